This design comes from an exercise in tuning for small area, a short achievable clock period and few clock cycles on the open sky130 flow, not from production work.
At most, simulation tests tie the RTL to the original design; equivalence was not proved.
Runs are listed by start time; runs that overlapped did not see each other's results, and the first one shown may already differ from the original design.
Not every run is shown, and edits may drop behaviour that the tests do not exercise.
The RTL of runs 2 to 5, 9 to 17, 23, 28, 29 and 31 was laid out without a check of its function.
Power and IR drop assume default switching activity.

## config.mk

```make
export PLATFORM = sky130hd
export DESIGN_NAME = mult
export DESIGN_NICKNAME = mult
export VERILOG_FILES = /design/flow/design.v
export SDC_FILE = /design/flow/constraint.sdc
export NUM_CORES = 4
export LEC_CHECK = 0
export CAP_MARGIN = 20
export CORE_MARGIN = 2
export CORE_UTILIZATION = 40
export PLACE_DENSITY = 0.6
export SLEW_MARGIN = 20
```

## constraint.sdc

```tcl
create_clock -name core_clock -period 10.0 [get_ports {clock}]
set_input_delay 2.0000 -clock core_clock [delete_from_list [all_inputs] [get_ports {clock}]]
set_output_delay 2.0000 -clock core_clock [all_outputs]
set_load 0.01 [all_outputs]
```

## design.v

```verilog
module mult #(parameter XLEN = 32, parameter NUM_STAGE = 4) 
(
    input clock, reset,
    input start,
    input [1:0] sign,
    input [XLEN-1:0] mcand, mplier,
    output [(2*XLEN)-1:0] product,
    output done
);
    logic [(2*XLEN)-1:0] mcand_out, next_mplier, mcand_in, multiplier_in;
    logic [NUM_STAGE:0][2*XLEN-1:0] internal_mcands, internal_mpliers;
    logic [NUM_STAGE:0][2*XLEN-1:0] internal_sums;
    logic [NUM_STAGE:0] internal_dones;
    assign mcand_in  = sign[0] ? {{XLEN{mcand[XLEN-1]}}, mcand}   : {{XLEN{1'b0}}, mcand} ;
    assign multiplier_in = sign[1] ? {{XLEN{mplier[XLEN-1]}}, mplier} : {{XLEN{1'b0}}, mplier};
    assign internal_mcands[0]   = mcand_in;
    assign internal_mpliers[0]  = multiplier_in;
    assign internal_sums[0] = 'h0;
    assign internal_dones[0]    = start;
    assign done    = internal_dones[NUM_STAGE];
    assign product = internal_sums[NUM_STAGE];
    genvar i;
    for (i = 0; i < NUM_STAGE; ++i) begin : mstage
        mult_stage ms (
            .clock(clock),
            .reset(reset),
            .start(internal_dones[i]),
            .prev_sum(internal_sums[i]),
            .mplier(internal_mpliers[i]),
            .mcand(internal_mcands[i]),
            .product_sum(internal_sums[i+1]),
            .next_mplier(internal_mpliers[i+1]),
            .next_mcand(internal_mcands[i+1]),
            .done(internal_dones[i+1])
        );
    end
    endmodule
module mult_stage (
    input clock, reset, start,
    input [63:0] prev_sum, mplier, mcand,
    output logic [63:0] product_sum, next_mplier, next_mcand,
    output logic done
);
    parameter SHIFT = 64/4;
    logic [63:0] partial_product, shifted_mplier, shifted_mcand;
    assign partial_product = mplier[SHIFT-1:0] * mcand;
    assign shifted_mplier = {{SHIFT{1'b0}}, mplier[63:SHIFT]};
    assign shifted_mcand = {mcand[63-SHIFT:0], {SHIFT{1'b0}}};
    always_ff @(posedge clock) begin
        product_sum <= prev_sum + partial_product;
        next_mplier <= shifted_mplier;
        next_mcand  <= shifted_mcand;
    end
    always_ff @(posedge clock) begin
        if (reset) begin
            done <= 1'b0;
        end else begin
            done <= start;
        end
    end
endmodule  
```

## run.sh

```bash
#!/bin/bash
# synth_recipe.tcl (not shown) runs the flow's synth.tcl, then flattens the netlist and writes it again
# the make line also repeats each setting of config.mk as NAME=value (left out here)
make -C /OpenROAD-flow-scripts/flow DESIGN_CONFIG=/design/flow/config.mk WORK_HOME=/design/flow/orfs CLKGATE_MAP_FILE= SYNTH_SCRIPT=/design/flow/synth_recipe.tcl finish
```

==> results of run 1 <==
[how the worst max path moves through the flow]
stage | from | end | slack (ns) | depth (start not counted)
6_report | mstage[0].ms.next_mplier[1] | mstage[1].ms.product_sum[62] | 0.43 | 33
5_1_grt | mstage[0].ms.next_mplier[1] | mstage[1].ms.product_sum[62] | 0.02 | 33
4_1_cts | mstage[0].ms.next_mplier[7] | mstage[1].ms.product_sum[62] | 0.14 | 34
3_5_place_dp | mstage[0].ms.next_mplier[7] | mstage[1].ms.product_sum[62] | 0.17 | 34
3_3_place_gp | mstage[0].ms.next_mplier[7] | mstage[1].ms.product_sum[62] | 0.19 | 34
2_1_floorplan | mstage[0].ms.next_mcand[30] | mstage[1].ms.product_sum[62] | 1.71 | 34
[routing by layer]
| metal | track usage, % | vias up |
|---|---|---|
| li1 | - | 17200 |
| met1 | 29.0 | 19300 |
| met2 | 35.6 | 1202 |
| met3 | 3.26 | 203 |
| met4 | 5.30 | 6 |
| met5 | 0 | - |
[per-stage QoR]
stage | util [%] | setup WS [ns] | hold WS, ns | cell area (um2) | cells
6_report | 43.9 | 0.434 | 0.322 | 59500 | 7612
5_1_grt | 43.9 | 0.0157 | 0.323 | 59500 | 7609
4_1_cts | 43.9 | 0.142 | 0.320 | 59500 | 7609
3_5_place_dp | 42.8 | 0.175 | 0.312 | 58000 | 7529
3_3_place_gp | 42.8 | 0.187 | 0.310 | 58000 | 7529
2_1_floorplan | - | 1.71 | 0.310 | 54700 | 5748
[final cells by class]
cell class	instances	area, um2
Fill cell	13000	76000
Clock buffer	55	1190
Antenna cell	3	7.51
Sequential cell	360	7220
Inverter	1235	4640
Timing Repair Buffer	252	2270
Multi-Input combinational cell	3901	41600
Tap cell	1781	2230
Clock inverter	25	322
[sequential cells by signal, indices dropped and copies added (netlist names)]
register,flops
mstage.ms.product_sum,256
mstage.ms.done,4
mstage.ms.next_mcand,81
mstage.ms.next_mplier,19
[cell usage after synthesis, types with 32 or more instances]
library cell     n  area (um2)
ha_1           323        4040
buf_4           64         480
and3_1          32         200
inv_1         1235        4640
o21ai_0         90         450
nand3_1         37         185
nor2_1         120         450
xor2_1          62         543
nand2_1        800        3000
and2_1         380        2380
clkbuf_1       187         702
a21o_1          98         736
dfxtp_1        360        7210
a21oi_1        186         931
xnor2_1        178        1560
fa_1          1219       24400
o21bai_1        38         285
[critical path: cells and delay by family, from the launching register on]
kind | cells | cell delay, ns
buffers and inverters | 5 | 0.55
adders and majority gates | 8 | 3.80
and+or+nand+nor | 8 | 1.79
DFF | 1 | 0.61
xor gates and xnor gates | 2 | 0.27
AOI/OAI and AO/OA | 10 | 2.48
[what timing repair did]
| action | 4_1_cts | 5_1_grt |
|---|---|---|
| endpoints found under the hold margin | 0 | 0 |
| setup endpoints to repair | 0 | 3 |
| resized for setup | 0 | 7 |
[cell families (layout without fill, tap and decap cells)]
kind of cell	count (synthesis)	count (layout)	share of synthesized area, %
compound gates	593	593	7.05
xor+xnor	240	240	3.85
fa+ha+maj	1542	1542	52.0
buf+inv	1487	1567	10.7
flops	360	360	13.2
mux	1	1	0.0183
other cells	0	3	0
simple gates	1525	1525	13.2
==> results.py, run 1 <==
metrics = {
    "status": {
        "outcome": "complete, no violations",
    },
    "flow_run": {
        "drv_cap": 0,
    },
    "clock_tree": {
        "clkSinkCount": 360,
        "clk_pin_slew_ns": 0.06,
        "cts_hold_buf": 0,
        "cts_buffers": 43,
        "worstSkewPairLatency_ns": 0.62,
        "cts_setup_buffers": 0,
        "cts_tree": "yes",
        "clockBufferDepth": 3,
        "cts-root-buf": "clkbuf_16",
        "htreeDepth": 2,
    },
    "place": {
        "portBuffers": 133,
        "dp_hpwl_um": 121000,
        "gp_congestion": 0.937,
    },
    "drt": {
        "drtIter0Drc": 2479,
        "viasPerCell": 4.98,
        "vias": 37900,
        "wire_per_inst_um": 19.1,
        "met1_length_um": 64200,
        "dr.max_layer_used": "met5",
        "met3WireLength_um": 9500,
        "drc_errors": 0,
        "firstDrtPassIters": 5,
        "drt.antenna.violating_nets": 0,
        "dr_wl_met2_um": 68200,
        "wirelength_um": 146000,
    },
    "timing": {
        "clock_skew_ns": 0.0384,
        "rsz0062_at_grt": "false",
        "relSlewSlack_pct": 29.8,
        "worst_pin_slew_ns": 1.05,
        "setup_tns_ns": 0,
        "period_share_pct": 95.7,
        "period_needed_ns": 9.57,
        "fmax_mhz": 105,
        "hold_viol": 0,
        "finalSetupViolCount": 0,
        "finalMaxSlewViolations": 0,
    },
    "global_routing": {
        "grt_pass1_wl_um": 234000,
        "grt_overflow": 0,
        "grt_max_degree": 34,
        "track_usage_pct": 21.3,
        "grt_pass1_vias": 41600,
        "antenna_found_initial": 7,
    },
    "setup_path": {
        "worst_setup_path_start_kind": "flop",
        "cp.arrival_ns": 10.10,
        "slowest_delay_ns": 0.61,
        "r2r_end": "mstage[1].ms.product_sum[62]",
        "crit_top_cell": "fa_1",
        "path_max_fanout": 12,
        "endpoint_kind": "flop",
        "rrSetupSlack_ns": 0.43,
        "critPathRequiredTime_ns": 10.54,
        "critical_path_class": "flop to flop",
        "cpMaxStageDelayCell": "dfxtp_1",
        "r2r_start": "mstage[0].ms.next_mplier[1]",
        "worstRegToRegCells": 33,
    },
    "synth": {
        "synth_area_um2": 54700,
        "synth-main-ff-cell": "dfxtp_1",
        "yosysSeqAreaShare_pct": 13.2,
        "syn_inst": 5748,
        "async_flop_share_pct": 0,
        "ys_types": 71,
        "yosys_warnings": 1,
        "synth_edf_count": 0,
        "avgSynthCellArea_um2": 9.51,
        "ys_ff_latch": 360,
    },
    "hold_path": {
        "hp-start": "mstage[2].ms.product_sum[37]",
        "holdPathStages": 0,
        "hold_end": "mstage[3].ms.product_sum[37]",
        "hold_class": "flop to flop",
    },
    "floorplan": {
        "core_um2": 135000,
        "fp-row-count": 135,
        "die_y_um": 374,
        "dieArea_um2": 140000,
        "die_x_um": 374,
        "start_util_pct": 40.3,
        "io_pins": 134,
    },
    "cells_and_area": {
        "mostFrequentLayoutCell": "inv_1",
        "syn2layout_area_growth_pct": 8.86,
        "layout_common_cells": "inv_1 (1,235), fa_1 (1,219), nand2_1 (800)",
        "fin_nets": 7404,
        "drive_gt1_share_pct": 3.98,
    },
}
Testbench counts, summed over its fixed seeds: cycles 8,024.
Power of run 1 is not shown: default switching activity piles up to over one toggle a cycle in this logic, so the estimate is an artifact.
==> run 2: too many edits to list; what changed since run 1 <==
design.v: 61 -> 1954 lines; modules unchanged: 0
  mult: edited, 37 -> 1946 lines, shown in part
  mult_fa: new, 4 lines
  mult_ha: new, 4 lines
  removed: mult_stage
==> module mult, changes in run 2, first 43 of 1975 lines <==
@@ -1,3 +1,3 @@
-module mult #(parameter XLEN = 32, parameter NUM_STAGE = 4) 
+module mult #(parameter XLEN = 32, parameter NUM_STAGE = 4)
 (
     input clock, reset,
@@ -6,32 +6,1941 @@
     input [XLEN-1:0] mcand, mplier,
     output [(2*XLEN)-1:0] product,
-    output done
+    output logic done
 );
-    logic [(2*XLEN)-1:0] mcand_out, next_mplier, mcand_in, multiplier_in;
-    logic [NUM_STAGE:0][2*XLEN-1:0] internal_mcands, internal_mpliers;
-    logic [NUM_STAGE:0][2*XLEN-1:0] internal_sums;
-    logic [NUM_STAGE:0] internal_dones;
-    assign mcand_in  = sign[0] ? {{XLEN{mcand[XLEN-1]}}, mcand}   : {{XLEN{1'b0}}, mcand} ;
-    assign multiplier_in = sign[1] ? {{XLEN{mplier[XLEN-1]}}, mplier} : {{XLEN{1'b0}}, mplier};
-    assign internal_mcands[0]   = mcand_in;
-    assign internal_mpliers[0]  = multiplier_in;
-    assign internal_sums[0] = 'h0;
-    assign internal_dones[0]    = start;
-    assign done    = internal_dones[NUM_STAGE];
-    assign product = internal_sums[NUM_STAGE];
-    genvar i;
-    for (i = 0; i < NUM_STAGE; ++i) begin : mstage
-        mult_stage ms (
-            .clock(clock),
-            .reset(reset),
-            .start(internal_dones[i]),
-            .prev_sum(internal_sums[i]),
-            .mplier(internal_mpliers[i]),
-            .mcand(internal_mcands[i]),
-            .product_sum(internal_sums[i+1]),
-            .next_mplier(internal_mpliers[i+1]),
-            .next_mcand(internal_mcands[i+1]),
-            .done(internal_dones[i+1])
-        );
+    wire [32:0] a = {sign[0] & mcand[31], mcand};
+    wire [32:0] b = {sign[1] & mplier[31], mplier};
+    wire one0_d = b[0] ^ 1'b0;
+    wire two0_d = (b[1] & ~b[0] & ~1'b0) | (~b[1] & b[0] & 1'b0);
+    wire neg0_d = b[1];
+    wire one1_d = b[2] ^ b[1];
==> module mult_fa as of run 2 <==
module mult_fa (input a, b, c, output s, co);
    assign s = a ^ b ^ c;
    assign co = (a & b) | (a & c) | (b & c);
endmodule
==> module mult_ha as of run 2 <==
module mult_ha (input a, b, output s, co);
    assign s = a ^ b;
    assign co = a & b;
endmodule
--- a/config.mk
+++ b/config.mk
@@ -6,4 +6,5 @@
 export NUM_CORES = 4
 export LEC_CHECK = 0
+export ABC_AREA = 1
 export CAP_MARGIN = 20
 export CORE_MARGIN = 2
@@ -11,2 +12,3 @@
 export PLACE_DENSITY = 0.6
 export SLEW_MARGIN = 20
+export SYNTH_HIERARCHICAL = 1
==> results.py, run 2 <==
metrics = {
    "floorplan": {
        "fp-row-count": 103,
        "die_y_um": 285,
        "io_pins": 134,
        "die_x_um": 285,
        "dieArea_um2": 81500,
        "start_util_pct": 40.2,
        "core_um2": 78700,
    },
    "place": {
        "dpl_cell_area_um2": 33900,
        "dp_hpwl_um": 79300,
        "portBuffers": 133,
        "gp_congestion": 0.957,
    },
    "timing": {
        "rsz0062_at_grt": "false",
        "period_needed_ns": 5.81,
        "setup_tns_ns": 0,
        "hold_viol": 0,
        "finalMaxSlewViolations": 0,
        "relSlewSlack_pct": 27.1,
        "worst_pin_slew_ns": 1.09,
        "period_share_pct": 58.1,
        "hold_ws_ns": 0.404,
        "fmax_mhz": 172,
        "finalSetupViolCount": 0,
        "clock_skew_ns": 0.0231,
    },
    "setup_path": {
        "critPathRequiredTime_ns": 8.00,
        "path_max_fanout": 5,
        "critPathBufInv": 2,
        "worst_setup_path_start_kind": "flop",
        "crit_chain": "fa_1 -> ha_1 -> nand2_1 -> nor2_2 -> inv_1 -> nor2_2 -> nand2_1 -> nor4_1 -> nand2_1 -> nand2_1 -> nand2_1 -> nand2_1 -> clkdlybuf4s50_1",
        "critical_path_class": "flop to output port",
        "cp_top_family": "simple AND/OR/NAND/NOR gates",
        "slowest_delay_ns": 0.55,
        "endpoint_kind": "output port",
        "crit_top_cell": "nand2_1",
        "cpMaxStageDelayCell": "clkdlybuf4s50_1",
        "cp.arrival_ns": 3.81,
    },
    "global_routing": {
        "track_usage_pct": 28.3,
        "grt_pass1_wl_um": 174000,
        "antenna_found_initial": 2,
        "grt_overflow": 0,
        "grt_pass1_vias": 27300,
        "grt_max_degree": 36,
    },
    "drt": {
        "drc_errors": 0,
        "wirelength_um": 117000,
        "viasPerCell": 5.73,
        "drt.antenna.violating_nets": 0,
        "vias": 27000,
        "wire_per_inst_um": 24.9,
        "drtIter0Drc": 3281,
        "firstDrtPassIters": 6,
    },
    "flow_run": {
        "drv_cap": 0,
    },
    "synth": {
        "synth_area_um2": 31700,
        "synth_common_cells": "nand2_1 (678), xor2_1 (591), o22ai_1 (512), fa_1 (481), inv_1 (408)",
        "synth-main-ff-cell": "dfxtp_1",
        "synth_area_leaders": "fa_1 (30%), dfxtp_1 (17%), xor2_1 (16%)",
        "synth_top_area_cell": "fa_1",
        "synth_edf_count": 0,
        "synth.most_common_cell": "nand2_1",
        "avgSynthCellArea_um2": 8.68,
        "syn_inst": 3649,
        "ys_ff_latch": 272,
        "synth_top_area_share_pct": 30.4,
        "ys_types": 30,
        "yosys_warnings": 7,
        "yosysSeqAreaShare_pct": 17.2,
        "async_flop_share_pct": 0,
    },
    "cells_and_area": {
        "multi_input_area_um2": 23700,
        "syn2layout_area_growth_pct": 10.3,
        "fillers": 7674,
        "largest_reg_flops": 187,
        "top_regs": "t5 x187, ar x33",
        "seq_area_um2": 5470,
        "design_area_um2": 35000,
        "layout_common_cells": "nand2_1 (678), xor2_1 (591), o22ai_1 (512)",
        "regMostFlops": "t5",
        "fin_nets": 4297,
        "drive_gt1_share_pct": 5.19,
        "mostFrequentLayoutCell": "nand2_1",
    },
    "status": {
        "outcome": "complete, no violations",
    },
    "clock_tree": {
        "cts_setup_buffers": 0,
        "htreeDepth": 1,
        "cts_hold_buf": 0,
        "clk_pin_slew_ns": 0.06,
        "cts_resized": 0,
        "worstSkewPairLatency_ns": 0.61,
        "cts_buffers": 29,
        "cts_tree": "yes",
        "clockBufferDepth": 3,
        "clkSinkCount": 272,
        "cts-root-buf": "clkbuf_16",
    },
    "hold_path": {
        "hold_class": "flop to flop",
    },
}
[run 2: changes by cell type after synthesis, sizes merged, moves of 34 or more]
cell	change
and2	-380
a21oi	-142
fa	-738
inv	-826
o21bai	-34
nand2	-112
ha	-214
o21ai	-81
xnor2	-161
xor2	+529
a21o	-99
o22ai	+508
dfxtp	-88
[run 2: path summary, 6_finish.rpt]
path,startpoint,end,slack [ns],depth (start not counted)
max,t5[107],product[62],4.19,13
min,vld[0],vld[1],0.40,2
max reg2reg,ar[32],t5[103],5.58,9
min reg2reg,vld[0],vld[1],0.40,2
[run 2: logic make-up (layout without fill, tap and decap cells)]
family          after synthesis  after routing  synth area share [%]
compound gates              581            581                  11.2
fa+ha+maj                   590            590                  34.7
flops                       272            272                  17.2
buf+inv                     673            670                  8.18
mux                          14             14                 0.498
xor+xnor                    608            608                  16.8
other cells                   1             18                0.0118
simple gates                910            910                  11.4
[run 2: Yosys stat by module, one instance, submodules excluded]
module	cells	cell area [um2]	times used	flops+latches
mult	3122	21500	1	272
mult_fa	1	20.0	481	0
mult_ha	1	12.5	46	0
[run 2: worst reg2reg max path: stages, from the launching register on]
cell and delay [ns]:
dfxtp_1 0.30, buf_4 0.21, inv_1 0.79, o22ai_1 0.25, xor2_1 0.21, fa_1 0.65, fa_1 0.46, fa_1 0.51
fa_1 0.42, fa_1 0.49
[run 2: routing by layer]
metal	track usage [%]	routed length (um)	vias up
li1	-	-	11700
met1	36.5	45800	13000
met2	42.4	49900	1940
met3	10.0	15400	413
met4	13.2	6240	2
met5	0	13	-
[run 2: final cells by class]
| class | instances | share of cell area [%] |
|---|---|---|
| multi-input cells | 2719 | 67.8 |
| well taps | 1050 | 3.76 |
| repair buffers | 207 | 5.40 |
| inverters | 409 | 4.39 |
| diodes | 2 | 0.0143 |
| clock buffers | 35 | 2.20 |
| clock inverters | 19 | 0.784 |
| flip-flops and latches | 272 | 15.6 |
[run 2: per-stage QoR]
step / instances / setup WS [ns] / utilization (%)
CTS: 4711 / 4.22 / 44.4
global placement: 4657 / 4.81 / 43.1
global route: 4711 / 4.05 / 44.4
floorplan: 3664 / 5.97 / -
finish: 4713 / 4.19 / 44.4
detailed placement: 4657 / 4.87 / 43.1
Power of run 2 is not shown: the default activity estimate is doubtful for this run.
==> run 3, diff against run 2 <==
--- a/design.v
+++ b/design.v
@@ -1451,249 +1451,249 @@
     wire hs60_40, hc60_40;
     mult_ha v40 (.a(pp14_32), .b(pp15_30), .s(hs60_40), .co(hc60_40));
+    logic [241:0] t4;
     wire hs4_41, hc4_41;
-    mult_ha v41 (.a(pp0_4), .b(pp1_2), .s(hs4_41), .co(hc4_41));
+    mult_ha v41 (.a(t4[8]), .b(t4[9]), .s(hs4_41), .co(hc4_41));
     wire hs5_42, hc5_42;
-    mult_ha v42 (.a(pp0_5), .b(pp1_3), .s(hs5_42), .co(hc5_42));
+    mult_ha v42 (.a(t4[12]), .b(t4[13]), .s(hs5_42), .co(hc5_42));
     wire s6_365, c6_365;
-    mult_fa u365 (.a(pp2_2), .b(pp3_0), .c(neg[3]), .s(s6_365), .co(c6_365));
+    mult_fa u365 (.a(t4[15]), .b(t4[16]), .c(t4[17]), .s(s6_365), .co(c6_365));
     wire s7_366, c7_366;
-    mult_fa u366 (.a(pp2_3), .b(pp3_1), .c(hc6_35), .s(s7_366), .co(c7_366));
+    mult_fa u366 (.a(t4[19]), .b(t4[20]), .c(t4[21]), .s(s7_366), .co(c7_366));
     wire s8_367, c8_367;
-    mult_fa u367 (.a(neg[4]), .b(hc7_36), .c(s8_265), .s(s8_367), .co(c8_367));
+    mult_fa u367 (.a(t4[23]), .b(t4[24]), .c(t4[25]), .s(s8_367), .co(c8_367));
     wire s9_368, c9_368;
-    mult_fa u368 (.a(c8_265), .b(hc8_37), .c(s9_266), .s(s9_368), .co(c9_368));
+    mult_fa u368 (.a(t4[27]), .b(t4[28]), .c(t4[29]), .s(s9_368), .co(c9_368));
     wire s10_369, c10_369;
-    mult_fa u369 (.a(c9_266), .b(hc9_38), .c(s10_267), .s(s10_369), .co(c10_369));
+    mult_fa u369 (.a(t4[31]), .b(t4[32]), .c(t4[33]), .s(s10_369), .co(c10_369));
     wire s11_370, c11_370;
-    mult_fa u370 (.a(c10_267), .b(c10_268), .c(s11_269), .s(s11_370), .co(c11_370));
+    mult_fa u370 (.a(t4[35]), .b(t4[36]), .c(t4[37]), .s(s11_370), .co(c11_370));
     wire s12_371, c12_371;
-    mult_fa u371 (.a(c11_269), .b(c11_270), .c(s12_271), .s(s12_371), .co(c12_371));
+    mult_fa u371 (.a(t4[39]), .b(t4[40]), .c(t4[41]), .s(s12_371), .co(c12_371));
     wire s13_372, c13_372;
-    mult_fa u372 (.a(c12_271), .b(c12_272), .c(s13_273), .s(s13_372), .co(c13_372));
+    mult_fa u372 (.a(t4[43]), .b(t4[44]), .c(t4[45]), .s(s13_372), .co(c13_372));
     wire s14_373, c14_373;
-    mult_fa u373 (.a(c13_273), .b(c13_274), .c(s14_275), .s(s14_373), .co(c14_373));
+    mult_fa u373 (.a(t4[47]), .b(t4[48]), .c(t4[49]), .s(s14_373), .co(c14_373));
     wire s15_374, c15_374;
-    mult_fa u374 (.a(c14_275), .b(c14_276), .c(s15_277), .s(s15_374), .co(c15_374));
+    mult_fa u374 (.a(t4[51]), .b(t4[52]), .c(t4[53]), .s(s15_374), .co(c15_374));
     wire s16_375, c16_375;
-    mult_fa u375 (.a(c15_277), .b(c15_278), .c(s16_279), .s(s16_375), .co(c16_375));
+    mult_fa u375 (.a(t4[55]), .b(t4[56]), .c(t4[57]), .s(s16_375), .co(c16_375));
     wire s17_376, c17_376;
-    mult_fa u376 (.a(c16_279), .b(c16_280), .c(s17_281), .s(s17_376), .co(c17_376));
+    mult_fa u376 (.a(t4[59]), .b(t4[60]), .c(t4[61]), .s(s17_376), .co(c17_376));
     wire s18_377, c18_377;
-    mult_fa u377 (.a(c17_281), .b(c17_282), .c(s18_283), .s(s18_377), .co(c18_377));
+    mult_fa u377 (.a(t4[63]), .b(t4[64]), .c(t4[65]), .s(s18_377), .co(c18_377));
     wire s19_378, c19_378;
-    mult_fa u378 (.a(c18_283), .b(c18_284), .c(s19_285), .s(s19_378), .co(c19_378));
+    mult_fa u378 (.a(t4[67]), .b(t4[68]), .c(t4[69]), .s(s19_378), .co(c19_378));
     wire s20_379, c20_379;
-    mult_fa u379 (.a(c19_285), .b(c19_286), .c(s20_287), .s(s20_379), .co(c20_379));
+    mult_fa u379 (.a(t4[71]), .b(t4[72]), .c(t4[73]), .s(s20_379), .co(c20_379));
     wire s21_380, c21_380;
-    mult_fa u380 (.a(c20_287), .b(c20_288), .c(s21_289), .s(s21_380), .co(c21_380));
+    mult_fa u380 (.a(t4[75]), .b(t4[76]), .c(t4[77]), .s(s21_380), .co(c21_380));
     wire s22_381, c22_381;
-    mult_fa u381 (.a(c21_289), .b(c21_290), .c(s22_291), .s(s22_381), .co(c22_381));
+    mult_fa u381 (.a(t4[79]), .b(t4[80]), .c(t4[81]), .s(s22_381), .co(c22_381));
     wire s23_382, c23_382;
-    mult_fa u382 (.a(c22_291), .b(c22_292), .c(s23_293), .s(s23_382), .co(c23_382));
+    mult_fa u382 (.a(t4[83]), .b(t4[84]), .c(t4[85]), .s(s23_382), .co(c23_382));
     wire s24_383, c24_383;
-    mult_fa u383 (.a(c23_293), .b(c23_294), .c(s24_295), .s(s24_383), .co(c24_383));
+    mult_fa u383 (.a(t4[87]), .b(t4[88]), .c(t4[89]), .s(s24_383), .co(c24_383));
     wire s25_384, c25_384;
-    mult_fa u384 (.a(c24_295), .b(c24_296), .c(s25_297), .s(s25_384), .co(c25_384));
+    mult_fa u384 (.a(t4[91]), .b(t4[92]), .c(t4[93]), .s(s25_384), .co(c25_384));
     wire s26_385, c26_385;
-    mult_fa u385 (.a(c25_297), .b(c25_298), .c(s26_299), .s(s26_385), .co(c26_385));
+    mult_fa u385 (.a(t4[95]), .b(t4[96]), .c(t4[97]), .s(s26_385), .co(c26_385));
     wire s27_386, c27_386;
-    mult_fa u386 (.a(c26_299), .b(c26_300), .c(s27_301), .s(s27_386), .co(c27_386));
+    mult_fa u386 (.a(t4[99]), .b(t4[100]), .c(t4[101]), .s(s27_386), .co(c27_386));
     wire s28_387, c28_387;
-    mult_fa u387 (.a(c27_301), .b(c27_302), .c(s28_303), .s(s28_387), .co(c28_387));
+    mult_fa u387 (.a(t4[103]), .b(t4[104]), .c(t4[105]), .s(s28_387), .co(c28_387));
     wire s29_388, c29_388;
-    mult_fa u388 (.a(c28_303), .b(c28_304), .c(s29_305), .s(s29_388), .co(c29_388));
+    mult_fa u388 (.a(t4[107]), .b(t4[108]), .c(t4[109]), .s(s29_388), .co(c29_388));
     wire s30_389, c30_389;
-    mult_fa u389 (.a(c29_305), .b(c29_306), .c(s30_307), .s(s30_389), .co(c30_389));
+    mult_fa u389 (.a(t4[111]), .b(t4[112]), .c(t4[113]), .s(s30_389), .co(c30_389));
     wire s31_390, c31_390;
-    mult_fa u390 (.a(c30_307), .b(c30_308), .c(s31_309), .s(s31_390), .co(c31_390));
+    mult_fa u390 (.a(t4[115]), .b(t4[116]), .c(t4[117]), .s(s31_390), .co(c31_390));
     wire s32_391, c32_391;
-    mult_fa u391 (.a(c31_309), .b(c31_310), .c(s32_311), .s(s32_391), .co(c32_391));
+    mult_fa u391 (.a(t4[119]), .b(t4[120]), .c(t4[121]), .s(s32_391), .co(c32_391));
     wire s33_392, c33_392;
-    mult_fa u392 (.a(c32_311), .b(c32_312), .c(s33_313), .s(s33_392), .co(c33_392));
+    mult_fa u392 (.a(t4[123]), .b(t4[124]), .c(t4[125]), .s(s33_392), .co(c33_392));
     wire s34_393, c34_393;
-    mult_fa u393 (.a(c33_313), .b(c33_314), .c(s34_315), .s(s34_393), .co(c34_393));
+    mult_fa u393 (.a(t4[127]), .b(t4[128]), .c(t4[129]), .s(s34_393), .co(c34_393));
     wire s35_394, c35_394;
-    mult_fa u394 (.a(c34_315), .b(c34_316), .c(s35_317), .s(s35_394), .co(c35_394));
+    mult_fa u394 (.a(t4[131]), .b(t4[132]), .c(t4[133]), .s(s35_394), .co(c35_394));
     wire s36_395, c36_395;
-    mult_fa u395 (.a(c35_317), .b(c35_318), .c(s36_319), .s(s36_395), .co(c36_395));
+    mult_fa u395 (.a(t4[135]), .b(t4[136]), .c(t4[137]), .s(s36_395), .co(c36_395));
     wire s37_396, c37_396;
-    mult_fa u396 (.a(c36_319), .b(c36_320), .c(s37_321), .s(s37_396), .co(c37_396));
+    mult_fa u396 (.a(t4[139]), .b(t4[140]), .c(t4[141]), .s(s37_396), .co(c37_396));
     wire s38_397, c38_397;
-    mult_fa u397 (.a(c37_321), .b(c37_322), .c(s38_323), .s(s38_397), .co(c38_397));
+    mult_fa u397 (.a(t4[143]), .b(t4[144]), .c(t4[145]), .s(s38_397), .co(c38_397));
     wire s39_398, c39_398;
-    mult_fa u398 (.a(c38_323), .b(c38_324), .c(s39_325), .s(s39_398), .co(c39_398));
+    mult_fa u398 (.a(t4[147]), .b(t4[148]), .c(t4[149]), .s(s39_398), .co(c39_398));
     wire s40_399, c40_399;
-    mult_fa u399 (.a(c39_325), .b(c39_326), .c(s40_327), .s(s40_399), .co(c40_399));
+    mult_fa u399 (.a(t4[151]), .b(t4[152]), .c(t4[153]), .s(s40_399), .co(c40_399));
     wire s41_400, c41_400;
-    mult_fa u400 (.a(c40_327), .b(c40_328), .c(s41_329), .s(s41_400), .co(c41_400));
+    mult_fa u400 (.a(t4[155]), .b(t4[156]), .c(t4[157]), .s(s41_400), .co(c41_400));
     wire s42_401, c42_401;
-    mult_fa u401 (.a(c41_329), .b(c41_330), .c(s42_331), .s(s42_401), .co(c42_401));
+    mult_fa u401 (.a(t4[159]), .b(t4[160]), .c(t4[161]), .s(s42_401), .co(c42_401));
     wire s43_402, c43_402;
-    mult_fa u402 (.a(c42_331), .b(c42_332), .c(s43_333), .s(s43_402), .co(c43_402));
+    mult_fa u402 (.a(t4[163]), .b(t4[164]), .c(t4[165]), .s(s43_402), .co(c43_402));
     wire s44_403, c44_403;
-    mult_fa u403 (.a(c43_333), .b(c43_334), .c(s44_335), .s(s44_403), .co(c44_403));
+    mult_fa u403 (.a(t4[167]), .b(t4[168]), .c(t4[169]), .s(s44_403), .co(c44_403));
     wire s45_404, c45_404;
-    mult_fa u404 (.a(c44_335), .b(c44_336), .c(s45_337), .s(s45_404), .co(c45_404));
+    mult_fa u404 (.a(t4[171]), .b(t4[172]), .c(t4[173]), .s(s45_404), .co(c45_404));
     wire s46_405, c46_405;
-    mult_fa u405 (.a(c45_337), .b(c45_338), .c(s46_339), .s(s46_405), .co(c46_405));
+    mult_fa u405 (.a(t4[175]), .b(t4[176]), .c(t4[177]), .s(s46_405), .co(c46_405));
     wire s47_406, c47_406;
-    mult_fa u406 (.a(c46_339), .b(c46_340), .c(s47_341), .s(s47_406), .co(c47_406));
+    mult_fa u406 (.a(t4[179]), .b(t4[180]), .c(t4[181]), .s(s47_406), .co(c47_406));
     wire s48_407, c48_407;
-    mult_fa u407 (.a(c47_341), .b(c47_342), .c(s48_343), .s(s48_407), .co(c48_407));
+    mult_fa u407 (.a(t4[183]), .b(t4[184]), .c(t4[185]), .s(s48_407), .co(c48_407));
     wire s49_408, c49_408;
-    mult_fa u408 (.a(c48_343), .b(c48_344), .c(s49_345), .s(s49_408), .co(c49_408));
+    mult_fa u408 (.a(t4[187]), .b(t4[188]), .c(t4[189]), .s(s49_408), .co(c49_408));
     wire s50_409, c50_409;
-    mult_fa u409 (.a(c49_345), .b(c49_346), .c(s50_347), .s(s50_409), .co(c50_409));
+    mult_fa u409 (.a(t4[191]), .b(t4[192]), .c(t4[193]), .s(s50_409), .co(c50_409));
     wire s51_410, c51_410;
-    mult_fa u410 (.a(c50_347), .b(c50_348), .c(s51_349), .s(s51_410), .co(c51_410));
+    mult_fa u410 (.a(t4[195]), .b(t4[196]), .c(t4[197]), .s(s51_410), .co(c51_410));
     wire s52_411, c52_411;
-    mult_fa u411 (.a(c51_349), .b(c51_350), .c(s52_351), .s(s52_411), .co(c52_411));
+    mult_fa u411 (.a(t4[199]), .b(t4[200]), .c(t4[201]), .s(s52_411), .co(c52_411));
     wire s53_412, c53_412;
-    mult_fa u412 (.a(c52_351), .b(c52_352), .c(s53_353), .s(s53_412), .co(c53_412));
+    mult_fa u412 (.a(t4[203]), .b(t4[204]), .c(t4[205]), .s(s53_412), .co(c53_412));
     wire s54_413, c54_413;
-    mult_fa u413 (.a(c53_353), .b(c53_354), .c(s54_355), .s(s54_413), .co(c54_413));
+    mult_fa u413 (.a(t4[207]), .b(t4[208]), .c(t4[209]), .s(s54_413), .co(c54_413));
     wire s55_414, c55_414;
-    mult_fa u414 (.a(c54_355), .b(c54_356), .c(s55_357), .s(s55_414), .co(c55_414));
+    mult_fa u414 (.a(t4[211]), .b(t4[212]), .c(t4[213]), .s(s55_414), .co(c55_414));
     wire s56_415, c56_415;
-    mult_fa u415 (.a(c55_357), .b(c55_358), .c(s56_359), .s(s56_415), .co(c56_415));
+    mult_fa u415 (.a(t4[215]), .b(t4[216]), .c(t4[217]), .s(s56_415), .co(c56_415));
     wire s57_416, c57_416;
-    mult_fa u416 (.a(c56_359), .b(c56_360), .c(s57_361), .s(s57_416), .co(c57_416));
+    mult_fa u416 (.a(t4[219]), .b(t4[220]), .c(t4[221]), .s(s57_416), .co(c57_416));
     wire s58_417, c58_417;
-    mult_fa u417 (.a(c57_361), .b(c57_362), .c(s58_363), .s(s58_417), .co(c58_417));
+    mult_fa u417 (.a(t4[223]), .b(t4[224]), .c(t4[225]), .s(s58_417), .co(c58_417));
     wire s59_418, c59_418;
-    mult_fa u418 (.a(pp16_27), .b(c58_363), .c(hc58_39), .s(s59_418), .co(c59_418));
+    mult_fa u418 (.a(t4[227]), .b(t4[228]), .c(t4[229]), .s(s59_418), .co(c59_418));
     wire s60_419, c60_419;
-    mult_fa u419 (.a(pp16_28), .b(1'b1), .c(c59_364), .s(s60_419), .co(c60_419));
+    mult_fa u419 (.a(t4[231]), .b(1'b1), .c(t4[232]), .s(s60_419), .co(c60_419));
     wire s61_420, c61_420;
-    mult_fa u420 (.a(pp14_33), .b(pp15_31), .c(pp16_29), .s(s61_420), .co(c61_420));
+    mult_fa u420 (.a(t4[234]), .b(t4[235]), .c(t4[236]), .s(s61_420), .co(c61_420));
     wire hs62_43, hc62_43;
-    mult_ha v43 (.a(pp15_32), .b(pp16_30), .s(hs62_43), .co(hc62_43));
-    logic [186:0] t5;
+    mult_ha v43 (.a(t4[238]), .b(t4[239]), .s(hs62_43), .co(hc62_43));
     wire hs2_44, hc2_44;
-    mult_ha v44 (.a(t5[3]), .b(t5[4]), .s(hs2_44), .co(hc2_44));
+    mult_ha v44 (.a(t4[3]), .b(t4[4]), .s(hs2_44), .co(hc2_44));
     wire hs3_45, hc3_45;
-    mult_ha v45 (.a(t5[6]), .b(t5[7]), .s(hs3_45), .co(hc3_45));
+    mult_ha v45 (.a(t4[6]), .b(t4[7]), .s(hs3_45), .co(hc3_45));
     wire s4_421, c4_421;
-    mult_fa u421 (.a(t5[8]), .b(t5[9]), .c(t5[10]), .s(s4_421), .co(c4_421));
+    mult_fa u421 (.a(t4[10]), .b(t4[11]), .c(hs4_41), .s(s4_421), .co(c4_421));
     wire s5_422, c5_422;
-    mult_fa u422 (.a(t5[11]), .b(t5[12]), .c(t5[13]), .s(s5_422), .co(c5_422));
+    mult_fa u422 (.a(t4[14]), .b(hc4_41), .c(hs5_42), .s(s5_422), .co(c5_422));
     wire s6_423, c6_423;
-    mult_fa u423 (.a(t5[14]), .b(t5[15]), .c(t5[16]), .s(s6_423), .co(c6_423));
+    mult_fa u423 (.a(t4[18]), .b(hc5_42), .c(s6_365), .s(s6_423), .co(c6_423));
     wire s7_424, c7_424;
-    mult_fa u424 (.a(t5[17]), .b(t5[18]), .c(t5[19]), .s(s7_424), .co(c7_424));
+    mult_fa u424 (.a(t4[22]), .b(c6_365), .c(s7_366), .s(s7_424), .co(c7_424));
     wire s8_425, c8_425;
-    mult_fa u425 (.a(t5[20]), .b(t5[21]), .c(t5[22]), .s(s8_425), .co(c8_425));
+    mult_fa u425 (.a(t4[26]), .b(c7_366), .c(s8_367), .s(s8_425), .co(c8_425));
     wire s9_426, c9_426;
-    mult_fa u426 (.a(t5[23]), .b(t5[24]), .c(t5[25]), .s(s9_426), .co(c9_426));
+    mult_fa u426 (.a(t4[30]), .b(c8_367), .c(s9_368), .s(s9_426), .co(c9_426));
     wire s10_427, c10_427;
-    mult_fa u427 (.a(t5[26]), .b(t5[27]), .c(t5[28]), .s(s10_427), .co(c10_427));
+    mult_fa u427 (.a(t4[34]), .b(c9_368), .c(s10_369), .s(s10_427), .co(c10_427));
     wire s11_428, c11_428;
-    mult_fa u428 (.a(t5[29]), .b(t5[30]), .c(t5[31]), .s(s11_428), .co(c11_428));
+    mult_fa u428 (.a(t4[38]), .b(c10_369), .c(s11_370), .s(s11_428), .co(c11_428));
     wire s12_429, c12_429;
-    mult_fa u429 (.a(t5[32]), .b(t5[33]), .c(t5[34]), .s(s12_429), .co(c12_429));
+    mult_fa u429 (.a(t4[42]), .b(c11_370), .c(s12_371), .s(s12_429), .co(c12_429));
     wire s13_430, c13_430;
-    mult_fa u430 (.a(t5[35]), .b(t5[36]), .c(t5[37]), .s(s13_430), .co(c13_430));
+    mult_fa u430 (.a(t4[46]), .b(c12_371), .c(s13_372), .s(s13_430), .co(c13_430));
     wire s14_431, c14_431;
-    mult_fa u431 (.a(t5[38]), .b(t5[39]), .c(t5[40]), .s(s14_431), .co(c14_431));
+    mult_fa u431 (.a(t4[50]), .b(c13_372), .c(s14_373), .s(s14_431), .co(c14_431));
     wire s15_432, c15_432;
-    mult_fa u432 (.a(t5[41]), .b(t5[42]), .c(t5[43]), .s(s15_432), .co(c15_432));
+    mult_fa u432 (.a(t4[54]), .b(c14_373), .c(s15_374), .s(s15_432), .co(c15_432));
     wire s16_433, c16_433;
-    mult_fa u433 (.a(t5[44]), .b(t5[45]), .c(t5[46]), .s(s16_433), .co(c16_433));
+    mult_fa u433 (.a(t4[58]), .b(c15_374), .c(s16_375), .s(s16_433), .co(c16_433));
     wire s17_434, c17_434;
-    mult_fa u434 (.a(t5[47]), .b(t5[48]), .c(t5[49]), .s(s17_434), .co(c17_434));
+    mult_fa u434 (.a(t4[62]), .b(c16_375), .c(s17_376), .s(s17_434), .co(c17_434));
     wire s18_435, c18_435;
-    mult_fa u435 (.a(t5[50]), .b(t5[51]), .c(t5[52]), .s(s18_435), .co(c18_435));
+    mult_fa u435 (.a(t4[66]), .b(c17_376), .c(s18_377), .s(s18_435), .co(c18_435));
     wire s19_436, c19_436;
-    mult_fa u436 (.a(t5[53]), .b(t5[54]), .c(t5[55]), .s(s19_436), .co(c19_436));
+    mult_fa u436 (.a(t4[70]), .b(c18_377), .c(s19_378), .s(s19_436), .co(c19_436));
     wire s20_437, c20_437;
-    mult_fa u437 (.a(t5[56]), .b(t5[57]), .c(t5[58]), .s(s20_437), .co(c20_437));
+    mult_fa u437 (.a(t4[74]), .b(c19_378), .c(s20_379), .s(s20_437), .co(c20_437));
     wire s21_438, c21_438;
-    mult_fa u438 (.a(t5[59]), .b(t5[60]), .c(t5[61]), .s(s21_438), .co(c21_438));
+    mult_fa u438 (.a(t4[78]), .b(c20_379), .c(s21_380), .s(s21_438), .co(c21_438));
     wire s22_439, c22_439;
-    mult_fa u439 (.a(t5[62]), .b(t5[63]), .c(t5[64]), .s(s22_439), .co(c22_439));
+    mult_fa u439 (.a(t4[82]), .b(c21_380), .c(s22_381), .s(s22_439), .co(c22_439));
     wire s23_440, c23_440;
-    mult_fa u440 (.a(t5[65]), .b(t5[66]), .c(t5[67]), .s(s23_440), .co(c23_440));
+    mult_fa u440 (.a(t4[86]), .b(c22_381), .c(s23_382), .s(s23_440), .co(c23_440));
     wire s24_441, c24_441;
-    mult_fa u441 (.a(t5[68]), .b(t5[69]), .c(t5[70]), .s(s24_441), .co(c24_441));
+    mult_fa u441 (.a(t4[90]), .b(c23_382), .c(s24_383), .s(s24_441), .co(c24_441));
     wire s25_442, c25_442;
-    mult_fa u442 (.a(t5[71]), .b(t5[72]), .c(t5[73]), .s(s25_442), .co(c25_442));
+    mult_fa u442 (.a(t4[94]), .b(c24_383), .c(s25_384), .s(s25_442), .co(c25_442));
     wire s26_443, c26_443;
-    mult_fa u443 (.a(t5[74]), .b(t5[75]), .c(t5[76]), .s(s26_443), .co(c26_443));
+    mult_fa u443 (.a(t4[98]), .b(c25_384), .c(s26_385), .s(s26_443), .co(c26_443));
     wire s27_444, c27_444;
-    mult_fa u444 (.a(t5[77]), .b(t5[78]), .c(t5[79]), .s(s27_444), .co(c27_444));
+    mult_fa u444 (.a(t4[102]), .b(c26_385), .c(s27_386), .s(s27_444), .co(c27_444));
     wire s28_445, c28_445;
-    mult_fa u445 (.a(t5[80]), .b(t5[81]), .c(t5[82]), .s(s28_445), .co(c28_445));
+    mult_fa u445 (.a(t4[106]), .b(c27_386), .c(s28_387), .s(s28_445), .co(c28_445));
     wire s29_446, c29_446;
-    mult_fa u446 (.a(t5[83]), .b(t5[84]), .c(t5[85]), .s(s29_446), .co(c29_446));
+    mult_fa u446 (.a(t4[110]), .b(c28_387), .c(s29_388), .s(s29_446), .co(c29_446));
     wire s30_447, c30_447;
-    mult_fa u447 (.a(t5[86]), .b(t5[87]), .c(t5[88]), .s(s30_447), .co(c30_447));
+    mult_fa u447 (.a(t4[114]), .b(c29_388), .c(s30_389), .s(s30_447), .co(c30_447));
     wire s31_448, c31_448;
-    mult_fa u448 (.a(t5[89]), .b(t5[90]), .c(t5[91]), .s(s31_448), .co(c31_448));
+    mult_fa u448 (.a(t4[118]), .b(c30_389), .c(s31_390), .s(s31_448), .co(c31_448));
     wire s32_449, c32_449;
-    mult_fa u449 (.a(t5[92]), .b(t5[93]), .c(t5[94]), .s(s32_449), .co(c32_449));
+    mult_fa u449 (.a(t4[122]), .b(c31_390), .c(s32_391), .s(s32_449), .co(c32_449));
     wire s33_450, c33_450;
-    mult_fa u450 (.a(t5[95]), .b(t5[96]), .c(t5[97]), .s(s33_450), .co(c33_450));
+    mult_fa u450 (.a(t4[126]), .b(c32_391), .c(s33_392), .s(s33_450), .co(c33_450));
     wire s34_451, c34_451;
-    mult_fa u451 (.a(t5[98]), .b(t5[99]), .c(t5[100]), .s(s34_451), .co(c34_451));
+    mult_fa u451 (.a(t4[130]), .b(c33_392), .c(s34_393), .s(s34_451), .co(c34_451));
     wire s35_452, c35_452;
-    mult_fa u452 (.a(t5[101]), .b(t5[102]), .c(t5[103]), .s(s35_452), .co(c35_452));
+    mult_fa u452 (.a(t4[134]), .b(c34_393), .c(s35_394), .s(s35_452), .co(c35_452));
     wire s36_453, c36_453;
-    mult_fa u453 (.a(t5[104]), .b(t5[105]), .c(t5[106]), .s(s36_453), .co(c36_453));
+    mult_fa u453 (.a(t4[138]), .b(c35_394), .c(s36_395), .s(s36_453), .co(c36_453));
     wire s37_454, c37_454;
-    mult_fa u454 (.a(t5[107]), .b(t5[108]), .c(t5[109]), .s(s37_454), .co(c37_454));
+    mult_fa u454 (.a(t4[142]), .b(c36_395), .c(s37_396), .s(s37_454), .co(c37_454));
     wire s38_455, c38_455;
-    mult_fa u455 (.a(t5[110]), .b(t5[111]), .c(t5[112]), .s(s38_455), .co(c38_455));
+    mult_fa u455 (.a(t4[146]), .b(c37_396), .c(s38_397), .s(s38_455), .co(c38_455));
     wire s39_456, c39_456;
-    mult_fa u456 (.a(t5[113]), .b(t5[114]), .c(t5[115]), .s(s39_456), .co(c39_456));
+    mult_fa u456 (.a(t4[150]), .b(c38_397), .c(s39_398), .s(s39_456), .co(c39_456));
     wire s40_457, c40_457;
-    mult_fa u457 (.a(t5[116]), .b(t5[117]), .c(t5[118]), .s(s40_457), .co(c40_457));
+    mult_fa u457 (.a(t4[154]), .b(c39_398), .c(s40_399), .s(s40_457), .co(c40_457));
     wire s41_458, c41_458;
-    mult_fa u458 (.a(t5[119]), .b(t5[120]), .c(t5[121]), .s(s41_458), .co(c41_458));
+    mult_fa u458 (.a(t4[158]), .b(c40_399), .c(s41_400), .s(s41_458), .co(c41_458));
     wire s42_459, c42_459;
-    mult_fa u459 (.a(t5[122]), .b(t5[123]), .c(t5[124]), .s(s42_459), .co(c42_459));
+    mult_fa u459 (.a(t4[162]), .b(c41_400), .c(s42_401), .s(s42_459), .co(c42_459));
     wire s43_460, c43_460;
-    mult_fa u460 (.a(t5[125]), .b(t5[126]), .c(t5[127]), .s(s43_460), .co(c43_460));
+    mult_fa u460 (.a(t4[166]), .b(c42_401), .c(s43_402), .s(s43_460), .co(c43_460));
     wire s44_461, c44_461;
-    mult_fa u461 (.a(t5[128]), .b(t5[129]), .c(t5[130]), .s(s44_461), .co(c44_461));
+    mult_fa u461 (.a(t4[170]), .b(c43_402), .c(s44_403), .s(s44_461), .co(c44_461));
     wire s45_462, c45_462;
-    mult_fa u462 (.a(t5[131]), .b(t5[132]), .c(t5[133]), .s(s45_462), .co(c45_462));
+    mult_fa u462 (.a(t4[174]), .b(c44_403), .c(s45_404), .s(s45_462), .co(c45_462));
     wire s46_463, c46_463;
-    mult_fa u463 (.a(t5[134]), .b(t5[135]), .c(t5[136]), .s(s46_463), .co(c46_463));
+    mult_fa u463 (.a(t4[178]), .b(c45_404), .c(s46_405), .s(s46_463), .co(c46_463));
     wire s47_464, c47_464;
-    mult_fa u464 (.a(t5[137]), .b(t5[138]), .c(t5[139]), .s(s47_464), .co(c47_464));
+    mult_fa u464 (.a(t4[182]), .b(c46_405), .c(s47_406), .s(s47_464), .co(c47_464));
     wire s48_465, c48_465;
-    mult_fa u465 (.a(t5[140]), .b(t5[141]), .c(t5[142]), .s(s48_465), .co(c48_465));
+    mult_fa u465 (.a(t4[186]), .b(c47_406), .c(s48_407), .s(s48_465), .co(c48_465));
     wire s49_466, c49_466;
-    mult_fa u466 (.a(t5[143]), .b(t5[144]), .c(t5[145]), .s(s49_466), .co(c49_466));
+    mult_fa u466 (.a(t4[190]), .b(c48_407), .c(s49_408), .s(s49_466), .co(c49_466));
     wire s50_467, c50_467;
-    mult_fa u467 (.a(t5[146]), .b(t5[147]), .c(t5[148]), .s(s50_467), .co(c50_467));
+    mult_fa u467 (.a(t4[194]), .b(c49_408), .c(s50_409), .s(s50_467), .co(c50_467));
     wire s51_468, c51_468;
-    mult_fa u468 (.a(t5[149]), .b(t5[150]), .c(t5[151]), .s(s51_468), .co(c51_468));
+    mult_fa u468 (.a(t4[198]), .b(c50_409), .c(s51_410), .s(s51_468), .co(c51_468));
     wire s52_469, c52_469;
-    mult_fa u469 (.a(t5[152]), .b(t5[153]), .c(t5[154]), .s(s52_469), .co(c52_469));
+    mult_fa u469 (.a(t4[202]), .b(c51_410), .c(s52_411), .s(s52_469), .co(c52_469));
     wire s53_470, c53_470;
-    mult_fa u470 (.a(t5[155]), .b(t5[156]), .c(t5[157]), .s(s53_470), .co(c53_470));
+    mult_fa u470 (.a(t4[206]), .b(c52_411), .c(s53_412), .s(s53_470), .co(c53_470));
     wire s54_471, c54_471;
-    mult_fa u471 (.a(t5[158]), .b(t5[159]), .c(t5[160]), .s(s54_471), .co(c54_471));
+    mult_fa u471 (.a(t4[210]), .b(c53_412), .c(s54_413), .s(s54_471), .co(c54_471));
     wire s55_472, c55_472;
-    mult_fa u472 (.a(t5[161]), .b(t5[162]), .c(t5[163]), .s(s55_472), .co(c55_472));
+    mult_fa u472 (.a(t4[214]), .b(c54_413), .c(s55_414), .s(s55_472), .co(c55_472));
     wire s56_473, c56_473;
-    mult_fa u473 (.a(t5[164]), .b(t5[165]), .c(t5[166]), .s(s56_473), .co(c56_473));
+    mult_fa u473 (.a(t4[218]), .b(c55_414), .c(s56_415), .s(s56_473), .co(c56_473));
     wire s57_474, c57_474;
-    mult_fa u474 (.a(t5[167]), .b(t5[168]), .c(t5[169]), .s(s57_474), .co(c57_474));
+    mult_fa u474 (.a(t4[222]), .b(c56_415), .c(s57_416), .s(s57_474), .co(c57_474));
     wire s58_475, c58_475;
-    mult_fa u475 (.a(t5[170]), .b(t5[171]), .c(t5[172]), .s(s58_475), .co(c58_475));
+    mult_fa u475 (.a(t4[226]), .b(c57_416), .c(s58_417), .s(s58_475), .co(c58_475));
     wire s59_476, c59_476;
-    mult_fa u476 (.a(t5[173]), .b(t5[174]), .c(t5[175]), .s(s59_476), .co(c59_476));
+    mult_fa u476 (.a(t4[230]), .b(c58_417), .c(s59_418), .s(s59_476), .co(c59_476));
     wire s60_477, c60_477;
-    mult_fa u477 (.a(t5[176]), .b(t5[177]), .c(t5[178]), .s(s60_477), .co(c60_477));
+    mult_fa u477 (.a(t4[233]), .b(c59_418), .c(s60_419), .s(s60_477), .co(c60_477));
     wire s61_478, c61_478;
-    mult_fa u478 (.a(t5[179]), .b(t5[180]), .c(t5[181]), .s(s61_478), .co(c61_478));
+    mult_fa u478 (.a(t4[237]), .b(c60_419), .c(s61_420), .s(s61_478), .co(c61_478));
     wire s62_479, c62_479;
-    mult_fa u479 (.a(1'b1), .b(t5[182]), .c(t5[183]), .s(s62_479), .co(c62_479));
+    mult_fa u479 (.a(1'b1), .b(c61_420), .c(hs62_43), .s(s62_479), .co(c62_479));
     wire s63_480, c63_480;
-    mult_fa u480 (.a(t5[184]), .b(t5[185]), .c(t5[186]), .s(s63_480), .co(c63_480));
-    wire [63:0] row0 = {c62_479, c61_478, c60_477, c59_476, c58_475, c57_474, c56_473, c55_472, c54_471, c53_470, c52_469, c51_468, c50_467, c49_466, c48_465, c47_464, c46_463, c45_462, c44_461, c43_460, c42_459, c41_458, c40_457, c39_456, c38_455, c37_454, c36_453, c35_452, c34_451, c33_450, c32_449, c31_448, c30_447, c29_446, c28_445, c27_444, c26_443, c25_442, c24_441, c23_440, c22_439, c21_438, c20_437, c19_436, c18_435, c17_434, c16_433, c15_432, c14_431, c13_430, c12_429, c11_428, c10_427, c9_426, c8_425, c7_424, c6_423, c5_422, c4_421, hc3_45, hc2_44, t5[5], t5[2], t5[0]};
-    wire [63:0] row1 = {s63_480, s62_479, s61_478, s60_477, s59_476, s58_475, s57_474, s56_473, s55_472, s54_471, s53_470, s52_469, s51_468, s50_467, s49_466, s48_465, s47_464, s46_463, s45_462, s44_461, s43_460, s42_459, s41_458, s40_457, s39_456, s38_455, s37_454, s36_453, s35_452, s34_451, s33_450, s32_449, s31_448, s30_447, s29_446, s28_445, s27_444, s26_443, s25_442, s24_441, s23_440, s22_439, s21_438, s20_437, s19_436, s18_435, s17_434, s16_433, s15_432, s14_431, s13_430, s12_429, s11_428, s10_427, s9_426, s8_425, s7_424, s6_423, s5_422, s4_421, hs3_45, hs2_44, 1'b0, t5[1]};
+    mult_fa u480 (.a(t4[240]), .b(t4[241]), .c(hc62_43), .s(s63_480), .co(c63_480));
+    wire [63:0] row0 = {c62_479, c61_478, c60_477, c59_476, c58_475, c57_474, c56_473, c55_472, c54_471, c53_470, c52_469, c51_468, c50_467, c49_466, c48_465, c47_464, c46_463, c45_462, c44_461, c43_460, c42_459, c41_458, c40_457, c39_456, c38_455, c37_454, c36_453, c35_452, c34_451, c33_450, c32_449, c31_448, c30_447, c29_446, c28_445, c27_444, c26_443, c25_442, c24_441, c23_440, c22_439, c21_438, c20_437, c19_436, c18_435, c17_434, c16_433, c15_432, c14_431, c13_430, c12_429, c11_428, c10_427, c9_426, c8_425, c7_424, c6_423, c5_422, c4_421, hc3_45, hc2_44, t4[5], t4[2], t4[0]};
+    wire [63:0] row1 = {s63_480, s62_479, s61_478, s60_477, s59_476, s58_475, s57_474, s56_473, s55_472, s54_471, s53_470, s52_469, s51_468, s50_467, s49_466, s48_465, s47_464, s46_463, s45_462, s44_461, s43_460, s42_459, s41_458, s40_457, s39_456, s38_455, s37_454, s36_453, s35_452, s34_451, s33_450, s32_449, s31_448, s30_447, s29_446, s28_445, s27_444, s26_443, s25_442, s24_441, s23_440, s22_439, s21_438, s20_437, s19_436, s18_435, s17_434, s16_433, s15_432, s14_431, s13_430, s12_429, s11_428, s10_427, s9_426, s8_425, s7_424, s6_423, s5_422, s4_421, hs3_45, hs2_44, 1'b0, t4[1]};
     assign product = row0 + row1;
     always_ff @(posedge clock) begin
@@ -1750,191 +1750,246 @@
         two[16] <= two16_d;
         neg[16] <= neg16_d;
-        t5[0] <= pp0_0;
-        t5[1] <= neg[0];
-        t5[2] <= pp0_1;
-        t5[3] <= pp0_2;
-        t5[4] <= pp1_0;
-        t5[5] <= neg[1];
-        t5[6] <= pp0_3;
-        t5[7] <= pp1_1;
-        t5[8] <= pp2_0;
-        t5[9] <= neg[2];
-        t5[10] <= hs4_41;
-        t5[11] <= pp2_1;
-        t5[12] <= hc4_41;
-        t5[13] <= hs5_42;
-        t5[14] <= hs6_35;
-        t5[15] <= hc5_42;
-        t5[16] <= s6_365;
-        t5[17] <= hs7_36;
-        t5[18] <= c6_365;
-        t5[19] <= s7_366;
-        t5[20] <= hs8_37;
-        t5[21] <= c7_366;
-        t5[22] <= s8_367;
-        t5[23] <= hs9_38;
-        t5[24] <= c8_367;
-        t5[25] <= s9_368;
-        t5[26] <= s10_268;
-        t5[27] <= c9_368;
-        t5[28] <= s10_369;
-        t5[29] <= s11_270;
-        t5[30] <= c10_369;
-        t5[31] <= s11_370;
-        t5[32] <= s12_272;
-        t5[33] <= c11_370;
-        t5[34] <= s12_371;
-        t5[35] <= s13_274;
-        t5[36] <= c12_371;
-        t5[37] <= s13_372;
-        t5[38] <= s14_276;
-        t5[39] <= c13_372;
-        t5[40] <= s14_373;
-        t5[41] <= s15_278;
-        t5[42] <= c14_373;
-        t5[43] <= s15_374;
-        t5[44] <= s16_280;
-        t5[45] <= c15_374;
-        t5[46] <= s16_375;
-        t5[47] <= s17_282;
-        t5[48] <= c16_375;
-        t5[49] <= s17_376;
-        t5[50] <= s18_284;
-        t5[51] <= c17_376;
-        t5[52] <= s18_377;
-        t5[53] <= s19_286;
-        t5[54] <= c18_377;
-        t5[55] <= s19_378;
-        t5[56] <= s20_288;
-        t5[57] <= c19_378;
-        t5[58] <= s20_379;
-        t5[59] <= s21_290;
-        t5[60] <= c20_379;
-        t5[61] <= s21_380;
-        t5[62] <= s22_292;
-        t5[63] <= c21_380;
-        t5[64] <= s22_381;
-        t5[65] <= s23_294;
-        t5[66] <= c22_381;
-        t5[67] <= s23_382;
-        t5[68] <= s24_296;
-        t5[69] <= c23_382;
-        t5[70] <= s24_383;
-        t5[71] <= s25_298;
-        t5[72] <= c24_383;
-        t5[73] <= s25_384;
-        t5[74] <= s26_300;
-        t5[75] <= c25_384;
-        t5[76] <= s26_385;
-        t5[77] <= s27_302;
-        t5[78] <= c26_385;
-        t5[79] <= s27_386;
-        t5[80] <= s28_304;
-        t5[81] <= c27_386;
-        t5[82] <= s28_387;
-        t5[83] <= s29_306;
-        t5[84] <= c28_387;
-        t5[85] <= s29_388;
-        t5[86] <= s30_308;
-        t5[87] <= c29_388;
-        t5[88] <= s30_389;
-        t5[89] <= s31_310;
-        t5[90] <= c30_389;
-        t5[91] <= s31_390;
-        t5[92] <= s32_312;
-        t5[93] <= c31_390;
-        t5[94] <= s32_391;
-        t5[95] <= s33_314;
-        t5[96] <= c32_391;
-        t5[97] <= s33_392;
-        t5[98] <= s34_316;
-        t5[99] <= c33_392;
-        t5[100] <= s34_393;
-        t5[101] <= s35_318;
-        t5[102] <= c34_393;
-        t5[103] <= s35_394;
-        t5[104] <= s36_320;
-        t5[105] <= c35_394;
-        t5[106] <= s36_395;
-        t5[107] <= s37_322;
-        t5[108] <= c36_395;
-        t5[109] <= s37_396;
-        t5[110] <= s38_324;
-        t5[111] <= c37_396;
-        t5[112] <= s38_397;
-        t5[113] <= s39_326;
-        t5[114] <= c38_397;
-        t5[115] <= s39_398;
-        t5[116] <= s40_328;
-        t5[117] <= c39_398;
-        t5[118] <= s40_399;
-        t5[119] <= s41_330;
-        t5[120] <= c40_399;
-        t5[121] <= s41_400;
-        t5[122] <= s42_332;
-        t5[123] <= c41_400;
-        t5[124] <= s42_401;
-        t5[125] <= s43_334;
-        t5[126] <= c42_401;
-        t5[127] <= s43_402;
-        t5[128] <= s44_336;
-        t5[129] <= c43_402;
-        t5[130] <= s44_403;
-        t5[131] <= s45_338;
-        t5[132] <= c44_403;
-        t5[133] <= s45_404;
-        t5[134] <= s46_340;
-        t5[135] <= c45_404;
-        t5[136] <= s46_405;
-        t5[137] <= s47_342;
-        t5[138] <= c46_405;
-        t5[139] <= s47_406;
-        t5[140] <= s48_344;
-        t5[141] <= c47_406;
-        t5[142] <= s48_407;
-        t5[143] <= s49_346;
-        t5[144] <= c48_407;
-        t5[145] <= s49_408;
-        t5[146] <= s50_348;
-        t5[147] <= c49_408;
-        t5[148] <= s50_409;
-        t5[149] <= s51_350;
-        t5[150] <= c50_409;
-        t5[151] <= s51_410;
-        t5[152] <= s52_352;
-        t5[153] <= c51_410;
-        t5[154] <= s52_411;
-        t5[155] <= s53_354;
-        t5[156] <= c52_411;
-        t5[157] <= s53_412;
-        t5[158] <= s54_356;
-        t5[159] <= c53_412;
-        t5[160] <= s54_413;
-        t5[161] <= s55_358;
-        t5[162] <= c54_413;
-        t5[163] <= s55_414;
-        t5[164] <= s56_360;
-        t5[165] <= c55_414;
-        t5[166] <= s56_415;
-        t5[167] <= s57_362;
-        t5[168] <= c56_415;
-        t5[169] <= s57_416;
-        t5[170] <= hs58_39;
-        t5[171] <= c57_416;
-        t5[172] <= s58_417;
-        t5[173] <= s59_364;
-        t5[174] <= c58_417;
-        t5[175] <= s59_418;
-        t5[176] <= hs60_40;
-        t5[177] <= c59_418;
-        t5[178] <= s60_419;
-        t5[179] <= hc60_40;
-        t5[180] <= c60_419;
-        t5[181] <= s61_420;
-        t5[182] <= c61_420;
-        t5[183] <= hs62_43;
-        t5[184] <= pp15_33;
-        t5[185] <= pp16_31;
-        t5[186] <= hc62_43;
+        t4[0] <= pp0_0;
+        t4[1] <= neg[0];
+        t4[2] <= pp0_1;
+        t4[3] <= pp0_2;
+        t4[4] <= pp1_0;
+        t4[5] <= neg[1];
+        t4[6] <= pp0_3;
+        t4[7] <= pp1_1;
+        t4[8] <= pp0_4;
+        t4[9] <= pp1_2;
+        t4[10] <= pp2_0;
+        t4[11] <= neg[2];
+        t4[12] <= pp0_5;
+        t4[13] <= pp1_3;
+        t4[14] <= pp2_1;
+        t4[15] <= pp2_2;
+        t4[16] <= pp3_0;
+        t4[17] <= neg[3];
+        t4[18] <= hs6_35;
+        t4[19] <= pp2_3;
+        t4[20] <= pp3_1;
+        t4[21] <= hc6_35;
+        t4[22] <= hs7_36;
+        t4[23] <= neg[4];
+        t4[24] <= hc7_36;
+        t4[25] <= s8_265;
+        t4[26] <= hs8_37;
+        t4[27] <= c8_265;
+        t4[28] <= hc8_37;
+        t4[29] <= s9_266;
+        t4[30] <= hs9_38;
+        t4[31] <= c9_266;
+        t4[32] <= hc9_38;
+        t4[33] <= s10_267;
+        t4[34] <= s10_268;
+        t4[35] <= c10_267;
+        t4[36] <= c10_268;
+        t4[37] <= s11_269;
+        t4[38] <= s11_270;
+        t4[39] <= c11_269;
+        t4[40] <= c11_270;
+        t4[41] <= s12_271;
+        t4[42] <= s12_272;
+        t4[43] <= c12_271;
+        t4[44] <= c12_272;
+        t4[45] <= s13_273;
+        t4[46] <= s13_274;
+        t4[47] <= c13_273;
+        t4[48] <= c13_274;
+        t4[49] <= s14_275;
+        t4[50] <= s14_276;
+        t4[51] <= c14_275;
+        t4[52] <= c14_276;
+        t4[53] <= s15_277;
+        t4[54] <= s15_278;
+        t4[55] <= c15_277;
+        t4[56] <= c15_278;
+        t4[57] <= s16_279;
+        t4[58] <= s16_280;
+        t4[59] <= c16_279;
+        t4[60] <= c16_280;
+        t4[61] <= s17_281;
+        t4[62] <= s17_282;
+        t4[63] <= c17_281;
+        t4[64] <= c17_282;
+        t4[65] <= s18_283;
+        t4[66] <= s18_284;
+        t4[67] <= c18_283;
+        t4[68] <= c18_284;
+        t4[69] <= s19_285;
+        t4[70] <= s19_286;
+        t4[71] <= c19_285;
+        t4[72] <= c19_286;
+        t4[73] <= s20_287;
+        t4[74] <= s20_288;
+        t4[75] <= c20_287;
+        t4[76] <= c20_288;
+        t4[77] <= s21_289;
+        t4[78] <= s21_290;
+        t4[79] <= c21_289;
+        t4[80] <= c21_290;
+        t4[81] <= s22_291;
+        t4[82] <= s22_292;
+        t4[83] <= c22_291;
+        t4[84] <= c22_292;
+        t4[85] <= s23_293;
+        t4[86] <= s23_294;
+        t4[87] <= c23_293;
+        t4[88] <= c23_294;
+        t4[89] <= s24_295;
+        t4[90] <= s24_296;
+        t4[91] <= c24_295;
+        t4[92] <= c24_296;
+        t4[93] <= s25_297;
+        t4[94] <= s25_298;
+        t4[95] <= c25_297;
+        t4[96] <= c25_298;
+        t4[97] <= s26_299;
+        t4[98] <= s26_300;
+        t4[99] <= c26_299;
+        t4[100] <= c26_300;
+        t4[101] <= s27_301;
+        t4[102] <= s27_302;
+        t4[103] <= c27_301;
+        t4[104] <= c27_302;
+        t4[105] <= s28_303;
+        t4[106] <= s28_304;
+        t4[107] <= c28_303;
+        t4[108] <= c28_304;
+        t4[109] <= s29_305;
+        t4[110] <= s29_306;
+        t4[111] <= c29_305;
+        t4[112] <= c29_306;
+        t4[113] <= s30_307;
+        t4[114] <= s30_308;
+        t4[115] <= c30_307;
+        t4[116] <= c30_308;
+        t4[117] <= s31_309;
+        t4[118] <= s31_310;
+        t4[119] <= c31_309;
+        t4[120] <= c31_310;
+        t4[121] <= s32_311;
+        t4[122] <= s32_312;
+        t4[123] <= c32_311;
+        t4[124] <= c32_312;
+        t4[125] <= s33_313;
+        t4[126] <= s33_314;
+        t4[127] <= c33_313;
+        t4[128] <= c33_314;
+        t4[129] <= s34_315;
+        t4[130] <= s34_316;
+        t4[131] <= c34_315;
+        t4[132] <= c34_316;
+        t4[133] <= s35_317;
+        t4[134] <= s35_318;
+        t4[135] <= c35_317;
+        t4[136] <= c35_318;
+        t4[137] <= s36_319;
+        t4[138] <= s36_320;
+        t4[139] <= c36_319;
+        t4[140] <= c36_320;
+        t4[141] <= s37_321;
+        t4[142] <= s37_322;
+        t4[143] <= c37_321;
+        t4[144] <= c37_322;
+        t4[145] <= s38_323;
+        t4[146] <= s38_324;
+        t4[147] <= c38_323;
+        t4[148] <= c38_324;
+        t4[149] <= s39_325;
+        t4[150] <= s39_326;
+        t4[151] <= c39_325;
+        t4[152] <= c39_326;
+        t4[153] <= s40_327;
+        t4[154] <= s40_328;
+        t4[155] <= c40_327;
+        t4[156] <= c40_328;
+        t4[157] <= s41_329;
+        t4[158] <= s41_330;
+        t4[159] <= c41_329;
+        t4[160] <= c41_330;
+        t4[161] <= s42_331;
+        t4[162] <= s42_332;
+        t4[163] <= c42_331;
+        t4[164] <= c42_332;
+        t4[165] <= s43_333;
+        t4[166] <= s43_334;
+        t4[167] <= c43_333;
+        t4[168] <= c43_334;
+        t4[169] <= s44_335;
+        t4[170] <= s44_336;
+        t4[171] <= c44_335;
+        t4[172] <= c44_336;
+        t4[173] <= s45_337;
+        t4[174] <= s45_338;
+        t4[175] <= c45_337;
+        t4[176] <= c45_338;
+        t4[177] <= s46_339;
+        t4[178] <= s46_340;
+        t4[179] <= c46_339;
+        t4[180] <= c46_340;
+        t4[181] <= s47_341;
+        t4[182] <= s47_342;
+        t4[183] <= c47_341;
+        t4[184] <= c47_342;
+        t4[185] <= s48_343;
+        t4[186] <= s48_344;
+        t4[187] <= c48_343;
+        t4[188] <= c48_344;
+        t4[189] <= s49_345;
+        t4[190] <= s49_346;
+        t4[191] <= c49_345;
+        t4[192] <= c49_346;
+        t4[193] <= s50_347;
+        t4[194] <= s50_348;
+        t4[195] <= c50_347;
+        t4[196] <= c50_348;
+        t4[197] <= s51_349;
+        t4[198] <= s51_350;
+        t4[199] <= c51_349;
+        t4[200] <= c51_350;
+        t4[201] <= s52_351;
+        t4[202] <= s52_352;
+        t4[203] <= c52_351;
+        t4[204] <= c52_352;
+        t4[205] <= s53_353;
+        t4[206] <= s53_354;
+        t4[207] <= c53_353;
+        t4[208] <= c53_354;
+        t4[209] <= s54_355;
+        t4[210] <= s54_356;
+        t4[211] <= c54_355;
+        t4[212] <= c54_356;
+        t4[213] <= s55_357;
+        t4[214] <= s55_358;
+        t4[215] <= c55_357;
+        t4[216] <= c55_358;
+        t4[217] <= s56_359;
+        t4[218] <= s56_360;
+        t4[219] <= c56_359;
+        t4[220] <= c56_360;
+        t4[221] <= s57_361;
+        t4[222] <= s57_362;
+        t4[223] <= c57_361;
+        t4[224] <= c57_362;
+        t4[225] <= s58_363;
+        t4[226] <= hs58_39;
+        t4[227] <= pp16_27;
+        t4[228] <= c58_363;
+        t4[229] <= hc58_39;
+        t4[230] <= s59_364;
+        t4[231] <= pp16_28;
+        t4[232] <= c59_364;
+        t4[233] <= hs60_40;
+        t4[234] <= pp14_33;
+        t4[235] <= pp15_31;
+        t4[236] <= pp16_29;
+        t4[237] <= hc60_40;
+        t4[238] <= pp15_32;
+        t4[239] <= pp16_30;
+        t4[240] <= pp15_33;
+        t4[241] <= pp16_31;
     end
     logic [1:0] vld;
==> results.py, run 3 <==
metrics = {
    "floorplan": {
        "io_pins": 134,
        "core_um2": 80800,
        "dieArea_um2": 84300,
        "die_x_um": 290,
        "fp-row-count": 104,
        "die_y_um": 290,
        "start_util_pct": 40.6,
    },
    "global_routing": {
        "antenna_found_initial": 7,
        "grt_max_degree": 36,
        "track_usage_pct": 28.3,
        "grt_pass1_vias": 27800,
        "grt_overflow": 0,
        "grt_pass1_wl_um": 179000,
    },
    "place": {
        "gp_congestion": 0.923,
        "dp_hpwl_um": 82200,
        "dpl_cell_area_um2": 35000,
        "portBuffers": 133,
    },
    "cells_and_area": {
        "fillers": 7812,
        "syn2layout_area_growth_pct": 10.9,
        "drive_gt1_share_pct": 5.60,
        "fin_nets": 4364,
        "top_regs": "t4 x242, ar x33",
        "design_area_um2": 36400,
        "mostFrequentLayoutCell": "nand2_1",
        "layout_common_cells": "nand2_1 (678), xor2_1 (591), o22ai_1 (512)",
        "largest_reg_flops": 242,
        "final_core_util_pct": 45.0,
        "regMostFlops": "t4",
    },
    "timing": {
        "period_needed_ns": 6.24,
        "finalMaxSlewViolations": 0,
        "fmax_mhz": 160,
        "setup_tns_ns": 0,
        "finalSetupViolCount": 0,
        "hold_viol": 0,
        "relSlewSlack_pct": 31.6,
        "clock_skew_ns": 0.0224,
        "worst_pin_slew_ns": 1.02,
        "period_share_pct": 62.4,
        "rsz0062_at_grt": "false",
    },
    "drt": {
        "firstDrtPassIters": 6,
        "drtIter0Drc": 3200,
        "wirelength_um": 121000,
        "wire_per_inst_um": 25.3,
        "viasPerCell": 5.68,
        "drt.antenna.violating_nets": 0,
        "vias": 27200,
        "drc_errors": 0,
    },
    "setup_path": {
        "cp.arrival_ns": 4.24,
        "path_max_fanout": 4,
        "critical_path_class": "flop to output port",
        "critPathRequiredTime_ns": 8.00,
        "endpoint_kind": "output port",
        "worstRegToRegCells": 7,
        "worst_setup_path_start_kind": "flop",
    },
    "synth": {
        "async_flop_share_pct": 0,
        "synth_edf_count": 0,
        "ys_types": 30,
        "syn_inst": 3704,
        "synth.most_common_cell": "nand2_1",
        "synth_area_um2": 32800,
        "synth_area_leaders": "fa_1 (29%), dfxtp_1 (20%), xor2_1 (16%)",
        "synth_top_area_share_pct": 29.4,
        "synth-main-ff-cell": "dfxtp_1",
        "avgSynthCellArea_um2": 8.85,
        "synth_top_area_cell": "fa_1",
        "yosys_warnings": 7,
        "yosysSeqAreaShare_pct": 20.0,
        "ys_ff_latch": 327,
        "synth_common_cells": "nand2_1 (678), xor2_1 (591), o22ai_1 (512), fa_1 (481), inv_1 (408)",
    },
    "clock_tree": {
        "clk_pin_slew_ns": 0.06,
        "cts_resized": 0,
        "cts_tree": "yes",
        "cts_hold_buf": 0,
        "cts_setup_buffers": 0,
        "clkSinkCount": 327,
        "worstSkewPairLatency_ns": 0.58,
        "htreeDepth": 2,
        "cts-root-buf": "clkbuf_16",
        "cts_buffers": 38,
        "clockBufferDepth": 3,
    },
    "flow_run": {
        "drv_cap": 0,
    },
    "status": {
        "outcome": "complete, no violations",
    },
    "hold_path": {
        "holdPathStages": 2,
        "hold_class": "flop to flop",
    },
}
==> run 3: cell count changes after synthesis, sizes merged <==
cell / delta
dfxtp: +55
==> run 3: modules after synthesis, one instance, submodules excluded <==
module / times used / area, um2
mult: 1 / 22600
mult_ha: 46 / 12.5
mult_fa: 481 / 20.0
==> run 3: cell type report <==
class	instances	area, um2	share of cell area [%]
timing repair buffer	210	1910	5.25
antenna	1	2.50	0.00688
tap	1060	1330	3.65
clock inverter	20	233	0.640
sequential	327	6570	18.1
inverter	409	1540	4.22
clock buffer	49	1080	2.98
multi-input combinational	2719	23700	65.2
==> run 3: per-layer routing <==
metal | track usage (%) | up-vias | wire length (um)
li1 | - | 11900 | -
met1 | 36.7 | 13100 | 47600
met2 | 42.5 | 1884 | 52000
met3 | 8.64 | 403 | 15200
met4 | 14.6 | 6 | 6580
met5 | 0 | - | 39
==> run 3: per-stage QoR <==
| stage | cells | setup WS [ns] | hold WS (ns) |
|---|---|---|---|
| floorplan | 3719 | 5.49 | 0.329 |
| global placement | 4725 | 4.36 | 0.392 |
| detailed placement | 4725 | 4.32 | 0.395 |
| CTS | 4794 | 3.72 | 0.407 |
| global route | 4795 | 3.56 | 0.450 |
| finish | 4795 | 3.76 | 0.406 |
==> run 3: worst paths after layout <==
path                start          end  slack (ns)
setup reg to reg  one[12]      t4[130]        6.04
hold reg to reg    vld[0]       vld[1]        0.41
setup / recovery   t4[27]  product[59]        3.76
hold / removal     vld[0]       vld[1]        0.41
==> run 3: critical path, stage by stage (launching register included) <==
cell and delay (ns):
dfxtp_1 0.32, fa_1 0.56, fa_1 0.44, ha_1 0.38
nand2_1 0.14, nor2_1 0.31, nand3_1 0.13, nand2_1 0.23
nand2_1 0.08, nand2_1 0.25, nand2_1 0.12, nand2_1 0.08
nand2_1 0.04, nand2_1 0.05, clkdlybuf4s50_1 0.57
==> run 3: cell families (layout without fill, tap and decap cells) <==
kind of cell    count (synthesis)  after routing  synth area share [%]
simple gates                  910            910                  11.0
other cells                     1             17                0.0114
mux                            14             14                 0.481
flops                         327            327                  20.0
compound gates                581            581                  10.9
xor+xnor                      608            608                  16.2
fa+ha+maj                     590            590                  33.5
buf+inv                       673            688                  7.90
Power of run 3 is left out: the tool's default activity adds up to more than one toggle a clock period on the data nets, which glitch-free logic cannot reach.
--- run 4: outline of the changes from run 3 ---
design.v: 2009 -> 2073 lines; modules unchanged: 2
  mult: edited, 2001 -> 2065 lines, shown in part
==> module mult, changes in run 4, first 30 of 928 lines <==
@@ -1451,250 +1451,429 @@
     wire hs60_40, hc60_40;
     mult_ha v40 (.a(pp14_32), .b(pp15_30), .s(hs60_40), .co(hc60_40));
-    logic [241:0] t4;
     wire hs4_41, hc4_41;
-    mult_ha v41 (.a(t4[8]), .b(t4[9]), .s(hs4_41), .co(hc4_41));
+    mult_ha v41 (.a(pp0_4), .b(pp1_2), .s(hs4_41), .co(hc4_41));
     wire hs5_42, hc5_42;
-    mult_ha v42 (.a(t4[12]), .b(t4[13]), .s(hs5_42), .co(hc5_42));
+    mult_ha v42 (.a(pp0_5), .b(pp1_3), .s(hs5_42), .co(hc5_42));
     wire s6_365, c6_365;
-    mult_fa u365 (.a(t4[15]), .b(t4[16]), .c(t4[17]), .s(s6_365), .co(c6_365));
+    mult_fa u365 (.a(pp2_2), .b(pp3_0), .c(neg[3]), .s(s6_365), .co(c6_365));
     wire s7_366, c7_366;
-    mult_fa u366 (.a(t4[19]), .b(t4[20]), .c(t4[21]), .s(s7_366), .co(c7_366));
+    mult_fa u366 (.a(pp2_3), .b(pp3_1), .c(hc6_35), .s(s7_366), .co(c7_366));
     wire s8_367, c8_367;
-    mult_fa u367 (.a(t4[23]), .b(t4[24]), .c(t4[25]), .s(s8_367), .co(c8_367));
+    mult_fa u367 (.a(neg[4]), .b(hc7_36), .c(s8_265), .s(s8_367), .co(c8_367));
     wire s9_368, c9_368;
-    mult_fa u368 (.a(t4[27]), .b(t4[28]), .c(t4[29]), .s(s9_368), .co(c9_368));
+    mult_fa u368 (.a(c8_265), .b(hc8_37), .c(s9_266), .s(s9_368), .co(c9_368));
     wire s10_369, c10_369;
-    mult_fa u369 (.a(t4[31]), .b(t4[32]), .c(t4[33]), .s(s10_369), .co(c10_369));
+    mult_fa u369 (.a(c9_266), .b(hc9_38), .c(s10_267), .s(s10_369), .co(c10_369));
     wire s11_370, c11_370;
-    mult_fa u370 (.a(t4[35]), .b(t4[36]), .c(t4[37]), .s(s11_370), .co(c11_370));
+    mult_fa u370 (.a(c10_267), .b(c10_268), .c(s11_269), .s(s11_370), .co(c11_370));
     wire s12_371, c12_371;
-    mult_fa u371 (.a(t4[39]), .b(t4[40]), .c(t4[41]), .s(s12_371), .co(c12_371));
removed: run.sh
==> flow/run.sh (new file) <==
#!/bin/bash
set -euo pipefail
bash standard.sh SETUP_SLACK_MARGIN=6.3 finish > flow_make.log 2>&1
==> standard.sh (new file) <==
#!/bin/bash
# synth_recipe.tcl (not shown) runs the flow's synth.tcl, then flattens the netlist and writes it again
# the make line also repeats each setting of config.mk as NAME=value (left out here)
make -C /OpenROAD-flow-scripts/flow DESIGN_CONFIG=/design/flow/config.mk WORK_HOME=/design/flow/orfs CLKGATE_MAP_FILE= SYNTH_SCRIPT=/design/flow/synth_recipe.tcl "${@:-finish}"
==> results.py, run 4 <==
metrics = {
    "setup_path": {
        "worstRegToRegCells": 9,
        "cp_top_family": "simple AND/OR/NAND/NOR gates",
        "slowest_delay_ns": 0.44,
        "r2r_start": "one[0]",
        "worst_setup_path_start_kind": "flop",
        "cpMaxStageDelayCell": "fa_2",
        "critPathRequiredTime_ns": 8.00,
        "rrSetupSlack_ns": 5.71,
        "r2r_end": "t6[66]",
        "critical_path_class": "flop to output port",
        "crit_chain": "ha_4 -> nand2_2 -> nor2_1 -> nand2_2 -> nor2_2 -> nand2_4 -> nand2_8 -> nand2_4 -> nand2_8 -> buf_12 -> clkinv_8 -> o21bai_4 -> nand3_2 -> nand2_2 -> fa_2 -> buf_6",
        "path_max_fanout": 4,
        "endpoint_kind": "output port",
        "critPathBufInv": 3,
        "cp.arrival_ns": 3.24,
        "crit_top_cell": "nand2_2",
    },
    "cells_and_area": {
        "design_area_um2": 36400,
        "layout_common_cells": "xor2_1 (489), o22ai_1 (374), fa_1 (279)",
        "top_regs": "t6 x127, ar x33",
        "largest_reg_flops": 127,
        "mostFrequentLayoutCell": "xor2_1",
        "fin_nets": 3469,
        "fillers": 5475,
        "syn2layout_area_growth_pct": 32.7,
        "drive_gt1_share_pct": 39.1,
        "regMostFlops": "t6",
    },
    "synth": {
        "yosys_warnings": 7,
        "syn_inst": 2653,
        "ys_ff_latch": 212,
        "synth_edf_count": 0,
        "async_flop_share_pct": 0,
        "yosysSeqAreaShare_pct": 15.5,
        "synth_common_cells": "xor2_1 (582), fa_1 (512), o22ai_1 (512), dfxtp_1 (212), clkbuf_1 (210)",
        "synth_top_area_cell": "fa_1",
        "synth_area_leaders": "fa_1 (37%), xor2_1 (19%), dfxtp_1 (15%)",
        "synth_top_area_share_pct": 37.4,
        "avgSynthCellArea_um2": 10.3,
        "ys_types": 35,
        "synth.most_common_cell": "xor2_1",
        "synth_area_um2": 27400,
        "synth-main-ff-cell": "dfxtp_1",
    },
    "clock_tree": {
        "cts_buffers": 25,
        "worstSkewPairLatency_ns": 0.59,
        "clkSinkCount": 212,
        "clockBufferDepth": 3,
        "cts_tree": "yes",
        "htreeDepth": 1,
        "clk_pin_slew_ns": 0.06,
        "cts-root-buf": "clkbuf_16",
        "cts_hold_buf": 0,
    },
    "floorplan": {
        "start_util_pct": 40.6,
        "fp-row-count": 95,
        "core_um2": 67500,
        "dieArea_um2": 70600,
        "die_y_um": 266,
        "die_x_um": 266,
        "io_pins": 134,
    },
    "timing": {
        "relSlewSlack_pct": 48.1,
        "finalMaxSlewViolations": 0,
        "worst_pin_slew_ns": 0.779,
        "setup_tns_ns": 0,
        "finalSetupViolCount": 0,
        "period_needed_ns": 5.24,
        "rsz0062_at_grt": "true",
        "period_share_pct": 52.4,
        "hold_viol": 0,
        "clock_skew_ns": 0.0102,
        "fmax_mhz": 191,
    },
    "global_routing": {
        "antenna_found_initial": 1,
        "grt_most_used_layer": "met2",
        "grtUsageMet3_pct": 8.57,
        "grt_use_met1_pct": 34.7,
        "grt_overflow": 0,
        "grt_pass1_wl_um": 151000,
        "grt_pass1_vias": 24400,
        "track_usage_pct": 28.2,
        "grt_max_degree": 36,
        "grt_util_met2_pct": 44.0,
    },
    "drt": {
        "wirelength_um": 102000,
        "viasPerCell": 6.18,
        "wire_per_inst_um": 27.8,
        "drtIter0Drc": 2988,
        "drt.antenna.violating_nets": 0,
        "drc_errors": 0,
        "vias": 22700,
        "firstDrtPassIters": 8,
    },
    "hold_path": {
        "hp-start": "vld[0]",
        "holdPathStages": 2,
        "hold_class": "flop to flop",
        "hold_end": "vld[1]",
    },
    "power": {
        "combPwrFrac_pct": 80.2,
        "clkPwrFrac_pct": 7.1,
        "pwr_density_cell_nw_per_um2": 345,
        "p_int_w": 0.00680,
        "ir_worst_vdd_mv": 0.270,
        "pwr-share-seq_pct": 12.7,
        "power.leakage_nw": 14.2,
        "p_sw_w": 0.00576,
        "netSwitchingFraction_pct": 45.9,
    },
    "place": {
        "portBuffers": 133,
        "dpl_cell_area_um2": 30000,
        "gp_congestion": 0.878,
        "dp_hpwl_um": 62900,
    },
    "flow_run": {
        "drv_cap": 0,
    },
    "status": {
        "outcome": "complete, no violations",
    },
}
[run 4: cell families after synthesis]
kind of cell             after synthesis  share of synthesized area, %
AO/OA/AOI/OAI                        574                          13.1
XOR/XNOR                             608                          19.4
AND/OR/NAND/NOR                      212                          3.16
adder cells (fa/ha/maj)              620                          42.3
multiplexers                          14                         0.575
other                                  1                        0.0137
buffers and inverters                412                          5.89
flip-flops                           212                          15.5
[run 4: power by group through the flow]
stage / registers (W) / logic (W) / clock network (W)
4_1_cts: 0.00156 / 0.00977 / 0.000922
5_1_grt: 0.00162 / 0.0113 / 0.000953
3_5_place_dp: 0.00153 / 0.00909 / 0
3_3_place_gp: 0.00151 / 0.00898 / 0
2_1_floorplan: 0.00148 / 0.00595 / 0
6_report: 0.00159 / 0.0101 / 0.000896
[run 4: what timing repair did]
item,CTS,global route
setup endpoints to repair,145,132
gates resized for setup,847,370
cloned,34,4
setup buffers,98,28
pin swaps,157,200
[run 4: metal layers]
metal | share of wire [%] | up-vias
li1 | - | 9065
met1 | 36 | 11500
met2 | 46 | 1710
met3 | 12 | 388
met4 | 5.9 | 0
met5 | 0 | -
[run 4: final cells by class]
cell class | instances | area, um2 | area share (%)
clock buffer | 34 | 679 | 1.87
tap | 873 | 1090 | 3.00
clock inverter | 12 | 109 | 0.299
multi-input combinational | 2044 | 25100 | 68.9
inverter | 147 | 1070 | 2.96
timing repair buffer | 331 | 3700 | 10.2
timing repair inverter | 19 | 164 | 0.451
sequential | 212 | 4480 | 12.3
antenna | 1 | 2.50 | 0.00688
[run 4: worst max-delay path by stage]
stage	startpoint	to	cells past startpoint
5_1_grt	t6[18]	product[63]	20
3_3_place_gp	t6[13]	product[62]	19
3_5_place_dp	t6[13]	product[63]	20
4_1_cts	t6[17]	product[59]	18
6_report	t6[37]	product[54]	16
2_1_floorplan	t6[5]	product[62]	17
[run 4: per-module statistics from Yosys, one instance, submodules excluded]
module,cell area (um2),cells
mult,17200,2126
mult_fa,20.0,1
mult_ha,12.5,1
[run 4: per-stage QoR]
stage | power, W | cells | worst slack, ns | util [%] | hold slack, ns
global placement | 0.0105 | 3462 | 4.73 | 44.4 | 0.395
finish | 0.0126 | 3673 | 4.76 | 53.9 | 0.401
global route | 0.0139 | 3673 | 4.64 | 53.9 | 0.432
floorplan | 0.00743 | 2668 | 5.79 | - | 0.330
CTS | 0.0122 | 3640 | 4.72 | 51.2 | 0.404
detailed placement | 0.0106 | 3462 | 4.73 | 44.4 | 0.400
[run 4: tightest hold or removal path, delay by kind of cell (launching register included)]
kind | cells | cell delay, ns
flip-flops | 1 | 0.29
AND/OR/NAND/NOR | 1 | 0.03
buffers and inverters | 1 | 0.04
==> run 5, diff against run 4 <==
==> run.sh (new file) <==
#!/bin/bash
# synth_recipe.tcl (not shown) runs the flow's synth.tcl, then flattens the netlist and writes it again
# the make line also repeats each setting of config.mk as NAME=value (left out here)
make -C /OpenROAD-flow-scripts/flow DESIGN_CONFIG=/design/flow/config.mk WORK_HOME=/design/flow/orfs CLKGATE_MAP_FILE= SYNTH_SCRIPT=/design/flow/synth_recipe.tcl finish
removed: flow/run.sh
removed: standard.sh
==> results.py, run 5 <==
metrics = {
    "clock_tree": {
        "worstSkewPairLatency_ns": 0.58,
        "cts_buffers": 25,
        "htreeDepth": 1,
        "clkSinkCount": 212,
        "clockBufferDepth": 3,
        "clk_pin_slew_ns": 0.06,
        "cts_resized": 0,
        "cts_tree": "yes",
        "cts-root-buf": "clkbuf_16",
        "cts_hold_buf": 0,
        "cts_setup_buffers": 0,
    },
    "setup_path": {
        "critPathRequiredTime_ns": 8.00,
        "path_max_fanout": 5,
        "critical_path_class": "flop to output port",
        "cp.arrival_ns": 3.86,
        "endpoint_kind": "output port",
        "worst_setup_path_start_kind": "flop",
    },
    "cells_and_area": {
        "top_regs": "t6 x127, ar x33",
        "regMostFlops": "t6",
        "syn2layout_area_growth_pct": 10.6,
        "fin_cells": 3538,
        "final_core_util_pct": 44.9,
        "layout_common_cells": "xor2_1 (582), o22ai_1 (512), fa_1 (512)",
        "drive_gt1_share_pct": 6.64,
        "fin_nets": 3334,
        "largest_reg_flops": 127,
        "mostFrequentLayoutCell": "xor2_1",
        "design_area_um2": 30300,
    },
    "synth": {
        "synth_common_cells": "xor2_1 (582), fa_1 (512), o22ai_1 (512), dfxtp_1 (212), clkbuf_1 (210)",
        "ys_types": 35,
        "synth_edf_count": 0,
        "syn_inst": 2653,
        "yosysSeqAreaShare_pct": 15.5,
        "async_flop_share_pct": 0,
        "ys_ff_latch": 212,
        "synth-main-ff-cell": "dfxtp_1",
        "synth_top_area_share_pct": 37.4,
        "synth.most_common_cell": "xor2_1",
        "synth_area_um2": 27400,
        "synth_top_area_cell": "fa_1",
        "yosys_warnings": 7,
        "avgSynthCellArea_um2": 10.3,
        "synth_area_leaders": "fa_1 (37%), xor2_1 (19%), dfxtp_1 (15%)",
    },
    "timing": {
        "setup_tns_ns": 0,
        "finalMaxSlewViolations": 0,
        "period_needed_ns": 5.86,
        "fmax_mhz": 171,
        "worst_pin_slew_ns": 1.11,
        "finalSetupViolCount": 0,
        "hold_viol": 0,
        "relSlewSlack_pct": 25.7,
        "clock_skew_ns": 0.0141,
        "rsz0062_at_grt": "false",
        "period_share_pct": 58.6,
    },
    "flow_run": {
        "drv_cap": 0,
    },
    "global_routing": {
        "grt_overflow": 0,
        "track_usage_pct": 25.5,
        "antenna_found_initial": 1,
        "grt_max_degree": 36,
        "grt_pass1_vias": 23000,
        "grt_pass1_wl_um": 139000,
    },
    "place": {
        "portBuffers": 133,
        "dp_hpwl_um": 62700,
        "gp_congestion": 0.898,
        "dpl_cell_area_um2": 29500,
        "post-place-cells": 3491,
    },
    "status": {
        "outcome": "complete, no violations",
    },
    "drt": {
        "vias": 21300,
        "drtIter0Drc": 2278,
        "drc_errors": 0,
        "wirelength_um": 90200,
        "wire_per_inst_um": 25.5,
        "firstDrtPassIters": 5,
        "drt.antenna.violating_nets": 0,
        "viasPerCell": 6.03,
    },
    "floorplan": {
        "io_pins": 134,
        "fp-row-count": 95,
        "core_um2": 67500,
        "die_x_um": 266,
        "start_util_pct": 40.6,
        "dieArea_um2": 70600,
        "die_y_um": 266,
    },
    "power": {
        "power.leakage_nw": 12.6,
        "pwr_density_cell_nw_per_um2": 364,
        "ir_worst_vdd_mv": 0.304,
    },
    "hold_path": {
        "hold_class": "flop to flop",
    },
}
==> run 5: per-stage QoR <==
step                      setup WS [ns]  hold slack, ns  total power (W)
after floorplan                    5.71           0.329          0.00700
after global placement             4.71           0.391           0.0101
after detailed placement           4.74           0.397           0.0102
after CTS                          4.10           0.416           0.0113
after global routing               3.86           0.439           0.0124
final                              4.14           0.413           0.0110
==> run 5: final cells by class <==
type / count / area, um2
sequential: 212 / 4260
tap: 873 / 1090
clock inverter: 13 / 168
timing repair buffer: 215 / 1950
antenna: 1 / 2.50
multi-input combinational: 2044 / 21600
clock buffer: 33 / 696
fill: 6231 / 37200
inverter: 147 / 552
==> run 5: worst paths after layout <==
| path | startpoint | endpoint | slack (ns) | depth (start not counted) |
|---|---|---|---|---|
| max | t6[13] | product[63] | 4.14 | 20 |
| max reg2reg | one[9] | t6[74] | 5.27 | 10 |
| min reg2reg | vld[0] | vld[1] | 0.41 | 2 |
| min | vld[0] | vld[1] | 0.41 | 2 |
==> run 5: cell families after synthesis <==
kind of cell,after synthesis,synth area share (%)
AO/OA/AOI/OAI,574,13.1
AND/OR/NAND/NOR,212,3.16
flip-flops,212,15.5
multiplexers,14,0.575
other,1,0.0137
XOR/XNOR,608,19.4
buffers and inverters,412,5.89
adder cells (fa/ha/maj),620,42.3
==> run 5: worst max-delay path, stage by stage, from the launching register on <==
cell,delay [ns]
dfxtp_1,0.30
ha_1,0.33
nand2_1,0.10
inv_1,0.04
a21oi_1,0.16
nand2_2,0.11
nand2_1,0.09
nand2_2,0.13
nand2_2,0.11
nand2_4,0.10
nand2_2,0.09
nand2_2,0.11
nand2_1,0.10
nand2_1,0.11
nand2_1,0.10
nand2_2,0.07
nand2_2,0.07
nand2_2,0.04
fa_1,0.37
xnor2_1,0.17
clkdlybuf4s50_1,0.55
==> run 5: metal layers <==
| layer | GRT usage [%] | wire, um |
|---|---|---|
| met4 | 11.0 | 4040 |
| met5 | 0 | 0 |
| met1 | 33.1 | 34500 |
| met3 | 6.77 | 10300 |
| met2 | 40.2 | 41400 |
==> run 5: per-module statistics from Yosys, one instance, submodules excluded <==
module / flip-flops and latches / area [um2]
mult: 212 / 17200
mult_ha: 0 / 12.5
mult_fa: 0 / 20.0
==> run 5: power breakdown <==
part           total, W  switching, W  internal (W)
registers       0.00150      0.000175       0.00133
clock network  0.000955      0.000386      0.000570
logic           0.00858       0.00447       0.00411
total            0.0110       0.00503       0.00601
==> run 6: too many edits to list; what changed since run 5 <==
design.v: 2073 -> 2011 lines; modules unchanged: 2
  mult: edited, 2065 -> 2003 lines, shown in part
==> module mult, changes in run 6, first 30 of 939 lines <==
@@ -1451,429 +1451,251 @@
     wire hs60_40, hc60_40;
     mult_ha v40 (.a(pp14_32), .b(pp15_30), .s(hs60_40), .co(hc60_40));
+    logic [241:0] t4;
     wire hs4_41, hc4_41;
-    mult_ha v41 (.a(pp0_4), .b(pp1_2), .s(hs4_41), .co(hc4_41));
+    mult_ha v41 (.a(t4[8]), .b(t4[9]), .s(hs4_41), .co(hc4_41));
     wire hs5_42, hc5_42;
-    mult_ha v42 (.a(pp0_5), .b(pp1_3), .s(hs5_42), .co(hc5_42));
+    mult_ha v42 (.a(t4[12]), .b(t4[13]), .s(hs5_42), .co(hc5_42));
     wire s6_365, c6_365;
-    mult_fa u365 (.a(pp2_2), .b(pp3_0), .c(neg[3]), .s(s6_365), .co(c6_365));
+    mult_fa u365 (.a(t4[15]), .b(t4[16]), .c(t4[17]), .s(s6_365), .co(c6_365));
     wire s7_366, c7_366;
-    mult_fa u366 (.a(pp2_3), .b(pp3_1), .c(hc6_35), .s(s7_366), .co(c7_366));
+    mult_fa u366 (.a(t4[19]), .b(t4[20]), .c(t4[21]), .s(s7_366), .co(c7_366));
     wire s8_367, c8_367;
-    mult_fa u367 (.a(neg[4]), .b(hc7_36), .c(s8_265), .s(s8_367), .co(c8_367));
+    mult_fa u367 (.a(t4[23]), .b(t4[24]), .c(t4[25]), .s(s8_367), .co(c8_367));
     wire s9_368, c9_368;
-    mult_fa u368 (.a(c8_265), .b(hc8_37), .c(s9_266), .s(s9_368), .co(c9_368));
+    mult_fa u368 (.a(t4[27]), .b(t4[28]), .c(t4[29]), .s(s9_368), .co(c9_368));
     wire s10_369, c10_369;
-    mult_fa u369 (.a(c9_266), .b(hc9_38), .c(s10_267), .s(s10_369), .co(c10_369));
+    mult_fa u369 (.a(t4[31]), .b(t4[32]), .c(t4[33]), .s(s10_369), .co(c10_369));
     wire s11_370, c11_370;
-    mult_fa u370 (.a(c10_267), .b(c10_268), .c(s11_269), .s(s11_370), .co(c11_370));
+    mult_fa u370 (.a(t4[35]), .b(t4[36]), .c(t4[37]), .s(s11_370), .co(c11_370));
     wire s12_371, c12_371;
-    mult_fa u371 (.a(c11_269), .b(c11_270), .c(s12_271), .s(s12_371), .co(c12_371));
==> results.py, run 6 <==
metrics = {
    "synth": {
        "synth-main-ff-cell": "dfxtp_1",
        "synth.most_common_cell": "nand2_1",
        "yosys_warnings": 7,
        "synth_top_area_share_pct": 28.2,
        "yosysSeqAreaShare_pct": 23.0,
        "synth_area_um2": 34100,
        "synth_edf_count": 0,
        "synth_area_leaders": "fa_1 (28%), dfxtp_1 (23%), xor2_1 (15%)",
        "synth_top_area_cell": "fa_1",
        "ys_types": 31,
        "ys_ff_latch": 392,
        "syn_inst": 3769,
        "synth_common_cells": "nand2_1 (673), xor2_1 (591), o22ai_1 (512), fa_1 (481), inv_1 (407)",
        "async_flop_share_pct": 0,
        "avgSynthCellArea_um2": 9.05,
    },
    "setup_path": {
        "cp.arrival_ns": 4.27,
        "r2r_start": "ar[32]",
        "worstRegToRegCells": 8,
        "critical_path.startpoint": "ar[32]",
        "endpoint_kind": "flop",
        "path_max_fanout": 17,
        "critical_path_class": "flop to flop",
        "worst_setup_path_start_kind": "flop",
        "critPathRequiredTime_ns": 10.50,
    },
    "floorplan": {
        "die_x_um": 296,
        "dieArea_um2": 87600,
        "die_y_um": 296,
        "fp-row-count": 107,
        "core_um2": 84900,
        "start_util_pct": 40.2,
        "io_pins": 134,
    },
    "timing": {
        "finalSetupViolCount": 0,
        "worst_pin_slew_ns": 0.836,
        "fmax_mhz": 265,
        "clock_skew_ns": 0.0367,
        "period_share_pct": 37.7,
        "rsz0062_at_grt": "false",
        "finalMaxSlewViolations": 0,
        "relSlewSlack_pct": 44.2,
        "period_needed_ns": 3.77,
        "hold_viol": 0,
        "setup_tns_ns": 0,
    },
    "hold_path": {
        "hp-start": "vld[1]",
        "hold_class": "flop to flop",
        "holdPathStages": 2,
    },
    "clock_tree": {
        "cts_resized": 0,
        "cts_setup_buffers": 0,
        "cts_tree": "yes",
        "clkSinkCount": 392,
        "clockBufferDepth": 3,
        "cts_buffers": 48,
        "htreeDepth": 2,
        "worstSkewPairLatency_ns": 0.62,
        "cts-root-buf": "clkbuf_16",
        "clk_pin_slew_ns": 0.06,
        "cts_hold_buf": 0,
    },
    "global_routing": {
        "track_usage_pct": 27.2,
        "antenna_found_initial": 0,
        "grt_pass1_wl_um": 177000,
        "grt_max_degree": 36,
        "grt_overflow": 0,
        "grt_pass1_vias": 27800,
    },
    "cells_and_area": {
        "syn2layout_area_growth_pct": 11.8,
        "top_regs": "t4 x242, p x64, ar x33",
        "layout_common_cells": "nand2_1 (673), xor2_1 (591), o22ai_1 (512)",
        "drive_gt1_share_pct": 5.97,
        "final_core_util_pct": 44.9,
        "largest_reg_flops": 242,
        "fin_nets": 4445,
        "regMostFlops": "t4",
        "fillers": 8290,
        "mostFrequentLayoutCell": "nand2_1",
    },
    "drt": {
        "viasPerCell": 5.52,
        "wire_per_inst_um": 23.9,
        "vias": 27400,
        "drc_errors": 0,
        "drt.antenna.violating_nets": 0,
        "wirelength_um": 119000,
        "firstDrtPassIters": 5,
        "drtIter0Drc": 3009,
    },
    "place": {
        "portBuffers": 133,
        "gp_congestion": 0.929,
        "dp_hpwl_um": 82700,
    },
    "status": {
        "outcome": "complete, no violations",
    },
    "flow_run": {
        "drv_cap": 0,
    },
}
[run 6: area by class of cell]
type | count | area (um2) | area share (%)
multi-input cells | 2718 | 23700 | 62.2
clock inverters | 22 | 269 | 0.705
inverters | 410 | 1540 | 4.04
diodes | 1 | 2.50 | 0.00656
clock buffers | 63 | 1340 | 3.51
well taps | 1144 | 1430 | 3.75
repair buffers | 216 | 1950 | 5.13
flip-flops and latches | 392 | 7870 | 20.6
[run 6: worst max-delay path, stage by stage (launching register included)]
cell and delay [ns]:
dfxtp_1 0.29, buf_4 0.22, inv_1 0.65, o22ai_1 0.22, xor2_1 0.20, fa_1 0.60
fa_1 0.45, fa_1 0.58, fa_1 0.42
[run 6: per-module statistics from Yosys, one instance, submodules excluded]
module,copies in the design,cell area (um2),cells
mult,1,23900,3242
mult_ha,46,12.5,1
mult_fa,481,20.0,1
[run 6: path summary, 6_finish.rpt]
kind | to | slack [ns]
worst max-delay path | t4[130] | 6.23
worst min-delay path | vld[2] | 0.40
worst max register to register | t4[130] | 6.23
worst min register to register | vld[2] | 0.40
[run 6: through the flow]
step | worst slack, ns | cell area, um2 | hold slack, ns | std cells
after floorplan | 6.91 | 34200 | 0.329 | 3784
after global placement | 6.19 | 36500 | 0.393 | 4880
after detailed placement | 6.32 | 36500 | 0.393 | 4880
after CTS | 6.31 | 38100 | 0.401 | 4965
after global routing | 6.12 | 38100 | 0.426 | 4965
final | 6.23 | 38100 | 0.400 | 4966
[run 6: logic make-up (layout without fill, tap and decap cells)]
kind of cell / count (synthesis) / in the layout / share of synthesized area [%]
AND/OR/NAND/NOR: 911 / 911 / 10.7
buffers and inverters: 674 / 711 / 7.61
XOR/XNOR: 608 / 608 / 15.6
adder cells (fa/ha/maj): 590 / 590 / 32.2
AO/OA/AOI/OAI: 579 / 579 / 10.4
flip-flops: 392 / 392 / 23.0
multiplexers: 14 / 14 / 0.462
other: 1 / 17 / 0.0110
[run 6: per-layer routing]
layer,track usage [%],vias up,wire length [um]
li1,-,12100,-
met1,35.1,13300,47000
met2,41.7,1648,51800
met3,7.81,377,13400
met4,13.3,0,6620
met5,0,-,0
Testbench counts for the RTL of run 6, summed over its fixed seeds: cycles 7,056.
Power of run 6 is left out: the tool's default activity adds up to more than one toggle a clock period on the data nets, which glitch-free logic cannot reach.
==> run 7, diff against run 6 <==
==> flow/run.sh (new file) <==
#!/bin/bash
set -euo pipefail
bash standard.sh SETUP_SLACK_MARGIN=6.6 finish > flow_make.log 2>&1
==> standard.sh (new file) <==
#!/bin/bash
# synth_recipe.tcl (not shown) runs the flow's synth.tcl, then flattens the netlist and writes it again
# the make line also repeats each setting of config.mk as NAME=value (left out here)
make -C /OpenROAD-flow-scripts/flow DESIGN_CONFIG=/design/flow/config.mk WORK_HOME=/design/flow/orfs CLKGATE_MAP_FILE= SYNTH_SCRIPT=/design/flow/synth_recipe.tcl "${@:-finish}"
removed: run.sh
==> results.py, run 7 <==
metrics = {
    "drt": {
        "wirelength_um": 119000,
        "drt.antenna.violating_nets": 0,
        "firstDrtPassIters": 6,
        "viasPerCell": 5.53,
        "drc_errors": 0,
        "wire_per_inst_um": 24.0,
        "vias": 27500,
        "drtIter0Drc": 3002,
    },
    "cells_and_area": {
        "drive_gt1_share_pct": 6.45,
        "regMostFlops": "t4",
        "mostFrequentLayoutCell": "nand2_1",
        "largest_reg_flops": 242,
        "top_regs": "t4 x242, p x64, ar x33",
        "design_area_um2": 38300,
        "fin_nets": 4455,
        "layout_common_cells": "nand2_1 (673), xor2_1 (590), o22ai_1 (508)",
        "syn2layout_area_growth_pct": 12.1,
    },
    "synth": {
        "synth_top_area_cell": "fa_1",
        "synth_area_um2": 34100,
        "synth_area_leaders": "fa_1 (28%), dfxtp_1 (23%), xor2_1 (15%)",
        "synth_edf_count": 0,
        "synth-main-ff-cell": "dfxtp_1",
        "syn_inst": 3769,
        "synth.most_common_cell": "nand2_1",
        "synth_top_area_share_pct": 28.2,
        "ys_ff_latch": 392,
        "yosys_warnings": 7,
        "synth_common_cells": "nand2_1 (673), xor2_1 (591), o22ai_1 (512), fa_1 (481), inv_1 (407)",
        "avgSynthCellArea_um2": 9.05,
        "ys_types": 31,
        "yosysSeqAreaShare_pct": 23.0,
        "async_flop_share_pct": 0,
    },
    "global_routing": {
        "grt_pass1_vias": 27800,
        "grt_pass1_wl_um": 177000,
        "track_usage_pct": 27.2,
        "antenna_found_initial": 0,
        "grt_overflow": 0,
        "grt_max_degree": 36,
    },
    "timing": {
        "finalSetupViolCount": 0,
        "fmax_mhz": 295,
        "finalMaxSlewViolations": 0,
        "relSlewSlack_pct": 47.7,
        "clock_skew_ns": 0.0366,
        "setup_tns_ns": 0,
        "hold_viol": 0,
        "worst_pin_slew_ns": 0.776,
        "period_share_pct": 33.9,
        "hold_ws_ns": 0.400,
        "rsz0062_at_grt": "false",
        "period_needed_ns": 3.39,
    },
    "clock_tree": {
        "cts-root-buf": "clkbuf_16",
        "worstSkewPairLatency_ns": 0.62,
        "clk_pin_slew_ns": 0.06,
        "htreeDepth": 2,
        "clkSinkCount": 392,
        "cts_buffers": 48,
        "clockBufferDepth": 3,
        "cts_tree": "yes",
    },
    "place": {
        "portBuffers": 133,
        "dpl_cell_area_um2": 36500,
        "gp_congestion": 0.929,
        "dp_hpwl_um": 82700,
    },
    "setup_path": {
        "cp.arrival_ns": 3.87,
        "worst_setup_path_start_kind": "flop",
        "path_max_fanout": 18,
        "critPathRequiredTime_ns": 10.48,
        "critical_path_class": "flop to flop",
        "endpoint_kind": "flop",
    },
    "floorplan": {
        "die_x_um": 296,
        "die_y_um": 296,
        "dieArea_um2": 87600,
        "core_um2": 84900,
        "start_util_pct": 40.2,
        "fp-row-count": 107,
        "io_pins": 134,
    },
    "hold_path": {
        "hold_class": "flop to flop",
    },
    "flow_run": {
        "drv_cap": 0,
    },
    "status": {
        "outcome": "complete, no violations",
    },
}
[run 7: critical path, stage by stage (launching register included)]
cell        delay [ns]
dfxtp_1           0.46
clkinvlp_4        0.40
buf_4             0.36
o22ai_1           0.24
xor2_1            0.36
fa_1              0.48
fa_1              0.53
fa_1              0.41
[run 7: per-stage QoR]
step | utilization [%] | setup WS [ns] | cells
5_1_grt | 45.1 | 6.60 | 4975
3_5_place_dp | 43.0 | 6.32 | 4880
2_1_floorplan | - | 6.91 | 3784
4_1_cts | 44.9 | 6.62 | 4968
6_report | 45.1 | 6.61 | 4976
3_3_place_gp | 43.0 | 6.19 | 4880
[run 7: layer usage]
| metal | wire length [um] | global-route usage (%) |
|---|---|---|
| met1 | 47000 | 34.9 |
| met2 | 51800 | 41.8 |
| met3 | 13800 | 7.98 |
| met4 | 6610 | 13.1 |
| met5 | 0 | 0 |
[run 7: final cells by class]
cell class / instances / area (um2)
timing repair buffer: 226 / 2030
tap: 1144 / 1430
inverter: 410 / 1560
fill: 8335 / 46600
multi-input combinational: 2718 / 23800
clock buffer: 63 / 1340
clock inverter: 22 / 269
sequential: 392 / 7870
antenna: 1 / 2.50
[run 7: cell families (layout without fill, tap and decap cells)]
family	Yosys count	after routing	share of synthesized area, %
AND/OR/NAND/NOR	911	911	10.7
buffers and inverters	674	721	7.61
XOR/XNOR	608	608	15.6
adder cells (fa/ha/maj)	590	590	32.2
AO/OA/AOI/OAI	579	579	10.4
flip-flops	392	392	23.0
multiplexers	14	14	0.462
other	1	17	0.0110
[run 7: path summary, 6_finish.rpt]
kind,start,endpoint,slack [ns],cells past startpoint
max,one[14],t4[110],6.61,7
max reg2reg,one[14],t4[110],6.61,7
min,vld[1],vld[2],0.40,2
min reg2reg,vld[1],vld[2],0.40,2
[run 7: timing repair]
item	4_1_cts	5_1_grt
setup buffers	3	7
hold buffers	0	0
pin swaps	0	3
resized for setup	68	26
endpoints found under the setup margin	109	28
[run 7: per-module statistics from Yosys (local to each module, per instance)]
module,cell area [um2],cells,times used
mult,23900,3242,1
mult_ha,12.5,1,46
mult_fa,20.0,1,481
Power of run 7 is left out for the same reason.
==> run 8, diff against run 7 <==
==> flow/run.sh (replaced) <==
#!/bin/bash
set -euo pipefail
bash standard.sh SETUP_SLACK_MARGIN=6.6 "BUFFER_PORTS_ARGS=-buffer_cell sky130_fd_sc_hd__buf_2" finish > flow_make.log 2>&1
==> results.py, run 8 <==
metrics = {
    "cells_and_area": {
        "seq_area_um2": 7880,
        "fillers": 8333,
        "multi_input_area_um2": 23800,
        "syn2layout_area_growth_pct": 11.5,
        "layout_common_cells": "nand2_1 (673), xor2_1 (589), o22ai_1 (509)",
        "fin_nets": 4468,
        "regMostFlops": "t4",
        "drive_gt1_share_pct": 10.7,
        "diodes": 0,
        "mostFrequentLayoutCell": "nand2_1",
        "largest_reg_flops": 242,
        "top_regs": "t4 x242, p x64, ar x33",
    },
    "hold_path": {
        "hp-start": "vld[1]",
        "hold_class": "flop to flop",
    },
    "synth": {
        "synth_common_cells": "nand2_1 (673), xor2_1 (591), o22ai_1 (512), fa_1 (481), inv_1 (407)",
        "synth_top_area_cell": "fa_1",
        "synth_top_area_share_pct": 28.2,
        "synthMuxAreaShare_pct": 0.462,
        "synth_area_um2": 34100,
        "synth_area_leaders": "fa_1 (28%), dfxtp_1 (23%), xor2_1 (15%)",
        "yosys_warnings": 7,
        "yosysSeqAreaShare_pct": 23.0,
        "ys_types": 31,
        "synth-adder-area-share_pct": 32.2,
        "async_flop_share_pct": 0,
        "ys_ff_latch": 392,
        "synth_compound_area_share_pct": 10.4,
        "synthXorXnorAreaFrac_pct": 15.6,
        "syn_inst": 3769,
        "synth.most_common_cell": "nand2_1",
        "yosys.area_share.simple_pct": 10.7,
        "avgSynthCellArea_um2": 9.05,
        "synth_edf_count": 0,
        "synth_top_family_by_area": "adder cells",
        "synth-main-ff-cell": "dfxtp_1",
    },
    "drt": {
        "wire_per_inst_um": 24.2,
        "drt.antenna.violating_nets": 0,
        "drtIter0Drc": 3217,
        "vias": 27700,
        "wirelength_um": 121000,
        "firstDrtPassIters": 8,
        "viasPerCell": 5.55,
        "drc_errors": 0,
    },
    "floorplan": {
        "io_pins": 134,
        "fp-row-count": 107,
        "die_x_um": 296,
        "core_um2": 84900,
        "start_util_pct": 40.2,
        "dieArea_um2": 87600,
        "die_y_um": 296,
    },
    "timing": {
        "rsz0062_at_grt": "true",
        "finalMaxSlewViolations": 0,
        "period_needed_ns": 3.37,
        "period_share_pct": 33.7,
        "relSlewSlack_pct": 24.9,
        "fmax_mhz": 297,
        "finalSetupViolCount": 0,
        "clock_skew_ns": 0.0310,
        "hold_viol": 0,
        "setup_tns_ns": 0,
        "worst_pin_slew_ns": 1.11,
    },
    "status": {
        "outcome": "complete, no violations",
    },
    "global_routing": {
        "antenna_found_initial": 1,
        "track_usage_pct": 27.5,
        "grt_overflow": 0,
        "grt_pass1_wl_um": 179000,
        "grt_pass1_vias": 28200,
        "grt_max_degree": 36,
    },
    "setup_path": {
        "cpMaxStageDelayCell": "fa_1",
        "cp.arrival_ns": 3.85,
        "worst_setup_path_start_kind": "flop",
        "slowest_delay_ns": 0.58,
        "crit_chain": "inv_1 -> buf_4 -> o22ai_1 -> xor2_1 -> fa_1 -> fa_1 -> fa_1",
        "critPathBufInv": 2,
        "rrSetupSlack_ns": 6.63,
        "critPathRequiredTime_ns": 10.48,
        "path_max_fanout": 17,
        "cp_top_family": "adder cells",
        "endpoint_kind": "flop",
        "critical_path_class": "flop to flop",
        "crit_top_cell": "fa_1",
        "r2r_start": "one[15]",
        "critical_path.startpoint": "one[15]",
    },
    "place": {
        "dp_hpwl_um": 83300,
        "portBuffers": 133,
        "gp_congestion": 0.961,
    },
    "clock_tree": {
        "cts_tree": "yes",
        "cts-root-buf": "clkbuf_16",
        "cts_buffers": 49,
        "worstSkewPairLatency_ns": 0.63,
        "cts_hold_buf": 0,
        "clockBufferDepth": 3,
        "clkSinkCount": 392,
        "htreeDepth": 2,
        "clk_pin_slew_ns": 0.06,
    },
    "flow_run": {
        "drv_cap": 0,
    },
}
run 8: cell counts after synthesis:
No cell type changed its count.
run 8: final cells by class:
cell class              count  area share (%)
clock buffers              61            3.64
clock inverters            30            1.11
inverters                 410            4.13
multi-input cells        2718            62.5
flip-flops and latches    392            20.7
well taps                1144            3.76
repair buffers            235            4.11
repair inverters            3          0.0526
run 8: final timing paths:
kind | to | depth (start not counted)
worst max register to register | t4[142] | 7
worst min register to register | vld[2] | 2
worst max-delay path | t4[142] | 7
worst min-delay path | vld[2] | 2
run 8: modules after synthesis (local to each module, per instance):
module	area (um2)	flops+latches	copies in the design
mult	23900	392	1
mult_fa	20.0	0	481
mult_ha	12.5	0	46
run 8: logic make-up (layout without fill, tap and decap cells):
logic type	count (synthesis)	count (layout)
AND/OR/NAND/NOR	911	911
other	1	16
flip-flops	392	392
XOR/XNOR	608	608
multiplexers	14	14
adder cells (fa/ha/maj)	590	590
buffers and inverters	674	739
AO/OA/AOI/OAI	579	579
run 8: per-stage QoR:
stage	utilization, %	hold WS [ns]	setup slack [ns]	instances	instance area, um2
after floorplan	-	0.329	6.91	3784	34200
after global placement	42.2	0.393	6.33	4879	35800
after detailed placement	42.2	0.398	6.25	4879	35800
after CTS	44.5	0.407	6.57	4981	37800
after global routing	44.8	0.423	6.59	4993	38000
final	44.8	0.405	6.63	4993	38000
run 8: metal layers:
layer | up-vias | global-route usage (%) | routed length (um)
li1 | 12200 | - | -
met1 | 13400 | 35.0 | 47400
met2 | 1735 | 42.2 | 53000
met3 | 394 | 8.05 | 13600
met4 | 2 | 14.5 | 7000
met5 | - | 0 | 13
run 8: repair_timing:
action | CTS | global route
cloned | 2 | 1
setup endpoints to repair | 35 | 42
gates resized for setup | 5 | 48
pin swaps | 0 | 2
buffers inserted | 9 | 11
run 8: tightest hold or removal path, cell delays in order, from the launching register on:
cell	delay, ns
dfxtp_1	0.30
inv_1	0.04
nor2_1	0.03
Power of run 8 is left out for the same reason.
==> run 9: too many edits to list; what changed since run 8 <==
design.v: 2011 -> 2014 lines; modules unchanged: 2
  mult: edited, 2003 -> 2006 lines, shown in part
==> module mult, changes in run 9, first 30 of 954 lines <==
@@ -690,23 +690,23 @@
     mult_ha v8 (.a(pp12_8), .b(pp13_6), .s(hs32_8), .co(hc32_8));
     wire s33_16, c33_16;
-    mult_fa u16 (.a(pp0_33), .b(pp1_31), .c(pp2_29), .s(s33_16), .co(c33_16));
+    mult_fa u16 (.a(1'b1), .b(pp0_33), .c(pp1_31), .s(s33_16), .co(c33_16));
     wire s33_17, c33_17;
-    mult_fa u17 (.a(pp3_27), .b(pp4_25), .c(pp5_23), .s(s33_17), .co(c33_17));
+    mult_fa u17 (.a(pp2_29), .b(pp3_27), .c(pp4_25), .s(s33_17), .co(c33_17));
     wire s33_18, c33_18;
-    mult_fa u18 (.a(pp6_21), .b(pp7_19), .c(pp8_17), .s(s33_18), .co(c33_18));
+    mult_fa u18 (.a(pp5_23), .b(pp6_21), .c(pp7_19), .s(s33_18), .co(c33_18));
     wire s33_19, c33_19;
-    mult_fa u19 (.a(pp9_15), .b(pp10_13), .c(pp11_11), .s(s33_19), .co(c33_19));
+    mult_fa u19 (.a(pp8_17), .b(pp9_15), .c(pp10_13), .s(s33_19), .co(c33_19));
     wire s33_20, c33_20;
-    mult_fa u20 (.a(pp12_9), .b(pp13_7), .c(pp14_5), .s(s33_20), .co(c33_20));
+    mult_fa u20 (.a(pp11_11), .b(pp12_9), .c(pp13_7), .s(s33_20), .co(c33_20));
     wire s34_21, c34_21;
-    mult_fa u21 (.a(pp1_32), .b(pp2_30), .c(pp3_28), .s(s34_21), .co(c34_21));
+    mult_fa u21 (.a(1'b1), .b(pp1_32), .c(pp2_30), .s(s34_21), .co(c34_21));
     wire s34_22, c34_22;
-    mult_fa u22 (.a(pp4_26), .b(pp5_24), .c(pp6_22), .s(s34_22), .co(c34_22));
+    mult_fa u22 (.a(pp3_28), .b(pp4_26), .c(pp5_24), .s(s34_22), .co(c34_22));
     wire s34_23, c34_23;
-    mult_fa u23 (.a(pp7_20), .b(pp8_18), .c(pp9_16), .s(s34_23), .co(c34_23));
+    mult_fa u23 (.a(pp6_22), .b(pp7_20), .c(pp8_18), .s(s34_23), .co(c34_23));
     wire s34_24, c34_24;
-    mult_fa u24 (.a(pp10_14), .b(pp11_12), .c(pp12_10), .s(s34_24), .co(c34_24));
+    mult_fa u24 (.a(pp9_16), .b(pp10_14), .c(pp11_12), .s(s34_24), .co(c34_24));
     wire hs34_9, hc34_9;
==> results.py, run 9 <==
metrics = {
    "drt": {
        "viasPerCell": 5.47,
        "firstDrtPassIters": 6,
        "wire_per_inst_um": 23.8,
        "drtIter0Drc": 3235,
        "drc_errors": 0,
        "vias": 27300,
        "drt.antenna.violating_nets": 0,
        "wirelength_um": 119000,
    },
    "global_routing": {
        "antenna_found_initial": 5,
        "grt_max_degree": 36,
        "grt_pass1_vias": 27300,
        "track_usage_pct": 27.0,
        "grt_pass1_wl_um": 177000,
        "grt_overflow": 0,
    },
    "floorplan": {
        "dieArea_um2": 87700,
        "die_x_um": 296,
        "die_y_um": 296,
        "io_pins": 134,
        "start_util_pct": 40.2,
        "core_um2": 84900,
        "fp-row-count": 107,
    },
    "cells_and_area": {
        "fillers": 8314,
        "syn2layout_area_growth_pct": 10.7,
        "layout_common_cells": "nand2_1 (671), xor2_1 (591), o22ai_1 (511)",
        "drive_gt1_share_pct": 10.3,
        "multi_input_area_um2": 23800,
        "fin_nets": 4467,
        "seq_area_um2": 7890,
        "design_area_um2": 37800,
        "regMostFlops": "t4",
        "final_core_util_pct": 44.6,
        "top_regs": "t4 x243, p x64, ar x33",
        "largest_reg_flops": 243,
        "mostFrequentLayoutCell": "nand2_1",
    },
    "clock_tree": {
        "cts-root-buf": "clkbuf_16",
        "clockBufferDepth": 3,
        "htreeDepth": 2,
        "clkSinkCount": 393,
        "cts_hold_buf": 0,
        "cts_buffers": 48,
        "worstSkewPairLatency_ns": 0.63,
        "clk_pin_slew_ns": 0.06,
        "cts_tree": "yes",
    },
    "setup_path": {
        "r2r_end": "t4[130]",
        "rrSetupSlack_ns": 6.66,
        "crit_top_cell": "fa_1",
        "crit_chain": "buf_12 -> clkinvlp_4 -> buf_4 -> o22ai_2 -> xor2_1 -> fa_1 -> fa_1 -> fa_1 -> fa_1",
        "r2r_start": "ar[32]",
        "path_max_fanout": 17,
        "worst_setup_path_start_kind": "flop",
        "cpMaxStageDelayCell": "fa_1",
        "cp_top_family": "adder cells",
        "critical_path_class": "flop to flop",
        "critPathBufInv": 3,
        "critPathRequiredTime_ns": 10.50,
        "slowest_delay_ns": 0.58,
        "cp.arrival_ns": 3.85,
        "worstRegToRegCells": 9,
        "endpoint_kind": "flop",
    },
    "synth": {
        "synth_area_leaders": "fa_1 (28%), dfxtp_1 (23%), xor2_1 (15%)",
        "synth.most_common_cell": "nand2_1",
        "yosys_warnings": 7,
        "synth_top_area_share_pct": 28.2,
        "synth_top_area_cell": "fa_1",
        "ys_types": 30,
        "async_flop_share_pct": 0,
        "synth_area_um2": 34200,
        "synth_common_cells": "nand2_1 (671), xor2_1 (591), o22ai_1 (512), fa_1 (481), inv_1 (405)",
        "ys_ff_latch": 393,
        "synth-main-ff-cell": "dfxtp_1",
        "synth_edf_count": 0,
        "yosysSeqAreaShare_pct": 23.0,
        "avgSynthCellArea_um2": 9.06,
        "syn_inst": 3769,
    },
    "timing": {
        "finalSetupViolCount": 0,
        "period_share_pct": 33.4,
        "fmax_mhz": 299,
        "rsz0062_at_grt": "false",
        "hold_viol": 0,
        "period_needed_ns": 3.34,
        "clock_skew_ns": 0.0307,
        "worst_pin_slew_ns": 1.03,
        "relSlewSlack_pct": 30.9,
        "setup_tns_ns": 0,
        "setup_slack_ns": 6.66,
        "finalMaxSlewViolations": 0,
    },
    "place": {
        "dp_slack_ns": 6.19,
        "gp_congestion": 0.966,
        "dp_hpwl_um": 83400,
        "dpl_cell_area_um2": 35900,
        "portBuffers": 133,
    },
    "hold_path": {
        "hold_class": "flop to flop",
        "hp-start": "vld[1]",
        "holdPathStages": 2,
        "hold_end": "vld[2]",
    },
    "status": {
        "outcome": "complete, no violations",
    },
    "flow_run": {
        "drv_cap": 0,
    },
}
run 9: how the worst max path moves through the flow:
stage | from | endpoint | cells after the start
floorplan | ar[32] | t4[134] | 8
finish | ar[32] | t4[130] | 9
detailed placement | ar[32] | t4[130] | 8
CTS | ar[32] | t4[130] | 8
global route | ar[32] | t4[130] | 9
global placement | ar[32] | t4[126] | 8
run 9: final cells by class:
type	count	area share, %
Multi-Input combinational cell	2718	62.8
Clock inverter	25	0.777
Sequential cell	393	20.9
Timing Repair Buffer	235	3.97
Timing Repair inverter	3	0.0529
Antenna cell	2	0.0132
Inverter	409	4.13
Clock buffer	64	3.60
Tap cell	1144	3.78
run 9: Yosys stat by module (local to each module, per instance):
module   flip-flops and latches  times used
mult                        393           1
mult_fa                       0         481
mult_ha                       0          46
run 9: timing repair:
item	in CTS	in global routing
pin swaps	0	2
endpoints found under the hold margin	0	0
setup buffers	6	16
gates resized for setup	7	20
gates cloned	3	0
endpoints found under the setup margin	46	33
run 9: stage by stage:
step	std cells	hold WS [ns]
3_5_place_dp	4877	0.403
3_3_place_gp	4877	0.395
5_1_grt	4991	0.422
6_report	4993	0.413
4_1_cts	4975	0.413
2_1_floorplan	3784	0.329
run 9: logic make-up (layout without fill, tap and decap cells):
logic type,Yosys count,after routing,share of synthesized area [%]
flops,393,393,23.0
compound gates,581,581,10.4
buf+inv,673,736,7.59
fa+ha+maj,590,590,32.2
simple gates,909,909,10.7
xor+xnor,608,608,15.6
other cells,1,18,0.0110
mux,14,14,0.462
run 9: tightest hold or removal path, stage by stage (launching register included):
cell     delay [ns]
dfxtp_1        0.30
inv_1          0.04
nor2_1         0.03
run 9: per-layer routing:
metal	global-route usage (%)	share of wire, %
met1	35.5	40
met2	41.0	43
met3	8.82	11
met4	11.1	4.8
met5	0	0.13
Power of run 9 is left out for the same reason.
==> run 10, diff against run 9 <==
--- a/design.v
+++ b/design.v
@@ -1699,5 +1699,328 @@
     wire [63:0] sum;
     assign product = p;
-    assign sum = row0 + row1;
+  wire [63:0] kg0 = row0 & row1;
+  wire [63:0] kp0 = row0 ^ row1;
+  wire kG0 = kg0[1] | (kp0[1] & kg0[0]);
+  wire kG1 = kg0[3] | (kp0[3] & kg0[2]);
+  wire kP1 = kp0[3] & kp0[2];
+  wire kG2 = kg0[5] | (kp0[5] & kg0[4]);
+  wire kP2 = kp0[5] & kp0[4];
+  wire kG3 = kg0[7] | (kp0[7] & kg0[6]);
+  wire kP3 = kp0[7] & kp0[6];
+  wire kG4 = kg0[9] | (kp0[9] & kg0[8]);
+  wire kP4 = kp0[9] & kp0[8];
+  wire kG5 = kg0[11] | (kp0[11] & kg0[10]);
+  wire kP5 = kp0[11] & kp0[10];
+  wire kG6 = kg0[13] | (kp0[13] & kg0[12]);
+  wire kP6 = kp0[13] & kp0[12];
+  wire kG7 = kg0[15] | (kp0[15] & kg0[14]);
+  wire kP7 = kp0[15] & kp0[14];
+  wire kG8 = kg0[17] | (kp0[17] & kg0[16]);
+  wire kP8 = kp0[17] & kp0[16];
+  wire kG9 = kg0[19] | (kp0[19] & kg0[18]);
+  wire kP9 = kp0[19] & kp0[18];
+  wire kG10 = kg0[21] | (kp0[21] & kg0[20]);
+  wire kP10 = kp0[21] & kp0[20];
+  wire kG11 = kg0[23] | (kp0[23] & kg0[22]);
+  wire kP11 = kp0[23] & kp0[22];
+  wire kG12 = kg0[25] | (kp0[25] & kg0[24]);
+  wire kP12 = kp0[25] & kp0[24];
+  wire kG13 = kg0[27] | (kp0[27] & kg0[26]);
+  wire kP13 = kp0[27] & kp0[26];
+  wire kG14 = kg0[29] | (kp0[29] & kg0[28]);
+  wire kP14 = kp0[29] & kp0[28];
+  wire kG15 = kg0[31] | (kp0[31] & kg0[30]);
+  wire kP15 = kp0[31] & kp0[30];
+  wire kG16 = kg0[33] | (kp0[33] & kg0[32]);
+  wire kP16 = kp0[33] & kp0[32];
+  wire kG17 = kg0[35] | (kp0[35] & kg0[34]);
+  wire kP17 = kp0[35] & kp0[34];
+  wire kG18 = kg0[37] | (kp0[37] & kg0[36]);
+  wire kP18 = kp0[37] & kp0[36];
+  wire kG19 = kg0[39] | (kp0[39] & kg0[38]);
+  wire kP19 = kp0[39] & kp0[38];
+  wire kG20 = kg0[41] | (kp0[41] & kg0[40]);
+  wire kP20 = kp0[41] & kp0[40];
+  wire kG21 = kg0[43] | (kp0[43] & kg0[42]);
+  wire kP21 = kp0[43] & kp0[42];
+  wire kG22 = kg0[45] | (kp0[45] & kg0[44]);
+  wire kP22 = kp0[45] & kp0[44];
+  wire kG23 = kg0[47] | (kp0[47] & kg0[46]);
+  wire kP23 = kp0[47] & kp0[46];
+  wire kG24 = kg0[49] | (kp0[49] & kg0[48]);
+  wire kP24 = kp0[49] & kp0[48];
+  wire kG25 = kg0[51] | (kp0[51] & kg0[50]);
+  wire kP25 = kp0[51] & kp0[50];
+  wire kG26 = kg0[53] | (kp0[53] & kg0[52]);
+  wire kP26 = kp0[53] & kp0[52];
+  wire kG27 = kg0[55] | (kp0[55] & kg0[54]);
+  wire kP27 = kp0[55] & kp0[54];
+  wire kG28 = kg0[57] | (kp0[57] & kg0[56]);
+  wire kP28 = kp0[57] & kp0[56];
+  wire kG29 = kg0[59] | (kp0[59] & kg0[58]);
+  wire kP29 = kp0[59] & kp0[58];
+  wire kG30 = kg0[61] | (kp0[61] & kg0[60]);
+  wire kP30 = kp0[61] & kp0[60];
+  wire kG31 = kg0[63] | (kp0[63] & kg0[62]);
+  wire kP31 = kp0[63] & kp0[62];
+  wire kG32 = kG1 | (kP1 & kG0);
+  wire kG33 = kG2 | (kP2 & kG1);
+  wire kP33 = kP2 & kP1;
+  wire kG34 = kG3 | (kP3 & kG2);
+  wire kP34 = kP3 & kP2;
+  wire kG35 = kG4 | (kP4 & kG3);
+  wire kP35 = kP4 & kP3;
+  wire kG36 = kG5 | (kP5 & kG4);
+  wire kP36 = kP5 & kP4;
+  wire kG37 = kG6 | (kP6 & kG5);
+  wire kP37 = kP6 & kP5;
+  wire kG38 = kG7 | (kP7 & kG6);
+  wire kP38 = kP7 & kP6;
+  wire kG39 = kG8 | (kP8 & kG7);
+  wire kP39 = kP8 & kP7;
+  wire kG40 = kG9 | (kP9 & kG8);
+  wire kP40 = kP9 & kP8;
+  wire kG41 = kG10 | (kP10 & kG9);
+  wire kP41 = kP10 & kP9;
+  wire kG42 = kG11 | (kP11 & kG10);
+  wire kP42 = kP11 & kP10;
+  wire kG43 = kG12 | (kP12 & kG11);
+  wire kP43 = kP12 & kP11;
+  wire kG44 = kG13 | (kP13 & kG12);
+  wire kP44 = kP13 & kP12;
+  wire kG45 = kG14 | (kP14 & kG13);
+  wire kP45 = kP14 & kP13;
+  wire kG46 = kG15 | (kP15 & kG14);
+  wire kP46 = kP15 & kP14;
+  wire kG47 = kG16 | (kP16 & kG15);
+  wire kP47 = kP16 & kP15;
+  wire kG48 = kG17 | (kP17 & kG16);
+  wire kP48 = kP17 & kP16;
+  wire kG49 = kG18 | (kP18 & kG17);
+  wire kP49 = kP18 & kP17;
+  wire kG50 = kG19 | (kP19 & kG18);
+  wire kP50 = kP19 & kP18;
+  wire kG51 = kG20 | (kP20 & kG19);
+  wire kP51 = kP20 & kP19;
+  wire kG52 = kG21 | (kP21 & kG20);
+  wire kP52 = kP21 & kP20;
+  wire kG53 = kG22 | (kP22 & kG21);
+  wire kP53 = kP22 & kP21;
+  wire kG54 = kG23 | (kP23 & kG22);
+  wire kP54 = kP23 & kP22;
+  wire kG55 = kG24 | (kP24 & kG23);
+  wire kP55 = kP24 & kP23;
+  wire kG56 = kG25 | (kP25 & kG24);
+  wire kP56 = kP25 & kP24;
+  wire kG57 = kG26 | (kP26 & kG25);
+  wire kP57 = kP26 & kP25;
+  wire kG58 = kG27 | (kP27 & kG26);
+  wire kP58 = kP27 & kP26;
+  wire kG59 = kG28 | (kP28 & kG27);
+  wire kP59 = kP28 & kP27;
+  wire kG60 = kG29 | (kP29 & kG28);
+  wire kP60 = kP29 & kP28;
+  wire kG61 = kG30 | (kP30 & kG29);
+  wire kP61 = kP30 & kP29;
+  wire kG62 = kG31 | (kP31 & kG30);
+  wire kP62 = kP31 & kP30;
+  wire kG63 = kG33 | (kP33 & kG0);
+  wire kG64 = kG34 | (kP34 & kG32);
+  wire kG65 = kG35 | (kP35 & kG33);
+  wire kP65 = kP35 & kP33;
+  wire kG66 = kG36 | (kP36 & kG34);
+  wire kP66 = kP36 & kP34;
+  wire kG67 = kG37 | (kP37 & kG35);
+  wire kP67 = kP37 & kP35;
+  wire kG68 = kG38 | (kP38 & kG36);
+  wire kP68 = kP38 & kP36;
+  wire kG69 = kG39 | (kP39 & kG37);
+  wire kP69 = kP39 & kP37;
+  wire kG70 = kG40 | (kP40 & kG38);
+  wire kP70 = kP40 & kP38;
+  wire kG71 = kG41 | (kP41 & kG39);
+  wire kP71 = kP41 & kP39;
+  wire kG72 = kG42 | (kP42 & kG40);
+  wire kP72 = kP42 & kP40;
+  wire kG73 = kG43 | (kP43 & kG41);
+  wire kP73 = kP43 & kP41;
+  wire kG74 = kG44 | (kP44 & kG42);
+  wire kP74 = kP44 & kP42;
+  wire kG75 = kG45 | (kP45 & kG43);
+  wire kP75 = kP45 & kP43;
+  wire kG76 = kG46 | (kP46 & kG44);
+  wire kP76 = kP46 & kP44;
+  wire kG77 = kG47 | (kP47 & kG45);
+  wire kP77 = kP47 & kP45;
+  wire kG78 = kG48 | (kP48 & kG46);
+  wire kP78 = kP48 & kP46;
+  wire kG79 = kG49 | (kP49 & kG47);
+  wire kP79 = kP49 & kP47;
+  wire kG80 = kG50 | (kP50 & kG48);
+  wire kP80 = kP50 & kP48;
+  wire kG81 = kG51 | (kP51 & kG49);
+  wire kP81 = kP51 & kP49;
+  wire kG82 = kG52 | (kP52 & kG50);
+  wire kP82 = kP52 & kP50;
+  wire kG83 = kG53 | (kP53 & kG51);
+  wire kP83 = kP53 & kP51;
+  wire kG84 = kG54 | (kP54 & kG52);
+  wire kP84 = kP54 & kP52;
+  wire kG85 = kG55 | (kP55 & kG53);
+  wire kP85 = kP55 & kP53;
+  wire kG86 = kG56 | (kP56 & kG54);
+  wire kP86 = kP56 & kP54;
+  wire kG87 = kG57 | (kP57 & kG55);
+  wire kP87 = kP57 & kP55;
+  wire kG88 = kG58 | (kP58 & kG56);
+  wire kP88 = kP58 & kP56;
+  wire kG89 = kG59 | (kP59 & kG57);
+  wire kP89 = kP59 & kP57;
+  wire kG90 = kG60 | (kP60 & kG58);
+  wire kP90 = kP60 & kP58;
+  wire kG91 = kG61 | (kP61 & kG59);
+  wire kP91 = kP61 & kP59;
+  wire kG92 = kG62 | (kP62 & kG60);
+  wire kP92 = kP62 & kP60;
+  wire kG93 = kG65 | (kP65 & kG0);
+  wire kG94 = kG66 | (kP66 & kG32);
+  wire kG95 = kG67 | (kP67 & kG63);
+  wire kG96 = kG68 | (kP68 & kG64);
+  wire kG97 = kG69 | (kP69 & kG65);
+  wire kP97 = kP69 & kP65;
+  wire kG98 = kG70 | (kP70 & kG66);
+  wire kP98 = kP70 & kP66;
+  wire kG99 = kG71 | (kP71 & kG67);
+  wire kP99 = kP71 & kP67;
+  wire kG100 = kG72 | (kP72 & kG68);
+  wire kP100 = kP72 & kP68;
+  wire kG101 = kG73 | (kP73 & kG69);
+  wire kP101 = kP73 & kP69;
+  wire kG102 = kG74 | (kP74 & kG70);
+  wire kP102 = kP74 & kP70;
+  wire kG103 = kG75 | (kP75 & kG71);
+  wire kP103 = kP75 & kP71;
+  wire kG104 = kG76 | (kP76 & kG72);
+  wire kP104 = kP76 & kP72;
+  wire kG105 = kG77 | (kP77 & kG73);
+  wire kP105 = kP77 & kP73;
+  wire kG106 = kG78 | (kP78 & kG74);
+  wire kP106 = kP78 & kP74;
+  wire kG107 = kG79 | (kP79 & kG75);
+  wire kP107 = kP79 & kP75;
+  wire kG108 = kG80 | (kP80 & kG76);
+  wire kP108 = kP80 & kP76;
+  wire kG109 = kG81 | (kP81 & kG77);
+  wire kP109 = kP81 & kP77;
+  wire kG110 = kG82 | (kP82 & kG78);
+  wire kP110 = kP82 & kP78;
+  wire kG111 = kG83 | (kP83 & kG79);
+  wire kP111 = kP83 & kP79;
+  wire kG112 = kG84 | (kP84 & kG80);
+  wire kP112 = kP84 & kP80;
+  wire kG113 = kG85 | (kP85 & kG81);
+  wire kP113 = kP85 & kP81;
+  wire kG114 = kG86 | (kP86 & kG82);
+  wire kP114 = kP86 & kP82;
+  wire kG115 = kG87 | (kP87 & kG83);
+  wire kP115 = kP87 & kP83;
+  wire kG116 = kG88 | (kP88 & kG84);
+  wire kP116 = kP88 & kP84;
+  wire kG117 = kG89 | (kP89 & kG85);
+  wire kP117 = kP89 & kP85;
+  wire kG118 = kG90 | (kP90 & kG86);
+  wire kP118 = kP90 & kP86;
+  wire kG119 = kG91 | (kP91 & kG87);
+  wire kP119 = kP91 & kP87;
+  wire kG120 = kG92 | (kP92 & kG88);
+  wire kP120 = kP92 & kP88;
+  wire kG121 = kG97 | (kP97 & kG0);
+  wire kG122 = kG98 | (kP98 & kG32);
+  wire kG123 = kG99 | (kP99 & kG63);
+  wire kG124 = kG100 | (kP100 & kG64);
+  wire kG125 = kG101 | (kP101 & kG93);
+  wire kG126 = kG102 | (kP102 & kG94);
+  wire kG127 = kG103 | (kP103 & kG95);
+  wire kG128 = kG104 | (kP104 & kG96);
+  wire kG129 = kG105 | (kP105 & kG97);
+  wire kP129 = kP105 & kP97;
+  wire kG130 = kG106 | (kP106 & kG98);
+  wire kP130 = kP106 & kP98;
+  wire kG131 = kG107 | (kP107 & kG99);
+  wire kP131 = kP107 & kP99;
+  wire kG132 = kG108 | (kP108 & kG100);
+  wire kP132 = kP108 & kP100;
+  wire kG133 = kG109 | (kP109 & kG101);
+  wire kP133 = kP109 & kP101;
+  wire kG134 = kG110 | (kP110 & kG102);
+  wire kP134 = kP110 & kP102;
+  wire kG135 = kG111 | (kP111 & kG103);
+  wire kP135 = kP111 & kP103;
+  wire kG136 = kG112 | (kP112 & kG104);
+  wire kP136 = kP112 & kP104;
+  wire kG137 = kG113 | (kP113 & kG105);
+  wire kP137 = kP113 & kP105;
+  wire kG138 = kG114 | (kP114 & kG106);
+  wire kP138 = kP114 & kP106;
+  wire kG139 = kG115 | (kP115 & kG107);
+  wire kP139 = kP115 & kP107;
+  wire kG140 = kG116 | (kP116 & kG108);
+  wire kP140 = kP116 & kP108;
+  wire kG141 = kG117 | (kP117 & kG109);
+  wire kP141 = kP117 & kP109;
+  wire kG142 = kG118 | (kP118 & kG110);
+  wire kP142 = kP118 & kP110;
+  wire kG143 = kG119 | (kP119 & kG111);
+  wire kP143 = kP119 & kP111;
+  wire kG144 = kG120 | (kP120 & kG112);
+  wire kP144 = kP120 & kP112;
+  wire kG145 = kG129 | (kP129 & kG0);
+  wire kG146 = kG130 | (kP130 & kG32);
+  wire kG147 = kG131 | (kP131 & kG63);
+  wire kG148 = kG132 | (kP132 & kG64);
+  wire kG149 = kG133 | (kP133 & kG93);
+  wire kG150 = kG134 | (kP134 & kG94);
+  wire kG151 = kG135 | (kP135 & kG95);
+  wire kG152 = kG136 | (kP136 & kG96);
+  wire kG153 = kG137 | (kP137 & kG121);
+  wire kG154 = kG138 | (kP138 & kG122);
+  wire kG155 = kG139 | (kP139 & kG123);
+  wire kG156 = kG140 | (kP140 & kG124);
+  wire kG157 = kG141 | (kP141 & kG125);
+  wire kG158 = kG142 | (kP142 & kG126);
+  wire kG159 = kG143 | (kP143 & kG127);
+  wire kG160 = kG144 | (kP144 & kG128);
+  wire kG161 = kg0[2] | (kp0[2] & kG0);
+  wire kG162 = kg0[4] | (kp0[4] & kG32);
+  wire kG163 = kg0[6] | (kp0[6] & kG63);
+  wire kG164 = kg0[8] | (kp0[8] & kG64);
+  wire kG165 = kg0[10] | (kp0[10] & kG93);
+  wire kG166 = kg0[12] | (kp0[12] & kG94);
+  wire kG167 = kg0[14] | (kp0[14] & kG95);
+  wire kG168 = kg0[16] | (kp0[16] & kG96);
+  wire kG169 = kg0[18] | (kp0[18] & kG121);
+  wire kG170 = kg0[20] | (kp0[20] & kG122);
+  wire kG171 = kg0[22] | (kp0[22] & kG123);
+  wire kG172 = kg0[24] | (kp0[24] & kG124);
+  wire kG173 = kg0[26] | (kp0[26] & kG125);
+  wire kG174 = kg0[28] | (kp0[28] & kG126);
+  wire kG175 = kg0[30] | (kp0[30] & kG127);
+  wire kG176 = kg0[32] | (kp0[32] & kG128);
+  wire kG177 = kg0[34] | (kp0[34] & kG145);
+  wire kG178 = kg0[36] | (kp0[36] & kG146);
+  wire kG179 = kg0[38] | (kp0[38] & kG147);
+  wire kG180 = kg0[40] | (kp0[40] & kG148);
+  wire kG181 = kg0[42] | (kp0[42] & kG149);
+  wire kG182 = kg0[44] | (kp0[44] & kG150);
+  wire kG183 = kg0[46] | (kp0[46] & kG151);
+  wire kG184 = kg0[48] | (kp0[48] & kG152);
+  wire kG185 = kg0[50] | (kp0[50] & kG153);
+  wire kG186 = kg0[52] | (kp0[52] & kG154);
+  wire kG187 = kg0[54] | (kp0[54] & kG155);
+  wire kG188 = kg0[56] | (kp0[56] & kG156);
+  wire kG189 = kg0[58] | (kp0[58] & kG157);
+  wire kG190 = kg0[60] | (kp0[60] & kG158);
+  wire kG191 = kg0[62] | (kp0[62] & kG159);
+  assign sum = {kp0[63] ^ kG191, kp0[62] ^ kG159, kp0[61] ^ kG190, kp0[60] ^ kG158, kp0[59] ^ kG189, kp0[58] ^ kG157, kp0[57] ^ kG188, kp0[56] ^ kG156, kp0[55] ^ kG187, kp0[54] ^ kG155, kp0[53] ^ kG186, kp0[52] ^ kG154, kp0[51] ^ kG185, kp0[50] ^ kG153, kp0[49] ^ kG184, kp0[48] ^ kG152, kp0[47] ^ kG183, kp0[46] ^ kG151, kp0[45] ^ kG182, kp0[44] ^ kG150, kp0[43] ^ kG181, kp0[42] ^ kG149, kp0[41] ^ kG180, kp0[40] ^ kG148, kp0[39] ^ kG179, kp0[38] ^ kG147, kp0[37] ^ kG178, kp0[36] ^ kG146, kp0[35] ^ kG177, kp0[34] ^ kG145, kp0[33] ^ kG176, kp0[32] ^ kG128, kp0[31] ^ kG175, kp0[30] ^ kG127, kp0[29] ^ kG174, kp0[28] ^ kG126, kp0[27] ^ kG173, kp0[26] ^ kG125, kp0[25] ^ kG172, kp0[24] ^ kG124, kp0[23] ^ kG171, kp0[22] ^ kG123, kp0[21] ^ kG170, kp0[20] ^ kG122, kp0[19] ^ kG169, kp0[18] ^ kG121, kp0[17] ^ kG168, kp0[16] ^ kG96, kp0[15] ^ kG167, kp0[14] ^ kG95, kp0[13] ^ kG166, kp0[12] ^ kG94, kp0[11] ^ kG165, kp0[10] ^ kG93, kp0[9] ^ kG164, kp0[8] ^ kG64, kp0[7] ^ kG163, kp0[6] ^ kG63, kp0[5] ^ kG162, kp0[4] ^ kG32, kp0[3] ^ kG161, kp0[2] ^ kG0, kp0[1] ^ kg0[0], kp0[0]};
     always_ff @(posedge clock) begin
         ar <= a;
==> results.py, run 10 <==
metrics = {
    "timing": {
        "clock_skew_ns": 0.0368,
        "setup_slack_ns": 6.54,
        "hold_ws_ns": 0.401,
        "period_share_pct": 34.6,
        "worst_pin_slew_ns": 0.870,
        "setup_tns_ns": 0,
        "period_needed_ns": 3.46,
        "rsz0062_at_grt": "true",
        "fmax_mhz": 289,
        "relSlewSlack_pct": 41.8,
        "finalSetupViolCount": 0,
        "finalMaxSlewViolations": 0,
        "hold_viol": 0,
    },
    "synth": {
        "synth_area_um2": 32300,
        "ys_types": 29,
        "synth-main-ff-cell": "dfxtp_1",
        "avgSynthCellArea_um2": 10.2,
        "yosysSeqAreaShare_pct": 24.3,
        "ys_ff_latch": 393,
        "synth_top_area_share_pct": 31.7,
        "synth_edf_count": 0,
        "yosys_warnings": 7,
        "synth_common_cells": "xor2_1 (582), fa_1 (512), o22ai_1 (512), dfxtp_1 (393), nand2_1 (307)",
        "async_flop_share_pct": 0,
        "synth_top_area_cell": "fa_1",
        "synth.most_common_cell": "xor2_1",
        "syn_inst": 3158,
        "synth_area_leaders": "fa_1 (32%), dfxtp_1 (24%), xor2_1 (16%)",
    },
    "setup_path": {
        "crit_chain": "fa_1 -> fa_1 -> ha_1 -> nand2_2 -> o21ai_1 -> a21oi_2 -> nand2_1 -> a21oi_2 -> nand2_4 -> fa_1 -> xor2_1",
        "slowest_delay_ns": 0.56,
        "critPathRequiredTime_ns": 10.48,
        "endpoint_kind": "flop",
        "critPathBufInv": 0,
        "cp.arrival_ns": 3.94,
        "cpMaxStageDelayCell": "fa_1",
        "path_max_fanout": 3,
        "critical_path_class": "flop to flop",
        "cp_top_family": "adder cells",
        "worst_setup_path_start_kind": "flop",
        "crit_top_cell": "fa_1",
    },
    "drt": {
        "firstDrtPassIters": 6,
        "vias": 24300,
        "drtIter0Drc": 2573,
        "wire_per_inst_um": 25.6,
        "drt.antenna.violating_nets": 0,
        "wirelength_um": 110000,
        "drc_errors": 0,
        "viasPerCell": 5.65,
    },
    "clock_tree": {
        "cts_hold_buf": 0,
        "cts-root-buf": "clkbuf_16",
        "worstSkewPairLatency_ns": 0.62,
        "clockBufferDepth": 3,
        "cts_tree": "yes",
        "htreeDepth": 2,
        "clk_pin_slew_ns": 0.06,
        "clkSinkCount": 393,
        "cts_buffers": 48,
    },
    "flow_run": {
        "drv_cap": 0,
    },
    "global_routing": {
        "antenna_found_initial": 4,
        "grt_overflow": 0,
        "grt_max_degree": 36,
        "grt_pass1_wl_um": 163000,
        "grt_pass1_vias": 25100,
        "track_usage_pct": 26.6,
    },
    "cells_and_area": {
        "mostFrequentLayoutCell": "xor2_1",
        "fin_nets": 3898,
        "fillers": 7454,
        "drive_gt1_share_pct": 17.2,
        "design_area_um2": 36700,
        "largest_reg_flops": 243,
        "syn2layout_area_growth_pct": 13.4,
        "top_regs": "t4 x243, p x64, ar x33",
        "layout_common_cells": "xor2_1 (574), o22ai_1 (512), fa_1 (499)",
        "regMostFlops": "t4",
    },
    "floorplan": {
        "dieArea_um2": 83100,
        "die_x_um": 288,
        "die_y_um": 288,
        "start_util_pct": 40.3,
        "io_pins": 134,
        "core_um2": 80300,
        "fp-row-count": 104,
    },
    "status": {
        "outcome": "complete, no violations",
    },
    "place": {
        "dp_hpwl_um": 73400,
        "dpl_cell_area_um2": 33900,
        "gp_congestion": 0.924,
        "dp_slack_ns": 6.07,
        "portBuffers": 133,
    },
    "hold_path": {
        "hold_class": "flop to flop",
    },
}
run 10: cell types whose count changed after synthesis, sizes merged, moves of 2 or more:
cell | before | now
o21bai | 4 | 6
xnor2 | 17 | 26
clkbuf | 191 | 183
nand2 | 686 | 322
nand3 | 54 | 23
xor2 | 591 | 582
inv | 408 | 258
buf | 73 | 81
nand4 | 9 | 2
nor2 | 145 | 82
a21oi | 45 | 26
nor3 | 13 | 7
fa | 481 | 512
run 10: cell type report:
type / instances / area (um2) / share of cell area [%]
antenna: 1 / 2.50 / 0.00683
clock buffer: 61 / 1320 / 3.60
clock inverter: 29 / 285 / 0.778
inverter: 259 / 1020 / 2.80
multi-input combinational: 2257 / 23200 / 63.2
sequential: 393 / 7890 / 21.5
tap: 1060 / 1330 / 3.62
timing repair buffer: 250 / 1630 / 4.44
run 10: path summary, 6_finish.rpt:
kind,endpoint,startpoint,slack (ns),cells past startpoint
worst max-delay path,p[61],t4[223],6.54,11
worst max register to register,p[61],t4[223],6.54,11
worst min-delay path,vld[2],vld[1],0.40,2
worst min register to register,vld[2],vld[1],0.40,2
run 10: Yosys stat by module (local to each module, per instance):
module,area [um2],flops+latches,cells,times used
mult,22100,393,2631,1
mult_fa,20.0,0,1,481
mult_ha,12.5,0,1,46
run 10: what timing repair did:
action                     in CTS  in global routing
setup buffers                  17                 18
gates resized for setup        80                106
pin swaps                       3                 18
setup endpoints to repair      82                 61
run 10: routing by layer:
| layer | GRT usage [%] | share of wire, % |
|---|---|---|
| met1 | 33.7 | 39 |
| met5 | 0 | 0.038 |
| met3 | 10.7 | 13 |
| met4 | 12.6 | 5.2 |
| met2 | 39.7 | 43 |
run 10: cell families after synthesis:
kind of cell    synth area share [%]
xor+xnor                        16.5
compound gates                  10.7
fa+ha+maj                       35.9
buf+inv                         6.35
mux                            0.488
other cells                   0.0116
simple gates                    5.70
flops                           24.3
run 10: worst reg2reg max path, cell delays in order, from the launching register on:
cell and delay (ns):
dfxtp_1 0.32, fa_1 0.56, fa_1 0.47, ha_1 0.34, nand2_2 0.21, o21ai_1 0.29
a21oi_2 0.21, nand2_1 0.08, a21oi_2 0.16, nand2_4 0.12, fa_1 0.39, xor2_1 0.19
run 10: per-stage QoR:
step	instances	utilization, %
6_report	4310	45.7
5_1_grt	4310	45.7
4_1_cts	4291	44.9
3_5_place_dp	4184	42.3
3_3_place_gp	4184	42.3
2_1_floorplan	3173	-
Power of run 10 is left out for the same reason.
==> run 11, diff against run 10 <==
==> design.v: back to that of run 9 <==
--- a/config.mk
+++ b/config.mk
@@ -10,4 +10,6 @@
 export CORE_MARGIN = 2
 export CORE_UTILIZATION = 40
+export CTS_BUF_LIST = sky130_fd_sc_hd__clkbuf_8
+export CTS_CLUSTER_SIZE = 30
 export PLACE_DENSITY = 0.6
 export SLEW_MARGIN = 20
==> results.py, run 11 <==
metrics = {
    "synth": {
        "syn_inst": 3769,
        "ys_ff_latch": 393,
        "synth_top_area_cell": "fa_1",
        "synth_common_cells": "nand2_1 (671), xor2_1 (591), o22ai_1 (512), fa_1 (481), inv_1 (405)",
        "synth_area_um2": 34200,
        "ys_types": 30,
        "synth_edf_count": 0,
        "yosysSeqAreaShare_pct": 23.0,
        "avgSynthCellArea_um2": 9.06,
        "synth-main-ff-cell": "dfxtp_1",
        "async_flop_share_pct": 0,
        "yosys_warnings": 7,
        "synth_area_leaders": "fa_1 (28%), dfxtp_1 (23%), xor2_1 (15%)",
        "synth_top_area_share_pct": 28.2,
        "synth.most_common_cell": "nand2_1",
    },
    "cells_and_area": {
        "layout_common_cells": "nand2_1 (671), xor2_1 (590), o22ai_1 (509)",
        "mostFrequentLayoutCell": "nand2_1",
        "fillers": 8330,
        "largest_reg_flops": 243,
        "seq_area_um2": 7890,
        "fin_nets": 4493,
        "top_regs": "t4 x243, p x64, ar x33",
        "multi_input_area_um2": 23800,
        "regMostFlops": "t4",
        "syn2layout_area_growth_pct": 10.6,
        "drive_gt1_share_pct": 11.2,
    },
    "global_routing": {
        "grt_max_degree": 36,
        "grt_pass1_wl_um": 176000,
        "grt_pass1_vias": 27700,
        "grt_overflow": 0,
        "track_usage_pct": 27.1,
        "antenna_found_initial": 5,
    },
    "clock_tree": {
        "cts-root-buf": "clkbuf_8",
        "clkSinkCount": 393,
        "clk_pin_slew_ns": 0.06,
        "worstSkewPairLatency_ns": 0.71,
        "clockBufferDepth": 3,
        "cts_tree": "yes",
        "cts_hold_buf": 0,
        "htreeDepth": 3,
        "cts_buffers": 77,
    },
    "drt": {
        "viasPerCell": 5.45,
        "drtIter0Drc": 3355,
        "firstDrtPassIters": 6,
        "drc_errors": 0,
        "wirelength_um": 119000,
        "wire_per_inst_um": 23.5,
        "vias": 27500,
        "drt.antenna.violating_nets": 0,
    },
    "floorplan": {
        "dieArea_um2": 87700,
        "start_util_pct": 40.2,
        "die_x_um": 296,
        "core_um2": 84900,
        "fp-row-count": 107,
        "io_pins": 134,
        "die_y_um": 296,
    },
    "timing": {
        "rsz0062_at_grt": "false",
        "period_needed_ns": 3.36,
        "clock_skew_ns": 0.0635,
        "finalMaxSlewViolations": 0,
        "setup_tns_ns": 0,
        "hold_viol": 0,
        "worst_pin_slew_ns": 1.02,
        "period_share_pct": 33.6,
        "fmax_mhz": 297,
        "relSlewSlack_pct": 31.4,
        "finalSetupViolCount": 0,
    },
    "setup_path": {
        "critPathRequiredTime_ns": 10.58,
        "path_max_fanout": 32,
        "r2r_start": "ar[25]",
        "rrSetupSlack_ns": 6.64,
        "crit_end": "t4[130]",
        "critical_path.startpoint": "ar[25]",
        "worst_setup_path_start_kind": "flop",
        "endpoint_kind": "flop",
        "cp.arrival_ns": 3.94,
        "critical_path_class": "flop to flop",
        "r2r_end": "t4[130]",
        "worstRegToRegCells": 8,
    },
    "place": {
        "gp_congestion": 0.966,
        "portBuffers": 133,
        "dp_hpwl_um": 83400,
    },
    "status": {
        "outcome": "complete, no violations",
    },
    "flow_run": {
        "drv_cap": 0,
    },
    "hold_path": {
        "hold_class": "flop to flop",
    },
}
==> run 11: per-stage QoR <==
step	setup WS (ns)	utilization, %	hold slack (ns)	cell area [um2]	instances
after floorplan	6.92	-	0.329	34200	3784
after global placement	6.21	42.3	0.395	35900	4877
after detailed placement	6.19	42.3	0.403	35900	4877
after CTS	6.59	44.2	0.414	37500	5026
after global routing	6.60	44.5	0.424	37800	5039
final	6.64	44.5	0.413	37800	5040
==> run 11: metal layers <==
metal	vias up	share of wire [%]	routed length [um]	GRT usage [%]
li1	12200	-	-	-
met1	13200	40	47500	35.2
met2	1758	43	50800	40.5
met3	333	12	14700	9.52
met4	6	4.8	5660	11.9
met5	-	0.030	35	0
==> run 11: worst min path at each step <==
stage                 from      to  depth (start not counted)
finish              vld[0]  vld[1]                          2
global route        vld[1]  vld[2]                          2
CTS                 vld[1]  vld[2]                          2
detailed placement  vld[1]  vld[2]                          2
global placement    vld[1]  vld[2]                          2
floorplan           neg[2]  t4[11]                          0
==> run 11: logic make-up after synthesis <==
group | after synthesis | share of synthesized area, %
compound gates | 581 | 10.4
xor+xnor | 608 | 15.6
fa+ha+maj | 590 | 32.2
buf+inv | 673 | 7.59
flops | 393 | 23.0
mux | 14 | 0.462
other cells | 1 | 0.0110
simple gates | 909 | 10.7
==> run 11: Yosys stat by module (local to each module, per instance) <==
module	cells	area, um2	times used
mult	3242	23900	1
mult_ha	1	12.5	46
mult_fa	1	20.0	481
==> run 11: timing repair <==
action | in CTS | in global routing
pin swaps | 0 | 3
cloned | 3 | 0
gates resized for setup | 5 | 24
setup buffers | 7 | 12
endpoints found under the setup margin | 46 | 40
==> run 11: critical path: stages, from the launching register on <==
cell	delay, ns
dfxtp_1	0.33
inv_1	0.05
buf_4	0.48
o22ai_1	0.17
xor2_1	0.19
fa_1	0.53
fa_1	0.47
fa_1	0.58
fa_1	0.44
==> run 11: final cells by class <==
class / instances / share of cell area (%)
Timing Repair inverter: 3 / 0.0530
Timing Repair Buffer: 232 / 3.96
Sequential cell: 393 / 20.9
Multi-Input combinational cell: 2718 / 63.0
Antenna cell: 2 / 0.0132
Clock buffer: 98 / 3.57
Clock inverter: 41 / 0.636
Inverter: 409 / 4.13
Tap cell: 1144 / 3.79
Power of run 11 is left out for the same reason.
==> run 12, diff against run 11 <==
--- a/config.mk
+++ b/config.mk
@@ -10,6 +10,6 @@
 export CORE_MARGIN = 2
 export CORE_UTILIZATION = 40
-export CTS_BUF_LIST = sky130_fd_sc_hd__clkbuf_8
-export CTS_CLUSTER_SIZE = 30
+export CTS_BUF_LIST = sky130_fd_sc_hd__clkbuf_4 sky130_fd_sc_hd__clkbuf_8
+export CTS_CLUSTER_SIZE = 20
 export PLACE_DENSITY = 0.6
 export SLEW_MARGIN = 20
==> results.py, run 12 <==
metrics = {
    "timing": {
        "clock_skew_ns": 0.0700,
        "relSlewSlack_pct": 33.7,
        "finalMaxSlewViolations": 0,
        "period_needed_ns": 3.37,
        "setup_tns_ns": 0,
        "fmax_mhz": 297,
        "period_share_pct": 33.7,
        "worst_pin_slew_ns": 0.983,
        "setup_slack_ns": 6.63,
        "finalSetupViolCount": 0,
        "rsz0062_at_grt": "false",
        "hold_viol": 0,
    },
    "global_routing": {
        "grt_pass1_vias": 27600,
        "grt_max_degree": 36,
        "grt_pass1_wl_um": 176000,
        "grt_util_met2_pct": 40.4,
        "antenna_found_initial": 5,
        "grt_overflow": 0,
        "grtUsageMet3_pct": 9.70,
        "grt_most_used_layer": "met2",
        "track_usage_pct": 27.1,
        "grt_use_met1_pct": 35.3,
    },
    "cells_and_area": {
        "top_regs": "t4 x243, p x64, ar x33",
        "drive_gt1_share_pct": 11.6,
        "layout_common_cells": "nand2_1 (671), xor2_1 (590), o22ai_1 (509)",
        "syn2layout_area_growth_pct": 10.8,
        "mostFrequentLayoutCell": "nand2_1",
        "regMostFlops": "t4",
        "fin_nets": 4492,
        "largest_reg_flops": 243,
    },
    "status": {
        "outcome": "complete, no violations",
    },
    "synth": {
        "synth-main-ff-cell": "dfxtp_1",
        "synth_top_area_share_pct": 28.2,
        "synth_edf_count": 0,
        "synth.most_common_cell": "nand2_1",
        "synth_common_cells": "nand2_1 (671), xor2_1 (591), o22ai_1 (512), fa_1 (481), inv_1 (405)",
        "synth_top_area_cell": "fa_1",
        "synth_area_um2": 34200,
        "async_flop_share_pct": 0,
        "yosysSeqAreaShare_pct": 23.0,
        "yosys_warnings": 7,
        "synth_area_leaders": "fa_1 (28%), dfxtp_1 (23%), xor2_1 (15%)",
        "ys_ff_latch": 393,
        "avgSynthCellArea_um2": 9.06,
        "syn_inst": 3769,
        "ys_types": 30,
    },
    "clock_tree": {
        "cts-root-buf": "clkbuf_8",
        "cts_buffers": 77,
        "htreeDepth": 3,
        "cts_hold_buf": 0,
        "clockBufferDepth": 3,
        "clkSinkCount": 393,
        "worstSkewPairLatency_ns": 0.71,
        "clk_pin_slew_ns": 0.06,
        "cts_tree": "yes",
    },
    "floorplan": {
        "fp-row-count": 107,
        "io_pins": 134,
        "core_um2": 84900,
        "die_y_um": 296,
        "start_util_pct": 40.2,
        "die_x_um": 296,
        "dieArea_um2": 87700,
    },
    "setup_path": {
        "slowest_delay_ns": 0.61,
        "endpoint_kind": "flop",
        "cp.arrival_ns": 3.93,
        "cpMaxStageDelayCell": "fa_1",
        "critPathRequiredTime_ns": 10.56,
        "path_max_fanout": 32,
        "crit_top_cell": "fa_1",
        "crit_chain": "inv_1 -> buf_4 -> o22ai_1 -> xor2_1 -> fa_1 -> fa_1 -> fa_1 -> fa_1",
        "worst_setup_path_start_kind": "flop",
        "rrSetupSlack_ns": 6.63,
        "critical_path_class": "flop to flop",
    },
    "drt": {
        "firstDrtPassIters": 6,
        "drtIter0Drc": 3141,
        "drt.antenna.violating_nets": 0,
        "drc_errors": 0,
        "viasPerCell": 5.44,
        "wirelength_um": 119000,
        "vias": 27400,
        "wire_per_inst_um": 23.6,
    },
    "place": {
        "gp_congestion": 0.966,
        "dp_hpwl_um": 83400,
        "dp_slack_ns": 6.19,
        "portBuffers": 133,
    },
    "hold_path": {
        "hold_class": "flop to flop",
    },
    "flow_run": {
        "drv_cap": 0,
    },
}
[run 12: repair_timing]
action | CTS | global route
gates cloned | 3 | 0
gates resized for setup | 5 | 24
endpoints found under the setup margin | 46 | 40
buffers inserted | 5 | 13
pin swaps | 0 | 3
[run 12: final timing paths]
path	end	startpoint	cells past startpoint
hold / removal	vld[1]	vld[0]	2
setup / recovery	t4[142]	ar[25]	8
hold reg to reg	vld[1]	vld[0]	2
setup reg to reg	t4[142]	ar[25]	8
[run 12: cell type report]
type                            instances  area (um2)
Fill cell                            8324       47000
Antenna cell                            1        2.50
Clock inverter                         21         165
Timing Repair Buffer                  231        1490
Timing Repair inverter                  3        20.0
Inverter                              409        1560
Multi-Input combinational cell       2718       23800
Clock buffer                          118        1500
Tap cell                             1144        1430
Sequential cell                       393        7890
[run 12: cell families (layout without fill, tap and decap cells)]
family | after synthesis | in the layout | synth area share, %
adders and majority gates | 590 | 590 | 32.2
buffers and inverters | 673 | 782 | 7.59
other | 1 | 17 | 0.0110
muxes | 14 | 14 | 0.462
DFF | 393 | 393 | 23.0
xor gates and xnor gates | 608 | 608 | 15.6
and+or+nand+nor | 909 | 909 | 10.7
AOI/OAI and AO/OA | 581 | 581 | 10.4
[run 12: critical path, delay by kind of cell (launching register included)]
kind                       cells  cell delay [ns]
DFF                            1             0.33
adders and majority gates      4             1.99
xor gates and xnor gates       1             0.19
buffers and inverters          2             0.54
AOI/OAI and AO/OA              1             0.17
[run 12: metrics by stage]
stage	utilization (%)	area (um2)	std cells	hold WS, ns
CTS	44.3	37600	5024	0.414
global placement	42.3	35900	4877	0.395
detailed placement	42.3	35900	4877	0.403
global route	44.6	37800	5038	0.424
finish	44.6	37800	5038	0.413
floorplan	-	34200	3784	0.329
[run 12: layer usage]
layer	wire length (um)	part of all wire (%)
met2	51100	43
met3	14800	12
met1	47600	40
met4	5340	4.5
met5	50	0.042
[run 12: per-module statistics from Yosys, one instance, submodules excluded]
module | flops+latches | cells inside | copies in the design | area [um2]
mult_fa | 0 | 1 | 481 | 20.0
mult | 393 | 3242 | 1 | 23900
mult_ha | 0 | 1 | 46 | 12.5
Power of run 12 is left out for the same reason.
==> run 13: too many edits to list; what changed since run 12 <==
design.v: 2014 -> 1983 lines; modules unchanged: 2
  mult: edited, 2006 -> 1975 lines, shown in part
==> module mult, changes in run 13, first 35 of 949 lines <==
@@ -1451,249 +1451,249 @@
     wire hs60_40, hc60_40;
     mult_ha v40 (.a(1'b1), .b(pp14_32), .s(hs60_40), .co(hc60_40));
-    logic [242:0] t4;
-    wire hs4_41, hc4_41;
-    mult_ha v41 (.a(t4[8]), .b(t4[9]), .s(hs4_41), .co(hc4_41));
-    wire hs5_42, hc5_42;
-    mult_ha v42 (.a(t4[12]), .b(t4[13]), .s(hs5_42), .co(hc5_42));
-    wire s6_365, c6_365;
-    mult_fa u365 (.a(t4[15]), .b(t4[16]), .c(t4[17]), .s(s6_365), .co(c6_365));
-    wire s7_366, c7_366;
-    mult_fa u366 (.a(t4[19]), .b(t4[20]), .c(t4[21]), .s(s7_366), .co(c7_366));
-    wire s8_367, c8_367;
-    mult_fa u367 (.a(t4[23]), .b(t4[24]), .c(t4[25]), .s(s8_367), .co(c8_367));
-    wire s9_368, c9_368;
-    mult_fa u368 (.a(t4[27]), .b(t4[28]), .c(t4[29]), .s(s9_368), .co(c9_368));
-    wire s10_369, c10_369;
-    mult_fa u369 (.a(t4[31]), .b(t4[32]), .c(t4[33]), .s(s10_369), .co(c10_369));
-    wire s11_370, c11_370;
-    mult_fa u370 (.a(t4[35]), .b(t4[36]), .c(t4[37]), .s(s11_370), .co(c11_370));
-    wire s12_371, c12_371;
-    mult_fa u371 (.a(t4[39]), .b(t4[40]), .c(t4[41]), .s(s12_371), .co(c12_371));
-    wire s13_372, c13_372;
-    mult_fa u372 (.a(t4[43]), .b(t4[44]), .c(t4[45]), .s(s13_372), .co(c13_372));
-    wire s14_373, c14_373;
-    mult_fa u373 (.a(t4[47]), .b(t4[48]), .c(t4[49]), .s(s14_373), .co(c14_373));
-    wire s15_374, c15_374;
-    mult_fa u374 (.a(t4[51]), .b(t4[52]), .c(t4[53]), .s(s15_374), .co(c15_374));
-    wire s16_375, c16_375;
-    mult_fa u375 (.a(t4[55]), .b(t4[56]), .c(t4[57]), .s(s16_375), .co(c16_375));
-    wire s17_376, c17_376;
-    mult_fa u376 (.a(t4[59]), .b(t4[60]), .c(t4[61]), .s(s17_376), .co(c17_376));
-    wire s18_377, c18_377;
-    mult_fa u377 (.a(t4[63]), .b(t4[64]), .c(t4[65]), .s(s18_377), .co(c18_377));
-    wire s19_378, c19_378;
--- a/config.mk
+++ b/config.mk
@@ -10,6 +10,4 @@
 export CORE_MARGIN = 2
 export CORE_UTILIZATION = 40
-export CTS_BUF_LIST = sky130_fd_sc_hd__clkbuf_4 sky130_fd_sc_hd__clkbuf_8
-export CTS_CLUSTER_SIZE = 20
 export PLACE_DENSITY = 0.6
 export SLEW_MARGIN = 20
==> results.py, run 13 <==
metrics = {
    "status": {
        "outcome": "complete, no violations",
    },
    "place": {
        "dp_slack_ns": 5.66,
        "gp_congestion": 0.948,
        "dpl_cell_area_um2": 35000,
        "dp_hpwl_um": 81800,
        "portBuffers": 133,
    },
    "timing": {
        "hold_viol": 0,
        "fmax_mhz": 295,
        "setup_slack_ns": 6.60,
        "period_needed_ns": 3.40,
        "finalSetupViolCount": 0,
        "finalMaxSlewViolations": 0,
        "relSlewSlack_pct": 44.6,
        "clock_skew_ns": 0.0247,
        "setup_tns_ns": 0,
        "rsz0062_at_grt": "true",
        "worst_pin_slew_ns": 0.831,
        "period_share_pct": 34.0,
    },
    "drt": {
        "firstDrtPassIters": 5,
        "drt.antenna.violating_nets": 0,
        "drc_errors": 0,
        "drtIter0Drc": 2922,
        "wire_per_inst_um": 24.6,
        "vias": 27200,
        "wirelength_um": 118000,
        "viasPerCell": 5.64,
    },
    "cells_and_area": {
        "design_area_um2": 36800,
        "drive_gt1_share_pct": 11.0,
        "syn2layout_area_growth_pct": 10.3,
        "regMostFlops": "t4",
        "top_regs": "t4 x212, p x64, ar x33",
        "fillers": 7923,
        "layout_common_cells": "nand2_1 (629), xor2_1 (593), o22ai_1 (512)",
        "mostFrequentLayoutCell": "nand2_1",
        "largest_reg_flops": 212,
        "fin_nets": 4371,
    },
    "setup_path": {
        "endpoint_kind": "flop",
        "crit_top_cell": "fa_1",
        "cp_top_family": "adder cells",
        "critPathRequiredTime_ns": 10.48,
        "crit_chain": "buf_4 -> xor2_1 -> fa_1 -> fa_1 -> fa_1 -> fa_1",
        "cp.arrival_ns": 3.88,
        "critPathBufInv": 1,
        "critical_path_class": "flop to flop",
        "cpMaxStageDelayCell": "buf_4",
        "worst_setup_path_start_kind": "flop",
        "path_max_fanout": 35,
        "rrSetupSlack_ns": 6.60,
        "slowest_delay_ns": 0.58,
    },
    "clock_tree": {
        "clockBufferDepth": 3,
        "cts_tree": "yes",
        "cts-root-buf": "clkbuf_16",
        "clk_pin_slew_ns": 0.06,
        "cts_buffers": 45,
        "cts_hold_buf": 0,
        "clkSinkCount": 362,
        "worstSkewPairLatency_ns": 0.60,
        "htreeDepth": 2,
    },
    "global_routing": {
        "antenna_found_initial": 3,
        "grt_max_degree": 36,
        "grt_pass1_wl_um": 176000,
        "grt_overflow": 0,
        "track_usage_pct": 27.5,
        "grt_pass1_vias": 27900,
    },
    "floorplan": {
        "die_x_um": 293,
        "die_y_um": 293,
        "fp-row-count": 105,
        "dieArea_um2": 85800,
        "io_pins": 134,
        "start_util_pct": 40.5,
        "core_um2": 82400,
    },
    "synth": {
        "yosysSeqAreaShare_pct": 21.7,
        "ys_types": 28,
        "synth_top_area_share_pct": 29.0,
        "avgSynthCellArea_um2": 9.05,
        "synth_common_cells": "nand2_1 (629), xor2_1 (593), o22ai_1 (512), fa_1 (484), inv_1 (382)",
        "synth_edf_count": 0,
        "synth_area_leaders": "fa_1 (29%), dfxtp_1 (22%), xor2_1 (16%)",
        "syn_inst": 3687,
        "synth-main-ff-cell": "dfxtp_1",
        "synth_area_um2": 33400,
        "yosys_warnings": 7,
        "synth_top_area_cell": "fa_1",
        "async_flop_share_pct": 0,
        "synth.most_common_cell": "nand2_1",
        "ys_ff_latch": 362,
    },
    "hold_path": {
        "hold_class": "flop to flop",
    },
    "flow_run": {
        "drv_cap": 0,
    },
}
[run 13: worst paths after layout]
path,end,startpoint,cells past startpoint
worst max-delay path,t4[169],neg[5],6
worst min-delay path,vld[1],vld[0],2
worst max register to register,t4[169],neg[5],6
worst min register to register,vld[1],vld[0],2
[run 13: area by class of cell]
cell class                      instances  area [um2]  share of cell area, %
Sequential cell                       362        7280                   19.8
Antenna cell                            2        5.00                 0.0136
Multi-Input combinational cell       2684       23700                   64.3
Tap cell                             1070        1340                   3.64
Timing Repair Buffer                  230        1470                   3.98
Clock buffer                           60        1230                   3.35
Clock inverter                         18         263                  0.714
Inverter                              392        1550                   4.21
[run 13: logic make-up (layout without fill, tap and decap cells)]
logic type | Yosys count | after routing | synth area share (%)
adders and majority gates | 587 | 587 | 32.9
other | 1 | 18 | 0.0112
buffers and inverters | 656 | 700 | 7.57
AOI/OAI and AO/OA | 575 | 575 | 10.6
muxes | 14 | 14 | 0.472
DFF | 362 | 362 | 21.7
and+or+nand+nor | 882 | 882 | 10.8
xor gates and xnor gates | 610 | 610 | 16.0
[run 13: modules after synthesis (local to each module, per instance)]
| module | copies in the design | cells inside | cell area (um2) | flops+latches |
|---|---|---|---|---|
| mult | 1 | 3160 | 23200 | 362 |
| mult_ha | 43 | 1 | 12.5 | 0 |
| mult_fa | 484 | 1 | 20.0 | 0 |
[run 13: metal layers]
metal	up-vias	track usage [%]	wire length (um)
li1	11900	-	-
met1	13200	35.2	46700
met2	1702	42.2	51600
met3	366	8.74	14100
met4	6	12.8	5930
met5	-	0	95
[run 13: timing repair]
action | in CTS | in global routing
setup endpoints to repair | 123 | 35
pin swaps | 0 | 0
setup buffers | 16 | 4
cloned | 0 | 0
resized for setup | 19 | 37
[run 13: metrics by stage]
stage | cells | utilization, % | hold slack (ns)
3_3_place_gp | 4718 | 42.5 | 0.391
4_1_cts | 4812 | 44.5 | 0.406
3_5_place_dp | 4718 | 42.5 | 0.397
2_1_floorplan | 3702 | - | 0.329
5_1_grt | 4816 | 44.7 | 0.423
6_report | 4818 | 44.7 | 0.402
[run 13: worst register-to-register path: cells and delay by family, from the launching register on]
family,cells,cell delay [ns]
buf+inv,1,0.58
xor+xnor,1,0.56
flops,1,0.31
fa+ha+maj,4,1.86
Power of run 13 is left out for the same reason.
==> run 14, diff against run 13 <==
--- a/config.mk
+++ b/config.mk
@@ -10,4 +10,6 @@
 export CORE_MARGIN = 2
 export CORE_UTILIZATION = 40
+export CTS_CLUSTER_DIAMETER = 100
+export CTS_CLUSTER_SIZE = 20
 export PLACE_DENSITY = 0.6
 export SLEW_MARGIN = 20
==> results.py, run 14 <==
metrics = {
    "clock_tree": {
        "htreeDepth": 1,
        "clkSinkCount": 362,
        "clk_pin_slew_ns": 0.08,
        "worstSkewPairLatency_ns": 0.61,
        "cts-root-buf": "clkbuf_16",
        "cts_hold_buf": 0,
        "cts_buffers": 27,
        "clockBufferDepth": 3,
        "cts_tree": "yes",
    },
    "cells_and_area": {
        "top_regs": "t4 x212, p x64, ar x33",
        "fillers": 8005,
        "regMostFlops": "t4",
        "design_area_um2": 36200,
        "mostFrequentLayoutCell": "nand2_1",
        "drive_gt1_share_pct": 10.5,
        "largest_reg_flops": 212,
        "layout_common_cells": "nand2_1 (629), xor2_1 (593), o22ai_1 (512)",
        "fin_nets": 4353,
        "syn2layout_area_growth_pct": 8.45,
    },
    "synth": {
        "synth_top_area_cell": "fa_1",
        "synthMuxAreaShare_pct": 0.472,
        "ys_ff_latch": 362,
        "avgSynthCellArea_um2": 9.05,
        "synth_common_cells": "nand2_1 (629), xor2_1 (593), o22ai_1 (512), fa_1 (484), inv_1 (382)",
        "yosys.area_share.simple_pct": 10.8,
        "synthXorXnorAreaFrac_pct": 16.0,
        "synth-adder-area-share_pct": 32.9,
        "synth.most_common_cell": "nand2_1",
        "syn_inst": 3687,
        "synth-main-ff-cell": "dfxtp_1",
        "synth_top_family_by_area": "adder cells",
        "synth_compound_area_share_pct": 10.6,
        "yosysSeqAreaShare_pct": 21.7,
        "async_flop_share_pct": 0,
        "synth_top_area_share_pct": 29.0,
        "synth_area_um2": 33400,
        "ys_types": 28,
        "synth_area_leaders": "fa_1 (29%), dfxtp_1 (22%), xor2_1 (16%)",
        "synth_edf_count": 0,
        "yosys_warnings": 7,
    },
    "drt": {
        "vias": 27000,
        "firstDrtPassIters": 6,
        "viasPerCell": 5.64,
        "drt.antenna.violating_nets": 0,
        "drtIter0Drc": 2937,
        "wirelength_um": 118000,
        "wire_per_inst_um": 24.7,
        "drc_errors": 0,
    },
    "global_routing": {
        "grt_overflow": 0,
        "antenna_found_initial": 2,
        "grtUsageMet3_pct": 8.82,
        "grt_use_met1_pct": 35.3,
        "grt_max_degree": 36,
        "grt_pass1_wl_um": 176000,
        "grt_most_used_layer": "met2",
        "track_usage_pct": 27.3,
        "grt_util_met2_pct": 41.7,
        "grt_pass1_vias": 27600,
    },
    "timing": {
        "setup_tns_ns": 0,
        "rsz0062_at_grt": "true",
        "clock_skew_ns": 0.0316,
        "finalSetupViolCount": 0,
        "relSlewSlack_pct": 44.4,
        "period_needed_ns": 3.43,
        "fmax_mhz": 292,
        "hold_ws_ns": 0.406,
        "finalMaxSlewViolations": 0,
        "worst_pin_slew_ns": 0.833,
        "period_share_pct": 34.3,
        "hold_viol": 0,
    },
    "floorplan": {
        "fp-row-count": 105,
        "die_x_um": 293,
        "core_um2": 82400,
        "start_util_pct": 40.5,
        "dieArea_um2": 85800,
        "io_pins": 134,
        "die_y_um": 293,
    },
    "setup_path": {
        "worst_setup_path_start_kind": "flop",
        "rrSetupSlack_ns": 6.57,
        "critical_path_class": "flop to flop",
        "r2r_start": "neg[5]",
        "worstRegToRegCells": 6,
        "path_max_fanout": 35,
        "r2r_end": "t4[169]",
        "endpoint_kind": "flop",
        "critPathRequiredTime_ns": 10.48,
        "cp.arrival_ns": 3.91,
    },
    "place": {
        "gp_congestion": 0.948,
        "dpl_cell_area_um2": 35000,
        "dp_hpwl_um": 81800,
        "portBuffers": 133,
    },
    "hold_path": {
        "hold_class": "flop to flop",
        "hold_end": "vld[1]",
        "hp-start": "vld[0]",
        "holdPathStages": 2,
    },
    "status": {
        "outcome": "complete, no violations",
    },
    "flow_run": {
        "drv_cap": 0,
    },
}
-- run 14: cell counts after synthesis --
No cell type changed its count.
-- run 14: logic make-up after synthesis --
group                    count (synthesis)
adder cells (fa/ha/maj)                587
multiplexers                            14
AO/OA/AOI/OAI                          575
XOR/XNOR                               610
other                                    1
AND/OR/NAND/NOR                        882
flip-flops                             362
buffers and inverters                  656
-- run 14: how the worst max path moves through the flow --
stage | startpoint | end | slack (ns)
after detailed placement | ar[32] | t4[131] | 5.66
after global routing | neg[5] | t4[169] | 6.59
after global placement | ar[32] | t4[127] | 5.68
final | neg[5] | t4[169] | 6.57
after floorplan | ar[32] | t4[131] | 6.92
after CTS | ar[32] | t4[131] | 6.60
-- run 14: Yosys stat by module (local to each module, per instance) --
module   times used  cells
mult              1   3160
mult_fa         484      1
mult_ha          43      1
-- run 14: metal layers --
| layer | wire (um) | part of all wire (%) | up-vias |
|---|---|---|---|
| met5 | 76 | 0.064 | - |
| met4 | 5770 | 4.9 | 2 |
| met3 | 14100 | 12 | 341 |
| met2 | 51300 | 43 | 1674 |
| met1 | 46700 | 40 | 13200 |
| li1 | - | - | 11800 |
-- run 14: layout make-up --
class	instances	area [um2]	area share (%)
Clock buffer	30	717	1.98
Inverter	392	1530	4.22
Timing Repair Buffer	230	1490	4.12
Multi-Input combinational cell	2684	23700	65.4
Antenna cell	3	7.51	0.0207
Tap cell	1070	1340	3.70
Sequential cell	362	7280	20.1
Clock inverter	13	169	0.467
-- run 14: per-stage QoR --
step / setup slack, ns / cells / utilization [%]
2_1_floorplan: 6.92 / 3702 / -
3_3_place_gp: 5.68 / 4718 / 42.5
3_5_place_dp: 5.66 / 4718 / 42.5
4_1_cts: 6.60 / 4777 / 43.8
5_1_grt: 6.59 / 4781 / 43.9
6_report: 6.57 / 4784 / 44.0
-- run 14: worst max-delay path, cell delays in order (launching register included) --
cell and delay [ns]:
dfxtp_2 0.31, buf_4 0.60, xor2_1 0.55, fa_1 0.53
fa_1 0.43, fa_1 0.44, fa_1 0.46
-- run 14: what timing repair did --
item                                    in CTS  in global routing
resized for setup                           22                 41
endpoints found under the setup margin     123                 36
endpoints found under the hold margin        0                  0
setup buffers                               16                  4
pin swaps                                    0                  0
Power of run 14 is left out for the same reason.
==> run 15, diff against run 14 <==
--- a/config.mk
+++ b/config.mk
@@ -10,6 +10,6 @@
 export CORE_MARGIN = 2
 export CORE_UTILIZATION = 40
-export CTS_CLUSTER_DIAMETER = 100
-export CTS_CLUSTER_SIZE = 20
+export CTS_CLUSTER_DIAMETER = 150
+export CTS_CLUSTER_SIZE = 25
 export PLACE_DENSITY = 0.6
 export SLEW_MARGIN = 20
==> results.py, run 15 <==
metrics = {
    "drt": {
        "wirelength_um": 118000,
        "drtIter0Drc": 2912,
        "firstDrtPassIters": 6,
        "drt.antenna.violating_nets": 0,
        "vias": 27000,
        "wire_per_inst_um": 24.8,
        "viasPerCell": 5.67,
        "drc_errors": 0,
    },
    "synth": {
        "syn_inst": 3687,
        "ys_ff_latch": 362,
        "avgSynthCellArea_um2": 9.05,
        "synth_area_um2": 33400,
        "ys_types": 28,
        "synth_common_cells": "nand2_1 (629), xor2_1 (593), o22ai_1 (512), fa_1 (484), inv_1 (382)",
        "synth_top_area_share_pct": 29.0,
        "synth_area_leaders": "fa_1 (29%), dfxtp_1 (22%), xor2_1 (16%)",
        "yosysSeqAreaShare_pct": 21.7,
        "synth.most_common_cell": "nand2_1",
        "async_flop_share_pct": 0,
        "yosys_warnings": 7,
        "synth-main-ff-cell": "dfxtp_1",
        "synth_top_area_cell": "fa_1",
        "synth_edf_count": 0,
    },
    "cells_and_area": {
        "drive_gt1_share_pct": 9.99,
        "syn2layout_area_growth_pct": 7.45,
        "mostFrequentLayoutCell": "nand2_1",
        "largest_reg_flops": 212,
        "fin_cells": 4763,
        "multi_input_area_um2": 23700,
        "regMostFlops": "t4",
        "top_regs": "t4 x212, p x64, ar x33",
        "fin_nets": 4345,
        "seq_area_um2": 7280,
        "fillers": 8032,
        "layout_common_cells": "nand2_1 (628), xor2_1 (593), o22ai_1 (512)",
    },
    "floorplan": {
        "die_y_um": 293,
        "fp-row-count": 105,
        "core_um2": 82400,
        "die_x_um": 293,
        "io_pins": 134,
        "start_util_pct": 40.5,
        "dieArea_um2": 85800,
    },
    "timing": {
        "finalSetupViolCount": 0,
        "worst_pin_slew_ns": 0.856,
        "fmax_mhz": 295,
        "period_share_pct": 33.9,
        "rsz0062_at_grt": "false",
        "period_needed_ns": 3.39,
        "setup_tns_ns": 0,
        "finalMaxSlewViolations": 0,
        "hold_viol": 0,
        "clock_skew_ns": 0.0361,
        "setup_slack_ns": 6.61,
        "relSlewSlack_pct": 42.9,
    },
    "setup_path": {
        "worst_setup_path_start_kind": "flop",
        "slowest_delay_ns": 0.59,
        "crit_top_cell": "fa_1",
        "crit_chain": "buf_4 -> xor2_1 -> fa_1 -> fa_1 -> fa_1 -> fa_1",
        "cpMaxStageDelayCell": "buf_4",
        "endpoint_kind": "flop",
        "cp.arrival_ns": 3.87,
        "critPathRequiredTime_ns": 10.47,
        "critical_path_class": "flop to flop",
        "path_max_fanout": 35,
    },
    "place": {
        "gp_congestion": 0.948,
        "portBuffers": 133,
        "dp_hpwl_um": 81800,
        "dp_slack_ns": 5.66,
        "post-place-cells": 4718,
    },
    "clock_tree": {
        "cts_tree": "yes",
        "clk_pin_slew_ns": 0.11,
        "clockBufferDepth": 3,
        "clkSinkCount": 362,
        "cts-root-buf": "clkbuf_16",
        "worstSkewPairLatency_ns": 0.59,
        "htreeDepth": 1,
        "cts_buffers": 19,
    },
    "global_routing": {
        "grt_pass1_vias": 27600,
        "grt_util_met2_pct": 42.1,
        "grt_overflow": 0,
        "grt_most_used_layer": "met2",
        "grt_pass1_wl_um": 175000,
        "antenna_found_initial": 4,
        "grtUsageMet3_pct": 7.87,
        "grt_max_degree": 36,
        "track_usage_pct": 27.3,
        "grt_use_met1_pct": 35.8,
    },
    "status": {
        "outcome": "complete, no violations",
    },
    "hold_path": {
        "hold_class": "flop to flop",
    },
    "flow_run": {
        "drv_cap": 0,
    },
}
==> run 15: cell count changes in the layout (fill, tap and decap cells not counted), moves of 2 or more <==
cell	before	now
buf_4	71	73
diode_2	3	1
clkbuf_8	3	1
clkinv_8	4	0
clkinv_4	3	1
buf_6	26	23
inv_8	3	1
clkbuf_16	27	19
==> run 15: critical path, delay by kind of cell, from the launching register on <==
family	cells	cell delay, ns
buffers and inverters	1	0.59
xor gates and xnor gates	1	0.54
DFF	1	0.31
adders and majority gates	4	1.86
==> run 15: cell type report <==
cell class                      count  share of cell area (%)
Antenna cell                        1                 0.00698
Timing Repair Buffer              230                    4.15
Clock buffer                       20                    1.36
Inverter                          392                    4.32
Tap cell                         1070                    3.73
Multi-Input combinational cell   2684                    66.0
Clock inverter                      4                   0.136
Sequential cell                   362                    20.3
==> run 15: per-module statistics from Yosys, one instance, submodules excluded <==
module | area (um2) | flops+latches | copies in the design | cells
mult_fa | 20.0 | 0 | 484 | 1
mult_ha | 12.5 | 0 | 43 | 1
mult | 23200 | 362 | 1 | 3160
==> run 15: cell families after synthesis <==
family | Yosys count | synth area share [%]
buf+inv | 656 | 7.57
mux | 14 | 0.472
flops | 362 | 21.7
other cells | 1 | 0.0112
simple gates | 882 | 10.8
xor+xnor | 610 | 16.0
fa+ha+maj | 587 | 32.9
compound gates | 575 | 10.6
==> run 15: what timing repair did <==
action | CTS | global route
hold buffers | 0 | 0
setup endpoints to repair | 123 | 40
pin swaps | 0 | 0
setup buffers | 16 | 4
hold endpoints to repair | 0 | 0
resized for setup | 21 | 42
==> run 15: final timing paths <==
kind / start / endpoint / slack (ns) / cells past startpoint
hold / removal: vld[0] / vld[1] / 0.41 / 2
setup / recovery: neg[5] / t4[169] / 6.61 / 6
setup reg to reg: neg[5] / t4[169] / 6.61 / 6
hold reg to reg: vld[0] / vld[1] / 0.41 / 2
==> run 15: stage by stage <==
| stage | util [%] | hold slack [ns] | cell area, um2 |
|---|---|---|---|
| 3_3_place_gp | 42.5 | 0.391 | 35000 |
| 5_1_grt | 43.5 | 0.430 | 35900 |
| 4_1_cts | 43.4 | 0.412 | 35700 |
| 3_5_place_dp | 42.5 | 0.397 | 35000 |
| 6_report | 43.5 | 0.408 | 35900 |
| 2_1_floorplan | - | 0.329 | 33400 |
==> run 15: per-layer routing <==
metal	up-vias	wire length, um
met3	353	14000
met4	4	5680
met2	1714	51500
li1	11800	-
met5	-	27
met1	13100	46900
Power of run 15 is left out for the same reason.
==> run 16, diff against run 15 <==
--- a/design.v
+++ b/design.v
@@ -690,5 +690,5 @@
     mult_ha v8 (.a(pp12_8), .b(pp13_6), .s(hs32_8), .co(hc32_8));
     wire s33_16, c33_16;
-    mult_fa u16 (.a(1'b1), .b(pp0_33), .c(pp1_31), .s(s33_16), .co(c33_16));
+    mult_fa1 u16 (.b(pp0_33), .c(pp1_31), .s(s33_16), .co(c33_16));
     wire s33_17, c33_17;
     mult_fa u17 (.a(pp2_29), .b(pp3_27), .c(pp4_25), .s(s33_17), .co(c33_17));
@@ -700,5 +700,5 @@
     mult_fa u20 (.a(pp11_11), .b(pp12_9), .c(pp13_7), .s(s33_20), .co(c33_20));
     wire s34_21, c34_21;
-    mult_fa u21 (.a(1'b1), .b(pp1_32), .c(pp2_30), .s(s34_21), .co(c34_21));
+    mult_fa1 u21 (.b(pp1_32), .c(pp2_30), .s(s34_21), .co(c34_21));
     wire s34_22, c34_22;
     mult_fa u22 (.a(pp3_28), .b(pp4_26), .c(pp5_24), .s(s34_22), .co(c34_22));
@@ -718,5 +718,5 @@
     mult_fa u28 (.a(pp10_15), .b(pp11_13), .c(pp12_11), .s(s35_28), .co(c35_28));
     wire s36_29, c36_29;
-    mult_fa u29 (.a(1'b1), .b(pp2_32), .c(pp3_30), .s(s36_29), .co(c36_29));
+    mult_fa1 u29 (.b(pp2_32), .c(pp3_30), .s(s36_29), .co(c36_29));
     wire s36_30, c36_30;
     mult_fa u30 (.a(pp4_28), .b(pp5_26), .c(pp6_24), .s(s36_30), .co(c36_30));
@@ -732,5 +732,5 @@
     mult_fa u34 (.a(pp8_21), .b(pp9_19), .c(pp10_17), .s(s37_34), .co(c37_34));
     wire s38_35, c38_35;
-    mult_fa u35 (.a(1'b1), .b(pp3_32), .c(pp4_30), .s(s38_35), .co(c38_35));
+    mult_fa1 u35 (.b(pp3_32), .c(pp4_30), .s(s38_35), .co(c38_35));
     wire s38_36, c38_36;
     mult_fa u36 (.a(pp5_28), .b(pp6_26), .c(pp7_24), .s(s38_36), .co(c38_36));
@@ -742,5 +742,5 @@
     mult_fa u38 (.a(pp6_27), .b(pp7_25), .c(pp8_23), .s(s39_38), .co(c39_38));
     wire s40_39, c40_39;
-    mult_fa u39 (.a(1'b1), .b(pp4_32), .c(pp5_30), .s(s40_39), .co(c40_39));
+    mult_fa1 u39 (.b(pp4_32), .c(pp5_30), .s(s40_39), .co(c40_39));
     wire hs40_12, hc40_12;
     mult_ha v12 (.a(pp6_28), .b(pp7_26), .s(hs40_12), .co(hc40_12));
@@ -748,5 +748,6 @@
     mult_fa u40 (.a(pp4_33), .b(pp5_31), .c(pp6_29), .s(s41_40), .co(c41_40));
     wire hs42_13, hc42_13;
-    mult_ha v13 (.a(1'b1), .b(pp5_32), .s(hs42_13), .co(hc42_13));
+    assign hs42_13 = ~pp5_32;
+    assign hc42_13 = pp5_32;
     wire hs16_14, hc16_14;
     mult_ha v14 (.a(pp0_16), .b(pp1_14), .s(hs16_14), .co(hc16_14));
@@ -950,5 +951,5 @@
     mult_fa u132 (.a(pp14_15), .b(pp15_13), .c(pp16_11), .s(s43_132), .co(c43_132));
     wire s44_133, c44_133;
-    mult_fa u133 (.a(1'b1), .b(pp6_32), .c(pp7_30), .s(s44_133), .co(c44_133));
+    mult_fa1 u133 (.b(pp6_32), .c(pp7_30), .s(s44_133), .co(c44_133));
     wire s44_134, c44_134;
     mult_fa u134 (.a(pp8_28), .b(pp9_26), .c(pp10_24), .s(s44_134), .co(c44_134));
@@ -964,5 +965,5 @@
     mult_fa u138 (.a(pp12_21), .b(pp13_19), .c(pp14_17), .s(s45_138), .co(c45_138));
     wire s46_139, c46_139;
-    mult_fa u139 (.a(1'b1), .b(pp7_32), .c(pp8_30), .s(s46_139), .co(c46_139));
+    mult_fa1 u139 (.b(pp7_32), .c(pp8_30), .s(s46_139), .co(c46_139));
     wire s46_140, c46_140;
     mult_fa u140 (.a(pp9_28), .b(pp10_26), .c(pp11_24), .s(s46_140), .co(c46_140));
@@ -974,5 +975,5 @@
     mult_fa u142 (.a(pp10_27), .b(pp11_25), .c(pp12_23), .s(s47_142), .co(c47_142));
     wire s48_143, c48_143;
-    mult_fa u143 (.a(1'b1), .b(pp8_32), .c(pp9_30), .s(s48_143), .co(c48_143));
+    mult_fa1 u143 (.b(pp8_32), .c(pp9_30), .s(s48_143), .co(c48_143));
     wire hs48_24, hc48_24;
     mult_ha v24 (.a(pp10_28), .b(pp11_26), .s(hs48_24), .co(hc48_24));
@@ -980,5 +981,6 @@
     mult_fa u144 (.a(pp8_33), .b(pp9_31), .c(pp10_29), .s(s49_144), .co(c49_144));
     wire hs50_25, hc50_25;
-    mult_ha v25 (.a(1'b1), .b(pp9_32), .s(hs50_25), .co(hc50_25));
+    assign hs50_25 = ~pp9_32;
+    assign hc50_25 = pp9_32;
     wire hs10_26, hc10_26;
     mult_ha v26 (.a(pp0_10), .b(pp1_8), .s(hs10_26), .co(hc10_26));
@@ -1222,5 +1224,5 @@
     mult_fa u258 (.a(pp15_21), .b(pp16_19), .c(hc50_25), .s(s51_258), .co(c51_258));
     wire s52_259, c52_259;
-    mult_fa u259 (.a(1'b1), .b(pp10_32), .c(pp11_30), .s(s52_259), .co(c52_259));
+    mult_fa1 u259 (.b(pp10_32), .c(pp11_30), .s(s52_259), .co(c52_259));
     wire s52_260, c52_260;
     mult_fa u260 (.a(pp12_28), .b(pp13_26), .c(pp14_24), .s(s52_260), .co(c52_260));
@@ -1232,5 +1234,5 @@
     mult_fa u262 (.a(pp13_27), .b(pp14_25), .c(pp15_23), .s(s53_262), .co(c53_262));
     wire s54_263, c54_263;
-    mult_fa u263 (.a(1'b1), .b(pp11_32), .c(pp12_30), .s(s54_263), .co(c54_263));
+    mult_fa1 u263 (.b(pp11_32), .c(pp12_30), .s(s54_263), .co(c54_263));
     wire hs54_33, hc54_33;
     mult_ha v33 (.a(pp13_28), .b(pp14_26), .s(hs54_33), .co(hc54_33));
@@ -1238,5 +1240,6 @@
     mult_fa u264 (.a(pp11_33), .b(pp12_31), .c(pp13_29), .s(s55_264), .co(c55_264));
     wire hs56_34, hc56_34;
-    mult_ha v34 (.a(1'b1), .b(pp12_32), .s(hs56_34), .co(hc56_34));
+    assign hs56_34 = ~pp12_32;
+    assign hc56_34 = pp12_32;
     wire hs6_35, hc6_35;
     mult_ha v35 (.a(pp0_6), .b(pp1_4), .s(hs6_35), .co(hc6_35));
@@ -1444,5 +1447,5 @@
     mult_fa u362 (.a(pp15_27), .b(pp16_25), .c(hc56_34), .s(s57_362), .co(c57_362));
     wire s58_363, c58_363;
-    mult_fa u363 (.a(1'b1), .b(pp13_32), .c(pp14_30), .s(s58_363), .co(c58_363));
+    mult_fa1 u363 (.b(pp13_32), .c(pp14_30), .s(s58_363), .co(c58_363));
     wire hs58_39, hc58_39;
     mult_ha v39 (.a(pp15_28), .b(pp16_26), .s(hs58_39), .co(hc58_39));
@@ -1450,7 +1453,8 @@
     mult_fa u364 (.a(pp13_33), .b(pp14_31), .c(pp15_29), .s(s59_364), .co(c59_364));
     wire hs60_40, hc60_40;
-    mult_ha v40 (.a(1'b1), .b(pp14_32), .s(hs60_40), .co(hc60_40));
+    assign hs60_40 = ~pp14_32;
+    assign hc60_40 = pp14_32;
     wire s62_365, c62_365;
-    mult_fa u365 (.a(1'b1), .b(pp15_32), .c(pp16_30), .s(s62_365), .co(c62_365));
+    mult_fa1 u365 (.b(pp15_32), .c(pp16_30), .s(s62_365), .co(c62_365));
     wire s61_366, c61_366;
     mult_fa u366 (.a(pp14_33), .b(pp15_31), .c(pp16_29), .s(s61_366), .co(c61_366));
@@ -1978,4 +1982,8 @@
     assign co = (a & b) | (a & c) | (b & c);
 endmodule
+module mult_fa1 (input b, c, output s, co);
+    assign s = ~(b ^ c);
+    assign co = b | c;
+endmodule
 module mult_ha (input a, b, output s, co);
     assign s = a ^ b;
==> flow/run.sh (replaced) <==
#!/bin/bash
set -euo pipefail
bash standard.sh SETUP_SLACK_MARGIN=6.8 "BUFFER_PORTS_ARGS=-buffer_cell sky130_fd_sc_hd__buf_2" finish > flow_make.log 2>&1
--- a/config.mk
+++ b/config.mk
@@ -10,6 +10,6 @@
 export CORE_MARGIN = 2
 export CORE_UTILIZATION = 40
-export CTS_CLUSTER_DIAMETER = 150
-export CTS_CLUSTER_SIZE = 25
+export CTS_CLUSTER_DIAMETER = 120
+export CTS_CLUSTER_SIZE = 22
 export PLACE_DENSITY = 0.6
 export SLEW_MARGIN = 20
==> results.py, run 16 <==
metrics = {
    "status": {
        "outcome": "complete, no violations",
    },
    "clock_tree": {
        "cts_hold_buf": 0,
        "cts_buffers": 23,
        "clk_pin_slew_ns": 0.10,
        "cts_tree": "yes",
        "htreeDepth": 1,
        "clkSinkCount": 362,
        "worstSkewPairLatency_ns": 0.61,
        "cts-root-buf": "clkbuf_16",
        "clockBufferDepth": 3,
    },
    "setup_path": {
        "r2r_end": "t4[197]",
        "worstRegToRegCells": 6,
        "critical_path.startpoint": "one[11]",
        "critical_path_class": "flop to flop",
        "crit_chain": "o21ai_0 -> xor2_1 -> fa_1 -> fa_1 -> fa_1 -> fa_1",
        "worst_setup_path_start_kind": "flop",
        "slowest_delay_ns": 0.61,
        "crit_top_cell": "fa_1",
        "path_max_fanout": 3,
        "critPathRequiredTime_ns": 10.50,
        "crit_end": "t4[197]",
        "cp.arrival_ns": 3.73,
        "r2r_start": "one[11]",
        "rrSetupSlack_ns": 6.77,
        "endpoint_kind": "flop",
        "cpMaxStageDelayCell": "o21ai_0",
    },
    "drt": {
        "vias": 27500,
        "met3WireLength_um": 15500,
        "firstDrtPassIters": 5,
        "dr.max_layer_used": "met5",
        "drc_errors": 0,
        "drtIter0Drc": 3188,
        "dr_wl_met2_um": 54700,
        "viasPerCell": 5.67,
        "met1_length_um": 47700,
        "wire_per_inst_um": 25.5,
        "drt.antenna.violating_nets": 0,
        "wirelength_um": 124000,
    },
    "global_routing": {
        "grt_max_degree": 36,
        "antenna_found_initial": 9,
        "grt_pass1_wl_um": 180000,
        "track_usage_pct": 28.2,
        "grt_overflow": 0,
        "grt_pass1_vias": 27600,
    },
    "cells_and_area": {
        "fillers": 8151,
        "fin_nets": 4408,
        "design_area_um2": 37700,
        "syn2layout_area_growth_pct": 12.6,
        "largest_reg_flops": 212,
        "top_regs": "t4 x212, p x64, ar x33",
        "mostFrequentLayoutCell": "nand2_1",
        "regMostFlops": "t4",
        "drive_gt1_share_pct": 14.4,
        "layout_common_cells": "nand2_1 (626), xor2_1 (580), o22ai_1 (468)",
    },
    "floorplan": {
        "fp-row-count": 106,
        "die_y_um": 293,
        "dieArea_um2": 86000,
        "core_um2": 83300,
        "start_util_pct": 40.2,
        "io_pins": 134,
        "die_x_um": 293,
    },
    "timing": {
        "period_needed_ns": 3.23,
        "clock_skew_ns": 0.0331,
        "relSlewSlack_pct": 39.1,
        "rsz0062_at_grt": "true",
        "worst_pin_slew_ns": 0.904,
        "hold_viol": 0,
        "period_share_pct": 32.3,
        "finalSetupViolCount": 0,
        "finalMaxSlewViolations": 0,
        "setup_tns_ns": 0,
        "fmax_mhz": 310,
        "hold_ws_ns": 0.411,
    },
    "flow_run": {
        "drv_cap": 0,
    },
    "synth": {
        "synth_top_family_by_area": "adder cells",
        "synth_compound_area_share_pct": 10.6,
        "yosys_warnings": 7,
        "avgSynthCellArea_um2": 8.95,
        "synth-main-ff-cell": "dfxtp_1",
        "ys_ff_latch": 362,
        "syn_inst": 3738,
        "synth.most_common_cell": "nand2_1",
        "synth_common_cells": "nand2_1 (629), xor2_1 (597), o22ai_1 (512), fa_1 (472), inv_1 (438)",
        "ys_types": 27,
        "yosys.area_share.simple_pct": 10.7,
        "async_flop_share_pct": 0,
        "synth_edf_count": 0,
        "synthMuxAreaShare_pct": 0.471,
        "synth_area_um2": 33400,
        "synth_area_leaders": "fa_1 (28%), dfxtp_1 (22%), xor2_1 (16%)",
        "synthXorXnorAreaFrac_pct": 16.0,
        "synth_top_area_cell": "fa_1",
        "yosysSeqAreaShare_pct": 21.7,
        "synth-adder-area-share_pct": 32.4,
        "synth_top_area_share_pct": 28.2,
    },
    "hold_path": {
        "holdPathStages": 2,
        "hold_class": "flop to flop",
    },
    "place": {
        "portBuffers": 133,
        "gp_congestion": 0.956,
        "dp_hpwl_um": 84000,
        "dpl_cell_area_um2": 35000,
    },
}
[run 16: cell count changes after synthesis, sizes merged, moves of 8 or more]
cell	delta
ha	+8
buf	+16
inv	+56
fa	-12
clkbuf	-16
[run 16: how the worst min path moves through the flow]
stage | slack [ns] | from | end
floorplan | 0.33 | neg[3] | t4[14]
global placement | 0.39 | vld[0] | vld[1]
detailed placement | 0.40 | vld[0] | vld[1]
CTS | 0.41 | vld[1] | vld[2]
global route | 0.44 | vld[1] | vld[2]
finish | 0.41 | vld[0] | vld[1]
[run 16: cell type report]
type / count / area, um2 / share of cell area (%)
repair inverters: 3 / 20.0 / 0.0531
clock inverters: 13 / 159 / 0.422
well taps: 1080 / 1350 / 3.59
repair buffers: 254 / 2350 / 6.25
inverters: 448 / 1750 / 4.65
clock buffers: 24 / 589 / 1.56
diodes: 6 / 15.0 / 0.0398
flip-flops and latches: 362 / 7340 / 19.5
multi-input cells: 2664 / 24100 / 63.9
[run 16: stage by stage]
step	utilization (%)	instances	setup slack [ns]
floorplan	-	3738	6.93
global placement	42.0	4763	6.14
detailed placement	42.0	4763	6.15
CTS	43.5	4820	6.80
global route	45.2	4849	6.75
finish	45.2	4854	6.77
[run 16: logic make-up (layout without fill, tap and decap cells)]
group / count (synthesis) / in the layout
compound gates: 575 / 575
fa+ha+maj: 583 / 583
simple gates: 882 / 882
xor+xnor: 610 / 610
flops: 362 / 362
mux: 14 / 14
buf+inv: 712 / 742
other cells: 0 / 6
[run 16: modules after synthesis, one instance, submodules excluded]
| module | flops+latches | times used | cells inside |
|---|---|---|---|
| mult_fa1 | 0 | 12 | 5 |
| mult_ha | 0 | 39 | 1 |
| mult_fa | 0 | 472 | 1 |
| mult | 362 | 1 | 3167 |
[run 16: routing by layer]
layer	global-route usage [%]	vias up
met1	36.2	13400
met3	9.30	329
li1	-	12000
met5	0	-
met2	43.5	1818
met4	12.0	6
[run 16: critical path: cells and delay by family, from the launching register on]
| family | cells | cell delay [ns] |
|---|---|---|
| flip-flops | 1 | 0.37 |
| adder cells (fa/ha/maj) | 4 | 1.91 |
| AO/OA/AOI/OAI | 1 | 0.61 |
| XOR/XNOR | 1 | 0.24 |
[run 16: repair_timing]
item,4_1_cts,5_1_grt
resized for setup,109,268
cloned,2,8
buffers inserted,18,20
setup endpoints to repair,83,66
pin swaps,0,26
Power of run 16 is left out for the same reason.
==> run 17, diff against run 16 <==
==> flow/run.sh (replaced) <==
#!/bin/bash
set -euo pipefail
bash standard.sh SETUP_SLACK_MARGIN=6.6 "BUFFER_PORTS_ARGS=-buffer_cell sky130_fd_sc_hd__buf_2" finish > flow_make.log 2>&1
--- a/config.mk
+++ b/config.mk
@@ -6,10 +6,10 @@
 export NUM_CORES = 4
 export LEC_CHECK = 0
-export ABC_AREA = 1
+export ABC_AREA = 0
 export CAP_MARGIN = 20
 export CORE_MARGIN = 2
 export CORE_UTILIZATION = 40
-export CTS_CLUSTER_DIAMETER = 120
-export CTS_CLUSTER_SIZE = 22
+export CTS_CLUSTER_DIAMETER = 100
+export CTS_CLUSTER_SIZE = 20
 export PLACE_DENSITY = 0.6
 export SLEW_MARGIN = 20
==> results.py, run 17 <==
metrics = {
    "global_routing": {
        "grt_pass1_wl_um": 162000,
        "grt_pass1_vias": 25500,
        "antenna_found_initial": 0,
        "grt_overflow": 0,
        "grt_max_degree": 36,
        "track_usage_pct": 25.8,
    },
    "floorplan": {
        "fp-row-count": 103,
        "core_um2": 79100,
        "die_x_um": 287,
        "die_y_um": 287,
        "io_pins": 134,
        "dieArea_um2": 82400,
        "start_util_pct": 40.5,
    },
    "synth": {
        "synth_common_cells": "xnor2_1 (596), a22oi_1 (513), fa_1 (472), dfxtp_1 (362), clkbuf_1 (299)",
        "synth_area_leaders": "fa_1 (29%), dfxtp_1 (23%), xnor2_1 (16%)",
        "ys_ff_latch": 362,
        "synth_top_area_share_pct": 29.5,
        "synth-main-ff-cell": "dfxtp_1",
        "yosys_warnings": 7,
        "syn_inst": 3032,
        "synth_edf_count": 0,
        "avgSynthCellArea_um2": 10.6,
        "synth.most_common_cell": "xnor2_1",
        "ys_types": 60,
        "yosysSeqAreaShare_pct": 22.6,
        "synth_top_area_cell": "fa_1",
        "synth_area_um2": 32000,
        "async_flop_share_pct": 0,
    },
    "setup_path": {
        "r2r_start": "t4[140]",
        "cpMaxStageDelayCell": "fa_1",
        "crit_end": "p[63]",
        "endpoint_kind": "flop",
        "worstRegToRegCells": 11,
        "r2r_end": "p[63]",
        "cp.arrival_ns": 4.23,
        "rrSetupSlack_ns": 6.29,
        "critical_path.startpoint": "t4[140]",
        "slowest_delay_ns": 0.58,
        "critPathRequiredTime_ns": 10.52,
        "path_max_fanout": 6,
        "critical_path_class": "flop to flop",
        "worst_setup_path_start_kind": "flop",
        "crit_chain": "fa_1 -> fa_1 -> ha_2 -> nand4_1 -> nor3_2 -> nand4_1 -> o2111ai_4 -> a211oi_4 -> buf_6 -> a221o_1 -> nor4_2",
    },
    "cells_and_area": {
        "fin_nets": 3612,
        "regMostFlops": "t4",
        "drive_gt1_share_pct": 16.7,
        "layout_common_cells": "xnor2_1 (589), a22oi_1 (512), fa_1 (471)",
        "fin_cells": 4020,
        "mostFrequentLayoutCell": "xnor2_1",
        "fillers": 7407,
        "syn2layout_area_growth_pct": 12.2,
        "largest_reg_flops": 212,
        "top_regs": "t4 x212, p x64, ar x33",
    },
    "drt": {
        "firstDrtPassIters": 6,
        "drc_errors": 0,
        "wire_per_inst_um": 26.9,
        "met3WireLength_um": 11800,
        "drtIter0Drc": 2315,
        "drt.antenna.violating_nets": 0,
        "met1_length_um": 42500,
        "vias": 24000,
        "dr_wl_met2_um": 48100,
        "wirelength_um": 108000,
        "viasPerCell": 5.96,
        "dr.max_layer_used": "met4",
    },
    "clock_tree": {
        "clk_pin_slew_ns": 0.09,
        "cts_tree": "yes",
        "clkSinkCount": 362,
        "worstSkewPairLatency_ns": 0.61,
        "cts-root-buf": "clkbuf_16",
        "cts_hold_buf": 0,
        "cts_buffers": 25,
        "clockBufferDepth": 3,
        "htreeDepth": 1,
    },
    "place": {
        "post-place-cells": 3927,
        "dp_hpwl_um": 68900,
        "portBuffers": 133,
        "gp_congestion": 0.864,
    },
    "status": {
        "outcome": "complete, no violations",
    },
    "timing": {
        "finalSetupViolCount": 0,
        "setup_tns_ns": 0,
        "period_share_pct": 37.1,
        "hold_viol": 0,
        "clock_skew_ns": 0.0248,
        "worst_pin_slew_ns": 0.932,
        "fmax_mhz": 270,
        "rsz0062_at_grt": "true",
        "finalMaxSlewViolations": 0,
        "period_needed_ns": 3.71,
        "relSlewSlack_pct": 37.8,
    },
    "flow_run": {
        "drv_cap": 0,
    },
    "hold_path": {
        "hold_class": "flop to flop",
        "hp-start": "vld[0]",
    },
}
[run 17: cell families (layout without fill, tap and decap cells)]
family                     count (synthesis)  after routing  share of synthesized area, %
xor gates and xnor gates                 652            652                          17.8
buffers and inverters                    415            352                          4.90
and+or+nand+nor                          274            274                          4.11
adders and majority gates                583            583                          33.8
other                                      0              1                             0
AOI/OAI and AO/OA                        746            746                          16.7
DFF                                      362            362                          22.6
[run 17: how the worst min path moves through the flow]
stage / slack, ns / end / cells after the start
4_1_cts: 0.45 / vld[1] / 1
3_5_place_dp: 0.43 / vld[1] / 1
2_1_floorplan: 0.33 / t4[14] / 0
6_report: 0.45 / vld[1] / 1
5_1_grt: 0.47 / vld[1] / 1
3_3_place_gp: 0.42 / vld[1] / 1
[run 17: final cells by class]
class	count	area [um2]	share of cell area (%)
clock buffers	28	647	1.80
clock inverters	8	98.8	0.275
repair buffers	250	1920	5.34
inverters	66	253	0.703
multi-input cells	2255	24300	67.7
well taps	1050	1310	3.65
diodes	1	2.50	0.00696
flip-flops and latches	362	7380	20.5
[run 17: stage by stage]
step	hold slack [ns]	worst slack, ns	area (um2)	util, %
4_1_cts	0.451	6.34	35300	44.6
6_report	0.446	6.29	35900	45.4
2_1_floorplan	0.329	6.64	32000	-
3_5_place_dp	0.430	5.68	33200	42.0
5_1_grt	0.475	6.16	35900	45.4
3_3_place_gp	0.417	5.69	33200	42.0
[run 17: modules after synthesis, one instance, submodules excluded]
module,times used,flops+latches,cells inside,area [um2]
mult_fa1,12,0,5,27.5
mult_ha,39,0,1,12.5
mult_fa,472,0,1,20.0
mult,1,362,2461,21800
[run 17: timing repair]
action	CTS	global route
resized for setup	204	91
buffers inserted	34	22
endpoints found under the setup margin	72	44
pin swaps	69	35
[run 17: per-layer routing]
metal / vias up / GRT usage [%]
li1: 10100 / -
met1: 12000 / 33.4
met2: 1527 / 40.5
met3: 320 / 6.18
met4: 0 / 12.5
met5: - / 0
[run 17: worst max-delay path, delay by kind of cell (launching register included)]
family	cells	cell delay, ns
AO/OA/AOI/OAI	3	0.81
AND/OR/NAND/NOR	4	0.89
buffers and inverters	1	0.15
flip-flops	1	0.32
adder cells (fa/ha/maj)	3	1.45
Power of run 17 is left out for the same reason.
==> run 18, diff against run 17 <==
--- a/design.v
+++ b/design.v
@@ -1703,5 +1703,328 @@
     wire [63:0] sum;
     assign product = p;
-    assign sum = row0 + row1;
+  wire [63:0] kg0 = row0 & row1;
+  wire [63:0] kp0 = row0 ^ row1;
+  wire kG0 = kg0[1] | (kp0[1] & kg0[0]);
+  wire kG1 = kg0[3] | (kp0[3] & kg0[2]);
+  wire kP1 = kp0[3] & kp0[2];
+  wire kG2 = kg0[5] | (kp0[5] & kg0[4]);
+  wire kP2 = kp0[5] & kp0[4];
+  wire kG3 = kg0[7] | (kp0[7] & kg0[6]);
+  wire kP3 = kp0[7] & kp0[6];
+  wire kG4 = kg0[9] | (kp0[9] & kg0[8]);
+  wire kP4 = kp0[9] & kp0[8];
+  wire kG5 = kg0[11] | (kp0[11] & kg0[10]);
+  wire kP5 = kp0[11] & kp0[10];
+  wire kG6 = kg0[13] | (kp0[13] & kg0[12]);
+  wire kP6 = kp0[13] & kp0[12];
+  wire kG7 = kg0[15] | (kp0[15] & kg0[14]);
+  wire kP7 = kp0[15] & kp0[14];
+  wire kG8 = kg0[17] | (kp0[17] & kg0[16]);
+  wire kP8 = kp0[17] & kp0[16];
+  wire kG9 = kg0[19] | (kp0[19] & kg0[18]);
+  wire kP9 = kp0[19] & kp0[18];
+  wire kG10 = kg0[21] | (kp0[21] & kg0[20]);
+  wire kP10 = kp0[21] & kp0[20];
+  wire kG11 = kg0[23] | (kp0[23] & kg0[22]);
+  wire kP11 = kp0[23] & kp0[22];
+  wire kG12 = kg0[25] | (kp0[25] & kg0[24]);
+  wire kP12 = kp0[25] & kp0[24];
+  wire kG13 = kg0[27] | (kp0[27] & kg0[26]);
+  wire kP13 = kp0[27] & kp0[26];
+  wire kG14 = kg0[29] | (kp0[29] & kg0[28]);
+  wire kP14 = kp0[29] & kp0[28];
+  wire kG15 = kg0[31] | (kp0[31] & kg0[30]);
+  wire kP15 = kp0[31] & kp0[30];
+  wire kG16 = kg0[33] | (kp0[33] & kg0[32]);
+  wire kP16 = kp0[33] & kp0[32];
+  wire kG17 = kg0[35] | (kp0[35] & kg0[34]);
+  wire kP17 = kp0[35] & kp0[34];
+  wire kG18 = kg0[37] | (kp0[37] & kg0[36]);
+  wire kP18 = kp0[37] & kp0[36];
+  wire kG19 = kg0[39] | (kp0[39] & kg0[38]);
+  wire kP19 = kp0[39] & kp0[38];
+  wire kG20 = kg0[41] | (kp0[41] & kg0[40]);
+  wire kP20 = kp0[41] & kp0[40];
+  wire kG21 = kg0[43] | (kp0[43] & kg0[42]);
+  wire kP21 = kp0[43] & kp0[42];
+  wire kG22 = kg0[45] | (kp0[45] & kg0[44]);
+  wire kP22 = kp0[45] & kp0[44];
+  wire kG23 = kg0[47] | (kp0[47] & kg0[46]);
+  wire kP23 = kp0[47] & kp0[46];
+  wire kG24 = kg0[49] | (kp0[49] & kg0[48]);
+  wire kP24 = kp0[49] & kp0[48];
+  wire kG25 = kg0[51] | (kp0[51] & kg0[50]);
+  wire kP25 = kp0[51] & kp0[50];
+  wire kG26 = kg0[53] | (kp0[53] & kg0[52]);
+  wire kP26 = kp0[53] & kp0[52];
+  wire kG27 = kg0[55] | (kp0[55] & kg0[54]);
+  wire kP27 = kp0[55] & kp0[54];
+  wire kG28 = kg0[57] | (kp0[57] & kg0[56]);
+  wire kP28 = kp0[57] & kp0[56];
+  wire kG29 = kg0[59] | (kp0[59] & kg0[58]);
+  wire kP29 = kp0[59] & kp0[58];
+  wire kG30 = kg0[61] | (kp0[61] & kg0[60]);
+  wire kP30 = kp0[61] & kp0[60];
+  wire kG31 = kg0[63] | (kp0[63] & kg0[62]);
+  wire kP31 = kp0[63] & kp0[62];
+  wire kG32 = kG1 | (kP1 & kG0);
+  wire kG33 = kG2 | (kP2 & kG1);
+  wire kP33 = kP2 & kP1;
+  wire kG34 = kG3 | (kP3 & kG2);
+  wire kP34 = kP3 & kP2;
+  wire kG35 = kG4 | (kP4 & kG3);
+  wire kP35 = kP4 & kP3;
+  wire kG36 = kG5 | (kP5 & kG4);
+  wire kP36 = kP5 & kP4;
+  wire kG37 = kG6 | (kP6 & kG5);
+  wire kP37 = kP6 & kP5;
+  wire kG38 = kG7 | (kP7 & kG6);
+  wire kP38 = kP7 & kP6;
+  wire kG39 = kG8 | (kP8 & kG7);
+  wire kP39 = kP8 & kP7;
+  wire kG40 = kG9 | (kP9 & kG8);
+  wire kP40 = kP9 & kP8;
+  wire kG41 = kG10 | (kP10 & kG9);
+  wire kP41 = kP10 & kP9;
+  wire kG42 = kG11 | (kP11 & kG10);
+  wire kP42 = kP11 & kP10;
+  wire kG43 = kG12 | (kP12 & kG11);
+  wire kP43 = kP12 & kP11;
+  wire kG44 = kG13 | (kP13 & kG12);
+  wire kP44 = kP13 & kP12;
+  wire kG45 = kG14 | (kP14 & kG13);
+  wire kP45 = kP14 & kP13;
+  wire kG46 = kG15 | (kP15 & kG14);
+  wire kP46 = kP15 & kP14;
+  wire kG47 = kG16 | (kP16 & kG15);
+  wire kP47 = kP16 & kP15;
+  wire kG48 = kG17 | (kP17 & kG16);
+  wire kP48 = kP17 & kP16;
+  wire kG49 = kG18 | (kP18 & kG17);
+  wire kP49 = kP18 & kP17;
+  wire kG50 = kG19 | (kP19 & kG18);
+  wire kP50 = kP19 & kP18;
+  wire kG51 = kG20 | (kP20 & kG19);
+  wire kP51 = kP20 & kP19;
+  wire kG52 = kG21 | (kP21 & kG20);
+  wire kP52 = kP21 & kP20;
+  wire kG53 = kG22 | (kP22 & kG21);
+  wire kP53 = kP22 & kP21;
+  wire kG54 = kG23 | (kP23 & kG22);
+  wire kP54 = kP23 & kP22;
+  wire kG55 = kG24 | (kP24 & kG23);
+  wire kP55 = kP24 & kP23;
+  wire kG56 = kG25 | (kP25 & kG24);
+  wire kP56 = kP25 & kP24;
+  wire kG57 = kG26 | (kP26 & kG25);
+  wire kP57 = kP26 & kP25;
+  wire kG58 = kG27 | (kP27 & kG26);
+  wire kP58 = kP27 & kP26;
+  wire kG59 = kG28 | (kP28 & kG27);
+  wire kP59 = kP28 & kP27;
+  wire kG60 = kG29 | (kP29 & kG28);
+  wire kP60 = kP29 & kP28;
+  wire kG61 = kG30 | (kP30 & kG29);
+  wire kP61 = kP30 & kP29;
+  wire kG62 = kG31 | (kP31 & kG30);
+  wire kP62 = kP31 & kP30;
+  wire kG63 = kG33 | (kP33 & kG0);
+  wire kG64 = kG34 | (kP34 & kG32);
+  wire kG65 = kG35 | (kP35 & kG33);
+  wire kP65 = kP35 & kP33;
+  wire kG66 = kG36 | (kP36 & kG34);
+  wire kP66 = kP36 & kP34;
+  wire kG67 = kG37 | (kP37 & kG35);
+  wire kP67 = kP37 & kP35;
+  wire kG68 = kG38 | (kP38 & kG36);
+  wire kP68 = kP38 & kP36;
+  wire kG69 = kG39 | (kP39 & kG37);
+  wire kP69 = kP39 & kP37;
+  wire kG70 = kG40 | (kP40 & kG38);
+  wire kP70 = kP40 & kP38;
+  wire kG71 = kG41 | (kP41 & kG39);
+  wire kP71 = kP41 & kP39;
+  wire kG72 = kG42 | (kP42 & kG40);
+  wire kP72 = kP42 & kP40;
+  wire kG73 = kG43 | (kP43 & kG41);
+  wire kP73 = kP43 & kP41;
+  wire kG74 = kG44 | (kP44 & kG42);
+  wire kP74 = kP44 & kP42;
+  wire kG75 = kG45 | (kP45 & kG43);
+  wire kP75 = kP45 & kP43;
+  wire kG76 = kG46 | (kP46 & kG44);
+  wire kP76 = kP46 & kP44;
+  wire kG77 = kG47 | (kP47 & kG45);
+  wire kP77 = kP47 & kP45;
+  wire kG78 = kG48 | (kP48 & kG46);
+  wire kP78 = kP48 & kP46;
+  wire kG79 = kG49 | (kP49 & kG47);
+  wire kP79 = kP49 & kP47;
+  wire kG80 = kG50 | (kP50 & kG48);
+  wire kP80 = kP50 & kP48;
+  wire kG81 = kG51 | (kP51 & kG49);
+  wire kP81 = kP51 & kP49;
+  wire kG82 = kG52 | (kP52 & kG50);
+  wire kP82 = kP52 & kP50;
+  wire kG83 = kG53 | (kP53 & kG51);
+  wire kP83 = kP53 & kP51;
+  wire kG84 = kG54 | (kP54 & kG52);
+  wire kP84 = kP54 & kP52;
+  wire kG85 = kG55 | (kP55 & kG53);
+  wire kP85 = kP55 & kP53;
+  wire kG86 = kG56 | (kP56 & kG54);
+  wire kP86 = kP56 & kP54;
+  wire kG87 = kG57 | (kP57 & kG55);
+  wire kP87 = kP57 & kP55;
+  wire kG88 = kG58 | (kP58 & kG56);
+  wire kP88 = kP58 & kP56;
+  wire kG89 = kG59 | (kP59 & kG57);
+  wire kP89 = kP59 & kP57;
+  wire kG90 = kG60 | (kP60 & kG58);
+  wire kP90 = kP60 & kP58;
+  wire kG91 = kG61 | (kP61 & kG59);
+  wire kP91 = kP61 & kP59;
+  wire kG92 = kG62 | (kP62 & kG60);
+  wire kP92 = kP62 & kP60;
+  wire kG93 = kG65 | (kP65 & kG0);
+  wire kG94 = kG66 | (kP66 & kG32);
+  wire kG95 = kG67 | (kP67 & kG63);
+  wire kG96 = kG68 | (kP68 & kG64);
+  wire kG97 = kG69 | (kP69 & kG65);
+  wire kP97 = kP69 & kP65;
+  wire kG98 = kG70 | (kP70 & kG66);
+  wire kP98 = kP70 & kP66;
+  wire kG99 = kG71 | (kP71 & kG67);
+  wire kP99 = kP71 & kP67;
+  wire kG100 = kG72 | (kP72 & kG68);
+  wire kP100 = kP72 & kP68;
+  wire kG101 = kG73 | (kP73 & kG69);
+  wire kP101 = kP73 & kP69;
+  wire kG102 = kG74 | (kP74 & kG70);
+  wire kP102 = kP74 & kP70;
+  wire kG103 = kG75 | (kP75 & kG71);
+  wire kP103 = kP75 & kP71;
+  wire kG104 = kG76 | (kP76 & kG72);
+  wire kP104 = kP76 & kP72;
+  wire kG105 = kG77 | (kP77 & kG73);
+  wire kP105 = kP77 & kP73;
+  wire kG106 = kG78 | (kP78 & kG74);
+  wire kP106 = kP78 & kP74;
+  wire kG107 = kG79 | (kP79 & kG75);
+  wire kP107 = kP79 & kP75;
+  wire kG108 = kG80 | (kP80 & kG76);
+  wire kP108 = kP80 & kP76;
+  wire kG109 = kG81 | (kP81 & kG77);
+  wire kP109 = kP81 & kP77;
+  wire kG110 = kG82 | (kP82 & kG78);
+  wire kP110 = kP82 & kP78;
+  wire kG111 = kG83 | (kP83 & kG79);
+  wire kP111 = kP83 & kP79;
+  wire kG112 = kG84 | (kP84 & kG80);
+  wire kP112 = kP84 & kP80;
+  wire kG113 = kG85 | (kP85 & kG81);
+  wire kP113 = kP85 & kP81;
+  wire kG114 = kG86 | (kP86 & kG82);
+  wire kP114 = kP86 & kP82;
+  wire kG115 = kG87 | (kP87 & kG83);
+  wire kP115 = kP87 & kP83;
+  wire kG116 = kG88 | (kP88 & kG84);
+  wire kP116 = kP88 & kP84;
+  wire kG117 = kG89 | (kP89 & kG85);
+  wire kP117 = kP89 & kP85;
+  wire kG118 = kG90 | (kP90 & kG86);
+  wire kP118 = kP90 & kP86;
+  wire kG119 = kG91 | (kP91 & kG87);
+  wire kP119 = kP91 & kP87;
+  wire kG120 = kG92 | (kP92 & kG88);
+  wire kP120 = kP92 & kP88;
+  wire kG121 = kG97 | (kP97 & kG0);
+  wire kG122 = kG98 | (kP98 & kG32);
+  wire kG123 = kG99 | (kP99 & kG63);
+  wire kG124 = kG100 | (kP100 & kG64);
+  wire kG125 = kG101 | (kP101 & kG93);
+  wire kG126 = kG102 | (kP102 & kG94);
+  wire kG127 = kG103 | (kP103 & kG95);
+  wire kG128 = kG104 | (kP104 & kG96);
+  wire kG129 = kG105 | (kP105 & kG97);
+  wire kP129 = kP105 & kP97;
+  wire kG130 = kG106 | (kP106 & kG98);
+  wire kP130 = kP106 & kP98;
+  wire kG131 = kG107 | (kP107 & kG99);
+  wire kP131 = kP107 & kP99;
+  wire kG132 = kG108 | (kP108 & kG100);
+  wire kP132 = kP108 & kP100;
+  wire kG133 = kG109 | (kP109 & kG101);
+  wire kP133 = kP109 & kP101;
+  wire kG134 = kG110 | (kP110 & kG102);
+  wire kP134 = kP110 & kP102;
+  wire kG135 = kG111 | (kP111 & kG103);
+  wire kP135 = kP111 & kP103;
+  wire kG136 = kG112 | (kP112 & kG104);
+  wire kP136 = kP112 & kP104;
+  wire kG137 = kG113 | (kP113 & kG105);
+  wire kP137 = kP113 & kP105;
+  wire kG138 = kG114 | (kP114 & kG106);
+  wire kP138 = kP114 & kP106;
+  wire kG139 = kG115 | (kP115 & kG107);
+  wire kP139 = kP115 & kP107;
+  wire kG140 = kG116 | (kP116 & kG108);
+  wire kP140 = kP116 & kP108;
+  wire kG141 = kG117 | (kP117 & kG109);
+  wire kP141 = kP117 & kP109;
+  wire kG142 = kG118 | (kP118 & kG110);
+  wire kP142 = kP118 & kP110;
+  wire kG143 = kG119 | (kP119 & kG111);
+  wire kP143 = kP119 & kP111;
+  wire kG144 = kG120 | (kP120 & kG112);
+  wire kP144 = kP120 & kP112;
+  wire kG145 = kG129 | (kP129 & kG0);
+  wire kG146 = kG130 | (kP130 & kG32);
+  wire kG147 = kG131 | (kP131 & kG63);
+  wire kG148 = kG132 | (kP132 & kG64);
+  wire kG149 = kG133 | (kP133 & kG93);
+  wire kG150 = kG134 | (kP134 & kG94);
+  wire kG151 = kG135 | (kP135 & kG95);
+  wire kG152 = kG136 | (kP136 & kG96);
+  wire kG153 = kG137 | (kP137 & kG121);
+  wire kG154 = kG138 | (kP138 & kG122);
+  wire kG155 = kG139 | (kP139 & kG123);
+  wire kG156 = kG140 | (kP140 & kG124);
+  wire kG157 = kG141 | (kP141 & kG125);
+  wire kG158 = kG142 | (kP142 & kG126);
+  wire kG159 = kG143 | (kP143 & kG127);
+  wire kG160 = kG144 | (kP144 & kG128);
+  wire kG161 = kg0[2] | (kp0[2] & kG0);
+  wire kG162 = kg0[4] | (kp0[4] & kG32);
+  wire kG163 = kg0[6] | (kp0[6] & kG63);
+  wire kG164 = kg0[8] | (kp0[8] & kG64);
+  wire kG165 = kg0[10] | (kp0[10] & kG93);
+  wire kG166 = kg0[12] | (kp0[12] & kG94);
+  wire kG167 = kg0[14] | (kp0[14] & kG95);
+  wire kG168 = kg0[16] | (kp0[16] & kG96);
+  wire kG169 = kg0[18] | (kp0[18] & kG121);
+  wire kG170 = kg0[20] | (kp0[20] & kG122);
+  wire kG171 = kg0[22] | (kp0[22] & kG123);
+  wire kG172 = kg0[24] | (kp0[24] & kG124);
+  wire kG173 = kg0[26] | (kp0[26] & kG125);
+  wire kG174 = kg0[28] | (kp0[28] & kG126);
+  wire kG175 = kg0[30] | (kp0[30] & kG127);
+  wire kG176 = kg0[32] | (kp0[32] & kG128);
+  wire kG177 = kg0[34] | (kp0[34] & kG145);
+  wire kG178 = kg0[36] | (kp0[36] & kG146);
+  wire kG179 = kg0[38] | (kp0[38] & kG147);
+  wire kG180 = kg0[40] | (kp0[40] & kG148);
+  wire kG181 = kg0[42] | (kp0[42] & kG149);
+  wire kG182 = kg0[44] | (kp0[44] & kG150);
+  wire kG183 = kg0[46] | (kp0[46] & kG151);
+  wire kG184 = kg0[48] | (kp0[48] & kG152);
+  wire kG185 = kg0[50] | (kp0[50] & kG153);
+  wire kG186 = kg0[52] | (kp0[52] & kG154);
+  wire kG187 = kg0[54] | (kp0[54] & kG155);
+  wire kG188 = kg0[56] | (kp0[56] & kG156);
+  wire kG189 = kg0[58] | (kp0[58] & kG157);
+  wire kG190 = kg0[60] | (kp0[60] & kG158);
+  wire kG191 = kg0[62] | (kp0[62] & kG159);
+  assign sum = {kp0[63] ^ kG191, kp0[62] ^ kG159, kp0[61] ^ kG190, kp0[60] ^ kG158, kp0[59] ^ kG189, kp0[58] ^ kG157, kp0[57] ^ kG188, kp0[56] ^ kG156, kp0[55] ^ kG187, kp0[54] ^ kG155, kp0[53] ^ kG186, kp0[52] ^ kG154, kp0[51] ^ kG185, kp0[50] ^ kG153, kp0[49] ^ kG184, kp0[48] ^ kG152, kp0[47] ^ kG183, kp0[46] ^ kG151, kp0[45] ^ kG182, kp0[44] ^ kG150, kp0[43] ^ kG181, kp0[42] ^ kG149, kp0[41] ^ kG180, kp0[40] ^ kG148, kp0[39] ^ kG179, kp0[38] ^ kG147, kp0[37] ^ kG178, kp0[36] ^ kG146, kp0[35] ^ kG177, kp0[34] ^ kG145, kp0[33] ^ kG176, kp0[32] ^ kG128, kp0[31] ^ kG175, kp0[30] ^ kG127, kp0[29] ^ kG174, kp0[28] ^ kG126, kp0[27] ^ kG173, kp0[26] ^ kG125, kp0[25] ^ kG172, kp0[24] ^ kG124, kp0[23] ^ kG171, kp0[22] ^ kG123, kp0[21] ^ kG170, kp0[20] ^ kG122, kp0[19] ^ kG169, kp0[18] ^ kG121, kp0[17] ^ kG168, kp0[16] ^ kG96, kp0[15] ^ kG167, kp0[14] ^ kG95, kp0[13] ^ kG166, kp0[12] ^ kG94, kp0[11] ^ kG165, kp0[10] ^ kG93, kp0[9] ^ kG164, kp0[8] ^ kG64, kp0[7] ^ kG163, kp0[6] ^ kG63, kp0[5] ^ kG162, kp0[4] ^ kG32, kp0[3] ^ kG161, kp0[2] ^ kG0, kp0[1] ^ kg0[0], kp0[0]};
     always_ff @(posedge clock) begin
         ar <= a;
--- a/config.mk
+++ b/config.mk
@@ -6,5 +6,5 @@
 export NUM_CORES = 4
 export LEC_CHECK = 0
-export ABC_AREA = 0
+export ABC_AREA = 1
 export CAP_MARGIN = 20
 export CORE_MARGIN = 2
==> results.py, run 18 <==
metrics = {
    "drt": {
        "drtIter0Drc": 2790,
        "vias": 24100,
        "viasPerCell": 5.71,
        "wirelength_um": 110000,
        "firstDrtPassIters": 7,
        "drt.antenna.violating_nets": 0,
        "drc_errors": 0,
        "wire_per_inst_um": 26.1,
    },
    "synth": {
        "yosys_warnings": 7,
        "synth_area_um2": 31800,
        "async_flop_share_pct": 0,
        "synth_area_leaders": "fa_1 (32%), dfxtp_1 (23%), xor2_1 (16%)",
        "synth-main-ff-cell": "dfxtp_1",
        "yosysSeqAreaShare_pct": 22.8,
        "ys_types": 33,
        "avgSynthCellArea_um2": 10.1,
        "synth_top_area_cell": "fa_1",
        "synth.most_common_cell": "xor2_1",
        "syn_inst": 3152,
        "ys_ff_latch": 362,
        "synth_common_cells": "xor2_1 (587), o22ai_1 (512), fa_1 (501), dfxtp_1 (362), inv_1 (288)",
        "synth_edf_count": 0,
        "synth_top_area_share_pct": 31.6,
    },
    "clock_tree": {
        "clk_pin_slew_ns": 0.09,
        "cts-root-buf": "clkbuf_16",
        "cts_hold_buf": 0,
        "worstSkewPairLatency_ns": 0.63,
        "htreeDepth": 1,
        "clockBufferDepth": 3,
        "cts_tree": "yes",
        "clkSinkCount": 362,
        "cts_buffers": 27,
    },
    "floorplan": {
        "die_x_um": 286,
        "io_pins": 134,
        "fp-row-count": 103,
        "die_y_um": 286,
        "dieArea_um2": 81700,
        "start_util_pct": 40.3,
        "core_um2": 78900,
    },
    "status": {
        "outcome": "complete, no violations",
    },
    "timing": {
        "finalMaxSlewViolations": 0,
        "setup_tns_ns": 0,
        "fmax_mhz": 292,
        "rsz0062_at_grt": "true",
        "clock_skew_ns": 0.0314,
        "worst_pin_slew_ns": 0.866,
        "period_share_pct": 34.2,
        "finalSetupViolCount": 0,
        "relSlewSlack_pct": 41.7,
        "hold_viol": 0,
        "hold_ws_ns": 0.407,
        "period_needed_ns": 3.42,
    },
    "setup_path": {
        "path_max_fanout": 32,
        "endpoint_kind": "flop",
        "cpMaxStageDelayCell": "fa_1",
        "crit_chain": "inv_1 -> buf_4 -> o22ai_1 -> xor2_1 -> fa_1 -> fa_1 -> fa_1 -> fa_1",
        "crit_top_cell": "fa_1",
        "critPathRequiredTime_ns": 10.50,
        "cp.arrival_ns": 3.92,
        "slowest_delay_ns": 0.62,
        "critical_path_class": "flop to flop",
        "worst_setup_path_start_kind": "flop",
    },
    "global_routing": {
        "grt_overflow": 0,
        "grt_pass1_wl_um": 162000,
        "grt_pass1_vias": 24300,
        "grt_max_degree": 36,
        "antenna_found_initial": 2,
        "track_usage_pct": 26.6,
    },
    "cells_and_area": {
        "design_area_um2": 34900,
        "layout_common_cells": "xor2_1 (578), o22ai_1 (511), fa_1 (488)",
        "largest_reg_flops": 212,
        "top_regs": "t4 x212, p x64, ar x33",
        "fillers": 7555,
        "final_core_util_pct": 44.2,
        "drive_gt1_share_pct": 15.4,
        "fin_nets": 3832,
        "regMostFlops": "t4",
        "syn2layout_area_growth_pct": 9.77,
        "mostFrequentLayoutCell": "xor2_1",
    },
    "flow_run": {
        "drv_cap": 0,
    },
    "place": {
        "dp_hpwl_um": 74200,
        "portBuffers": 133,
        "gp_congestion": 0.949,
        "dpl_cell_area_um2": 33300,
    },
    "hold_path": {
        "hold_class": "flop to flop",
    },
}
[run 18: area by class of cell]
cell class                      count  area (um2)  area share, %
Tap cell                         1050        1310           3.77
Sequential cell                   362        7290           20.9
Clock inverter                     12         140          0.402
Multi-Input combinational cell   2220       22800           65.3
Inverter                          306        1180           3.37
Clock buffer                       29         683           1.96
Timing Repair Buffer              232        1520           4.35
Antenna cell                        1        2.50        0.00717
[run 18: per-layer routing]
metal	GRT usage [%]	vias to the layer above	part of all wire [%]
met5	0.872	-	0.34
li1	-	10200	-
met2	39.6	1621	42
met4	10.7	8	4.7
met1	35.2	11900	39
met3	9.56	307	14
[run 18: metrics by stage]
stage	std cells	worst slack (ns)
after global routing	4211	6.53
after global placement	4153	6.17
final	4212	6.58
after floorplan	3152	6.99
after CTS	4205	6.51
after detailed placement	4153	6.20
[run 18: kinds of logic after synthesis]
family,count (synthesis),share of synthesized area (%)
compound gates,561,10.9
xor+xnor,608,16.8
fa+ha+maj,614,36.0
buf+inv,570,7.10
flops,362,22.8
mux,14,0.496
simple gates,423,5.91
[run 18: worst paths after layout]
check	startpoint	endpoint	slack, ns	cells after the start
setup / recovery	one[7]	t4[127]	6.58	8
hold / removal	vld[0]	vld[1]	0.41	2
setup reg to reg	one[7]	t4[127]	6.58	8
hold reg to reg	vld[0]	vld[1]	0.41	2
[run 18: critical path, delay by kind of cell (launching register included)]
kind            cells  cell delay, ns
xor+xnor            1            0.19
compound gates      1            0.19
buf+inv             2            0.47
fa+ha+maj           4            2.05
flops               1            0.33
[run 18: repair_timing]
| action | CTS | global route |
|---|---|---|
| endpoints found under the setup margin | 91 | 68 |
| buffers inserted | 11 | 6 |
| resized for setup | 43 | 112 |
| pin swaps | 5 | 26 |
[run 18: Yosys stat by module (local to each module, per instance)]
module    copies in the design  flip-flops and latches
mult                         1                     362
mult_ha                     39                       0
mult_fa1                    12                       0
mult_fa                    472                       0
Testbench counts for the RTL of run 18, summed over its fixed seeds: cycles 7,056.
Power of run 18 is not shown: the default activity estimate is doubtful for this run.
==> run 19, diff against run 18 <==
--- a/config.mk
+++ b/config.mk
@@ -9,8 +9,8 @@
 export CAP_MARGIN = 20
 export CORE_MARGIN = 2
-export CORE_UTILIZATION = 40
+export CORE_UTILIZATION = 65
 export CTS_CLUSTER_DIAMETER = 100
 export CTS_CLUSTER_SIZE = 20
-export PLACE_DENSITY = 0.6
+export PLACE_DENSITY = 0.75
 export SLEW_MARGIN = 20
 export SYNTH_HIERARCHICAL = 1
==> results.py, run 19 <==
metrics = {
    "synth": {
        "syn_inst": 3152,
        "yosysSeqAreaShare_pct": 22.8,
        "synth_area_leaders": "fa_1 (32%), dfxtp_1 (23%), xor2_1 (16%)",
        "synth_area_um2": 31800,
        "synth_common_cells": "xor2_1 (587), o22ai_1 (512), fa_1 (501), dfxtp_1 (362), inv_1 (288)",
        "synth_edf_count": 0,
        "synth_top_area_cell": "fa_1",
        "async_flop_share_pct": 0,
        "synth_top_area_share_pct": 31.6,
        "synth-main-ff-cell": "dfxtp_1",
        "yosys_warnings": 7,
        "ys_ff_latch": 362,
        "ys_types": 33,
        "avgSynthCellArea_um2": 10.1,
        "synth.most_common_cell": "xor2_1",
    },
    "clock_tree": {
        "clkSinkCount": 362,
        "worstSkewPairLatency_ns": 0.58,
        "cts_hold_buf": 0,
        "cts_buffers": 23,
        "clk_pin_slew_ns": 0.09,
        "cts_tree": "yes",
        "htreeDepth": 1,
        "cts-root-buf": "clkbuf_16",
        "clockBufferDepth": 3,
    },
    "cells_and_area": {
        "multi_input_area_um2": 22900,
        "syn2layout_area_growth_pct": 8.51,
        "largest_reg_flops": 212,
        "seq_area_um2": 7290,
        "fin_nets": 3833,
        "top_regs": "t4 x212, p x64, ar x33",
        "regMostFlops": "t4",
        "mostFrequentLayoutCell": "xor2_1",
        "drive_gt1_share_pct": 15.9,
        "layout_common_cells": "xor2_1 (581), o22ai_1 (510), fa_1 (490)",
        "fin_cells": 3780,
        "final_core_util_pct": 70.9,
        "fillers": 3520,
    },
    "drt": {
        "drt.antenna.violating_nets": 0,
        "viasPerCell": 6.68,
        "wirelength_um": 112000,
        "vias": 25300,
        "drtIter0Drc": 3499,
        "firstDrtPassIters": 7,
        "drc_errors": 0,
        "wire_per_inst_um": 29.6,
    },
    "timing": {
        "hold_viol": 0,
        "finalMaxSlewViolations": 0,
        "setup_slack_ns": 6.58,
        "setup_tns_ns": 0,
        "clock_skew_ns": 0.0167,
        "worst_pin_slew_ns": 1.13,
        "rsz0062_at_grt": "true",
        "fmax_mhz": 292,
        "finalSetupViolCount": 0,
        "period_share_pct": 34.2,
        "relSlewSlack_pct": 24.1,
        "period_needed_ns": 3.42,
    },
    "floorplan": {
        "dieArea_um2": 50700,
        "die_y_um": 225,
        "io_pins": 134,
        "fp-row-count": 81,
        "die_x_um": 225,
        "core_um2": 48600,
        "start_util_pct": 65.3,
    },
    "global_routing": {
        "grt_util_met2_pct": 62.7,
        "grt_max_degree": 36,
        "track_usage_pct": 44.2,
        "grt_overflow": 0,
        "grt_use_met1_pct": 57.2,
        "grt_pass1_vias": 26000,
        "antenna_found_initial": 4,
        "grtUsageMet3_pct": 20.9,
        "grt_most_used_layer": "met2",
        "grt_pass1_wl_um": 164000,
    },
    "setup_path": {
        "rrSetupSlack_ns": 6.58,
        "path_max_fanout": 3,
        "critPathRequiredTime_ns": 10.47,
        "endpoint_kind": "flop",
        "r2r_end": "p[58]",
        "cpMaxStageDelayCell": "fa_1",
        "cp.arrival_ns": 3.88,
        "crit_chain": "fa_1 -> fa_1 -> ha_2 -> nand2_4 -> nor2_2 -> nand2_1 -> inv_1 -> nand3_2 -> nand2_2 -> nand2_2 -> nand2_4 -> fa_2",
        "worstRegToRegCells": 12,
        "slowest_delay_ns": 0.55,
        "worst_setup_path_start_kind": "flop",
        "r2r_start": "t4[56]",
        "critical_path_class": "flop to flop",
    },
    "hold_path": {
        "holdPathStages": 2,
        "hold_end": "vld[1]",
        "hp-start": "vld[0]",
        "hold_class": "flop to flop",
    },
    "place": {
        "dp_hpwl_um": 75000,
        "dp_slack_ns": 6.18,
        "portBuffers": 133,
        "post-place-cells": 3722,
        "gp_congestion": 0.962,
    },
    "flow_run": {
        "drv_cap": 0,
    },
    "status": {
        "outcome": "complete, no violations",
    },
}
run 19: cell counts after synthesis:
Identical to the previous run, type by type.
run 19: logic make-up after synthesis:
group,share of synthesized area (%)
adder cells (fa/ha/maj),36.0
XOR/XNOR,16.8
buffers and inverters,7.10
AO/OA/AOI/OAI,10.9
AND/OR/NAND/NOR,5.91
flip-flops,22.8
multiplexers,0.496
run 19: cell type report:
type	count	area share [%]
timing repair buffer	236	4.78
multi-input combinational	2220	66.5
sequential	362	21.1
antenna	2	0.0145
timing repair inverter	1	0.0218
tap	622	2.26
inverter	306	3.39
clock buffer	25	1.75
clock inverter	6	0.160
run 19: how the worst max path moves through the flow:
| stage | start | end | cells after the start |
|---|---|---|---|
| global route | t4[60] | p[61] | 15 |
| CTS | t4[56] | p[55] | 15 |
| finish | t4[56] | p[58] | 12 |
| floorplan | two[2] | t4[127] | 8 |
| global placement | ar[0] | t4[115] | 6 |
| detailed placement | t4[56] | p[55] | 15 |
run 19: per-module statistics from Yosys, one instance, submodules excluded:
module	cell area (um2)	flip-flops and latches	copies in the design
mult	21500	362	1
mult_fa1	27.5	0	12
mult_fa	20.0	0	472
mult_ha	12.5	0	39
run 19: layer usage:
layer,wire length [um],vias up
li1,-,10200
met5,21,-
met1,40400,12400
met4,6230,4
met2,46400,2175
met3,18600,503
run 19: per-stage QoR:
step	hold WS (ns)	area, um2
final	0.407	34500
after global routing	0.425	34500
after CTS	0.410	33800
after detailed placement	0.398	32700
after global placement	0.392	32700
after floorplan	0.326	31800
run 19: critical path: cells and delay by family (launching register included):
kind / cells / cell delay [ns]
fa+ha+maj: 4 / 1.86
buf+inv: 1 / 0.11
flops: 1 / 0.32
simple gates: 7 / 1.00
run 19: what timing repair did:
action,in CTS,in global routing
gates cloned,1,0
hold endpoints to repair,0,0
pin swaps,2,25
setup buffers,11,13
endpoints found under the setup margin,101,61
resized for setup,61,137
Power of run 19 is not shown: the default activity estimate is doubtful for this run.
## Run 20: large edit since run 19, in outline
design.v: 2314 -> 2314 lines; modules unchanged: 3
  mult: edited, 2302 -> 2302 lines, shown in part
==> module mult as of run 20, first 45 of 2302 lines <==
module mult #(parameter XLEN = 32, parameter NUM_STAGE = 4)
(
    input clock, reset,
    input start,
    input [1:0] sign,
    input [XLEN-1:0] mcand, mplier,
    output [(2*XLEN)-1:0] product,
    output logic done
);
    wire [32:0] a = {sign[0] & mcand[31], mcand};
    wire [32:0] b = {sign[1] & mplier[31], mplier};
    wire one0_d = b[0] ^ 1'b0;
    wire two0_d = (b[1] & ~b[0] & ~1'b0) | (~b[1] & b[0] & 1'b0);
    wire neg0_d = b[1];
    wire one1_d = b[2] ^ b[1];
    wire two1_d = (b[3] & ~b[2] & ~b[1]) | (~b[3] & b[2] & b[1]);
    wire neg1_d = b[3];
    wire one2_d = b[4] ^ b[3];
    wire two2_d = (b[5] & ~b[4] & ~b[3]) | (~b[5] & b[4] & b[3]);
    wire neg2_d = b[5];
    wire one3_d = b[6] ^ b[5];
    wire two3_d = (b[7] & ~b[6] & ~b[5]) | (~b[7] & b[6] & b[5]);
    wire neg3_d = b[7];
    wire one4_d = b[8] ^ b[7];
    wire two4_d = (b[9] & ~b[8] & ~b[7]) | (~b[9] & b[8] & b[7]);
    wire neg4_d = b[9];
    wire one5_d = b[10] ^ b[9];
    wire two5_d = (b[11] & ~b[10] & ~b[9]) | (~b[11] & b[10] & b[9]);
    wire neg5_d = b[11];
    wire one6_d = b[12] ^ b[11];
    wire two6_d = (b[13] & ~b[12] & ~b[11]) | (~b[13] & b[12] & b[11]);
    wire neg6_d = b[13];
    wire one7_d = b[14] ^ b[13];
    wire two7_d = (b[15] & ~b[14] & ~b[13]) | (~b[15] & b[14] & b[13]);
    wire neg7_d = b[15];
    wire one8_d = b[16] ^ b[15];
    wire two8_d = (b[17] & ~b[16] & ~b[15]) | (~b[17] & b[16] & b[15]);
    wire neg8_d = b[17];
    wire one9_d = b[18] ^ b[17];
    wire two9_d = (b[19] & ~b[18] & ~b[17]) | (~b[19] & b[18] & b[17]);
    wire neg9_d = b[19];
    wire one10_d = b[20] ^ b[19];
    wire two10_d = (b[21] & ~b[20] & ~b[19]) | (~b[21] & b[20] & b[19]);
    wire neg10_d = b[21];
    wire one11_d = b[22] ^ b[21];
--- a/config.mk
+++ b/config.mk
@@ -9,8 +9,8 @@
 export CAP_MARGIN = 20
 export CORE_MARGIN = 2
-export CORE_UTILIZATION = 65
+export CORE_UTILIZATION = 40
 export CTS_CLUSTER_DIAMETER = 100
 export CTS_CLUSTER_SIZE = 20
-export PLACE_DENSITY = 0.75
+export PLACE_DENSITY = 0.6
 export SLEW_MARGIN = 20
 export SYNTH_HIERARCHICAL = 1
==> results.py, run 20 <==
metrics = {
    "clock_tree": {
        "clockBufferDepth": 3,
        "htreeDepth": 1,
        "cts_buffers": 27,
        "cts-root-buf": "clkbuf_16",
        "cts_tree": "yes",
        "clk_pin_slew_ns": 0.08,
        "clkSinkCount": 362,
        "worstSkewPairLatency_ns": 0.63,
    },
    "drt": {
        "drtIter0Drc": 2740,
        "drt.antenna.violating_nets": 0,
        "drc_errors": 0,
        "wire_per_inst_um": 25.1,
        "wirelength_um": 104000,
        "firstDrtPassIters": 7,
        "vias": 23700,
        "viasPerCell": 5.69,
    },
    "synth": {
        "ys_ff_latch": 362,
        "syn_inst": 3184,
        "avgSynthCellArea_um2": 10.1,
        "synth_common_cells": "xor2_1 (583), o22ai_1 (512), fa_1 (501), dfxtp_1 (362), nand2_1 (242)",
        "ys_types": 28,
        "async_flop_share_pct": 0,
        "synth_area_um2": 32000,
        "synth.most_common_cell": "xor2_1",
        "synth-main-ff-cell": "dfxtp_1",
        "synth_area_leaders": "fa_1 (31%), dfxtp_1 (23%), xor2_1 (16%)",
        "synth_top_area_share_pct": 31.3,
        "yosys_warnings": 7,
        "synth_edf_count": 0,
        "yosysSeqAreaShare_pct": 22.6,
        "synth_top_area_cell": "fa_1",
    },
    "hold_path": {
        "holdPathStages": 2,
        "hold_class": "flop to flop",
    },
    "setup_path": {
        "worstRegToRegCells": 6,
        "cp.arrival_ns": 3.86,
        "critPathBufInv": 1,
        "cp_top_family": "adder cells",
        "crit_top_cell": "fa_1",
        "crit_chain": "buf_4 -> xor2_1 -> fa_1 -> fa_1 -> fa_1 -> fa_1",
        "path_depth": 6,
        "cpMaxStageDelayCell": "fa_1",
        "worst_setup_path_start_kind": "flop",
        "critPathRequiredTime_ns": 10.46,
        "critical_path_class": "flop to flop",
        "slowest_delay_ns": 0.61,
        "path_max_fanout": 35,
        "endpoint_kind": "flop",
    },
    "timing": {
        "fmax_mhz": 294,
        "relSlewSlack_pct": 35.9,
        "period_needed_ns": 3.40,
        "setup_slack_ns": 6.60,
        "worst_pin_slew_ns": 0.962,
        "setup_tns_ns": 0,
        "finalMaxSlewViolations": 0,
        "hold_viol": 0,
        "rsz0062_at_grt": "true",
        "finalSetupViolCount": 0,
        "clock_skew_ns": 0.0363,
        "period_share_pct": 34.0,
    },
    "flow_run": {
        "drv_cap": 0,
    },
    "floorplan": {
        "fp-row-count": 103,
        "core_um2": 79100,
        "die_x_um": 287,
        "start_util_pct": 40.5,
        "dieArea_um2": 82400,
        "io_pins": 134,
        "die_y_um": 287,
    },
    "cells_and_area": {
        "fin_nets": 3777,
        "mostFrequentLayoutCell": "xor2_1",
        "syn2layout_area_growth_pct": 7.62,
        "fillers": 7611,
        "regMostFlops": "t4",
        "top_regs": "t4 x212, p x64, nar x33",
        "drive_gt1_share_pct": 13.9,
        "layout_common_cells": "xor2_1 (580), o22ai_1 (512), fa_1 (494)",
        "largest_reg_flops": 212,
    },
    "global_routing": {
        "grt_pass1_vias": 24200,
        "track_usage_pct": 25.1,
        "grt_max_degree": 36,
        "grt_overflow": 0,
        "antenna_found_initial": 6,
        "grt_pass1_wl_um": 156000,
    },
    "place": {
        "portBuffers": 133,
        "gp_congestion": 0.902,
        "dp_slack_ns": 6.32,
        "dp_hpwl_um": 69500,
    },
    "status": {
        "outcome": "complete, no violations",
    },
}
-- run 20: cell types whose count changed in the layout (fill, tap and decap cells not counted), moves of 7 or more --
cell / before / now
a21oi_1: 12 / 42
buf_4: 53 / 63
buf_6: 47 / 13
dfxtp_4: 2 / 9
ha_1: 93 / 105
ha_4: 19 / 7
inv_1: 280 / 235
mux2_2: 14 / 0
nand2_1: 249 / 221
nand2_2: 53 / 40
nor2_1: 53 / 99
o21ai_0: 18 / 0
xnor2_1: 21 / 40
-- run 20: cell type report --
class | instances | area [um2] | share of cell area, %
timing repair buffer | 211 | 1320 | 3.81
tap | 1050 | 1310 | 3.81
multi-input combinational | 2236 | 22700 | 65.9
clock inverter | 10 | 159 | 0.461
sequential | 362 | 7310 | 21.2
antenna | 2 | 5.00 | 0.0145
clock buffer | 28 | 679 | 1.97
inverter | 256 | 961 | 2.79
-- run 20: final timing paths --
| path | from | to | slack (ns) |
|---|---|---|---|
| worst max-delay path | neg[3] | t4[125] | 6.60 |
| worst min-delay path | vld[0] | vld[1] | 0.41 |
| worst max register to register | neg[3] | t4[125] | 6.60 |
| worst min register to register | vld[0] | vld[1] | 0.41 |
-- run 20: per-stage QoR --
step / cells / util, % / hold slack [ns] / cell area [um2]
after floorplan: 3184 / - / 0.326 / 32000
after global placement: 4111 / 41.9 / 0.390 / 33100
after detailed placement: 4111 / 41.9 / 0.401 / 33100
after CTS: 4150 / 43.1 / 0.413 / 34100
after global routing: 4154 / 43.6 / 0.437 / 34500
final: 4155 / 43.6 / 0.408 / 34500
-- run 20: cells by family (layout without fill, tap and decap cells) --
family                   after synthesis  count (layout)  share of synthesized area (%)
flip-flops                           362             362                           22.6
XOR/XNOR                             623             623                           17.0
adder cells (fa/ha/maj)              614             614                           35.7
AND/OR/NAND/NOR                      428             428                           5.97
other                                  0               2                              0
AO/OA/AOI/OAI                        571             571                           11.0
buffers and inverters                586             505                           7.66
-- run 20: per-layer routing --
| metal | routed length (um) | up-vias | GRT usage, % |
|---|---|---|---|
| met5 | 29 | - | 0.116 |
| met4 | 3810 | 4 | 10.4 |
| met3 | 13000 | 277 | 8.17 |
| met2 | 45400 | 1617 | 37.4 |
| met1 | 42200 | 11700 | 33.7 |
| li1 | - | 10100 | - |
-- run 20: Yosys stat by module (local to each module, per instance) --
module    cells  cell area, um2
mult_ha       1            12.5
mult_fa1      5            27.5
mult_fa       1            20.0
mult       2613           21800
-- run 20: worst min-delay path, stage by stage, from the launching register on --
cell	delay, ns
dfxtp_1	0.30
inv_1	0.04
nor2_1	0.03
-- run 20: repair_timing --
item	CTS	global route
setup buffers	1	3
hold buffers	0	0
resized for setup	37	72
setup endpoints to repair	56	42
pin swaps	2	6
Testbench counts for the RTL of run 20, summed over its fixed seeds: cycles 7,056.
Power of run 20 is not shown: the default activity estimate is doubtful for this run.
==> run 21, diff against run 20 <==
==> flow/run.sh (replaced) <==
#!/bin/bash
set -euo pipefail
bash standard.sh SETUP_SLACK_MARGIN=6.6 "BUFFER_PORTS_ARGS=-buffer_cell sky130_fd_sc_hd__buf_1" finish > flow_make.log 2>&1
==> results.py, run 21 <==
metrics = {
    "status": {
        "outcome": "complete, no violations",
    },
    "synth": {
        "synth_common_cells": "xor2_1 (583), o22ai_1 (512), fa_1 (501), dfxtp_1 (362), nand2_1 (242)",
        "async_flop_share_pct": 0,
        "avgSynthCellArea_um2": 10.1,
        "synth_compound_area_share_pct": 11.0,
        "synth_area_um2": 32000,
        "yosys.area_share.simple_pct": 5.97,
        "synth_top_area_cell": "fa_1",
        "syn_inst": 3184,
        "synth_top_area_share_pct": 31.3,
        "synthXorXnorAreaFrac_pct": 17.0,
        "yosysSeqAreaShare_pct": 22.6,
        "synth.most_common_cell": "xor2_1",
        "ys_ff_latch": 362,
        "synth-adder-area-share_pct": 35.7,
        "synthMuxAreaShare_pct": 0,
        "yosys_warnings": 7,
        "synth_edf_count": 0,
        "synth_area_leaders": "fa_1 (31%), dfxtp_1 (23%), xor2_1 (16%)",
        "synth-main-ff-cell": "dfxtp_1",
        "ys_types": 28,
        "synth_top_family_by_area": "adder cells",
    },
    "setup_path": {
        "cpMaxStageDelayCell": "fa_1",
        "critPathRequiredTime_ns": 10.46,
        "slowest_delay_ns": 0.61,
        "cp_top_family": "adder cells",
        "crit_chain": "buf_4 -> xor2_1 -> fa_1 -> fa_1 -> fa_1 -> fa_1",
        "cp.arrival_ns": 3.84,
        "worst_setup_path_start_kind": "flop",
        "critPathBufInv": 1,
        "critical_path_class": "flop to flop",
        "path_max_fanout": 35,
        "endpoint_kind": "flop",
        "crit_top_cell": "fa_1",
    },
    "timing": {
        "worst_pin_slew_ns": 0.936,
        "rsz0062_at_grt": "true",
        "setup_slack_ns": 6.62,
        "fmax_mhz": 296,
        "period_needed_ns": 3.38,
        "clock_skew_ns": 0.0244,
        "relSlewSlack_pct": 37.6,
        "finalMaxSlewViolations": 0,
        "finalSetupViolCount": 0,
        "period_share_pct": 33.8,
        "hold_viol": 0,
        "setup_tns_ns": 0,
    },
    "drt": {
        "firstDrtPassIters": 6,
        "wirelength_um": 103000,
        "drt.antenna.violating_nets": 0,
        "viasPerCell": 5.64,
        "wire_per_inst_um": 24.9,
        "drtIter0Drc": 2597,
        "drc_errors": 0,
        "vias": 23400,
    },
    "place": {
        "portBuffers": 133,
        "dp_hpwl_um": 69300,
        "gp_congestion": 0.890,
        "dp_slack_ns": 6.34,
    },
    "cells_and_area": {
        "multi_input_area_um2": 22800,
        "largest_reg_flops": 212,
        "seq_area_um2": 7320,
        "syn2layout_area_growth_pct": 7.55,
        "regMostFlops": "t4",
        "drive_gt1_share_pct": 10.1,
        "top_regs": "t4 x212, p x64, nar x33",
        "fin_nets": 3775,
        "fillers": 7627,
        "mostFrequentLayoutCell": "xor2_1",
        "layout_common_cells": "xor2_1 (578), o22ai_1 (512), fa_1 (493)",
    },
    "global_routing": {
        "grt_overflow": 0,
        "grt_pass1_vias": 24200,
        "grt_max_degree": 36,
        "antenna_found_initial": 5,
        "track_usage_pct": 25.2,
        "grt_pass1_wl_um": 156000,
    },
    "floorplan": {
        "fp-row-count": 103,
        "start_util_pct": 40.5,
        "die_x_um": 287,
        "die_y_um": 287,
        "io_pins": 134,
        "dieArea_um2": 82400,
        "core_um2": 79100,
    },
    "clock_tree": {
        "cts-root-buf": "clkbuf_16",
        "clockBufferDepth": 3,
        "htreeDepth": 1,
        "cts_buffers": 28,
        "clk_pin_slew_ns": 0.09,
        "clkSinkCount": 362,
        "cts_hold_buf": 0,
        "worstSkewPairLatency_ns": 0.62,
        "cts_tree": "yes",
    },
    "flow_run": {
        "drv_cap": 0,
    },
    "hold_path": {
        "hold_class": "flop to flop",
    },
}
## run 21: modules after synthesis (local to each module, per instance)
module,cells inside,flip-flops and latches,cell area [um2],copies in the design
mult,2613,362,21800,1
mult_fa,1,0,20.0,472
mult_fa1,5,0,27.5,12
mult_ha,1,0,12.5,39
## run 21: kinds of logic after synthesis
group	after synthesis
fa+ha+maj	614
simple gates	428
xor+xnor	623
buf+inv	586
compound gates	571
flops	362
## run 21: through the flow
step / cell area [um2] / utilization (%) / hold slack [ns] / cells
after global placement: 32900 / 41.6 / 0.390 / 4106
after detailed placement: 32900 / 41.6 / 0.405 / 4106
final: 34500 / 43.6 / 0.413 / 4156
after CTS: 34000 / 43.0 / 0.418 / 4147
after global routing: 34500 / 43.6 / 0.422 / 4153
after floorplan: 32000 / - / 0.326 / 3184
## run 21: what timing repair did
action                                 in CTS  in global routing
resized for setup                          38                 84
setup endpoints to repair                  45                 54
endpoints found under the hold margin       0                  0
gates cloned                                0                  0
pin swaps                                   2                 17
setup buffers                               0                  6
## run 21: final cells by class
type | count | area share, %
Tap cell | 1050 | 3.81
Inverter | 256 | 2.79
Clock buffer | 29 | 2.11
Multi-Input combinational cell | 2236 | 66.1
Timing Repair Buffer | 208 | 3.27
Clock inverter | 12 | 0.621
Antenna cell | 3 | 0.0218
Sequential cell | 362 | 21.2
## run 21: metal layers
metal,GRT usage [%],vias up,share of wire [%],wire length (um)
li1,-,10100,-,-
met1,34.5,11600,42,43000
met2,37.9,1435,44,45200
met3,6.82,254,11,11300
met4,9.60,2,3.8,3900
met5,0,-,0.013,13
## run 21: worst paths after layout
path	slack, ns	endpoint	depth (start not counted)	from
setup / recovery	6.62	t4[125]	6	neg[3]
hold / removal	0.41	vld[2]	2	vld[1]
setup reg to reg	6.62	t4[125]	6	neg[3]
hold reg to reg	0.41	vld[2]	2	vld[1]
## run 21: worst register-to-register path, stage by stage, from the launching register on
cell and delay [ns]:
dfxtp_2 0.32, buf_4 0.56, xor2_1 0.29, fa_1 0.51
fa_1 0.61, fa_1 0.44, fa_1 0.50
Power of run 21 is not shown: default switching activity piles up to over one toggle a cycle in this logic, so the estimate is an artifact.
==> run 22, diff against run 21 <==
==> flow/run.sh (replaced) <==
#!/bin/bash
set -euo pipefail
bash standard.sh SETUP_SLACK_MARGIN=6.7 "BUFFER_PORTS_ARGS=-buffer_cell sky130_fd_sc_hd__buf_1" finish > flow_make.log 2>&1
==> results.py, run 22 <==
metrics = {
    "drt": {
        "met3WireLength_um": 11700,
        "drtIter0Drc": 2579,
        "drt.antenna.violating_nets": 0,
        "firstDrtPassIters": 5,
        "met1_length_um": 43600,
        "drc_errors": 0,
        "vias": 23800,
        "dr_wl_met2_um": 46100,
        "wire_per_inst_um": 25.3,
        "wirelength_um": 105000,
        "dr.max_layer_used": "met5",
        "viasPerCell": 5.70,
    },
    "synth": {
        "synth_edf_count": 0,
        "synthMuxAreaShare_pct": 0,
        "synth_area_um2": 32000,
        "avgSynthCellArea_um2": 10.1,
        "yosys.area_share.simple_pct": 5.97,
        "synth-adder-area-share_pct": 35.7,
        "synth_area_leaders": "fa_1 (31%), dfxtp_1 (23%), xor2_1 (16%)",
        "syn_inst": 3184,
        "synth_compound_area_share_pct": 11.0,
        "synth.most_common_cell": "xor2_1",
        "async_flop_share_pct": 0,
        "synth_top_area_share_pct": 31.3,
        "ys_types": 28,
        "synthXorXnorAreaFrac_pct": 17.0,
        "synth-main-ff-cell": "dfxtp_1",
        "synth_common_cells": "xor2_1 (583), o22ai_1 (512), fa_1 (501), dfxtp_1 (362), nand2_1 (242)",
        "yosysSeqAreaShare_pct": 22.6,
        "ys_ff_latch": 362,
        "synth_top_family_by_area": "adder cells",
        "yosys_warnings": 7,
        "synth_top_area_cell": "fa_1",
    },
    "floorplan": {
        "die_y_um": 287,
        "core_um2": 79100,
        "die_x_um": 287,
        "start_util_pct": 40.5,
        "dieArea_um2": 82400,
        "io_pins": 134,
        "fp-row-count": 103,
    },
    "setup_path": {
        "critical_path_class": "flop to flop",
        "path_max_fanout": 33,
        "r2r_start": "nar[16]",
        "worst_setup_path_start_kind": "flop",
        "critPathRequiredTime_ns": 10.46,
        "worstRegToRegCells": 7,
        "endpoint_kind": "flop",
        "r2r_end": "t4[125]",
        "cp.arrival_ns": 3.76,
        "rrSetupSlack_ns": 6.69,
    },
    "cells_and_area": {
        "regMostFlops": "t4",
        "multi_input_area_um2": 23300,
        "largest_reg_flops": 212,
        "fin_nets": 3791,
        "mostFrequentLayoutCell": "xor2_1",
        "top_regs": "t4 x212, p x64, nar x33",
        "final_core_util_pct": 44.7,
        "layout_common_cells": "xor2_1 (576), o22ai_1 (512), fa_1 (474)",
        "syn2layout_area_growth_pct": 10.3,
        "drive_gt1_share_pct": 13.5,
        "diodes": 0,
        "fillers": 7513,
        "seq_area_um2": 7330,
    },
    "timing": {
        "finalMaxSlewViolations": 0,
        "period_share_pct": 33.1,
        "rsz0062_at_grt": "true",
        "setup_tns_ns": 0,
        "fmax_mhz": 303,
        "relSlewSlack_pct": 37.3,
        "worst_pin_slew_ns": 0.940,
        "finalSetupViolCount": 0,
        "clock_skew_ns": 0.0261,
        "hold_viol": 0,
        "period_needed_ns": 3.31,
    },
    "clock_tree": {
        "clockBufferDepth": 3,
        "cts_hold_buf": 0,
        "worstSkewPairLatency_ns": 0.62,
        "clk_pin_slew_ns": 0.09,
        "cts_tree": "yes",
        "clkSinkCount": 362,
        "cts-root-buf": "clkbuf_16",
        "cts_buffers": 28,
        "htreeDepth": 1,
    },
    "hold_path": {
        "hp-start": "vld[1]",
        "hold_end": "vld[2]",
        "hold_class": "flop to flop",
        "holdPathStages": 2,
    },
    "global_routing": {
        "grt_max_degree": 36,
        "grt_overflow": 0,
        "grt_pass1_wl_um": 156000,
        "track_usage_pct": 25.3,
        "antenna_found_initial": 5,
        "grt_pass1_vias": 24300,
    },
    "flow_run": {
        "drv_cap": 0,
    },
    "place": {
        "dp_hpwl_um": 69300,
        "gp_congestion": 0.890,
        "portBuffers": 133,
    },
    "status": {
        "outcome": "complete, no violations",
    },
}
[run 22: cell types whose count changed in the layout (fill, tap and decap cells not counted), moves of 17 or more]
cell / previous run / this run
nand2_2: 40 / 70
fa_1: 493 / 474
buf_6: 8 / 42
fa_2: 8 / 27
ha_1: 102 / 85
nand2_1: 218 / 181
buf_4: 63 / 38
ha_4: 8 / 28
[run 22: worst max-delay path by stage]
stage	slack, ns	cells after the start	start	end
3_3_place_gp	6.32	14	t4[112]	p[49]
5_1_grt	6.65	14	t4[38]	p[46]
4_1_cts	6.67	12	t4[108]	p[52]
2_1_floorplan	6.97	8	nar[31]	t4[123]
6_report	6.69	7	nar[16]	t4[125]
3_5_place_dp	6.34	15	t4[16]	p[55]
[run 22: area by class of cell]
class / count / share of cell area, %
Sequential cell: 362 / 20.7
Clock inverter: 12 / 0.605
Multi-Input combinational cell: 2236 / 66.0
Clock buffer: 29 / 2.05
Tap cell: 1050 / 3.72
Inverter: 256 / 2.72
Timing Repair Buffer: 224 / 4.18
[run 22: cells by family (layout without fill, tap and decap cells)]
logic type,after synthesis,count (layout)
AOI/OAI and AO/OA,571,571
xor gates and xnor gates,623,623
adders and majority gates,614,614
buffers and inverters,586,521
DFF,362,362
and+or+nand+nor,428,428
[run 22: metrics by stage]
step	cell area [um2]	hold WS (ns)	cells	setup slack [ns]
2_1_floorplan	32000	0.326	3184	6.97
3_3_place_gp	32900	0.390	4106	6.32
3_5_place_dp	32900	0.405	4106	6.34
4_1_cts	34400	0.418	4151	6.67
5_1_grt	35400	0.422	4169	6.65
6_report	35400	0.413	4169	6.69
[run 22: critical path: stages, from the launching register on]
cell and delay, ns:
dfxtp_1 0.31, buf_4 0.46, o22ai_1 0.16, xor2_1 0.19
fa_1 0.60, fa_1 0.45, fa_1 0.46, fa_1 0.49
[run 22: Yosys stat by module (local to each module, per instance)]
module,cell area [um2],flip-flops and latches,times used
mult_fa1,27.5,0,12
mult,21800,362,1
mult_ha,12.5,0,39
mult_fa,20.0,0,472
[run 22: what timing repair did]
action,4_1_cts,5_1_grt
hold endpoints to repair,0,0
setup buffers,4,18
pin swaps,13,79
endpoints found under the setup margin,81,69
resized for setup,102,180
[run 22: layer usage]
layer | vias to the layer above | track usage (%)
li1 | 10100 | -
met1 | 11800 | 34.4
met2 | 1501 | 38.5
met3 | 283 | 6.74
met4 | 2 | 9.26
met5 | - | 0
Power of run 22 is left out for the same reason.
==> run 23, diff against run 22 <==
--- a/design.v
+++ b/design.v
@@ -1703,328 +1703,5 @@
     wire [63:0] sum;
     assign product = p;
-  wire [63:0] kg0 = row0 & row1;
-  wire [63:0] kp0 = row0 ^ row1;
-  wire kG0 = kg0[1] | (kp0[1] & kg0[0]);
-  wire kG1 = kg0[3] | (kp0[3] & kg0[2]);
-  wire kP1 = kp0[3] & kp0[2];
-  wire kG2 = kg0[5] | (kp0[5] & kg0[4]);
-  wire kP2 = kp0[5] & kp0[4];
-  wire kG3 = kg0[7] | (kp0[7] & kg0[6]);
-  wire kP3 = kp0[7] & kp0[6];
-  wire kG4 = kg0[9] | (kp0[9] & kg0[8]);
-  wire kP4 = kp0[9] & kp0[8];
-  wire kG5 = kg0[11] | (kp0[11] & kg0[10]);
-  wire kP5 = kp0[11] & kp0[10];
-  wire kG6 = kg0[13] | (kp0[13] & kg0[12]);
-  wire kP6 = kp0[13] & kp0[12];
-  wire kG7 = kg0[15] | (kp0[15] & kg0[14]);
-  wire kP7 = kp0[15] & kp0[14];
-  wire kG8 = kg0[17] | (kp0[17] & kg0[16]);
-  wire kP8 = kp0[17] & kp0[16];
-  wire kG9 = kg0[19] | (kp0[19] & kg0[18]);
-  wire kP9 = kp0[19] & kp0[18];
-  wire kG10 = kg0[21] | (kp0[21] & kg0[20]);
-  wire kP10 = kp0[21] & kp0[20];
-  wire kG11 = kg0[23] | (kp0[23] & kg0[22]);
-  wire kP11 = kp0[23] & kp0[22];
-  wire kG12 = kg0[25] | (kp0[25] & kg0[24]);
-  wire kP12 = kp0[25] & kp0[24];
-  wire kG13 = kg0[27] | (kp0[27] & kg0[26]);
-  wire kP13 = kp0[27] & kp0[26];
-  wire kG14 = kg0[29] | (kp0[29] & kg0[28]);
-  wire kP14 = kp0[29] & kp0[28];
-  wire kG15 = kg0[31] | (kp0[31] & kg0[30]);
-  wire kP15 = kp0[31] & kp0[30];
-  wire kG16 = kg0[33] | (kp0[33] & kg0[32]);
-  wire kP16 = kp0[33] & kp0[32];
-  wire kG17 = kg0[35] | (kp0[35] & kg0[34]);
-  wire kP17 = kp0[35] & kp0[34];
-  wire kG18 = kg0[37] | (kp0[37] & kg0[36]);
-  wire kP18 = kp0[37] & kp0[36];
-  wire kG19 = kg0[39] | (kp0[39] & kg0[38]);
-  wire kP19 = kp0[39] & kp0[38];
-  wire kG20 = kg0[41] | (kp0[41] & kg0[40]);
-  wire kP20 = kp0[41] & kp0[40];
-  wire kG21 = kg0[43] | (kp0[43] & kg0[42]);
-  wire kP21 = kp0[43] & kp0[42];
-  wire kG22 = kg0[45] | (kp0[45] & kg0[44]);
-  wire kP22 = kp0[45] & kp0[44];
-  wire kG23 = kg0[47] | (kp0[47] & kg0[46]);
-  wire kP23 = kp0[47] & kp0[46];
-  wire kG24 = kg0[49] | (kp0[49] & kg0[48]);
-  wire kP24 = kp0[49] & kp0[48];
-  wire kG25 = kg0[51] | (kp0[51] & kg0[50]);
-  wire kP25 = kp0[51] & kp0[50];
-  wire kG26 = kg0[53] | (kp0[53] & kg0[52]);
-  wire kP26 = kp0[53] & kp0[52];
-  wire kG27 = kg0[55] | (kp0[55] & kg0[54]);
-  wire kP27 = kp0[55] & kp0[54];
-  wire kG28 = kg0[57] | (kp0[57] & kg0[56]);
-  wire kP28 = kp0[57] & kp0[56];
-  wire kG29 = kg0[59] | (kp0[59] & kg0[58]);
-  wire kP29 = kp0[59] & kp0[58];
-  wire kG30 = kg0[61] | (kp0[61] & kg0[60]);
-  wire kP30 = kp0[61] & kp0[60];
-  wire kG31 = kg0[63] | (kp0[63] & kg0[62]);
-  wire kP31 = kp0[63] & kp0[62];
-  wire kG32 = kG1 | (kP1 & kG0);
-  wire kG33 = kG2 | (kP2 & kG1);
-  wire kP33 = kP2 & kP1;
-  wire kG34 = kG3 | (kP3 & kG2);
-  wire kP34 = kP3 & kP2;
-  wire kG35 = kG4 | (kP4 & kG3);
-  wire kP35 = kP4 & kP3;
-  wire kG36 = kG5 | (kP5 & kG4);
-  wire kP36 = kP5 & kP4;
-  wire kG37 = kG6 | (kP6 & kG5);
-  wire kP37 = kP6 & kP5;
-  wire kG38 = kG7 | (kP7 & kG6);
-  wire kP38 = kP7 & kP6;
-  wire kG39 = kG8 | (kP8 & kG7);
-  wire kP39 = kP8 & kP7;
-  wire kG40 = kG9 | (kP9 & kG8);
-  wire kP40 = kP9 & kP8;
-  wire kG41 = kG10 | (kP10 & kG9);
-  wire kP41 = kP10 & kP9;
-  wire kG42 = kG11 | (kP11 & kG10);
-  wire kP42 = kP11 & kP10;
-  wire kG43 = kG12 | (kP12 & kG11);
-  wire kP43 = kP12 & kP11;
-  wire kG44 = kG13 | (kP13 & kG12);
-  wire kP44 = kP13 & kP12;
-  wire kG45 = kG14 | (kP14 & kG13);
-  wire kP45 = kP14 & kP13;
-  wire kG46 = kG15 | (kP15 & kG14);
-  wire kP46 = kP15 & kP14;
-  wire kG47 = kG16 | (kP16 & kG15);
-  wire kP47 = kP16 & kP15;
-  wire kG48 = kG17 | (kP17 & kG16);
-  wire kP48 = kP17 & kP16;
-  wire kG49 = kG18 | (kP18 & kG17);
-  wire kP49 = kP18 & kP17;
-  wire kG50 = kG19 | (kP19 & kG18);
-  wire kP50 = kP19 & kP18;
-  wire kG51 = kG20 | (kP20 & kG19);
-  wire kP51 = kP20 & kP19;
-  wire kG52 = kG21 | (kP21 & kG20);
-  wire kP52 = kP21 & kP20;
-  wire kG53 = kG22 | (kP22 & kG21);
-  wire kP53 = kP22 & kP21;
-  wire kG54 = kG23 | (kP23 & kG22);
-  wire kP54 = kP23 & kP22;
-  wire kG55 = kG24 | (kP24 & kG23);
-  wire kP55 = kP24 & kP23;
-  wire kG56 = kG25 | (kP25 & kG24);
-  wire kP56 = kP25 & kP24;
-  wire kG57 = kG26 | (kP26 & kG25);
-  wire kP57 = kP26 & kP25;
-  wire kG58 = kG27 | (kP27 & kG26);
-  wire kP58 = kP27 & kP26;
-  wire kG59 = kG28 | (kP28 & kG27);
-  wire kP59 = kP28 & kP27;
-  wire kG60 = kG29 | (kP29 & kG28);
-  wire kP60 = kP29 & kP28;
-  wire kG61 = kG30 | (kP30 & kG29);
-  wire kP61 = kP30 & kP29;
-  wire kG62 = kG31 | (kP31 & kG30);
-  wire kP62 = kP31 & kP30;
-  wire kG63 = kG33 | (kP33 & kG0);
-  wire kG64 = kG34 | (kP34 & kG32);
-  wire kG65 = kG35 | (kP35 & kG33);
-  wire kP65 = kP35 & kP33;
-  wire kG66 = kG36 | (kP36 & kG34);
-  wire kP66 = kP36 & kP34;
-  wire kG67 = kG37 | (kP37 & kG35);
-  wire kP67 = kP37 & kP35;
-  wire kG68 = kG38 | (kP38 & kG36);
-  wire kP68 = kP38 & kP36;
-  wire kG69 = kG39 | (kP39 & kG37);
-  wire kP69 = kP39 & kP37;
-  wire kG70 = kG40 | (kP40 & kG38);
-  wire kP70 = kP40 & kP38;
-  wire kG71 = kG41 | (kP41 & kG39);
-  wire kP71 = kP41 & kP39;
-  wire kG72 = kG42 | (kP42 & kG40);
-  wire kP72 = kP42 & kP40;
-  wire kG73 = kG43 | (kP43 & kG41);
-  wire kP73 = kP43 & kP41;
-  wire kG74 = kG44 | (kP44 & kG42);
-  wire kP74 = kP44 & kP42;
-  wire kG75 = kG45 | (kP45 & kG43);
-  wire kP75 = kP45 & kP43;
-  wire kG76 = kG46 | (kP46 & kG44);
-  wire kP76 = kP46 & kP44;
-  wire kG77 = kG47 | (kP47 & kG45);
-  wire kP77 = kP47 & kP45;
-  wire kG78 = kG48 | (kP48 & kG46);
-  wire kP78 = kP48 & kP46;
-  wire kG79 = kG49 | (kP49 & kG47);
-  wire kP79 = kP49 & kP47;
-  wire kG80 = kG50 | (kP50 & kG48);
-  wire kP80 = kP50 & kP48;
-  wire kG81 = kG51 | (kP51 & kG49);
-  wire kP81 = kP51 & kP49;
-  wire kG82 = kG52 | (kP52 & kG50);
-  wire kP82 = kP52 & kP50;
-  wire kG83 = kG53 | (kP53 & kG51);
-  wire kP83 = kP53 & kP51;
-  wire kG84 = kG54 | (kP54 & kG52);
-  wire kP84 = kP54 & kP52;
-  wire kG85 = kG55 | (kP55 & kG53);
-  wire kP85 = kP55 & kP53;
-  wire kG86 = kG56 | (kP56 & kG54);
-  wire kP86 = kP56 & kP54;
-  wire kG87 = kG57 | (kP57 & kG55);
-  wire kP87 = kP57 & kP55;
-  wire kG88 = kG58 | (kP58 & kG56);
-  wire kP88 = kP58 & kP56;
-  wire kG89 = kG59 | (kP59 & kG57);
-  wire kP89 = kP59 & kP57;
-  wire kG90 = kG60 | (kP60 & kG58);
-  wire kP90 = kP60 & kP58;
-  wire kG91 = kG61 | (kP61 & kG59);
-  wire kP91 = kP61 & kP59;
-  wire kG92 = kG62 | (kP62 & kG60);
-  wire kP92 = kP62 & kP60;
-  wire kG93 = kG65 | (kP65 & kG0);
-  wire kG94 = kG66 | (kP66 & kG32);
-  wire kG95 = kG67 | (kP67 & kG63);
-  wire kG96 = kG68 | (kP68 & kG64);
-  wire kG97 = kG69 | (kP69 & kG65);
-  wire kP97 = kP69 & kP65;
-  wire kG98 = kG70 | (kP70 & kG66);
-  wire kP98 = kP70 & kP66;
-  wire kG99 = kG71 | (kP71 & kG67);
-  wire kP99 = kP71 & kP67;
-  wire kG100 = kG72 | (kP72 & kG68);
-  wire kP100 = kP72 & kP68;
-  wire kG101 = kG73 | (kP73 & kG69);
-  wire kP101 = kP73 & kP69;
-  wire kG102 = kG74 | (kP74 & kG70);
-  wire kP102 = kP74 & kP70;
-  wire kG103 = kG75 | (kP75 & kG71);
-  wire kP103 = kP75 & kP71;
-  wire kG104 = kG76 | (kP76 & kG72);
-  wire kP104 = kP76 & kP72;
-  wire kG105 = kG77 | (kP77 & kG73);
-  wire kP105 = kP77 & kP73;
-  wire kG106 = kG78 | (kP78 & kG74);
-  wire kP106 = kP78 & kP74;
-  wire kG107 = kG79 | (kP79 & kG75);
-  wire kP107 = kP79 & kP75;
-  wire kG108 = kG80 | (kP80 & kG76);
-  wire kP108 = kP80 & kP76;
-  wire kG109 = kG81 | (kP81 & kG77);
-  wire kP109 = kP81 & kP77;
-  wire kG110 = kG82 | (kP82 & kG78);
-  wire kP110 = kP82 & kP78;
-  wire kG111 = kG83 | (kP83 & kG79);
-  wire kP111 = kP83 & kP79;
-  wire kG112 = kG84 | (kP84 & kG80);
-  wire kP112 = kP84 & kP80;
-  wire kG113 = kG85 | (kP85 & kG81);
-  wire kP113 = kP85 & kP81;
-  wire kG114 = kG86 | (kP86 & kG82);
-  wire kP114 = kP86 & kP82;
-  wire kG115 = kG87 | (kP87 & kG83);
-  wire kP115 = kP87 & kP83;
-  wire kG116 = kG88 | (kP88 & kG84);
-  wire kP116 = kP88 & kP84;
-  wire kG117 = kG89 | (kP89 & kG85);
-  wire kP117 = kP89 & kP85;
-  wire kG118 = kG90 | (kP90 & kG86);
-  wire kP118 = kP90 & kP86;
-  wire kG119 = kG91 | (kP91 & kG87);
-  wire kP119 = kP91 & kP87;
-  wire kG120 = kG92 | (kP92 & kG88);
-  wire kP120 = kP92 & kP88;
-  wire kG121 = kG97 | (kP97 & kG0);
-  wire kG122 = kG98 | (kP98 & kG32);
-  wire kG123 = kG99 | (kP99 & kG63);
-  wire kG124 = kG100 | (kP100 & kG64);
-  wire kG125 = kG101 | (kP101 & kG93);
-  wire kG126 = kG102 | (kP102 & kG94);
-  wire kG127 = kG103 | (kP103 & kG95);
-  wire kG128 = kG104 | (kP104 & kG96);
-  wire kG129 = kG105 | (kP105 & kG97);
-  wire kP129 = kP105 & kP97;
-  wire kG130 = kG106 | (kP106 & kG98);
-  wire kP130 = kP106 & kP98;
-  wire kG131 = kG107 | (kP107 & kG99);
-  wire kP131 = kP107 & kP99;
-  wire kG132 = kG108 | (kP108 & kG100);
-  wire kP132 = kP108 & kP100;
-  wire kG133 = kG109 | (kP109 & kG101);
-  wire kP133 = kP109 & kP101;
-  wire kG134 = kG110 | (kP110 & kG102);
-  wire kP134 = kP110 & kP102;
-  wire kG135 = kG111 | (kP111 & kG103);
-  wire kP135 = kP111 & kP103;
-  wire kG136 = kG112 | (kP112 & kG104);
-  wire kP136 = kP112 & kP104;
-  wire kG137 = kG113 | (kP113 & kG105);
-  wire kP137 = kP113 & kP105;
-  wire kG138 = kG114 | (kP114 & kG106);
-  wire kP138 = kP114 & kP106;
-  wire kG139 = kG115 | (kP115 & kG107);
-  wire kP139 = kP115 & kP107;
-  wire kG140 = kG116 | (kP116 & kG108);
-  wire kP140 = kP116 & kP108;
-  wire kG141 = kG117 | (kP117 & kG109);
-  wire kP141 = kP117 & kP109;
-  wire kG142 = kG118 | (kP118 & kG110);
-  wire kP142 = kP118 & kP110;
-  wire kG143 = kG119 | (kP119 & kG111);
-  wire kP143 = kP119 & kP111;
-  wire kG144 = kG120 | (kP120 & kG112);
-  wire kP144 = kP120 & kP112;
-  wire kG145 = kG129 | (kP129 & kG0);
-  wire kG146 = kG130 | (kP130 & kG32);
-  wire kG147 = kG131 | (kP131 & kG63);
-  wire kG148 = kG132 | (kP132 & kG64);
-  wire kG149 = kG133 | (kP133 & kG93);
-  wire kG150 = kG134 | (kP134 & kG94);
-  wire kG151 = kG135 | (kP135 & kG95);
-  wire kG152 = kG136 | (kP136 & kG96);
-  wire kG153 = kG137 | (kP137 & kG121);
-  wire kG154 = kG138 | (kP138 & kG122);
-  wire kG155 = kG139 | (kP139 & kG123);
-  wire kG156 = kG140 | (kP140 & kG124);
-  wire kG157 = kG141 | (kP141 & kG125);
-  wire kG158 = kG142 | (kP142 & kG126);
-  wire kG159 = kG143 | (kP143 & kG127);
-  wire kG160 = kG144 | (kP144 & kG128);
-  wire kG161 = kg0[2] | (kp0[2] & kG0);
-  wire kG162 = kg0[4] | (kp0[4] & kG32);
-  wire kG163 = kg0[6] | (kp0[6] & kG63);
-  wire kG164 = kg0[8] | (kp0[8] & kG64);
-  wire kG165 = kg0[10] | (kp0[10] & kG93);
-  wire kG166 = kg0[12] | (kp0[12] & kG94);
-  wire kG167 = kg0[14] | (kp0[14] & kG95);
-  wire kG168 = kg0[16] | (kp0[16] & kG96);
-  wire kG169 = kg0[18] | (kp0[18] & kG121);
-  wire kG170 = kg0[20] | (kp0[20] & kG122);
-  wire kG171 = kg0[22] | (kp0[22] & kG123);
-  wire kG172 = kg0[24] | (kp0[24] & kG124);
-  wire kG173 = kg0[26] | (kp0[26] & kG125);
-  wire kG174 = kg0[28] | (kp0[28] & kG126);
-  wire kG175 = kg0[30] | (kp0[30] & kG127);
-  wire kG176 = kg0[32] | (kp0[32] & kG128);
-  wire kG177 = kg0[34] | (kp0[34] & kG145);
-  wire kG178 = kg0[36] | (kp0[36] & kG146);
-  wire kG179 = kg0[38] | (kp0[38] & kG147);
-  wire kG180 = kg0[40] | (kp0[40] & kG148);
-  wire kG181 = kg0[42] | (kp0[42] & kG149);
-  wire kG182 = kg0[44] | (kp0[44] & kG150);
-  wire kG183 = kg0[46] | (kp0[46] & kG151);
-  wire kG184 = kg0[48] | (kp0[48] & kG152);
-  wire kG185 = kg0[50] | (kp0[50] & kG153);
-  wire kG186 = kg0[52] | (kp0[52] & kG154);
-  wire kG187 = kg0[54] | (kp0[54] & kG155);
-  wire kG188 = kg0[56] | (kp0[56] & kG156);
-  wire kG189 = kg0[58] | (kp0[58] & kG157);
-  wire kG190 = kg0[60] | (kp0[60] & kG158);
-  wire kG191 = kg0[62] | (kp0[62] & kG159);
-  assign sum = {kp0[63] ^ kG191, kp0[62] ^ kG159, kp0[61] ^ kG190, kp0[60] ^ kG158, kp0[59] ^ kG189, kp0[58] ^ kG157, kp0[57] ^ kG188, kp0[56] ^ kG156, kp0[55] ^ kG187, kp0[54] ^ kG155, kp0[53] ^ kG186, kp0[52] ^ kG154, kp0[51] ^ kG185, kp0[50] ^ kG153, kp0[49] ^ kG184, kp0[48] ^ kG152, kp0[47] ^ kG183, kp0[46] ^ kG151, kp0[45] ^ kG182, kp0[44] ^ kG150, kp0[43] ^ kG181, kp0[42] ^ kG149, kp0[41] ^ kG180, kp0[40] ^ kG148, kp0[39] ^ kG179, kp0[38] ^ kG147, kp0[37] ^ kG178, kp0[36] ^ kG146, kp0[35] ^ kG177, kp0[34] ^ kG145, kp0[33] ^ kG176, kp0[32] ^ kG128, kp0[31] ^ kG175, kp0[30] ^ kG127, kp0[29] ^ kG174, kp0[28] ^ kG126, kp0[27] ^ kG173, kp0[26] ^ kG125, kp0[25] ^ kG172, kp0[24] ^ kG124, kp0[23] ^ kG171, kp0[22] ^ kG123, kp0[21] ^ kG170, kp0[20] ^ kG122, kp0[19] ^ kG169, kp0[18] ^ kG121, kp0[17] ^ kG168, kp0[16] ^ kG96, kp0[15] ^ kG167, kp0[14] ^ kG95, kp0[13] ^ kG166, kp0[12] ^ kG94, kp0[11] ^ kG165, kp0[10] ^ kG93, kp0[9] ^ kG164, kp0[8] ^ kG64, kp0[7] ^ kG163, kp0[6] ^ kG63, kp0[5] ^ kG162, kp0[4] ^ kG32, kp0[3] ^ kG161, kp0[2] ^ kG0, kp0[1] ^ kg0[0], kp0[0]};
+    assign sum = row0 + row1;
     always_ff @(posedge clock) begin
         nar <= ~a;
==> results.py, run 23 <==
metrics = {
    "status": {
        "outcome": "complete, no violations",
    },
    "clock_tree": {
        "worstSkewPairLatency_ns": 0.61,
        "clockBufferDepth": 3,
        "clkSinkCount": 362,
        "cts_tree": "yes",
        "cts-root-buf": "clkbuf_16",
        "cts_setup_buffers": 0,
        "cts_buffers": 26,
        "htreeDepth": 1,
        "clk_pin_slew_ns": 0.09,
        "cts_hold_buf": 0,
    },
    "cells_and_area": {
        "fin_nets": 4325,
        "largest_reg_flops": 212,
        "final_core_util_pct": 43.0,
        "syn2layout_area_growth_pct": 6.72,
        "regMostFlops": "t4",
        "diodes": 0,
        "multi_input_area_um2": 23600,
        "mostFrequentLayoutCell": "xor2_1",
        "drive_gt1_share_pct": 6.02,
        "layout_common_cells": "xor2_1 (593), nand2_1 (582), o22ai_1 (512)",
        "seq_area_um2": 7300,
        "top_regs": "t4 x212, p x64, nar x33",
        "fillers": 8163,
    },
    "timing": {
        "worst_pin_slew_ns": 0.791,
        "relSlewSlack_pct": 47.3,
        "hold_viol": 0,
        "rsz0062_at_grt": "true",
        "setup_slack_ns": 6.70,
        "fmax_mhz": 303,
        "clock_skew_ns": 0.0215,
        "setup_tns_ns": 0,
        "period_needed_ns": 3.30,
        "period_share_pct": 33.0,
        "finalMaxSlewViolations": 0,
        "finalSetupViolCount": 0,
    },
    "global_routing": {
        "antenna_found_initial": 1,
        "grt_pass1_wl_um": 171000,
        "grt_pass1_vias": 27400,
        "grt_overflow": 0,
        "grt_max_degree": 36,
        "track_usage_pct": 26.2,
    },
    "setup_path": {
        "endpoint_kind": "flop",
        "crit_end": "t4[169]",
        "cp.arrival_ns": 3.78,
        "critPathRequiredTime_ns": 10.48,
        "worst_setup_path_start_kind": "flop",
        "path_max_fanout": 33,
        "critical_path.startpoint": "ntwo[7]",
        "critical_path_class": "flop to flop",
        "rrSetupSlack_ns": 6.70,
        "r2r_end": "t4[169]",
        "worstRegToRegCells": 7,
        "r2r_start": "ntwo[7]",
    },
    "synth": {
        "avgSynthCellArea_um2": 8.91,
        "synth_top_area_cell": "fa_1",
        "synth_top_area_share_pct": 28.2,
        "synth.most_common_cell": "xor2_1",
        "ys_types": 25,
        "ys_ff_latch": 362,
        "synth_area_um2": 33500,
        "synth_area_leaders": "fa_1 (28%), dfxtp_1 (22%), xor2_1 (15%)",
        "syn_inst": 3766,
        "synth-main-ff-cell": "dfxtp_1",
        "yosys_warnings": 7,
        "async_flop_share_pct": 0,
        "yosysSeqAreaShare_pct": 21.6,
        "synth_common_cells": "xor2_1 (593), nand2_1 (584), o22ai_1 (512), fa_1 (472), inv_1 (387)",
        "synth_edf_count": 0,
    },
    "hold_path": {
        "hold_class": "flop to flop",
    },
    "floorplan": {
        "start_util_pct": 40.3,
        "die_y_um": 294,
        "die_x_um": 294,
        "core_um2": 83300,
        "dieArea_um2": 86200,
        "fp-row-count": 106,
        "io_pins": 134,
    },
    "place": {
        "gp_congestion": 0.953,
        "portBuffers": 133,
        "dp_hpwl_um": 76100,
        "dp_slack_ns": 6.60,
    },
    "drt": {
        "wire_per_inst_um": 23.8,
        "drc_errors": 0,
        "firstDrtPassIters": 5,
        "drtIter0Drc": 2749,
        "vias": 26800,
        "drt.antenna.violating_nets": 0,
        "wirelength_um": 114000,
        "viasPerCell": 5.63,
    },
    "flow_run": {
        "drv_cap": 0,
    },
}
[run 23: changes by cell type in the layout (fill, tap and decap cells not counted), sizes merged, moves of 4 or more]
cell and delta:
buf -14, inv +140, o21ai +4, nand2 +326, a21oi +16, nand3 +30, xnor2 -8, nor3 +14
xor2 +10, nand4 +13, fa -29, nor2 +67
[run 23: worst min path at each step]
stage            from     end  depth (start not counted)
4_1_cts        vld[1]  vld[2]                          2
2_1_floorplan  neg[3]  t4[14]                          0
3_5_place_dp   vld[1]  vld[2]                          2
3_3_place_gp   vld[1]  vld[2]                          2
6_report       vld[1]  vld[2]                          2
5_1_grt        vld[1]  vld[2]                          2
[run 23: cell type report]
cell class | count | share of cell area [%]
clock buffer | 29 | 1.96
clock inverter | 12 | 0.472
inverter | 396 | 4.15
multi-input combinational | 2678 | 65.9
sequential | 362 | 20.4
tap | 1080 | 3.77
timing repair buffer | 209 | 3.40
[run 23: worst max-delay path: stages (launching register included)]
cell and delay, ns:
dfxtp_1 0.32, buf_4 0.42, o22ai_1 0.19, xor2_1 0.19
fa_1 0.52, fa_1 0.62, fa_1 0.44, fa_1 0.45
[run 23: modules after synthesis, one instance, submodules excluded]
| module | cells inside | area, um2 | flip-flops and latches |
|---|---|---|---|
| mult | 3195 | 23300 | 362 |
| mult_fa | 1 | 20.0 | 0 |
| mult_fa1 | 5 | 27.5 | 0 |
| mult_ha | 1 | 12.5 | 0 |
[run 23: cells by family after synthesis]
family | Yosys count | share of synthesized area [%]
AND/OR/NAND/NOR | 881 | 10.7
buffers and inverters | 726 | 8.31
XOR/XNOR | 625 | 16.3
AO/OA/AOI/OAI | 589 | 10.8
adder cells (fa/ha/maj) | 583 | 32.3
flip-flops | 362 | 21.6
[run 23: layer usage]
layer / part of all wire [%] / routed length, um / global-route usage [%] / vias up
met5: 0.011 / 13 / 0 / -
met4: 4.5 / 5100 / 10.4 / 2
met3: 13 / 14600 / 9.19 / 317
met2: 42 / 48100 / 39.2 / 1768
met1: 40 / 45700 / 34.5 / 12900
li1: - / - / - / 11800
[run 23: what timing repair did]
action | in CTS | in global routing
setup endpoints to repair | 26 | 41
gates resized for setup | 10 | 62
gates cloned | 0 | 0
hold endpoints to repair | 0 | 0
[run 23: through the flow]
stage | area [um2] | hold slack, ns | instances
2_1_floorplan | 33500 | 0.329 | 3766
3_3_place_gp | 34700 | 0.392 | 4725
3_5_place_dp | 34700 | 0.401 | 4725
4_1_cts | 35600 | 0.414 | 4766
5_1_grt | 35800 | 0.428 | 4766
6_report | 35800 | 0.409 | 4766
Power of run 23 is left out for the same reason.
==> run 24, diff against run 23 <==
==> design.v: back to that of run 20 <==
==> flow/run.sh (replaced) <==
#!/bin/bash
set -euo pipefail
bash standard.sh SETUP_SLACK_MARGIN=6.75 "BUFFER_PORTS_ARGS=-buffer_cell sky130_fd_sc_hd__buf_2" finish > flow_make.log 2>&1
==> results.py, run 24 <==
metrics = {
    "status": {
        "outcome": "complete, no violations",
    },
    "timing": {
        "setup_tns_ns": 0,
        "fmax_mhz": 308,
        "hold_viol": 0,
        "rsz0062_at_grt": "true",
        "relSlewSlack_pct": 50.5,
        "clock_skew_ns": 0.0365,
        "period_share_pct": 32.4,
        "period_needed_ns": 3.24,
        "finalSetupViolCount": 0,
        "finalMaxSlewViolations": 0,
        "worst_pin_slew_ns": 0.742,
    },
    "floorplan": {
        "core_um2": 79100,
        "fp-row-count": 103,
        "start_util_pct": 40.5,
        "die_x_um": 287,
        "dieArea_um2": 82400,
        "io_pins": 134,
        "die_y_um": 287,
    },
    "synth": {
        "synth_top_area_share_pct": 31.3,
        "synth_top_area_cell": "fa_1",
        "synth-main-ff-cell": "dfxtp_1",
        "avgSynthCellArea_um2": 10.1,
        "synth_area_um2": 32000,
        "synth.most_common_cell": "xor2_1",
        "synth_common_cells": "xor2_1 (583), o22ai_1 (512), fa_1 (501), dfxtp_1 (362), nand2_1 (242)",
        "ys_types": 28,
        "yosys_warnings": 7,
        "syn_inst": 3184,
        "synth_edf_count": 0,
        "synth_area_leaders": "fa_1 (31%), dfxtp_1 (23%), xor2_1 (16%)",
        "ys_ff_latch": 362,
        "yosysSeqAreaShare_pct": 22.6,
        "async_flop_share_pct": 0,
    },
    "drt": {
        "vias": 23900,
        "drc_errors": 0,
        "drt.antenna.violating_nets": 0,
        "drtIter0Drc": 2378,
        "firstDrtPassIters": 6,
        "wirelength_um": 106000,
        "wire_per_inst_um": 25.4,
        "viasPerCell": 5.71,
    },
    "cells_and_area": {
        "regMostFlops": "t4",
        "syn2layout_area_growth_pct": 11.3,
        "drive_gt1_share_pct": 18.2,
        "fin_nets": 3802,
        "top_regs": "t4 x212, p x64, nar x33",
        "fillers": 7447,
        "layout_common_cells": "xor2_1 (575), o22ai_1 (510), fa_1 (483)",
        "design_area_um2": 35700,
        "mostFrequentLayoutCell": "xor2_1",
        "largest_reg_flops": 212,
    },
    "place": {
        "dp_hpwl_um": 69500,
        "gp_congestion": 0.902,
        "dpl_cell_area_um2": 33100,
        "portBuffers": 133,
    },
    "global_routing": {
        "grt_pass1_vias": 24400,
        "grt_overflow": 0,
        "grt_pass1_wl_um": 156000,
        "grt_max_degree": 36,
        "antenna_found_initial": 7,
        "track_usage_pct": 25.2,
    },
    "hold_path": {
        "hold_class": "flop to flop",
    },
    "setup_path": {
        "critPathRequiredTime_ns": 10.45,
        "critical_path_class": "flop to flop",
        "crit_chain": "buf_6 -> o22ai_1 -> xor2_1 -> fa_1 -> fa_1 -> fa_1 -> fa_1",
        "rrSetupSlack_ns": 6.76,
        "endpoint_kind": "flop",
        "path_max_fanout": 33,
        "slowest_delay_ns": 0.56,
        "crit_top_cell": "fa_1",
        "worst_setup_path_start_kind": "flop",
        "cpMaxStageDelayCell": "fa_1",
        "cp.arrival_ns": 3.69,
    },
    "clock_tree": {
        "cts_tree": "yes",
        "worstSkewPairLatency_ns": 0.63,
        "cts_buffers": 27,
        "clk_pin_slew_ns": 0.09,
        "cts_hold_buf": 0,
        "cts-root-buf": "clkbuf_16",
        "clockBufferDepth": 3,
        "clkSinkCount": 362,
        "htreeDepth": 1,
    },
    "flow_run": {
        "drv_cap": 0,
    },
}
[run 24: cell count changes after synthesis, sizes merged, moves of 16 or more]
cell / delta
a21oi: -16
buf: +152
clkbuf: -152
fa: +29
inv: -142
nand2: -326
nand3: -30
nor2: -67
[run 24: final cells by class]
| class | instances | area [um2] | area share, % |
|---|---|---|---|
| Multi-Input combinational cell | 2236 | 23400 | 65.6 |
| Sequential cell | 362 | 7320 | 20.5 |
| Timing Repair Buffer | 236 | 1840 | 5.15 |
| Tap cell | 1050 | 1310 | 3.68 |
| Inverter | 256 | 966 | 2.71 |
| Clock buffer | 28 | 679 | 1.91 |
| Clock inverter | 10 | 159 | 0.446 |
| Antenna cell | 1 | 2.50 | 0.00702 |
[run 24: through the flow]
step                instances  util, %  worst slack, ns  hold slack, ns
floorplan                3184        -             6.97           0.326
global placement         4111     41.9             6.33           0.390
detailed placement       4111     41.9             6.32           0.401
CTS                      4159     43.9             6.72           0.413
global route             4179     45.1             6.66           0.437
finish                   4179     45.1             6.76           0.408
[run 24: path summary, 6_finish.rpt]
kind                              start  endpoint  depth (start not counted)
worst max register to register  nar[17]   t4[121]                          7
worst max-delay path            nar[17]   t4[121]                          7
worst min register to register   vld[0]    vld[1]                          2
worst min-delay path             vld[0]    vld[1]                          2
[run 24: worst max-delay path, delay by kind of cell, from the launching register on]
family          cells  cell delay (ns)
flops               1             0.34
fa+ha+maj           4             2.02
xor+xnor            1             0.18
compound gates      1             0.16
buf+inv             1             0.34
[run 24: kinds of logic after synthesis]
| group | Yosys count | synth area share, % |
|---|---|---|
| adder cells (fa/ha/maj) | 614 | 35.7 |
| AO/OA/AOI/OAI | 571 | 11.0 |
| XOR/XNOR | 623 | 17.0 |
| AND/OR/NAND/NOR | 428 | 5.97 |
| buffers and inverters | 586 | 7.66 |
| flip-flops | 362 | 22.6 |
[run 24: per-module statistics from Yosys, one instance, submodules excluded]
module	flops+latches	cells inside	cell area, um2
mult	362	2613	21800
mult_fa	0	1	20.0
mult_fa1	0	5	27.5
mult_ha	0	1	12.5
[run 24: routing by layer]
| metal | vias to the layer above | global-route usage, % | part of all wire [%] |
|---|---|---|---|
| li1 | 10100 | - | - |
| met1 | 11800 | 34.0 | 40 |
| met2 | 1556 | 37.4 | 43 |
| met3 | 334 | 7.82 | 12 |
| met4 | 6 | 10.6 | 4.3 |
| met5 | - | 0.116 | 0.027 |
[run 24: repair_timing]
action	4_1_cts	5_1_grt
setup buffers	10	19
resized for setup	154	160
pin swaps	29	54
setup endpoints to repair	97	64
Testbench counts for the RTL of run 24, summed over its fixed seeds: cycles 7,056.
Power of run 24 is left out for the same reason.
## Run 25: large edit since run 24, in outline
design.v: 2314 -> 2301 lines; modules unchanged: 3
  mult: edited, 2302 -> 2289 lines, shown in part
==> module mult as of run 25, first 45 of 2289 lines <==
module mult #(parameter XLEN = 32, parameter NUM_STAGE = 4)
(
    input clock, reset,
    input start,
    input [1:0] sign,
    input [XLEN-1:0] mcand, mplier,
    output [(2*XLEN)-1:0] product,
    output logic done
);
    wire [32:0] a = {sign[0] & mcand[31], mcand};
    wire [32:0] b = {sign[1] & mplier[31], mplier};
    wire one0_d = b[0] ^ 1'b0;
    wire two0_d = (b[1] & ~b[0] & ~1'b0) | (~b[1] & b[0] & 1'b0);
    wire neg0_d = b[1];
    wire one1_d = b[2] ^ b[1];
    wire two1_d = (b[3] & ~b[2] & ~b[1]) | (~b[3] & b[2] & b[1]);
    wire neg1_d = b[3];
    wire one2_d = b[4] ^ b[3];
    wire two2_d = (b[5] & ~b[4] & ~b[3]) | (~b[5] & b[4] & b[3]);
    wire neg2_d = b[5];
    wire one3_d = b[6] ^ b[5];
    wire two3_d = (b[7] & ~b[6] & ~b[5]) | (~b[7] & b[6] & b[5]);
    wire neg3_d = b[7];
    wire one4_d = b[8] ^ b[7];
    wire two4_d = (b[9] & ~b[8] & ~b[7]) | (~b[9] & b[8] & b[7]);
    wire neg4_d = b[9];
    wire one5_d = b[10] ^ b[9];
    wire two5_d = (b[11] & ~b[10] & ~b[9]) | (~b[11] & b[10] & b[9]);
    wire neg5_d = b[11];
    wire one6_d = b[12] ^ b[11];
    wire two6_d = (b[13] & ~b[12] & ~b[11]) | (~b[13] & b[12] & b[11]);
    wire neg6_d = b[13];
    wire one7_d = b[14] ^ b[13];
    wire two7_d = (b[15] & ~b[14] & ~b[13]) | (~b[15] & b[14] & b[13]);
    wire neg7_d = b[15];
    wire one8_d = b[16] ^ b[15];
    wire two8_d = (b[17] & ~b[16] & ~b[15]) | (~b[17] & b[16] & b[15]);
    wire neg8_d = b[17];
    wire one9_d = b[18] ^ b[17];
    wire two9_d = (b[19] & ~b[18] & ~b[17]) | (~b[19] & b[18] & b[17]);
    wire neg9_d = b[19];
    wire one10_d = b[20] ^ b[19];
    wire two10_d = (b[21] & ~b[20] & ~b[19]) | (~b[21] & b[20] & b[19]);
    wire neg10_d = b[21];
    wire one11_d = b[22] ^ b[21];
==> results.py, run 25 <==
metrics = {
    "cells_and_area": {
        "seq_area_um2": 7180,
        "mostFrequentLayoutCell": "xor2_1",
        "layout_common_cells": "xor2_1 (581), o22ai_1 (511), fa_1 (480)",
        "fillers": 7285,
        "multi_input_area_um2": 23200,
        "top_regs": "t4 x203, p x64, nar x33",
        "drive_gt1_share_pct": 17.9,
        "largest_reg_flops": 203,
        "regMostFlops": "t4",
        "syn2layout_area_growth_pct": 12.1,
        "fin_nets": 3778,
    },
    "synth": {
        "synth-adder-area-share_pct": 36.1,
        "synth-main-ff-cell": "dfxtp_1",
        "synth_top_family_by_area": "adder cells",
        "synth_area_um2": 31700,
        "synth_area_leaders": "fa_1 (31%), dfxtp_1 (22%), xor2_1 (16%)",
        "synth_compound_area_share_pct": 11.3,
        "ys_ff_latch": 353,
        "yosysSeqAreaShare_pct": 22.3,
        "yosys_warnings": 7,
        "synth.most_common_cell": "xor2_1",
        "synth_top_area_share_pct": 31.5,
        "synth_top_area_cell": "fa_1",
        "syn_inst": 3154,
        "ys_types": 30,
        "synth_common_cells": "xor2_1 (584), o22ai_1 (512), fa_1 (498), dfxtp_1 (353), inv_1 (240)",
        "yosys.area_share.simple_pct": 5.57,
        "async_flop_share_pct": 0,
        "synthMuxAreaShare_pct": 0,
        "avgSynthCellArea_um2": 10.0,
        "synth_edf_count": 0,
        "synthXorXnorAreaFrac_pct": 17.2,
    },
    "drt": {
        "wirelength_um": 108000,
        "firstDrtPassIters": 5,
        "viasPerCell": 5.75,
        "drc_errors": 0,
        "dr.max_layer_used": "met5",
        "dr_wl_met2_um": 46500,
        "met1_length_um": 42600,
        "wire_per_inst_um": 26.1,
        "met3WireLength_um": 13400,
        "drt.antenna.violating_nets": 0,
        "vias": 23900,
        "drtIter0Drc": 2707,
    },
    "timing": {
        "setup_tns_ns": 0,
        "fmax_mhz": 306,
        "rsz0062_at_grt": "true",
        "clock_skew_ns": 0.0259,
        "hold_viol": 0,
        "finalSetupViolCount": 0,
        "worst_pin_slew_ns": 0.698,
        "period_needed_ns": 3.27,
        "finalMaxSlewViolations": 0,
        "period_share_pct": 32.7,
        "relSlewSlack_pct": 53.5,
    },
    "place": {
        "dp_hpwl_um": 69400,
        "portBuffers": 133,
        "gp_congestion": 0.931,
    },
    "clock_tree": {
        "htreeDepth": 1,
        "cts_hold_buf": 0,
        "clkSinkCount": 353,
        "cts_tree": "yes",
        "worstSkewPairLatency_ns": 0.61,
        "clockBufferDepth": 3,
        "cts-root-buf": "clkbuf_16",
        "clk_pin_slew_ns": 0.08,
        "cts_buffers": 26,
    },
    "floorplan": {
        "start_util_pct": 40.2,
        "die_y_um": 285,
        "fp-row-count": 103,
        "core_um2": 78700,
        "dieArea_um2": 81500,
        "die_x_um": 285,
        "io_pins": 134,
    },
    "flow_run": {
        "drv_cap": 0,
    },
    "setup_path": {
        "worst_setup_path_start_kind": "flop",
        "endpoint_kind": "flop",
        "critical_path_class": "flop to flop",
        "critPathRequiredTime_ns": 10.49,
        "path_max_fanout": 4,
        "cp.arrival_ns": 3.76,
    },
    "hold_path": {
        "hold_class": "flop to flop",
    },
    "status": {
        "outcome": "complete, no violations",
    },
    "global_routing": {
        "grt_pass1_wl_um": 157000,
        "grt_pass1_vias": 24500,
        "track_usage_pct": 25.5,
        "antenna_found_initial": 2,
        "grt_max_degree": 36,
        "grt_overflow": 0,
    },
}
run 25: kinds of logic (layout without fill, tap and decap cells):
logic type / after synthesis / after routing
DFF: 353 / 353
buffers and inverters: 580 / 530
adders and majority gates: 614 / 614
AOI/OAI and AO/OA: 580 / 580
xor gates and xnor gates: 623 / 623
other: 0 / 1
and+or+nand+nor: 404 / 404
run 25: what timing repair did:
item	in CTS	in global routing
setup endpoints to repair	119	75
cloned	0	0
pin swaps	25	85
buffers inserted	19	29
resized for setup	122	198
run 25: path summary, 6_finish.rpt:
path / startpoint / end / slack [ns] / cells after the start
worst max register to register: t4[86] / p[52] / 6.73 / 12
worst min-delay path: vld[1] / vld[2] / 0.40 / 2
worst max-delay path: t4[86] / p[52] / 6.73 / 12
worst min register to register: vld[1] / vld[2] / 0.40 / 2
run 25: worst max-delay path: stages, from the launching register on:
cell	delay, ns
dfxtp_1	0.32
fa_1	0.50
fa_1	0.52
ha_1	0.31
nand2_2	0.09
nor2_2	0.28
nand2_1	0.15
inv_4	0.13
nand2_2	0.08
nor2_2	0.12
nand2_2	0.08
nand3_4	0.11
fa_2	0.46
run 25: cell type report:
class	count	share of cell area, %
sequential	353	20.2
tap	1050	3.70
timing repair buffer	243	5.76
clock buffer	28	1.94
inverter	250	2.66
clock inverter	9	0.359
multi-input combinational	2221	65.3
antenna	1	0.00705
run 25: per-module statistics from Yosys (local to each module, per instance):
module | cells | times used | flops+latches
mult_ha | 1 | 39 | 0
mult_fa1 | 5 | 16 | 0
mult | 2563 | 1 | 353
mult_fa | 1 | 472 | 0
run 25: metrics by stage:
step | hold WS [ns] | utilization (%) | setup WS, ns | std cells | instance area [um2]
3_3_place_gp | 0.390 | 41.6 | 6.31 | 4069 | 32700
2_1_floorplan | 0.326 | - | 6.94 | 3154 | 31700
6_report | 0.403 | 45.1 | 6.73 | 4155 | 35500
3_5_place_dp | 0.396 | 41.6 | 6.33 | 4069 | 32700
5_1_grt | 0.420 | 45.1 | 6.65 | 4154 | 35500
4_1_cts | 0.406 | 43.6 | 6.69 | 4125 | 34300
run 25: routing by layer:
| metal | up-vias | global-route usage (%) |
|---|---|---|
| met5 | - | 0.988 |
| met4 | 6 | 11.0 |
| met3 | 378 | 8.69 |
| met2 | 1607 | 38.5 |
| met1 | 11800 | 33.2 |
| li1 | 10100 | - |
Testbench counts for the RTL of run 25, summed over its fixed seeds: cycles 7,056.
Power of run 25 is left out for the same reason.
==> run 26, diff against run 25 <==
==> flow/run.sh (replaced) <==
#!/bin/bash
set -euo pipefail
bash standard.sh SETUP_SLACK_MARGIN=6.75 "BUFFER_PORTS_ARGS=-buffer_cell sky130_fd_sc_hd__buf_1" finish > flow_make.log 2>&1
--- a/config.mk
+++ b/config.mk
@@ -15,2 +15,3 @@
 export SLEW_MARGIN = 20
 export SYNTH_HIERARCHICAL = 1
+export TNS_END_PERCENT = 5
==> results.py, run 26 <==
metrics = {
    "drt": {
        "drt.antenna.violating_nets": 0,
        "wirelength_um": 107000,
        "drtIter0Drc": 2610,
        "dr_wl_met2_um": 46000,
        "wire_per_inst_um": 25.9,
        "met1_length_um": 42300,
        "drc_errors": 0,
        "met3WireLength_um": 13800,
        "dr.max_layer_used": "met5",
        "firstDrtPassIters": 6,
        "vias": 23500,
        "viasPerCell": 5.69,
    },
    "clock_tree": {
        "cts_buffers": 27,
        "cts_tree": "yes",
        "clk_pin_slew_ns": 0.09,
        "clkSinkCount": 353,
        "cts_hold_buf": 0,
        "worstSkewPairLatency_ns": 0.61,
        "clockBufferDepth": 3,
        "cts-root-buf": "clkbuf_16",
        "htreeDepth": 1,
    },
    "setup_path": {
        "cp.arrival_ns": 3.84,
        "endpoint_kind": "flop",
        "slowest_delay_ns": 0.74,
        "cpMaxStageDelayCell": "fa_1",
        "critPathRequiredTime_ns": 10.48,
        "worst_setup_path_start_kind": "flop",
        "crit_chain": "buf_4 -> o22ai_1 -> xor2_1 -> fa_1 -> fa_1 -> fa_1 -> fa_1",
        "critical_path_class": "flop to flop",
        "path_max_fanout": 33,
        "crit_top_cell": "fa_1",
    },
    "global_routing": {
        "grt_max_degree": 36,
        "grt_pass1_vias": 24600,
        "track_usage_pct": 25.7,
        "antenna_found_initial": 1,
        "grt_overflow": 0,
        "grt_pass1_wl_um": 158000,
    },
    "timing": {
        "setup_tns_ns": 0,
        "hold_viol": 0,
        "period_needed_ns": 3.37,
        "relSlewSlack_pct": 48.5,
        "period_share_pct": 33.7,
        "rsz0062_at_grt": "true",
        "fmax_mhz": 297,
        "finalMaxSlewViolations": 0,
        "clock_skew_ns": 0.0235,
        "hold_ws_ns": 0.403,
        "worst_pin_slew_ns": 0.773,
        "finalSetupViolCount": 0,
    },
    "cells_and_area": {
        "top_regs": "t4 x203, p x64, nar x33",
        "fin_nets": 3759,
        "mostFrequentLayoutCell": "xor2_1",
        "drive_gt1_share_pct": 11.8,
        "regMostFlops": "t4",
        "diodes": 0,
        "largest_reg_flops": 203,
        "syn2layout_area_growth_pct": 9.78,
        "layout_common_cells": "xor2_1 (582), o22ai_1 (512), fa_1 (482)",
    },
    "floorplan": {
        "core_um2": 78700,
        "fp-row-count": 103,
        "dieArea_um2": 81500,
        "die_x_um": 285,
        "start_util_pct": 40.2,
        "io_pins": 134,
        "die_y_um": 285,
    },
    "synth": {
        "ys_types": 30,
        "synth_common_cells": "xor2_1 (584), o22ai_1 (512), fa_1 (498), dfxtp_1 (353), inv_1 (240)",
        "synth_top_area_share_pct": 31.5,
        "synth_edf_count": 0,
        "yosys_warnings": 7,
        "synth_area_um2": 31700,
        "ys_ff_latch": 353,
        "syn_inst": 3154,
        "async_flop_share_pct": 0,
        "synth_area_leaders": "fa_1 (31%), dfxtp_1 (22%), xor2_1 (16%)",
        "yosysSeqAreaShare_pct": 22.3,
        "synth-main-ff-cell": "dfxtp_1",
        "synth.most_common_cell": "xor2_1",
        "synth_top_area_cell": "fa_1",
        "avgSynthCellArea_um2": 10.0,
    },
    "place": {
        "portBuffers": 133,
        "dp_hpwl_um": 68900,
        "gp_congestion": 0.946,
    },
    "status": {
        "outcome": "complete, no violations",
    },
    "hold_path": {
        "hold_class": "flop to flop",
    },
    "flow_run": {
        "drv_cap": 0,
    },
}
run 26: cell counts after synthesis:
No cell type changed its count.
run 26: Yosys stat by module (local to each module, per instance):
module	cell area, um2	times used
mult	21300	1
mult_fa1	27.5	16
mult_ha	12.5	39
mult_fa	20.0	472
run 26: per-stage QoR:
stage	cell area, um2	util (%)	setup slack [ns]	cells
detailed placement	32600	41.4	6.38	4073
CTS	34000	43.1	6.67	4120
global placement	32600	41.4	6.36	4073
global route	34800	44.2	6.63	4136
floorplan	31700	-	6.94	3154
finish	34800	44.2	6.63	4136
run 26: cell families after synthesis:
logic type                 count (synthesis)  share of synthesized area (%)
and+or+nand+nor                          404                           5.57
buffers and inverters                    580                           7.53
DFF                                      353                           22.3
adders and majority gates                614                           36.1
AOI/OAI and AO/OA                        580                           11.3
xor gates and xnor gates                 623                           17.2
run 26: metal layers:
metal	global-route usage [%]	up-vias
li1	-	10000
met2	38.8	1525
met4	9.93	4
met3	9.26	336
met1	33.5	11600
met5	0.814	-
run 26: worst max-delay path, delay by kind of cell (launching register included):
family	cells	cell delay (ns)
DFF	1	0.32
AOI/OAI and AO/OA	1	0.16
xor gates and xnor gates	1	0.19
adders and majority gates	4	2.07
buffers and inverters	1	0.50
run 26: repair_timing:
item | CTS | global route
setup endpoints to repair | 113 | 82
pin swaps | 7 | 52
setup buffers | 8 | 16
resized for setup | 86 | 148
run 26: layout make-up:
class	count	area, um2
Fill cell	7314	44000
Tap cell	1050	1310
Multi-Input combinational cell	2221	23000
Inverter	250	941
Timing Repair Buffer	223	1520
Clock buffer	30	707
Sequential cell	353	7160
Clock inverter	9	145
run 26: worst paths after layout:
check / start / cells after the start / slack (ns) / to
worst max register to register: nar[7] / 7 / 6.63 / t4[110]
worst min-delay path: vld[0] / 2 / 0.40 / vld[1]
worst max-delay path: nar[7] / 7 / 6.63 / t4[110]
worst min register to register: vld[0] / 2 / 0.40 / vld[1]
Power of run 26 is left out for the same reason.
==> run 27, diff against run 26 <==
--- a/config.mk
+++ b/config.mk
@@ -15,3 +15,2 @@
 export SLEW_MARGIN = 20
 export SYNTH_HIERARCHICAL = 1
-export TNS_END_PERCENT = 5
==> results.py, run 27 <==
metrics = {
    "status": {
        "outcome": "complete, no violations",
    },
    "timing": {
        "period_needed_ns": 3.27,
        "setup_tns_ns": 0,
        "fmax_mhz": 306,
        "period_share_pct": 32.7,
        "clock_skew_ns": 0.0233,
        "hold_viol": 0,
        "worst_pin_slew_ns": 0.702,
        "relSlewSlack_pct": 53.2,
        "hold_ws_ns": 0.403,
        "finalSetupViolCount": 0,
        "finalMaxSlewViolations": 0,
        "rsz0062_at_grt": "true",
    },
    "drt": {
        "firstDrtPassIters": 7,
        "drc_errors": 0,
        "wire_per_inst_um": 26.3,
        "drtIter0Drc": 2803,
        "vias": 23900,
        "wirelength_um": 109000,
        "viasPerCell": 5.76,
        "drt.antenna.violating_nets": 0,
    },
    "setup_path": {
        "endpoint_kind": "flop",
        "critical_path_class": "flop to flop",
        "worst_setup_path_start_kind": "flop",
        "cp.arrival_ns": 3.76,
        "path_max_fanout": 4,
        "critPathRequiredTime_ns": 10.49,
    },
    "flow_run": {
        "drv_cap": 0,
    },
    "place": {
        "dp_hpwl_um": 68900,
        "portBuffers": 133,
        "gp_congestion": 0.946,
    },
    "cells_and_area": {
        "fillers": 7242,
        "regMostFlops": "t4",
        "mostFrequentLayoutCell": "xor2_1",
        "largest_reg_flops": 203,
        "fin_nets": 3771,
        "syn2layout_area_growth_pct": 11.3,
        "final_core_util_pct": 44.8,
        "layout_common_cells": "xor2_1 (582), o22ai_1 (511), fa_1 (471)",
        "drive_gt1_share_pct": 13.4,
        "top_regs": "t4 x203, p x64, nar x33",
        "diodes": 0,
    },
    "synth": {
        "synth.most_common_cell": "xor2_1",
        "synth_area_leaders": "fa_1 (31%), dfxtp_1 (22%), xor2_1 (16%)",
        "synth-main-ff-cell": "dfxtp_1",
        "yosysSeqAreaShare_pct": 22.3,
        "synth_top_area_share_pct": 31.5,
        "synth_common_cells": "xor2_1 (584), o22ai_1 (512), fa_1 (498), dfxtp_1 (353), inv_1 (240)",
        "ys_types": 30,
        "yosys_warnings": 7,
        "synth_top_area_cell": "fa_1",
        "synth_edf_count": 0,
        "syn_inst": 3154,
        "synth_area_um2": 31700,
        "ys_ff_latch": 353,
        "async_flop_share_pct": 0,
        "avgSynthCellArea_um2": 10.0,
    },
    "clock_tree": {
        "clk_pin_slew_ns": 0.08,
        "cts-root-buf": "clkbuf_16",
        "cts_tree": "yes",
        "clockBufferDepth": 3,
        "cts_buffers": 27,
        "clkSinkCount": 353,
        "worstSkewPairLatency_ns": 0.61,
        "cts_hold_buf": 0,
        "htreeDepth": 1,
    },
    "hold_path": {
        "hold_class": "flop to flop",
    },
    "floorplan": {
        "fp-row-count": 103,
        "dieArea_um2": 81500,
        "die_x_um": 285,
        "io_pins": 134,
        "core_um2": 78700,
        "start_util_pct": 40.2,
        "die_y_um": 285,
    },
    "global_routing": {
        "antenna_found_initial": 1,
        "grt_pass1_vias": 24600,
        "grt_overflow": 0,
        "grt_pass1_wl_um": 158000,
        "grt_max_degree": 36,
        "track_usage_pct": 25.7,
    },
}
==> run 27: Yosys stat by module (local to each module, per instance) <==
module,area (um2),copies in the design,cells inside
mult_ha,12.5,39,1
mult_fa,20.0,472,1
mult,21300,1,2563
mult_fa1,27.5,16,5
==> run 27: what timing repair did <==
item                                    CTS  global route
setup buffers                             8            27
pin swaps                                 8            71
resized for setup                       113           209
endpoints found under the setup margin  113            73
cloned                                    0             1
==> run 27: critical path, cell delays in order, from the launching register on <==
cell and delay [ns]:
dfxtp_1 0.32, fa_1 0.55, fa_1 0.42, ha_2 0.39
nand2_4 0.10, nor2_4 0.18, nand2_1 0.16, nor2_1 0.12
nand2_1 0.09, nand3_4 0.16, nand2_4 0.07, nand3_4 0.14
fa_2 0.45
==> run 27: logic make-up after synthesis <==
logic type,after synthesis,synth area share [%]
fa+ha+maj,614,36.1
xor+xnor,623,17.2
flops,353,22.3
compound gates,580,11.3
buf+inv,580,7.53
simple gates,404,5.57
==> run 27: final cells by class <==
class | count | area (um2) | share of cell area (%)
Tap cell | 1050 | 1310 | 3.73
Timing Repair Buffer | 235 | 1830 | 5.18
Inverter | 250 | 941 | 2.67
Clock inverter | 9 | 145 | 0.412
Sequential cell | 353 | 7160 | 20.3
Multi-Input combinational cell | 2221 | 23200 | 65.7
Clock buffer | 30 | 707 | 2.00
==> run 27: through the flow <==
| stage | cell area [um2] | std cells | setup WS [ns] |
|---|---|---|---|
| after detailed placement | 32600 | 4073 | 6.38 |
| after global routing | 35300 | 4148 | 6.64 |
| after floorplan | 31700 | 3154 | 6.94 |
| final | 35300 | 4148 | 6.73 |
| after global placement | 32600 | 4073 | 6.36 |
| after CTS | 34100 | 4120 | 6.68 |
==> run 27: final timing paths <==
check        startpoint      to  slack, ns  cells after the start
max reg2reg      t4[72]   p[56]       6.73                     12
min              vld[0]  vld[1]       0.40                      2
min reg2reg      vld[0]  vld[1]       0.40                      2
max              t4[72]   p[56]       6.73                     12
==> run 27: layer usage <==
| layer | share of wire (%) | GRT usage [%] | vias to the layer above |
|---|---|---|---|
| met4 | 4.6 | 9.91 | 4 |
| met3 | 13 | 9.41 | 367 |
| met2 | 43 | 39.1 | 1691 |
| met1 | 39 | 33.4 | 11700 |
| li1 | - | - | 10100 |
| met5 | 0.094 | 0.814 | - |
Power of run 27 is left out for the same reason.
--- run 28: outline of the changes from run 27 ---
design.v: 2301 -> 2032 lines; modules unchanged: 3
  mult: edited, 2289 -> 2020 lines, shown in part
==> module mult as of run 28, first 45 of 2020 lines <==
module mult #(parameter XLEN = 32, parameter NUM_STAGE = 4)
(
    input clock, reset,
    input start,
    input [1:0] sign,
    input [XLEN-1:0] mcand, mplier,
    output [(2*XLEN)-1:0] product,
    output logic done
);
    wire [32:0] a = {sign[0] & mcand[31], mcand};
    wire [32:0] b = {sign[1] & mplier[31], mplier};
    wire one0_d = b[0] ^ 1'b0;
    wire two0_d = (b[1] & ~b[0] & ~1'b0) | (~b[1] & b[0] & 1'b0);
    wire neg0_d = b[1];
    wire one1_d = b[2] ^ b[1];
    wire two1_d = (b[3] & ~b[2] & ~b[1]) | (~b[3] & b[2] & b[1]);
    wire neg1_d = b[3];
    wire one2_d = b[4] ^ b[3];
    wire two2_d = (b[5] & ~b[4] & ~b[3]) | (~b[5] & b[4] & b[3]);
    wire neg2_d = b[5];
    wire one3_d = b[6] ^ b[5];
    wire two3_d = (b[7] & ~b[6] & ~b[5]) | (~b[7] & b[6] & b[5]);
    wire neg3_d = b[7];
    wire one4_d = b[8] ^ b[7];
    wire two4_d = (b[9] & ~b[8] & ~b[7]) | (~b[9] & b[8] & b[7]);
    wire neg4_d = b[9];
    wire one5_d = b[10] ^ b[9];
    wire two5_d = (b[11] & ~b[10] & ~b[9]) | (~b[11] & b[10] & b[9]);
    wire neg5_d = b[11];
    wire one6_d = b[12] ^ b[11];
    wire two6_d = (b[13] & ~b[12] & ~b[11]) | (~b[13] & b[12] & b[11]);
    wire neg6_d = b[13];
    wire one7_d = b[14] ^ b[13];
    wire two7_d = (b[15] & ~b[14] & ~b[13]) | (~b[15] & b[14] & b[13]);
    wire neg7_d = b[15];
    wire one8_d = b[16] ^ b[15];
    wire two8_d = (b[17] & ~b[16] & ~b[15]) | (~b[17] & b[16] & b[15]);
    wire neg8_d = b[17];
    wire one9_d = b[18] ^ b[17];
    wire two9_d = (b[19] & ~b[18] & ~b[17]) | (~b[19] & b[18] & b[17]);
    wire neg9_d = b[19];
    wire one10_d = b[20] ^ b[19];
    wire two10_d = (b[21] & ~b[20] & ~b[19]) | (~b[21] & b[20] & b[19]);
    wire neg10_d = b[21];
    wire one11_d = b[22] ^ b[21];
==> flow/run.sh (replaced) <==
#!/bin/bash
set -euo pipefail
bash standard.sh SETUP_SLACK_MARGIN=6.85 "BUFFER_PORTS_ARGS=-buffer_cell sky130_fd_sc_hd__buf_1" finish > flow_make.log 2>&1
==> results.py, run 28 <==
metrics = {
    "status": {
        "outcome": "complete, no violations",
    },
    "drt": {
        "firstDrtPassIters": 6,
        "wirelength_um": 118000,
        "wire_per_inst_um": 25.0,
        "viasPerCell": 5.75,
        "vias": 27100,
        "drc_errors": 0,
        "drt.antenna.violating_nets": 0,
        "drtIter0Drc": 2928,
    },
    "floorplan": {
        "die_x_um": 292,
        "core_um2": 82100,
        "fp-row-count": 105,
        "io_pins": 134,
        "start_util_pct": 40.4,
        "dieArea_um2": 85300,
        "die_y_um": 292,
    },
    "clock_tree": {
        "cts_hold_buf": 0,
        "cts_tree": "yes",
        "clkSinkCount": 353,
        "clk_pin_slew_ns": 0.08,
        "clockBufferDepth": 3,
        "cts-root-buf": "clkbuf_16",
        "worstSkewPairLatency_ns": 0.61,
        "cts_buffers": 25,
        "htreeDepth": 1,
    },
    "cells_and_area": {
        "top_regs": "t4 x203, p x64, nar x33",
        "fin_nets": 4282,
        "largest_reg_flops": 203,
        "mostFrequentLayoutCell": "xor2_1",
        "multi_input_area_um2": 23900,
        "layout_common_cells": "xor2_1 (588), nand2_1 (538), o22ai_1 (503)",
        "drive_gt1_share_pct": 8.38,
        "seq_area_um2": 7150,
        "diodes": 0,
        "fillers": 7931,
        "syn2layout_area_growth_pct": 10.4,
        "regMostFlops": "t4",
    },
    "synth": {
        "syn_inst": 3712,
        "yosysSeqAreaShare_pct": 21.3,
        "synth_common_cells": "xor2_1 (591), nand2_1 (548), o22ai_1 (513), fa_1 (472), inv_1 (369)",
        "ys_types": 29,
        "ys_ff_latch": 353,
        "synth_top_area_cell": "fa_1",
        "synth_area_um2": 33200,
        "avgSynthCellArea_um2": 8.95,
        "synth-main-ff-cell": "dfxtp_1",
        "synth_edf_count": 0,
        "yosys_warnings": 7,
        "synth_area_leaders": "fa_1 (28%), dfxtp_1 (21%), xor2_1 (16%)",
        "synth_top_area_share_pct": 28.5,
        "synth.most_common_cell": "xor2_1",
        "async_flop_share_pct": 0,
    },
    "setup_path": {
        "critical_path.startpoint": "nar[29]",
        "rrSetupSlack_ns": 6.87,
        "cp.arrival_ns": 3.58,
        "critPathRequiredTime_ns": 10.45,
        "worst_setup_path_start_kind": "flop",
        "crit_end": "t4[107]",
        "critical_path_class": "flop to flop",
        "r2r_start": "nar[29]",
        "r2r_end": "t4[107]",
        "endpoint_kind": "flop",
        "path_max_fanout": 33,
        "worstRegToRegCells": 7,
    },
    "timing": {
        "setup_slack_ns": 6.87,
        "setup_tns_ns": 0,
        "finalSetupViolCount": 0,
        "relSlewSlack_pct": 60.9,
        "clock_skew_ns": 0.0478,
        "worst_pin_slew_ns": 0.586,
        "rsz0062_at_grt": "true",
        "hold_viol": 0,
        "finalMaxSlewViolations": 0,
        "period_share_pct": 31.3,
        "period_needed_ns": 3.13,
        "fmax_mhz": 319,
        "hold_ws_ns": 0.406,
    },
    "global_routing": {
        "grt_pass1_wl_um": 173000,
        "grt_max_degree": 36,
        "grt_overflow": 0,
        "track_usage_pct": 26.7,
        "grt_pass1_vias": 27800,
        "antenna_found_initial": 2,
    },
    "hold_path": {
        "hp-start": "vld[0]",
        "hold_class": "flop to flop",
    },
    "place": {
        "portBuffers": 133,
        "gp_congestion": 0.966,
        "dp_hpwl_um": 74400,
        "dp_slack_ns": 6.51,
    },
    "flow_run": {
        "drv_cap": 0,
    },
}
==> run 28: worst min-delay path by stage <==
| stage | slack, ns | endpoint | cells past startpoint |
|---|---|---|---|
| 2_1_floorplan | 0.33 | t4[1] | 0 |
| 3_3_place_gp | 0.39 | vld[1] | 2 |
| 3_5_place_dp | 0.40 | vld[2] | 2 |
| 4_1_cts | 0.41 | vld[1] | 2 |
| 5_1_grt | 0.45 | vld[1] | 2 |
| 6_report | 0.41 | vld[1] | 2 |
==> run 28: critical path: stages, from the launching register on <==
cell and delay, ns:
dfxtp_1 0.33, clkbuf_8 0.35, o22ai_1 0.13, xor2_1 0.18
fa_1 0.47, fa_1 0.50, fa_1 0.57, fa_1 0.43
==> run 28: area by class of cell <==
class / instances / area share (%)
clock buffers: 26 / 1.74
clock inverters: 11 / 0.614
inverters: 378 / 3.87
multi-input cells: 2651 / 65.2
flip-flops and latches: 353 / 19.5
well taps: 1070 / 3.65
repair buffers: 221 / 5.39
==> run 28: metal layers <==
| metal | track usage, % | vias up | wire length, um |
|---|---|---|---|
| li1 | - | 11700 | - |
| met1 | 34.6 | 13100 | 45400 |
| met2 | 41.8 | 1883 | 51700 |
| met3 | 8.68 | 338 | 16000 |
| met4 | 9.52 | 2 | 4650 |
| met5 | 0 | - | 8 |
==> run 28: logic make-up (layout without fill, tap and decap cells) <==
kind of cell	after synthesis	count (layout)	synth area share [%]
flip-flops	353	353	21.3
buffers and inverters	708	636	8.20
XOR/XNOR	626	626	16.5
AO/OA/AOI/OAI	604	604	11.1
adder cells (fa/ha/maj)	583	583	32.6
AND/OR/NAND/NOR	838	838	10.3
==> run 28: metrics by stage <==
| stage | cell area [um2] | util, % | std cells |
|---|---|---|---|
| after floorplan | 33200 | - | 3712 |
| after global placement | 34300 | 41.8 | 4657 |
| after detailed placement | 34300 | 41.8 | 4657 |
| after CTS | 35500 | 43.3 | 4695 |
| after global routing | 36700 | 44.6 | 4710 |
| final | 36700 | 44.6 | 4710 |
==> run 28: modules after synthesis (local to each module, per instance) <==
module | cells inside | area [um2]
mult | 3121 | 22800
mult_fa1 | 5 | 27.5
mult_fa | 1 | 20.0
mult_ha | 1 | 12.5
==> run 28: repair_timing <==
| action | CTS | global route |
|---|---|---|
| pin swaps | 0 | 6 |
| gates cloned | 0 | 2 |
| buffers inserted | 1 | 13 |
| gates resized for setup | 102 | 217 |
| endpoints found under the hold margin | 0 | 0 |
| endpoints found under the setup margin | 108 | 81 |
Power of run 28 is left out for the same reason.
## Run 29: large edit since run 28, in outline
design.v: 2032 -> 2157 lines; modules unchanged: 3
  mult: edited, 2020 -> 2145 lines, shown in part
==> module mult, changes in run 29, first 26 of 1141 lines <==
@@ -63,6 +63,4 @@
     logic [32:0] nar;
     logic [16:0] none, ntwo, neg;
-    logic [32:0] nar2;
-    logic [16:0] none2, ntwo2, neg2;
     wire pp0_0 = ((~none[0] & ~nar[0]) | (~ntwo[0] & 1'b0)) ^ neg[0];
     wire pp0_1 = ((~none[0] & ~nar[1]) | (~ntwo[0] & ~nar[0])) ^ neg[0];
@@ -82,21 +80,21 @@
     wire pp0_15 = ((~none[0] & ~nar[15]) | (~ntwo[0] & ~nar[14])) ^ neg[0];
     wire pp0_16 = ((~none[0] & ~nar[16]) | (~ntwo[0] & ~nar[15])) ^ neg[0];
-    wire pp0_17 = ((~none2[0] & ~nar[17]) | (~ntwo2[0] & ~nar[16])) ^ neg2[0];
-    wire pp0_18 = ((~none2[0] & ~nar[18]) | (~ntwo2[0] & ~nar[17])) ^ neg2[0];
-    wire pp0_19 = ((~none2[0] & ~nar[19]) | (~ntwo2[0] & ~nar[18])) ^ neg2[0];
-    wire pp0_20 = ((~none2[0] & ~nar[20]) | (~ntwo2[0] & ~nar[19])) ^ neg2[0];
-    wire pp0_21 = ((~none2[0] & ~nar[21]) | (~ntwo2[0] & ~nar[20])) ^ neg2[0];
-    wire pp0_22 = ((~none2[0] & ~nar[22]) | (~ntwo2[0] & ~nar[21])) ^ neg2[0];
-    wire pp0_23 = ((~none2[0] & ~nar[23]) | (~ntwo2[0] & ~nar[22])) ^ neg2[0];
-    wire pp0_24 = ((~none2[0] & ~nar[24]) | (~ntwo2[0] & ~nar[23])) ^ neg2[0];
-    wire pp0_25 = ((~none2[0] & ~nar[25]) | (~ntwo2[0] & ~nar[24])) ^ neg2[0];
-    wire pp0_26 = ((~none2[0] & ~nar[26]) | (~ntwo2[0] & ~nar[25])) ^ neg2[0];
-    wire pp0_27 = ((~none2[0] & ~nar[27]) | (~ntwo2[0] & ~nar[26])) ^ neg2[0];
-    wire pp0_28 = ((~none2[0] & ~nar[28]) | (~ntwo2[0] & ~nar[27])) ^ neg2[0];
-    wire pp0_29 = ((~none2[0] & ~nar[29]) | (~ntwo2[0] & ~nar[28])) ^ neg2[0];
-    wire pp0_30 = ((~none2[0] & ~nar[30]) | (~ntwo2[0] & ~nar[29])) ^ neg2[0];
-    wire pp0_31 = ((~none2[0] & ~nar[31]) | (~ntwo2[0] & ~nar[30])) ^ neg2[0];
-    wire pp0_32 = ((~none2[0] & ~nar[32]) | (~ntwo2[0] & ~nar[31])) ^ neg2[0];
==> flow/run.sh (replaced) <==
#!/bin/bash
set -euo pipefail
bash standard.sh SETUP_SLACK_MARGIN=6.75 "BUFFER_PORTS_ARGS=-buffer_cell sky130_fd_sc_hd__buf_1" finish > flow_make.log 2>&1
==> results.py, run 29 <==
metrics = {
    "clock_tree": {
        "cts_tree": "yes",
        "worstSkewPairLatency_ns": 0.60,
        "clk_pin_slew_ns": 0.09,
        "cts_buffers": 25,
        "htreeDepth": 1,
        "cts-root-buf": "clkbuf_16",
        "cts_hold_buf": 0,
        "clockBufferDepth": 3,
        "clkSinkCount": 353,
    },
    "synth": {
        "synth_edf_count": 0,
        "avgSynthCellArea_um2": 10.6,
        "synth-main-ff-cell": "dfxtp_1",
        "syn_inst": 2868,
        "synth_top_area_cell": "fa_1",
        "ys_ff_latch": 353,
        "synth.most_common_cell": "xor2_1",
        "synth_top_area_share_pct": 32.9,
        "yosys_warnings": 7,
        "synth_area_leaders": "fa_1 (33%), dfxtp_1 (23%), xor2_1 (17%)",
        "synth_area_um2": 30300,
        "synth_common_cells": "xor2_1 (584), o22ai_1 (512), fa_1 (498), dfxtp_1 (353), clkbuf_1 (279)",
        "ys_types": 34,
        "yosysSeqAreaShare_pct": 23.3,
        "async_flop_share_pct": 0,
    },
    "cells_and_area": {
        "syn2layout_area_growth_pct": 11.5,
        "drive_gt1_share_pct": 11.7,
        "regMostFlops": "t4",
        "largest_reg_flops": 203,
        "fin_nets": 3502,
        "mostFrequentLayoutCell": "xor2_1",
        "fillers": 6861,
        "layout_common_cells": "xor2_1 (578), o22ai_1 (504), fa_1 (477)",
        "top_regs": "t4 x203, p x64, nar x33",
    },
    "setup_path": {
        "critPathBufInv": 1,
        "endpoint_kind": "flop",
        "crit_chain": "fa_1 -> fa_1 -> ha_4 -> nand2_1 -> nand2_1 -> a21oi_2 -> nand2_2 -> a21oi_4 -> nand2_8 -> nand2_4 -> nand2_8 -> nand2_4 -> nand2_4 -> inv_4 -> o21ai_2 -> fa_2 -> xor2_1",
        "cp.arrival_ns": 3.95,
        "path_max_fanout": 5,
        "critical_path_class": "flop to flop",
        "slowest_delay_ns": 0.57,
        "cp_top_family": "adder cells",
        "cpMaxStageDelayCell": "fa_1",
        "worst_setup_path_start_kind": "flop",
        "critPathRequiredTime_ns": 10.47,
        "crit_top_cell": "nand2_4",
    },
    "floorplan": {
        "start_util_pct": 40.6,
        "core_um2": 74800,
        "fp-row-count": 100,
        "dieArea_um2": 78100,
        "die_y_um": 279,
        "die_x_um": 279,
        "io_pins": 134,
    },
    "place": {
        "gp_congestion": 0.906,
        "dp_hpwl_um": 60800,
        "portBuffers": 133,
    },
    "timing": {
        "relSlewSlack_pct": 52.8,
        "fmax_mhz": 287,
        "hold_viol": 0,
        "period_needed_ns": 3.48,
        "period_share_pct": 34.8,
        "setup_tns_ns": 0,
        "finalSetupViolCount": 0,
        "worst_pin_slew_ns": 0.708,
        "clock_skew_ns": 0.0476,
        "rsz0062_at_grt": "true",
        "hold_ws_ns": 0.405,
        "finalMaxSlewViolations": 0,
    },
    "hold_path": {
        "hold_class": "flop to flop",
    },
    "drt": {
        "drtIter0Drc": 2419,
        "wirelength_um": 101000,
        "drc_errors": 0,
        "wire_per_inst_um": 26.5,
        "vias": 22900,
        "viasPerCell": 6.03,
        "drt.antenna.violating_nets": 0,
        "firstDrtPassIters": 6,
    },
    "global_routing": {
        "track_usage_pct": 24.8,
        "grt_pass1_wl_um": 149000,
        "grt_max_degree": 36,
        "grt_pass1_vias": 24900,
        "antenna_found_initial": 4,
        "grt_overflow": 0,
    },
    "status": {
        "outcome": "complete, no violations",
    },
    "flow_run": {
        "drv_cap": 0,
    },
}
run 29: final cells by class:
| class | count | area [um2] | area share, % |
|---|---|---|---|
| tap | 969 | 1210 | 3.58 |
| multi-input combinational | 2030 | 22000 | 65.1 |
| antenna | 3 | 7.51 | 0.0222 |
| inverter | 155 | 587 | 1.73 |
| timing repair buffer | 254 | 2060 | 6.08 |
| clock inverter | 10 | 136 | 0.403 |
| clock buffer | 28 | 637 | 1.88 |
| sequential | 353 | 7190 | 21.2 |
run 29: path summary, 6_finish.rpt:
check,from,endpoint,slack [ns],cells after the start
worst max-delay path,t4[64],p[59],6.52,17
worst min-delay path,vld[1],vld[2],0.40,2
worst max register to register,t4[64],p[59],6.52,17
worst min register to register,vld[1],vld[2],0.40,2
run 29: per-module statistics from Yosys (local to each module, per instance):
module | cell area [um2] | flops+latches
mult | 20000 | 353
mult_fa1 | 27.5 | 0
mult_fa | 20.0 | 0
mult_ha | 12.5 | 0
run 29: routing by layer:
| metal | GRT usage (%) | routed length [um] | up-vias |
|---|---|---|---|
| li1 | - | - | 9342 |
| met1 | 31.0 | 36600 | 11400 |
| met2 | 39.3 | 45600 | 1711 |
| met3 | 7.17 | 13000 | 433 |
| met4 | 12.2 | 5550 | 0 |
| met5 | 0 | 0 | - |
run 29: cell families after synthesis:
logic type	share of synthesized area, %
fa+ha+maj	37.6
flops	23.3
xor+xnor	18.0
compound gates	12.0
simple gates	2.83
buf+inv	6.21
run 29: repair_timing:
action / in CTS / in global routing
endpoints found under the setup margin: 122 / 75
setup buffers: 25 / 30
resized for setup: 137 / 138
pin swaps: 11 / 34
gates cloned: 0 / 0
run 29: worst reg2reg max path, delay by kind of cell (launching register included):
| family | cells | cell delay, ns |
|---|---|---|
| simple gates | 8 | 0.74 |
| buf+inv | 1 | 0.08 |
| compound gates | 3 | 0.42 |
| flops | 1 | 0.32 |
| xor+xnor | 1 | 0.16 |
| fa+ha+maj | 4 | 1.63 |
run 29: through the flow:
step / worst slack [ns] / util, % / cells / cell area (um2)
after floorplan: 6.81 / - / 2868 / 30300
after global routing: 6.38 / 45.2 / 3800 / 33800
after CTS: 6.52 / 44.0 / 3769 / 32900
after global placement: 6.26 / 41.8 / 3706 / 31300
final: 6.52 / 45.2 / 3802 / 33800
after detailed placement: 6.22 / 41.8 / 3706 / 31300
Power of run 29 is not shown: the default activity estimate is doubtful for this run.
==> run 30, diff against run 29 <==
--- a/design.v
+++ b/design.v
@@ -1764,119 +1764,263 @@
   wire kG31 = kg0[63] | (kp0[63] & kg0[62]);
   wire kP31 = kp0[63] & kp0[62];
-  wire kG32 = kG1 | (kP1 & kG0);
-  wire kG33 = kG3 | (kP3 & kG2);
-  wire kP33 = kP3 & kP2;
-  wire kG34 = kG5 | (kP5 & kG4);
-  wire kP34 = kP5 & kP4;
-  wire kG35 = kG7 | (kP7 & kG6);
-  wire kP35 = kP7 & kP6;
-  wire kG36 = kG9 | (kP9 & kG8);
-  wire kP36 = kP9 & kP8;
-  wire kG37 = kG11 | (kP11 & kG10);
-  wire kP37 = kP11 & kP10;
-  wire kG38 = kG13 | (kP13 & kG12);
-  wire kP38 = kP13 & kP12;
-  wire kG39 = kG15 | (kP15 & kG14);
-  wire kP39 = kP15 & kP14;
-  wire kG40 = kG17 | (kP17 & kG16);
-  wire kP40 = kP17 & kP16;
-  wire kG41 = kG19 | (kP19 & kG18);
-  wire kP41 = kP19 & kP18;
-  wire kG42 = kG21 | (kP21 & kG20);
-  wire kP42 = kP21 & kP20;
-  wire kG43 = kG23 | (kP23 & kG22);
-  wire kP43 = kP23 & kP22;
-  wire kG44 = kG25 | (kP25 & kG24);
-  wire kP44 = kP25 & kP24;
-  wire kG45 = kG27 | (kP27 & kG26);
-  wire kP45 = kP27 & kP26;
-  wire kG46 = kG29 | (kP29 & kG28);
-  wire kP46 = kP29 & kP28;
-  wire kG47 = kG31 | (kP31 & kG30);
-  wire kP47 = kP31 & kP30;
-  wire kG48 = kG33 | (kP33 & kG32);
-  wire kG49 = kG35 | (kP35 & kG34);
-  wire kP49 = kP35 & kP34;
-  wire kG50 = kG37 | (kP37 & kG36);
-  wire kP50 = kP37 & kP36;
-  wire kG51 = kG39 | (kP39 & kG38);
-  wire kP51 = kP39 & kP38;
-  wire kG52 = kG41 | (kP41 & kG40);
-  wire kP52 = kP41 & kP40;
-  wire kG53 = kG43 | (kP43 & kG42);
-  wire kP53 = kP43 & kP42;
-  wire kG54 = kG45 | (kP45 & kG44);
-  wire kP54 = kP45 & kP44;
-  wire kG55 = kG47 | (kP47 & kG46);
-  wire kP55 = kP47 & kP46;
-  wire kG56 = kG49 | (kP49 & kG48);
-  wire kG57 = kG51 | (kP51 & kG50);
-  wire kP57 = kP51 & kP50;
-  wire kG58 = kG53 | (kP53 & kG52);
-  wire kP58 = kP53 & kP52;
-  wire kG59 = kG55 | (kP55 & kG54);
-  wire kP59 = kP55 & kP54;
-  wire kG60 = kG57 | (kP57 & kG56);
-  wire kG61 = kG59 | (kP59 & kG58);
-  wire kP61 = kP59 & kP58;
-  wire kG62 = kG61 | (kP61 & kG60);
-  wire kG63 = kG58 | (kP58 & kG60);
-  wire kG64 = kG50 | (kP50 & kG56);
-  wire kG65 = kG52 | (kP52 & kG60);
-  wire kG66 = kG54 | (kP54 & kG63);
-  wire kG67 = kG34 | (kP34 & kG48);
-  wire kG68 = kG36 | (kP36 & kG56);
-  wire kG69 = kG38 | (kP38 & kG64);
-  wire kG70 = kG40 | (kP40 & kG60);
-  wire kG71 = kG42 | (kP42 & kG65);
-  wire kG72 = kG44 | (kP44 & kG63);
-  wire kG73 = kG46 | (kP46 & kG66);
-  wire kG74 = kG2 | (kP2 & kG32);
-  wire kG75 = kG4 | (kP4 & kG48);
-  wire kG76 = kG6 | (kP6 & kG67);
-  wire kG77 = kG8 | (kP8 & kG56);
-  wire kG78 = kG10 | (kP10 & kG68);
-  wire kG79 = kG12 | (kP12 & kG64);
-  wire kG80 = kG14 | (kP14 & kG69);
-  wire kG81 = kG16 | (kP16 & kG60);
-  wire kG82 = kG18 | (kP18 & kG70);
-  wire kG83 = kG20 | (kP20 & kG65);
-  wire kG84 = kG22 | (kP22 & kG71);
-  wire kG85 = kG24 | (kP24 & kG63);
-  wire kG86 = kG26 | (kP26 & kG72);
-  wire kG87 = kG28 | (kP28 & kG66);
-  wire kG88 = kG30 | (kP30 & kG73);
-  wire kG89 = kg0[2] | (kp0[2] & kG0);
-  wire kG90 = kg0[4] | (kp0[4] & kG32);
-  wire kG91 = kg0[6] | (kp0[6] & kG74);
-  wire kG92 = kg0[8] | (kp0[8] & kG48);
-  wire kG93 = kg0[10] | (kp0[10] & kG75);
-  wire kG94 = kg0[12] | (kp0[12] & kG67);
-  wire kG95 = kg0[14] | (kp0[14] & kG76);
-  wire kG96 = kg0[16] | (kp0[16] & kG56);
-  wire kG97 = kg0[18] | (kp0[18] & kG77);
-  wire kG98 = kg0[20] | (kp0[20] & kG68);
-  wire kG99 = kg0[22] | (kp0[22] & kG78);
-  wire kG100 = kg0[24] | (kp0[24] & kG64);
-  wire kG101 = kg0[26] | (kp0[26] & kG79);
-  wire kG102 = kg0[28] | (kp0[28] & kG69);
-  wire kG103 = kg0[30] | (kp0[30] & kG80);
-  wire kG104 = kg0[32] | (kp0[32] & kG60);
-  wire kG105 = kg0[34] | (kp0[34] & kG81);
-  wire kG106 = kg0[36] | (kp0[36] & kG70);
-  wire kG107 = kg0[38] | (kp0[38] & kG82);
-  wire kG108 = kg0[40] | (kp0[40] & kG65);
-  wire kG109 = kg0[42] | (kp0[42] & kG83);
-  wire kG110 = kg0[44] | (kp0[44] & kG71);
-  wire kG111 = kg0[46] | (kp0[46] & kG84);
-  wire kG112 = kg0[48] | (kp0[48] & kG63);
-  wire kG113 = kg0[50] | (kp0[50] & kG85);
-  wire kG114 = kg0[52] | (kp0[52] & kG72);
-  wire kG115 = kg0[54] | (kp0[54] & kG86);
-  wire kG116 = kg0[56] | (kp0[56] & kG66);
-  wire kG117 = kg0[58] | (kp0[58] & kG87);
-  wire kG118 = kg0[60] | (kp0[60] & kG73);
-  wire kG119 = kg0[62] | (kp0[62] & kG88);
-  assign sum = {kp0[63] ^ kG119, kp0[62] ^ kG88, kp0[61] ^ kG118, kp0[60] ^ kG73, kp0[59] ^ kG117, kp0[58] ^ kG87, kp0[57] ^ kG116, kp0[56] ^ kG66, kp0[55] ^ kG115, kp0[54] ^ kG86, kp0[53] ^ kG114, kp0[52] ^ kG72, kp0[51] ^ kG113, kp0[50] ^ kG85, kp0[49] ^ kG112, kp0[48] ^ kG63, kp0[47] ^ kG111, kp0[46] ^ kG84, kp0[45] ^ kG110, kp0[44] ^ kG71, kp0[43] ^ kG109, kp0[42] ^ kG83, kp0[41] ^ kG108, kp0[40] ^ kG65, kp0[39] ^ kG107, kp0[38] ^ kG82, kp0[37] ^ kG106, kp0[36] ^ kG70, kp0[35] ^ kG105, kp0[34] ^ kG81, kp0[33] ^ kG104, kp0[32] ^ kG60, kp0[31] ^ kG103, kp0[30] ^ kG80, kp0[29] ^ kG102, kp0[28] ^ kG69, kp0[27] ^ kG101, kp0[26] ^ kG79, kp0[25] ^ kG100, kp0[24] ^ kG64, kp0[23] ^ kG99, kp0[22] ^ kG78, kp0[21] ^ kG98, kp0[20] ^ kG68, kp0[19] ^ kG97, kp0[18] ^ kG77, kp0[17] ^ kG96, kp0[16] ^ kG56, kp0[15] ^ kG95, kp0[14] ^ kG76, kp0[13] ^ kG94, kp0[12] ^ kG67, kp0[11] ^ kG93, kp0[10] ^ kG75, kp0[9] ^ kG92, kp0[8] ^ kG48, kp0[7] ^ kG91, kp0[6] ^ kG74, kp0[5] ^ kG90, kp0[4] ^ kG32, kp0[3] ^ kG89, kp0[2] ^ kG0, kp0[1] ^ kg0[0], kp0[0]};
+  wire kG32 = kg0[2] | (kp0[2] & kG0);
+  wire kG33 = kG1 | (kP1 & kG0);
+  wire kG34 = kg0[6] | (kp0[6] & kG2);
+  wire kP34 = kp0[6] & kP2;
+  wire kG35 = kG3 | (kP3 & kG2);
+  wire kP35 = kP3 & kP2;
+  wire kG36 = kg0[10] | (kp0[10] & kG4);
+  wire kP36 = kp0[10] & kP4;
+  wire kG37 = kG5 | (kP5 & kG4);
+  wire kP37 = kP5 & kP4;
+  wire kG38 = kg0[14] | (kp0[14] & kG6);
+  wire kP38 = kp0[14] & kP6;
+  wire kG39 = kG7 | (kP7 & kG6);
+  wire kP39 = kP7 & kP6;
+  wire kG40 = kg0[18] | (kp0[18] & kG8);
+  wire kP40 = kp0[18] & kP8;
+  wire kG41 = kG9 | (kP9 & kG8);
+  wire kP41 = kP9 & kP8;
+  wire kG42 = kg0[22] | (kp0[22] & kG10);
+  wire kP42 = kp0[22] & kP10;
+  wire kG43 = kG11 | (kP11 & kG10);
+  wire kP43 = kP11 & kP10;
+  wire kG44 = kg0[26] | (kp0[26] & kG12);
+  wire kP44 = kp0[26] & kP12;
+  wire kG45 = kG13 | (kP13 & kG12);
+  wire kP45 = kP13 & kP12;
+  wire kG46 = kg0[30] | (kp0[30] & kG14);
+  wire kP46 = kp0[30] & kP14;
+  wire kG47 = kG15 | (kP15 & kG14);
+  wire kP47 = kP15 & kP14;
+  wire kG48 = kg0[34] | (kp0[34] & kG16);
+  wire kP48 = kp0[34] & kP16;
+  wire kG49 = kG17 | (kP17 & kG16);
+  wire kP49 = kP17 & kP16;
+  wire kG50 = kg0[38] | (kp0[38] & kG18);
+  wire kP50 = kp0[38] & kP18;
+  wire kG51 = kG19 | (kP19 & kG18);
+  wire kP51 = kP19 & kP18;
+  wire kG52 = kg0[42] | (kp0[42] & kG20);
+  wire kP52 = kp0[42] & kP20;
+  wire kG53 = kG21 | (kP21 & kG20);
+  wire kP53 = kP21 & kP20;
+  wire kG54 = kg0[46] | (kp0[46] & kG22);
+  wire kP54 = kp0[46] & kP22;
+  wire kG55 = kG23 | (kP23 & kG22);
+  wire kP55 = kP23 & kP22;
+  wire kG56 = kg0[50] | (kp0[50] & kG24);
+  wire kP56 = kp0[50] & kP24;
+  wire kG57 = kG25 | (kP25 & kG24);
+  wire kP57 = kP25 & kP24;
+  wire kG58 = kg0[54] | (kp0[54] & kG26);
+  wire kP58 = kp0[54] & kP26;
+  wire kG59 = kG27 | (kP27 & kG26);
+  wire kP59 = kP27 & kP26;
+  wire kG60 = kg0[58] | (kp0[58] & kG28);
+  wire kP60 = kp0[58] & kP28;
+  wire kG61 = kG29 | (kP29 & kG28);
+  wire kP61 = kP29 & kP28;
+  wire kG62 = kg0[62] | (kp0[62] & kG30);
+  wire kP62 = kp0[62] & kP30;
+  wire kG63 = kG31 | (kP31 & kG30);
+  wire kP63 = kP31 & kP30;
+  wire kG64 = kg0[4] | (kp0[4] & kG33);
+  wire kG65 = kG2 | (kP2 & kG33);
+  wire kG66 = kG34 | (kP34 & kG33);
+  wire kG67 = kG35 | (kP35 & kG33);
+  wire kG68 = kg0[12] | (kp0[12] & kG37);
+  wire kP68 = kp0[12] & kP37;
+  wire kG69 = kG6 | (kP6 & kG37);
+  wire kP69 = kP6 & kP37;
+  wire kG70 = kG38 | (kP38 & kG37);
+  wire kP70 = kP38 & kP37;
+  wire kG71 = kG39 | (kP39 & kG37);
+  wire kP71 = kP39 & kP37;
+  wire kG72 = kg0[20] | (kp0[20] & kG41);
+  wire kP72 = kp0[20] & kP41;
+  wire kG73 = kG10 | (kP10 & kG41);
+  wire kP73 = kP10 & kP41;
+  wire kG74 = kG42 | (kP42 & kG41);
+  wire kP74 = kP42 & kP41;
+  wire kG75 = kG43 | (kP43 & kG41);
+  wire kP75 = kP43 & kP41;
+  wire kG76 = kg0[28] | (kp0[28] & kG45);
+  wire kP76 = kp0[28] & kP45;
+  wire kG77 = kG14 | (kP14 & kG45);
+  wire kP77 = kP14 & kP45;
+  wire kG78 = kG46 | (kP46 & kG45);
+  wire kP78 = kP46 & kP45;
+  wire kG79 = kG47 | (kP47 & kG45);
+  wire kP79 = kP47 & kP45;
+  wire kG80 = kg0[36] | (kp0[36] & kG49);
+  wire kP80 = kp0[36] & kP49;
+  wire kG81 = kG18 | (kP18 & kG49);
+  wire kP81 = kP18 & kP49;
+  wire kG82 = kG50 | (kP50 & kG49);
+  wire kP82 = kP50 & kP49;
+  wire kG83 = kG51 | (kP51 & kG49);
+  wire kP83 = kP51 & kP49;
+  wire kG84 = kg0[44] | (kp0[44] & kG53);
+  wire kP84 = kp0[44] & kP53;
+  wire kG85 = kG22 | (kP22 & kG53);
+  wire kP85 = kP22 & kP53;
+  wire kG86 = kG54 | (kP54 & kG53);
+  wire kP86 = kP54 & kP53;
+  wire kG87 = kG55 | (kP55 & kG53);
+  wire kP87 = kP55 & kP53;
+  wire kG88 = kg0[52] | (kp0[52] & kG57);
+  wire kP88 = kp0[52] & kP57;
+  wire kG89 = kG26 | (kP26 & kG57);
+  wire kP89 = kP26 & kP57;
+  wire kG90 = kG58 | (kP58 & kG57);
+  wire kP90 = kP58 & kP57;
+  wire kG91 = kG59 | (kP59 & kG57);
+  wire kP91 = kP59 & kP57;
+  wire kG92 = kg0[60] | (kp0[60] & kG61);
+  wire kP92 = kp0[60] & kP61;
+  wire kG93 = kG30 | (kP30 & kG61);
+  wire kP93 = kP30 & kP61;
+  wire kG94 = kG62 | (kP62 & kG61);
+  wire kP94 = kP62 & kP61;
+  wire kG95 = kG63 | (kP63 & kG61);
+  wire kP95 = kP63 & kP61;
+  wire kG96 = kg0[8] | (kp0[8] & kG67);
+  wire kG97 = kG4 | (kP4 & kG67);
+  wire kG98 = kG36 | (kP36 & kG67);
+  wire kG99 = kG37 | (kP37 & kG67);
+  wire kG100 = kG68 | (kP68 & kG67);
+  wire kG101 = kG69 | (kP69 & kG67);
+  wire kG102 = kG70 | (kP70 & kG67);
+  wire kG103 = kG71 | (kP71 & kG67);
+  wire kG104 = kg0[24] | (kp0[24] & kG75);
+  wire kP104 = kp0[24] & kP75;
+  wire kG105 = kG12 | (kP12 & kG75);
+  wire kP105 = kP12 & kP75;
+  wire kG106 = kG44 | (kP44 & kG75);
+  wire kP106 = kP44 & kP75;
+  wire kG107 = kG45 | (kP45 & kG75);
+  wire kP107 = kP45 & kP75;
+  wire kG108 = kG76 | (kP76 & kG75);
+  wire kP108 = kP76 & kP75;
+  wire kG109 = kG77 | (kP77 & kG75);
+  wire kP109 = kP77 & kP75;
+  wire kG110 = kG78 | (kP78 & kG75);
+  wire kP110 = kP78 & kP75;
+  wire kG111 = kG79 | (kP79 & kG75);
+  wire kP111 = kP79 & kP75;
+  wire kG112 = kg0[40] | (kp0[40] & kG83);
+  wire kP112 = kp0[40] & kP83;
+  wire kG113 = kG20 | (kP20 & kG83);
+  wire kP113 = kP20 & kP83;
+  wire kG114 = kG52 | (kP52 & kG83);
+  wire kP114 = kP52 & kP83;
+  wire kG115 = kG53 | (kP53 & kG83);
+  wire kP115 = kP53 & kP83;
+  wire kG116 = kG84 | (kP84 & kG83);
+  wire kP116 = kP84 & kP83;
+  wire kG117 = kG85 | (kP85 & kG83);
+  wire kP117 = kP85 & kP83;
+  wire kG118 = kG86 | (kP86 & kG83);
+  wire kP118 = kP86 & kP83;
+  wire kG119 = kG87 | (kP87 & kG83);
+  wire kP119 = kP87 & kP83;
+  wire kG120 = kg0[56] | (kp0[56] & kG91);
+  wire kP120 = kp0[56] & kP91;
+  wire kG121 = kG28 | (kP28 & kG91);
+  wire kP121 = kP28 & kP91;
+  wire kG122 = kG60 | (kP60 & kG91);
+  wire kP122 = kP60 & kP91;
+  wire kG123 = kG61 | (kP61 & kG91);
+  wire kP123 = kP61 & kP91;
+  wire kG124 = kG92 | (kP92 & kG91);
+  wire kP124 = kP92 & kP91;
+  wire kG125 = kG93 | (kP93 & kG91);
+  wire kP125 = kP93 & kP91;
+  wire kG126 = kG94 | (kP94 & kG91);
+  wire kP126 = kP94 & kP91;
+  wire kG127 = kG95 | (kP95 & kG91);
+  wire kP127 = kP95 & kP91;
+  wire kG128 = kg0[16] | (kp0[16] & kG103);
+  wire kG129 = kG8 | (kP8 & kG103);
+  wire kG130 = kG40 | (kP40 & kG103);
+  wire kG131 = kG41 | (kP41 & kG103);
+  wire kG132 = kG72 | (kP72 & kG103);
+  wire kG133 = kG73 | (kP73 & kG103);
+  wire kG134 = kG74 | (kP74 & kG103);
+  wire kG135 = kG75 | (kP75 & kG103);
+  wire kG136 = kG104 | (kP104 & kG103);
+  wire kG137 = kG105 | (kP105 & kG103);
+  wire kG138 = kG106 | (kP106 & kG103);
+  wire kG139 = kG107 | (kP107 & kG103);
+  wire kG140 = kG108 | (kP108 & kG103);
+  wire kG141 = kG109 | (kP109 & kG103);
+  wire kG142 = kG110 | (kP110 & kG103);
+  wire kG143 = kG111 | (kP111 & kG103);
+  wire kG144 = kg0[48] | (kp0[48] & kG119);
+  wire kP144 = kp0[48] & kP119;
+  wire kG145 = kG24 | (kP24 & kG119);
+  wire kP145 = kP24 & kP119;
+  wire kG146 = kG56 | (kP56 & kG119);
+  wire kP146 = kP56 & kP119;
+  wire kG147 = kG57 | (kP57 & kG119);
+  wire kP147 = kP57 & kP119;
+  wire kG148 = kG88 | (kP88 & kG119);
+  wire kP148 = kP88 & kP119;
+  wire kG149 = kG89 | (kP89 & kG119);
+  wire kP149 = kP89 & kP119;
+  wire kG150 = kG90 | (kP90 & kG119);
+  wire kP150 = kP90 & kP119;
+  wire kG151 = kG91 | (kP91 & kG119);
+  wire kP151 = kP91 & kP119;
+  wire kG152 = kG120 | (kP120 & kG119);
+  wire kP152 = kP120 & kP119;
+  wire kG153 = kG121 | (kP121 & kG119);
+  wire kP153 = kP121 & kP119;
+  wire kG154 = kG122 | (kP122 & kG119);
+  wire kP154 = kP122 & kP119;
+  wire kG155 = kG123 | (kP123 & kG119);
+  wire kP155 = kP123 & kP119;
+  wire kG156 = kG124 | (kP124 & kG119);
+  wire kP156 = kP124 & kP119;
+  wire kG157 = kG125 | (kP125 & kG119);
+  wire kP157 = kP125 & kP119;
+  wire kG158 = kG126 | (kP126 & kG119);
+  wire kP158 = kP126 & kP119;
+  wire kG159 = kG127 | (kP127 & kG119);
+  wire kP159 = kP127 & kP119;
+  wire kG160 = kg0[32] | (kp0[32] & kG143);
+  wire kG161 = kG16 | (kP16 & kG143);
+  wire kG162 = kG48 | (kP48 & kG143);
+  wire kG163 = kG49 | (kP49 & kG143);
+  wire kG164 = kG80 | (kP80 & kG143);
+  wire kG165 = kG81 | (kP81 & kG143);
+  wire kG166 = kG82 | (kP82 & kG143);
+  wire kG167 = kG83 | (kP83 & kG143);
+  wire kG168 = kG112 | (kP112 & kG143);
+  wire kG169 = kG113 | (kP113 & kG143);
+  wire kG170 = kG114 | (kP114 & kG143);
+  wire kG171 = kG115 | (kP115 & kG143);
+  wire kG172 = kG116 | (kP116 & kG143);
+  wire kG173 = kG117 | (kP117 & kG143);
+  wire kG174 = kG118 | (kP118 & kG143);
+  wire kG175 = kG119 | (kP119 & kG143);
+  wire kG176 = kG144 | (kP144 & kG143);
+  wire kG177 = kG145 | (kP145 & kG143);
+  wire kG178 = kG146 | (kP146 & kG143);
+  wire kG179 = kG147 | (kP147 & kG143);
+  wire kG180 = kG148 | (kP148 & kG143);
+  wire kG181 = kG149 | (kP149 & kG143);
+  wire kG182 = kG150 | (kP150 & kG143);
+  wire kG183 = kG151 | (kP151 & kG143);
+  wire kG184 = kG152 | (kP152 & kG143);
+  wire kG185 = kG153 | (kP153 & kG143);
+  wire kG186 = kG154 | (kP154 & kG143);
+  wire kG187 = kG155 | (kP155 & kG143);
+  wire kG188 = kG156 | (kP156 & kG143);
+  wire kG189 = kG157 | (kP157 & kG143);
+  wire kG190 = kG158 | (kP158 & kG143);
+  wire kG191 = kG159 | (kP159 & kG143);
+  assign sum = {kp0[63] ^ kG190, kp0[62] ^ kG189, kp0[61] ^ kG188, kp0[60] ^ kG187, kp0[59] ^ kG186, kp0[58] ^ kG185, kp0[57] ^ kG184, kp0[56] ^ kG183, kp0[55] ^ kG182, kp0[54] ^ kG181, kp0[53] ^ kG180, kp0[52] ^ kG179, kp0[51] ^ kG178, kp0[50] ^ kG177, kp0[49] ^ kG176, kp0[48] ^ kG175, kp0[47] ^ kG174, kp0[46] ^ kG173, kp0[45] ^ kG172, kp0[44] ^ kG171, kp0[43] ^ kG170, kp0[42] ^ kG169, kp0[41] ^ kG168, kp0[40] ^ kG167, kp0[39] ^ kG166, kp0[38] ^ kG165, kp0[37] ^ kG164, kp0[36] ^ kG163, kp0[35] ^ kG162, kp0[34] ^ kG161, kp0[33] ^ kG160, kp0[32] ^ kG143, kp0[31] ^ kG142, kp0[30] ^ kG141, kp0[29] ^ kG140, kp0[28] ^ kG139, kp0[27] ^ kG138, kp0[26] ^ kG137, kp0[25] ^ kG136, kp0[24] ^ kG135, kp0[23] ^ kG134, kp0[22] ^ kG133, kp0[21] ^ kG132, kp0[20] ^ kG131, kp0[19] ^ kG130, kp0[18] ^ kG129, kp0[17] ^ kG128, kp0[16] ^ kG103, kp0[15] ^ kG102, kp0[14] ^ kG101, kp0[13] ^ kG100, kp0[12] ^ kG99, kp0[11] ^ kG98, kp0[10] ^ kG97, kp0[9] ^ kG96, kp0[8] ^ kG67, kp0[7] ^ kG66, kp0[6] ^ kG65, kp0[5] ^ kG64, kp0[4] ^ kG33, kp0[3] ^ kG32, kp0[2] ^ kG0, kp0[1] ^ kg0[0], kp0[0]};
     always_ff @(posedge clock) begin
         nar <= ~a;
==> results.py, run 30 <==
metrics = {
    "timing": {
        "worst_pin_slew_ns": 0.706,
        "finalMaxSlewViolations": 0,
        "rsz0062_at_grt": "true",
        "fmax_mhz": 305,
        "setup_tns_ns": 0,
        "clock_skew_ns": 0.0483,
        "period_share_pct": 32.8,
        "relSlewSlack_pct": 52.9,
        "finalSetupViolCount": 0,
        "hold_viol": 0,
        "period_needed_ns": 3.28,
    },
    "setup_path": {
        "cp_top_family": "adder cells",
        "cpMaxStageDelayCell": "fa_1",
        "cp.arrival_ns": 3.71,
        "slowest_delay_ns": 0.61,
        "critPathBufInv": 1,
        "worst_setup_path_start_kind": "flop",
        "critPathRequiredTime_ns": 10.42,
        "crit_chain": "buf_6 -> o22ai_1 -> xor2_1 -> fa_1 -> fa_1 -> fa_1 -> fa_1",
        "endpoint_kind": "flop",
        "path_max_fanout": 33,
        "critical_path_class": "flop to flop",
        "crit_top_cell": "fa_1",
    },
    "cells_and_area": {
        "layout_common_cells": "xor2_1 (575), o22ai_1 (510), fa_1 (471)",
        "regMostFlops": "t4",
        "top_regs": "t4 x203, p x64, nar x33",
        "diodes": 0,
        "drive_gt1_share_pct": 7.50,
        "syn2layout_area_growth_pct": 9.07,
        "fin_nets": 3783,
        "largest_reg_flops": 203,
        "mostFrequentLayoutCell": "xor2_1",
    },
    "hold_path": {
        "hold_class": "flop to flop",
    },
    "synth": {
        "synth_area_leaders": "fa_1 (30%), dfxtp_1 (23%), xor2_1 (16%)",
        "synth_common_cells": "xor2_1 (575), o22ai_1 (512), fa_1 (475), dfxtp_1 (353), nand2_1 (286)",
        "async_flop_share_pct": 0,
        "yosys_warnings": 7,
        "synth_area_um2": 31400,
        "syn_inst": 3216,
        "yosysSeqAreaShare_pct": 22.5,
        "synth_top_area_share_pct": 30.3,
        "ys_ff_latch": 353,
        "avgSynthCellArea_um2": 9.75,
        "synth.most_common_cell": "xor2_1",
        "synth_top_area_cell": "fa_1",
        "ys_types": 35,
        "synth-main-ff-cell": "dfxtp_1",
        "synth_edf_count": 0,
    },
    "place": {
        "gp_congestion": 0.864,
        "dp_hpwl_um": 59700,
        "portBuffers": 133,
    },
    "floorplan": {
        "dieArea_um2": 80600,
        "fp-row-count": 102,
        "core_um2": 77500,
        "io_pins": 134,
        "die_x_um": 284,
        "start_util_pct": 40.5,
        "die_y_um": 284,
    },
    "clock_tree": {
        "cts_tree": "yes",
        "htreeDepth": 1,
        "cts-root-buf": "clkbuf_16",
        "cts_hold_buf": 0,
        "clk_pin_slew_ns": 0.08,
        "clockBufferDepth": 3,
        "cts_buffers": 25,
        "worstSkewPairLatency_ns": 0.60,
        "clkSinkCount": 353,
    },
    "drt": {
        "vias": 23800,
        "wirelength_um": 96800,
        "drt.antenna.violating_nets": 0,
        "drc_errors": 0,
        "viasPerCell": 5.69,
        "wire_per_inst_um": 23.2,
        "drtIter0Drc": 2500,
        "firstDrtPassIters": 6,
    },
    "global_routing": {
        "grt_pass1_wl_um": 145000,
        "grt_pass1_vias": 24500,
        "antenna_found_initial": 2,
        "grt_max_degree": 36,
        "track_usage_pct": 23.0,
        "grt_overflow": 0,
    },
    "status": {
        "outcome": "complete, no violations",
    },
    "flow_run": {
        "drv_cap": 0,
    },
}
-- run 30: metal layers --
layer | vias to the layer above | wire length [um] | global-route usage (%)
met5 | - | 23 | 0
met4 | 4 | 4250 | 7.96
met1 | 11800 | 39300 | 30.3
met2 | 1368 | 43000 | 36.9
li1 | 10300 | - | -
met3 | 307 | 10200 | 5.72
-- run 30: modules after synthesis, one instance, submodules excluded --
| module | times used | flip-flops and latches | area (um2) | cells inside |
|---|---|---|---|---|
| mult | 1 | 353 | 21000 | 2625 |
| mult_fa | 472 | 0 | 20.0 | 1 |
| mult_fa1 | 16 | 0 | 27.5 | 5 |
| mult_ha | 39 | 0 | 12.5 | 1 |
-- run 30: worst reg2reg max path, stage by stage (launching register included) --
cell and delay [ns]:
dfxtp_1 0.33, buf_6 0.29, o22ai_1 0.15, xor2_1 0.17, fa_1 0.52, fa_1 0.54
fa_1 0.61, fa_1 0.50
-- run 30: final cells by class --
cell class	instances	area, um2
Fill cell	7422	43300
Inverter	216	811
Clock inverter	11	114
Multi-Input combinational cell	2313	22400
Timing Repair Buffer	217	1780
Tap cell	1040	1300
Sequential cell	353	7190
Clock buffer	25	626
-- run 30: metrics by stage --
| stage | instance area, um2 | std cells | hold slack, ns | utilization [%] | worst slack (ns) |
|---|---|---|---|---|---|
| 6_report | 34200 | 4175 | 0.410 | 44.1 | 6.72 |
| 5_1_grt | 34200 | 4175 | 0.442 | 44.1 | 6.71 |
| 4_1_cts | 33300 | 4156 | 0.413 | 43.0 | 6.75 |
| 3_5_place_dp | 32300 | 4116 | 0.395 | 41.7 | 6.22 |
| 3_3_place_gp | 32300 | 4116 | 0.388 | 41.7 | 6.21 |
| 2_1_floorplan | 31400 | 3216 | 0.329 | - | 6.89 |
-- run 30: kinds of logic (layout without fill, tap and decap cells) --
group | count (synthesis) | in the layout | share of synthesized area, %
flip-flops | 353 | 353 | 22.5
AND/OR/NAND/NOR | 499 | 500 | 6.55
buffers and inverters | 551 | 469 | 6.90
adder cells (fa/ha/maj) | 588 | 588 | 34.8
AO/OA/AOI/OAI | 612 | 612 | 12.0
XOR/XNOR | 613 | 613 | 17.1
-- run 30: what timing repair did --
| item | CTS | global route |
|---|---|---|
| buffers inserted | 3 | 19 |
| endpoints found under the setup margin | 111 | 76 |
| resized for setup | 58 | 91 |
| pin swaps | 2 | 4 |
| gates cloned | 1 | 0 |
-- run 30: worst paths after layout --
path	start	to	slack, ns	cells past startpoint
setup / recovery	nar[30]	t4[107]	6.72	7
setup reg to reg	nar[30]	t4[107]	6.72	7
hold reg to reg	vld[0]	vld[1]	0.41	2
hold / removal	vld[0]	vld[1]	0.41	2
Testbench counts for the RTL of run 30, summed over its fixed seeds: cycles 7,056.
Power of run 30 is not shown: the default activity estimate is doubtful for this run.
==> run 31, diff against run 30 <==
--- a/design.v
+++ b/design.v
@@ -1764,263 +1764,165 @@
   wire kG31 = kg0[63] | (kp0[63] & kg0[62]);
   wire kP31 = kp0[63] & kp0[62];
-  wire kG32 = kg0[2] | (kp0[2] & kG0);
-  wire kG33 = kG1 | (kP1 & kG0);
-  wire kG34 = kg0[6] | (kp0[6] & kG2);
-  wire kP34 = kp0[6] & kP2;
-  wire kG35 = kG3 | (kP3 & kG2);
-  wire kP35 = kP3 & kP2;
-  wire kG36 = kg0[10] | (kp0[10] & kG4);
-  wire kP36 = kp0[10] & kP4;
-  wire kG37 = kG5 | (kP5 & kG4);
-  wire kP37 = kP5 & kP4;
-  wire kG38 = kg0[14] | (kp0[14] & kG6);
-  wire kP38 = kp0[14] & kP6;
-  wire kG39 = kG7 | (kP7 & kG6);
-  wire kP39 = kP7 & kP6;
-  wire kG40 = kg0[18] | (kp0[18] & kG8);
-  wire kP40 = kp0[18] & kP8;
-  wire kG41 = kG9 | (kP9 & kG8);
-  wire kP41 = kP9 & kP8;
-  wire kG42 = kg0[22] | (kp0[22] & kG10);
-  wire kP42 = kp0[22] & kP10;
-  wire kG43 = kG11 | (kP11 & kG10);
-  wire kP43 = kP11 & kP10;
-  wire kG44 = kg0[26] | (kp0[26] & kG12);
-  wire kP44 = kp0[26] & kP12;
-  wire kG45 = kG13 | (kP13 & kG12);
-  wire kP45 = kP13 & kP12;
-  wire kG46 = kg0[30] | (kp0[30] & kG14);
-  wire kP46 = kp0[30] & kP14;
-  wire kG47 = kG15 | (kP15 & kG14);
-  wire kP47 = kP15 & kP14;
-  wire kG48 = kg0[34] | (kp0[34] & kG16);
-  wire kP48 = kp0[34] & kP16;
-  wire kG49 = kG17 | (kP17 & kG16);
-  wire kP49 = kP17 & kP16;
-  wire kG50 = kg0[38] | (kp0[38] & kG18);
-  wire kP50 = kp0[38] & kP18;
-  wire kG51 = kG19 | (kP19 & kG18);
-  wire kP51 = kP19 & kP18;
-  wire kG52 = kg0[42] | (kp0[42] & kG20);
-  wire kP52 = kp0[42] & kP20;
-  wire kG53 = kG21 | (kP21 & kG20);
-  wire kP53 = kP21 & kP20;
-  wire kG54 = kg0[46] | (kp0[46] & kG22);
-  wire kP54 = kp0[46] & kP22;
-  wire kG55 = kG23 | (kP23 & kG22);
-  wire kP55 = kP23 & kP22;
-  wire kG56 = kg0[50] | (kp0[50] & kG24);
-  wire kP56 = kp0[50] & kP24;
-  wire kG57 = kG25 | (kP25 & kG24);
-  wire kP57 = kP25 & kP24;
-  wire kG58 = kg0[54] | (kp0[54] & kG26);
-  wire kP58 = kp0[54] & kP26;
-  wire kG59 = kG27 | (kP27 & kG26);
-  wire kP59 = kP27 & kP26;
-  wire kG60 = kg0[58] | (kp0[58] & kG28);
-  wire kP60 = kp0[58] & kP28;
-  wire kG61 = kG29 | (kP29 & kG28);
-  wire kP61 = kP29 & kP28;
-  wire kG62 = kg0[62] | (kp0[62] & kG30);
-  wire kP62 = kp0[62] & kP30;
-  wire kG63 = kG31 | (kP31 & kG30);
-  wire kP63 = kP31 & kP30;
-  wire kG64 = kg0[4] | (kp0[4] & kG33);
-  wire kG65 = kG2 | (kP2 & kG33);
-  wire kG66 = kG34 | (kP34 & kG33);
-  wire kG67 = kG35 | (kP35 & kG33);
-  wire kG68 = kg0[12] | (kp0[12] & kG37);
-  wire kP68 = kp0[12] & kP37;
-  wire kG69 = kG6 | (kP6 & kG37);
-  wire kP69 = kP6 & kP37;
-  wire kG70 = kG38 | (kP38 & kG37);
-  wire kP70 = kP38 & kP37;
-  wire kG71 = kG39 | (kP39 & kG37);
-  wire kP71 = kP39 & kP37;
-  wire kG72 = kg0[20] | (kp0[20] & kG41);
-  wire kP72 = kp0[20] & kP41;
-  wire kG73 = kG10 | (kP10 & kG41);
-  wire kP73 = kP10 & kP41;
-  wire kG74 = kG42 | (kP42 & kG41);
-  wire kP74 = kP42 & kP41;
-  wire kG75 = kG43 | (kP43 & kG41);
-  wire kP75 = kP43 & kP41;
-  wire kG76 = kg0[28] | (kp0[28] & kG45);
-  wire kP76 = kp0[28] & kP45;
-  wire kG77 = kG14 | (kP14 & kG45);
-  wire kP77 = kP14 & kP45;
-  wire kG78 = kG46 | (kP46 & kG45);
-  wire kP78 = kP46 & kP45;
-  wire kG79 = kG47 | (kP47 & kG45);
-  wire kP79 = kP47 & kP45;
-  wire kG80 = kg0[36] | (kp0[36] & kG49);
-  wire kP80 = kp0[36] & kP49;
-  wire kG81 = kG18 | (kP18 & kG49);
-  wire kP81 = kP18 & kP49;
-  wire kG82 = kG50 | (kP50 & kG49);
-  wire kP82 = kP50 & kP49;
-  wire kG83 = kG51 | (kP51 & kG49);
-  wire kP83 = kP51 & kP49;
-  wire kG84 = kg0[44] | (kp0[44] & kG53);
-  wire kP84 = kp0[44] & kP53;
-  wire kG85 = kG22 | (kP22 & kG53);
-  wire kP85 = kP22 & kP53;
-  wire kG86 = kG54 | (kP54 & kG53);
-  wire kP86 = kP54 & kP53;
-  wire kG87 = kG55 | (kP55 & kG53);
-  wire kP87 = kP55 & kP53;
-  wire kG88 = kg0[52] | (kp0[52] & kG57);
-  wire kP88 = kp0[52] & kP57;
-  wire kG89 = kG26 | (kP26 & kG57);
-  wire kP89 = kP26 & kP57;
-  wire kG90 = kG58 | (kP58 & kG57);
-  wire kP90 = kP58 & kP57;
-  wire kG91 = kG59 | (kP59 & kG57);
-  wire kP91 = kP59 & kP57;
-  wire kG92 = kg0[60] | (kp0[60] & kG61);
-  wire kP92 = kp0[60] & kP61;
-  wire kG93 = kG30 | (kP30 & kG61);
-  wire kP93 = kP30 & kP61;
-  wire kG94 = kG62 | (kP62 & kG61);
-  wire kP94 = kP62 & kP61;
-  wire kG95 = kG63 | (kP63 & kG61);
-  wire kP95 = kP63 & kP61;
-  wire kG96 = kg0[8] | (kp0[8] & kG67);
-  wire kG97 = kG4 | (kP4 & kG67);
-  wire kG98 = kG36 | (kP36 & kG67);
-  wire kG99 = kG37 | (kP37 & kG67);
-  wire kG100 = kG68 | (kP68 & kG67);
-  wire kG101 = kG69 | (kP69 & kG67);
-  wire kG102 = kG70 | (kP70 & kG67);
-  wire kG103 = kG71 | (kP71 & kG67);
-  wire kG104 = kg0[24] | (kp0[24] & kG75);
-  wire kP104 = kp0[24] & kP75;
-  wire kG105 = kG12 | (kP12 & kG75);
-  wire kP105 = kP12 & kP75;
-  wire kG106 = kG44 | (kP44 & kG75);
-  wire kP106 = kP44 & kP75;
-  wire kG107 = kG45 | (kP45 & kG75);
-  wire kP107 = kP45 & kP75;
-  wire kG108 = kG76 | (kP76 & kG75);
-  wire kP108 = kP76 & kP75;
-  wire kG109 = kG77 | (kP77 & kG75);
-  wire kP109 = kP77 & kP75;
-  wire kG110 = kG78 | (kP78 & kG75);
-  wire kP110 = kP78 & kP75;
-  wire kG111 = kG79 | (kP79 & kG75);
-  wire kP111 = kP79 & kP75;
-  wire kG112 = kg0[40] | (kp0[40] & kG83);
-  wire kP112 = kp0[40] & kP83;
-  wire kG113 = kG20 | (kP20 & kG83);
-  wire kP113 = kP20 & kP83;
-  wire kG114 = kG52 | (kP52 & kG83);
-  wire kP114 = kP52 & kP83;
-  wire kG115 = kG53 | (kP53 & kG83);
-  wire kP115 = kP53 & kP83;
-  wire kG116 = kG84 | (kP84 & kG83);
-  wire kP116 = kP84 & kP83;
-  wire kG117 = kG85 | (kP85 & kG83);
-  wire kP117 = kP85 & kP83;
-  wire kG118 = kG86 | (kP86 & kG83);
-  wire kP118 = kP86 & kP83;
-  wire kG119 = kG87 | (kP87 & kG83);
-  wire kP119 = kP87 & kP83;
-  wire kG120 = kg0[56] | (kp0[56] & kG91);
-  wire kP120 = kp0[56] & kP91;
-  wire kG121 = kG28 | (kP28 & kG91);
-  wire kP121 = kP28 & kP91;
-  wire kG122 = kG60 | (kP60 & kG91);
-  wire kP122 = kP60 & kP91;
-  wire kG123 = kG61 | (kP61 & kG91);
-  wire kP123 = kP61 & kP91;
-  wire kG124 = kG92 | (kP92 & kG91);
-  wire kP124 = kP92 & kP91;
-  wire kG125 = kG93 | (kP93 & kG91);
-  wire kP125 = kP93 & kP91;
-  wire kG126 = kG94 | (kP94 & kG91);
-  wire kP126 = kP94 & kP91;
-  wire kG127 = kG95 | (kP95 & kG91);
-  wire kP127 = kP95 & kP91;
-  wire kG128 = kg0[16] | (kp0[16] & kG103);
-  wire kG129 = kG8 | (kP8 & kG103);
-  wire kG130 = kG40 | (kP40 & kG103);
-  wire kG131 = kG41 | (kP41 & kG103);
-  wire kG132 = kG72 | (kP72 & kG103);
-  wire kG133 = kG73 | (kP73 & kG103);
-  wire kG134 = kG74 | (kP74 & kG103);
-  wire kG135 = kG75 | (kP75 & kG103);
-  wire kG136 = kG104 | (kP104 & kG103);
-  wire kG137 = kG105 | (kP105 & kG103);
-  wire kG138 = kG106 | (kP106 & kG103);
-  wire kG139 = kG107 | (kP107 & kG103);
-  wire kG140 = kG108 | (kP108 & kG103);
-  wire kG141 = kG109 | (kP109 & kG103);
-  wire kG142 = kG110 | (kP110 & kG103);
-  wire kG143 = kG111 | (kP111 & kG103);
-  wire kG144 = kg0[48] | (kp0[48] & kG119);
-  wire kP144 = kp0[48] & kP119;
-  wire kG145 = kG24 | (kP24 & kG119);
-  wire kP145 = kP24 & kP119;
-  wire kG146 = kG56 | (kP56 & kG119);
-  wire kP146 = kP56 & kP119;
-  wire kG147 = kG57 | (kP57 & kG119);
-  wire kP147 = kP57 & kP119;
-  wire kG148 = kG88 | (kP88 & kG119);
-  wire kP148 = kP88 & kP119;
-  wire kG149 = kG89 | (kP89 & kG119);
-  wire kP149 = kP89 & kP119;
-  wire kG150 = kG90 | (kP90 & kG119);
-  wire kP150 = kP90 & kP119;
-  wire kG151 = kG91 | (kP91 & kG119);
-  wire kP151 = kP91 & kP119;
-  wire kG152 = kG120 | (kP120 & kG119);
-  wire kP152 = kP120 & kP119;
-  wire kG153 = kG121 | (kP121 & kG119);
-  wire kP153 = kP121 & kP119;
-  wire kG154 = kG122 | (kP122 & kG119);
-  wire kP154 = kP122 & kP119;
-  wire kG155 = kG123 | (kP123 & kG119);
-  wire kP155 = kP123 & kP119;
-  wire kG156 = kG124 | (kP124 & kG119);
-  wire kP156 = kP124 & kP119;
-  wire kG157 = kG125 | (kP125 & kG119);
-  wire kP157 = kP125 & kP119;
-  wire kG158 = kG126 | (kP126 & kG119);
-  wire kP158 = kP126 & kP119;
-  wire kG159 = kG127 | (kP127 & kG119);
-  wire kP159 = kP127 & kP119;
-  wire kG160 = kg0[32] | (kp0[32] & kG143);
-  wire kG161 = kG16 | (kP16 & kG143);
-  wire kG162 = kG48 | (kP48 & kG143);
-  wire kG163 = kG49 | (kP49 & kG143);
-  wire kG164 = kG80 | (kP80 & kG143);
-  wire kG165 = kG81 | (kP81 & kG143);
-  wire kG166 = kG82 | (kP82 & kG143);
-  wire kG167 = kG83 | (kP83 & kG143);
-  wire kG168 = kG112 | (kP112 & kG143);
-  wire kG169 = kG113 | (kP113 & kG143);
-  wire kG170 = kG114 | (kP114 & kG143);
-  wire kG171 = kG115 | (kP115 & kG143);
-  wire kG172 = kG116 | (kP116 & kG143);
-  wire kG173 = kG117 | (kP117 & kG143);
-  wire kG174 = kG118 | (kP118 & kG143);
-  wire kG175 = kG119 | (kP119 & kG143);
-  wire kG176 = kG144 | (kP144 & kG143);
-  wire kG177 = kG145 | (kP145 & kG143);
-  wire kG178 = kG146 | (kP146 & kG143);
-  wire kG179 = kG147 | (kP147 & kG143);
-  wire kG180 = kG148 | (kP148 & kG143);
-  wire kG181 = kG149 | (kP149 & kG143);
-  wire kG182 = kG150 | (kP150 & kG143);
-  wire kG183 = kG151 | (kP151 & kG143);
-  wire kG184 = kG152 | (kP152 & kG143);
-  wire kG185 = kG153 | (kP153 & kG143);
-  wire kG186 = kG154 | (kP154 & kG143);
-  wire kG187 = kG155 | (kP155 & kG143);
-  wire kG188 = kG156 | (kP156 & kG143);
-  wire kG189 = kG157 | (kP157 & kG143);
-  wire kG190 = kG158 | (kP158 & kG143);
-  wire kG191 = kG159 | (kP159 & kG143);
-  assign sum = {kp0[63] ^ kG190, kp0[62] ^ kG189, kp0[61] ^ kG188, kp0[60] ^ kG187, kp0[59] ^ kG186, kp0[58] ^ kG185, kp0[57] ^ kG184, kp0[56] ^ kG183, kp0[55] ^ kG182, kp0[54] ^ kG181, kp0[53] ^ kG180, kp0[52] ^ kG179, kp0[51] ^ kG178, kp0[50] ^ kG177, kp0[49] ^ kG176, kp0[48] ^ kG175, kp0[47] ^ kG174, kp0[46] ^ kG173, kp0[45] ^ kG172, kp0[44] ^ kG171, kp0[43] ^ kG170, kp0[42] ^ kG169, kp0[41] ^ kG168, kp0[40] ^ kG167, kp0[39] ^ kG166, kp0[38] ^ kG165, kp0[37] ^ kG164, kp0[36] ^ kG163, kp0[35] ^ kG162, kp0[34] ^ kG161, kp0[33] ^ kG160, kp0[32] ^ kG143, kp0[31] ^ kG142, kp0[30] ^ kG141, kp0[29] ^ kG140, kp0[28] ^ kG139, kp0[27] ^ kG138, kp0[26] ^ kG137, kp0[25] ^ kG136, kp0[24] ^ kG135, kp0[23] ^ kG134, kp0[22] ^ kG133, kp0[21] ^ kG132, kp0[20] ^ kG131, kp0[19] ^ kG130, kp0[18] ^ kG129, kp0[17] ^ kG128, kp0[16] ^ kG103, kp0[15] ^ kG102, kp0[14] ^ kG101, kp0[13] ^ kG100, kp0[12] ^ kG99, kp0[11] ^ kG98, kp0[10] ^ kG97, kp0[9] ^ kG96, kp0[8] ^ kG67, kp0[7] ^ kG66, kp0[6] ^ kG65, kp0[5] ^ kG64, kp0[4] ^ kG33, kp0[3] ^ kG32, kp0[2] ^ kG0, kp0[1] ^ kg0[0], kp0[0]};
+  wire kG32 = kG1 | (kP1 & kG0);
+  wire kG33 = kG3 | (kP3 & kG2);
+  wire kP33 = kP3 & kP2;
+  wire kG34 = kG5 | (kP5 & kG4);
+  wire kP34 = kP5 & kP4;
+  wire kG35 = kG7 | (kP7 & kG6);
+  wire kP35 = kP7 & kP6;
+  wire kG36 = kG9 | (kP9 & kG8);
+  wire kP36 = kP9 & kP8;
+  wire kG37 = kG11 | (kP11 & kG10);
+  wire kP37 = kP11 & kP10;
+  wire kG38 = kG13 | (kP13 & kG12);
+  wire kP38 = kP13 & kP12;
+  wire kG39 = kG15 | (kP15 & kG14);
+  wire kP39 = kP15 & kP14;
+  wire kG40 = kG17 | (kP17 & kG16);
+  wire kP40 = kP17 & kP16;
+  wire kG41 = kG19 | (kP19 & kG18);
+  wire kP41 = kP19 & kP18;
+  wire kG42 = kG21 | (kP21 & kG20);
+  wire kP42 = kP21 & kP20;
+  wire kG43 = kG23 | (kP23 & kG22);
+  wire kP43 = kP23 & kP22;
+  wire kG44 = kG25 | (kP25 & kG24);
+  wire kP44 = kP25 & kP24;
+  wire kG45 = kG27 | (kP27 & kG26);
+  wire kP45 = kP27 & kP26;
+  wire kG46 = kG29 | (kP29 & kG28);
+  wire kP46 = kP29 & kP28;
+  wire kG47 = kG31 | (kP31 & kG30);
+  wire kP47 = kP31 & kP30;
+  wire kG48 = kG2 | (kP2 & kG32);
+  wire kG49 = kG33 | (kP33 & kG32);
+  wire kG50 = kG6 | (kP6 & kG34);
+  wire kP50 = kP6 & kP34;
+  wire kG51 = kG35 | (kP35 & kG34);
+  wire kP51 = kP35 & kP34;
+  wire kG52 = kG10 | (kP10 & kG36);
+  wire kP52 = kP10 & kP36;
+  wire kG53 = kG37 | (kP37 & kG36);
+  wire kP53 = kP37 & kP36;
+  wire kG54 = kG14 | (kP14 & kG38);
+  wire kP54 = kP14 & kP38;
+  wire kG55 = kG39 | (kP39 & kG38);
+  wire kP55 = kP39 & kP38;
+  wire kG56 = kG18 | (kP18 & kG40);
+  wire kP56 = kP18 & kP40;
+  wire kG57 = kG41 | (kP41 & kG40);
+  wire kP57 = kP41 & kP40;
+  wire kG58 = kG22 | (kP22 & kG42);
+  wire kP58 = kP22 & kP42;
+  wire kG59 = kG43 | (kP43 & kG42);
+  wire kP59 = kP43 & kP42;
+  wire kG60 = kG26 | (kP26 & kG44);
+  wire kP60 = kP26 & kP44;
+  wire kG61 = kG45 | (kP45 & kG44);
+  wire kP61 = kP45 & kP44;
+  wire kG62 = kG30 | (kP30 & kG46);
+  wire kP62 = kP30 & kP46;
+  wire kG63 = kG47 | (kP47 & kG46);
+  wire kP63 = kP47 & kP46;
+  wire kG64 = kG4 | (kP4 & kG49);
+  wire kG65 = kG34 | (kP34 & kG49);
+  wire kG66 = kG50 | (kP50 & kG49);
+  wire kG67 = kG51 | (kP51 & kG49);
+  wire kG68 = kG12 | (kP12 & kG53);
+  wire kP68 = kP12 & kP53;
+  wire kG69 = kG38 | (kP38 & kG53);
+  wire kP69 = kP38 & kP53;
+  wire kG70 = kG54 | (kP54 & kG53);
+  wire kP70 = kP54 & kP53;
+  wire kG71 = kG55 | (kP55 & kG53);
+  wire kP71 = kP55 & kP53;
+  wire kG72 = kG20 | (kP20 & kG57);
+  wire kP72 = kP20 & kP57;
+  wire kG73 = kG42 | (kP42 & kG57);
+  wire kP73 = kP42 & kP57;
+  wire kG74 = kG58 | (kP58 & kG57);
+  wire kP74 = kP58 & kP57;
+  wire kG75 = kG59 | (kP59 & kG57);
+  wire kP75 = kP59 & kP57;
+  wire kG76 = kG28 | (kP28 & kG61);
+  wire kP76 = kP28 & kP61;
+  wire kG77 = kG46 | (kP46 & kG61);
+  wire kP77 = kP46 & kP61;
+  wire kG78 = kG62 | (kP62 & kG61);
+  wire kP78 = kP62 & kP61;
+  wire kG79 = kG63 | (kP63 & kG61);
+  wire kP79 = kP63 & kP61;
+  wire kG80 = kG8 | (kP8 & kG67);
+  wire kG81 = kG36 | (kP36 & kG67);
+  wire kG82 = kG52 | (kP52 & kG67);
+  wire kG83 = kG53 | (kP53 & kG67);
+  wire kG84 = kG68 | (kP68 & kG67);
+  wire kG85 = kG69 | (kP69 & kG67);
+  wire kG86 = kG70 | (kP70 & kG67);
+  wire kG87 = kG71 | (kP71 & kG67);
+  wire kG88 = kG24 | (kP24 & kG75);
+  wire kP88 = kP24 & kP75;
+  wire kG89 = kG44 | (kP44 & kG75);
+  wire kP89 = kP44 & kP75;
+  wire kG90 = kG60 | (kP60 & kG75);
+  wire kP90 = kP60 & kP75;
+  wire kG91 = kG61 | (kP61 & kG75);
+  wire kP91 = kP61 & kP75;
+  wire kG92 = kG76 | (kP76 & kG75);
+  wire kP92 = kP76 & kP75;
+  wire kG93 = kG77 | (kP77 & kG75);
+  wire kP93 = kP77 & kP75;
+  wire kG94 = kG78 | (kP78 & kG75);
+  wire kP94 = kP78 & kP75;
+  wire kG95 = kG79 | (kP79 & kG75);
+  wire kP95 = kP79 & kP75;
+  wire kG96 = kG16 | (kP16 & kG87);
+  wire kG97 = kG40 | (kP40 & kG87);
+  wire kG98 = kG56 | (kP56 & kG87);
+  wire kG99 = kG57 | (kP57 & kG87);
+  wire kG100 = kG72 | (kP72 & kG87);
+  wire kG101 = kG73 | (kP73 & kG87);
+  wire kG102 = kG74 | (kP74 & kG87);
+  wire kG103 = kG75 | (kP75 & kG87);
+  wire kG104 = kG88 | (kP88 & kG87);
+  wire kG105 = kG89 | (kP89 & kG87);
+  wire kG106 = kG90 | (kP90 & kG87);
+  wire kG107 = kG91 | (kP91 & kG87);
+  wire kG108 = kG92 | (kP92 & kG87);
+  wire kG109 = kG93 | (kP93 & kG87);
+  wire kG110 = kG94 | (kP94 & kG87);
+  wire kG111 = kG95 | (kP95 & kG87);
+  wire kG112 = kg0[2] | (kp0[2] & kG0);
+  wire kG113 = kg0[4] | (kp0[4] & kG32);
+  wire kG114 = kg0[6] | (kp0[6] & kG48);
+  wire kG115 = kg0[8] | (kp0[8] & kG49);
+  wire kG116 = kg0[10] | (kp0[10] & kG64);
+  wire kG117 = kg0[12] | (kp0[12] & kG65);
+  wire kG118 = kg0[14] | (kp0[14] & kG66);
+  wire kG119 = kg0[16] | (kp0[16] & kG67);
+  wire kG120 = kg0[18] | (kp0[18] & kG80);
+  wire kG121 = kg0[20] | (kp0[20] & kG81);
+  wire kG122 = kg0[22] | (kp0[22] & kG82);
+  wire kG123 = kg0[24] | (kp0[24] & kG83);
+  wire kG124 = kg0[26] | (kp0[26] & kG84);
+  wire kG125 = kg0[28] | (kp0[28] & kG85);
+  wire kG126 = kg0[30] | (kp0[30] & kG86);
+  wire kG127 = kg0[32] | (kp0[32] & kG87);
+  wire kG128 = kg0[34] | (kp0[34] & kG96);
+  wire kG129 = kg0[36] | (kp0[36] & kG97);
+  wire kG130 = kg0[38] | (kp0[38] & kG98);
+  wire kG131 = kg0[40] | (kp0[40] & kG99);
+  wire kG132 = kg0[42] | (kp0[42] & kG100);
+  wire kG133 = kg0[44] | (kp0[44] & kG101);
+  wire kG134 = kg0[46] | (kp0[46] & kG102);
+  wire kG135 = kg0[48] | (kp0[48] & kG103);
+  wire kG136 = kg0[50] | (kp0[50] & kG104);
+  wire kG137 = kg0[52] | (kp0[52] & kG105);
+  wire kG138 = kg0[54] | (kp0[54] & kG106);
+  wire kG139 = kg0[56] | (kp0[56] & kG107);
+  wire kG140 = kg0[58] | (kp0[58] & kG108);
+  wire kG141 = kg0[60] | (kp0[60] & kG109);
+  wire kG142 = kg0[62] | (kp0[62] & kG110);
+  assign sum = {kp0[63] ^ kG142, kp0[62] ^ kG110, kp0[61] ^ kG141, kp0[60] ^ kG109, kp0[59] ^ kG140, kp0[58] ^ kG108, kp0[57] ^ kG139, kp0[56] ^ kG107, kp0[55] ^ kG138, kp0[54] ^ kG106, kp0[53] ^ kG137, kp0[52] ^ kG105, kp0[51] ^ kG136, kp0[50] ^ kG104, kp0[49] ^ kG135, kp0[48] ^ kG103, kp0[47] ^ kG134, kp0[46] ^ kG102, kp0[45] ^ kG133, kp0[44] ^ kG101, kp0[43] ^ kG132, kp0[42] ^ kG100, kp0[41] ^ kG131, kp0[40] ^ kG99, kp0[39] ^ kG130, kp0[38] ^ kG98, kp0[37] ^ kG129, kp0[36] ^ kG97, kp0[35] ^ kG128, kp0[34] ^ kG96, kp0[33] ^ kG127, kp0[32] ^ kG87, kp0[31] ^ kG126, kp0[30] ^ kG86, kp0[29] ^ kG125, kp0[28] ^ kG85, kp0[27] ^ kG124, kp0[26] ^ kG84, kp0[25] ^ kG123, kp0[24] ^ kG83, kp0[23] ^ kG122, kp0[22] ^ kG82, kp0[21] ^ kG121, kp0[20] ^ kG81, kp0[19] ^ kG120, kp0[18] ^ kG80, kp0[17] ^ kG119, kp0[16] ^ kG67, kp0[15] ^ kG118, kp0[14] ^ kG66, kp0[13] ^ kG117, kp0[12] ^ kG65, kp0[11] ^ kG116, kp0[10] ^ kG64, kp0[9] ^ kG115, kp0[8] ^ kG49, kp0[7] ^ kG114, kp0[6] ^ kG48, kp0[5] ^ kG113, kp0[4] ^ kG32, kp0[3] ^ kG112, kp0[2] ^ kG0, kp0[1] ^ kg0[0], kp0[0]};
     always_ff @(posedge clock) begin
         nar <= ~a;
==> results.py, run 31 <==
metrics = {
    "place": {
        "portBuffers": 133,
        "dp_hpwl_um": 59500,
        "gp_congestion": 0.867,
    },
    "timing": {
        "period_share_pct": 33.6,
        "clock_skew_ns": 0.0128,
        "fmax_mhz": 297,
        "worst_pin_slew_ns": 0.706,
        "rsz0062_at_grt": "true",
        "setup_tns_ns": 0,
        "relSlewSlack_pct": 52.9,
        "period_needed_ns": 3.36,
        "hold_viol": 0,
        "finalSetupViolCount": 0,
        "finalMaxSlewViolations": 0,
    },
    "setup_path": {
        "cp_top_family": "adder cells",
        "path_depth": 14,
        "worstRegToRegCells": 14,
        "critPathRequiredTime_ns": 10.49,
        "path_max_fanout": 3,
        "crit_top_cell": "nor2_2",
        "endpoint_kind": "flop",
        "slowest_delay_ns": 0.56,
        "crit_chain": "fa_1 -> fa_1 -> ha_4 -> nand2_1 -> nor2_2 -> inv_1 -> nor2_4 -> nand2_1 -> nor2_2 -> nand2_2 -> nor2_2 -> a21oi_4 -> fa_2 -> inv_1",
        "critPathBufInv": 2,
        "cpMaxStageDelayCell": "fa_1",
        "cp.arrival_ns": 3.85,
        "critical_path_class": "flop to flop",
        "worst_setup_path_start_kind": "flop",
    },
    "synth": {
        "synth.most_common_cell": "xor2_1",
        "ys_types": 30,
        "synth_area_leaders": "fa_1 (33%), dfxtp_1 (23%), xor2_1 (17%)",
        "synth_edf_count": 0,
        "ys_ff_latch": 353,
        "synth_area_um2": 30600,
        "syn_inst": 2953,
        "synth-main-ff-cell": "dfxtp_1",
        "synth_top_area_share_pct": 32.6,
        "avgSynthCellArea_um2": 10.4,
        "yosysSeqAreaShare_pct": 23.1,
        "async_flop_share_pct": 0,
        "synth_top_area_cell": "fa_1",
        "yosys_warnings": 7,
        "synth_common_cells": "xor2_1 (586), o22ai_1 (512), fa_1 (498), dfxtp_1 (353), clkbuf_1 (278)",
    },
    "flow_run": {
        "drv_cap": 0,
    },
    "drt": {
        "wire_per_inst_um": 25.0,
        "drtIter0Drc": 2216,
        "vias": 22500,
        "wirelength_um": 96700,
        "met3WireLength_um": 11200,
        "dr_wl_met2_um": 43800,
        "firstDrtPassIters": 5,
        "drc_errors": 0,
        "viasPerCell": 5.82,
        "dr.max_layer_used": "met4",
        "drt.antenna.violating_nets": 0,
        "met1_length_um": 38200,
    },
    "clock_tree": {
        "cts_hold_buf": 0,
        "cts_tree": "yes",
        "htreeDepth": 1,
        "cts-root-buf": "clkbuf_16",
        "worstSkewPairLatency_ns": 0.59,
        "cts_buffers": 22,
        "clkSinkCount": 353,
        "clockBufferDepth": 3,
        "clk_pin_slew_ns": 0.08,
    },
    "cells_and_area": {
        "syn2layout_area_growth_pct": 10.2,
        "mostFrequentLayoutCell": "xor2_1",
        "regMostFlops": "t4",
        "layout_common_cells": "xor2_1 (586), o22ai_1 (511), fa_1 (475)",
        "fillers": 7132,
        "top_regs": "t4 x203, p x64, nar x33",
        "largest_reg_flops": 203,
        "fin_nets": 3562,
        "drive_gt1_share_pct": 10.3,
    },
    "floorplan": {
        "die_x_um": 281,
        "io_pins": 134,
        "die_y_um": 281,
        "core_um2": 75800,
        "start_util_pct": 40.4,
        "dieArea_um2": 78700,
        "fp-row-count": 101,
    },
    "hold_path": {
        "holdPathStages": 2,
        "hold_class": "flop to flop",
    },
    "global_routing": {
        "grt_pass1_vias": 23400,
        "track_usage_pct": 23.8,
        "grt_overflow": 0,
        "grt_max_degree": 36,
        "grt_pass1_wl_um": 144000,
        "antenna_found_initial": 2,
    },
    "status": {
        "outcome": "complete, no violations",
    },
}
-- run 31: per-module statistics from Yosys (local to each module, per instance) --
module / cells inside / flops+latches
mult: 2362 / 353
mult_fa: 1 / 0
mult_fa1: 5 / 0
mult_ha: 1 / 0
-- run 31: through the flow --
stage          cell area, um2  hold slack [ns]  cells  setup WS [ns]  util, %
3_5_place_dp            31600            0.401   3801           6.37     41.6
6_report                33700            0.411   3865           6.64     44.5
3_3_place_gp            31600            0.390   3801           6.38     41.6
2_1_floorplan           30600            0.329   2953           6.89        -
4_1_cts                 32700            0.413   3836           6.67     43.1
5_1_grt                 33700            0.427   3865           6.53     44.5
-- run 31: final cells by class --
class                   count  area, um2  area share (%)
multi-input cells        2101      22200            65.9
flip-flops and latches    353       7170            21.3
repair buffers            232       1760            5.21
well taps                 978       1220            3.63
inverters                 169        634            1.88
clock buffers              24        558            1.66
clock inverters             6        138           0.408
diodes                      2       5.00          0.0148
-- run 31: path summary, 6_finish.rpt --
kind | slack [ns] | to | startpoint
setup / recovery | 6.64 | p[56] | t4[136]
hold / removal | 0.41 | vld[1] | vld[0]
setup reg to reg | 6.64 | p[56] | t4[136]
hold reg to reg | 0.41 | vld[1] | vld[0]
-- run 31: worst register-to-register path, stage by stage (launching register included) --
cell	delay (ns)
dfxtp_1	0.33
fa_1	0.56
fa_1	0.46
ha_4	0.31
nand2_1	0.07
nor2_2	0.15
inv_1	0.10
nor2_4	0.16
nand2_1	0.10
nor2_2	0.13
nand2_2	0.12
nor2_2	0.15
a21oi_4	0.07
fa_2	0.51
inv_1	0.04
-- run 31: what timing repair did --
action                                  4_1_cts  5_1_grt
buffers inserted                              4       27
cloned                                        1        0
endpoints found under the setup margin      117       90
gates resized for setup                      89      162
pin swaps                                    14       39
-- run 31: logic make-up (layout without fill, tap and decap cells) --
kind of cell	Yosys count	after routing	synth area share [%]
xor gates and xnor gates	623	623	17.8
adders and majority gates	614	614	37.3
other	0	2	0
DFF	353	353	23.1
AOI/OAI and AO/OA	582	582	11.7
and+or+nand+nor	281	282	3.69
buffers and inverters	500	431	6.37
-- run 31: metal layers --
metal,up-vias,track usage [%]
met5,-,0
met4,0,8.80
met3,234,6.44
met2,1358,37.5
met1,11400,31.4
li1,9513,-
Power of run 31 is not shown: the default activity estimate is doubtful for this run.
==> run 32, diff against run 31 <==
==> design.v: back to that of run 30 <==
==> flow/run.sh (replaced) <==
#!/bin/bash
set -euo pipefail
bash standard.sh SETUP_SLACK_MARGIN=6.85 "BUFFER_PORTS_ARGS=-buffer_cell sky130_fd_sc_hd__buf_1" finish > flow_make.log 2>&1
==> results.py, run 32 <==
metrics = {
    "cells_and_area": {
        "syn2layout_area_growth_pct": 12.7,
        "multi_input_area_um2": 22700,
        "fillers": 7287,
        "layout_common_cells": "xor2_1 (573), o22ai_1 (502), fa_1 (465)",
        "regMostFlops": "t4",
        "drive_gt1_share_pct": 11.1,
        "seq_area_um2": 7210,
        "mostFrequentLayoutCell": "xor2_1",
        "fin_cells": 4217,
        "top_regs": "t4 x203, p x64, nar x33",
        "largest_reg_flops": 203,
        "diodes": 0,
        "fin_nets": 3825,
    },
    "clock_tree": {
        "clockBufferDepth": 3,
        "worstSkewPairLatency_ns": 0.60,
        "cts_tree": "yes",
        "cts-root-buf": "clkbuf_16",
        "cts_buffers": 25,
        "htreeDepth": 1,
        "clk_pin_slew_ns": 0.08,
        "clkSinkCount": 353,
    },
    "global_routing": {
        "antenna_found_initial": 1,
        "grt_overflow": 0,
        "grt_max_degree": 36,
        "grt_pass1_wl_um": 149000,
        "grt_pass1_vias": 24800,
        "track_usage_pct": 23.9,
    },
    "synth": {
        "syn_inst": 3216,
        "ys_types": 35,
        "synth_top_area_cell": "fa_1",
        "yosysSeqAreaShare_pct": 22.5,
        "avgSynthCellArea_um2": 9.75,
        "yosys_warnings": 7,
        "synth_area_leaders": "fa_1 (30%), dfxtp_1 (23%), xor2_1 (16%)",
        "synth_area_um2": 31400,
        "synth_common_cells": "xor2_1 (575), o22ai_1 (512), fa_1 (475), dfxtp_1 (353), nand2_1 (286)",
        "synth_top_area_share_pct": 30.3,
        "synth-main-ff-cell": "dfxtp_1",
        "synth_edf_count": 0,
        "synth.most_common_cell": "xor2_1",
        "ys_ff_latch": 353,
        "async_flop_share_pct": 0,
    },
    "floorplan": {
        "fp-row-count": 102,
        "die_x_um": 284,
        "die_y_um": 284,
        "core_um2": 77500,
        "dieArea_um2": 80600,
        "io_pins": 134,
        "start_util_pct": 40.5,
    },
    "drt": {
        "wire_per_inst_um": 23.7,
        "viasPerCell": 5.71,
        "drtIter0Drc": 2520,
        "drc_errors": 0,
        "firstDrtPassIters": 6,
        "drt.antenna.violating_nets": 0,
        "wirelength_um": 100000,
        "vias": 24100,
    },
    "flow_run": {
        "drv_cap": 0,
    },
    "timing": {
        "clock_skew_ns": 0.0463,
        "hold_viol": 0,
        "worst_pin_slew_ns": 0.583,
        "fmax_mhz": 315,
        "rsz0062_at_grt": "true",
        "period_needed_ns": 3.18,
        "period_share_pct": 31.8,
        "relSlewSlack_pct": 61.2,
        "hold_ws_ns": 0.410,
        "finalMaxSlewViolations": 0,
        "finalSetupViolCount": 0,
        "setup_tns_ns": 0,
    },
    "setup_path": {
        "endpoint_kind": "flop",
        "cpMaxStageDelayCell": "fa_1",
        "rrSetupSlack_ns": 6.82,
        "critPathRequiredTime_ns": 10.52,
        "worst_setup_path_start_kind": "flop",
        "cp.arrival_ns": 3.70,
        "path_max_fanout": 4,
        "crit_chain": "fa_1 -> fa_1 -> ha_4 -> nand2_1 -> nand2_1 -> nand2_1 -> nand2_1 -> nor2_2 -> nand3_4 -> nand2_8 -> nand2_8 -> inv_2 -> fa_1 -> inv_1",
        "crit_top_cell": "nand2_1",
        "slowest_delay_ns": 0.58,
        "critical_path_class": "flop to flop",
    },
    "place": {
        "gp_congestion": 0.864,
        "dp_hpwl_um": 59700,
        "post-place-cells": 4116,
        "portBuffers": 133,
    },
    "status": {
        "outcome": "complete, no violations",
    },
    "hold_path": {
        "hold_class": "flop to flop",
    },
}
## run 32: cell types whose count changed after synthesis, moves of 6 or more
cell	before	now
fa_1	498	475
a21oi_2	1	11
inv_1	169	210
inv_2	0	6
nor3_1	4	11
nand3_1	7	41
nor2_1	106	136
nand2_1	147	286
a21oi_1	57	75
xor2_1	586	575
## run 32: worst max-delay path: cells and delay by family (launching register included)
family | cells | cell delay (ns)
flip-flops | 1 | 0.33
AND/OR/NAND/NOR | 8 | 0.90
adder cells (fa/ha/maj) | 4 | 1.73
buffers and inverters | 2 | 0.12
## run 32: stage by stage
stage / setup WS, ns / cell area [um2] / utilization, %
finish: 6.82 / 35300 / 45.6
global route: 6.70 / 35300 / 45.6
CTS: 6.84 / 34000 / 43.9
detailed placement: 6.22 / 32300 / 41.7
global placement: 6.21 / 32300 / 41.7
floorplan: 6.89 / 31400 / -
## run 32: worst paths after layout
check             cells past startpoint      to   start
setup / recovery                     14   p[32]  t4[34]
hold / removal                        2  vld[1]  vld[0]
setup reg to reg                     14   p[32]  t4[34]
hold reg to reg                       2  vld[1]  vld[0]
## run 32: Yosys stat by module (local to each module, per instance)
module    cell area [um2]  flip-flops and latches  times used
mult                21000                     353           1
mult_fa              20.0                       0         472
mult_fa1             27.5                       0          16
mult_ha              12.5                       0          39
## run 32: kinds of logic (layout without fill, tap and decap cells)
logic type / after synthesis / after routing / synth area share (%)
XOR/XNOR: 613 / 613 / 17.1
AO/OA/AOI/OAI: 612 / 612 / 12.0
adder cells (fa/ha/maj): 588 / 588 / 34.8
buffers and inverters: 551 / 510 / 6.90
AND/OR/NAND/NOR: 499 / 501 / 6.55
flip-flops: 353 / 353 / 22.5
## run 32: cell type report
class | instances | area share, %
clock buffer | 25 | 1.77
clock inverter | 11 | 0.322
inverter | 216 | 2.29
multi-input combinational | 2314 | 64.1
sequential | 353 | 20.4
tap | 1040 | 3.68
timing repair buffer | 258 | 7.40
## run 32: per-layer routing
metal,global-route usage [%],wire length [um],vias up
met5,0.714,89,-
met1,31.0,40100,11900
met2,37.4,44700,1461
met4,10.6,4810,4
li1,-,-,10400
met3,6.18,10300,348
## run 32: what timing repair did
action                                  CTS  global route
pin swaps                                 2            28
gates resized for setup                 117           181
hold buffers                              0             0
endpoints found under the setup margin  125            92
gates cloned                              1            11
setup buffers                            21            32
Testbench counts for the RTL of run 32, summed over its fixed seeds: cycles 7,056.
Power of run 32 is not shown: the default activity estimate is doubtful for this run.
==> run 33, diff against run 32 <==
--- a/config.mk
+++ b/config.mk
@@ -10,6 +10,7 @@
 export CORE_MARGIN = 2
 export CORE_UTILIZATION = 40
-export CTS_CLUSTER_DIAMETER = 100
-export CTS_CLUSTER_SIZE = 20
+export CTS_BUF_LIST = sky130_fd_sc_hd__clkbuf_8
+export CTS_CLUSTER_DIAMETER = 80
+export CTS_CLUSTER_SIZE = 14
 export PLACE_DENSITY = 0.6
 export SLEW_MARGIN = 20
==> results.py, run 33 <==
metrics = {
    "status": {
        "outcome": "complete, no violations",
    },
    "cells_and_area": {
        "regMostFlops": "t4",
        "mostFrequentLayoutCell": "xor2_1",
        "fin_nets": 3842,
        "fin_cells": 4242,
        "largest_reg_flops": 203,
        "fillers": 7255,
        "drive_gt1_share_pct": 13.5,
        "layout_common_cells": "xor2_1 (573), o22ai_1 (503), fa_1 (461)",
        "top_regs": "t4 x203, p x64, nar x33",
        "design_area_um2": 35600,
        "syn2layout_area_growth_pct": 13.7,
    },
    "clock_tree": {
        "clockBufferDepth": 3,
        "htreeDepth": 2,
        "cts_hold_buf": 0,
        "cts-root-buf": "clkbuf_8",
        "cts_buffers": 38,
        "cts_tree": "yes",
        "clk_pin_slew_ns": 0.09,
        "worstSkewPairLatency_ns": 0.66,
        "clkSinkCount": 353,
    },
    "synth": {
        "synth_top_family_by_area": "adder cells",
        "synth_common_cells": "xor2_1 (575), o22ai_1 (512), fa_1 (475), dfxtp_1 (353), nand2_1 (286)",
        "async_flop_share_pct": 0,
        "synth-adder-area-share_pct": 34.8,
        "synth_area_leaders": "fa_1 (30%), dfxtp_1 (23%), xor2_1 (16%)",
        "yosys.area_share.simple_pct": 6.55,
        "synth.most_common_cell": "xor2_1",
        "yosys_warnings": 7,
        "syn_inst": 3216,
        "synth_area_um2": 31400,
        "synth_top_area_cell": "fa_1",
        "synth_edf_count": 0,
        "synthMuxAreaShare_pct": 0,
        "ys_ff_latch": 353,
        "synth_top_area_share_pct": 30.3,
        "synthXorXnorAreaFrac_pct": 17.1,
        "yosysSeqAreaShare_pct": 22.5,
        "synth-main-ff-cell": "dfxtp_1",
        "synth_compound_area_share_pct": 12.0,
        "ys_types": 35,
        "avgSynthCellArea_um2": 9.75,
    },
    "drt": {
        "drtIter0Drc": 2708,
        "drt.antenna.violating_nets": 0,
        "wirelength_um": 102000,
        "drc_errors": 0,
        "vias": 24400,
        "firstDrtPassIters": 6,
        "viasPerCell": 5.74,
        "wire_per_inst_um": 23.9,
    },
    "global_routing": {
        "grt_overflow": 0,
        "grt_pass1_wl_um": 150000,
        "grt_pass1_vias": 24900,
        "grt_use_met1_pct": 30.9,
        "grt_util_met2_pct": 37.8,
        "grt_most_used_layer": "met2",
        "antenna_found_initial": 1,
        "grt_max_degree": 36,
        "grtUsageMet3_pct": 6.74,
        "track_usage_pct": 24.2,
    },
    "hold_path": {
        "hp-start": "vld[0]",
        "hold_class": "flop to flop",
    },
    "setup_path": {
        "cpMaxStageDelayCell": "dfxtp_4",
        "path_max_fanout": 18,
        "critical_path.startpoint": "ntwo[8]",
        "critical_path_class": "flop to flop",
        "critPathRequiredTime_ns": 10.47,
        "crit_top_cell": "fa_1",
        "r2r_start": "ntwo[8]",
        "endpoint_kind": "flop",
        "cp.arrival_ns": 3.65,
        "slowest_delay_ns": 0.59,
        "crit_chain": "o22ai_1 -> xor2_1 -> fa_1 -> fa_1 -> fa_1 -> fa_1",
        "worst_setup_path_start_kind": "flop",
    },
    "floorplan": {
        "die_x_um": 284,
        "fp-row-count": 102,
        "dieArea_um2": 80600,
        "start_util_pct": 40.5,
        "io_pins": 134,
        "core_um2": 77500,
        "die_y_um": 284,
    },
    "timing": {
        "period_share_pct": 31.8,
        "clock_skew_ns": 0.0554,
        "rsz0062_at_grt": "true",
        "finalMaxSlewViolations": 0,
        "finalSetupViolCount": 0,
        "fmax_mhz": 315,
        "period_needed_ns": 3.18,
        "worst_pin_slew_ns": 0.585,
        "hold_ws_ns": 0.404,
        "setup_tns_ns": 0,
        "relSlewSlack_pct": 61.0,
        "hold_viol": 0,
    },
    "place": {
        "post-place-cells": 4116,
        "gp_congestion": 0.864,
        "portBuffers": 133,
        "dpl_cell_area_um2": 32300,
        "dp_hpwl_um": 59700,
    },
    "flow_run": {
        "drv_cap": 0,
    },
}
==> run 33: cell counts after synthesis <==
No cell type changed its count.
==> run 33: cell families after synthesis <==
logic type | after synthesis
compound gates | 612
xor+xnor | 613
fa+ha+maj | 588
buf+inv | 551
flops | 353
simple gates | 499
==> run 33: critical path: cells and delay by family, from the launching register on <==
| kind | cells | cell delay [ns] |
|---|---|---|
| adders and majority gates | 4 | 2.03 |
| DFF | 1 | 0.59 |
| xor gates and xnor gates | 1 | 0.19 |
| AOI/OAI and AO/OA | 1 | 0.16 |
==> run 33: repair_timing <==
action / in CTS / in global routing
pin swaps: 3 / 27
setup endpoints to repair: 165 / 95
cloned: 3 / 16
setup buffers: 23 / 27
gates resized for setup: 181 / 181
==> run 33: metrics by stage <==
stage	setup slack [ns]	util, %
after CTS	6.84	44.2
after global placement	6.21	41.7
after floorplan	6.89	-
final	6.82	46.0
after detailed placement	6.22	41.7
after global routing	6.75	46.0
==> run 33: area by class of cell <==
cell class	count	area [um2]	share of cell area (%)
Multi-Input combinational cell	2314	22600	63.5
Sequential cell	353	7230	20.3
Timing Repair Buffer	262	2910	8.18
Tap cell	1040	1300	3.65
Inverter	216	813	2.28
Clock buffer	39	537	1.51
Clock inverter	17	209	0.586
Antenna cell	1	2.50	0.00702
==> run 33: final timing paths <==
kind,to,slack [ns],cells past startpoint
worst max-delay path,t4[111],6.82,6
worst min-delay path,vld[1],0.40,2
worst min register to register,vld[1],0.40,2
worst max register to register,t4[111],6.82,6
==> run 33: per-module statistics from Yosys, one instance, submodules excluded <==
module / cell area (um2) / copies in the design / flops+latches / cells inside
mult_fa: 20.0 / 472 / 0 / 1
mult_fa1: 27.5 / 16 / 0 / 5
mult: 21000 / 1 / 353 / 2625
mult_ha: 12.5 / 39 / 0 / 1
==> run 33: layer usage <==
layer | part of all wire [%] | wire length [um]
met4 | 5.2 | 5260
met5 | 0.078 | 79
met3 | 12 | 11800
met1 | 39 | 39500
met2 | 44 | 44900
Power of run 33 is not shown: the default activity estimate is doubtful for this run.

==> separate check: timing with driven ports <==
How much do the figures lean on ideal ports? The routed layouts below were timed once more, with nothing changed but the port constraints. Step 1, drivers: a clkbuf_16 drives clock and a buf_2 each remaining input, both assumed. Step 2 moves the port delays by t, midway between the first and last clock arrival at a register: inputs arrive t later, outputs are due t later. That takes back most of the time a late clock gives input paths. a / b / c = no drivers / after step 1 / after step 2; a / b = the first two.
run	t, ns	slack for setup (ns)	worst setup path at the end	latest minus earliest clock arrival (ns)	worst register clock-pin slew, ns
run 1	0.667	0.434 / 0.434 / 0.434	register to register	0.038 / 0.039	0.08 / 0.08
run 2	0.658	4.192 / 4.129 / 4.787	register to output	0.024 / 0.024	0.07 / 0.07
run 3	0.631	3.757 / 3.694 / 4.325	register to output	0.025 / 0.025	0.07 / 0.07
run 4	0.649	4.758 / 4.696 / 5.344	register to output	0.010 / 0.011	0.07 / 0.07
run 5	0.631	4.141 / 4.079 / 4.710	register to output	0.015 / 0.015	0.06 / 0.06
run 6	0.672	6.227 / 6.227 / 6.227	register to register	0.040 / 0.039	0.07 / 0.07
run 7	0.669	6.614 / 6.614 / 6.614	register to register	0.040 / 0.039	0.07 / 0.07
run 8	0.681	6.629 / 6.629 / 6.629	register to register	0.031 / 0.031	0.07 / 0.07
run 9	0.679	6.657 / 6.657 / 6.657	register to register	0.031 / 0.031	0.07 / 0.07
run 10	0.665	6.543 / 6.543 / 6.543	register to register	0.037 / 0.037	0.07 / 0.07
run 11	0.744	6.636 / 6.636 / 6.636	register to register	0.064 / 0.064	0.07 / 0.07
run 12	0.738	6.633 / 6.633 / 6.633	register to register	0.071 / 0.071	0.07 / 0.07
run 13	0.651	6.605 / 6.605 / 6.605	register to register	0.025 / 0.025	0.06 / 0.06
run 14	0.657	6.570 / 6.570 / 6.570	register to register	0.033 / 0.033	0.09 / 0.09
run 15	0.635	6.608 / 6.608 / 6.608	register to register	0.036 / 0.036	0.12 / 0.12
run 16	0.669	6.771 / 6.771 / 6.771	register to register	0.033 / 0.033	0.10 / 0.10
run 17	0.661	6.290 / 6.290 / 6.290	register to register	0.024 / 0.025	0.09 / 0.09
run 18	0.673	6.581 / 6.581 / 6.581	register to register	0.031 / 0.031	0.09 / 0.09
run 19	0.639	6.581 / 6.581 / 6.581	register to register	0.016 / 0.017	0.09 / 0.09
run 20	0.676	6.603 / 6.603 / 6.603	register to register	0.036 / 0.036	0.10 / 0.10
run 21	0.673	6.619 / 6.619 / 6.619	register to register	0.025 / 0.025	0.09 / 0.09
run 22	0.671	6.695 / 6.695 / 6.695	register to register	0.027 / 0.027	0.09 / 0.09
run 23	0.659	6.704 / 6.704 / 6.704	register to register	0.022 / 0.023	0.09 / 0.09
run 24	0.673	6.755 / 6.755 / 6.755	register to register	0.037 / 0.036	0.09 / 0.09
run 25	0.665	6.728 / 6.728 / 6.728	register to register	0.027 / 0.027	0.09 / 0.09
run 26	0.663	6.634 / 6.634 / 6.634	register to register	0.023 / 0.024	0.09 / 0.09
run 27	0.666	6.729 / 6.729 / 6.729	register to register	0.024 / 0.024	0.09 / 0.09
run 28	0.647	6.868 / 6.868 / 6.868	register to register	0.052 / 0.052	0.09 / 0.09
run 29	0.639	6.518 / 6.518 / 6.518	register to register	0.049 / 0.048	0.09 / 0.09
run 30	0.644	6.716 / 6.716 / 6.716	register to register	0.048 / 0.048	0.09 / 0.09
run 31	0.643	6.637 / 6.637 / 6.637	register to register	0.013 / 0.013	0.09 / 0.09
run 32	0.639	6.824 / 6.824 / 6.824	register to register	0.047 / 0.047	0.09 / 0.09
run 33	0.696	6.822 / 6.822 / 6.822	register to register	0.058 / 0.058	0.10 / 0.10
After both steps every run listed still meets setup and hold.
